This is an optimization exercise on Yosys and OpenROAD, whose aim is small area, a short achievable clock period and few clock cycles per item, not a production implementation.
RTL that was checked went through simulation tests only; none was proved equivalent to the original.
Order is by start time. A run may have started before the one above it ended, and the first run may already hold edits.
The series may have gaps, and a smaller design here may also do less where the tests do not look.
Function not checked in run 1: the RTL went through the layout flow alone.
Power is estimated from default activity; no workload was simulated.

<file path="flow/design.v">
module PipeLatch #(
    parameter size = 8
)(
    input clk,
    input rst_n,
    input iStart,
    input iDone,
    input [size-1:0] iData,
    output [size-1:0] oData,
    output oLocked
);
reg lock;
reg [size-1:0] data;
assign oData = data;
assign oLocked = lock;
always @(posedge clk, negedge rst_n) begin
    if(!rst_n) begin
        lock <= 0;
        data <= 0;
    end else begin
        if(!lock) begin
            lock <= iStart;
            data <= iData;
        end else begin
            if(iDone) begin
                lock <= iStart;
                data <= iData;
            end else begin
                lock <= 1;
                data <= data;
            end
        end
    end
end
endmodule
module Cordic_Vec_Core(
    input clk,
    input rst_n,
    input start,
    input signed [15:0] angle,   
    input signed [15:0] x_in,
    input signed [15:0] y_in,
    output signed [16:0] cos_out,
    output signed [16:0] sin_out,
    output done,
    output busy
);
parameter ITERATIONS = 14;
reg [4:0] dCounter, qCounter;
reg signed [16:0] qX, dX, dY, qY;
reg signed [15:0] dAngle, qAngle;
reg qDone, dDone;
reg qBusy, dBusy;
reg signed [15:0] atan_val;  
always @(*) begin
    case(qCounter[3:0])
        4'd0: atan_val = 16'sd8192;
        4'd1: atan_val = 16'sd4836;
        4'd2: atan_val = 16'sd2555;
        4'd3: atan_val = 16'sd1297;
        4'd4: atan_val = 16'sd651;
        4'd5: atan_val = 16'sd325;
        4'd6: atan_val = 16'sd162;
        4'd7: atan_val = 16'sd81;
        4'd8: atan_val = 16'sd40;
        4'd9: atan_val = 16'sd20;
        4'd10: atan_val = 16'sd10;
        4'd11: atan_val = 16'sd5;
        4'd12: atan_val = 16'sd2;
        4'd13: atan_val = 16'sd1;
        4'd14: atan_val = 16'sd0;
        4'd15: atan_val = 16'sd0;
    endcase
end
assign cos_out = qX;
assign sin_out = qY;
assign busy = qBusy;
assign done = qDone;
always @(*) begin
    dBusy = qBusy;
    dDone = 0;
    dX = x_in;
    dY = y_in;
    dAngle = angle;
    dCounter = qCounter;
    if(start) begin
        dBusy = 1;
    end
    if(qBusy) begin    
        if (qAngle >= 0) begin
            dX = qX - (qY >>> qCounter);
            dY = qY + (qX >>> qCounter);
            dAngle = qAngle - atan_val;
        end else begin
            dX = qX + (qY >>> qCounter);
            dY = qY - (qX >>> qCounter);
            dAngle = qAngle + atan_val;
        end
        if(qCounter <= ITERATIONS-1)
            dCounter = qCounter + 1;
        else begin
            dCounter = 0;
            dDone = 1;
            dBusy = 0;
        end
    end
end
always @(posedge clk or negedge rst_n) begin
    if (!rst_n) begin
        qCounter <= 0;
        qX <= 0;
        qY <= 0;
        qAngle <= 0;
        qDone <= 0;
        qBusy <= 0;
    end else begin
        qCounter <= dCounter;
        qX <= dX;
        qY <= dY;
        qAngle <= dAngle;
        qDone <= dDone;
        qBusy <= dBusy;
    end
end
endmodule
module Cordic_Vec(
    input clk,
    input rst_n,
    input iStart,
    input signed [15:0] iAngle,
    input signed [15:0] iX,
    input signed [15:0] iY,
    output signed [15:0] oX,
    output signed [15:0] oY,
    output oDone
);
parameter signed [15:0] cordic_gain = 16'd19898;  
reg [15:0] angleReduced, xReduced, yReduced;
always @(*) begin
    angleReduced = iAngle[13:0];
    case(iAngle[15:14])
        2'b00: begin  
            xReduced = iX;
            yReduced = iY;
        end
        2'b01: begin  
            xReduced = -iY;
            yReduced = iX;
        end
        2'b10: begin  
            xReduced = -iX;
            yReduced = -iY;
        end
        2'b11: begin  
            xReduced = iY;
            yReduced = -iX;
        end
    endcase
end
wire doneCore, busyCore;
wire signed [16:0] xCore, yCore;
Cordic_Vec_Core core (
    .clk(clk),
    .rst_n(rst_n),
    .start(iStart),
    .angle(angleReduced),
    .x_in(xReduced),
    .y_in(yReduced),
    .cos_out(xCore),
    .sin_out(yCore),
    .done(doneCore),
    .busy(busyCore)
);
reg done;
reg signed [31:0] xScaled, yScaled;
always @(posedge clk, negedge rst_n) begin
    if(!rst_n) begin
        xScaled <= 0;
        yScaled <= 0;
        done <= 0;
    end else begin
        xScaled <= xCore*cordic_gain;
        yScaled <= yCore*cordic_gain;
        done <= doneCore;
    end
end
assign oDone = done;
assign oX = xScaled[30:15];
assign oY = yScaled[30:15];
endmodule
module Cordic_3d (
    input clk,
    input rst_n,
    input iStart,
    output oDone,
    input signed [15:0] iAlpha,
    input signed [15:0] iBeta,
    input signed [15:0] iGamma,
    input signed [15:0] iX,
    input signed [15:0] iY,
    input signed [15:0] iZ,
    output signed [15:0] oX,
    output signed [15:0] oY,
    output signed [15:0] oZ
);
wire alphaDone;
wire [15:0] alphaX, alphaY, alphaZ;
wire [15:0] alphaBeta, alphaGamma;
Cordic_Vec alpha (
    .clk(clk),
    .rst_n(rst_n),
    .iStart(iStart),
    .iAngle(iAlpha),
    .iX(iX),
    .iY(iY),
    .oX(alphaX),
    .oY(alphaY),
    .oDone(alphaDone)
);
PipeLatch #(.size(16+16+16)) alphaLatch (
    .clk(clk),
    .rst_n(rst_n),
    .iStart(iStart),
    .iDone(alphaDone),
    .iData({iBeta, iGamma, iZ}),
    .oData({alphaBeta, alphaGamma, alphaZ})
);
wire betaDone;
wire [15:0] betaX, betaY, betaZ;
wire [15:0] betaGamma;
Cordic_Vec beta (
    .clk(clk),
    .rst_n(rst_n),
    .iStart(alphaDone),
    .iAngle(alphaBeta),
    .iX(alphaY),
    .iY(alphaZ),
    .oX(betaY),
    .oY(betaZ),
    .oDone(betaDone)
);
PipeLatch #(.size(16+16)) betaLatch (
    .clk(clk),
    .rst_n(rst_n),
    .iStart(alphaDone),
    .iDone(betaDone),
    .iData({alphaGamma, alphaX}),
    .oData({betaGamma, betaX})
);
wire gammaDone;
wire [15:0] gammaX, gammaY, gammaZ;
Cordic_Vec gamma (
    .clk(clk),
    .rst_n(rst_n),
    .iStart(betaDone),
    .iAngle(betaGamma),
    .iX(betaZ),
    .iY(betaX),
    .oX(gammaZ),
    .oY(gammaX),
    .oDone(gammaDone)
);
PipeLatch #(.size(16)) gammaLatch (
    .clk(clk),
    .rst_n(rst_n),
    .iStart(betaDone),
    .iDone(gammaDone),
    .iData(betaY),
    .oData(gammaY)
);
assign oX = gammaX;
assign oY = gammaY;
assign oZ = gammaZ;
assign oDone = gammaDone;
endmodule
module Divider (
    input  wire clk,
    input  wire rst_n,
    input  wire start,
    input  wire [15:0] numerator,
    input  wire [15:0] denominator,
    output      [15:0] q016_result,
    output reg  done
);
reg [3:0] state, next_state;
reg [31:0] dividend, next_dividend;
reg [15:0] divisor, next_divisor;
reg [15:0] quotient, next_quotient;
reg [5:0] count, next_count;
assign q016_result = next_quotient;
localparam IDLE  = 4'd0,
            INIT  = 4'd1,
            DIV   = 4'd2,
            DONE  = 4'd3;
always @(posedge clk or negedge rst_n) begin
        if (!rst_n) begin
            state <= IDLE;
            dividend <= 0;
            divisor <= 0;
            quotient <= 0;
            count <= 0;
            done <= 0;
        end else begin
            state <= next_state;
            dividend <= next_dividend;
            divisor <= next_divisor;
            quotient <= next_quotient;
            count <= next_count;
            done <= (next_state == DONE);
        end
    end
always @(*) begin
        next_state = state;
        next_dividend = dividend;
        next_divisor = divisor;
        next_quotient = quotient;
        next_count = count;
        case (state)
            IDLE: begin
                if (start) begin
                    next_dividend = {numerator, 16'b0};
                    next_divisor = denominator;
                    next_quotient = 0;
                    next_count = 16;
                    next_state = DIV;
                end
            end
            DIV: begin
                next_dividend = next_dividend << 1;
                if (next_dividend[31:16] >= divisor) begin
                    next_dividend[31:16] = next_dividend[31:16] - divisor;
                    next_quotient = (quotient << 1) | 1'b1;
                end else begin
                    next_quotient = quotient << 1;
                end
                next_count = count - 1;
                if (count == 1)
                    next_state = DONE;
            end
            DONE: begin
                next_state = IDLE;
            end
        endcase
    end
endmodule
module Perspective #(
    parameter CAMERA_DISTANCE = 1120,  
    parameter BOX_SIZE = 600
)(
    input clk,
    input rst_n,
    input iStart,
    output oDone,
    input signed [15:0] iX,
    input signed [15:0] iY,
    input signed [15:0] iZ,
    output signed [15:0] oX,
    output signed [15:0] oY
);
wire [15:0] scale;
wire divDone;
wire [15:0] num = CAMERA_DISTANCE;
wire [15:0] den = CAMERA_DISTANCE + BOX_SIZE/2 - iZ;
Divider div (
    .clk(clk),
    .rst_n(rst_n),
    .start(iStart),
    .numerator(num),
    .denominator(den),
    .q016_result(scale),
    .done(divDone)
);
wire signed [15:0] lX, lY;
PipeLatch #(.size(16+16)) xyLatch (
    .clk(clk),
    .rst_n(rst_n),
    .iStart(iStart),
    .iDone(divDone),
    .iData({iX, iY}),
    .oData({lX, lY})
);
reg signed [31:0] U, V;
reg done;
always @(posedge clk, negedge rst_n) begin
    if(!rst_n) begin
        V <= 0;
        U <= 0;
        done <= 0;
    end else begin
        U <= lX * $signed(scale>>1) ;
        V <= lY * $signed(scale>>1);
        done <= divDone;
    end
end
assign oX = U[30:15];
assign oY = V[30:15];
assign oDone = done;
endmodule
module Transformer#(
    parameter CAMERA_DISTANCE = 1120 <<< 3,  
    parameter BOX_SIZE = 600 <<< 3
)(
    input clk,
    input rst_n,
    input iStart,
    output oDone,
    input signed [15:0] iAlpha,
    input signed [15:0] iBeta,
    input signed [15:0] iGamma,
    input signed [15:0] iX,
    input signed [15:0] iY,
    input signed [15:0] iZ,
    output signed [15:0] oX,
    output signed [15:0] oY
);
wire rotateDone;
wire signed [15:0] U, V, W;
Cordic_3d rotater (
    .clk(clk),
    .rst_n(rst_n),
    .iStart(iStart),
    .iX(iX),
    .iY(iY),
    .iZ(iZ),
    .oX(U),
    .oY(V),
    .oZ(W),
    .iAlpha(iAlpha),
    .iBeta(iBeta),
    .iGamma(iGamma),
    .oDone(rotateDone)
);
Perspective #(
    .BOX_SIZE(BOX_SIZE),
    .CAMERA_DISTANCE(CAMERA_DISTANCE)
) projector (
    .clk(clk),
    .rst_n(rst_n),
    .iStart(rotateDone),
    .oDone(oDone),
    .iX(U),
    .iY(V),
    .iZ(W),
    .oX(oX),
    .oY(oY)
);
endmodule
module Polygon #(
    parameter HALF_EYE_ANGLE = 520
)
(
    input clk,
    input rst_n,
    output reg oReadReq,
    input iRAMBusy,
    output [19:0] oRAMAddr,
    input  [15:0] iRAMData,
    input [19:0] iRAMPointCount,
    output [13:0] oAddr,
    input signed [15:0] iMemData,
    input [13:0] iPointCount,
    input signed [15:0] iAlpha, iBeta, iGamma,
    input iUseRAM,
    input i3D,
    input iStart,
    output oFinish,
    input iLineDrawRead,
    output signed [15:0] oU1, oU2, oV1, oV2,
    output oPointValid,
    output oIsRed
);
localparam S_IDLE = 0;
localparam S_MEM = 1;
localparam S_WAIT_DRAW = 2;
localparam S_RAM = 3;
localparam S_WAIT_RAM = 4;
localparam S_RAM_WAIT_DRAW = 5;
reg [13:0] dAddrCntr, qAddrCntr;
reg [3:0] dDesPtr, qDesPtr;
reg dMemReq, qMemReq;
reg [13:0] dLineCntr, qLineCntr;
reg [9:0] dState, qState;
reg signed [15:0] dPointVector [0:5];  
reg signed [15:0] qPointVector [0:5];
reg dTransformerStart, qTransformerStart;
reg d3D, q3D;
reg dRedblue, qRedblue;
wire signed [15:0] lAlpha, lBeta, lGamma;
wire [13:0] lPointCount;
wire [19:0] lRAMPointCount;
assign oRAMAddr = {10'b0, qAddrCntr};
assign oAddr = qAddrCntr;
assign oFinish = qState == S_IDLE;
assign oIsRed = qRedblue;
always_comb begin
    dAddrCntr = qAddrCntr;
    case(qState)
        S_MEM: begin
            dAddrCntr = qAddrCntr + 1;
            if(qDesPtr == 5 && q3D && !qRedblue) begin
                dAddrCntr = qAddrCntr - qDesPtr;
            end
        end
        S_WAIT_DRAW: begin
            if(iLineDrawRead) begin
                if(!q3D) begin
                    if(qLineCntr == lPointCount-1) dAddrCntr = 0;
                end else begin
                    if(qRedblue && qLineCntr == lPointCount-1) dAddrCntr = 0;
                end
            end
        end
        S_RAM: begin
            if(!iRAMBusy) begin
                dAddrCntr = qAddrCntr + 1;
                if(qDesPtr == 5) begin
                    dAddrCntr = qAddrCntr - 2;
                    if(q3D && !qRedblue) begin
                        dAddrCntr = qAddrCntr - qDesPtr;
                    end
                end
            end
        end
        S_RAM_WAIT_DRAW: begin
            if(iLineDrawRead) begin
                if(!q3D) begin
                    if(qLineCntr == lRAMPointCount-2) dAddrCntr = 0;
                end else begin
                    if(qRedblue && qLineCntr == lRAMPointCount-2) dAddrCntr = 0;
                end
            end
        end
    endcase
end
always_comb begin
    dDesPtr = qDesPtr;
    case(qState)
        S_IDLE: begin
            if(iStart) dDesPtr = 0;
        end
        S_MEM: begin
            dDesPtr = qDesPtr + 1;
            if(qDesPtr == 5) dDesPtr = 0;
        end
        S_RAM: begin
            if(!iRAMBusy) begin
                dDesPtr = qDesPtr + 1;
                if(qDesPtr == 5) dDesPtr = 0;
            end
        end
    endcase
end
always_comb begin
    oReadReq = 0;
    case(qState)
        S_RAM: begin
            if(!iRAMBusy) begin
                oReadReq = 1;
            end
        end
    endcase
end
always_comb begin
    dLineCntr = qLineCntr;
    case(qState)
        S_IDLE: begin
            if(iStart) dLineCntr = 0;
        end
        S_WAIT_DRAW: begin
            if(iLineDrawRead) begin
                if(!q3D) begin
                    if(qLineCntr != lPointCount-1) dLineCntr = qLineCntr + 1;
                    else dLineCntr = 0;
                end else begin
                    if(qRedblue) begin
                        if(qLineCntr != lPointCount-1) dLineCntr = qLineCntr + 1;
                        else dLineCntr = 0;
                    end
                end
            end
        end
        S_RAM_WAIT_DRAW: begin
            if(iLineDrawRead) begin
                if(!q3D) begin
                    if(qLineCntr != lRAMPointCount-2) dLineCntr = qLineCntr + 1;
                    else dLineCntr = 0;
                end else begin
                    if(qRedblue) begin
                        if(qLineCntr != lRAMPointCount-2) dLineCntr = qLineCntr + 1;
                        else dLineCntr = 0;
                    end
                end
            end
        end
    endcase
end
always_comb begin
    dState = qState;
    case(qState)
        S_IDLE: begin
            if(iStart) begin
                if(!iUseRAM) dState = S_MEM;
                else dState = S_RAM;
            end
        end
        S_MEM: begin
            if(qDesPtr == 5) dState = S_WAIT_DRAW;
        end
        S_WAIT_DRAW: begin
            if(iLineDrawRead) begin
                if(!q3D) begin
                    if(qLineCntr != lPointCount-1) dState = S_MEM;
                    else dState = S_IDLE;
                end else begin
                    if(!qRedblue) dState = S_MEM;
                    else begin
                        if(qLineCntr != lPointCount-1) dState = S_MEM;
                        else dState = S_IDLE;
                    end
                end
            end
        end
        S_RAM: begin
            if(!iRAMBusy && qDesPtr == 5) dState = S_RAM_WAIT_DRAW;
        end
        S_RAM_WAIT_DRAW: begin
            if(iLineDrawRead) begin
                if(!q3D) begin
                    if(qLineCntr != lRAMPointCount-2) dState = S_RAM;
                    else dState = S_IDLE;
                end else begin
                    if(!qRedblue) dState = S_RAM;
                    else begin
                        if(qLineCntr != lRAMPointCount-2) dState = S_RAM;
                        else dState = S_IDLE;
                    end
                end
            end
        end
    endcase
end
always_comb begin
    for(integer i = 0; i < 6; i++) dPointVector[i] = qPointVector[i];
    case(qState)
        S_MEM: begin
            dPointVector[qDesPtr] = iMemData;
        end
        S_RAM: begin
            if(!iRAMBusy) begin
                dPointVector[qDesPtr] = iRAMData;
            end
        end
    endcase
end
always_comb begin
    dTransformerStart = 0;
    case(qState)
        S_MEM: begin
            if(qDesPtr == 5) dTransformerStart = 1;
        end
        S_RAM: begin
            if(qDesPtr == 5 && !iRAMBusy) dTransformerStart = 1;
        end
    endcase
end
always_comb begin
    d3D = q3D;
    dRedblue = qRedblue;
    case(qState)
        S_IDLE: begin
            if(iStart) begin
                d3D = i3D;
                dRedblue = 0;
            end 
        end
        S_WAIT_DRAW: begin
            if(iLineDrawRead && q3D) begin
                dRedblue = ~qRedblue;
                if(qRedblue && qLineCntr == lPointCount-1) d3D = 0;  
            end
        end
        S_RAM_WAIT_DRAW: begin
            if(iLineDrawRead && q3D) begin
                dRedblue = ~qRedblue;
                if(qRedblue && qLineCntr == lRAMPointCount-2) d3D = 0;
            end
        end
    endcase
end
always @(posedge clk, negedge rst_n) begin
    if(!rst_n) begin
        qState <= S_IDLE;
        qAddrCntr <= 0;
        qMemReq <= 0;
        qLineCntr <= 0;
        qDesPtr <= 0;
        for(integer i = 0; i < 6; i++) begin
            qPointVector[i] <= 0;
        end
        qTransformerStart <= 0;
        q3D <= 0;
        qRedblue <= 0;
    end else begin
        qState <= dState;
        qAddrCntr <= dAddrCntr;
        qMemReq <= dMemReq;
        qLineCntr <= dLineCntr;
        qDesPtr <= dDesPtr;
        for(integer i = 0; i < 6; i++) begin
            qPointVector[i] <= dPointVector[i];
        end 
        qTransformerStart <= dTransformerStart;
        q3D <= d3D;
        qRedblue <= dRedblue;
    end
end
wire signed [15:0] gamma3DSpiced = 
    !q3D ? 
        lGamma : qRedblue ?
            lGamma - HALF_EYE_ANGLE : lGamma + HALF_EYE_ANGLE;
PipeLatch #(.size(16*3 + 14 + 20)) angleLatch (
    .clk(clk),
    .rst_n(rst_n),
    .iStart(iStart),
    .iDone(oFinish),
    .iData({iAlpha, iBeta, iGamma, iPointCount, iRAMPointCount}),
    .oData({lAlpha, lBeta, lGamma, lPointCount, lRAMPointCount})
);
wire done1;
wire signed [15:0] u1, v1;
Transformer point1 (
    .clk(clk),
    .rst_n(rst_n),
    .iStart(qTransformerStart),
    .oDone(done1),
    .iX(qPointVector[0]<<<3),
    .iY(qPointVector[1]<<<3),
    .iZ(qPointVector[2]<<<3),
    .oX(u1),
    .oY(v1),
    .iAlpha(lAlpha),
    .iBeta(lBeta),
    .iGamma(gamma3DSpiced)
);
wire done2;
wire signed [15:0] u2, v2;
Transformer point2 (
    .clk(clk),
    .rst_n(rst_n),
    .iStart(qTransformerStart),
    .oDone(done2),
    .iX(qPointVector[3]<<<3),
    .iY(qPointVector[4]<<<3),
    .iZ(qPointVector[5]<<<3),
    .oX(u2),
    .oY(v2),
    .iAlpha(lAlpha),
    .iBeta(lBeta),
    .iGamma(gamma3DSpiced)
);
wire queueFull1;
PipeLatch #(.size(16*2)) pointQueue1 (
    .clk(clk),
    .rst_n(rst_n),
    .iStart(done1),
    .iDone(iLineDrawRead),
    .iData({u1>>>3, v1>>>3}),
    .oData({oU1, oV1}),
    .oLocked(queueFull1)
);
wire queueFull2;
PipeLatch #(.size(16*2)) pointQueue2 (
    .clk(clk),
    .rst_n(rst_n),
    .iStart(done2),
    .iDone(iLineDrawRead),
    .iData({u2>>>3, v2>>>3}),
    .oData({oU2, oV2}),
    .oLocked(queueFull2)
);
assign oPointValid = queueFull1 & queueFull2;
endmodule
</file>
<file path="flow/run.sh">
#!/bin/bash
# synth_recipe.tcl (not shown) runs the flow's synth.tcl, then flattens the netlist and writes it again
# the make line also repeats each setting of config.mk as NAME=value (left out here)
make -C /OpenROAD-flow-scripts/flow DESIGN_CONFIG=/design/flow/config.mk WORK_HOME=/design/flow/orfs CLKGATE_MAP_FILE= SYNTH_SCRIPT=/design/flow/synth_recipe.tcl finish
</file>
<file path="flow/config.mk">
export PLATFORM = sky130hd
export DESIGN_NAME = Polygon
export DESIGN_NICKNAME = Polygon
export VERILOG_FILES = /design/flow/design.v
export SDC_FILE = /design/flow/constraint.sdc
export NUM_CORES = 4
export LEC_CHECK = 0
export CAP_MARGIN = 20
export CORE_MARGIN = 2
export CORE_UTILIZATION = 40
export SLEW_MARGIN = 20
</file>
<file path="flow/constraint.sdc">
create_clock -name core_clock -period 12.0 [get_ports {clk}]
set_input_delay 2.4000 -clock core_clock [delete_from_list [all_inputs] [get_ports {clk}]]
set_output_delay 2.4000 -clock core_clock [all_outputs]
set_load 0.01 [all_outputs]
</file>
==> run summary, run 1 <==
- The flow ran to the end and the layout has no timing, DRC or antenna violations.
- The final total negative setup slack is 0 ps.
- The vertical die dimension is 664.6 µm.
- At the worst endpoint, the arrival time is 9700 ps.
- The maximum fanout along the worst path is 28.
- For this run, design rule violations remaining after detail routing come to 0.
- The total wirelength of the detailed-routed design is 430200 µm.
- The global placement routability congestion is 0.8963.
- Relative to the synthesized area, the layout overhead comes to 7.683%.
- The hold path depth is 0.
- Global routing consumed, on the met2 layer, 31.92% of the routing resources.
- The number of warnings reported in the yosys synthesis log is 11.
- The floorplan die area is 441600 µm².
- The number of cells on the worst reg-to-reg path is 25.
- The cell with the most instances on the worst path is fa_1.
- The sequential element share of the synthesized area is 17.51%.
- The count of input and output buffers is 210.
- Counting along the longest clock path gives a buffer depth of 4.
- The number of setup buffers added after CTS is 0.
- The kind of end point of the critical path is a register.
- At the worst endpoint, the required time is 12780 ps.
- Of the cells placed in the final design, the portion with a size suffix greater than 1 is 6.916%.
- The worst clock skew is 67.73 ps.
- The width of the chip is 664.6 µm.
- The maximum number of pins on one net before global-route repair is 167.
- The wire length of the first global-routing pass is 708400 µm.
- Detailed routing inserted a total of 125.1k vias.
- The final critical path takes up 74.38% of the cycle.
- The number of antenna violations at the first check in global routing is 24.
- The initial utilization of the core area, before any placement, comes to 40.17%.
- The clock buffer count from CTS is 163.
- The largest delay contributor family on the critical path is adder cells.
- The pre-antenna-repair detailed-routing pass consisted of 6 iterations.
- On the critical path, the stage with the largest delay is an instance of nor3_1.
- The netlist area before placement is 174500 µm².
- Of all cell types, the one taking the most synthesized area is fa_1.
- During I/O placement, the number of pins put on the boundary was 223.
- The worst-case hold path end point is point1.rotater.beta.done.
- The global routing stage identified its most utilized layer as met2.
- The kind of critical path is register to register.
- The delay of the slowest cell on the worst path is 710 ps.
- The maximum level of the CTS H-tree is 4.
- The count of routing violations after the opening detailed-route iteration is 7844.
- The clock-pin transition on the worst setup and hold timing paths is 60 ps.
- The average wire per standard cell is 17.89 µm.
- The count of endpoints failing hold in the final timing report is 0.
- For the worst-skew pair, the clock arrives at the later sink with an insertion delay of 900 ps.
- Max-cap violations in this run came to 0.
- For this run, global-route usage on met3 was measured as 2.404%.
- The fraction of registers with async set or reset after synthesis is 100.0%.
- The startpoint of the worst register-to-register path is point1.rotater.gamma.done.
- The placement row count is 242.
- Measured against its own limit, the worst slew margin works out to 20.93%.
- The number of synthesized register bits is 1221.
- The number of global-route vias before repair is 129.1k.
- Counting I/O delays and the setup requirement, the final critical path takes 8926 ps.
- The cell at the root of the clock tree is clkbuf_16.
- The average instance in the mapped netlist occupies 9.520 µm².
- Once the clock tree was built, the resizer swapped 0 gates to a different size.
- The reg-to-reg critical path endpoint is point1.projector.U[30].
- The layout has 41.91k filler cells.
- The detail route stage leaves a number of antenna-violating nets equal to 0.
- The total count of max-transition violations in the final report was 0.
- Summed over all layers, the global routing overflow is 0.
- The area share of the largest cell type after synthesis is 26.76%.
- Yosys mapped the design onto 95 distinct sky130hd cell types.
- The net count of the finished layout is 22.57k.
- STA classifies the critical path startpoint as a register.
- Leaving out fill and tap cells, the most frequent cells in the layout are 3562 x inv_1, 2333 x fa_1, 1935 x ha_1.
- Synthesis produced a netlist whose cell count is 18.33k.
- Counting every sink on the clock net gives 1221.
- After floorplanning, the core was sized to cover 434500 µm².
- Detailed placement ended at an HPWL of 336500 µm.
- The type of the worst min-delay path is register to register.
- For this run, the top clock speed supported by timing is 0.1120 GHz.
- In this run, post-CTS hold repair placed 0 buffers.
- By area the synthesized netlist is led by fa_1 27%, dfrtp_1 18%, ha_1 14%.
- The met1 demand-to-capacity share in global routing is 27.96%.
- The critical path contains buffers and inverters numbering 4 combined.
- For flop-to-flop paths, the worst setup slack is 3070 ps.
- The detailed-route vias per instance is 5.201.
- The startpoint identified for the worst hold timing path is point1.rotater.beta.core.qDone.
- The count of flip-flops with a built-in enable after synthesis is 0.
- The overall global routing resource usage is 19.69%.
- Setup repair after global routing left no endpoint under its margin.
- For the pin with the worst max-slew slack, the measured transition is 1153 ps.
- Setup violations remaining at the end of the flow were counted as 0.
- The most common library cell in the layout ignoring fill and taps is inv_1.
- The TritonCTS clock tree is built.
- The most common flop cell mapped by yosys is dfrtp_1.
## routing by layer
metal / wire (µm) / share of wire, %
met1: 199200 / 46
met2: 197900 / 46
met3: 21590 / 5.0
met4: 11380 / 2.6
met5: 151 / 0.035
## state kept, by name (all words and copies together) (netlist names), 17 cells and up
signal,cells
point1.rotater.alpha.core.qX,17
point1.rotater.alphaLatch.data,45
point2.rotater.alphaLatch.data,45
pointQueue2.data,26
point2.rotater.gamma.core.qX,17
point2.rotater.betaLatch.data,32
point1.rotater.gamma.core.qX,17
angleLatch.data,82
point2.rotater.beta.core.qX,17
point1.rotater.beta.core.qY,17
point1.rotater.beta.core.qX,17
point1.projector.xyLatch.data,32
pointQueue1.data,26
point1.rotater.gamma.core.qY,17
point2.rotater.alpha.core.qX,17
point2.rotater.alpha.core.qY,17
qPointVector,78
point2.projector.xyLatch.data,32
point2.rotater.gamma.core.qY,17
point1.rotater.betaLatch.data,32
point2.rotater.beta.core.qY,17
point1.rotater.alpha.core.qY,17
## synthesized netlist by cell type (93+ instances only)
cell type and count:
a31oi_1 93, a21oi_1 677, nand2b_1 110, xnor2_1 572
and2_1 532, a21o_1 181, clkbuf_1 528, fa_1 2333
ha_1 1935, a211oi_1 94, xor2_1 311, nand2_1 1616
nor3_1 224, o21ai_0 735, nand3_1 244, mux2_2 412
or3_1 106, nor2_1 849, mux4_2 267, o31ai_1 117
inv_1 3562, buf_1 101, o21a_1 98, dfrtp_1 1221
mux2i_1 246, nor2b_1 105
## cells by family (layout without fill, tap and decap cells)
family / Yosys count / count (layout) / share of synthesized area (%)
simple gates: 4134 / 4134 / 11.08
buf+inv: 4273 / 4241 / 9.287
fa+ha+maj: 4268 / 4268 / 40.63
other cells: 1 / 12 / 0.002149
mux: 925 / 925 / 7.514
compound gates: 2626 / 2626 / 9.521
xor+xnor: 885 / 885 / 4.458
flops: 1221 / 1221 / 17.51
## worst reg2reg max path, stage by stage (launching register included)
cell and delay (ps):
dfrtp_1 430, nor2_1 210, or2_2 580, a22o_1 460
buf_4 390, nand2_1 140, fa_1 540, fa_1 570
fa_1 440, fa_1 560, inv_1 50, fa_1 500
inv_1 50, fa_1 470, inv_1 40, ha_1 280
a21o_1 180, a211o_1 310, a211o_1 270, nor3_1 710
o211ai_1 310, o41a_1 460, a31o_2 310, o21a_1 230
a21oi_1 200, xnor2_1 140
## final cells by class
type                            instances  area (µm²)  share of cell area [%]
Inverter                             3583       13450                   7.156
Tap cell                             5734        7174                   3.817
Clock inverter                         81       934.6                  0.4973
Multi-Input combinational cell      12840      127900                   68.04
Sequential cell                      1221       30590                   16.28
Timing Repair Buffer                  366        3341                   1.777
Clock buffer                          211        4562                   2.427
Antenna cell                            6       15.01                0.007989
## worst max path at each step
stage | startpoint | end | slack, ps | cells past startpoint
3_3_place_gp | point1.projector.div.state[0] | point1.projector.V[30] | 3130 | 26
3_5_place_dp | point1.projector.div.state[0] | point1.projector.V[30] | 3030 | 26
5_1_grt | point1.rotater.gamma.done | point1.projector.U[30] | 2550 | 25
6_report | point1.rotater.gamma.done | point1.projector.U[30] | 3070 | 25
4_1_cts | point1.projector.div.state[0] | point1.projector.V[30] | 2990 | 26
2_1_floorplan | point1.projector.div.state[3] | point1.projector.U[30] | 4360 | 25
## per-stage QoR
step                std cells  setup slack [ps]  area (µm²)  hold slack (ps)  util (%)
floorplan               18340              4355      174600            331.2         -
finish                  24050              3074      187900            347.5     43.25
detailed placement      23750              3030      182400            340.3     41.98
global route            24040              2552      187900            354.1     43.25
global placement        23750              3128      182400            334.3     41.98
CTS                     24040              2986      187900            344.9     43.25
Power of run 1 is left out: the tool's default activity adds up to more than one toggle a clock period on the data nets, which glitch-free logic cannot reach.
==> run 2, diff against run 1 <==
==> flow/design.v (replaced) <==
module Polygon #(
    parameter HALF_EYE_ANGLE = 520
)
(
    input clk,
    input rst_n,
    output reg oReadReq,
    input iRAMBusy,
    output [19:0] oRAMAddr,
    input  [15:0] iRAMData,
    input [19:0] iRAMPointCount,
    output [13:0] oAddr,
    input signed [15:0] iMemData,
    input [13:0] iPointCount,
    input signed [15:0] iAlpha, iBeta, iGamma,
    input iUseRAM,
    input i3D,
    input iStart,
    output oFinish,
    input iLineDrawRead,
    output signed [15:0] oU1, oU2, oV1, oV2,
    output oPointValid,
    output oIsRed
);
localparam PH_RDX = 2'd0, PH_LOAD = 2'd1, PH_ITER = 2'd2, PH_IDLE = 2'd3;
localparam T_A = 2'd0, T_B = 2'd1, T_G = 2'd2;
reg run, fin;
reg mRAM, m3D;
reg [15:0] pA, pB, pG;
reg [13:0] lastPt;           
reg [12:0] rnd;              
reg [13:0] base;             
reg [13:0] ad;
assign oAddr = ad;
assign oRAMAddr = {6'd0, ad};
assign oFinish = fin;
reg [1:0] ph;
reg [2:0] pidx;
reg [3:0] cnt;
reg signed [16:0] x, y;
reg signed [15:0] ang;
reg [15:0] stage;
reg xs_ok;
reg pend;                    
reg [1:0] ptT; reg ptt;      
reg [15:0] s1 [0:1];         
reg [15:0] s2 [0:1];         
reg [15:0] s3 [0:1];         
function automatic [1:0] ptype(input [2:0] p);
    ptype = (p[2]) ? T_G : (p[1] ? T_B : T_A);
endfunction
function automatic pthread(input [2:0] p, input d3);
    pthread = (p[2] & d3) ? p[1] : p[0];
endfunction
wire [1:0] cT = ptype(pidx);
wire       ct = pthread(pidx, m3D);
wire       ce = m3D & pidx[0];           
wire       rEnd = m3D ? (pidx == 3'd7) : (pidx == 3'd5);
wire       lastRnd = (rnd == lastPt[13:1]);
wire [2:0] npidx = rEnd ? 3'd0 : pidx + 3'd1;
wire [1:0] nT = ptype(npidx);
wire       nt = pthread(npidx, m3D);
wire [13:0] nbase = rEnd ? base + 14'd6 : base;
wire [13:0] nXad = nbase + (nt ? 14'd3 : 14'd0);
wire [15:0] memw = mRAM ? iRAMData : iMemData;
wire memok = !mRAM || !iRAMBusy;
wire gacc;
wire [15:0] gAng = m3D ? (ce ? pG - HALF_EYE_ANGLE : pG + HALF_EYE_ANGLE) : pG;
wire [15:0] lAng = (cT == T_A) ? pA : (cT == T_B) ? pB : gAng;
wire [15:0] la = (cT == T_A) ? {stage[12:0], 3'b0} : s2[ct];
wire [15:0] lb = (cT == T_G) ? s1[ct] : {memw[12:0], 3'b0};
wire [15:0] nla = -la;
wire [15:0] nlb = -lb;
reg  [15:0] lx, ly;
always @(*) begin
    case (lAng[15:14])
        2'b00: begin lx = la;  ly = lb;  end
        2'b01: begin lx = nlb; ly = la;  end
        2'b10: begin lx = nla; ly = nlb; end
        default: begin lx = lb; ly = nla; end
    endcase
end
reg signed [15:0] atan;
always @(*) begin
    case (cnt)
        4'd0: atan = 16'sd8192;
        4'd1: atan = 16'sd4836;
        4'd2: atan = 16'sd2555;
        4'd3: atan = 16'sd1297;
        4'd4: atan = 16'sd651;
        4'd5: atan = 16'sd325;
        4'd6: atan = 16'sd162;
        4'd7: atan = 16'sd81;
        4'd8: atan = 16'sd40;
        4'd9: atan = 16'sd20;
        4'd10: atan = 16'sd10;
        4'd11: atan = 16'sd5;
        4'd12: atan = 16'sd2;
        4'd13: atan = 16'sd1;
        default: atan = 16'sd0;
    endcase
end
wire signed [16:0] shy = y >>> cnt;
wire signed [16:0] shx = x >>> cnt;
wire dpos = ~ang[15];
wire signed [16:0] nx = dpos ? x - shy : x + shy;
wire signed [16:0] ny = dpos ? y + shx : y - shx;
wire signed [15:0] nang = dpos ? ang - atan : ang + atan;
wire needMemLoad = (cT != T_G);
wire loadFire = (ph == PH_LOAD) && (!pend || gacc) && (!needMemLoad || memok);
wire iterEnd = (ph == PH_ITER) && (cnt == 4'd14);
wire pfWant = (ph == PH_ITER) && (nT == T_A) && !xs_ok;   
wire pfGot = pfWant && memok;
always @(posedge clk or negedge rst_n) begin
    if (!rst_n) begin
        ph <= PH_IDLE;
        pidx <= 3'd0;
        cnt <= 4'd0;
        xs_ok <= 1'b0;
        pend <= 1'b0;
        oReadReq <= 1'b0;
        rnd <= 13'd0;
        base <= 14'd0;
        ad <= 14'd0;
    end else if (!run) begin
        pend <= 1'b0;
        xs_ok <= 1'b0;
        pidx <= 3'd0;
        cnt <= 4'd0;
        rnd <= 13'd0;
        base <= 14'd0;
        ad <= 14'd0;
        if (iStart) begin
            ph <= PH_RDX;
            oReadReq <= iUseRAM;
        end else begin
            ph <= PH_IDLE;
            oReadReq <= 1'b0;
        end
    end else begin
        if (gacc) pend <= 1'b0;
        case (ph)
            PH_RDX: begin
                if (memok) begin
                    ph <= PH_LOAD;
                    ad <= ad + 14'd1;
                    oReadReq <= mRAM;
                end
            end
            PH_LOAD: begin
                if (loadFire) begin
                    ph <= PH_ITER;
                    cnt <= 4'd0;
                    xs_ok <= 1'b0;
                    if (nT == T_A) begin
                        ad <= nXad;
                        oReadReq <= mRAM;
                    end else begin
                        oReadReq <= 1'b0;
                    end
                end
            end
            PH_ITER: begin
                cnt <= cnt + 4'd1;
                if (pfGot) begin
                    xs_ok <= 1'b1;
                    oReadReq <= 1'b0;
                end
                if (iterEnd) begin
                    pend <= 1'b1;
                    pidx <= npidx;
                    if (rEnd) begin
                        rnd <= rnd + 13'd1;
                        base <= nbase;
                    end
                    if (rEnd && lastRnd) begin
                        ph <= PH_IDLE;
                        oReadReq <= 1'b0;
                    end else if (nT == T_A) begin
                        if (xs_ok || pfGot) begin
                            ph <= PH_LOAD;
                            ad <= nXad + 14'd1;
                        end else begin
                            ph <= PH_RDX;
                        end
                        oReadReq <= mRAM;
                    end else if (nT == T_B) begin
                        ph <= PH_LOAD;
                        ad <= nXad + 14'd2;
                        oReadReq <= mRAM;
                    end else begin
                        ph <= PH_LOAD;
                        oReadReq <= 1'b0;
                    end
                end
            end
            default: ;
        endcase
    end
end
always @(posedge clk) begin
    if (iterEnd) begin
        ptT <= cT;
        ptt <= ct;
    end
    if ((ph == PH_RDX && memok) || pfGot) stage <= memw;
    if (loadFire) begin
        x <= {lx[15], lx};
        y <= {ly[15], ly};
        ang <= {2'b00, lAng[13:0]};
    end else if (ph == PH_ITER) begin
        x <= nx;
        y <= ny;
        ang <= nang;
    end
end
reg gbusy;
reg [3:0] gc;                
reg [1:0] gT; reg gt;
reg signed [17:0] acc;
reg signed [16:0] gv, gv2;
wire [15:0] gres = acc[16:1];
wire gw1 = gbusy && (gc == 4'd5);
wire gw2 = gbusy && (gc == 4'd11);
wire dfree;                  
wire gHold = gw1 && (gT == T_G) && !dfree;
assign gacc = pend && (!gbusy || gw2);
reg [2:0] gstep;
always @(*) begin
    gstep = (gc < 4'd5) ? gc[2:0] : (gc - 4'd6);
end
wire gsub = (gstep < 3'd3);
wire signed [17:0] gsh = (gstep == 3'd0 || gstep == 3'd4) ? (acc >>> 2) : (acc >>> 3);
wire signed [17:0] gvx = {gv[16], gv};
wire signed [17:0] gnext = gsub ? gsh - gvx : gsh + gvx;
always @(posedge clk or negedge rst_n) begin
    if (!rst_n) begin
        gbusy <= 1'b0;
        gc <= 4'd0;
    end else if (!run) begin
        gbusy <= 1'b0;
        gc <= 4'd0;
    end else begin
        if (gacc) begin
            gbusy <= 1'b1;
            gc <= 4'd0;
        end else if (gw2) begin
            gbusy <= 1'b0;
        end else if (gbusy && !gHold) begin
            gc <= gc + 4'd1;
        end
    end
end
always @(posedge clk) begin
    if (gacc) begin
        gv  <= (ptT == T_G) ? x : y;
        gv2 <= (ptT == T_G) ? y : x;
        acc <= (ptT == T_G) ? {x[16], x} : {y[16], y};
        gT <= ptT;
        gt <= ptt;
    end else if (gw1) begin
        if (!gHold) begin
            gv <= gv2;
            acc <= {gv2[16], gv2};
        end
    end else if (gbusy && !gw2) begin
        acc <= gnext;
    end
    if (gw1 && !gHold) begin
        if (gT == T_A) s2[gt] <= gres;       
        if (gT == T_B) s2[gt] <= gres;       
    end
    if (gw2) begin
        if (gT == T_A) s1[gt] <= gres;       
        if (gT == T_B) s3[gt] <= gres;       
    end
end
reg dbusy;
reg [4:0] dc;
reg dxok;
reg [15:0] dR, dd, dq;
reg [15:0] dX, dY;
wire dStart = gw1 && (gT == T_G) && dfree;
assign dfree = !dbusy || dHand;
wire [15:0] dRs = {dR[14:0], 1'b0};
wire dge = (dRs >= dd);
wire dDone = dbusy && (dc == 5'd16) && dxok;
wire mfree;
wire dHand = dDone && mfree;
always @(posedge clk or negedge rst_n) begin
    if (!rst_n) begin
        dbusy <= 1'b0;
        dc <= 5'd0;
        dxok <= 1'b0;
    end else if (!run) begin
        dbusy <= 1'b0;
        dc <= 5'd0;
        dxok <= 1'b0;
    end else begin
        if (dStart) begin
            dbusy <= 1'b1;
            dc <= 5'd0;
            dxok <= 1'b0;
        end else begin
            if (dbusy && dc != 5'd16) dc <= dc + 5'd1;
            if (gw2 && gT == T_G) dxok <= 1'b1;
            if (dHand) dbusy <= 1'b0;
        end
    end
end
always @(posedge clk) begin
    if (dStart) begin
        dR <= 16'd8960;
        dd <= 16'd11360 - gres;
    end else if (dbusy && dc != 5'd16) begin
        dR <= dge ? dRs - dd : dRs;
        dq <= {dq[14:0], dge};
    end
    if (gw2 && gT == T_G) begin
        dX <= gres;
        dY <= s3[gt];
    end
end
reg mbusy;
reg [3:0] mc;
reg [14:0] ms;
reg signed [15:0] mX, mY, aU, aV;
wire mDone = mbusy && (mc == 4'd15);
wire aTake;                  
assign mfree = !mbusy || aTake;
wire signed [16:0] sU = {aU[15], aU} + (ms[0] ? {mX[15], mX} : 17'sd0);
wire signed [16:0] sV = {aV[15], aV} + (ms[0] ? {mY[15], mY} : 17'sd0);
always @(posedge clk or negedge rst_n) begin
    if (!rst_n) begin
        mbusy <= 1'b0;
        mc <= 4'd0;
    end else if (!run) begin
        mbusy <= 1'b0;
        mc <= 4'd0;
    end else begin
        if (dHand) begin
            mbusy <= 1'b1;
            mc <= 4'd0;
        end else begin
            if (mbusy && !mDone) mc <= mc + 4'd1;
            if (aTake) mbusy <= 1'b0;
        end
    end
end
always @(posedge clk) begin
    if (dHand) begin
        ms <= dq[15:1];
        mX <= dX;
        mY <= dY;
        aU <= 16'sd0;
        aV <= 16'sd0;
    end else if (mbusy && !mDone) begin
        aU <= sU[16:1];
        aV <= sV[16:1];
        ms <= ms >> 1;
    end
end
reg [13:0] rJ;               
reg rEye;                    
reg ended;                   
reg [25:0] Lp, Lm;           
reg oValid, oRed, oLast;
reg [12:0] oU1r, oV1r, oU2r, oV2r;
wire [25:0] res = {aU[15:3], aV[15:3]};
wire aEmit = (mRAM ? (rJ != 14'd0) : rJ[0]) && !ended;
wire oFree = !oValid || iLineDrawRead;
assign aTake = mDone && (!aEmit || oFree);
wire isLast = (rJ == lastPt) && (rEye || !m3D);
wire lineRead = oValid && iLineDrawRead;
assign oPointValid = oValid;
assign oIsRed = oRed;
assign oU1 = {{3{oU1r[12]}}, oU1r};
assign oV1 = {{3{oV1r[12]}}, oV1r};
assign oU2 = {{3{oU2r[12]}}, oU2r};
assign oV2 = {{3{oV2r[12]}}, oV2r};
always @(posedge clk or negedge rst_n) begin
    if (!rst_n) begin
        run <= 1'b0;
        fin <= 1'b1;
        oValid <= 1'b0;
        oLast <= 1'b0;
        ended <= 1'b0;
        rJ <= 14'd0;
        rEye <= 1'b0;
    end else if (!run) begin
        oValid <= 1'b0;
        oLast <= 1'b0;
        ended <= 1'b0;
        rJ <= 14'd0;
        rEye <= 1'b0;
        if (iStart) begin
            run <= 1'b1;
            fin <= 1'b0;
        end
    end else begin
        if (lineRead) begin
            oValid <= 1'b0;
            if (oLast) begin
                run <= 1'b0;
                fin <= 1'b1;
            end
        end
        if (aTake && !ended) begin
            if (aEmit) begin
                oValid <= 1'b1;
                oLast <= isLast;
                if (isLast) ended <= 1'b1;
            end
            if (m3D && !rEye) begin
                rEye <= 1'b1;
            end else begin
                rEye <= 1'b0;
                rJ <= rJ + 14'd1;
            end
        end
    end
end
always @(posedge clk) begin
    if (!run && iStart) begin
        mRAM <= iUseRAM;
        m3D <= i3D;
        pA <= iAlpha;
        pB <= iBeta;
        pG <= iGamma;
        lastPt <= iUseRAM ? iRAMPointCount[13:0] - 14'd1 : {iPointCount[12:0] - 13'd1, 1'b1};
    end
    if (run && aTake && !ended) begin
        if (aEmit) begin
            {oU1r, oV1r} <= rEye ? Lm : Lp;
            {oU2r, oV2r} <= res;
            oRed <= rEye;
        end
        if (rEye) Lm <= res; else Lp <= res;
    end
end
endmodule
==> run summary, run 2 <==
- The flow ran to the end and the layout has no timing, DRC or antenna violations.
- Clock-pin slew was measured on the worst setup and hold paths at 60 ps.
- Using the TritonRoute via totals, the vias-per-cell ratio works out to 5.496.
- The largest registers in the layout are s1 (32), s2 (32), s3 (32).
- The number of synthesized register bits is 632.
- Dividing total power by cell area gives a power density of 233.0 nW/µm².
- After synthesis, the cell types taking the most area are edfxtp_1 40%, dfrtp_1 5.8%, ha_1 5.2%.
- The length in cells of the worst reg-to-reg path is 20.
- The beginning of the worst hold path is dX[7].
- The number of antenna violations at the first check in global routing was 1.
- The deepest clock path buffer count is 3.
- Measured along the y axis, the die boundary spans 308.1 µm.
- The wire length of the first global-routing pass is 144400 µm.
- At the pin with the least slew margin, the transition time is 1054 ps.
- The fraction of registers with async set or reset after synthesis is 14.08%.
- In this run the power spent charging and discharging nets is 3.767 mW.
- The sequential element share of the synthesized area is 48.78%.
- The maximum operating frequency is 0.1657 GHz.
- The total wirelength of the detailed-routed design is 91830 µm.
- The area share of the largest cell type after synthesis is 40.10%.
- The tree built by TritonCTS fans out to 632 sinks.
- The final route contains 26.98k vias.
- For this run, the leading register cell type out of synthesis is edfxtp_1.
- The residual DRC count is 0.
- The largest total area in the synthesized netlist belongs to edfxtp_1.
- The worst hold path passes through 0 cells.
- Summed over all nets, the half-perimeter wirelength after detailed placement is 65200 µm.
- The diode insertion count for antenna repair is 0.
- Counting flops with a built-in enable in the synthesized netlist gives 494.
- The global placement routability congestion is 0.8939.
- The final standard cell area without fillers is 42590 µm².
- The cell internal power dissipation is 6.155 mW.
- Across all register-to-register paths, the minimum setup slack is 5970 ps.
- The maximum number of pins on one net before global-route repair is 62.
- For the finished layout, the period the worst path requires is 6035 ps.
- Hold repair after CTS inserted 0 buffers.
- The average wire per standard cell is 18.71 µm.
- The die covers 94930 µm².
- The number of distinct library cells after synthesis is 101.
- Once the clock tree was built, the setup fixing pass inserted 0 buffers.
- The arrival time at the worst endpoint is 6380 ps.
- The cell at the root of the clock tree is clkbuf_16.
- Per report_power, the clock group accounts for 23.4% of the total.
- The final net count is 3952.
- The post-synthesis to final-layout area growth is 15.14%.
- Of the available clock period, the critical path in the final layout requires 50.29%.
- The delay of the slowest cell on the worst path is 680 ps.
- The worst register-to-register path ends at x[16].
- STA classifies the critical path endpoint as a register.
- In the final layout, the share of cells above drive strength 1 is 9.508%.
- The number of warnings reported in the yosys synthesis log is 1.
- The most common cell in the netlist is edfxtp_1.
- In the layout the commonest cells are 494 x edfxtp_1, 336 x nand2_1, 327 x nor2_1.
- The overall global routing resource usage is 19.31%.
- TritonCTS built the clock tree.
- The synthesized area per cell is 10.50 µm².
- The maximum fanout along the worst path is 42.
- The signal on the critical path passes through buf_4 -> mux4_2 -> mux2i_1 -> nor2_1 -> a21oi_1 -> ha_1 -> inv_1 -> mux2i_1 -> fa_1 -> a21o_1 -> a21oi_1 -> o21a_1 -> nor3_1 -> a2111oi_0 -> o21bai_1 -> a21oi_1 -> o21ai_0 -> a31oi_1 -> xnor2_1 -> o221ai_1.
- Once the floorplan was initialized, standard cells occupied 40.36% of the core.
- In this run the tightest slew margin relative to its limit is 29.51%.
- For this design the static power due to leakage is 16.00 nW.
- Setup violations remaining at the end of the flow were counted as 0.
- The clock arrives with 41.96 ps of skew.
- The final total negative setup slack is 0 ps.
- The count of endpoints failing hold in the final timing report came to 0.
- In this run switching power makes up 37.97% of total power.
- The number of max-capacitance violations reported is 0.
- The H-tree generated during clock tree synthesis spans 3 levels.
- The area inside the core boundary is 91660 µm².
- For the worst-skew pair, the clock arrives at the later sink with an insertion delay of 640 ps.
- Setup repair after global routing left no endpoint under its margin.
- The maximum vdd ir drop is 0.1596 mV.
- For the worst setup path, the data required time is 12340 ps.
- The cell family contributing the most delay on the critical path is compound AO/OA/AOI/OAI gates.
- In this run the remaining antenna-violating nets after routing total 0.
- The total global routing overflow is 0.
- The worst-case hold path end point is mX[7].
- The number of global-route vias before repair was 25.56k.
- Once the clock tree was built, the resizer swapped 0 gates to a different size.
- The startpoint type of the worst setup path is a register.
- The critical path contains buffers and inverters numbering 2 combined.
- In the synthesized netlist, the cells that appear most often are 494 x edfxtp_1, 336 x nand2_1, 329 x nor2_1, 215 x a21oi_1, 199 x o21ai_0.
- The path class of the tightest hold or removal check is register to register.
- The worst setup path is of the register to register kind.
- The I/O pin count is 223.
- The total count of max-transition violations in the final report came to 0.
- The share of power burned in registers is 31.8%.
- In this run the critical register-to-register path is launched from cnt[0].
- The most common library cell in the layout ignoring fill and taps is edfxtp_1.
- The instance area after placement is 40090 µm².
- The largest individual stage delay along the critical path comes from the cell mux4_2.
- The cell with the most instances on the worst path is a21oi_1.
- The tightest hold path in the finished design has a slack of 416.4 ps.
- Combinational logic burns 44.8% of the power.
- Synthesis produced a netlist whose cell count is 3523.
- The completed layout was analyzed and its total power is 9.922 mW.
- For this block, the initial DRC count from the detailed router was 1863.
- From left edge to right edge, the die measures 308.1 µm.
- Clock tree synthesis inserted a total of 73 buffers.
- Buffers placed on the I/O ports in this run total 203.
- In this run the cell area of the synthesized design comes to 36990 µm².
- The placement row count is 111.
- For this run, the detailed router's first-pass iteration total came to 5.
## run 2: cell count changes after synthesis, sizes merged, moves of 494 or more
cell	before	now
o21ai	739	207
inv	3568	122
ha	1935	155
fa	2333	9
edfxtp	0	494
nor2	849	330
nand2	1617	337
dfrtp	1221	86
## run 2: worst max path at each step
stage | end | cells after the start | startpoint | slack (ps)
6_report | x[16] | 20 | cnt[0] | 5970
5_1_grt | x[16] | 20 | cnt[0] | 5460
2_1_floorplan | lastPt[0] | 1 | iStart | 6260
3_3_place_gp | x[16] | 20 | cnt[0] | 6030
3_5_place_dp | x[16] | 20 | cnt[0] | 6000
4_1_cts | x[16] | 20 | cnt[0] | 5960
## run 2: power by group through the flow
stage / registers, mW / clock network [mW] / logic [mW]
global route: 3.19 / 2.46 / 4.97
finish: 3.16 / 2.32 / 4.44
global placement: 3.19 / 0 / 4.34
floorplan: 3.02 / 0 / 3.46
CTS: 3.16 / 2.37 / 4.43
detailed placement: 3.20 / 0 / 4.39
## run 2: cells by family (layout without fill, tap and decap cells)
family	Yosys count	after routing	synth area share [%]
flip-flops	632	632	48.78
adder cells (fa/ha/maj)	164	164	5.730
AND/OR/NAND/NOR	1135	1135	14.45
AO/OA/AOI/OAI	769	769	13.27
other	1	7	0.01014
buffers and inverters	311	505	3.619
XOR/XNOR	297	297	7.082
multiplexers	214	214	7.055
## run 2: layer usage
metal  GRT usage, %  vias up  part of all wire [%]
li1               -    13210                     -
met4          6.523        0                   2.9
met1          27.03    12950                    46
met3          2.810      144                   5.3
met5              0        -                     0
met2          30.65      675                    46
## run 2: metrics by stage
step	cells	worst slack, ps	util (%)
final	4909	5965	46.47
after floorplan	3529	6259	-
after global routing	4909	5458	46.47
after CTS	4909	5957	46.47
after detailed placement	4778	6000	43.74
after global placement	4778	6031	43.74
## run 2: final cells by class
| class | count | area, µm² |
|---|---|---|
| fillers | 8410 | 49070 |
| flip-flops and latches | 632 | 18050 |
| multi-input cells | 2586 | 17710 |
| repair buffers | 250 | 2382 |
| clock buffers | 89 | 1937 |
| well taps | 1186 | 1484 |
| clock inverters | 42 | 565.5 |
| inverters | 124 | 465.4 |
## run 2: worst reg2reg max path: stages, from the launching register on
cell       delay [ps]
dfrtp_2           340
buf_4             530
mux4_2            740
mux2i_1           330
nor2_1             80
a21oi_1           200
ha_1              270
inv_1              50
mux2i_1           120
fa_1              470
a21o_1            180
a21oi_1           250
o21a_1            180
nor3_1             60
a2111oi_0         660
o21bai_1          190
a21oi_1           300
o21ai_0           190
a31oi_1           230
xnor2_1           190
o221ai_1          170
Testbench counts for the RTL of run 2, summed over its fixed seeds: cycles 220,019, lines 3,390.
==> run 3, diff against run 2 <==
==> flow/design.v (replaced) <==
module Polygon #(
    parameter HALF_EYE_ANGLE = 520
)
(
    input clk,
    input rst_n,
    output reg oReadReq,
    input iRAMBusy,
    output [19:0] oRAMAddr,
    input  [15:0] iRAMData,
    input [19:0] iRAMPointCount,
    output [13:0] oAddr,
    input signed [15:0] iMemData,
    input [13:0] iPointCount,
    input signed [15:0] iAlpha, iBeta, iGamma,
    input iUseRAM,
    input i3D,
    input iStart,
    output oFinish,
    input iLineDrawRead,
    output signed [15:0] oU1, oU2, oV1, oV2,
    output oPointValid,
    output oIsRed
);
localparam T_A = 2'd0, T_B = 2'd1, T_G = 2'd2;
reg run, fin;
reg mRAM, m3D;
reg [15:0] pA, pB, pG;
reg [13:0] NP;               
assign oFinish = fin;
always @(posedge clk) begin
    if (!run) begin
        mRAM <= iUseRAM;
        m3D <= i3D;
        pA <= iAlpha;
        pB <= iBeta;
        pG <= iGamma;
        NP <= iUseRAM ? iRAMPointCount[13:0] : {iPointCount[12:0], 1'b0};
    end
end
function automatic [1:0] ptype(input [2:0] p);
    ptype = (p[2]) ? T_G : (p[1] ? T_B : T_A);
endfunction
function automatic pthread(input [2:0] p, input d3);
    pthread = (p[2] & d3) ? p[1] : p[0];
endfunction
reg [2:0] up;                
reg upV;                     
reg [13:0] pn2;              
wire [1:0] uT = ptype(up);
wire       ut = pthread(up, m3D);
wire       ue = m3D & up[0];             
wire       rEnd = m3D ? (up == 3'd7) : (up == 3'd5);
wire       lastRnd = (pn2 >= NP);
wire [2:0] nu = rEnd ? 3'd0 : up + 3'd1;
wire [1:0] nuT = ptype(nu);
wire       nut = pthread(nu, m3D);
wire       nuV = !(rEnd && lastRnd);
wire [1:0] needN = !nuV ? 2'd0 : (nuT == T_A) ? 2'd2 : (nuT == T_B) ? 2'd1 : 2'd0;
wire [13:0] adDelta = (nuT == T_A) ? (nut ? 14'd1 : 14'd0) :
                      (nut ? 14'd2 : 14'h3ffd);
reg [13:0] ad;
reg [1:0] need;              
reg [15:0] SX, SY;
assign oAddr = ad;
assign oRAMAddr = {6'd0, ad};
wire [15:0] memw = mRAM ? iRAMData : iMemData;
wire fetch = (need != 2'd0) && (!mRAM || !iRAMBusy);
always @(posedge clk) begin
    if (fetch) begin
        if (need == 2'd2) SX <= memw; else SY <= memw;
    end
end
reg [15:0] s1 [0:1];         
reg [15:0] s2 [0:1];         
reg [15:0] s3 [0:1];         
wire [15:0] gAng = m3D ? (ue ? pG - HALF_EYE_ANGLE : pG + HALF_EYE_ANGLE) : pG;
wire [15:0] uAng = (uT == T_A) ? pA : (uT == T_B) ? pB : gAng;
wire [15:0] la = (uT == T_A) ? {SX[12:0], 3'b0} : s2[ut];
wire [15:0] lb = (uT == T_G) ? s1[ut] : {SY[12:0], 3'b0};
wire [15:0] nla = -la;
wire [15:0] nlb = -lb;
reg  [15:0] lx, ly;
always @(*) begin
    case (uAng[15:14])
        2'b00: begin lx = la;  ly = lb;  end
        2'b01: begin lx = nlb; ly = la;  end
        2'b10: begin lx = nla; ly = nlb; end
        default: begin lx = lb; ly = nla; end
    endcase
end
reg signed [15:0] L1x, L1y;
reg signed [16:0] P2x, P2y;
always @(posedge clk) begin
    L1x <= lx;
    L1y <= ly;
    P2x <= {L1x[15], L1x} - {L1y[15], L1y};
    P2y <= {L1y[15], L1y} + {L1x[15], L1x};
end
reg running;
reg [14:1] oh;               
reg signed [16:0] x, y;
reg signed [15:0] ang;
reg [1:0] curT; reg curt;    
reg r1, r2;                  
reg signed [15:0] atan;
reg signed [16:0] shx, shy;
integer k;
always @(*) begin
    atan = 16'sd0;
    shx = 17'sd0;
    shy = 17'sd0;
    for (k = 1; k < 15; k = k + 1) begin
        if (oh[k]) begin
            shx = shx | (x >>> k);
            shy = shy | (y >>> k);
        end
    end
    case (1'b1)
        oh[1]: atan = 16'sd4836;
        oh[2]: atan = 16'sd2555;
        oh[3]: atan = 16'sd1297;
        oh[4]: atan = 16'sd651;
        oh[5]: atan = 16'sd325;
        oh[6]: atan = 16'sd162;
        oh[7]: atan = 16'sd81;
        oh[8]: atan = 16'sd40;
        oh[9]: atan = 16'sd20;
        oh[10]: atan = 16'sd10;
        oh[11]: atan = 16'sd5;
        oh[12]: atan = 16'sd2;
        oh[13]: atan = 16'sd1;
        default: atan = 16'sd0;
    endcase
end
wire dpos = ~ang[15];
wire signed [16:0] nx = dpos ? x - shy : x + shy;
wire signed [16:0] ny = dpos ? y + shx : y - shx;
wire signed [15:0] nang = dpos ? ang - atan : ang + atan;
wire gfree;
wire gacc = running && oh[14] && gfree;          
wire canStart = upV && r2;
wire startFire = canStart && (!running || gacc);
wire inFinal;
always @(posedge clk or negedge rst_n) begin
    if (!rst_n) begin
        running <= 1'b0;
        up <= 3'd0;
        upV <= 1'b0;
        pn2 <= 14'd2;
        need <= 2'd0;
        ad <= 14'd0;
        oReadReq <= 1'b0;
        r1 <= 1'b0;
        r2 <= 1'b0;
    end else if (!run) begin
        running <= 1'b0;
        up <= 3'd0;
        upV <= 1'b1;
        pn2 <= 14'd2;
        need <= 2'd2;
        ad <= 14'd0;
        oReadReq <= iUseRAM;
        r1 <= 1'b0;
        r2 <= 1'b0;
    end else begin
        r1 <= inFinal;
        r2 <= r1;
        if (fetch) begin
            need <= need - 2'd1;
            ad <= ad + 14'd1;
            if (need == 2'd1) oReadReq <= 1'b0;
        end
        if (gacc) running <= 1'b0;
        if (startFire) begin
            running <= 1'b1;
            up <= nu;
            upV <= nuV;
            if (rEnd) pn2 <= pn2 + 14'd2;
            need <= needN;
            if (needN != 2'd0) ad <= ad + adDelta;
            oReadReq <= mRAM && (needN != 2'd0);
            r1 <= 1'b0;
            r2 <= 1'b0;
        end
    end
end
always @(posedge clk) begin
    if (startFire) begin
        x <= P2x;
        y <= P2y;
        ang <= {{3{~uAng[13]}}, uAng[12:0]};     
        oh <= 14'd1;
        curT <= uT;
        curt <= ut;
    end else if (running && !oh[14]) begin
        x <= nx;
        y <= ny;
        ang <= nang;
        oh <= {oh[13:1], 1'b0};
    end
end
reg gbusy;
reg [3:0] gc;                
reg [1:0] gT; reg gt;
reg signed [17:0] acc;
reg signed [16:0] gv, gv2;
wire [15:0] gres = acc[16:1];
wire gw1 = gbusy && (gc == 4'd5);
wire gw2 = gbusy && (gc == 4'd10);
assign gfree = !gbusy || gw2;
wire dfree;                  
wire gHold = gw1 && (gT == T_G) && !dfree;
assign inFinal = (need == 2'd0) && !(gbusy && (gc <= 4'd5) && (gT != T_G));
wire [2:0] gstep = gw1 ? 3'd0 : (gc < 4'd5) ? gc[2:0] : (gc[2:0] - 3'd5);
wire signed [17:0] gAin = gw1 ? {gv2[16], gv2} : acc;
wire signed [17:0] gVin = gw1 ? {gv2[16], gv2} : {gv[16], gv};
wire gsub = (gstep < 3'd3);
wire signed [17:0] gsh = (gstep == 3'd0 || gstep == 3'd4) ? (gAin >>> 2) : (gAin >>> 3);
wire signed [17:0] gnext = gsub ? gsh - gVin : gsh + gVin;
always @(posedge clk or negedge rst_n) begin
    if (!rst_n) begin
        gbusy <= 1'b0;
        gc <= 4'd0;
    end else if (!run) begin
        gbusy <= 1'b0;
        gc <= 4'd0;
    end else begin
        if (gacc) begin
            gbusy <= 1'b1;
            gc <= 4'd0;
        end else if (gw2) begin
            gbusy <= 1'b0;
        end else if (gbusy && !gHold) begin
            gc <= gc + 4'd1;
        end
    end
end
always @(posedge clk) begin
    if (gacc) begin
        gv  <= (curT == T_G) ? nx : ny;
        gv2 <= (curT == T_G) ? ny : nx;
        acc <= (curT == T_G) ? {nx[16], nx} : {ny[16], ny};
        gT <= curT;
        gt <= curt;
    end else if (gbusy && !gw2 && !gHold) begin
        acc <= gnext;
        if (gw1) gv <= gv2;
    end
    if (gw1 && !gHold && gT != T_G) s2[gt] <= gres;      
    if (gw2) begin
        if (gT == T_A) s1[gt] <= gres;                   
        if (gT == T_B) s3[gt] <= gres;                   
    end
end
reg dbusy;
reg [4:0] dc;
reg dxok;
reg [15:0] dR, dd, dq;
reg [15:0] dX, dY;
wire dStart = gw1 && (gT == T_G) && dfree;
wire [15:0] dRs = {dR[14:0], 1'b0};
wire dge = (dRs >= dd);
wire dDone = dbusy && (dc == 5'd16) && dxok;
wire mfree;
wire dHand = dDone && mfree;
assign dfree = !dbusy || dHand;
always @(posedge clk or negedge rst_n) begin
    if (!rst_n) begin
        dbusy <= 1'b0;
        dc <= 5'd0;
        dxok <= 1'b0;
    end else if (!run) begin
        dbusy <= 1'b0;
        dc <= 5'd0;
        dxok <= 1'b0;
    end else begin
        if (dStart) begin
            dbusy <= 1'b1;
            dc <= 5'd0;
            dxok <= 1'b0;
        end else begin
            if (dbusy && dc != 5'd16) dc <= dc + 5'd1;
            if (gw2 && gT == T_G) dxok <= 1'b1;
            if (dHand) dbusy <= 1'b0;
        end
    end
end
always @(posedge clk) begin
    if (dStart) begin
        dR <= 16'd8960;
        dd <= 16'd11360 - gres;
    end else if (dbusy && dc != 5'd16) begin
        dR <= dge ? dRs - dd : dRs;
        dq <= {dq[14:0], dge};
    end
    if (gw2 && gT == T_G) begin
        dX <= gres;
        dY <= s3[gt];
    end
end
reg mbusy;
reg [3:0] mc;
reg [14:0] ms;
reg signed [15:0] mX, mY, aU, aV;
wire mDone = mbusy && (mc == 4'd15);
wire aTake;                  
assign mfree = !mbusy || aTake;
wire signed [16:0] sU = {aU[15], aU} + (ms[0] ? {mX[15], mX} : 17'sd0);
wire signed [16:0] sV = {aV[15], aV} + (ms[0] ? {mY[15], mY} : 17'sd0);
always @(posedge clk or negedge rst_n) begin
    if (!rst_n) begin
        mbusy <= 1'b0;
        mc <= 4'd0;
    end else if (!run) begin
        mbusy <= 1'b0;
        mc <= 4'd0;
    end else begin
        if (dHand) begin
            mbusy <= 1'b1;
            mc <= 4'd0;
        end else begin
            if (mbusy && !mDone) mc <= mc + 4'd1;
            if (aTake) mbusy <= 1'b0;
        end
    end
end
always @(posedge clk) begin
    if (dHand) begin
        ms <= dq[15:1];
        mX <= dX;
        mY <= dY;
        aU <= 16'sd0;
        aV <= 16'sd0;
    end else if (mbusy && !mDone) begin
        aU <= sU[16:1];
        aV <= sV[16:1];
        ms <= ms >> 1;
    end
end
reg [13:0] rJ1;              
reg rEye;                    
reg ended;                   
reg [25:0] Lp, Lm;           
reg oValid, oRed, oLast;
reg [12:0] oU1r, oV1r, oU2r, oV2r;
wire [25:0] res = {aU[15:3], aV[15:3]};
wire aEmit = (mRAM ? (rJ1 != 14'd1) : !rJ1[0]) && !ended;
assign aTake = mDone && (!aEmit || !oValid);
wire isLast = (rJ1 == NP) && (rEye || !m3D);
wire lineRead = oValid && iLineDrawRead;
assign oPointValid = oValid;
assign oIsRed = oRed;
assign oU1 = {{3{oU1r[12]}}, oU1r};
assign oV1 = {{3{oV1r[12]}}, oV1r};
assign oU2 = {{3{oU2r[12]}}, oU2r};
assign oV2 = {{3{oV2r[12]}}, oV2r};
always @(posedge clk or negedge rst_n) begin
    if (!rst_n) begin
        run <= 1'b0;
        fin <= 1'b1;
        oValid <= 1'b0;
        oLast <= 1'b0;
        ended <= 1'b0;
        rJ1 <= 14'd1;
        rEye <= 1'b0;
    end else if (!run) begin
        oValid <= 1'b0;
        oLast <= 1'b0;
        ended <= 1'b0;
        rJ1 <= 14'd1;
        rEye <= 1'b0;
        if (iStart) begin
            run <= 1'b1;
            fin <= 1'b0;
        end
    end else begin
        if (lineRead) begin
            oValid <= 1'b0;
            if (oLast) begin
                run <= 1'b0;
                fin <= 1'b1;
            end
        end
        if (aTake && !ended) begin
            if (aEmit) begin
                oValid <= 1'b1;
                oLast <= isLast;
                if (isLast) ended <= 1'b1;
            end
            if (m3D && !rEye) begin
                rEye <= 1'b1;
            end else begin
                rEye <= 1'b0;
                rJ1 <= rJ1 + 14'd1;
            end
        end
    end
end
always @(posedge clk) begin
    if (run && aTake && !ended) begin
        if (aEmit) begin
            {oU1r, oV1r} <= rEye ? Lm : Lp;
            {oU2r, oV2r} <= res;
            oRed <= rEye;
        end
        if (rEye) Lm <= res; else Lp <= res;
    end
end
endmodule
==> run summary, run 3 <==
- The flow ran to the end and the layout has no timing, DRC or antenna violations.
- The cell with the most instances on the worst path is ha_1.
- Counting instances in the post-synthesis netlist gives the leading cell types as 509 x edfxtp_1, 392 x nand2_1, 303 x nor2_1, 251 x a21oi_1, 216 x o21ai_0.
- The I/O pin count is 223.
- After detailed routing, the met2 layer carries 45870 µm of wire.
- The TritonCTS clock tree is built.
- The largest delay contributor family on the critical path is compound AO/OA/AOI/OAI gates.
- The proportion of layout cells with a drive suffix above 1 is 7.698%.
- CTS built an H-tree with a depth of 3.
- Together, buffers and inverters on the worst path number 2.
- Setup repair after global routing left no endpoint under its margin.
- After synthesis, the share of flip-flops with an asynchronous set or reset is 10.44%.
- The wire length of the first global-routing pass is 152700 µm.
- The tree is rooted in a clkbuf_16.
- Once detail routing completed, the nets flagged for antenna violations numbered 0.
- The detailed-route vias per instance is 5.447.
- The area share of the largest cell type after synthesis is 38.67%.
- The hold buffer count at CTS is 0.
- Traced cell by cell, the critical path runs through ha_1 -> nand4b_1 -> buf_4 -> mux2i_1 -> ha_1 -> inv_1 -> or2_2 -> nor2_1 -> nor2_1 -> xnor2_1 -> ha_1 -> a21o_1 -> a21o_1 -> a21oi_1 -> o22ai_1 -> a2111oi_0 -> or2_2 -> nand2b_1 -> a21oi_1 -> xor2_1 -> a21boi_0.
- Summed over all layers, the routed wires come to 96060 µm.
- The first routing iteration left 2361 violations.
- Gates resized during post-CTS repair numbered 0.
- The worst register-to-register path begins at gc[0].
- In the final routing, the length of wire on met1 measures 42630 µm.
- Max-cap violations in this run came to 0.
- The largest registers in the layout are s1 (32), s2 (32), s3 (32).
- In this run the standard cell core region covers 98130 µm².
- The placement row count is 115.
- The worst hold path passes through 0 cells.
- The number of global-route vias before repair was 27.91k.
- The wire-length estimate of the detail-placed layout is 67360 µm.
- The count of endpoints failing hold in the final timing report is 0.
- The final net count is 4300.
- The number of antenna violations at the first check in global routing is 2.
- The most used flip-flop cell after synthesis is edfxtp_1.
- The most common cell in the synthesized netlist is edfxtp_1.
- The average wire per standard cell is 18.07 µm.
- The final setup violation count is 0.
- The number of distinct library cells after synthesis is 95.
- In this run the register-to-register setup slack is 6540 ps.
- The worst setup path is captured at a register.
- For this run, the number of Yosys warnings is 1.
- In this run the critical register-to-register path is captured at acc[15].
- The floorplan die area is 101400 µm².
- The maximum number of pins on one net before global-route repair is 78.
- The number of iterations in the first detailed-routing pass is 7.
- Counting every sink on the clock net gives 709.
- The post-synthesis to final-layout area growth is 14.52%.
- The congestion estimate from routability-driven global placement came to 0.8469.
- The kind of critical path is register to register.
- After detailed routing, the number of remaining DRC violations is 0.
- The number of setup buffers added after CTS is 0.
- The count of buffers added on input and output ports is 203.
- The detailed route wirelength on metal3 is 5036 µm.
- The effective utilization at floorplan is 40.28%.
- The routed design could run at a clock period as short as 5461 ps.
- Counting flops and latches in the post-synthesis netlist gives 709.
- In the post-synthesis netlist, the biggest area contributors are edfxtp_1 39%, ha_1 6.4%, dfxtp_1 6.4%.
- The netlist area before placement is 39530 µm².
- The worst slew slack as a fraction of its limit is 27.98%.
- The actual transition at the worst max-transition pin is 1080 ps.
- Summed over all layers, the global routing overflow is 0.
- Summing the sequential cell areas from Yosys gives 49.74% of the chip area.
- In this run the deepest clock path goes through 3 buffers.
- The total number of vias is 28.95k.
- The clock-pin transition on the worst setup and hold timing paths is 60 ps.
- The synthesized instance count is 3849.
- The path class of the tightest hold or removal check is register to register.
- For the final routed database, the setup TNS stands at 0 ps.
- In this design, the stage delay of the slowest critical-path cell is 570 ps.
- At the worst endpoint, the arrival time is 5810 ps.
- The width of the chip is 318.4 µm.
- The worst hold path terminates at mX[2].
- The data required time at the worst endpoint is 12350 ps.
- The vertical die dimension is 318.4 µm.
- The library cell used most frequently in the layout, excluding fill and tap cells, is edfxtp_1.
- Between clock sinks in the finished design, the worst skew comes to 24.62 ps.
- The synthesized area per cell is 10.27 µm².
- The final worst-path cycle share is 45.51%.
- Signal routing reaches up to met4.
- The total count of max-transition violations in the final report came to 0.
- The library cells used most frequently in the layout, excluding fill and tap cells, are 509 x edfxtp_1, 391 x nand2_1, 298 x nor2_1.
- Summed over all instances, the cell type with the most area after synthesis is edfxtp_1.
- The maximum fanout along the worst path is 28.
- For the worst-skew pair, the clock arrives at the later sink with an insertion delay of 640 ps.
- In this run the most critical hold path is launched from dX[2].
- The slowest stage of the critical path is the a2111oi_0 cell.
- Counting flops with a built-in enable in the synthesized netlist gives 509.
- The length in cells of the worst reg-to-reg path is 21.
- The maximum operating frequency is 0.1831 GHz.
- The startpoint type of the worst setup path is a register.
- The overall global routing resource usage is 18.64%.
- The clock buffer count from CTS is 75.
run 3: area by class of cell:
class,count,area (µm²)
Fill cell,9160,52860
Sequential cell,709,19660
Multi-Input combinational cell,2746,18300
Timing Repair Buffer,260,2477
Clock buffer,98,2004
Tap cell,1287,1610
Inverter,174,655.6
Clock inverter,40,558.0
Antenna cell,1,2.502
run 3: cells by family (layout without fill, tap and decap cells):
group	count (synthesis)	count (layout)	share of synthesized area [%]
compound gates	927	927	15.08
mux	163	163	4.390
buf+inv	399	572	4.194
fa+ha+maj	213	213	6.951
other cells	1	7	0.009486
simple gates	1179	1179	13.92
xor+xnor	258	258	5.716
flops	709	709	49.74
run 3: metal layers:
layer / GRT usage, % / up-vias
li1: - / 14200
met1: 24.45 / 13840
met2: 31.57 / 743
met3: 2.856 / 171
met4: 5.919 / 0
met5: 0 / -
run 3: per-stage QoR:
stage | instance area (µm²) | setup WS [ps] | std cells | utilization [%] | hold WS, ps
after global routing | 45270 | 6054 | 5314 | 46.13 | 420.5
after CTS | 45240 | 6534 | 5313 | 46.10 | 409.9
after detailed placement | 42680 | 6575 | 5175 | 43.49 | 404.5
final | 45270 | 6539 | 5315 | 46.13 | 414.9
after global placement | 42680 | 6595 | 5175 | 43.49 | 400.7
after floorplan | 39550 | 6543 | 3854 | - | 400.3
run 3: worst max-delay path by stage:
stage | to | cells after the start | from | slack, ps
after detailed placement | acc[15] | 21 | gc[0] | 6580
after CTS | acc[15] | 21 | gc[0] | 6530
after floorplan | oRed | 5 | run | 6540
final | acc[15] | 21 | gc[0] | 6540
after global routing | acc[15] | 19 | x[15] | 6050
after global placement | acc[16] | 18 | oh[11] | 6590
Testbench counts for the RTL of run 3, summed over its fixed seeds: cycles 198,205, lines 3,390.
Power of run 3 is left out: the tool's default activity adds up to more than one toggle a clock period on the data nets, which glitch-free logic cannot reach.
==> run 4, diff against run 3 <==
==> flow/flow/run.sh (new file) <==
#!/bin/bash
set -euo pipefail
bash standard.sh SETUP_SLACK_MARGIN=8 finish > standard_flow.log 2>&1
==> flow/standard.sh (new file) <==
#!/bin/bash
# synth_recipe.tcl (not shown) runs the flow's synth.tcl, then flattens the netlist and writes it again
# the make line also repeats each setting of config.mk as NAME=value (left out here)
make -C /OpenROAD-flow-scripts/flow DESIGN_CONFIG=/design/flow/config.mk WORK_HOME=/design/flow/orfs CLKGATE_MAP_FILE= SYNTH_SCRIPT=/design/flow/synth_recipe.tcl "${@:-finish}"
removed: flow/run.sh
==> run summary, run 4 <==
- The flow ran to the end and the layout has no timing, DRC or antenna violations.
- Clock tree synthesis found a total of 709 sinks.
- Counting instances, the worst hold path has a depth of 0.
- The count of input and output buffers is 203.
- Once routing completed, OpenROAD measured the worst setup slack at 7511 ps.
- The total count of max-transition violations in the final report was 0.
- The number of warnings reported in the yosys synthesis log is 1.
- The most common library cell in the layout ignoring fill and taps is edfxtp_1.
- The dominant cell type by area after synthesis is edfxtp_1.
- The cell with the largest stage delay on the worst path is dfxtp_4.
- The residual DRC count is 0.
- The vertical die dimension is 318.4 µm.
- In the final layout, the share of cells above drive strength 1 is 18.98%.
- The internal reg-to-reg setup slack is 7510 ps.
- In the synthesized netlist, the cells that appear most often are 509 x edfxtp_1, 392 x nand2_1, 303 x nor2_1, 251 x a21oi_1, 216 x o21ai_0.
- The startpoint type of the worst setup path is a register.
- In this run the critical register-to-register path is captured at acc[16].
- The maximum fanout along the worst path is 6.
- The hold buffer count at CTS is 0.
- The global-route track usage on met2 is 32.61%.
- The number of iterations in the first detailed-routing pass is 8.
- The path with the worst hold slack has its endpoint at mY[1].
- Setup repair after global routing could not meet its margin everywhere.
- In the post-synthesis netlist, the biggest area contributors are edfxtp_1 39%, ha_1 6.4%, dfxtp_1 6.4%.
- The number of antenna violations at the first check in global routing is 1.
- The clock passes through at most 3 buffers.
- The later pin in the worst-skew pair is clocked with a latency of 640 ps.
- Registers take 19740 µm².
- For this run, global-route usage on met3 was measured as 3.441%.
- Traced cell by cell, the critical path runs through buf_4 -> a22o_1 -> a221oi_2 -> nand3_1 -> nor2_2 -> ha_2 -> buf_4 -> buf_4 -> nor2_1 -> xnor2_1 -> ha_1 -> a21o_1 -> a21oi_2 -> o21bai_1 -> a21oi_2 -> o21bai_4 -> a21o_1 -> a2111oi_4 -> nor3_2 -> xnor2_1 -> buf_4 -> mux2_4 -> mux2i_1.
- The final setup violation count is 0.
- Once detail routing completed, the nets flagged for antenna violations numbered 0.
- The final total negative setup slack is 0 ps.
- The fraction of registers with async set or reset after synthesis is 10.44%.
- 0 antenna diodes ended up in the layout.
- Subtracting the final worst setup slack from the clock period gives 4489 ps.
- Clock-pin slew was measured on the worst setup and hold paths at 60 ps.
- The number of global-route vias before repair was 29.17k.
- The type of the worst min-delay path is register to register.
- In the synthesized netlist, the number of instances is 3849.
- The die covers 101400 µm².
- Based on the critical path, the design can be clocked at up to 0.2228 GHz.
- The kind of end point of the critical path is a register.
- The beginning of the worst hold path is dY[1].
- Global routing consumed, on the met1 layer, 25.66% of the routing resources.
- The floorplan step defined a core boundary enclosing 98130 µm².
- The number of clock buffers added by TritonCTS is 77.
- Yosys mapped a number of flops with a built-in enable equal to 509.
- Max-cap violations in this run came to 0.
- The global placement routability congestion is 0.8704.
- The worst register-to-register path begins at oh[11].
- The total wirelength of the detailed-routed design is 104900 µm.
- The detailed-route vias per instance is 5.517.
- In the final layout, the registers with the most flip-flops are s1 (32), s2 (32), s3 (32).
- Entering global routing, the biggest net connects 80 pins.
- The most common flop cell mapped by yosys is edfxtp_1.
- Once the floorplan was initialized, standard cells occupied 40.28% of the core.
- After the last flow step, the layout net total stands at 4534.
- The I/O pin count is 223.
- The post-detailed-placement half-perimeter wirelength is 68080 µm.
- The area share of the largest cell type after synthesis is 38.67%.
- Global routing finished with a remaining overflow of 0.
- The wire length of the first global-routing pass is 160200 µm.
- In this design, the stage delay of the slowest critical-path cell is 380 ps.
- The worst clock skew is 18.21 ps.
- The worst slew slack as a fraction of its limit is 32.06%.
- The share of the Yosys chip area taken by registers is 49.74%.
- The netlist area before placement is 39530 µm².
- The placement row count is 115.
- STA puts the critical path data required time at 12490 ps.
- The cell with the most instances on the worst path is buf_4.
- Detailed routing inserted a total of 30.62k vias.
- Counting the fill cells in the layout gives 8864.
- The length in cells of the worst reg-to-reg path is 23.
- The count of endpoints failing hold in the final timing report is 0.
- For the pin with the worst max-slew slack, the measured transition is 1019 ps.
- The top cell types in the final layout, fill and taps aside, are 509 x edfxtp_1, 387 x nand2_1, 282 x nor2_1.
- The maximum level of the CTS H-tree is 3.
- After detailed routing, the average wire length per cell comes to 18.89 µm.
- The arrival time at the worst endpoint is 4970 ps.
- The worst setup path is of the register to register kind.
- The number of different library cells used by synthesis comes to 95.
- The synthesized area per cell is 10.27 µm².
- The cell sitting at the root of the clock tree is a clkbuf_16.
- The post-synthesis to final-layout area growth is 24.32%.
- The overall global routing resource usage is 19.70%.
- Timing analysis after detailed placement gives a worst setup slack of 6323 ps.
- The width of the chip is 318.4 µm.
- After global routing, the most crowded layer is met2.
- The final worst-path cycle share is 37.41%.
- The TritonCTS clock tree is built.
- Yosys instantiated no cell more often than edfxtp_1.
- In the final layout, the multi-input gates occupy 19970 µm².
- After synthesis the netlist holds a flip-flop and latch count of 709.
- The first routing iteration left 2886 violations.
-- run 4: worst max-delay path by stage --
stage	startpoint	endpoint	cells past startpoint
floorplan	oh[2]	acc[16]	24
global placement	gc[1]	acc[17]	21
detailed placement	gc[1]	acc[15]	21
CTS	oh[11]	acc[15]	17
global route	gc[1]	acc[15]	23
finish	oh[11]	acc[16]	23
-- run 4: final cells by class --
cell class / instances / area share [%]
clock buffers: 105 / 4.600
clock inverters: 37 / 0.7409
inverters: 174 / 1.375
multi-input cells: 2752 / 40.62
flip-flops and latches: 709 / 40.17
well taps: 1287 / 3.277
repair buffers: 485 / 9.198
repair inverters: 1 / 0.01528
-- run 4: cells by family after synthesis --
family          count (synthesis)  synth area share [%]
simple gates                 1179                 13.92
fa+ha+maj                     213                 6.951
xor+xnor                      258                 5.716
mux                           163                 4.390
other cells                     1              0.009486
flops                         709                 49.74
compound gates                927                 15.08
buf+inv                       399                 4.194
-- run 4: repair_timing --
action,in CTS,in global routing
cloned,7,7
resized for setup,294,153
endpoints found under the hold margin,0,0
endpoints found under the setup margin,276,173
buffers inserted,152,66
pin swaps,96,121
-- run 4: critical path: cells and delay by family, from the launching register on --
| family | cells | cell delay (ps) |
|---|---|---|
| buffers and inverters | 4 | 530 |
| multiplexers | 2 | 440 |
| flip-flops | 1 | 380 |
| XOR/XNOR | 2 | 350 |
| AND/OR/NAND/NOR | 4 | 400 |
| AO/OA/AOI/OAI | 9 | 1770 |
| adder cells (fa/ha/maj) | 2 | 480 |
-- run 4: per-stage QoR --
stage	hold WS [ps]	instances	utilization, %	cell area [µm²]
floorplan	400.3	3854	-	39990
global placement	400.5	5176	43.71	42900
detailed placement	404.5	5176	43.72	42900
CTS	404.4	5477	48.65	47740
global route	417.6	5550	50.08	49150
finish	410.8	5550	50.08	49150
-- run 4: metal layers --
metal  vias to the layer above  wire length (µm)
met1                     14730             45210
li1                      14700                 -
met2                       962             49400
met5                         -                 0
met3                       234              6535
met4                         0              3720
Power of run 4 is left out for the same reason.
==> run 5, diff against run 4 <==
--- a/flow/design.v
+++ b/flow/design.v
@@ -78,15 +78,22 @@
 wire [15:0] uAng = (uT == T_A) ? pA : (uT == T_B) ? pB : gAng;
 wire [15:0] la = (uT == T_A) ? {SX[12:0], 3'b0} : s2[ut];
 wire [15:0] lb = (uT == T_G) ? s1[ut] : {SY[12:0], 3'b0};
-wire [15:0] nla = -la;
-wire [15:0] nlb = -lb;
+reg [15:0] L0a, L0b;
+reg [1:0] L0q;
+always @(posedge clk) begin
+    L0a <= la;
+    L0b <= lb;
+    L0q <= uAng[15:14];
+end
+wire [15:0] nla = -L0a;
+wire [15:0] nlb = -L0b;
 reg  [15:0] lx, ly;
 always @(*) begin
-    case (uAng[15:14])
-        2'b00: begin lx = la;  ly = lb;  end
-        2'b01: begin lx = nlb; ly = la;  end
+    case (L0q)
+        2'b00: begin lx = L0a; ly = L0b; end
+        2'b01: begin lx = nlb; ly = L0a; end
         2'b10: begin lx = nla; ly = nlb; end
-        default: begin lx = lb; ly = nla; end
+        default: begin lx = L0b; ly = nla; end
     endcase
 end
 reg signed [15:0] L1x, L1y;
@@ -102,7 +109,7 @@
 reg signed [16:0] x, y;
 reg signed [15:0] ang;
 reg [1:0] curT; reg curt;    
-reg r1, r2;                  
+reg r1, r2, r3;              
 reg signed [15:0] atan;
 reg signed [16:0] shx, shy;
 integer k;
@@ -116,22 +123,13 @@
             shy = shy | (y >>> k);
         end
     end
-    case (1'b1)
-        oh[1]: atan = 16'sd4836;
-        oh[2]: atan = 16'sd2555;
-        oh[3]: atan = 16'sd1297;
-        oh[4]: atan = 16'sd651;
-        oh[5]: atan = 16'sd325;
-        oh[6]: atan = 16'sd162;
-        oh[7]: atan = 16'sd81;
-        oh[8]: atan = 16'sd40;
-        oh[9]: atan = 16'sd20;
-        oh[10]: atan = 16'sd10;
-        oh[11]: atan = 16'sd5;
-        oh[12]: atan = 16'sd2;
-        oh[13]: atan = 16'sd1;
-        default: atan = 16'sd0;
-    endcase
+    atan = ({16{oh[1]}} & 16'sd4836) | ({16{oh[2]}} & 16'sd2555) |
+           ({16{oh[3]}} & 16'sd1297) | ({16{oh[4]}} & 16'sd651) |
+           ({16{oh[5]}} & 16'sd325) | ({16{oh[6]}} & 16'sd162) |
+           ({16{oh[7]}} & 16'sd81) | ({16{oh[8]}} & 16'sd40) |
+           ({16{oh[9]}} & 16'sd20) | ({16{oh[10]}} & 16'sd10) |
+           ({16{oh[11]}} & 16'sd5) | ({16{oh[12]}} & 16'sd2) |
+           ({16{oh[13]}} & 16'sd1);
 end
 wire dpos = ~ang[15];
 wire signed [16:0] nx = dpos ? x - shy : x + shy;
@@ -139,7 +137,7 @@
 wire signed [15:0] nang = dpos ? ang - atan : ang + atan;
 wire gfree;
 wire gacc = running && oh[14] && gfree;          
-wire canStart = upV && r2;
+wire canStart = upV && r3;
 wire startFire = canStart && (!running || gacc);
 wire inFinal;
 always @(posedge clk or negedge rst_n) begin
@@ -153,6 +151,7 @@
         oReadReq <= 1'b0;
         r1 <= 1'b0;
         r2 <= 1'b0;
+        r3 <= 1'b0;
     end else if (!run) begin
         running <= 1'b0;
         up <= 3'd0;
@@ -163,9 +162,11 @@
         oReadReq <= iUseRAM;
         r1 <= 1'b0;
         r2 <= 1'b0;
+        r3 <= 1'b0;
     end else begin
         r1 <= inFinal;
         r2 <= r1;
+        r3 <= r2;
         if (fetch) begin
             need <= need - 2'd1;
             ad <= ad + 14'd1;
@@ -182,6 +183,7 @@
             oReadReq <= mRAM && (needN != 2'd0);
             r1 <= 1'b0;
             r2 <= 1'b0;
+            r3 <= 1'b0;
         end
     end
 end
@@ -201,38 +203,39 @@
     end
 end
 reg gbusy;
-reg [3:0] gc;                
+reg [10:0] gh;               
 reg [1:0] gT; reg gt;
 reg signed [17:0] acc;
 reg signed [16:0] gv, gv2;
 wire [15:0] gres = acc[16:1];
-wire gw1 = gbusy && (gc == 4'd5);
-wire gw2 = gbusy && (gc == 4'd10);
+wire gw1 = gh[5];
+wire gw2 = gh[10];
 assign gfree = !gbusy || gw2;
 wire dfree;                  
 wire gHold = gw1 && (gT == T_G) && !dfree;
-assign inFinal = (need == 2'd0) && !(gbusy && (gc <= 4'd5) && (gT != T_G));
-wire [2:0] gstep = gw1 ? 3'd0 : (gc < 4'd5) ? gc[2:0] : (gc[2:0] - 3'd5);
+assign inFinal = (need == 2'd0) && !((|gh[5:0]) && (gT != T_G));
 wire signed [17:0] gAin = gw1 ? {gv2[16], gv2} : acc;
 wire signed [17:0] gVin = gw1 ? {gv2[16], gv2} : {gv[16], gv};
-wire gsub = (gstep < 3'd3);
-wire signed [17:0] gsh = (gstep == 3'd0 || gstep == 3'd4) ? (gAin >>> 2) : (gAin >>> 3);
+wire gsub = gh[0] | gh[1] | gh[2] | gh[5] | gh[6] | gh[7];
+wire gsh2 = gh[0] | gh[4] | gh[5] | gh[9];
+wire signed [17:0] gsh = gsh2 ? (gAin >>> 2) : (gAin >>> 3);
 wire signed [17:0] gnext = gsub ? gsh - gVin : gsh + gVin;
 always @(posedge clk or negedge rst_n) begin
     if (!rst_n) begin
         gbusy <= 1'b0;
-        gc <= 4'd0;
+        gh <= 11'd0;
     end else if (!run) begin
         gbusy <= 1'b0;
-        gc <= 4'd0;
+        gh <= 11'd0;
     end else begin
         if (gacc) begin
             gbusy <= 1'b1;
-            gc <= 4'd0;
+            gh <= 11'd1;
         end else if (gw2) begin
             gbusy <= 1'b0;
-        end else if (gbusy && !gHold) begin
-            gc <= gc + 4'd1;
+            gh <= 11'd0;
+        end else if (!gHold) begin
+            gh <= {gh[9:0], 1'b0};
         end
     end
 end
==> flow/run.sh (new file) <==
#!/bin/bash
# synth_recipe.tcl (not shown) runs the flow's synth.tcl, then flattens the netlist and writes it again
# the make line also repeats each setting of config.mk as NAME=value (left out here)
make -C /OpenROAD-flow-scripts/flow DESIGN_CONFIG=/design/flow/config.mk WORK_HOME=/design/flow/orfs CLKGATE_MAP_FILE= SYNTH_SCRIPT=/design/flow/synth_recipe.tcl finish
removed: flow/flow/run.sh
removed: flow/standard.sh
==> run summary, run 5 <==
- The flow ran to the end and the layout has no timing, DRC or antenna violations.
- The number of iterations in the first detailed-routing pass is 6.
- The dominant cell type by area after synthesis is edfxtp_1.
- The worst hold path passes through 0 cells.
- In the synthesized netlist, the cells that appear most often are 509 x edfxtp_1, 383 x nand2_1, 297 x nor2_1, 226 x a21oi_1, 200 x o21ai_0.
- In this run the worst path has a maximum fanout of 15.
- The final setup violation count is 0.
- The multi-input combinational cells in the finished layout cover a total of 18200 µm².
- The residual DRC count is 0.
- The cell at the root of the clock tree is clkbuf_16.
- The time the final worst path needs with I/O delays and setup is 5784 ps.
- The sequential cells in the finished layout cover a total of 20550 µm².
- The wire length of the first global-routing pass is 152700 µm.
- Counting flops with an async set or reset pin after synthesis yields a share of 10.92%.
- The die covers 102900 µm².
- The count of routing violations after the opening detailed-route iteration is 2315.
- The global placement routability congestion is 0.8726.
- The arrival time at the worst endpoint is 6180 ps.
- Summing the areas of all and, or, nand and nor instances in the mapped netlist gives 13.81% of the synthesized area.
- The number of distinct library cells after synthesis is 86.
- In the final layout, the share of cells above drive strength 1 is 8.093%.
- The clock latency on the worst-skew pair is 650 ps.
- By area, the combinational part of the netlist is dominated by compound AO/OA/AOI/OAI gates.
- The sequential element share of the synthesized area is 51.16%.
- The worst clock skew is 31.23 ps.
- In the final layout, the registers with the most flip-flops are s1 (32), s2 (32), s3 (32).
- Dividing the synthesized area by the synthesized cell count gives 10.47 µm².
- The worst setup path is captured at a register.
- The number of antenna-violating nets in the routed design is 0.
- Global routing consumed, over all layers together, 18.31% of the routing resources.
- The share of the synthesized area in compound gates (AO/OA/AOI/OAI) is 14.59%.
- The type of the worst min-delay path is register to register.
- Of the total synthesized cell area, the portion taken by full adders, half adders and majority gates is 6.717%.
- After clock tree synthesis, the clock-pin slew on the worst setup and hold paths is 70 ps.
- The fill cell total of the finished layout is 9243.
- The post-synthesis to final-layout area growth is 14.69%.
- The synthesized instance count is 3834.
- The maximum level of the CTS H-tree is 3.
- Setup repair after global routing left no endpoint under its margin.
- Summed over all layers, the routed wires come to 95110 µm.
- The worst register-to-register path has a depth of 16.
- The routed layout has 28.84k vias.
- Measured against its own limit, the worst slew margin works out to 32.49%.
- The diode insertion count for antenna repair is 0.
- The core region is 99860 µm².
- 223 I/O pins were placed.
- Of the total synthesized cell area, the portion taken by XOR and XNOR cells is 5.409%.
- The number of max-capacitance violations reported is 0.
- After detailed routing, the number of vias per cell comes to 5.415.
- The area share of the largest cell type after synthesis is 38.06%.
- The kind of critical path is register to register.
- For the pin with the worst max-slew slack, the measured transition is 1013 ps.
- Post-CTS timing repair inserted 0 buffers for setup.
- The synthesized netlist occupies a cell area of 40160 µm².
- The clock buffer count from CTS is 79.
- The number of antenna violations at the first check in global routing is 0.
- For this run, the leading register cell type out of synthesis is edfxtp_1.
- The deepest clock path buffer count is 3.
- The final net count is 4293.
- The data required time at the worst endpoint is 12390 ps.
- The placement row count is 116.
- Multiplexer cells account for 4.515% of the synthesized area.
- Once the floorplan was initialized, standard cells occupied 40.22% of the core.
- The total count of max-transition violations in the final report is 0.
- The most common cell in the netlist is edfxtp_1.
- The vertical die dimension is 320.9 µm.
- The count of endpoints failing hold in the final timing report is 0.
- The startpoint type of the worst setup path is a register.
- The final total negative setup slack is 0 ps.
- The hold buffer count at CTS is 0.
- The average wire per standard cell is 17.86 µm.
- Post-CTS repair changed the size of 0 cells.
- The TritonCTS clock tree is built.
- The number of synthesized register bits is 751.
- The number of warnings reported in the yosys synthesis log is 1.
- Yosys mapped a number of flops with a built-in enable equal to 509.
- Based on the critical path, the design can be clocked at up to 0.1729 GHz.
- The number of global-route vias before repair was 27.90k.
- By area the synthesized netlist is led by edfxtp_1 38%, dfxtp_1 8.0%, ha_1 6.2%.
- Counting every sink on the clock net gives 751.
- The maximum number of pins on one net before global-route repair is 82.
- The library cells used most frequently in the layout, excluding fill and tap cells, are 509 x edfxtp_1, 382 x nand2_1, 292 x nor2_1.
- Measured along the x axis, the die boundary spans 320.9 µm.
- The HPWL after detailed placement is 66310 µm.
- The library cell used most frequently in the layout, excluding fill and tap cells, is edfxtp_1.
- After global routing the overflow that remains totals 0.
- The count of input and output buffers is 203.
- The final worst-path cycle share is 48.20%.
run 5: cell count changes in the layout (fill, tap and decap cells not counted), moves of 24 or more:
cell / before / now
buf_4: 229 / 57
buf_6: 30 / 0
dlygate4sd2_1: 49 / 0
dfrtp_1: 54 / 78
a211oi_1: 43 / 73
clkdlybuf4s50_1: 152 / 202
dfxtp_1: 112 / 158
run 5: cell families after synthesis:
family / after synthesis
fa+ha+maj: 209
other cells: 1
compound gates: 903
mux: 168
xor+xnor: 248
simple gates: 1182
flops: 751
buf+inv: 372
run 5: cell type report:
cell class | instances | share of cell area [%]
flip-flops and latches | 751 | 44.61
multi-input cells | 2716 | 39.51
repair buffers | 259 | 5.319
clock buffers | 100 | 4.618
well taps | 1298 | 3.526
inverters | 156 | 1.277
clock inverters | 46 | 1.136
run 5: metal layers:
| layer | vias to the layer above | share of wire [%] | GRT usage, % | routed length, µm |
|---|---|---|---|---|
| met3 | 132 | 4.5 | 2.474 | 4282 |
| met4 | 0 | 2.0 | 4.559 | 1908 |
| met2 | 656 | 48 | 30.93 | 45250 |
| met1 | 13810 | 46 | 24.85 | 43660 |
| met5 | - | 0 | 0 | 0 |
| li1 | 14240 | - | - | - |
run 5: path summary, 6_finish.rpt:
kind | start | end | slack (ps)
min in group asynchronous | rst_n | oValid | 1760
setup / recovery | x[14] | gv[13] | 6220
max in group asynchronous | rst_n | up[2] | 9230
setup reg to reg | x[14] | gv[13] | 6220
hold reg to reg | dX[2] | mX[2] | 420
hold / removal | dX[2] | mX[2] | 420
run 5: metrics by stage:
step / instance area, µm² / cells / hold WS (ps) / worst slack (ps) / utilization (%)
after CTS: 46050 / 5326 / 418.2 / 6378 / 46.12
final: 46060 / 5326 / 415.9 / 6216 / 46.12
after global placement: 43400 / 5180 / 401.4 / 6488 / 43.47
after global routing: 46060 / 5326 / 423.8 / 6054 / 46.12
after detailed placement: 43400 / 5180 / 404.5 / 6418 / 43.47
after floorplan: 40180 / 3839 / 400.3 / 6563 / -
run 5: worst max-delay path, stage by stage (launching register included):
cell	delay, ps
edfxtp_1	660
a22oi_1	310
nand2_1	90
nor3_1	450
ha_1	270
inv_1	50
nor3_1	550
a21oi_1	170
xor2_1	200
ha_1	250
o41ai_1	710
a211oi_1	240
or3_1	390
a21oi_1	180
xor2_1	350
o21ai_0	290
mux2_2	330
Testbench counts for the RTL of run 5, summed over its fixed seeds: cycles 198,397, lines 3,390.
Power of run 5 is left out for the same reason.
==> run 6, diff against run 5 <==
--- a/flow/design.v
+++ b/flow/design.v
@@ -109,6 +109,7 @@
 reg signed [16:0] x, y;
 reg signed [15:0] ang;
 reg [1:0] curT; reg curt;    
+reg curL;                    
 reg r1, r2, r3;              
 reg signed [15:0] atan;
 reg signed [16:0] shx, shy;
@@ -195,6 +196,7 @@
         oh <= 14'd1;
         curT <= uT;
         curt <= ut;
+        curL <= lastRnd;
     end else if (running && !oh[14]) begin
         x <= nx;
         y <= ny;
@@ -204,9 +206,10 @@
 end
 reg gbusy;
 reg [10:0] gh;               
-reg [1:0] gT; reg gt;
+reg gord;                    
+reg [1:0] gT; reg gt, gL;
 reg signed [17:0] acc;
-reg signed [16:0] gv, gv2;
+reg signed [16:0] gx, gy;
 wire [15:0] gres = acc[16:1];
 wire gw1 = gh[5];
 wire gw2 = gh[10];
@@ -214,8 +217,10 @@
 wire dfree;                  
 wire gHold = gw1 && (gT == T_G) && !dfree;
 assign inFinal = (need == 2'd0) && !((|gh[5:0]) && (gT != T_G));
-wire signed [17:0] gAin = gw1 ? {gv2[16], gv2} : acc;
-wire signed [17:0] gVin = gw1 ? {gv2[16], gv2} : {gv[16], gv};
+wire gsecond = |gh[10:5];
+wire signed [16:0] gV = (gord ^ gsecond) ? gx : gy;
+wire signed [17:0] gVin = {gV[16], gV};
+wire signed [17:0] gAin = (gh[0] | gh[5]) ? gVin : acc;
 wire gsub = gh[0] | gh[1] | gh[2] | gh[5] | gh[6] | gh[7];
 wire gsh2 = gh[0] | gh[4] | gh[5] | gh[9];
 wire signed [17:0] gsh = gsh2 ? (gAin >>> 2) : (gAin >>> 3);
@@ -241,15 +246,14 @@
 end
 always @(posedge clk) begin
     if (gacc) begin
-        gv  <= (curT == T_G) ? nx : ny;
-        gv2 <= (curT == T_G) ? ny : nx;
-        acc <= (curT == T_G) ? {nx[16], nx} : {ny[16], ny};
+        gx <= nx;
+        gy <= ny;
+        gord <= (curT == T_G);
         gT <= curT;
         gt <= curt;
-    end else if (gbusy && !gw2 && !gHold) begin
-        acc <= gnext;
-        if (gw1) gv <= gv2;
+        gL <= curL;
     end
+    if (gbusy && !gw2 && !gHold) acc <= gnext;
     if (gw1 && !gHold && gT != T_G) s2[gt] <= gres;      
     if (gw2) begin
         if (gT == T_A) s1[gt] <= gres;                   
@@ -261,6 +265,7 @@
 reg dxok;
 reg [15:0] dR, dd, dq;
 reg [15:0] dX, dY;
+reg dt, dL;
 wire dStart = gw1 && (gT == T_G) && dfree;
 wire [15:0] dRs = {dR[14:0], 1'b0};
 wire dge = (dRs >= dd);
@@ -300,12 +305,15 @@
     if (gw2 && gT == T_G) begin
         dX <= gres;
         dY <= s3[gt];
+        dt <= gt;
+        dL <= gL;
     end
 end
 reg mbusy;
 reg [3:0] mc;
 reg [14:0] ms;
 reg signed [15:0] mX, mY, aU, aV;
+reg mt, mL;
 wire mDone = mbusy && (mc == 4'd15);
 wire aTake;                  
 assign mfree = !mbusy || aTake;
@@ -333,6 +341,8 @@
         ms <= dq[15:1];
         mX <= dX;
         mY <= dY;
+        mt <= dt;
+        mL <= dL;
         aU <= 16'sd0;
         aV <= 16'sd0;
     end else if (mbusy && !mDone) begin
@@ -341,23 +351,23 @@
         ms <= ms >> 1;
     end
 end
-reg [13:0] rJ1;              
 reg rEye;                    
+reg gotFirst;                
 reg ended;                   
-reg [25:0] Lp, Lm;           
 reg oValid, oRed, oLast;
-reg [12:0] oU1r, oV1r, oU2r, oV2r;
+reg [25:0] O1, O2, Xs;       
 wire [25:0] res = {aU[15:3], aV[15:3]};
-wire aEmit = (mRAM ? (rJ1 != 14'd1) : !rJ1[0]) && !ended;
-assign aTake = mDone && (!aEmit || !oValid);
-wire isLast = (rJ1 == NP) && (rEye || !m3D);
+wire aEmit = (mRAM ? gotFirst : mt) && !ended;
+assign aTake = mDone && !oValid;
+wire isLast = mL && (mt ^ NP[0]) && (rEye || !m3D);
 wire lineRead = oValid && iLineDrawRead;
+wire aUpd = run && aTake && !ended;
 assign oPointValid = oValid;
 assign oIsRed = oRed;
-assign oU1 = {{3{oU1r[12]}}, oU1r};
-assign oV1 = {{3{oV1r[12]}}, oV1r};
-assign oU2 = {{3{oU2r[12]}}, oU2r};
-assign oV2 = {{3{oV2r[12]}}, oV2r};
+assign oU1 = {{3{O1[25]}}, O1[25:13]};
+assign oV1 = {{3{O1[12]}}, O1[12:0]};
+assign oU2 = {{3{O2[25]}}, O2[25:13]};
+assign oV2 = {{3{O2[12]}}, O2[12:0]};
 always @(posedge clk or negedge rst_n) begin
     if (!rst_n) begin
         run <= 1'b0;
@@ -365,13 +375,13 @@
         oValid <= 1'b0;
         oLast <= 1'b0;
         ended <= 1'b0;
-        rJ1 <= 14'd1;
+        gotFirst <= 1'b0;
         rEye <= 1'b0;
     end else if (!run) begin
         oValid <= 1'b0;
         oLast <= 1'b0;
         ended <= 1'b0;
-        rJ1 <= 14'd1;
+        gotFirst <= 1'b0;
         rEye <= 1'b0;
         if (iStart) begin
             run <= 1'b1;
@@ -391,23 +401,29 @@
                 oLast <= isLast;
                 if (isLast) ended <= 1'b1;
             end
-            if (m3D && !rEye) begin
-                rEye <= 1'b1;
-            end else begin
-                rEye <= 1'b0;
-                rJ1 <= rJ1 + 14'd1;
-            end
+            if (m3D) rEye <= !rEye;
+            if (!m3D || rEye) gotFirst <= 1'b1;
         end
     end
 end
 always @(posedge clk) begin
-    if (run && aTake && !ended) begin
-        if (aEmit) begin
-            {oU1r, oV1r} <= rEye ? Lm : Lp;
-            {oU2r, oV2r} <= res;
-            oRed <= rEye;
+    if (aUpd) begin
+        oRed <= rEye;
+        if (mRAM) begin
+            if (gotFirst) O1 <= m3D ? Xs : O2;
+            if (gotFirst || !m3D || rEye) O2 <= res;
+            if (m3D) begin
+                if (gotFirst) Xs <= O2;
+                else if (!rEye) Xs <= res;
+            end
+        end else begin
+            if (!mt) begin
+                if (!rEye) O1 <= res; else Xs <= res;
+            end else begin
+                O2 <= res;
+                if (rEye) O1 <= Xs;
+            end
         end
-        if (rEye) Lm <= res; else Lp <= res;
     end
 end
 endmodule
==> flow/flow/run.sh (new file) <==
#!/bin/bash
set -euo pipefail
bash standard.sh SETUP_SLACK_MARGIN=8 finish > standard_flow.log 2>&1
==> flow/standard.sh (new file) <==
#!/bin/bash
# synth_recipe.tcl (not shown) runs the flow's synth.tcl, then flattens the netlist and writes it again
# the make line also repeats each setting of config.mk as NAME=value (left out here)
make -C /OpenROAD-flow-scripts/flow DESIGN_CONFIG=/design/flow/config.mk WORK_HOME=/design/flow/orfs CLKGATE_MAP_FILE= SYNTH_SCRIPT=/design/flow/synth_recipe.tcl "${@:-finish}"
removed: flow/run.sh
==> run summary, run 6 <==
- Sorting the synthesized cells by area gives the leading types as edfxtp_1 38%, dfxtp_1 8.3%, ha_1 6.4%.
- In the layout the commonest cells are 490 x edfxtp_1, 369 x nand2_1, 237 x buf_4.
- The count of endpoints failing hold in the final timing report was 0.
- The total clock sinks is 719.
- The largest registers in the layout are s1 (32), s2 (32), s3 (32).
- The cell count after synthesis came out at 3650.
- The average wire per standard cell is 18.95 µm.
- The deepest clock path buffer count is 3.
- Entering global routing, the biggest net connects 74 pins.
- The worst hold slack is 395.5 ps.
- Synthesis inferred 719 register bits.
- After the last flow step, the layout net total stands at 4343.
- After detailed routing, the number of vias per cell comes to 5.397.
- The worst slew slack as a fraction of its limit is 29.38%.
- By count the netlist is led by 490 x edfxtp_1, 377 x nand2_1, 257 x nor2_1, 220 x a21oi_1, 196 x ha_1.
- The sequential element share of the synthesized area is 50.98%.
- The worst clock skew is 33.03 ps.
- Adding up every negative setup slack in the final design gives 0 ps.
- The total number of vias is 28.86k.
- Relative to the synthesized area, the layout overhead comes to 24.10%.
- The number of distinct library cells after synthesis is 80.
- For the pin with the worst max-slew slack, the measured transition is 1056 ps.
- Summed over all layers, the routed wires come to 101300 µm.
- Cells with a size suffix above 1 make up 19.11% of the layout.
- The fill cell total of the finished layout is 8493.
- The residual DRC count is 0.
- The cell at the root of the clock tree is clkbuf_16.
- 223 I/O pins were placed.
- The placement row count is 113.
- Of the post-synthesis cell area, the dominant cell type holds 38.18%.
- The number of antenna violations at the first check in global routing came to 2.
- The data required time at the worst endpoint is 12350 ps.
- After global routing the overflow that remains totals 0.
- Data on the critical path arrives at its endpoint at 4610 ps.
- The wire length of the first global-routing pass is 154600 µm.
- The width of the chip is 314.4 µm.
- The hold buffer count at CTS is 0.
- For this run, the detailed router's first-pass iteration total came to 10.
- The die is 314.4 µm tall.
- Input and output buffers added on the ports amount to 203.
- The maximum operating frequency is 0.2347 GHz.
- The flow ran to the end and the layout has no timing, DRC or antenna violations.
- The clock buffer count from CTS is 79.
- The most common cell in the netlist is edfxtp_1.
- The HPWL after detailed placement is 64420 µm.
- The number of global-route vias before repair came to 27.42k.
- The total area inside the core boundary comes to 95290 µm².
- The biggest area contributor in the post-synthesis netlist is edfxtp_1.
- In this run the worst hold path is classified as register to register.
- The detail route stage leaves a number of antenna-violating nets equal to 0.
- The clock latency on the worst-skew pair is 660 ps.
- The worst setup path is of the register to register kind.
- The synthesized area per cell is 10.56 µm².
- The number of max-capacitance violations reported is 0.
- The effective utilization at floorplan is 40.44%.
- The kind of end point of the critical path is a register.
- The overall global routing resource usage is 19.71%.
- The final worst-path cycle share is 35.50%.
- The H-tree was split into 3 levels.
- The count of flip-flops with a built-in enable after synthesis is 490.
- For this run, asynchronously set or reset flops after synthesis account for 9.597%.
- The count of routing violations after the opening detailed-route iteration is 2783.
- The congestion estimate from routability-driven global placement came to 0.8912.
- Setup violations remaining at the end of the flow were counted as 0.
- TritonCTS built the clock tree.
- The most common flop cell mapped by yosys is edfxtp_1.
- The clock-pin transition on the worst setup and hold timing paths is 60 ps.
- The total count of max-transition violations in the final report is 0.
- The maximum fanout along the worst path is 6.
- The die covers 98850 µm².
- The startpoint type of the worst setup path is a register.
- Setup repair after global routing could not meet its margin everywhere.
- The number of warnings reported in the yosys synthesis log is 1.
- Subtracting the final worst setup slack from the clock period gives 4260 ps.
- In this run the cell area of the synthesized design comes to 38540 µm².
- The most common library cell in the layout ignoring fill and taps is edfxtp_1.
[run 6: changes by cell type after synthesis, moves of 11 or more]
cell,before,now
a21boi_0,22,10
and2_1,54,39
dfrtp_1,79,67
edfxtp_1,509,490
mux2i_1,84,95
nand3_1,119,92
nor2_1,297,257
nor2b_1,35,65
nor3_1,89,74
o21a_1,28,14
o21ai_0,200,166
xnor2_1,143,158
xor2_1,105,118
[run 6: final timing paths]
path                        from  slack, ps  depth (start not counted)     to
hold reg to reg            dX[0]        400                          0  mX[0]
hold / removal             dX[0]        400                          0  mX[0]
setup / recovery            y[5]       7740                         17  x[16]
max in group asynchronous  rst_n       9160                          2  up[2]
setup reg to reg            y[5]       7740                         17  x[16]
min in group asynchronous  rst_n       1610                          1  mc[3]
[run 6: per-stage QoR]
step	area (µm²)	util (%)	setup slack, ps	cells
final	47830	50.19	7740	5348
after global routing	47830	50.19	7594	5347
after CTS	46750	49.06	7782	5289
after detailed placement	41740	43.80	6816	4953
after global placement	41730	43.79	6824	4953
after floorplan	38730	-	7470	3655
[run 6: worst max-delay path: stages, from the launching register on]
cell and delay [ps]:
edfxtp_1 540, a222oi_1 360, nand2_1 140, nor2_4 170, nand3_2 120, or4_4 600
nor3_4 190, and3_4 260, buf_6 100, a41oi_2 110, xnor2_1 180, ha_2 430
nand3_2 100, nor3_2 200, o31ai_2 80, buf_4 150, a21oi_4 150, o31ai_1 80
[run 6: final cells by class]
| cell class | count | area [µm²] | area share, % |
|---|---|---|---|
| multi-input combinational | 2576 | 18770 | 39.25 |
| inverter | 152 | 576.8 | 1.206 |
| clock inverter | 31 | 489.2 | 1.023 |
| sequential | 719 | 19700 | 41.19 |
| clock buffer | 117 | 2246 | 4.696 |
| tap | 1265 | 1583 | 3.309 |
| antenna | 1 | 2.502 | 0.005232 |
| timing repair buffer | 487 | 4461 | 9.326 |
[run 6: cells by family (layout without fill, tap and decap cells)]
| group | count (synthesis) | after routing | share of synthesized area (%) |
|---|---|---|---|
| AND/OR/NAND/NOR | 1101 | 1102 | 13.46 |
| AO/OA/AOI/OAI | 797 | 797 | 13.27 |
| buffers and inverters | 362 | 787 | 3.863 |
| multiplexers | 187 | 187 | 5.214 |
| other | 1 | 7 | 0.009730 |
| XOR/XNOR | 276 | 277 | 6.272 |
| adder cells (fa/ha/maj) | 207 | 207 | 6.935 |
| flip-flops | 719 | 719 | 50.98 |
[run 6: timing repair]
action	in CTS	in global routing
setup endpoints to repair	144	69
cloned	4	4
pin swaps	124	105
setup buffers	184	54
resized for setup	281	136
[run 6: routing by layer]
metal / routed length (µm) / part of all wire [%] / GRT usage [%]
met4: 2810 / 2.8 / 5.974
met1: 45560 / 45 / 27.54
met2: 46190 / 46 / 31.74
met3: 6773 / 6.7 / 2.806
met5: 0 / 0 / 0
Testbench counts for the RTL of run 6, summed over its fixed seeds: cycles 198,397, lines 3,390.
Power of run 6 is left out for the same reason.
==> run 7, diff against run 6 <==
==> flow/flow/run.sh (replaced) <==
#!/bin/bash
set -euo pipefail
bash standard.sh SETUP_SLACK_MARGIN=9 finish > standard_flow.log 2>&1
==> run summary, run 7 <==
- The total count of max-transition violations in the final report came to 0.
- The hold path depth is 0.
- The I/O pin count is 223.
- The clock drives 719 sinks.
- The kind of critical path is register to register.
- Averaged over all synthesized cells, the footprint is 10.56 µm².
- For this block, the routed nets add up to 105000 µm of wire.
- Compared with the post-synthesis result, the final layout area differs by 30.41%.
- The floorplan step set the die width to 314.4 µm.
- The number of different library cells used by synthesis comes to 80.
- Data on the critical path arrives at its endpoint at 4650 ps.
- At the end of routability-driven placement, the weighted congestion stood at 0.8760.
- The cell at the root of the clock tree is clkbuf_16.
- The total global routing overflow is 0.
- The clock-pin transition on the worst setup and hold timing paths is 70 ps.
- The H-tree was split into 3 levels.
- Input and output buffers added on the ports amount to 203.
- Synthesis inferred 719 register bits.
- The reg-to-reg critical path endpoint is acc[16].
- The effective utilization at floorplan is 40.44%.
- Cells fill 52.74% of the core in the end.
- The first global-routing pass estimated 158400 µm of wire.
- Derived from the worst setup path, the maximum achievable clock frequency is 0.2340 GHz.
- Dividing the detail-routed wire length by the instance count gives 19.23 µm.
- The hold buffer count at CTS is 0.
- The count of flip-flops with a built-in enable after synthesis is 490.
- The number of antenna violations at the first check in global routing was 3.
- The fraction of registers with async set or reset after synthesis is 9.597%.
- The floorplan die area is 98850 µm².
- Global routing consumed, over all layers together, 20.15% of the routing resources.
- The final setup violation count is 0.
- The proportion of layout cells with a drive suffix above 1 is 27.46%.
- For the final database, setup skew stands at 40.55 ps.
- The final net count is 4457.
- After synthesis, the most frequently instantiated cells are 490 x edfxtp_1, 377 x nand2_1, 257 x nor2_1, 220 x a21oi_1, 196 x ha_1.
- The floorplan step set the die height to 314.4 µm.
- Clock latency on the worst-skew pair, taken at its later pin, is 650 ps.
- The startpoint type of the worst setup path is a register.
- The number of antenna-violating nets in the routed design is 0.
- The number of warnings reported in the yosys synthesis log is 1.
- For the finished layout, the period the worst path requires is 4273 ps.
- The startpoint of the worst register-to-register path is gh[8].
- Dividing the detail-routed via count by the number of cells gives 5.407.
- The type of the worst min-delay path is register to register.
- The number of max-capacitance violations reported is 0.
- For the worst setup path, the data required time is 12370 ps.
- In this run the deepest clock path goes through 3 buffers.
- In this run the tightest slew margin relative to its limit is 27.20%.
- The internal reg-to-reg setup slack is 7730 ps.
- The first detailed-routing pass ran for 9 iterations.
- For this run, the leading register cell type out of synthesis is edfxtp_1.
- The maximum number of pins on one net before global-route repair is 70.
- The placement row count is 113.
- The top cell types in the final layout, fill and taps aside, are 490 x edfxtp_1, 365 x nand2_1, 279 x buf_4.
- The residual DRC count is 0.
- The most common library cell in the layout ignoring fill and taps is edfxtp_1.
- Counting cells, the worst reg-to-reg path comes to 17.
- The final worst-path cycle share is 35.61%.
- For the pin with the worst max-slew slack, the measured transition is 1092 ps.
- Setup repair after global routing could not meet its margin everywhere.
- The most common cell in the netlist is edfxtp_1.
- In the final timing run, aggregate negative setup slack is 0 ps.
- The worst hold path terminates at mY[7].
- The run finished with no timing, DRC or antenna violations.
- Of the synthesized area, sequential elements account for 50.98%.
- The maximum fanout along the worst path is 5.
- The area inside the core boundary is 95290 µm².
- The kind of end point of the critical path is a register.
- The count of endpoints failing hold in the final timing report is 0.
- In the final layout, the registers with the most flip-flops are s1 (32), s2 (32), s3 (32).
- The beginning of the worst hold path is dY[7].
- The synthesized instance count is 3650.
- The area share of the largest cell type after synthesis is 38.18%.
- 0 antenna diodes ended up in the layout.
- The mapped netlist covers 38540 µm².
- TritonCTS built the clock tree.
- The number of clock buffers added by TritonCTS is 79.
- The routed layout has 29.52k vias.
- The number of global-route vias before repair is 28.20k.
- The dominant cell type by area after synthesis is edfxtp_1.
- The count of routing violations after the opening detailed-route iteration is 2425.
- Detailed placement ended at an HPWL of 63620 µm.
- Sorting the synthesized cells by area gives the leading types as edfxtp_1 38%, dfxtp_1 8.3%, ha_1 6.4%.
## run 7: area by class of cell
class | count | area (µm²)
sequential | 719 | 19700
clock inverter | 42 | 619.3
fill | 8181 | 45040
clock buffer | 105 | 2250
multi-input combinational | 2580 | 20030
timing repair buffer | 596 | 5473
tap | 1265 | 1583
timing repair inverter | 1 | 7.507
inverter | 152 | 593.1
## run 7: critical path, stage by stage (launching register included)
cell and delay (ps):
dfrtp_1 390, or4_4 560, nor2_4 170, xnor2_4 180
mux2i_2 280, ha_2 300, o21a_1 200, fa_2 350
nor2b_2 150, o21ai_2 90, a21boi_2 180, o21ai_2 80
a21oi_2 150, nand4_1 190, a311oi_2 270, o21a_1 200
o21a_1 140, o211ai_1 90
## run 7: metal layers
| metal | GRT usage (%) | routed length (µm) | vias up | part of all wire, % |
|---|---|---|---|---|
| li1 | - | - | 14180 | - |
| met5 | 0 | 25 | - | 0.024 |
| met1 | 27.14 | 45770 | 14140 | 44 |
| met2 | 33.32 | 49490 | 962 | 47 |
| met3 | 3.116 | 6689 | 229 | 6.4 |
| met4 | 6.407 | 3042 | 4 | 2.9 |
## run 7: how the worst max path moves through the flow
stage	from	endpoint	slack, ps	cells after the start
after floorplan	gh[5]	acc[16]	7470	21
after global placement	up[1]	ad[12]	7140	16
after detailed placement	gh[5]	acc[16]	7140	18
after CTS	gh[5]	acc[16]	7710	17
after global routing	gh[8]	acc[16]	7580	17
final	gh[8]	acc[16]	7730	17
## run 7: cells by family (layout without fill, tap and decap cells)
group           after synthesis  count (layout)  share of synthesized area, %
mux                         187             187                         5.214
compound gates              797             800                         13.27
xor+xnor                    276             277                         6.272
flops                       719             719                         50.98
buf+inv                     362             896                         3.863
simple gates               1101            1103                         13.46
fa+ha+maj                   207             207                         6.935
other cells                   1               6                      0.009730
## run 7: through the flow
stage | area [µm²] | cells | setup WS (ps) | hold slack, ps
global route | 50260 | 5460 | 7578 | 422.3
CTS | 48090 | 5362 | 7707 | 407.8
finish | 50260 | 5460 | 7727 | 413.4
detailed placement | 42030 | 4951 | 7136 | 404.5
floorplan | 39270 | 3655 | 7471 | 400.3
global placement | 42030 | 4951 | 7141 | 400.9
## run 7: what timing repair did
| action | in CTS | in global routing |
|---|---|---|
| cloned | 7 | 7 |
| endpoints found under the setup margin | 322 | 475 |
| resized for setup | 705 | 298 |
| pin swaps | 187 | 188 |
| setup buffers | 257 | 91 |
Power of run 7 is left out for the same reason.
==> run 8, diff against run 7 <==
--- a/flow/design.v
+++ b/flow/design.v
@@ -105,7 +105,7 @@
     P2y <= {L1y[15], L1y} + {L1x[15], L1x};
 end
 reg running;
-reg [14:1] oh;               
+reg [13:1] oh;               
 reg signed [16:0] x, y;
 reg signed [15:0] ang;
 reg [1:0] curT; reg curt;    
@@ -118,7 +118,7 @@
     atan = 16'sd0;
     shx = 17'sd0;
     shy = 17'sd0;
-    for (k = 1; k < 15; k = k + 1) begin
+    for (k = 1; k < 14; k = k + 1) begin
         if (oh[k]) begin
             shx = shx | (x >>> k);
             shy = shy | (y >>> k);
@@ -136,10 +136,20 @@
 wire signed [16:0] nx = dpos ? x - shy : x + shy;
 wire signed [16:0] ny = dpos ? y + shx : y - shx;
 wire signed [15:0] nang = dpos ? ang - atan : ang + atan;
-wire gfree;
-wire gacc = running && oh[14] && gfree;          
+reg qv;
+reg signed [16:0] qx, qy;
+reg qd;
+reg [1:0] qT; reg qt, qL;
+wire gfree;                  
+wire gacc = qv && gfree;
+wire qfree = !qv || gacc;
+wire hand = running && oh[13] && qfree;          
 wire canStart = upV && r3;
-wire startFire = canStart && (!running || gacc);
+wire startFire = canStart && (!running || hand);
+wire signed [16:0] qshy = qy >>> 14;
+wire signed [16:0] qshx = qx >>> 14;
+wire signed [16:0] fx = qd ? qx - qshy : qx + qshy;
+wire signed [16:0] fy = qd ? qy + qshx : qy - qshx;
 wire inFinal;
 always @(posedge clk or negedge rst_n) begin
     if (!rst_n) begin
@@ -173,7 +183,7 @@
             ad <= ad + 14'd1;
             if (need == 2'd1) oReadReq <= 1'b0;
         end
-        if (gacc) running <= 1'b0;
+        if (hand) running <= 1'b0;
         if (startFire) begin
             running <= 1'b1;
             up <= nu;
@@ -197,13 +207,29 @@
         curT <= uT;
         curt <= ut;
         curL <= lastRnd;
-    end else if (running && !oh[14]) begin
+    end else if (running && !oh[13]) begin
         x <= nx;
         y <= ny;
         ang <= nang;
         oh <= {oh[13:1], 1'b0};
     end
 end
+always @(posedge clk or negedge rst_n) begin
+    if (!rst_n) qv <= 1'b0;
+    else if (!run) qv <= 1'b0;
+    else if (hand) qv <= 1'b1;
+    else if (gacc) qv <= 1'b0;
+end
+always @(posedge clk) begin
+    if (hand) begin
+        qx <= nx;
+        qy <= ny;
+        qd <= ~nang[15];
+        qT <= curT;
+        qt <= curt;
+        qL <= curL;
+    end
+end
 reg gbusy;
 reg [10:0] gh;               
 reg gord;                    
@@ -216,15 +242,30 @@
 assign gfree = !gbusy || gw2;
 wire dfree;                  
 wire gHold = gw1 && (gT == T_G) && !dfree;
-assign inFinal = (need == 2'd0) && !((|gh[5:0]) && (gT != T_G));
-wire gsecond = |gh[10:5];
-wire signed [16:0] gV = (gord ^ gsecond) ? gx : gy;
+reg [1:0] pw;
+assign inFinal = (need == 2'd0) && !((uT != T_A) && pw[ut]);
+always @(posedge clk or negedge rst_n) begin
+    if (!rst_n) pw <= 2'b00;
+    else if (!run) pw <= 2'b00;
+    else begin
+        if (gw1 && !gHold && gT != T_G) pw[gt] <= 1'b0;
+        if (hand && curT != T_G) pw[curt] <= 1'b1;
+    end
+end
+wire [10:0] ghN = gacc ? 11'd1 : gw2 ? 11'd0 : gHold ? gh : {gh[9:0], 1'b0};
+wire gordN = gacc ? (qT == T_G) : gord;
+reg cInit, cSh2, cSub, cUseX;
+always @(posedge clk) begin
+    cInit <= ghN[0] | ghN[5];
+    cSh2 <= ghN[0] | ghN[4] | ghN[5] | ghN[9];
+    cSub <= ghN[0] | ghN[1] | ghN[2] | ghN[5] | ghN[6] | ghN[7];
+    cUseX <= gordN ^ (|ghN[10:5]);
+end
+wire signed [16:0] gV = cUseX ? gx : gy;
 wire signed [17:0] gVin = {gV[16], gV};
-wire signed [17:0] gAin = (gh[0] | gh[5]) ? gVin : acc;
-wire gsub = gh[0] | gh[1] | gh[2] | gh[5] | gh[6] | gh[7];
-wire gsh2 = gh[0] | gh[4] | gh[5] | gh[9];
-wire signed [17:0] gsh = gsh2 ? (gAin >>> 2) : (gAin >>> 3);
-wire signed [17:0] gnext = gsub ? gsh - gVin : gsh + gVin;
+wire signed [17:0] gAin = cInit ? gVin : acc;
+wire signed [17:0] gsh = cSh2 ? (gAin >>> 2) : (gAin >>> 3);
+wire signed [17:0] gnext = cSub ? gsh - gVin : gsh + gVin;
 always @(posedge clk or negedge rst_n) begin
     if (!rst_n) begin
         gbusy <= 1'b0;
@@ -246,12 +287,12 @@
 end
 always @(posedge clk) begin
     if (gacc) begin
-        gx <= nx;
-        gy <= ny;
-        gord <= (curT == T_G);
-        gT <= curT;
-        gt <= curt;
-        gL <= curL;
+        gx <= fx;
+        gy <= fy;
+        gord <= gordN;
+        gT <= qT;
+        gt <= qt;
+        gL <= qL;
     end
     if (gbusy && !gw2 && !gHold) acc <= gnext;
     if (gw1 && !gHold && gT != T_G) s2[gt] <= gres;      
==> flow/flow/run.sh (replaced) <==
#!/bin/bash
set -euo pipefail
bash standard.sh SETUP_SLACK_MARGIN=8 finish > standard_flow.log 2>&1
==> run summary, run 8 <==
- The flow ran to the end and the layout has no timing, DRC or antenna violations.
- Max-cap violations in this run came to 0.
- edfxtp_1 is the most common cell in the netlist.
- The final net count is 4546.
- The final worst-path cycle share is 35.00%.
- Data on the critical path arrives at its endpoint at 4580 ps.
- Entering global routing, the biggest net connects 83 pins.
- The count of endpoints failing hold in the final timing report is 0.
- The worst slew slack as a fraction of its limit is 25.96%.
- The count of input and output buffers is 203.
- Clock-pin slew was measured on the worst setup and hold paths at 60 ps.
- The total count of max-transition violations in the final report is 0.
- The area share of the largest cell type after synthesis is 37.80%.
- Ranked by instance count, the synthesized netlist is headed by 529 x edfxtp_1, 349 x nand2_1, 294 x nor2_1, 254 x a21oi_1, 234 x ha_1.
- The area inside the core boundary is 103800 µm².
- The first global-routing pass estimated 161700 µm of wire.
- The vertical die dimension is 328.1 µm.
- The critical path is of the register to register type.
- The critical path starts at y[13].
- Global routing used 18.83% of the available tracks.
- Along the worst path, the maximum fanout reaches 4.
- The maximum level of the CTS H-tree is 3.
- Yosys mapped the design onto 88 distinct sky130hd cell types.
- Once the floorplan was initialized, standard cells occupied 40.49% of the core.
- The number of antenna-violating nets in the routed design is 0.
- The fraction of registers with async set or reset after synthesis is 9.424%.
- The clock drives 764 sinks.
- During I/O placement, the number of pins put on the boundary was 223.
- For this run, the number of Yosys warnings is 1.
- After detailed routing, the number of remaining DRC violations is 0.
- The internal reg-to-reg setup slack is 7800 ps.
- The number of antenna violations at the first check in global routing was 1.
- STA classifies the critical path endpoint as a register.
- The fill cell total of the finished layout is 9326.
- The final setup violation count is 0.
- The actual transition at the worst max-transition pin is 1111 ps.
- The tree is rooted in a clkbuf_16.
- Clock latency on the worst-skew pair, taken at its later pin, is 630 ps.
- After global routing the overflow that remains totals 0.
- For this run, the leading register cell type out of synthesis is edfxtp_1.
- The synthesized instance count is 3926.
- The diode insertion count for antenna repair is 0.
- The floorplan has 118 rows.
- The dominant cell type by area after synthesis is edfxtp_1.
- The path class of the tightest hold or removal check is register to register.
- After the first detailed-routing iteration, the DRC count stood at 2401.
- The largest registers in the layout are s1 (32), s2 (32), s3 (32).
- The synthesized area per cell is 10.70 µm².
- Setup repair after global routing could not meet its margin everywhere.
- The most common library cell in the layout ignoring fill and taps is edfxtp_1.
- Data on the critical path is required at its endpoint by 12370 ps.
- The beginning of the worst hold path is qt.
- The total wirelength of the detailed-routed design is 103800 µm.
- Dividing the detail-routed via count by the number of cells gives 5.398.
- In this run the deepest clock path goes through 3 buffers.
- The final total negative setup slack is 0 ps.
- The netlist area before placement is 42020 µm².
- In the layout the commonest cells are 529 x edfxtp_1, 346 x nand2_1, 274 x nor2_1.
- The number of global-route vias before repair is 29.17k.
- After detailed routing, the average wire length per cell comes to 18.46 µm.
- The smallest clock period supported by the final layout is computed as 4201 ps.
- The die is 328.1 µm wide.
- Compared with the post-synthesis result, the final layout area differs by 19.16%.
- The startpoint identified for the worst register-to-register timing path is y[13].
- The worst clock skew is 21.17 ps.
- The die covers 107700 µm².
- The maximum operating frequency is 0.2381 GHz.
- The hold buffer count at CTS is 0.
- Summing the sequential cell areas from Yosys gives 49.86% of the chip area.
- The post-detailed-placement half-perimeter wirelength is 69460 µm.
- TritonCTS built the clock tree.
- The synthesized design contains 764 register bits.
- The count of flip-flops with a built-in enable after synthesis is 529.
- The worst setup path is launched from a register.
- The clock buffer count from CTS is 80.
- The first TritonRoute pass finished after 10 iterations.
- The proportion of layout cells with a drive suffix above 1 is 14.82%.
- Sorting the synthesized cells by area gives the leading types as edfxtp_1 38%, dfxtp_1 7.8%, ha_1 7.0%.
- The global placement routability congestion is 0.8466.
- Detailed routing inserted a total of 30.36k vias.
[run 8: logic make-up (layout without fill, tap and decap cells)]
group	after synthesis	in the layout	synth area share, %
XOR/XNOR	302	302	6.327
multiplexers	223	223	6.238
AND/OR/NAND/NOR	1148	1148	13.03
AO/OA/AOI/OAI	853	853	13.19
flip-flops	764	764	49.86
other	1	6	0.008924
adder cells (fa/ha/maj)	247	247	7.587
buffers and inverters	388	702	3.758
[run 8: what timing repair did]
item,in CTS,in global routing
hold endpoints to repair,0,0
buffers inserted,91,42
pin swaps,50,68
gates cloned,1,2
setup endpoints to repair,110,67
gates resized for setup,159,110
[run 8: through the flow]
stage	hold slack [ps]	setup WS (ps)	utilization, %	cells	cell area [µm²]
global placement	400.8	7075	43.63	5340	45290
finish	412.3	7799	48.24	5625	50070
detailed placement	404.5	7099	43.63	5340	45290
CTS	412.4	7876	47.42	5581	49210
floorplan	400.3	7919	-	3931	42070
global route	414.8	7647	48.24	5625	50070
[run 8: area by class of cell]
cell class	count	area [µm²]	area share, %
flip-flops and latches	764	21000	41.94
clock buffers	106	2293	4.580
clock inverters	43	500.5	0.9995
well taps	1380	1727	3.448
inverters	171	644.4	1.287
multi-input cells	2779	20340	40.63
repair buffers	382	3566	7.121
[run 8: path summary, 6_finish.rpt]
path                          to  depth (start not counted)
min                           gt                          0
min reg2reg                   gt                          0
max in group asynchronous  up[0]                          1
max reg2reg                x[12]                         16
min in group asynchronous  ad[0]                          1
max                        x[12]                         16
[run 8: layer usage]
metal / vias up / routed length [µm] / track usage, %
li1: 14830 / - / -
met1: 14620 / 47240 / 25.94
met2: 733 / 49000 / 30.96
met3: 173 / 5049 / 2.669
met4: 0 / 2539 / 5.215
met5: - / 0 / 0
[run 8: critical path: stages (launching register included)]
cell	delay, ps
edfxtp_1	530
a222oi_1	340
nand3_1	130
nor2_2	160
ha_2	230
inv_2	50
nor3_4	220
a31oi_1	150
xnor2_1	280
ha_2	370
o21a_1	130
o221a_4	270
o41ai_4	300
o21bai_1	160
a21oi_2	220
xnor2_2	120
mux2_2	270
Testbench counts for the RTL of run 8, summed over its fixed seeds: cycles 186,817, lines 3,390.
Power of run 8 is left out for the same reason.
==> run 9, diff against run 8 <==
--- a/flow/config.mk
+++ b/flow/config.mk
@@ -8,4 +8,6 @@
 export CAP_MARGIN = 20
 export CORE_MARGIN = 2
 export CORE_UTILIZATION = 40
+export CTS_BUF_LIST = sky130_fd_sc_hd__clkbuf_8
+export CTS_CLUSTER_SIZE = 30
 export SLEW_MARGIN = 20
==> run summary, run 9 <==
- The worst slew slack as a fraction of its limit is 31.73%.
- After global routing the overflow that remains totals 0.
- At the later pin of the worst-skew pair, clock insertion delay measures 760 ps.
- Clock tree synthesis found a total of 764 sinks.
- Global routing used 18.94% of the available tracks across all layers.
- The clock-pin transition on the worst setup and hold timing paths is 70 ps.
- 223 I/O pins were placed.
- In the final layout, the registers with the most flip-flops are s1 (32), s2 (32), s3 (32).
- The count of endpoints failing hold in the final timing report is 0.
- The die is 328.1 µm tall.
- The commonest cells after synthesis are 529 x edfxtp_1, 349 x nand2_1, 294 x nor2_1, 254 x a21oi_1, 234 x ha_1.
- Yosys instantiated no cell more often than edfxtp_1.
- The number of synthesized register bits is 764.
- The number of max-capacitance violations reported is 0.
- The synthesized instance count is 3926.
- Counting flops with a built-in enable in the synthesized netlist gives 529.
- The number of buffers and inverters on the critical path is 1.
- Across the routed clock network, the largest skew measured is 35.08 ps.
- In this design, the stage delay of the slowest critical-path cell is 550 ps.
- The maximum fanout along the worst path is 6.
- Entering global routing, the biggest net connects 83 pins.
- For this block, the initial DRC count from the detailed router was 2451.
- The most common flop cell mapped by yosys is edfxtp_1.
- The fraction of registers with async set or reset after synthesis is 9.424%.
- The synthesized area per cell is 10.70 µm².
- Once detailed placement completed, the half-perimeter wirelength came to 69460 µm.
- The area share of the largest cell type after synthesis is 37.80%.
- The number of global-route vias before repair is 29.47k.
- The final layout contains 4589 nets.
- Setup violations remaining at the end of the flow were counted as 0.
- The global placement routability congestion is 0.8466.
- For this run, the number of Yosys warnings is 1.
- The final worst-path cycle share is 34.49%.
- The average wire per standard cell is 18.22 µm.
- After detailed routing, the total wire length is 104000 µm.
- Data arrives at the worst endpoint at 4650 ps.
- The maximum level of the CTS H-tree is 3.
- The flow ran to the end and the layout has no timing, DRC or antenna violations.
- Of the synthesized area, sequential elements account for 49.86%.
- The number of iterations in the first detailed-routing pass is 7.
- Yosys mapped the design onto 88 distinct sky130hd cell types.
- The mapped netlist covers 42020 µm².
- The deepest clock path buffer count is 3.
- Row generation in the floorplan step produced 118 rows.
- The number of antenna violations at the first check in global routing is 1.
- The time the final worst path needs with I/O delays and setup is 4139 ps.
- The effective utilization at floorplan is 40.49%.
- The library cells used most frequently in the layout, excluding fill and tap cells, are 529 x edfxtp_1, 346 x nand2_1, 270 x nor2_1.
- The worst setup path is captured at a register.
- The total number of vias is 30.52k.
- TritonCTS built the clock tree.
- Setup repair after global routing could not meet its margin everywhere.
- The largest individual stage delay along the critical path comes from the cell edfxtp_1.
- CTS placed an instance of clkbuf_8 at the clock tree root.
- The width of the chip is 328.1 µm.
- The residual DRC count is 0.
- The detail route stage leaves a number of antenna-violating nets equal to 0.
- The detailed-route vias per instance is 5.344.
- During placement, the flow inserted port buffers numbering 203.
- The maximum operating frequency is 0.2416 GHz.
- Clock tree synthesis inserted a total of 121 buffers.
- The proportion of layout cells with a drive suffix above 1 is 15.82%.
- The final total negative setup slack is 0 ps.
- The die covers 107700 µm².
- The kind of critical path is register to register.
- Yosys attributes the largest share of cell area to edfxtp_1 38%, dfxtp_1 7.8%, ha_1 7.0%.
- The post-synthesis to final-layout area growth is 18.65%.
- The wire length of the first global-routing pass is 162400 µm.
- The type of the worst min-delay path is register to register.
- The data required time at the worst endpoint is 12510 ps.
- The actual transition at the worst max-transition pin is 1022 ps.
- Summed over all instances, the cell type with the most area after synthesis is edfxtp_1.
- The library cell used most frequently in the layout, excluding fill and tap cells, is edfxtp_1.
- The area inside the core boundary is 103800 µm².
- Among cell families on the critical path, the largest total delay comes from compound AO/OA/AOI/OAI gates.
- STA classifies the critical path startpoint as a register.
- The signal on the critical path passes through a222oi_1 -> nand3_1 -> nor2_2 -> ha_2 -> inv_2 -> nor3_4 -> a21oi_2 -> xnor2_2 -> ha_1 -> or3_1 -> o221a_4 -> o41ai_4 -> o21bai_1 -> a21oi_2 -> xnor2_2 -> mux2_4.
- The total count of max-transition violations in the final report was 0.
run 9: changes by cell type in the layout (fill, tap and decap cells not counted), moves of 4 or more:
cell / delta
clkbuf_16: -84
dlymetal6s2s_1: -18
dlygate4sd2_1: +44
clkinvlp_4: -5
bufinv_16: +4
nor2_1: -4
clkbuf_2: +4
clkdlybuf4s50_1: -33
buf_6: +5
clkinv_2: +11
clkbuf_8: +125
clkinv_1: +5
inv_1: +40
clkbuf_1: -10
run 9: per-layer routing:
metal	part of all wire [%]	GRT usage [%]	vias to the layer above
met4	2.7	5.624	0
met1	46	25.82	14580
met2	47	31.11	796
li1	-	-	14940
met5	0	0	-
met3	5.0	2.917	200
run 9: logic make-up after synthesis:
| group | synth area share, % |
|---|---|
| other | 0.008924 |
| adder cells (fa/ha/maj) | 7.587 |
| AND/OR/NAND/NOR | 13.03 |
| multiplexers | 6.238 |
| AO/OA/AOI/OAI | 13.19 |
| XOR/XNOR | 6.327 |
| flip-flops | 49.86 |
| buffers and inverters | 3.758 |
run 9: final cells by class:
cell class | count | area (µm²)
fillers | 9393 | 53930
flip-flops and latches | 764 | 21000
multi-input cells | 2779 | 20350
repair buffers | 384 | 3493
clock buffers | 138 | 1899
well taps | 1380 | 1727
clock inverters | 94 | 743.2
inverters | 171 | 644.4
diodes | 1 | 2.502
run 9: path summary, 6_finish.rpt:
path                       endpoint  startpoint  depth (start not counted)  slack, ps
max                           x[12]       y[12]                         16       7860
min                          mY[10]      dY[10]                          0        410
max reg2reg                   x[12]       y[12]                         16       7860
min reg2reg                  mY[10]      dY[10]                          0        410
max in group asynchronous     ad[3]       rst_n                          1       9750
min in group asynchronous     ad[0]       rst_n                          1       1680
run 9: metrics by stage:
| step | utilization [%] | worst slack [ps] | instance area, µm² | hold WS, ps | instances |
|---|---|---|---|---|---|
| global route | 48.04 | 7661 | 49860 | 420.5 | 5711 |
| detailed placement | 43.63 | 7099 | 45290 | 404.5 | 5340 |
| finish | 48.04 | 7861 | 49860 | 406.2 | 5711 |
| CTS | 47.26 | 7879 | 49060 | 406.8 | 5667 |
| floorplan | - | 7919 | 42070 | 400.3 | 3931 |
| global placement | 43.63 | 7075 | 45290 | 400.8 | 5340 |
run 9: repair_timing:
item	CTS	global route
hold buffers	0	0
resized for setup	224	104
cloned	2	1
setup buffers	93	41
pin swaps	54	50
endpoints found under the setup margin	146	56
Power of run 9 is left out for the same reason.
==> run 10, diff against run 9 <==
--- a/flow/config.mk
+++ b/flow/config.mk
@@ -8,6 +8,5 @@
 export CAP_MARGIN = 20
 export CORE_MARGIN = 2
 export CORE_UTILIZATION = 40
-export CTS_BUF_LIST = sky130_fd_sc_hd__clkbuf_8
-export CTS_CLUSTER_SIZE = 30
 export SLEW_MARGIN = 20
+export TNS_END_PERCENT = 5
==> run summary, run 10 <==
- The actual transition at the worst max-transition pin is 1107 ps.
- Relative to the synthesized area, the layout overhead comes to 17.89%.
- Setup violations remaining at the end of the flow were counted as 0.
- The floorplan die area is 107700 µm².
- Across the routed clock network, the largest skew measured is 32.30 ps.
- The count of endpoints failing hold in the final timing report is 0.
- The count of flip-flops with a built-in enable after synthesis is 529.
- Entering global routing, the biggest net connects 83 pins.
- At the end of routability-driven placement, the weighted congestion stood at 0.8676.
- In this run the biggest area consumer among cell types represents 37.80% of the synthesized area.
- Sorting the synthesized cells by area gives the leading types as edfxtp_1 38%, dfxtp_1 7.8%, ha_1 7.0%.
- For this run, the share of the core covered by cells in the final layout is 47.73%.
- The largest single stage delay on the critical path is 530 ps.
- For this run, the register share of the synthesized area comes to 49.86%.
- In this run the count of I/O pins placed on the die edge is 223.
- The hold buffer count at CTS is 0.
- The largest delay contributor family on the critical path is simple AND/OR/NAND/NOR gates.
- The worst slew slack as a fraction of its limit is 26.17%.
- In this run the register-to-register setup slack is 7650 ps.
- Setup repair after global routing could not meet its margin everywhere.
- The residual DRC count is 0.
- The final total negative setup slack is 0 ps.
- The number of global-route vias before repair is 29.19k.
- The time the final worst path needs with I/O delays and setup is 4352 ps.
- TritonCTS created 80 clock buffers.
- The detail route stage leaves a number of antenna-violating nets equal to 0.
- The netlist area before placement is 42020 µm².
- The final layout contains 4505 nets.
- The H-tree was split into 3 levels.
- The arrival time at the worst endpoint is 4740 ps.
- Counting the fill cells in the layout gives 9435.
- The deepest clock path buffer count is 3.
- The count of input and output buffers is 203.
- In this run the vertical extent of the chip is 328.1 µm.
- The largest total area in the synthesized netlist belongs to edfxtp_1.
- The number of iterations in the first detailed-routing pass is 9.
- STA classifies the critical path startpoint as a register.
- After detailed routing, the average wire length per cell comes to 18.42 µm.
- Across the whole layout, storage elements account for 20980 µm².
- Of all nets on the critical path, the largest fanout is 4.
- After detailed routing, the number of vias per cell comes to 5.431.
- The number of max-capacitance violations reported is 0.
- TritonCTS built the clock tree.
- The cell at the root of the clock tree is clkbuf_16.
- The reg-to-reg critical path endpoint is y[15].
- Dividing the final minimum period by the clock period gives 36.27%.
- The fraction of registers with async set or reset after synthesis is 9.424%.
- The effective utilization at floorplan is 40.49%.
- The number of antenna violations at the first check in global routing is 0.
- In this run, the number of DRC markers left after iteration 0 of detailed routing was 2729.
- The commonest cells after synthesis are 529 x edfxtp_1, 349 x nand2_1, 294 x nor2_1, 254 x a21oi_1, 234 x ha_1.
- The largest registers in the layout are s1 (32), s2 (32), s3 (32).
- The most common library cell in the layout ignoring fill and taps is edfxtp_1.
- In this run the mean area of a mapped cell was 10.70 µm².
- The core region is 103800 µm².
- After synthesis the netlist holds a flip-flop and latch count of 764.
- For the worst-skew pair, the clock arrives at the later sink with an insertion delay of 650 ps.
- The worst-case hold path end point is mX[8].
- The most common flop cell mapped by yosys is edfxtp_1.
- The wire length of the first global-routing pass is 161700 µm.
- The data required time at the worst endpoint is 12390 ps.
- The type of the worst min-delay path is register to register.
- The worst register-to-register path begins at x[13].
- For this run the aggregate overflow at the end of global routing stands at 0.
- The width of the chip is 328.1 µm.
- Among all cell types in the netlist, the one instantiated most often is edfxtp_1.
- The kind of critical path is register to register.
- The hold path depth is 0.
- The signal on the critical path passes through buf_6 -> a222oi_1 -> nand3_1 -> nor4_4 -> buf_4 -> nand4_1 -> nor2_2 -> nor4b_4 -> buf_4 -> a41oi_2 -> xnor2_1 -> ha_1 -> a21o_1 -> a41oi_2 -> xnor2_2 -> mux2_4.
- The kind of end point of the critical path is a register.
- The library cells used most frequently in the layout, excluding fill and tap cells, are 529 x edfxtp_1, 348 x nand2_1, 278 x nor2_1.
- The run finished with no timing, DRC or antenna violations.
- The beginning of the worst hold path is dX[8].
- The total count of max-transition violations in the final report was 0.
- The overall global routing resource usage is 18.74%.
- For the worst flop-to-flop path, the logic depth is 16.
- The number of buffers and inverters on the critical path is 3.
- The post-detailed-placement half-perimeter wirelength is 70290 µm.
- The multi-input gate area in the final layout is 20150 µm².
- The number of warnings reported in the yosys synthesis log is 1.
- The total number of vias is 30.34k.
- The total wirelength of the detailed-routed design is 102900 µm.
- The slowest stage of the critical path is the edfxtp_1 cell.
- The placement row count is 118.
- The synthesized instance count is 3926.
- The proportion of layout cells with a drive suffix above 1 is 12.56%.
- The maximum operating frequency is 0.2298 GHz.
- Clock-pin slew was measured on the worst setup and hold paths at 60 ps.
- The total clock sinks is 764.
- In this run, distinct cell masters in the synthesized netlist total 88.
run 10: cell counts after synthesis:
No cell type changed its count.
run 10: stage by stage:
step / cell area, µm² / std cells / hold slack (ps) / worst slack (ps)
final: 49540 / 5586 / 405.3 / 7648
after global routing: 49540 / 5585 / 410.1 / 7566
after CTS: 49140 / 5565 / 398.2 / 7805
after detailed placement: 45260 / 5337 / 404.5 / 6936
after global placement: 45260 / 5337 / 401.1 / 6990
after floorplan: 42060 / 3931 / 400.3 / 7919
run 10: how the worst max path moves through the flow:
stage,from,end,slack (ps),cells after the start
floorplan,oh[1],x[16],7920,18
global placement,iRAMBusy,ad[11],6990,7
detailed placement,iRAMBusy,ad[11],6940,7
CTS,cUseX,acc[15],7800,13
global route,x[13],y[16],7570,16
finish,x[13],y[15],7650,16
run 10: worst reg2reg max path, delay by kind of cell, from the launching register on:
kind                     cells  cell delay (ps)
XOR/XNOR                     2              380
AND/OR/NAND/NOR              5             1190
buffers and inverters        3              530
adder cells (fa/ha/maj)      1              320
multiplexers                 1              270
flip-flops                   1              530
AO/OA/AOI/OAI                4              890
run 10: final cells by class:
cell class | instances | share of cell area (%)
well taps | 1380 | 3.485
repair buffers | 341 | 6.478
inverters | 171 | 1.301
clock inverters | 44 | 1.169
flip-flops and latches | 764 | 42.35
multi-input cells | 2779 | 40.68
diodes | 1 | 0.005051
clock buffers | 106 | 4.529
run 10: layer usage:
layer  track usage [%]  up-vias  part of all wire [%]
met4             4.727        0                   2.1
li1                  -    14770                     -
met3             2.778      181                   4.6
met2             30.96      756                    48
met5                 0        -                     0
met1             25.78    14630                    45
run 10: repair_timing:
item | 4_1_cts | 5_1_grt
resized for setup | 101 | 43
cloned | 1 | 0
pin swaps | 51 | 43
setup buffers | 77 | 20
endpoints found under the setup margin | 124 | 115
run 10: kinds of logic after synthesis:
| family | Yosys count | share of synthesized area [%] |
|---|---|---|
| xor+xnor | 302 | 6.327 |
| mux | 223 | 6.238 |
| flops | 764 | 49.86 |
| fa+ha+maj | 247 | 7.587 |
| buf+inv | 388 | 3.758 |
| other cells | 1 | 0.008924 |
| simple gates | 1148 | 13.03 |
| compound gates | 853 | 13.19 |
Power of run 10 is left out for the same reason.
==> run 11, diff against run 10 <==
==> flow/design.v (replaced) <==
module Polygon #(
    parameter HALF_EYE_ANGLE = 520
)
(
    input clk,
    input rst_n,
    output reg oReadReq,
    input iRAMBusy,
    output [19:0] oRAMAddr,
    input  [15:0] iRAMData,
    input [19:0] iRAMPointCount,
    output [13:0] oAddr,
    input signed [15:0] iMemData,
    input [13:0] iPointCount,
    input signed [15:0] iAlpha, iBeta, iGamma,
    input iUseRAM,
    input i3D,
    input iStart,
    output oFinish,
    input iLineDrawRead,
    output signed [15:0] oU1, oU2, oV1, oV2,
    output oPointValid,
    output oIsRed
);
localparam T_A = 2'd0, T_B = 2'd1, T_G = 2'd2;
reg run, fin;
reg mRAM, m3D;
reg [15:0] pA, pB, pG;
reg [13:0] NP;               
assign oFinish = fin;
always @(posedge clk) begin
    if (!run) begin
        mRAM <= iUseRAM;
        m3D <= i3D;
        pA <= iAlpha;
        pB <= iBeta;
        pG <= iGamma;
        NP <= iUseRAM ? iRAMPointCount[13:0] : {iPointCount[12:0], 1'b0};
    end
end
function automatic [1:0] ptype(input [2:0] p);
    ptype = (p[2]) ? T_G : (p[1] ? T_B : T_A);
endfunction
function automatic pthread(input [2:0] p, input d3);
    pthread = (p[2] & d3) ? p[1] : p[0];
endfunction
reg [2:0] up;                
reg upV;                     
reg [13:0] pn4;              
wire [1:0] uT = ptype(up);
wire       ut = pthread(up, m3D);
wire       ue = m3D & up[0];             
wire       rEnd = m3D ? (up == 3'd7) : (up == 3'd5);
wire       lastRnd = (pn4 >= NP);
wire [2:0] nu = rEnd ? 3'd0 : up + 3'd1;
wire [1:0] nuT = ptype(nu);
wire       nut = pthread(nu, m3D);
wire       nuV = !(rEnd && lastRnd);
wire [2:0] needN = !nuV ? 3'd0 : (nuT == T_A) ? 3'd4 : (nuT == T_B) ? 3'd2 : 3'd0;
wire [13:0] adDelta = (nuT == T_A) ? (nut ? 14'd1 : 14'd0) :
                      (nut ? 14'd2 : 14'h3ff7);
reg [13:0] ad;
reg [2:0] need;              
reg fA;                      
assign oAddr = ad;
assign oRAMAddr = {6'd0, ad};
wire [15:0] memw = mRAM ? iRAMData : iMemData;
wire fetch = (need != 3'd0) && (!mRAM || !iRAMBusy);
wire capX0 = fetch && fA && (need == 3'd4);
wire capY0 = fetch && (fA ? (need == 3'd3) : (need == 3'd2));
wire capX1 = fetch && fA && (need == 3'd2);
wire capY1 = fetch && (need == 3'd1);
wire [13:0] adStep = (fA && need == 3'd3) ? 14'd2 : (!fA && need == 3'd2) ? 14'd3 : 14'd1;
wire [15:0] gAng = m3D ? (ue ? pG - HALF_EYE_ANGLE : pG + HALF_EYE_ANGLE) : pG;
wire [15:0] uAng = (uT == T_A) ? pA : (uT == T_B) ? pB : gAng;
reg [1:0] L0q;
always @(posedge clk) L0q <= uAng[15:14];
reg running;
reg [13:1] oh;               
reg signed [15:0] ang;
reg [1:0] curT; reg curt;    
reg curL;                    
reg r1, r2, r3;              
reg signed [15:0] atan;
always @(*) begin
    atan = ({16{oh[1]}} & 16'sd4836) | ({16{oh[2]}} & 16'sd2555) |
           ({16{oh[3]}} & 16'sd1297) | ({16{oh[4]}} & 16'sd651) |
           ({16{oh[5]}} & 16'sd325) | ({16{oh[6]}} & 16'sd162) |
           ({16{oh[7]}} & 16'sd81) | ({16{oh[8]}} & 16'sd40) |
           ({16{oh[9]}} & 16'sd20) | ({16{oh[10]}} & 16'sd10) |
           ({16{oh[11]}} & 16'sd5) | ({16{oh[12]}} & 16'sd2) |
           ({16{oh[13]}} & 16'sd1);
end
wire dpos = ~ang[15];
wire signed [15:0] nang = dpos ? ang - atan : ang + atan;
wire iter = running && !oh[13];
reg qv;
reg qd;
reg [1:0] qT; reg qt, qL;
wire gfree;                  
wire gacc = qv && gfree;
wire qfree = !qv || gacc;
wire hand = running && oh[13] && qfree;          
wire canStart = upV && r3;
wire startFire = canStart && (!running || hand);
wire inFinal;
always @(posedge clk or negedge rst_n) begin
    if (!rst_n) begin
        running <= 1'b0;
        up <= 3'd0;
        upV <= 1'b0;
        pn4 <= 14'd4;
        need <= 3'd0;
        fA <= 1'b1;
        ad <= 14'd0;
        oReadReq <= 1'b0;
        r1 <= 1'b0;
        r2 <= 1'b0;
        r3 <= 1'b0;
    end else if (!run) begin
        running <= 1'b0;
        up <= 3'd0;
        upV <= 1'b1;
        pn4 <= 14'd4;
        need <= 3'd4;
        fA <= 1'b1;
        ad <= 14'd0;
        oReadReq <= iUseRAM;
        r1 <= 1'b0;
        r2 <= 1'b0;
        r3 <= 1'b0;
    end else begin
        r1 <= inFinal;
        r2 <= r1;
        r3 <= r2;
        if (fetch) begin
            need <= need - 3'd1;
            ad <= ad + adStep;
            if (need == 3'd1) oReadReq <= 1'b0;
        end
        if (hand) running <= 1'b0;
        if (startFire) begin
            running <= 1'b1;
            up <= nu;
            upV <= nuV;
            if (rEnd) pn4 <= pn4 + 14'd4;
            need <= needN;
            fA <= (nuT == T_A);
            if (needN != 3'd0) ad <= ad + adDelta;
            oReadReq <= mRAM && (needN != 3'd0);
            r1 <= 1'b0;
            r2 <= 1'b0;
            r3 <= 1'b0;
        end
    end
end
always @(posedge clk) begin
    if (startFire) begin
        ang <= {{3{~uAng[13]}}, uAng[12:0]};     
        oh <= 13'd1;
        curT <= uT;
        curt <= ut;
        curL <= lastRnd;
    end else if (iter) begin
        ang <= nang;
        oh <= {oh[12:1], 1'b0};
    end
end
always @(posedge clk or negedge rst_n) begin
    if (!rst_n) qv <= 1'b0;
    else if (!run) qv <= 1'b0;
    else if (hand) qv <= 1'b1;
    else if (gacc) qv <= 1'b0;
end
always @(posedge clk) begin
    if (hand) begin
        qd <= ~nang[15];
        qT <= curT;
        qt <= curt;
        qL <= curL;
    end
end
reg gbusy;
reg [10:0] gh;               
reg gord;                    
reg [1:0] gT; reg gt, gL;
wire gw1 = gh[5];
wire gw2 = gh[10];
assign gfree = !gbusy || gw2;
wire dfree0, dfree1;
wire dfree = dfree0 && dfree1;
wire gHold = gw1 && (gT == T_G) && !dfree;
wire dStart = gw1 && (gT == T_G) && dfree;
reg [1:0] pw;
assign inFinal = (need == 3'd0) && !((uT != T_A) && pw[ut]);
always @(posedge clk or negedge rst_n) begin
    if (!rst_n) pw <= 2'b00;
    else if (!run) pw <= 2'b00;
    else begin
        if (gw1 && !gHold && gT != T_G) pw[gt] <= 1'b0;
        if (hand && curT != T_G) pw[curt] <= 1'b1;
    end
end
wire [10:0] ghN = gacc ? 11'd1 : gw2 ? 11'd0 : gHold ? gh : {gh[9:0], 1'b0};
wire gordN = gacc ? (qT == T_G) : gord;
reg cInit, cSh2, cSub, cUseX;
always @(posedge clk) begin
    cInit <= ghN[0] | ghN[5];
    cSh2 <= ghN[0] | ghN[4] | ghN[5] | ghN[9];
    cSub <= ghN[0] | ghN[1] | ghN[2] | ghN[5] | ghN[6] | ghN[7];
    cUseX <= gordN ^ (|ghN[10:5]);
end
always @(posedge clk or negedge rst_n) begin
    if (!rst_n) begin
        gbusy <= 1'b0;
        gh <= 11'd0;
    end else if (!run) begin
        gbusy <= 1'b0;
        gh <= 11'd0;
    end else begin
        if (gacc) begin
            gbusy <= 1'b1;
            gh <= 11'd1;
        end else if (gw2) begin
            gbusy <= 1'b0;
            gh <= 11'd0;
        end else if (!gHold) begin
            gh <= {gh[9:0], 1'b0};
        end
    end
end
always @(posedge clk) begin
    if (gacc) begin
        gord <= gordN;
        gT <= qT;
        gt <= qt;
        gL <= qL;
    end
end
wire accEn = gbusy && !gw2 && !gHold;
wire w1s2 = gw1 && !gHold && (gT != T_G);       
wire w2s1 = gw2 && (gT == T_A);                  
wire w2s3 = gw2 && (gT == T_B);                  
wire w2g = gw2 && (gT == T_G);                   
wire mDone0, mDone1, mt0, mt1, mL0, mL1;
wire [25:0] res0, res1;
wire aTake0, aTake1;
PolyLane lane0 (
    .clk(clk), .rst_n(rst_n), .run(run),
    .memw(memw), .capX(capX0), .capY(capY0),
    .uT(uT), .ut(ut), .L0q(L0q),
    .startFire(startFire), .iter(iter), .oh(oh), .dpos(dpos), .hand(hand), .qd(qd),
    .gacc(gacc), .cInit(cInit), .cSh2(cSh2), .cSub(cSub), .cUseX(cUseX), .accEn(accEn),
    .gt(gt), .gL(gL), .w1s2(w1s2), .w2s1(w2s1), .w2s3(w2s3), .w2g(w2g),
    .dStart(dStart), .aTake(aTake0),
    .dfree(dfree0), .mDone(mDone0), .res(res0), .mt(mt0), .mL(mL0)
);
PolyLane lane1 (
    .clk(clk), .rst_n(rst_n), .run(run),
    .memw(memw), .capX(capX1), .capY(capY1),
    .uT(uT), .ut(ut), .L0q(L0q),
    .startFire(startFire), .iter(iter), .oh(oh), .dpos(dpos), .hand(hand), .qd(qd),
    .gacc(gacc), .cInit(cInit), .cSh2(cSh2), .cSub(cSub), .cUseX(cUseX), .accEn(accEn),
    .gt(gt), .gL(gL), .w1s2(w1s2), .w2s1(w2s1), .w2s3(w2s3), .w2g(w2g),
    .dStart(dStart), .aTake(aTake1),
    .dfree(dfree1), .mDone(mDone1), .res(res1), .mt(mt1), .mL(mL1)
);
reg sel;                     
reg rEye;                    
reg gotFirst;                
reg ended;                   
reg oValid, oRed, oLast;
reg [25:0] O1, O2, Xs;       
wire [25:0] res = sel ? res1 : res0;
wire rDone = sel ? mDone1 : mDone0;
wire rt = sel ? mt1 : mt0;
wire rL = sel ? mL1 : mL0;
wire aEmit = (mRAM ? gotFirst : sel) && !ended;
wire take = rDone && !oValid && !ended;
assign aTake0 = mDone0 && (ended || (!sel && !oValid));
assign aTake1 = mDone1 && (ended || (sel && !oValid));
wire [1:0] lastIdx = NP[1:0] - 2'd1;
wire isLast = rL && ({rt, sel} == lastIdx) && (rEye || !m3D);
wire lineRead = oValid && iLineDrawRead;
wire aUpd = run && take;
assign oPointValid = oValid;
assign oIsRed = oRed;
assign oU1 = {{3{O1[25]}}, O1[25:13]};
assign oV1 = {{3{O1[12]}}, O1[12:0]};
assign oU2 = {{3{O2[25]}}, O2[25:13]};
assign oV2 = {{3{O2[12]}}, O2[12:0]};
always @(posedge clk or negedge rst_n) begin
    if (!rst_n) begin
        run <= 1'b0;
        fin <= 1'b1;
        oValid <= 1'b0;
        oLast <= 1'b0;
        ended <= 1'b0;
        gotFirst <= 1'b0;
        rEye <= 1'b0;
        sel <= 1'b0;
    end else if (!run) begin
        oValid <= 1'b0;
        oLast <= 1'b0;
        ended <= 1'b0;
        gotFirst <= 1'b0;
        rEye <= 1'b0;
        sel <= 1'b0;
        if (iStart) begin
            run <= 1'b1;
            fin <= 1'b0;
        end
    end else begin
        if (lineRead) begin
            oValid <= 1'b0;
            if (oLast) begin
                run <= 1'b0;
                fin <= 1'b1;
            end
        end
        if (take) begin
            if (aEmit) begin
                oValid <= 1'b1;
                oLast <= isLast;
                if (isLast) ended <= 1'b1;
            end
            if (m3D) rEye <= !rEye;
            if (!m3D || rEye) begin
                gotFirst <= 1'b1;
                sel <= !sel;
            end
        end
    end
end
always @(posedge clk) begin
    if (aUpd) begin
        oRed <= rEye;
        if (mRAM) begin
            if (gotFirst) O1 <= m3D ? Xs : O2;
            if (gotFirst || !m3D || rEye) O2 <= res;
            if (m3D) begin
                if (gotFirst) Xs <= O2;
                else if (!rEye) Xs <= res;
            end
        end else begin
            if (!sel) begin
                if (!rEye) O1 <= res; else Xs <= res;
            end else begin
                O2 <= res;
                if (rEye) O1 <= Xs;
            end
        end
    end
end
endmodule
module PolyLane (
    input clk,
    input rst_n,
    input run,
    input [15:0] memw,
    input capX,
    input capY,
    input [1:0] uT,
    input ut,
    input [1:0] L0q,
    input startFire,
    input iter,
    input [13:1] oh,
    input dpos,
    input hand,
    input qd,
    input gacc,
    input cInit,
    input cSh2,
    input cSub,
    input cUseX,
    input accEn,
    input gt,
    input gL,
    input w1s2,
    input w2s1,
    input w2s3,
    input w2g,
    input dStart,
    input aTake,
    output dfree,
    output mDone,
    output [25:0] res,
    output reg mt,
    output reg mL
);
localparam T_A = 2'd0, T_B = 2'd1, T_G = 2'd2;
reg [15:0] SX, SY;
always @(posedge clk) begin
    if (capX) SX <= memw;
    if (capY) SY <= memw;
end
reg [15:0] s1 [0:1];         
reg [15:0] s2 [0:1];         
reg [15:0] s3 [0:1];         
wire [15:0] la = (uT == T_A) ? {SX[12:0], 3'b0} : s2[ut];
wire [15:0] lb = (uT == T_G) ? s1[ut] : {SY[12:0], 3'b0};
reg [15:0] L0a, L0b;
always @(posedge clk) begin
    L0a <= la;
    L0b <= lb;
end
wire [15:0] nla = -L0a;
wire [15:0] nlb = -L0b;
reg  [15:0] lx, ly;
always @(*) begin
    case (L0q)
        2'b00: begin lx = L0a; ly = L0b; end
        2'b01: begin lx = nlb; ly = L0a; end
        2'b10: begin lx = nla; ly = nlb; end
        default: begin lx = L0b; ly = nla; end
    endcase
end
reg signed [15:0] L1x, L1y;
reg signed [16:0] P2x, P2y;
always @(posedge clk) begin
    L1x <= lx;
    L1y <= ly;
    P2x <= {L1x[15], L1x} - {L1y[15], L1y};
    P2y <= {L1y[15], L1y} + {L1x[15], L1x};
end
reg signed [16:0] x, y;
reg signed [16:0] shx, shy;
integer k;
always @(*) begin
    shx = 17'sd0;
    shy = 17'sd0;
    for (k = 1; k < 14; k = k + 1) begin
        if (oh[k]) begin
            shx = shx | (x >>> k);
            shy = shy | (y >>> k);
        end
    end
end
wire signed [16:0] nx = dpos ? x - shy : x + shy;
wire signed [16:0] ny = dpos ? y + shx : y - shx;
always @(posedge clk) begin
    if (startFire) begin
        x <= P2x;
        y <= P2y;
    end else if (iter) begin
        x <= nx;
        y <= ny;
    end
end
reg signed [16:0] qx, qy;
always @(posedge clk) begin
    if (hand) begin
        qx <= nx;
        qy <= ny;
    end
end
wire signed [16:0] qshy = qy >>> 14;
wire signed [16:0] qshx = qx >>> 14;
wire signed [16:0] fx = qd ? qx - qshy : qx + qshy;
wire signed [16:0] fy = qd ? qy + qshx : qy - qshx;
reg signed [17:0] acc;
reg signed [16:0] gx, gy;
wire [15:0] gres = acc[16:1];
wire signed [16:0] gV = cUseX ? gx : gy;
wire signed [17:0] gVin = {gV[16], gV};
wire signed [17:0] gAin = cInit ? gVin : acc;
wire signed [17:0] gsh = cSh2 ? (gAin >>> 2) : (gAin >>> 3);
wire signed [17:0] gnext = cSub ? gsh - gVin : gsh + gVin;
always @(posedge clk) begin
    if (gacc) begin
        gx <= fx;
        gy <= fy;
    end
    if (accEn) acc <= gnext;
    if (w1s2) s2[gt] <= gres;
    if (w2s1) s1[gt] <= gres;
    if (w2s3) s3[gt] <= gres;
end
reg dbusy;
reg [4:0] dc;
reg dxok;
reg [15:0] dR, dd, dq;
reg [15:0] dX, dY;
reg dt, dL;
wire [15:0] dRs = {dR[14:0], 1'b0};
wire dge = (dRs >= dd);
wire dDone = dbusy && (dc == 5'd16) && dxok;
wire mfree;
wire dHand = dDone && mfree;
assign dfree = !dbusy || dHand;
always @(posedge clk or negedge rst_n) begin
    if (!rst_n) begin
        dbusy <= 1'b0;
        dc <= 5'd0;
        dxok <= 1'b0;
    end else if (!run) begin
        dbusy <= 1'b0;
        dc <= 5'd0;
        dxok <= 1'b0;
    end else begin
        if (dStart) begin
            dbusy <= 1'b1;
            dc <= 5'd0;
            dxok <= 1'b0;
        end else begin
            if (dbusy && dc != 5'd16) dc <= dc + 5'd1;
            if (w2g) dxok <= 1'b1;
            if (dHand) dbusy <= 1'b0;
        end
    end
end
always @(posedge clk) begin
    if (dStart) begin
        dR <= 16'd8960;
        dd <= 16'd11360 - gres;
    end else if (dbusy && dc != 5'd16) begin
        dR <= dge ? dRs - dd : dRs;
        dq <= {dq[14:0], dge};
    end
    if (w2g) begin
        dX <= gres;
        dY <= s3[gt];
        dt <= gt;
        dL <= gL;
    end
end
reg mbusy;
reg [3:0] mc;
reg [14:0] ms;
reg signed [15:0] mX, mY, aU, aV;
assign mDone = mbusy && (mc == 4'd15);
assign mfree = !mbusy || aTake;
wire signed [16:0] sU = {aU[15], aU} + (ms[0] ? {mX[15], mX} : 17'sd0);
wire signed [16:0] sV = {aV[15], aV} + (ms[0] ? {mY[15], mY} : 17'sd0);
assign res = {aU[15:3], aV[15:3]};
always @(posedge clk or negedge rst_n) begin
    if (!rst_n) begin
        mbusy <= 1'b0;
        mc <= 4'd0;
    end else if (!run) begin
        mbusy <= 1'b0;
        mc <= 4'd0;
    end else begin
        if (dHand) begin
            mbusy <= 1'b1;
            mc <= 4'd0;
        end else begin
            if (mbusy && !mDone) mc <= mc + 4'd1;
            if (aTake) mbusy <= 1'b0;
        end
    end
end
always @(posedge clk) begin
    if (dHand) begin
        ms <= dq[15:1];
        mX <= dX;
        mY <= dY;
        mt <= dt;
        mL <= dL;
        aU <= 16'sd0;
        aV <= 16'sd0;
    end else if (mbusy && !mDone) begin
        aU <= sU[16:1];
        aV <= sV[16:1];
        ms <= ms >> 1;
    end
end
endmodule
--- a/flow/config.mk
+++ b/flow/config.mk
@@ -9,4 +9,3 @@
 export CORE_MARGIN = 2
 export CORE_UTILIZATION = 40
 export SLEW_MARGIN = 20
-export TNS_END_PERCENT = 5
==> run summary, run 11 <==
- The worst path setup slack after routing is 7731 ps.
- For hold timing, the worst endpoint is lane0.mX[3].
- The floorplan has 153 rows.
- Detailed placement ended at an HPWL of 131100 µm.
- Multiplexer cells account for 5.392% of the synthesized area.
- The first routing iteration left 5097 violations.
- The net count of the finished layout is 7492.
- Measured along the x axis, the die boundary spans 421.9 µm.
- The synthesized netlist occupies a cell area of 69840 µm².
- Along the worst hold path, the cell count comes to 0.
- Cells with a size suffix above 1 make up 16.15% of the layout.
- The flow ran to the end and the layout has no timing, DRC or antenna violations.
- The number of antenna violations at the first check in global routing is 8.
- The worst hold path begins at lane0.dX[3].
- The sequential element share of the synthesized area is 49.82%.
- The fill cell total of the finished layout is 15.78k.
- The count of input and output buffers is 203.
- Yosys printed 2 warnings.
- Counting instances in the post-synthesis netlist gives the leading cell types as 883 x edfxtp_1, 730 x nand2_1, 452 x a21oi_1, 417 x nor2_1, 408 x ha_1.
- The total count of max-transition violations in the final report is 0.
- The area occupied by registers is 34860 µm².
- The final route contains 52.24k vias.
- The internal reg-to-reg setup slack is 7730 ps.
- The number of synthesized register bits is 1275.
- The worst hold slack is 404.7 ps.
- The actual transition at the worst max-transition pin is 989.7 ps.
- The worst hold path belongs to the class register to register.
- The count of endpoints failing hold in the final timing report is 0.
- The final setup violation count is 0.
- The detailed-route vias per instance is 5.562.
- The library cells used most frequently in the layout, excluding fill and tap cells, are 883 x edfxtp_1, 717 x nand2_1, 411 x a21oi_1.
- Static timing analysis puts the maximum clock frequency at 0.2342 GHz.
- The number of iterations in the first detailed-routing pass is 12.
- The clock buffer count from CTS is 145.
- The cell sitting at the root of the clock tree is a clkbuf_16.
- The worst setup path is launched from a register.
- The global placement routability congestion is 0.8874.
- The startpoint of the worst register-to-register path is oh[11].
- The clock latency on the worst-skew pair is 810 ps.
- The number of placed instances with taps included is 8838.
- Of the total synthesized cell area, the portion taken by full adders, half adders and majority gates is 7.997%.
- Leaving out fill and tap cells, the most frequent cell in the layout is edfxtp_1.
- The total wirelength of the detailed-routed design is 195400 µm.
- Ranked by total cell area, the synthesized netlist is headed by edfxtp_1 38%, dfxtp_1 8.8%, ha_1 7.3%.
- The initial utilization of the core area, before any placement, comes to 40.22%.
- The number of antenna-violating nets in the routed design is 0.
- The deepest clock path buffer count is 3.
- The highest signal layer in the routed design is met5.
- The final total negative setup slack is 0 ps.
- The most common flop cell mapped by yosys is edfxtp_1.
- The reg-to-reg critical path endpoint is lane0.y[16].
- Counting distinct cell types in the post-synthesis netlist gives 88.
- TritonCTS built the clock tree.
- In the final routing, the length of wire on met1 measures 80910 µm.
- The share of the synthesized area in compound gates (AO/OA/AOI/OAI) is 14.55%.
- The kind of critical path is register to register.
- In this run, synthesis inferred 883 flip-flops with an integrated enable.
- The number of max-capacitance violations reported is 0.
- In this run the mean area of a mapped cell was 10.61 µm².
- In the finished design, the share of the clock period the worst path needs comes to 35.58%.
- Across every metal layer, demand over resource in global routing totals 21.13%.
- The total global routing overflow is 0.
- The detailed route wirelength on metal3 is 12050 µm.
- The routed design uses 93090 µm of met2 wire.
- The worst path needs 4269 ps of the cycle, external delays included.
- Setup repair after global routing could not meet its margin everywhere.
- Clock-pin slew was measured on the worst setup and hold paths at 60 ps.
- The largest family of logic cells by synthesized area is compound AO/OA/AOI/OAI gates.
- Leaving out filler cells and counting taps, the final layout contains 9393.
- The xor/xnor share of the synthesized area is 6.046%.
- Synthesis handed over a netlist of 6583 instances.
- The fraction of registers with async set or reset after synthesis is 6.667%.
- The biggest area contributor in the post-synthesis netlist is edfxtp_1.
- Prior to clock tree synthesis, the placed netlist has a worst setup slack of 6841 ps.
- The residual DRC count is 0.
- The wire length of the first global-routing pass is 295100 µm.
- After floorplanning, the core was sized to cover 173600 µm².
- The number of global-route vias before repair is 50.82k.
- The floorplan step set the die height to 421.9 µm.
- The maximum fanout along the worst path is 5.
- The maximum number of pins on one net before global-route repair is 93.
- The total clock sinks is 1275.
- The I/O pin count is 223.
- The worst slew slack as a fraction of its limit is 33.95%.
- The top cell type by area accounts for 37.97% of the synthesized area.
- The length in cells of the worst reg-to-reg path is 20.
- The kind of end point of the critical path is a register.
- The most common cell in the netlist is edfxtp_1.
- CTS built an H-tree with a depth of 4.
- The post-synthesis to final-layout area growth is 18.70%.
- The floorplan step defined a die boundary enclosing 178000 µm².
- At the worst endpoint, the required time is 12540 ps.
- STA puts the critical path data arrival time at 4810 ps.
- The simple logic cell fraction of the synthesized area is 12.44%.
- Dividing the detail-routed wire length by the instance count gives 20.81 µm.
- The multi-input combinational cells in the finished layout cover a total of 33940 µm².
- The worst clock skew is 59.64 ps.
## run 11: changes by cell type in the layout (fill, tap and decap cells not counted), sizes merged, moves of 79 or more
cell | previous run | this run
dfxtp | 163 | 307
inv | 173 | 305
clkbuf | 106 | 196
clkdlybuf4s50 | 202 | 106
a31oi | 33 | 121
ha | 234 | 408
a21o | 49 | 128
xnor2 | 192 | 311
nor2 | 294 | 417
nand2 | 349 | 731
a21oi | 254 | 452
buf | 138 | 364
o21ai | 154 | 268
edfxtp | 529 | 883
## run 11: cells by family (layout without fill, tap and decap cells)
logic type      after synthesis  after routing
simple gates               1883           1883
flops                      1275           1275
fa+ha+maj                   432            432
buf+inv                     663           1139
xor+xnor                    479            479
other cells                   1             10
mux                         287            287
compound gates             1563           1563
## run 11: cell type report
class	instances	share of cell area, %
clock inverters	80	1.016
multi-input cells	4650	40.95
repair buffers	564	6.277
inverters	303	1.386
flip-flops and latches	1275	42.06
clock buffers	192	4.800
well taps	2325	3.509
diodes	4	0.01207
## run 11: per-stage QoR
step,utilization [%],cell area (µm²)
2_1_floorplan,-,70270
3_3_place_gp,42.72,74170
3_5_place_dp,42.72,74170
4_1_cts,46.93,81490
5_1_grt,47.74,82890
6_report,47.74,82900
## run 11: critical path, cell delays in order, from the launching register on
cell and delay [ps]:
dfxtp_4 390, buf_12 150, or4_4 610, nand2_2 100, and3_4 190, and3_4 200, nand2_4 60, nor2_1 110
nor2_1 60, xnor2_1 170, ha_1 350, a21o_1 170, a21o_1 170, nand2_1 70, nand2_1 50, a211o_1 270
a21o_1 220, a21oi_2 180, o21ai_2 80, xnor2_1 140, mux2_4 260
## run 11: per-layer routing
layer / vias up / global-route usage, %
met5: - / 0
met4: 4 / 9.815
met3: 471 / 3.593
met2: 1733 / 35.35
met1: 25280 / 26.60
li1: 24750 / -
## run 11: worst max path at each step
stage / slack, ps / endpoint / start
5_1_grt: 7580 / lane0.x[16] / oh[11]
2_1_floorplan: 7790 / lane0.acc[16] / cUseX
6_report: 7730 / lane0.y[16] / oh[11]
3_3_place_gp: 7010 / lane1.x[16] / oh[9]
3_5_place_dp: 6840 / lane1.x[16] / oh[9]
4_1_cts: 7800 / lane0.y[16] / oh[12]
## run 11: timing repair
| item | in CTS | in global routing |
|---|---|---|
| pin swaps | 128 | 114 |
| gates resized for setup | 359 | 172 |
| setup endpoints to repair | 201 | 94 |
| hold buffers | 0 | 0 |
| buffers inserted | 195 | 73 |
| cloned | 9 | 2 |
Testbench counts for the RTL of run 11, summed over its fixed seeds: cycles 108,063, lines 3,390.
Power of run 11 is left out for the same reason.
==> run 12, diff against run 11 <==
--- a/flow/design.v
+++ b/flow/design.v
@@ -275,12 +275,15 @@
 wire rDone = sel ? mDone1 : mDone0;
 wire rt = sel ? mt1 : mt0;
 wire rL = sel ? mL1 : mL0;
-wire aEmit = (mRAM ? gotFirst : sel) && !ended;
-wire take = rDone && !oValid && !ended;
-assign aTake0 = mDone0 && (ended || (!sel && !oValid));
-assign aTake1 = mDone1 && (ended || (sel && !oValid));
+wire aEmit = (mRAM ? gotFirst : 1'b1) && !ended;
+wire romTake = !mRAM && mDone0 && mDone1 && !oValid && !ended;
+wire ramTake = mRAM && rDone && !oValid && !ended;
+wire take = romTake || ramTake;
+assign aTake0 = mDone0 && (ended || romTake || (ramTake && !sel));
+assign aTake1 = mDone1 && (ended || romTake || (ramTake && sel));
 wire [1:0] lastIdx = NP[1:0] - 2'd1;
-wire isLast = rL && ({rt, sel} == lastIdx) && (rEye || !m3D);
+wire isLast = (mRAM ? (rL && ({rt, sel} == lastIdx)) : (mL1 && (mt1 == lastIdx[1]))) &&
+              (rEye || !m3D);
 wire lineRead = oValid && iLineDrawRead;
 wire aUpd = run && take;
 assign oPointValid = oValid;
@@ -327,7 +330,7 @@
             if (m3D) rEye <= !rEye;
             if (!m3D || rEye) begin
                 gotFirst <= 1'b1;
-                sel <= !sel;
+                if (mRAM) sel <= !sel;
             end
         end
     end
@@ -343,12 +346,8 @@
                 else if (!rEye) Xs <= res;
             end
         end else begin
-            if (!sel) begin
-                if (!rEye) O1 <= res; else Xs <= res;
-            end else begin
-                O2 <= res;
-                if (rEye) O1 <= Xs;
-            end
+            O1 <= res0;
+            O2 <= res1;
         end
     end
 end
==> run summary, run 12 <==
- After Yosys synthesis, and, or, nand and nor cells account for 13.49% of the synthesized area.
- The most common library cell in the layout ignoring fill and taps is edfxtp_1.
- For this block, the routed nets add up to 199900 µm of wire.
- The final layout contains 7659 nets.
- The dominant cell type by area after synthesis is edfxtp_1.
- The clock buffer count from CTS is 143.
- In this run the horizontal extent of the chip is 424.1 µm.
- The first global-routing pass estimated 302300 µm of wire.
- A synthesized cell averages 10.48 µm².
- On the final layout, the worst clock skew is 60.96 ps.
- The final setup violation count is 0.
- For this run, design rule violations remaining after detail routing come to 0.
- Among all flip-flop cells after synthesis, the most frequent one is edfxtp_1.
- In the synthesized netlist, the cells that appear most often are 883 x edfxtp_1, 711 x nand2_1, 536 x nor2_1, 430 x a21oi_1, 408 x ha_1.
- Leaving out fill and tap cells, the most frequent cells in the layout are 883 x edfxtp_1, 704 x nand2_1, 503 x nor2_1.
- Ranked by total cell area, the synthesized netlist is headed by edfxtp_1 38%, dfxtp_1 8.7%, ha_1 7.2%.
- The worst slew slack as a fraction of its limit is 29.73%.
- The length in cells of the worst reg-to-reg path is 17.
- The I/O pin count is 223.
- The total count of max-transition violations in the final report is 0.
- Setup slack on the worst reg-to-reg path comes out at 7600 ps.
- The maximum number of pins on one net before global-route repair is 77.
- The share of the synthesized area in compound gates (AO/OA/AOI/OAI) is 13.37%.
- Sequential elements use 49.29% of the synthesized area.
- The final worst-path cycle share is 36.66%.
- The number of warnings reported in the yosys synthesis log is 2.
- The post-detailed-placement half-perimeter wirelength is 132400 µm.
- The netlist area before placement is 70590 µm².
- The detailed-route vias per instance is 5.607.
- In the global route stage, overall resource usage came out at 21.53%.
- The number of antenna violations at the first check in global routing is 6.
- TritonCTS built the clock tree.
- After synthesis the netlist holds a flip-flop and latch count of 1275.
- In this run the critical register-to-register path is captured at lane0.y[16].
- The total number of vias is 53.65k.
- In this run the biggest area consumer among cell types represents 37.56% of the synthesized area.
- The netlist uses 85 different library cells.
- The startpoint of the worst register-to-register path is lane0.x[12].
- At the worst endpoint, the required time is 12570 ps.
- The most common cell in the netlist is edfxtp_1.
- The detail route stage leaves a number of antenna-violating nets equal to 0.
- The total global routing overflow is 0.
- The critical path in this run is classified as register to register.
- The fraction of registers with async set or reset after synthesis is 6.667%.
- The cell at the root of the clock tree is clkbuf_16.
- The worst setup path is launched from a register.
- Yosys mapped a number of flops with a built-in enable equal to 883.
- The time the final worst path needs with I/O delays and setup is 4399 ps.
- The count of endpoints failing hold in the final timing report is 0.
- Counting every instance in the synthesized netlist gives 6737.
- The count of routing violations after the opening detailed-route iteration is 5145.
- The largest family of logic cells by synthesized area is simple AND/OR/NAND/NOR gates.
- The xor/xnor share of the synthesized area is 5.858%.
- Of the total synthesized cell area, the portion taken by full adders, half adders and majority gates is 7.912%.
- The number of global-route vias before repair is 52.01k.
- The number of max-capacitance violations reported is 0.
- In the final timing run, aggregate negative setup slack is 0 ps.
- STA classifies the critical path endpoint as a register.
- Input and output buffers added on the ports amount to 203.
- The maximum fanout along the worst path is 4.
- The vertical die dimension is 424.1 µm.
- The number of iterations in the first detailed-routing pass is 11.
- The flow ran to the end and the layout has no timing, DRC or antenna violations.
- The floorplan step defined a die boundary enclosing 179900 µm².
- The effective utilization at floorplan is 40.17%.
- The proportion of layout cells with a drive suffix above 1 is 15.79%.
- The start point of the critical path is lane0.x[12].
- The total clock sinks is 1275.
- At the end of routability-driven placement, the weighted congestion stood at 0.8760.
- Setup repair after global routing could not meet its margin everywhere.
- Relative to the synthesized area, the layout overhead comes to 19.13%.
- The placement row count is 154.
- The actual transition at the worst max-transition pin is 1051 ps.
- The type of the worst min-delay path is register to register.
- Of the post-synthesis cell area, the part taken by muxes is 6.273%.
- The maximum level of the CTS H-tree is 4.
- In the final routed layout, each cell accounts on average for 20.89 µm.
- The arrival time at the worst endpoint is 4970 ps.
- Static timing analysis puts the maximum clock frequency at 0.2273 GHz.
- The core region is 175700 µm².
- Clock latency on the worst-skew pair, taken at its later pin, is 830 ps.
- After clock tree synthesis, the clock-pin slew on the worst setup and hold paths is 60 ps.
- The capture point of the worst path is lane0.y[16].
- The longest clock path from root to sink contains 3 buffers.
-- run 12: changes by cell type in the layout (fill, tap and decap cells not counted), moves of 31 or more --
cell           before  now
nand3_1           164  195
nor3_1             87  137
a21o_1            128   64
dlygate4sd2_1      75   42
nor2_1            382  503
mux2i_1            72  121
nor2b_1            88   52
-- run 12: what timing repair did --
action / in CTS / in global routing
endpoints found under the setup margin: 331 / 155
gates resized for setup: 408 / 150
pin swaps: 105 / 113
hold buffers: 0 / 0
buffers inserted: 218 / 71
gates cloned: 11 / 5
-- run 12: metrics by stage --
step           utilization [%]  hold slack (ps)  setup WS [ps]  cell area, µm²  instances
6_report                 47.85            398.6           7601           84090       9568
5_1_grt                  47.85            404.7           7489           84090       9567
4_1_cts                  47.12            390.7           7618           82800       9490
3_5_place_dp             42.65            404.5           6317           74960       8995
3_3_place_gp             42.65            401.9           6410           74950       8995
2_1_floorplan                -            400.3           7516           71000       6742
-- run 12: critical path: stages (launching register included) --
cell and delay (ps):
edfxtp_1 540, buf_4 210, a222oi_1 320, nand3_1 170, nor2_4 190, nand2_1 90, or3_4 340, buf_4 150
nor3_2 170, nor2_1 70, xnor2_1 290, ha_2 350, and4_1 150, a221o_1 380, nand4_1 100, nand4b_1 140
xor2_2 200, mux2_4 270
-- run 12: logic make-up after synthesis --
group,Yosys count
simple gates,2067
flops,1275
other cells,1
fa+ha+maj,432
xor+xnor,469
compound gates,1473
buf+inv,681
mux,339
-- run 12: layer usage --
layer / up-vias / routed length, µm / track usage, %
li1: 25320 / - / -
met1: 26010 / 84070 / 28.17
met2: 1832 / 94550 / 35.78
met3: 484 / 13020 / 3.369
met4: 0 / 8265 / 8.244
met5: - / 0 / 0
-- run 12: worst min path at each step --
stage               depth (start not counted)          end        start  slack [ps]
floorplan                                   0           gL           qL         400
global placement                            0  lane1.mY[0]  lane1.dY[0]         400
detailed placement                          0  lane0.mY[8]  lane0.dY[8]         400
CTS                                         0        qT[0]      curT[0]         390
global route                                0        qT[0]      curT[0]         400
finish                                      0        qT[0]      curT[0]         400
-- run 12: cell type report --
type | count | area, µm²
fill | 15810 | 91640
sequential | 1275 | 34850
multi-input combinational | 4786 | 34650
timing repair buffer | 587 | 5564
clock buffer | 184 | 3854
tap | 2340 | 2928
inverter | 313 | 1186
clock inverter | 82 | 1060
antenna | 1 | 2.502
Testbench counts for the RTL of run 12, summed over its fixed seeds: cycles 103,731, lines 3,390.
Power of run 12 is left out for the same reason.
==> run 13, diff against run 12 <==
--- a/flow/config.mk
+++ b/flow/config.mk
@@ -8,4 +8,6 @@
 export CAP_MARGIN = 20
 export CORE_MARGIN = 2
 export CORE_UTILIZATION = 40
+export CTS_BUF_LIST = sky130_fd_sc_hd__clkbuf_8
+export CTS_CLUSTER_SIZE = 30
 export SLEW_MARGIN = 20
==> run summary, run 13 <==
- At the pin with the least slew margin, the transition time is 1028 ps.
- The critical path crosses 17 cells after its start point.
- The top cell types in the final layout, fill and taps aside, are 883 x edfxtp_1, 702 x nand2_1, 501 x nor2_1.
- The number of buffers and inverters on the critical path is 0.
- The clock latency on the worst-skew pair is 1020 ps.
- The area share of the largest cell type after synthesis is 37.56%.
- The Yosys step of the flow raised 2 warnings.
- Global routing used 21.61% of the available tracks across all layers.
- The cell with the largest stage delay on the worst path is edfxtp_1.
- The total clock sinks is 1275.
- The number of synthesized register bits is 1275.
- The signal on the critical path passes through a22oi_1 -> nand3_1 -> nor2_4 -> and2_4 -> and3_4 -> a21oi_2 -> xnor2_2 -> ha_4 -> a21o_1 -> a21o_1 -> or3_1 -> o311a_1 -> o21a_1 -> o21a_1 -> o41ai_4 -> xnor2_1 -> mux2_2.
- The synthesized netlist occupies a cell area of 70590 µm².
- The capture point of the worst path is lane0.x[15].
- The start point of the critical path is lane0.y[14].
- The tree is rooted in a clkbuf_8.
- The number of antenna violations at the first check in global routing is 10.
- The startpoint of the worst register-to-register path is lane0.y[14].
- For the finished layout, the period the worst path requires is 4399 ps.
- The vertical die dimension is 424.1 µm.
- Counting cells, the worst reg-to-reg path comes to 17.
- Synthesis produced a netlist whose cell count is 6737.
- Based on the critical path, the design can be clocked at up to 0.2273 GHz.
- The flow ran to the end and the layout has no timing, DRC or antenna violations.
- The effective utilization at floorplan is 40.17%.
- The layout has 15.94k filler cells.
- For the worst setup path, the data required time is 12720 ps.
- The detailed router placed 54.26k vias in this run.
- The global routing met3 resource utilization is 3.599%.
- The maximum level of the CTS H-tree is 4.
- For this block, the routed nets add up to 201600 µm of wire.
- The count of flip-flops with a built-in enable after synthesis is 883.
- The first global-routing pass estimated 304200 µm of wire.
- Sequential cells were found to cover 49.29% of the synthesized design area.
- The met1 demand-to-capacity share in global routing is 28.05%.
- The layer with the highest usage is met2.
- In this run the count of I/O pins placed on the die edge is 223.
- The HPWL after detailed placement is 132400 µm.
- Setup repair after global routing could not meet its margin everywhere.
- After clock tree synthesis, the clock-pin slew on the worst setup and hold paths is 60 ps.
- The most common library cell in the layout ignoring fill and taps is edfxtp_1.
- The count of endpoints failing hold in the final timing report came to 0.
- Yosys instantiated no cell more often than edfxtp_1.
- At the end of routability-driven placement, the weighted congestion stood at 0.8760.
- The clock arrives with 92.63 ps of skew.
- The area inside the core boundary is 175700 µm².
- In this run the remaining antenna-violating nets after routing total 0.
- The final total negative setup slack is 0 ps.
- The synthesized area per cell is 10.48 µm².
- The clock passes through at most 3 buffers.
- Summed over all instances, the cell type with the most area after synthesis is edfxtp_1.
- The floorplan die area is 179900 µm².
- The area occupied by registers is 34860 µm².
- Entering global routing, the biggest net connects 77 pins.
- In this run the worst hold path is classified as register to register.
- Compared with the post-synthesis result, the final layout area differs by 19.36%.
- The most used flip-flop cell after synthesis is edfxtp_1.
- In the global route stage, met2 resource usage came out at 35.90%.
- The total count of max-transition violations in the final report is 0.
- The maximum fanout along the worst path is 14.
- Yosys attributes the largest share of cell area to edfxtp_1 38%, dfxtp_1 8.7%, ha_1 7.2%.
- The worst register-to-register path ends at lane0.x[15].
- The width of the chip is 424.1 µm.
- The count of input and output buffers is 203.
- The delay of the slowest cell on the worst path is 620 ps.
- Of all flip-flops after synthesis, the portion carrying an async set or reset was 6.667%.
- The number of distinct library cells after synthesis is 85.
- Clock tree synthesis inserted a total of 209 buffers.
- The arrival time at the worst endpoint is 5120 ps.
- By count the netlist is led by 883 x edfxtp_1, 711 x nand2_1, 536 x nor2_1, 430 x a21oi_1, 408 x ha_1.
- The multi-input gate area in the final layout is 34930 µm².
- For this run, the post-layout net count is 7764.
- Row generation in the floorplan step produced 154 rows.
- For this run, design rule violations remaining after detail routing come to 0.
- The worst setup path is captured at a register.
- The final setup violation count is 0.
- For this run, the detailed router's first-pass iteration total came to 14.
- In the routed layout, each cell is associated on average with a via count of 5.568.
- The total global routing overflow is 0.
- The worst hold path was traced through 0 stages.
- In the final layout, the share of cells above drive strength 1 is 18.30%.
- The largest delay contributor family on the critical path is compound AO/OA/AOI/OAI gates.
- Setup slack on the worst reg-to-reg path comes out at 7600 ps.
- The tool flagged a number of max-cap violations equal to 0.
- The first routing iteration left 5388 violations.
- Of the available clock period, the critical path in the final layout requires 36.66%.
- The startpoint type of the worst setup path is a register.
- TritonCTS built the clock tree.
- The average wire per standard cell is 20.68 µm.
- The number of global-route vias before repair was 52.86k.
- In this run the tightest slew margin relative to its limit is 31.24%.
- The worst setup path is of the register to register kind.
-- run 13: metrics by stage --
step                      utilization [%]  setup WS [ps]  cells  area (µm²)  hold slack [ps]
final                               47.95           7601   9745       84250            400.6
after global placement              42.65           6410   8995       74950            401.9
after global routing                47.94           7440   9742       84250            392.7
after CTS                           46.97           7597   9642       82540            389.1
after detailed placement            42.65           6317   8995       74960            404.5
after floorplan                         -           7516   6742       71000            400.3
-- run 13: how the worst min path moves through the flow --
stage / from / to / slack (ps)
floorplan: qL / gL / 400
global placement: lane1.dY[0] / lane1.mY[0] / 400
detailed placement: lane0.dY[8] / lane0.mY[8] / 400
CTS: lane1.dq[2] / lane1.dq[3] / 390
global route: curT[0] / qT[0] / 390
finish: curT[0] / qT[0] / 400
-- run 13: metal layers --
layer  vias to the layer above  part of all wire, %
met5                         -               0.0050
met4                         2                  4.0
li1                      25570                    -
met2                      1862                   47
met1                     26290                   42
met3                       529                  6.6
-- run 13: logic make-up after synthesis --
kind of cell / Yosys count / synth area share [%]
other cells: 1 / 0.005312
xor+xnor: 469 / 5.858
flops: 1275 / 49.29
simple gates: 2067 / 13.49
buf+inv: 681 / 3.800
mux: 339 / 6.273
fa+ha+maj: 432 / 7.912
compound gates: 1473 / 13.37
-- run 13: cell type report --
type	count	share of cell area (%)
multi-input cells	4786	41.46
flip-flops and latches	1275	41.37
repair buffers	626	6.954
clock buffers	222	3.626
well taps	2340	3.475
clock inverters	175	1.677
inverters	313	1.408
diodes	8	0.02376
-- run 13: timing repair --
item                                    in CTS  in global routing
setup buffers                              238                 90
gates resized for setup                    680                198
cloned                                      12                  4
hold buffers                                 0                  0
endpoints found under the hold margin        0                  0
pin swaps                                  102                129
endpoints found under the setup margin     333                237
Power of run 13 is left out for the same reason.
==> run 14, diff against run 13 <==
--- a/flow/config.mk
+++ b/flow/config.mk
@@ -7,7 +7,6 @@
 export LEC_CHECK = 0
 export CAP_MARGIN = 20
 export CORE_MARGIN = 2
-export CORE_UTILIZATION = 40
-export CTS_BUF_LIST = sky130_fd_sc_hd__clkbuf_8
-export CTS_CLUSTER_SIZE = 30
+export CORE_UTILIZATION = 55
+export PLACE_DENSITY = 0.7
 export SLEW_MARGIN = 20
==> run summary, run 14 <==
- Along the worst path, the maximum fanout reaches 8.
- The beginning of the worst hold path is lane1.dY[11].
- In this run the cell area of the synthesized design comes to 70590 µm².
- The number of iterations in the first detailed-routing pass is 9.
- The synthesized area per cell is 10.48 µm².
- Counting instances in the post-synthesis netlist gives the leading cell types as 883 x edfxtp_1, 711 x nand2_1, 536 x nor2_1, 430 x a21oi_1, 408 x ha_1.
- The time the final worst path needs with I/O delays and setup is 4512 ps.
- Across all layers, the routed design uses 54.11k vias.
- In the global route stage, met1 resource usage came out at 37.70%.
- TritonCTS built the clock tree.
- Dividing the detail-routed via count by the number of cells gives 6.106.
- The post-synthesis to final-layout area growth is 17.10%.
- Measured against its own limit, the worst slew margin works out to 30.06%.
- The final worst-path cycle share is 37.60%.
- The sequential element share of the synthesized area is 49.29%.
- STA puts the critical path data required time at 12510 ps.
- Global routing used 28.20% of the available tracks across all layers.
- Summed over all layers, the global routing overflow is 0.
- The post-route netlist has 15.26% of its cells at a drive strength greater than 1.
- The critical path in this run is classified as register to register.
- The startpoint of the worst register-to-register path is lane0.x[7].
- The worst hold slack is 402.8 ps.
- The number of global-route vias before repair is 50.97k.
- For this run, the post-layout net count is 7638.
- The most common flop cell mapped by yosys is edfxtp_1.
- The area inside the core boundary is 127500 µm².
- Synthesis produced a netlist whose cell count is 6737.
- The hold buffer count at CTS is 0.
- The count of endpoints failing hold in the final timing report is 0.
- Detailed placement ended at an HPWL of 126800 µm.
- Among all cell types in the netlist, the one instantiated most often is edfxtp_1.
- In this run the horizontal extent of the chip is 362.3 µm.
- The number of synthesized register bits is 1275.
- The die covers 131200 µm².
- The global placement routability congestion is 0.9218.
- The dominant cell type by area after synthesis is edfxtp_1.
- The effective utilization at floorplan is 55.36%.
- For met2 alone, demand over resource in global routing was 46.44%.
- The start point of the critical path is lane0.x[7].
- In this run the remaining antenna-violating nets after routing total 0.
- The library cell used most frequently in the layout, excluding fill and tap cells, is edfxtp_1.
- The detailed router finished its first iteration with 5990 violations.
- In the final routed layout, each cell accounts on average for 21.75 µm.
- The vertical die dimension is 362.3 µm.
- The maximum level of the CTS H-tree is 4.
- The worst hold path belongs to the class register to register.
- By area the synthesized netlist is led by edfxtp_1 38%, dfxtp_1 8.7%, ha_1 7.2%.
- The first global-routing pass estimated 288700 µm of wire.
- In the routed design, unresolved DRC markers number 0.
- The root buffer cell chosen for the clock tree is clkbuf_16.
- The worst setup path is launched from a register.
- In the layout the commonest cells are 883 x edfxtp_1, 704 x nand2_1, 505 x nor2_1.
- The repair_antennas step left the layout with diodes totalling 0.
- For this run, asynchronously set or reset flops after synthesis account for 6.667%.
- The maximum operating frequency is 0.2216 GHz.
- In this run the biggest area consumer among cell types represents 37.56% of the synthesized area.
- The number of warnings reported in the yosys synthesis log is 2.
- The count of flip-flops with a built-in enable after synthesis is 883.
- Global routing used 4.592% of the available met3 tracks.
- Counting along the longest clock path gives a buffer depth of 3.
- The total count of max-transition violations in the final report is 0.
- Setup violations remaining at the end of the flow were counted as 0.
- The routed design has 192700 µm of wire.
- For the worst setup path, the data arrival time is 5020 ps.
- The number of antenna violations at the first check in global routing was 9.
- Entering global routing, the biggest net connects 88 pins.
- The clock latency on the worst-skew pair is 790 ps.
- The tool flagged a number of max-cap violations equal to 0.
- The layer with the highest usage is met2.
- Setup repair after global routing could not meet its margin everywhere.
- The worst clock skew is 37.47 ps.
- STA classifies the critical path endpoint as a register.
- The flow ran to the end and the layout has no timing, DRC or antenna violations.
- The clock-pin transition on the worst setup and hold timing paths is 60 ps.
- The total clock sinks is 1275.
- The final total negative setup slack is 0 ps.
- The number of distinct library cells after synthesis is 85.
- The floorplan has 131 rows.
- The count of buffers added on input and output ports is 203.
- At the pin with the least slew margin, the transition time is 1048 ps.
- TritonCTS created 137 clock buffers.
- The I/O pin count is 223.
==> run 14: cell families after synthesis <==
family | share of synthesized area [%]
simple gates | 13.49
compound gates | 13.37
flops | 49.29
buf+inv | 3.800
xor+xnor | 5.858
fa+ha+maj | 7.912
mux | 6.273
other cells | 0.005312
==> run 14: routing by layer <==
metal	vias up	wire, µm	share of wire (%)
li1	25260	-	-
met1	26110	79710	41
met2	2245	91210	47
met3	495	14550	7.5
met4	2	7265	3.8
met5	-	13	0.0067
==> run 14: what timing repair did <==
item	in CTS	in global routing
cloned	8	6
endpoints found under the setup margin	244	153
pin swaps	92	117
gates resized for setup	329	166
buffers inserted	171	108
==> run 14: final cells by class <==
type                    count  area (µm²)
clock buffers             188        3835
clock inverters            66       710.7
fillers                  9826       44860
inverters                 313        1181
multi-input cells        4786       34660
flip-flops and latches   1275       34850
well taps                1662        2079
repair buffers            572        5346
==> run 14: critical path, stage by stage, from the launching register on <==
cell and delay [ps]:
edfxtp_1 630, a222oi_1 350, nand3_1 180, nor2_4 180, nand3_2 100, or3_4 340, inv_2 60, buf_4 90
a41oi_1 130, xor2_1 280, ha_1 370, a21o_1 250, and3_1 190, a221o_1 310, nand4_1 110, nand4b_1 180
xor2_2 210, mux2_2 270
==> run 14: worst paths after layout <==
path,depth (start not counted),to,slack (ps)
worst max-delay path,17,lane0.y[16],7490
worst min-delay path,0,lane1.mY[11],400
worst max register to register,17,lane0.y[16],7490
worst min register to register,0,lane1.mY[11],400
max in group asynchronous,2,up[0],9230
min in group asynchronous,1,ended,1590
==> run 14: per-stage QoR <==
step | std cells | worst slack (ps) | instance area [µm²] | util [%]
2_1_floorplan | 6742 | 7516 | 71000 | -
3_3_place_gp | 8314 | 6712 | 74080 | 58.09
3_5_place_dp | 8314 | 6623 | 74080 | 58.09
4_1_cts | 8747 | 7578 | 80970 | 63.50
5_1_grt | 8862 | 7350 | 82660 | 64.82
6_report | 8862 | 7488 | 82660 | 64.82
Power of run 14 is left out for the same reason.
==> run 15, diff against run 14 <==
--- a/flow/design.v
+++ b/flow/design.v
@@ -75,9 +75,11 @@
 wire [15:0] uAng = (uT == T_A) ? pA : (uT == T_B) ? pB : gAng;
 reg [1:0] L0q;
 always @(posedge clk) L0q <= uAng[15:14];
-reg running;
-reg [13:1] oh;               
+reg [12:1] oh;               
+reg full;
 reg signed [15:0] ang;
+reg signed [15:0] A1r;       
+always @(posedge clk) A1r <= {{3{~uAng[13]}}, uAng[12:0]};
 reg [1:0] curT; reg curt;    
 reg curL;                    
 reg r1, r2, r3;              
@@ -88,25 +90,28 @@
            ({16{oh[5]}} & 16'sd325) | ({16{oh[6]}} & 16'sd162) |
            ({16{oh[7]}} & 16'sd81) | ({16{oh[8]}} & 16'sd40) |
            ({16{oh[9]}} & 16'sd20) | ({16{oh[10]}} & 16'sd10) |
-           ({16{oh[11]}} & 16'sd5) | ({16{oh[12]}} & 16'sd2) |
-           ({16{oh[13]}} & 16'sd1);
+           ({16{oh[11]}} & 16'sd5) | ({16{oh[12]}} & 16'sd2);
 end
+wire busyIter = |oh;
 wire dpos = ~ang[15];
-wire signed [15:0] nang = dpos ? ang - atan : ang + atan;
-wire iter = running && !oh[13];
+wire signed [15:0] angA = busyIter ? ang : A1r;
+wire signed [15:0] nang = dpos ? angA - atan : angA + atan;
+wire d13 = ~ang[15];
+wire signed [15:0] a14 = d13 ? ang - 16'sd1 : ang + 16'sd1;
 reg qv;
-reg qd;
+reg qd13, qd14;
 reg [1:0] qT; reg qt, qL;
 wire gfree;                  
 wire gacc = qv && gfree;
 wire qfree = !qv || gacc;
-wire hand = running && oh[13] && qfree;          
+wire hand = full && qfree;                       
 wire canStart = upV && r3;
-wire startFire = canStart && (!running || hand);
+wire startFire = canStart && !busyIter && (!full || hand);
 wire inFinal;
 always @(posedge clk or negedge rst_n) begin
     if (!rst_n) begin
-        running <= 1'b0;
+        oh <= 12'd0;
+        full <= 1'b0;
         up <= 3'd0;
         upV <= 1'b0;
         pn4 <= 14'd4;
@@ -118,7 +123,8 @@
         r2 <= 1'b0;
         r3 <= 1'b0;
     end else if (!run) begin
-        running <= 1'b0;
+        oh <= 12'd0;
+        full <= 1'b0;
         up <= 3'd0;
         upV <= 1'b1;
         pn4 <= 14'd4;
@@ -138,9 +144,11 @@
             ad <= ad + adStep;
             if (need == 3'd1) oReadReq <= 1'b0;
         end
-        if (hand) running <= 1'b0;
+        if (oh[12]) full <= 1'b1;
+        else if (hand) full <= 1'b0;
+        if (startFire) oh <= 12'd1;
+        else oh <= {oh[11:1], 1'b0};
         if (startFire) begin
-            running <= 1'b1;
             up <= nu;
             upV <= nuV;
             if (rEnd) pn4 <= pn4 + 14'd4;
@@ -155,15 +163,11 @@
     end
 end
 always @(posedge clk) begin
+    if (startFire || busyIter) ang <= nang;
     if (startFire) begin
-        ang <= {{3{~uAng[13]}}, uAng[12:0]};     
-        oh <= 13'd1;
         curT <= uT;
         curt <= ut;
         curL <= lastRnd;
-    end else if (iter) begin
-        ang <= nang;
-        oh <= {oh[12:1], 1'b0};
     end
 end
 always @(posedge clk or negedge rst_n) begin
@@ -174,7 +178,8 @@
 end
 always @(posedge clk) begin
     if (hand) begin
-        qd <= ~nang[15];
+        qd13 <= d13;
+        qd14 <= ~a14[15];
         qT <= curT;
         qt <= curt;
         qL <= curL;
@@ -249,7 +254,8 @@
     .clk(clk), .rst_n(rst_n), .run(run),
     .memw(memw), .capX(capX0), .capY(capY0),
     .uT(uT), .ut(ut), .L0q(L0q),
-    .startFire(startFire), .iter(iter), .oh(oh), .dpos(dpos), .hand(hand), .qd(qd),
+    .startFire(startFire), .busyIter(busyIter), .oh(oh), .dpos(dpos), .hand(hand),
+    .qd13(qd13), .qd14(qd14),
     .gacc(gacc), .cInit(cInit), .cSh2(cSh2), .cSub(cSub), .cUseX(cUseX), .accEn(accEn),
     .gt(gt), .gL(gL), .w1s2(w1s2), .w2s1(w2s1), .w2s3(w2s3), .w2g(w2g),
     .dStart(dStart), .aTake(aTake0),
@@ -259,7 +265,8 @@
     .clk(clk), .rst_n(rst_n), .run(run),
     .memw(memw), .capX(capX1), .capY(capY1),
     .uT(uT), .ut(ut), .L0q(L0q),
-    .startFire(startFire), .iter(iter), .oh(oh), .dpos(dpos), .hand(hand), .qd(qd),
+    .startFire(startFire), .busyIter(busyIter), .oh(oh), .dpos(dpos), .hand(hand),
+    .qd13(qd13), .qd14(qd14),
     .gacc(gacc), .cInit(cInit), .cSh2(cSh2), .cSub(cSub), .cUseX(cUseX), .accEn(accEn),
     .gt(gt), .gL(gL), .w1s2(w1s2), .w2s1(w2s1), .w2s3(w2s3), .w2g(w2g),
     .dStart(dStart), .aTake(aTake1),
@@ -363,11 +370,12 @@
     input ut,
     input [1:0] L0q,
     input startFire,
-    input iter,
-    input [13:1] oh,
+    input busyIter,
+    input [12:1] oh,
     input dpos,
     input hand,
-    input qd,
+    input qd13,
+    input qd14,
     input gacc,
     input cInit,
     input cSh2,
@@ -429,20 +437,19 @@
 always @(*) begin
     shx = 17'sd0;
     shy = 17'sd0;
-    for (k = 1; k < 14; k = k + 1) begin
+    for (k = 1; k < 13; k = k + 1) begin
         if (oh[k]) begin
             shx = shx | (x >>> k);
             shy = shy | (y >>> k);
         end
     end
 end
-wire signed [16:0] nx = dpos ? x - shy : x + shy;
-wire signed [16:0] ny = dpos ? y + shx : y - shx;
+wire signed [16:0] ax = busyIter ? x : P2x;
+wire signed [16:0] ay = busyIter ? y : P2y;
+wire signed [16:0] nx = dpos ? ax - shy : ax + shy;
+wire signed [16:0] ny = dpos ? ay + shx : ay - shx;
 always @(posedge clk) begin
-    if (startFire) begin
-        x <= P2x;
-        y <= P2y;
-    end else if (iter) begin
+    if (startFire || busyIter) begin
         x <= nx;
         y <= ny;
     end
@@ -450,14 +457,14 @@
 reg signed [16:0] qx, qy;
 always @(posedge clk) begin
     if (hand) begin
-        qx <= nx;
-        qy <= ny;
+        qx <= x;
+        qy <= y;
     end
 end
-wire signed [16:0] qshy = qy >>> 14;
-wire signed [16:0] qshx = qx >>> 14;
-wire signed [16:0] fx = qd ? qx - qshy : qx + qshy;
-wire signed [16:0] fy = qd ? qy + qshx : qy - qshx;
+wire signed [16:0] ex = qd13 ? qx - (qy >>> 13) : qx + (qy >>> 13);
+wire signed [16:0] ey = qd13 ? qy + (qx >>> 13) : qy - (qx >>> 13);
+wire signed [16:0] fx = qd14 ? ex - (ey >>> 14) : ex + (ey >>> 14);
+wire signed [16:0] fy = qd14 ? ey + (ex >>> 14) : ey - (ex >>> 14);
 reg signed [17:0] acc;
 reg signed [16:0] gx, gy;
 wire [15:0] gres = acc[16:1];
@@ -477,33 +484,35 @@
     if (w2s3) s3[gt] <= gres;
 end
 reg dbusy;
-reg [4:0] dc;
+reg [3:0] dc;
 reg dxok;
-reg [15:0] dR, dd, dq;
+reg [15:0] dR, dd;
+reg [14:0] dq;               
 reg [15:0] dX, dY;
 reg dt, dL;
 wire [15:0] dRs = {dR[14:0], 1'b0};
 wire dge = (dRs >= dd);
-wire dDone = dbusy && (dc == 5'd16) && dxok;
+wire dDone = dbusy && (dc == 4'd14) && dxok;
+wire dq15 = (gres <= 16'd11360) || (gres >= 16'd58976);
 wire mfree;
 wire dHand = dDone && mfree;
 assign dfree = !dbusy || dHand;
 always @(posedge clk or negedge rst_n) begin
     if (!rst_n) begin
         dbusy <= 1'b0;
-        dc <= 5'd0;
+        dc <= 4'd0;
         dxok <= 1'b0;
     end else if (!run) begin
         dbusy <= 1'b0;
-        dc <= 5'd0;
+        dc <= 4'd0;
         dxok <= 1'b0;
     end else begin
         if (dStart) begin
             dbusy <= 1'b1;
-            dc <= 5'd0;
+            dc <= 4'd0;
             dxok <= 1'b0;
         end else begin
-            if (dbusy && dc != 5'd16) dc <= dc + 5'd1;
+            if (dbusy && dc != 4'd14) dc <= dc + 4'd1;
             if (w2g) dxok <= 1'b1;
             if (dHand) dbusy <= 1'b0;
         end
@@ -511,11 +520,12 @@
 end
 always @(posedge clk) begin
     if (dStart) begin
-        dR <= 16'd8960;
+        dR <= dq15 ? gres + 16'd6560 : 16'd17920;
+        dq <= {14'd0, dq15};
         dd <= 16'd11360 - gres;
-    end else if (dbusy && dc != 5'd16) begin
+    end else if (dbusy && dc != 4'd14) begin
         dR <= dge ? dRs - dd : dRs;
-        dq <= {dq[14:0], dge};
+        dq <= {dq[13:0], dge};
     end
     if (w2g) begin
         dX <= gres;
@@ -526,9 +536,9 @@
 end
 reg mbusy;
 reg [3:0] mc;
-reg [14:0] ms;
+reg [13:0] ms;
 reg signed [15:0] mX, mY, aU, aV;
-assign mDone = mbusy && (mc == 4'd15);
+assign mDone = mbusy && (mc == 4'd14);
 assign mfree = !mbusy || aTake;
 wire signed [16:0] sU = {aU[15], aU} + (ms[0] ? {mX[15], mX} : 17'sd0);
 wire signed [16:0] sV = {aV[15], aV} + (ms[0] ? {mY[15], mY} : 17'sd0);
@@ -552,13 +562,13 @@
 end
 always @(posedge clk) begin
     if (dHand) begin
-        ms <= dq[15:1];
+        ms <= dq[14:1];
         mX <= dX;
         mY <= dY;
         mt <= dt;
         mL <= dL;
-        aU <= 16'sd0;
-        aV <= 16'sd0;
+        aU <= dq[0] ? {dX[15], dX[15:1]} : 16'sd0;
+        aV <= dq[0] ? {dY[15], dY[15:1]} : 16'sd0;
     end else if (mbusy && !mDone) begin
         aU <= sU[16:1];
         aV <= sV[16:1];
--- a/flow/config.mk
+++ b/flow/config.mk
@@ -7,6 +7,5 @@
 export LEC_CHECK = 0
 export CAP_MARGIN = 20
 export CORE_MARGIN = 2
-export CORE_UTILIZATION = 55
-export PLACE_DENSITY = 0.7
+export CORE_UTILIZATION = 40
 export SLEW_MARGIN = 20
==> run summary, run 15 <==
- The run finished with no timing, DRC or antenna violations.
- For this run, asynchronously set or reset flops after synthesis account for 7.405%.
- The hold buffer count at CTS is 0.
- The maximum level of the CTS H-tree is 4.
- Detailed placement finished with a half-perimeter wire length of 143200 µm.
- Input and output buffers added on the ports amount to 203.
- For this block, the via count after detailed routing is 59.42k.
- The worst slew slack as a fraction of its limit is 20.87%.
- The clock-pin transition on the worst setup and hold timing paths is 60 ps.
- Wires add up to 218700 µm.
- The number of antenna violations at the first check in global routing is 21.
- The global routing met3 resource utilization is 3.106%.
- The layer with the highest usage is met2.
- STA classifies the critical path startpoint as a register.
- The most common flop cell mapped by yosys is edfxtp_1.
- The worst clock skew is 49.06 ps.
- The average wire per standard cell is 20.78 µm.
- After layout, the minimum clock period comes to 5800 ps.
- Setup repair after global routing could not meet its margin everywhere.
- The worst path setup slack after routing is 6201 ps.
- The I/O pin count is 223.
- The width of the chip is 440.0 µm.
- The effective utilization at floorplan is 40.12%.
- The area share of the largest cell type after synthesis is 37.35%.
- The clock buffer count from CTS is 146.
- The worst register-to-register path begins at lane0.qy[14].
- The wire length of the first global-routing pass is 331500 µm.
- The total clock sinks is 1283.
- The area inside the core boundary is 189600 µm².
- The start point of the critical path is lane0.qy[14].
- Synthesis inferred 1283 register bits.
- The residual DRC count is 0.
- In this run the deepest clock path goes through 3 buffers.
- After global routing the overflow that remains totals 0.
- The netlist area before placement is 76050 µm².
- Yosys attributes the largest share of cell area to edfxtp_1 37%, ha_1 8.4%, dfxtp_1 6.4%.
- For this run, the detailed router's first-pass iteration total came to 9.
- For met2 alone, demand over resource in global routing was 37.35%.
- For the pin with the worst max-slew slack, the measured transition is 1187 ps.
- Setup violations remaining at the end of the flow were counted as 0.
- The floorplan die area is 193600 µm².
- The count of flip-flops with a built-in enable after synthesis is 946.
- Compared with the post-synthesis result, the final layout area differs by 22.52%.
- The final worst-path cycle share is 48.33%.
- The post-route netlist has 19.55% of its cells at a drive strength greater than 1.
- The total count of max-transition violations in the final report is 0.
- Along the worst path, the maximum fanout reaches 5.
- The number of max-capacitance violations reported is 0.
- The filler cells instantiated in the layout total 16.87k.
- Data on the critical path arrives at its endpoint at 6380 ps.
- In the layout the commonest cells are 946 x edfxtp_1, 801 x nand2_1, 517 x nor2_1.
- The data required time at the worst endpoint is 12590 ps.
- Entering global routing, the biggest net connects 88 pins.
- For this run, the post-layout net count is 8548.
- The worst setup path is captured at a register.
- The count of routing violations after the opening detailed-route iteration is 5272.
- Summed over all failing endpoints, the final setup total negative slack is 0 ps.
- Synthesis handed over a netlist of 7440 instances.
- The root buffer cell chosen for the clock tree is clkbuf_16.
- The beginning of the worst hold path is qt.
- In the final layout, the multi-input gates occupy 41160 µm².
- For this run, the number of standard cells in the final layout without fillers is 10.53k.
- The Yosys step of the flow raised 2 warnings.
- The number of antenna-violating nets in the routed design is 0.
- The sequential element share of the synthesized area is 46.85%.
- TritonCTS built the clock tree.
- The global placement routability congestion is 0.8574.
- Summed over all instances, the cell type with the most area after synthesis is edfxtp_1.
- The count of endpoints failing hold in the final timing report came to 0.
- The tightest min-delay check is of the register to register type.
- The most common cell in the netlist is edfxtp_1.
- The met1 demand-to-capacity share in global routing is 27.59%.
- The area occupied by registers is 35690 µm².
- Counting instances in the post-synthesis netlist gives the leading cell types as 946 x edfxtp_1, 848 x nand2_1, 552 x nor2_1, 508 x ha_1, 480 x a21oi_1.
- OpenSTA, run right after detailed placement, puts the worst setup slack at 5459 ps.
- The number of global-route vias before repair is 57.87k.
- The overall global routing resource usage is 21.76%.
- The placement row count is 160.
- The synthesized area per cell is 10.22 µm².
- The kind of critical path is register to register.
- The clock latency on the worst-skew pair is 800 ps.
- The maximum operating frequency is 0.1724 GHz.
- The number of placed instances with taps included is 9838.
- The number of distinct library cells after synthesis is 92.
- The detailed-route vias per instance is 5.645.
- The library cell used most frequently in the layout, excluding fill and tap cells, is edfxtp_1.
- Measured along the y axis, the die boundary spans 440.0 µm.
==> run 15: area by class of cell <==
type	instances	share of cell area, %
Antenna cell	1	0.002686
Clock buffer	204	4.429
Clock inverter	67	0.9789
Inverter	365	1.504
Multi-Input combinational cell	5395	44.18
Sequential cell	1283	38.30
Tap cell	2511	3.372
Timing Repair Buffer	699	7.231
Timing Repair inverter	1	0.008057
==> run 15: final timing paths <==
kind | to | slack, ps | cells past startpoint
worst max-delay path | lane0.gy[15] | 6200 | 25
worst min-delay path | gt | 420 | 0
worst max register to register | lane0.gy[15] | 6200 | 25
worst min register to register | gt | 420 | 0
max in group asynchronous | oh[2] | 9000 | 2
min in group asynchronous | pn4[13] | 1510 | 1
==> run 15: cells by family (layout without fill, tap and decap cells) <==
family	count (synthesis)	in the layout	share of synthesized area [%]
XOR/XNOR	506	506	5.827
adder cells (fa/ha/maj)	536	536	9.095
AND/OR/NAND/NOR	2295	2296	13.91
AO/OA/AOI/OAI	1724	1724	14.85
buffers and inverters	768	1336	3.971
flip-flops	1283	1283	46.85
other	1	7	0.004931
multiplexers	327	327	5.483
==> run 15: metrics by stage <==
stage                     cell area (µm²)  hold slack (ps)  utilization, %
final                               93180            421.3           49.15
after global routing                93180            428.3           49.15
after CTS                           90890            422.5           47.94
after detailed placement            81110            409.0           42.78
after global placement              81110            400.9           42.78
after floorplan                     77050            400.3               -
==> run 15: timing repair <==
item	in CTS	in global routing
pin swaps	245	216
cloned	13	2
resized for setup	611	307
endpoints found under the setup margin	445	141
buffers inserted	294	107
==> run 15: worst max-delay path, stage by stage (launching register included) <==
cell and delay [ps]:
edfxtp_1 470, or3_4 430, nand2b_4 160, ha_4 240
inv_2 60, o21ai_4 70, ha_4 300, and3_4 180
and3_4 170, inv_2 40, a211o_4 340, a2111oi_4 330
a211o_1 230, inv_2 70, ha_4 220, mux2_4 280
ha_4 210, a21o_1 170, a21oi_2 150, nor2b_1 70
o21ai_2 140, a2111o_1 220, a21oi_2 80, or4_4 440
a2111o_1 390, o311ai_1 110
==> run 15: metal layers <==
metal	vias up	share of wire [%]
met2	1933	49
met3	523	5.6
met4	2	4.3
met1	28910	42
li1	28050	-
met5	-	0.0082
Testbench counts for the RTL of run 15, summed over its fixed seeds: cycles 100,942, lines 3,390.
Power of run 15 is left out for the same reason.
==> run 16, diff against run 15 <==
--- a/flow/design.v
+++ b/flow/design.v
@@ -76,13 +76,14 @@
 reg [1:0] L0q;
 always @(posedge clk) L0q <= uAng[15:14];
 reg [12:1] oh;               
+reg itr;                     
 reg full;
 reg signed [15:0] ang;
 reg signed [15:0] A1r;       
 always @(posedge clk) A1r <= {{3{~uAng[13]}}, uAng[12:0]};
 reg [1:0] curT; reg curt;    
 reg curL;                    
-reg r1, r2, r3;              
+reg r1, r2;                  
 reg signed [15:0] atan;
 always @(*) begin
     atan = ({16{oh[1]}} & 16'sd4836) | ({16{oh[2]}} & 16'sd2555) |
@@ -92,8 +93,8 @@
            ({16{oh[9]}} & 16'sd20) | ({16{oh[10]}} & 16'sd10) |
            ({16{oh[11]}} & 16'sd5) | ({16{oh[12]}} & 16'sd2);
 end
-wire busyIter = |oh;
-wire dpos = ~ang[15];
+wire busyIter = itr;
+wire dpos = ~ang[15] | ~busyIter;       
 wire signed [15:0] angA = busyIter ? ang : A1r;
 wire signed [15:0] nang = dpos ? angA - atan : angA + atan;
 wire d13 = ~ang[15];
@@ -105,12 +106,13 @@
 wire gacc = qv && gfree;
 wire qfree = !qv || gacc;
 wire hand = full && qfree;                       
-wire canStart = upV && r3;
+wire canStart = upV && r2;
 wire startFire = canStart && !busyIter && (!full || hand);
 wire inFinal;
 always @(posedge clk or negedge rst_n) begin
     if (!rst_n) begin
         oh <= 12'd0;
+        itr <= 1'b0;
         full <= 1'b0;
         up <= 3'd0;
         upV <= 1'b0;
@@ -121,9 +123,9 @@
         oReadReq <= 1'b0;
         r1 <= 1'b0;
         r2 <= 1'b0;
-        r3 <= 1'b0;
     end else if (!run) begin
         oh <= 12'd0;
+        itr <= 1'b0;
         full <= 1'b0;
         up <= 3'd0;
         upV <= 1'b1;
@@ -134,11 +136,9 @@
         oReadReq <= iUseRAM;
         r1 <= 1'b0;
         r2 <= 1'b0;
-        r3 <= 1'b0;
     end else begin
         r1 <= inFinal;
         r2 <= r1;
-        r3 <= r2;
         if (fetch) begin
             need <= need - 3'd1;
             ad <= ad + adStep;
@@ -148,6 +148,7 @@
         else if (hand) full <= 1'b0;
         if (startFire) oh <= 12'd1;
         else oh <= {oh[11:1], 1'b0};
+        itr <= startFire || (|oh[11:1]);
         if (startFire) begin
             up <= nu;
             upV <= nuV;
@@ -158,8 +159,7 @@
             oReadReq <= mRAM && (needN != 3'd0);
             r1 <= 1'b0;
             r2 <= 1'b0;
-            r3 <= 1'b0;
-        end
+            end
     end
 end
 always @(posedge clk) begin
@@ -424,19 +424,16 @@
     endcase
 end
 reg signed [15:0] L1x, L1y;
-reg signed [16:0] P2x, P2y;
 always @(posedge clk) begin
     L1x <= lx;
     L1y <= ly;
-    P2x <= {L1x[15], L1x} - {L1y[15], L1y};
-    P2y <= {L1y[15], L1y} + {L1x[15], L1x};
 end
 reg signed [16:0] x, y;
 reg signed [16:0] shx, shy;
 integer k;
 always @(*) begin
-    shx = 17'sd0;
-    shy = 17'sd0;
+    shx = busyIter ? 17'sd0 : {L1x[15], L1x};
+    shy = busyIter ? 17'sd0 : {L1y[15], L1y};
     for (k = 1; k < 13; k = k + 1) begin
         if (oh[k]) begin
             shx = shx | (x >>> k);
@@ -444,8 +441,8 @@
         end
     end
 end
-wire signed [16:0] ax = busyIter ? x : P2x;
-wire signed [16:0] ay = busyIter ? y : P2y;
+wire signed [16:0] ax = busyIter ? x : {L1x[15], L1x};
+wire signed [16:0] ay = busyIter ? y : {L1y[15], L1y};
 wire signed [16:0] nx = dpos ? ax - shy : ax + shy;
 wire signed [16:0] ny = dpos ? ay + shx : ay - shx;
 always @(posedge clk) begin
==> run summary, run 16 <==
- The flow ran to the end and the layout has no timing, DRC or antenna violations.
- The post-placement setup slack is 5586 ps.
- Once the floorplan was initialized, standard cells occupied 40.29% of the core.
- Summing every instance area after synthesis gives 71880 µm².
- Counting the buffers created by CTS gives 132.
- The total wirelength of the detailed-routed design is 206800 µm.
- The die covers 183100 µm².
- The clock-pin transition on the worst setup and hold timing paths is 60 ps.
- In this run the count of I/O pins placed on the die edge is 223.
- The area inside the core boundary is 178400 µm².
- The number of antenna violations at the first check in global routing is 19.
- The critical path is of the register to register type.
- The HPWL after detailed placement is 134200 µm.
- The utilization after layout is 49.29%.
- The most common flop cell mapped by yosys is edfxtp_1.
- The total global routing overflow is 0.
- Routability-driven placement finished with a final weighted congestion of 0.8761.
- In the final timing run, aggregate negative setup slack is 0 ps.
- The most common cell in the netlist is edfxtp_1.
- The later pin in the worst-skew pair is clocked with a latency of 780 ps.
- The time the final worst path needs with I/O delays and setup is 5805 ps.
- The wire length of the first global-routing pass is 312800 µm.
- The largest delay contributor family on the critical path is compound AO/OA/AOI/OAI gates.
- The cell at the root of the clock tree is clkbuf_16.
- The actual transition at the worst max-transition pin is 1080 ps.
- The overall global routing resource usage is 21.59%.
- By count the netlist is led by 946 x edfxtp_1, 736 x nand2_1, 536 x nor2_1, 447 x a21oi_1, 443 x ha_1.
- Setup repair after global routing could not meet its margin everywhere.
- The type of the worst min-delay path is register to register.
- The internal reg-to-reg setup slack is 6200 ps.
- In the final routed layout, each cell accounts on average for 20.95 µm.
- The number of max-capacitance violations reported is 0.
- The maximum level of the CTS H-tree is 4.
- The total number of vias is 56.00k.
- Summed over all instances, the cell type with the most area after synthesis is edfxtp_1.
- The number of iterations in the first detailed-routing pass is 8.
- The count of endpoints failing hold in the final timing report is 0.
- The maximum number of pins on one net before global-route repair is 101.
- The startpoint of the worst register-to-register path is lane1.qx[14].
- After synthesis, the largest area contributor takes up 39.52% of total cell area.
- The count of routing violations after the opening detailed-route iteration is 5735.
- The beginning of the worst hold path is qt.
- Among all stages on the critical path, the largest delay is contributed by edfxtp_1.
- The final worst-path cycle share is 48.37%.
- Hold timing on the final database bottoms out at a slack of 417.6 ps.
- The worst path setup slack after routing is 6195 ps.
- The most common library cell in the layout ignoring fill and taps is edfxtp_1.
- The library cells used most frequently in the layout, excluding fill and tap cells, are 946 x edfxtp_1, 719 x nand2_1, 480 x nor2_1.
- The residual DRC count is 0.
- The total count of max-transition violations in the final report is 0.
- Data on the critical path is required at its endpoint by 12510 ps.
- The longest clock path from root to sink contains 3 buffers.
- After synthesis, the mean cell area works out to 10.35 µm².
- The number of buffers and inverters on the critical path is 1.
- The kind of end point of the critical path is a register.
- The placement row count is 155.
- The number of distinct library cells after synthesis is 91.
- During placement, the flow inserted port buffers numbering 203.
- The startpoint type of the worst setup path is a register.
- The proportion of layout cells with a drive suffix above 1 is 20.51%.
- The sequential element share of the synthesized area is 47.73%.
- In the post-synthesis netlist, the biggest area contributors are edfxtp_1 40%, ha_1 7.7%, dfxtp_1 4.9%.
- TritonCTS built the clock tree.
- Clock skew on the completed layout was measured at 29.24 ps.
- The count of flip-flops with a built-in enable after synthesis is 946.
- The start point of the critical path is lane1.qx[14].
- Based on the critical path, the design can be clocked at up to 0.1723 GHz.
- Data arrives at the worst endpoint at 6310 ps.
- The detailed-route vias per instance is 5.676.
- The final setup violation count is 0.
- The clock net in this run drives a total of 1217 sinks.
- The number of synthesized register bits is 1217.
- The fraction of registers with async set or reset after synthesis is 7.806%.
- The post-synthesis to final-layout area growth is 22.35%.
- The final net count is 7991.
- The detail route stage leaves a number of antenna-violating nets equal to 0.
- The width of the chip is 427.9 µm.
- The vertical die dimension is 427.9 µm.
- In the synthesized netlist, the number of instances is 6944.
- For this run, the slowest stage of the critical path takes 450 ps.
- During synthesis, Yosys emitted a total of 2 warnings.
- The worst pin sits at a relative slew slack of 27.99%.
- The number of global-route vias before repair is 54.22k.
- The maximum fanout along the worst path is 3.
==> run 16: stage by stage <==
stage                     instance area, µm²  instances
after floorplan                        72720       6949
after global placement                 76770       9215
after detailed placement               76770       9215
after CTS                              85200       9727
after global routing                   87950       9866
final                                  87950       9867
==> run 16: cells by family after synthesis <==
kind of cell	Yosys count	synth area share, %
AOI/OAI and AO/OA	1575	14.07
and+or+nand+nor	2193	14.25
buffers and inverters	668	3.667
adders and majority gates	467	8.379
other	1	0.005217
DFF	1217	47.73
xor gates and xnor gates	470	5.746
muxes	353	6.153
==> run 16: path summary, 6_finish.rpt <==
check	to	cells past startpoint
setup / recovery	lane1.gx[16]	25
hold / removal	gt	0
setup reg to reg	lane1.gx[16]	25
hold reg to reg	gt	0
max in group asynchronous	sel	2
min in group asynchronous	ad[12]	1
==> run 16: layout make-up <==
| class | instances | area (µm²) |
|---|---|---|
| antenna | 2 | 5.005 |
| clock inverter | 60 | 498.0 |
| sequential | 1217 | 34370 |
| multi-input combinational | 5064 | 38510 |
| tap | 2355 | 2947 |
| fill | 15860 | 90470 |
| clock buffer | 181 | 3770 |
| inverter | 285 | 1104 |
| timing repair buffer | 703 | 6745 |
==> run 16: worst register-to-register path: stages, from the launching register on <==
cell and delay (ps):
edfxtp_1 450, or3_4 400, buf_4 150, ha_4 260, a21oi_2 50, ha_1 300, o21a_1 220, o21ai_2 90
a21oi_2 90, a41o_1 220, a2bb2oi_2 140, a221oi_2 330, xnor2_2 130, or3_1 320, ha_1 310, o21a_1 220
ha_4 250, o21ai_4 160, a21oi_4 50, o21ai_2 180, a21boi_2 100, o2111a_1 270, o31a_1 280, a31o_2 230
a31o_2 210, xnor2_1 140
==> run 16: what timing repair did <==
action                     4_1_cts  5_1_grt
setup endpoints to repair      335      146
cloned                          11       10
resized for setup              538      312
setup buffers                  260      124
hold buffers                     0        0
pin swaps                      239      245
==> run 16: per-layer routing <==
layer / track usage [%] / vias up / part of all wire (%)
li1: - / 26410 / -
met1: 28.41 / 26990 / 42
met2: 34.95 / 2079 / 46
met3: 3.523 / 522 / 6.9
met4: 9.760 / 0 / 5.0
met5: 0 / - / 0
Testbench counts for the RTL of run 16, summed over its fixed seeds: cycles 100,489, lines 3,390.
Power of run 16 is not shown: the default activity estimate is doubtful for this run.
==> run 17, diff against run 16 <==
--- a/flow/design.v
+++ b/flow/design.v
@@ -186,15 +186,20 @@
     end
 end
 reg gbusy;
-reg [10:0] gh;               
+reg [11:0] gh;               
+reg gd14;                    
 reg gord;                    
 reg [1:0] gT; reg gt, gL;
-wire gw1 = gh[5];
-wire gw2 = gh[10];
-assign gfree = !gbusy || gw2;
+wire gw1 = gh[6];
+wire gw2 = gh[11];
+wire git = gh[0];
+wire gHold;
+assign gfree = !gbusy || (gw2 && !gHold);
 wire dfree0, dfree1;
 wire dfree = dfree0 && dfree1;
-wire gHold = gw1 && (gT == T_G) && !dfree;
+wire dbz0, dbz1, dbt0, dbt1;
+wire dBlk = (dbz0 && (dbt0 == gt)) || (dbz1 && (dbt1 == gt));
+assign gHold = (gw1 && (gT == T_G) && !dfree) || (gw2 && (gT == T_B) && dBlk);
 wire dStart = gw1 && (gT == T_G) && dfree;
 reg [1:0] pw;
 assign inFinal = (need == 3'd0) && !((uT != T_A) && pw[ut]);
@@ -206,36 +211,38 @@
         if (hand && curT != T_G) pw[curt] <= 1'b1;
     end
 end
-wire [10:0] ghN = gacc ? 11'd1 : gw2 ? 11'd0 : gHold ? gh : {gh[9:0], 1'b0};
+wire [11:0] ghN = gacc ? 12'd1 : gHold ? gh : gw2 ? 12'd0 : {gh[10:0], 1'b0};
 wire gordN = gacc ? (qT == T_G) : gord;
 reg cInit, cSh2, cSub, cUseX;
 always @(posedge clk) begin
-    cInit <= ghN[0] | ghN[5];
-    cSh2 <= ghN[0] | ghN[4] | ghN[5] | ghN[9];
-    cSub <= ghN[0] | ghN[1] | ghN[2] | ghN[5] | ghN[6] | ghN[7];
-    cUseX <= gordN ^ (|ghN[10:5]);
+    cInit <= ghN[1] | ghN[6];
+    cSh2 <= ghN[1] | ghN[5] | ghN[6] | ghN[10];
+    cSub <= ghN[1] | ghN[2] | ghN[3] | ghN[6] | ghN[7] | ghN[8];
+    cUseX <= gordN ^ (|ghN[11:6]);
 end
 always @(posedge clk or negedge rst_n) begin
     if (!rst_n) begin
         gbusy <= 1'b0;
-        gh <= 11'd0;
+        gh <= 12'd0;
     end else if (!run) begin
         gbusy <= 1'b0;
-        gh <= 11'd0;
+        gh <= 12'd0;
     end else begin
         if (gacc) begin
             gbusy <= 1'b1;
-            gh <= 11'd1;
+            gh <= 12'd1;
+        end else if (gHold) begin
         end else if (gw2) begin
             gbusy <= 1'b0;
-            gh <= 11'd0;
-        end else if (!gHold) begin
-            gh <= {gh[9:0], 1'b0};
+            gh <= 12'd0;
+        end else begin
+            gh <= {gh[10:0], 1'b0};
         end
     end
 end
 always @(posedge clk) begin
     if (gacc) begin
+        gd14 <= qd14;
         gord <= gordN;
         gT <= qT;
         gt <= qt;
@@ -245,7 +252,7 @@
 wire accEn = gbusy && !gw2 && !gHold;
 wire w1s2 = gw1 && !gHold && (gT != T_G);       
 wire w2s1 = gw2 && (gT == T_A);                  
-wire w2s3 = gw2 && (gT == T_B);                  
+wire w2s3 = gw2 && (gT == T_B) && !gHold;        
 wire w2g = gw2 && (gT == T_G);                   
 wire mDone0, mDone1, mt0, mt1, mL0, mL1;
 wire [25:0] res0, res1;
@@ -255,22 +262,22 @@
     .memw(memw), .capX(capX0), .capY(capY0),
     .uT(uT), .ut(ut), .L0q(L0q),
     .startFire(startFire), .busyIter(busyIter), .oh(oh), .dpos(dpos), .hand(hand),
-    .qd13(qd13), .qd14(qd14),
+    .qd13(qd13), .gd14(gd14), .git(git),
     .gacc(gacc), .cInit(cInit), .cSh2(cSh2), .cSub(cSub), .cUseX(cUseX), .accEn(accEn),
     .gt(gt), .gL(gL), .w1s2(w1s2), .w2s1(w2s1), .w2s3(w2s3), .w2g(w2g),
     .dStart(dStart), .aTake(aTake0),
-    .dfree(dfree0), .mDone(mDone0), .res(res0), .mt(mt0), .mL(mL0)
+    .dfree(dfree0), .dbz(dbz0), .dbt(dbt0), .mDone(mDone0), .res(res0), .mt(mt0), .mL(mL0)
 );
 PolyLane lane1 (
     .clk(clk), .rst_n(rst_n), .run(run),
     .memw(memw), .capX(capX1), .capY(capY1),
     .uT(uT), .ut(ut), .L0q(L0q),
     .startFire(startFire), .busyIter(busyIter), .oh(oh), .dpos(dpos), .hand(hand),
-    .qd13(qd13), .qd14(qd14),
+    .qd13(qd13), .gd14(gd14), .git(git),
     .gacc(gacc), .cInit(cInit), .cSh2(cSh2), .cSub(cSub), .cUseX(cUseX), .accEn(accEn),
     .gt(gt), .gL(gL), .w1s2(w1s2), .w2s1(w2s1), .w2s3(w2s3), .w2g(w2g),
     .dStart(dStart), .aTake(aTake1),
-    .dfree(dfree1), .mDone(mDone1), .res(res1), .mt(mt1), .mL(mL1)
+    .dfree(dfree1), .dbz(dbz1), .dbt(dbt1), .mDone(mDone1), .res(res1), .mt(mt1), .mL(mL1)
 );
 reg sel;                     
 reg rEye;                    
@@ -375,7 +382,8 @@
     input dpos,
     input hand,
     input qd13,
-    input qd14,
+    input gd14,
+    input git,
     input gacc,
     input cInit,
     input cSh2,
@@ -391,26 +399,24 @@
     input dStart,
     input aTake,
     output dfree,
+    output dbz,
+    output dbt,
     output mDone,
     output [25:0] res,
     output reg mt,
     output reg mL
 );
 localparam T_A = 2'd0, T_B = 2'd1, T_G = 2'd2;
-reg [15:0] SX, SY;
-always @(posedge clk) begin
-    if (capX) SX <= memw;
-    if (capY) SY <= memw;
-end
 reg [15:0] s1 [0:1];         
 reg [15:0] s2 [0:1];         
 reg [15:0] s3 [0:1];         
-wire [15:0] la = (uT == T_A) ? {SX[12:0], 3'b0} : s2[ut];
-wire [15:0] lb = (uT == T_G) ? s1[ut] : {SY[12:0], 3'b0};
+wire [15:0] mw8 = {memw[12:0], 3'b0};
 reg [15:0] L0a, L0b;
 always @(posedge clk) begin
-    L0a <= la;
-    L0b <= lb;
+    if (uT != T_A) L0a <= s2[ut];
+    else if (capX) L0a <= mw8;
+    if (uT == T_G) L0b <= s1[ut];
+    else if (capY) L0b <= mw8;
 end
 wire [15:0] nla = -L0a;
 wire [15:0] nlb = -L0b;
@@ -460,8 +466,8 @@
 end
 wire signed [16:0] ex = qd13 ? qx - (qy >>> 13) : qx + (qy >>> 13);
 wire signed [16:0] ey = qd13 ? qy + (qx >>> 13) : qy - (qx >>> 13);
-wire signed [16:0] fx = qd14 ? ex - (ey >>> 14) : ex + (ey >>> 14);
-wire signed [16:0] fy = qd14 ? ey + (ex >>> 14) : ey - (ex >>> 14);
+wire signed [16:0] fx = gd14 ? gx - (gy >>> 14) : gx + (gy >>> 14);
+wire signed [16:0] fy = gd14 ? gy + (gx >>> 14) : gy - (gx >>> 14);
 reg signed [17:0] acc;
 reg signed [16:0] gx, gy;
 wire [15:0] gres = acc[16:1];
@@ -472,6 +478,9 @@
 wire signed [17:0] gnext = cSub ? gsh - gVin : gsh + gVin;
 always @(posedge clk) begin
     if (gacc) begin
+        gx <= ex;
+        gy <= ey;
+    end else if (git) begin
         gx <= fx;
         gy <= fy;
     end
@@ -485,8 +494,10 @@
 reg dxok;
 reg [15:0] dR, dd;
 reg [14:0] dq;               
-reg [15:0] dX, dY;
+reg [15:0] dX;
 reg dt, dL;
+assign dbz = dbusy;
+assign dbt = dt;
 wire [15:0] dRs = {dR[14:0], 1'b0};
 wire dge = (dRs >= dd);
 wire dDone = dbusy && (dc == 4'd14) && dxok;
@@ -526,7 +537,6 @@
     end
     if (w2g) begin
         dX <= gres;
-        dY <= s3[gt];
         dt <= gt;
         dL <= gL;
     end
@@ -561,11 +571,11 @@
     if (dHand) begin
         ms <= dq[14:1];
         mX <= dX;
-        mY <= dY;
+        mY <= s3[dt];
         mt <= dt;
         mL <= dL;
         aU <= dq[0] ? {dX[15], dX[15:1]} : 16'sd0;
-        aV <= dq[0] ? {dY[15], dY[15:1]} : 16'sd0;
+        aV <= dq[0] ? {s3[dt][15], s3[dt][15:1]} : 16'sd0;
     end else if (mbusy && !mDone) begin
         aU <= sU[16:1];
         aV <= sV[16:1];
==> run summary, run 17 <==
- Once detailed placement completed, the half-perimeter wirelength came to 131800 µm.
- The deepest clock path buffer count is 3.
- STA classifies the critical path endpoint as a register.
- The number of antenna-violating nets in the routed design is 0.
- The floorplan has 153 rows.
- The maximum number of pins on one net before global-route repair is 86.
- Max-cap violations in this run came to 0.
- The width of the chip is 422.3 µm.
- The final route contains 54.07k vias.
- The first global-routing pass estimated 306700 µm of wire.
- The worst path in the final design needs a cycle of 4358 ps, including I/O delays and setup.
- The total count of max-transition violations in the final report was 0.
- edfxtp_1 is the most common cell in the netlist.
- The startpoint type of the worst setup path is a register.
- The kind of critical path is register to register.
- The type of the worst min-delay path is register to register.
- The library cells used most frequently in the layout, excluding fill and tap cells, are 927 x edfxtp_1, 735 x nand2_1, 426 x ha_1.
- The synthesized area per cell is 10.36 µm².
- Summed over all layers, the routed wires come to 203800 µm.
- The total global routing overflow is 0.
- The average wire per standard cell is 21.51 µm.
- The sequential element share of the synthesized area is 46.45%.
- STA puts the critical path data arrival time at 4900 ps.
- The total clock sinks is 1136.
- The area growth from synthesis to layout is 18.28%.
- The final setup violation count is 0.
- For this run, the leading register cell type out of synthesis is edfxtp_1.
- The vertical die dimension is 422.3 µm.
- For the pin with the worst max-slew slack, the measured transition is 1202 ps.
- The number of iterations in the first detailed-routing pass is 9.
- The floorplan die area is 178300 µm².
- The netlist area before placement is 69980 µm².
- The count of endpoints failing hold in the final timing report is 0.
- The synthesized instance count is 6752.
- Derived from the worst setup path, the maximum achievable clock frequency is 0.2295 GHz.
- Once the floorplan was initialized, standard cells occupied 40.26% of the core.
- The number of antenna violations at the first check in global routing is 9.
- The number of distinct library cells after synthesis is 89.
- The clock buffer count from CTS is 121.
- Summed over all failing endpoints, the final setup total negative slack is 0 ps.
- In the routed layout, each cell is associated on average with a via count of 5.707.
- During synthesis, Yosys emitted a total of 2 warnings.
- In this run, post-CTS hold repair placed 0 buffers.
- The area inside the core boundary is 173800 µm².
- The fraction of registers with async set or reset after synthesis is 8.451%.
- The number of global-route vias before repair came to 51.75k.
- The worst slew slack as a fraction of its limit is 19.87%.
- The data required time at the worst endpoint is 12540 ps.
- Yosys mapped a number of flops with a built-in enable equal to 927.
- At the end of routability-driven placement, the weighted congestion stood at 0.8821.
- The run finished with no timing, DRC or antenna violations.
- TritonCTS built the clock tree.
- Setup repair after global routing could not meet its margin everywhere.
- The proportion of layout cells with a drive suffix above 1 is 16.15%.
- The count of input and output buffers is 203.
- The clock-pin transition on the worst setup and hold timing paths is 70 ps.
- The library cell used most frequently in the layout, excluding fill and tap cells, is edfxtp_1.
- The tree is rooted in a clkbuf_16.
- The maximum level of the CTS H-tree is 3.
- After detailed routing, the number of remaining DRC violations is 0.
- The clock latency on the worst-skew pair is 790 ps.
- In this run the worst path has a maximum fanout of 3.
- In this run the count of I/O pins placed on the die edge is 223.
- The dominant cell type by area after synthesis is edfxtp_1.
- After the last flow step, the layout net total stands at 7628.
- In the global route stage, overall resource usage came out at 21.83%.
- The worst path uses 36.32% of the clock period.
- The worst clock skew is 50.63 ps.
- In the post-synthesis netlist, the biggest area contributors are edfxtp_1 40%, ha_1 7.9%, nand2_1 4.0%.
- The count of routing violations after the opening detailed-route iteration is 5230.
- The commonest cells after synthesis are 927 x edfxtp_1, 748 x nand2_1, 461 x a21oi_1, 458 x nor2_1, 442 x ha_1.
- The area share of the largest cell type after synthesis is 39.78%.
- In this run, synthesis produced a sequential element count of 1136.
## run 17: cell count changes in the layout (fill, tap and decap cells not counted), moves of 50 or more
cell,before,now
mux2i_1,125,186
buf_4,387,257
a21oi_1,369,419
nor2_1,480,420
dfxtp_1,172,110
ha_1,374,426
a31oi_1,100,32
## run 17: through the flow
step | util, % | hold slack [ps] | area (µm²) | setup slack, ps | instances
floorplan | - | 400.3 | 70470 | 7932 | 6757
CTS | 46.52 | 416.7 | 80860 | 7614 | 9367
detailed placement | 42.77 | 404.5 | 74340 | 6220 | 8993
global route | 47.62 | 431.4 | 82770 | 7512 | 9472
global placement | 42.77 | 401.6 | 74340 | 6292 | 8993
finish | 47.62 | 421.7 | 82770 | 7642 | 9474
## run 17: what timing repair did
action | CTS | global route
endpoints found under the setup margin | 824 | 300
resized for setup | 351 | 262
pin swaps | 115 | 147
cloned | 13 | 3
buffers inserted | 133 | 101
endpoints found under the hold margin | 0 | 0
## run 17: cell families (layout without fill, tap and decap cells)
kind of cell	Yosys count	in the layout	synth area share [%]
AND/OR/NAND/NOR	2047	2047	13.61
flip-flops	1136	1136	46.45
multiplexers	427	427	7.550
AO/OA/AOI/OAI	1524	1524	13.87
adder cells (fa/ha/maj)	466	466	8.589
XOR/XNOR	491	491	6.184
buffers and inverters	660	1049	3.744
other	1	9	0.005359
## run 17: worst paths after layout
path | start | end | slack, ps | cells past startpoint
max | oh[2] | ang[14] | 7640 | 21
min | curL | qL | 420 | 0
max reg2reg | oh[2] | ang[14] | 7640 | 21
min reg2reg | curL | qL | 420 | 0
max in group asynchronous | rst_n | oh[2] | 9130 | 2
min in group asynchronous | rst_n | ad[10] | 1610 | 1
## run 17: cell type report
class	count	area, µm²
diodes	3	7.507
clock buffers	166	3477
clock inverters	62	726.9
fillers	15970	91050
inverters	282	1107
multi-input cells	4961	36740
flip-flops and latches	1136	32560
well taps	2325	2909
repair buffers	539	5250
## run 17: critical path, cell delays in order (launching register included)
cell and delay (ps):
dfrtp_4 530, buf_6 150, buf_6 110, buf_6 110, or3_4 330, or3_4 370
inv_4 70, ha_4 130, nor2_2 30, xor2_1 200, ha_1 310, a21o_1 190
a21oi_2 180, o21ai_2 70, a21oi_2 160, o21bai_1 90, a21oi_2 170, o21ai_2 100
o41a_1 390, a21o_1 210, a21oi_2 150, xnor2_1 70
## run 17: metal layers
metal / GRT usage, % / routed length, µm / up-vias
met2: 35.34 / 93590 / 1950
met3: 3.557 / 14240 / 442
met4: 7.036 / 7530 / 0
li1: - / - / 25390
met1: 29.81 / 88430 / 26290
met5: 0 / 0 / -
Testbench counts for the RTL of run 17, summed over its fixed seeds: cycles 101,203, lines 3,390.
Power of run 17 is not shown: the default activity estimate is doubtful for this run.
==> run 18, diff against run 17 <==
--- a/flow/design.v
+++ b/flow/design.v
@@ -75,15 +75,12 @@
 wire [15:0] uAng = (uT == T_A) ? pA : (uT == T_B) ? pB : gAng;
 reg [1:0] L0q;
 always @(posedge clk) L0q <= uAng[15:14];
-reg [12:1] oh;               
-reg itr;                     
-reg full;
+reg running;
+reg [13:1] oh;               
 reg signed [15:0] ang;
-reg signed [15:0] A1r;       
-always @(posedge clk) A1r <= {{3{~uAng[13]}}, uAng[12:0]};
 reg [1:0] curT; reg curt;    
 reg curL;                    
-reg r1, r2;                  
+reg r1, r2, r3;              
 reg signed [15:0] atan;
 always @(*) begin
     atan = ({16{oh[1]}} & 16'sd4836) | ({16{oh[2]}} & 16'sd2555) |
@@ -91,29 +88,25 @@
            ({16{oh[5]}} & 16'sd325) | ({16{oh[6]}} & 16'sd162) |
            ({16{oh[7]}} & 16'sd81) | ({16{oh[8]}} & 16'sd40) |
            ({16{oh[9]}} & 16'sd20) | ({16{oh[10]}} & 16'sd10) |
-           ({16{oh[11]}} & 16'sd5) | ({16{oh[12]}} & 16'sd2);
+           ({16{oh[11]}} & 16'sd5) | ({16{oh[12]}} & 16'sd2) |
+           ({16{oh[13]}} & 16'sd1);
 end
-wire busyIter = itr;
-wire dpos = ~ang[15] | ~busyIter;       
-wire signed [15:0] angA = busyIter ? ang : A1r;
-wire signed [15:0] nang = dpos ? angA - atan : angA + atan;
-wire d13 = ~ang[15];
-wire signed [15:0] a14 = d13 ? ang - 16'sd1 : ang + 16'sd1;
+wire dpos = ~ang[15];
+wire signed [15:0] nang = dpos ? ang - atan : ang + atan;
+wire iter = running && !oh[13];
 reg qv;
-reg qd13, qd14;
+reg qd;
 reg [1:0] qT; reg qt, qL;
 wire gfree;                  
 wire gacc = qv && gfree;
 wire qfree = !qv || gacc;
-wire hand = full && qfree;                       
-wire canStart = upV && r2;
-wire startFire = canStart && !busyIter && (!full || hand);
+wire hand = running && oh[13] && qfree;          
+wire canStart = upV && r3;
+wire startFire = canStart && (!running || hand);
 wire inFinal;
 always @(posedge clk or negedge rst_n) begin
     if (!rst_n) begin
-        oh <= 12'd0;
-        itr <= 1'b0;
-        full <= 1'b0;
+        running <= 1'b0;
         up <= 3'd0;
         upV <= 1'b0;
         pn4 <= 14'd4;
@@ -123,10 +116,9 @@
         oReadReq <= 1'b0;
         r1 <= 1'b0;
         r2 <= 1'b0;
+        r3 <= 1'b0;
     end else if (!run) begin
-        oh <= 12'd0;
-        itr <= 1'b0;
-        full <= 1'b0;
+        running <= 1'b0;
         up <= 3'd0;
         upV <= 1'b1;
         pn4 <= 14'd4;
@@ -136,20 +128,19 @@
         oReadReq <= iUseRAM;
         r1 <= 1'b0;
         r2 <= 1'b0;
+        r3 <= 1'b0;
     end else begin
         r1 <= inFinal;
         r2 <= r1;
+        r3 <= r2;
         if (fetch) begin
             need <= need - 3'd1;
             ad <= ad + adStep;
             if (need == 3'd1) oReadReq <= 1'b0;
         end
-        if (oh[12]) full <= 1'b1;
-        else if (hand) full <= 1'b0;
-        if (startFire) oh <= 12'd1;
-        else oh <= {oh[11:1], 1'b0};
-        itr <= startFire || (|oh[11:1]);
+        if (hand) running <= 1'b0;
         if (startFire) begin
+            running <= 1'b1;
             up <= nu;
             upV <= nuV;
             if (rEnd) pn4 <= pn4 + 14'd4;
@@ -159,15 +150,20 @@
             oReadReq <= mRAM && (needN != 3'd0);
             r1 <= 1'b0;
             r2 <= 1'b0;
-            end
+            r3 <= 1'b0;
+        end
     end
 end
 always @(posedge clk) begin
-    if (startFire || busyIter) ang <= nang;
     if (startFire) begin
+        ang <= {{3{~uAng[13]}}, uAng[12:0]};     
+        oh <= 13'd1;
         curT <= uT;
         curt <= ut;
         curL <= lastRnd;
+    end else if (iter) begin
+        ang <= nang;
+        oh <= {oh[12:1], 1'b0};
     end
 end
 always @(posedge clk or negedge rst_n) begin
@@ -178,28 +174,22 @@
 end
 always @(posedge clk) begin
     if (hand) begin
-        qd13 <= d13;
-        qd14 <= ~a14[15];
+        qd <= ~nang[15];
         qT <= curT;
         qt <= curt;
         qL <= curL;
     end
 end
 reg gbusy;
-reg [11:0] gh;               
-reg gd14;                    
+reg [10:0] gh;               
 reg gord;                    
 reg [1:0] gT; reg gt, gL;
-wire gw1 = gh[6];
-wire gw2 = gh[11];
-wire git = gh[0];
-wire gHold;
-assign gfree = !gbusy || (gw2 && !gHold);
+wire gw1 = gh[5];
+wire gw2 = gh[10];
+assign gfree = !gbusy || gw2;
 wire dfree0, dfree1;
 wire dfree = dfree0 && dfree1;
-wire dbz0, dbz1, dbt0, dbt1;
-wire dBlk = (dbz0 && (dbt0 == gt)) || (dbz1 && (dbt1 == gt));
-assign gHold = (gw1 && (gT == T_G) && !dfree) || (gw2 && (gT == T_B) && dBlk);
+wire gHold = gw1 && (gT == T_G) && !dfree;
 wire dStart = gw1 && (gT == T_G) && dfree;
 reg [1:0] pw;
 assign inFinal = (need == 3'd0) && !((uT != T_A) && pw[ut]);
@@ -211,38 +201,36 @@
         if (hand && curT != T_G) pw[curt] <= 1'b1;
     end
 end
-wire [11:0] ghN = gacc ? 12'd1 : gHold ? gh : gw2 ? 12'd0 : {gh[10:0], 1'b0};
+wire [10:0] ghN = gacc ? 11'd1 : gw2 ? 11'd0 : gHold ? gh : {gh[9:0], 1'b0};
 wire gordN = gacc ? (qT == T_G) : gord;
 reg cInit, cSh2, cSub, cUseX;
 always @(posedge clk) begin
-    cInit <= ghN[1] | ghN[6];
-    cSh2 <= ghN[1] | ghN[5] | ghN[6] | ghN[10];
-    cSub <= ghN[1] | ghN[2] | ghN[3] | ghN[6] | ghN[7] | ghN[8];
-    cUseX <= gordN ^ (|ghN[11:6]);
+    cInit <= ghN[0] | ghN[5];
+    cSh2 <= ghN[0] | ghN[4] | ghN[5] | ghN[9];
+    cSub <= ghN[0] | ghN[1] | ghN[2] | ghN[5] | ghN[6] | ghN[7];
+    cUseX <= gordN ^ (|ghN[10:5]);
 end
 always @(posedge clk or negedge rst_n) begin
     if (!rst_n) begin
         gbusy <= 1'b0;
-        gh <= 12'd0;
+        gh <= 11'd0;
     end else if (!run) begin
         gbusy <= 1'b0;
-        gh <= 12'd0;
+        gh <= 11'd0;
     end else begin
         if (gacc) begin
             gbusy <= 1'b1;
-            gh <= 12'd1;
-        end else if (gHold) begin
+            gh <= 11'd1;
         end else if (gw2) begin
             gbusy <= 1'b0;
-            gh <= 12'd0;
-        end else begin
-            gh <= {gh[10:0], 1'b0};
+            gh <= 11'd0;
+        end else if (!gHold) begin
+            gh <= {gh[9:0], 1'b0};
         end
     end
 end
 always @(posedge clk) begin
     if (gacc) begin
-        gd14 <= qd14;
         gord <= gordN;
         gT <= qT;
         gt <= qt;
@@ -252,7 +240,7 @@
 wire accEn = gbusy && !gw2 && !gHold;
 wire w1s2 = gw1 && !gHold && (gT != T_G);       
 wire w2s1 = gw2 && (gT == T_A);                  
-wire w2s3 = gw2 && (gT == T_B) && !gHold;        
+wire w2s3 = gw2 && (gT == T_B);                  
 wire w2g = gw2 && (gT == T_G);                   
 wire mDone0, mDone1, mt0, mt1, mL0, mL1;
 wire [25:0] res0, res1;
@@ -261,23 +249,21 @@
     .clk(clk), .rst_n(rst_n), .run(run),
     .memw(memw), .capX(capX0), .capY(capY0),
     .uT(uT), .ut(ut), .L0q(L0q),
-    .startFire(startFire), .busyIter(busyIter), .oh(oh), .dpos(dpos), .hand(hand),
-    .qd13(qd13), .gd14(gd14), .git(git),
+    .startFire(startFire), .iter(iter), .oh(oh), .dpos(dpos), .hand(hand), .qd(qd),
     .gacc(gacc), .cInit(cInit), .cSh2(cSh2), .cSub(cSub), .cUseX(cUseX), .accEn(accEn),
     .gt(gt), .gL(gL), .w1s2(w1s2), .w2s1(w2s1), .w2s3(w2s3), .w2g(w2g),
     .dStart(dStart), .aTake(aTake0),
-    .dfree(dfree0), .dbz(dbz0), .dbt(dbt0), .mDone(mDone0), .res(res0), .mt(mt0), .mL(mL0)
+    .dfree(dfree0), .mDone(mDone0), .res(res0), .mt(mt0), .mL(mL0)
 );
 PolyLane lane1 (
     .clk(clk), .rst_n(rst_n), .run(run),
     .memw(memw), .capX(capX1), .capY(capY1),
     .uT(uT), .ut(ut), .L0q(L0q),
-    .startFire(startFire), .busyIter(busyIter), .oh(oh), .dpos(dpos), .hand(hand),
-    .qd13(qd13), .gd14(gd14), .git(git),
+    .startFire(startFire), .iter(iter), .oh(oh), .dpos(dpos), .hand(hand), .qd(qd),
     .gacc(gacc), .cInit(cInit), .cSh2(cSh2), .cSub(cSub), .cUseX(cUseX), .accEn(accEn),
     .gt(gt), .gL(gL), .w1s2(w1s2), .w2s1(w2s1), .w2s3(w2s3), .w2g(w2g),
     .dStart(dStart), .aTake(aTake1),
-    .dfree(dfree1), .dbz(dbz1), .dbt(dbt1), .mDone(mDone1), .res(res1), .mt(mt1), .mL(mL1)
+    .dfree(dfree1), .mDone(mDone1), .res(res1), .mt(mt1), .mL(mL1)
 );
 reg sel;                     
 reg rEye;                    
@@ -377,13 +363,11 @@
     input ut,
     input [1:0] L0q,
     input startFire,
-    input busyIter,
-    input [12:1] oh,
+    input iter,
+    input [13:1] oh,
     input dpos,
     input hand,
-    input qd13,
-    input gd14,
-    input git,
+    input qd,
     input gacc,
     input cInit,
     input cSh2,
@@ -399,24 +383,26 @@
     input dStart,
     input aTake,
     output dfree,
-    output dbz,
-    output dbt,
     output mDone,
     output [25:0] res,
     output reg mt,
     output reg mL
 );
 localparam T_A = 2'd0, T_B = 2'd1, T_G = 2'd2;
+reg [15:0] SX, SY;
+always @(posedge clk) begin
+    if (capX) SX <= memw;
+    if (capY) SY <= memw;
+end
 reg [15:0] s1 [0:1];         
 reg [15:0] s2 [0:1];         
 reg [15:0] s3 [0:1];         
-wire [15:0] mw8 = {memw[12:0], 3'b0};
+wire [15:0] la = (uT == T_A) ? {SX[12:0], 3'b0} : s2[ut];
+wire [15:0] lb = (uT == T_G) ? s1[ut] : {SY[12:0], 3'b0};
 reg [15:0] L0a, L0b;
 always @(posedge clk) begin
-    if (uT != T_A) L0a <= s2[ut];
-    else if (capX) L0a <= mw8;
-    if (uT == T_G) L0b <= s1[ut];
-    else if (capY) L0b <= mw8;
+    L0a <= la;
+    L0b <= lb;
 end
 wire [15:0] nla = -L0a;
 wire [15:0] nlb = -L0b;
@@ -430,29 +416,33 @@
     endcase
 end
 reg signed [15:0] L1x, L1y;
+reg signed [16:0] P2x, P2y;
 always @(posedge clk) begin
     L1x <= lx;
     L1y <= ly;
+    P2x <= {L1x[15], L1x} - {L1y[15], L1y};
+    P2y <= {L1y[15], L1y} + {L1x[15], L1x};
 end
 reg signed [16:0] x, y;
 reg signed [16:0] shx, shy;
 integer k;
 always @(*) begin
-    shx = busyIter ? 17'sd0 : {L1x[15], L1x};
-    shy = busyIter ? 17'sd0 : {L1y[15], L1y};
-    for (k = 1; k < 13; k = k + 1) begin
+    shx = 17'sd0;
+    shy = 17'sd0;
+    for (k = 1; k < 14; k = k + 1) begin
         if (oh[k]) begin
             shx = shx | (x >>> k);
             shy = shy | (y >>> k);
         end
     end
 end
-wire signed [16:0] ax = busyIter ? x : {L1x[15], L1x};
-wire signed [16:0] ay = busyIter ? y : {L1y[15], L1y};
-wire signed [16:0] nx = dpos ? ax - shy : ax + shy;
-wire signed [16:0] ny = dpos ? ay + shx : ay - shx;
+wire signed [16:0] nx = dpos ? x - shy : x + shy;
+wire signed [16:0] ny = dpos ? y + shx : y - shx;
 always @(posedge clk) begin
-    if (startFire || busyIter) begin
+    if (startFire) begin
+        x <= P2x;
+        y <= P2y;
+    end else if (iter) begin
         x <= nx;
         y <= ny;
     end
@@ -460,14 +450,14 @@
 reg signed [16:0] qx, qy;
 always @(posedge clk) begin
     if (hand) begin
-        qx <= x;
-        qy <= y;
+        qx <= nx;
+        qy <= ny;
     end
 end
-wire signed [16:0] ex = qd13 ? qx - (qy >>> 13) : qx + (qy >>> 13);
-wire signed [16:0] ey = qd13 ? qy + (qx >>> 13) : qy - (qx >>> 13);
-wire signed [16:0] fx = gd14 ? gx - (gy >>> 14) : gx + (gy >>> 14);
-wire signed [16:0] fy = gd14 ? gy + (gx >>> 14) : gy - (gx >>> 14);
+wire signed [16:0] qshy = qy >>> 14;
+wire signed [16:0] qshx = qx >>> 14;
+wire signed [16:0] fx = qd ? qx - qshy : qx + qshy;
+wire signed [16:0] fy = qd ? qy + qshx : qy - qshx;
 reg signed [17:0] acc;
 reg signed [16:0] gx, gy;
 wire [15:0] gres = acc[16:1];
@@ -478,9 +468,6 @@
 wire signed [17:0] gnext = cSub ? gsh - gVin : gsh + gVin;
 always @(posedge clk) begin
     if (gacc) begin
-        gx <= ex;
-        gy <= ey;
-    end else if (git) begin
         gx <= fx;
         gy <= fy;
     end
@@ -494,10 +481,8 @@
 reg dxok;
 reg [15:0] dR, dd;
 reg [14:0] dq;               
-reg [15:0] dX;
+reg [15:0] dX, dY;
 reg dt, dL;
-assign dbz = dbusy;
-assign dbt = dt;
 wire [15:0] dRs = {dR[14:0], 1'b0};
 wire dge = (dRs >= dd);
 wire dDone = dbusy && (dc == 4'd14) && dxok;
@@ -537,6 +522,7 @@
     end
     if (w2g) begin
         dX <= gres;
+        dY <= s3[gt];
         dt <= gt;
         dL <= gL;
     end
@@ -571,11 +557,11 @@
     if (dHand) begin
         ms <= dq[14:1];
         mX <= dX;
-        mY <= s3[dt];
+        mY <= dY;
         mt <= dt;
         mL <= dL;
         aU <= dq[0] ? {dX[15], dX[15:1]} : 16'sd0;
-        aV <= dq[0] ? {s3[dt][15], s3[dt][15:1]} : 16'sd0;
+        aV <= dq[0] ? {dY[15], dY[15:1]} : 16'sd0;
     end else if (mbusy && !mDone) begin
         aU <= sU[16:1];
         aV <= sV[16:1];
==> run summary, run 18 <==
- The final total negative setup slack is 0 ps.
- The floorplan die area is 185000 µm².
- The count of input and output buffers is 203.
- The worst clock skew is 44.30 ps.
- Entering global routing, the biggest net connects 91 pins.
- The actual transition at the worst max-transition pin is 1171 ps.
- The fill cell total of the finished layout is 16.19k.
- The worst hold slack is 405.0 ps.
- The number of antenna violations at the first check in global routing is 14.
- TritonCTS built the clock tree.
- The cell with the most instances on the worst path is buf_4.
- Summed over all layers, the global routing overflow is 0.
- Counting flops and latches in the post-synthesis netlist gives 1269.
- The hold buffer count at CTS is 0.
- The count of endpoints failing hold in the final timing report is 0.
- The data required time at the worst endpoint is 12530 ps.
- The residual DRC count is 0.
- The count of routing violations after the opening detailed-route iteration is 5269.
- The number of iterations in the first detailed-routing pass is 10.
- The clock latency on the worst-skew pair is 800 ps.
- The total count of max-transition violations in the final report is 0.
- The kind of end point of the critical path is a register.
- For this run, asynchronously set or reset flops after synthesis account for 6.541%.
- The tree is rooted in a clkbuf_16.
- 223 I/O pins were placed.
- In the synthesized netlist, the cells that appear most often are 945 x edfxtp_1, 720 x nand2_1, 549 x nor2_1, 447 x a21oi_1, 412 x ha_1.
- Sorting the synthesized cells by area gives the leading types as edfxtp_1 39%, ha_1 7.1%, dfxtp_1 6.6%.
- Clock-pin slew was measured on the worst setup and hold paths at 60 ps.
- Setup repair after global routing could not meet its margin everywhere.
- In the final layout, the multi-input gates occupy 36610 µm².
- Subtracting the final worst setup slack from the clock period gives 4401 ps.
- edfxtp_1 is the most common cell in the netlist.
- In the post-route analysis, the smallest setup slack over all paths is 7599 ps.
- The type of the worst min-delay path is register to register.
- In this run, CTS created clock tree buffers numbering 138.
- Summing all flip-flop and latch instances after layout gives 35350 µm².
- The initialized floorplan defines 156 standard-cell rows.
- The tree built by TritonCTS fans out to 1269 sinks.
- The library cell used most frequently in the layout, excluding fill and tap cells, is edfxtp_1.
- The number of max-capacitance violations reported is 0.
- Setup violations remaining at the end of the flow were counted as 0.
- The synthesized instance count is 6956.
- For this run, the top clock speed supported by timing is 0.2272 GHz.
- The final net count is 7846.
- The H-tree was split into 4 levels.
- The post-placement setup slack is 6509 ps.
- The number of antenna-violating nets in the routed design is 0.
- Of all cell types, the one taking the most synthesized area is edfxtp_1.
- In this run the register-to-register setup slack is 7600 ps.
- Of the available clock period, the critical path in the final layout requires 36.67%.
- The run finished with no timing, DRC or antenna violations.
- The number of global-route vias before repair is 53.99k.
- The number of buffers and inverters on the critical path is 16.
- Among cell families on the critical path, the largest total delay comes from buffers and inverters.
- The average wire per standard cell is 20.91 µm.
- The proportion of layout cells with a drive suffix above 1 is 16.29%.
- The effective utilization at floorplan is 40.22%.
- In this run, synthesis inferred 945 flip-flops with an integrated enable.
- Across every metal layer, demand over resource in global routing totals 21.08%.
- Routability-driven placement finished with a final weighted congestion of 0.8667.
- Walking the worst path, the cells encountered are buf_6 -> buf_4 -> a22oi_1 -> nand4_1 -> a21oi_2 -> nand3_2 -> buf_4 -> nor3_4 -> buf_4 -> buf_4 -> buf_4 -> buf_4 -> buf_4 -> buf_4 -> buf_4 -> buf_4 -> buf_4 -> buf_4 -> buf_4 -> buf_4 -> buf_4 -> o211ai_1 -> xnor2_1 -> mux2_2.
- The total number of vias is 56.14k.
- The number of warnings reported in the yosys synthesis log is 2.
- The sequential element share of the synthesized area is 48.58%.
- Measured along the x axis, the die boundary spans 430.1 µm.
- Leaving out fill and tap cells, the most frequent cells in the layout are 945 x edfxtp_1, 709 x nand2_1, 505 x nor2_1.
- The post-detailed-placement half-perimeter wirelength is 136800 µm.
- The largest individual stage delay along the critical path comes from the cell edfxtp_1.
- The netlist area before placement is 72620 µm².
- Synthesis instantiated 92 different standard cells from the library.
- The most common flop cell mapped by yosys is edfxtp_1.
- The maximum fanout along the worst path is 6.
- The worst setup path is launched from a register.
- The first global-routing pass estimated 307500 µm of wire.
- After floorplanning, the core was sized to cover 180500 µm².
- The utilization after layout is 47.72%.
- The area growth from synthesis to layout is 18.65%.
- The area share of the largest cell type after synthesis is 39.07%.
- The synthesized area per cell is 10.44 µm².
- The vertical die dimension is 430.1 µm.
- The clock passes through at most 3 buffers.
- The detailed-route vias per instance is 5.740.
- The total wirelength of the detailed-routed design is 204500 µm.
- For this run, the slowest stage of the critical path takes 470 ps.
- The arrival time at the worst endpoint is 4930 ps.
- In this run the tightest slew margin relative to its limit is 21.67%.
- The kind of critical path is register to register.
[run 18: area by class of cell]
class	instances	share of cell area, %
clock inverters	74	0.8074
multi-input cells	5002	42.48
well taps	2370	3.441
flip-flops and latches	1269	41.03
inverters	287	1.255
diodes	6	0.01742
repair buffers	591	6.380
clock buffers	182	4.586
[run 18: per-stage QoR]
| stage | std cells | cell area [µm²] |
|---|---|---|
| global placement | 9226 | 76960 |
| CTS | 9677 | 84100 |
| global route | 9776 | 86150 |
| detailed placement | 9226 | 76960 |
| finish | 9781 | 86170 |
| floorplan | 6961 | 73000 |
[run 18: what timing repair did]
action	CTS	global route
setup endpoints to repair	220	88
pin swaps	91	149
resized for setup	329	252
cloned	6	8
setup buffers	189	88
[run 18: final timing paths]
path                        startpoint  cells past startpoint           to
setup / recovery           lane1.x[11]                     24  lane1.y[16]
hold / removal             lane0.dX[0]                      0  lane0.mX[0]
setup reg to reg           lane1.x[11]                     24  lane1.y[16]
hold reg to reg            lane0.dX[0]                      0  lane0.mX[0]
max in group asynchronous        rst_n                      2       ad[10]
min in group asynchronous        rst_n                      1      pn4[13]
[run 18: layer usage]
layer	share of wire (%)	vias up	global-route usage, %	routed length [µm]
met2	48	1975	35.87	98060
met4	4.4	0	8.543	8908
met5	0	-	0	0
met1	41	27390	26.99	84820
met3	6.2	550	2.890	12730
li1	-	26230	-	-
[run 18: kinds of logic (layout without fill, tap and decap cells)]
group	after synthesis	after routing	synth area share (%)
buffers and inverters	690	1134	3.768
XOR/XNOR	455	455	5.525
other	1	12	0.005164
adder cells (fa/ha/maj)	436	436	7.760
flip-flops	1269	1269	48.58
multiplexers	368	368	6.406
AND/OR/NAND/NOR	2153	2153	13.81
AO/OA/AOI/OAI	1584	1584	14.14
Testbench counts for the RTL of run 18, summed over its fixed seeds: cycles 100,942, lines 3,390.
Power of run 18 is left out: the tool's default activity adds up to more than one toggle a clock period on the data nets, which glitch-free logic cannot reach.
==> run 19, diff against run 18 <==
--- a/flow/design.v
+++ b/flow/design.v
@@ -75,12 +75,15 @@
 wire [15:0] uAng = (uT == T_A) ? pA : (uT == T_B) ? pB : gAng;
 reg [1:0] L0q;
 always @(posedge clk) L0q <= uAng[15:14];
-reg running;
-reg [13:1] oh;               
+reg [12:1] oh;               
+reg itr;                     
+reg full;
 reg signed [15:0] ang;
+reg signed [15:0] A1r;       
+always @(posedge clk) A1r <= {{3{~uAng[13]}}, uAng[12:0]};
 reg [1:0] curT; reg curt;    
 reg curL;                    
-reg r1, r2, r3;              
+reg r1, r2;                  
 reg signed [15:0] atan;
 always @(*) begin
     atan = ({16{oh[1]}} & 16'sd4836) | ({16{oh[2]}} & 16'sd2555) |
@@ -88,25 +91,30 @@
            ({16{oh[5]}} & 16'sd325) | ({16{oh[6]}} & 16'sd162) |
            ({16{oh[7]}} & 16'sd81) | ({16{oh[8]}} & 16'sd40) |
            ({16{oh[9]}} & 16'sd20) | ({16{oh[10]}} & 16'sd10) |
-           ({16{oh[11]}} & 16'sd5) | ({16{oh[12]}} & 16'sd2) |
-           ({16{oh[13]}} & 16'sd1);
+           ({16{oh[11]}} & 16'sd5) | ({16{oh[12]}} & 16'sd2);
 end
-wire dpos = ~ang[15];
-wire signed [15:0] nang = dpos ? ang - atan : ang + atan;
-wire iter = running && !oh[13];
+wire busyIter = itr;
+wire dpos = ~ang[15] | ~busyIter;       
+wire signed [15:0] angA = busyIter ? ang : A1r;
+wire dposA = ~ang[15];       
+wire signed [15:0] nang = angA + (atan ^ {16{dposA}}) + {15'd0, dposA};
+wire d13 = ~ang[15];
+wire signed [15:0] a14 = ang + (d13 ? 16'hffff : 16'h0001);
 reg qv;
-reg qd;
+reg qd13, qd14;
 reg [1:0] qT; reg qt, qL;
 wire gfree;                  
 wire gacc = qv && gfree;
 wire qfree = !qv || gacc;
-wire hand = running && oh[13] && qfree;          
-wire canStart = upV && r3;
-wire startFire = canStart && (!running || hand);
+wire hand = full && qfree;                       
+wire canStart = upV && r2;
+wire startFire = canStart && !busyIter && (!full || hand);
 wire inFinal;
 always @(posedge clk or negedge rst_n) begin
     if (!rst_n) begin
-        running <= 1'b0;
+        oh <= 12'd0;
+        itr <= 1'b0;
+        full <= 1'b0;
         up <= 3'd0;
         upV <= 1'b0;
         pn4 <= 14'd4;
@@ -116,9 +124,10 @@
         oReadReq <= 1'b0;
         r1 <= 1'b0;
         r2 <= 1'b0;
-        r3 <= 1'b0;
     end else if (!run) begin
-        running <= 1'b0;
+        oh <= 12'd0;
+        itr <= 1'b0;
+        full <= 1'b0;
         up <= 3'd0;
         upV <= 1'b1;
         pn4 <= 14'd4;
@@ -128,19 +137,20 @@
         oReadReq <= iUseRAM;
         r1 <= 1'b0;
         r2 <= 1'b0;
-        r3 <= 1'b0;
     end else begin
         r1 <= inFinal;
         r2 <= r1;
-        r3 <= r2;
         if (fetch) begin
             need <= need - 3'd1;
             ad <= ad + adStep;
             if (need == 3'd1) oReadReq <= 1'b0;
         end
-        if (hand) running <= 1'b0;
+        if (oh[12]) full <= 1'b1;
+        else if (hand) full <= 1'b0;
+        if (startFire) oh <= 12'd1;
+        else oh <= {oh[11:1], 1'b0};
+        itr <= startFire || (|oh[11:1]);
         if (startFire) begin
-            running <= 1'b1;
             up <= nu;
             upV <= nuV;
             if (rEnd) pn4 <= pn4 + 14'd4;
@@ -150,20 +160,15 @@
             oReadReq <= mRAM && (needN != 3'd0);
             r1 <= 1'b0;
             r2 <= 1'b0;
-            r3 <= 1'b0;
-        end
+            end
     end
 end
 always @(posedge clk) begin
+    if (startFire || busyIter) ang <= nang;
     if (startFire) begin
-        ang <= {{3{~uAng[13]}}, uAng[12:0]};     
-        oh <= 13'd1;
         curT <= uT;
         curt <= ut;
         curL <= lastRnd;
-    end else if (iter) begin
-        ang <= nang;
-        oh <= {oh[12:1], 1'b0};
     end
 end
 always @(posedge clk or negedge rst_n) begin
@@ -174,22 +179,28 @@
 end
 always @(posedge clk) begin
     if (hand) begin
-        qd <= ~nang[15];
+        qd13 <= d13;
+        qd14 <= ~a14[15];
         qT <= curT;
         qt <= curt;
         qL <= curL;
     end
 end
 reg gbusy;
-reg [10:0] gh;               
+reg [11:0] gh;               
+reg gd14;                    
 reg gord;                    
 reg [1:0] gT; reg gt, gL;
-wire gw1 = gh[5];
-wire gw2 = gh[10];
-assign gfree = !gbusy || gw2;
+wire gw1 = gh[6];
+wire gw2 = gh[11];
+wire git = gh[0];
+wire gHold;
+assign gfree = !gbusy || (gw2 && !gHold);
 wire dfree0, dfree1;
 wire dfree = dfree0 && dfree1;
-wire gHold = gw1 && (gT == T_G) && !dfree;
+wire dbz0, dbz1, dbt0, dbt1;
+wire dBlk = (dbz0 && (dbt0 == gt)) || (dbz1 && (dbt1 == gt));
+assign gHold = (gw1 && (gT == T_G) && !dfree) || (gw2 && (gT == T_B) && dBlk);
 wire dStart = gw1 && (gT == T_G) && dfree;
 reg [1:0] pw;
 assign inFinal = (need == 3'd0) && !((uT != T_A) && pw[ut]);
@@ -201,36 +212,38 @@
         if (hand && curT != T_G) pw[curt] <= 1'b1;
     end
 end
-wire [10:0] ghN = gacc ? 11'd1 : gw2 ? 11'd0 : gHold ? gh : {gh[9:0], 1'b0};
+wire [11:0] ghN = gacc ? 12'd1 : gHold ? gh : gw2 ? 12'd0 : {gh[10:0], 1'b0};
 wire gordN = gacc ? (qT == T_G) : gord;
 reg cInit, cSh2, cSub, cUseX;
 always @(posedge clk) begin
-    cInit <= ghN[0] | ghN[5];
-    cSh2 <= ghN[0] | ghN[4] | ghN[5] | ghN[9];
-    cSub <= ghN[0] | ghN[1] | ghN[2] | ghN[5] | ghN[6] | ghN[7];
-    cUseX <= gordN ^ (|ghN[10:5]);
+    cInit <= ghN[1] | ghN[6];
+    cSh2 <= ghN[1] | ghN[5] | ghN[6] | ghN[10];
+    cSub <= ghN[1] | ghN[2] | ghN[3] | ghN[6] | ghN[7] | ghN[8];
+    cUseX <= gordN ^ (|ghN[11:6]);
 end
 always @(posedge clk or negedge rst_n) begin
     if (!rst_n) begin
         gbusy <= 1'b0;
-        gh <= 11'd0;
+        gh <= 12'd0;
     end else if (!run) begin
         gbusy <= 1'b0;
-        gh <= 11'd0;
+        gh <= 12'd0;
     end else begin
         if (gacc) begin
             gbusy <= 1'b1;
-            gh <= 11'd1;
+            gh <= 12'd1;
+        end else if (gHold) begin
         end else if (gw2) begin
             gbusy <= 1'b0;
-            gh <= 11'd0;
-        end else if (!gHold) begin
-            gh <= {gh[9:0], 1'b0};
+            gh <= 12'd0;
+        end else begin
+            gh <= {gh[10:0], 1'b0};
         end
     end
 end
 always @(posedge clk) begin
     if (gacc) begin
+        gd14 <= qd14;
         gord <= gordN;
         gT <= qT;
         gt <= qt;
@@ -240,7 +253,7 @@
 wire accEn = gbusy && !gw2 && !gHold;
 wire w1s2 = gw1 && !gHold && (gT != T_G);       
 wire w2s1 = gw2 && (gT == T_A);                  
-wire w2s3 = gw2 && (gT == T_B);                  
+wire w2s3 = gw2 && (gT == T_B) && !gHold;        
 wire w2g = gw2 && (gT == T_G);                   
 wire mDone0, mDone1, mt0, mt1, mL0, mL1;
 wire [25:0] res0, res1;
@@ -249,21 +262,23 @@
     .clk(clk), .rst_n(rst_n), .run(run),
     .memw(memw), .capX(capX0), .capY(capY0),
     .uT(uT), .ut(ut), .L0q(L0q),
-    .startFire(startFire), .iter(iter), .oh(oh), .dpos(dpos), .hand(hand), .qd(qd),
+    .startFire(startFire), .busyIter(busyIter), .oh(oh), .dpos(dpos), .hand(hand),
+    .qd13(qd13), .gd14(gd14), .git(git),
     .gacc(gacc), .cInit(cInit), .cSh2(cSh2), .cSub(cSub), .cUseX(cUseX), .accEn(accEn),
     .gt(gt), .gL(gL), .w1s2(w1s2), .w2s1(w2s1), .w2s3(w2s3), .w2g(w2g),
     .dStart(dStart), .aTake(aTake0),
-    .dfree(dfree0), .mDone(mDone0), .res(res0), .mt(mt0), .mL(mL0)
+    .dfree(dfree0), .dbz(dbz0), .dbt(dbt0), .mDone(mDone0), .res(res0), .mt(mt0), .mL(mL0)
 );
 PolyLane lane1 (
     .clk(clk), .rst_n(rst_n), .run(run),
     .memw(memw), .capX(capX1), .capY(capY1),
     .uT(uT), .ut(ut), .L0q(L0q),
-    .startFire(startFire), .iter(iter), .oh(oh), .dpos(dpos), .hand(hand), .qd(qd),
+    .startFire(startFire), .busyIter(busyIter), .oh(oh), .dpos(dpos), .hand(hand),
+    .qd13(qd13), .gd14(gd14), .git(git),
     .gacc(gacc), .cInit(cInit), .cSh2(cSh2), .cSub(cSub), .cUseX(cUseX), .accEn(accEn),
     .gt(gt), .gL(gL), .w1s2(w1s2), .w2s1(w2s1), .w2s3(w2s3), .w2g(w2g),
     .dStart(dStart), .aTake(aTake1),
-    .dfree(dfree1), .mDone(mDone1), .res(res1), .mt(mt1), .mL(mL1)
+    .dfree(dfree1), .dbz(dbz1), .dbt(dbt1), .mDone(mDone1), .res(res1), .mt(mt1), .mL(mL1)
 );
 reg sel;                     
 reg rEye;                    
@@ -363,11 +378,13 @@
     input ut,
     input [1:0] L0q,
     input startFire,
-    input iter,
-    input [13:1] oh,
+    input busyIter,
+    input [12:1] oh,
     input dpos,
     input hand,
-    input qd,
+    input qd13,
+    input gd14,
+    input git,
     input gacc,
     input cInit,
     input cSh2,
@@ -383,26 +400,24 @@
     input dStart,
     input aTake,
     output dfree,
+    output dbz,
+    output dbt,
     output mDone,
     output [25:0] res,
     output reg mt,
     output reg mL
 );
 localparam T_A = 2'd0, T_B = 2'd1, T_G = 2'd2;
-reg [15:0] SX, SY;
-always @(posedge clk) begin
-    if (capX) SX <= memw;
-    if (capY) SY <= memw;
-end
 reg [15:0] s1 [0:1];         
 reg [15:0] s2 [0:1];         
 reg [15:0] s3 [0:1];         
-wire [15:0] la = (uT == T_A) ? {SX[12:0], 3'b0} : s2[ut];
-wire [15:0] lb = (uT == T_G) ? s1[ut] : {SY[12:0], 3'b0};
+wire [15:0] mw8 = {memw[12:0], 3'b0};
 reg [15:0] L0a, L0b;
 always @(posedge clk) begin
-    L0a <= la;
-    L0b <= lb;
+    if (uT != T_A) L0a <= s2[ut];
+    else if (capX) L0a <= mw8;
+    if (uT == T_G) L0b <= s1[ut];
+    else if (capY) L0b <= mw8;
 end
 wire [15:0] nla = -L0a;
 wire [15:0] nlb = -L0b;
@@ -416,33 +431,29 @@
     endcase
 end
 reg signed [15:0] L1x, L1y;
-reg signed [16:0] P2x, P2y;
 always @(posedge clk) begin
     L1x <= lx;
     L1y <= ly;
-    P2x <= {L1x[15], L1x} - {L1y[15], L1y};
-    P2y <= {L1y[15], L1y} + {L1x[15], L1x};
 end
 reg signed [16:0] x, y;
 reg signed [16:0] shx, shy;
 integer k;
 always @(*) begin
-    shx = 17'sd0;
-    shy = 17'sd0;
-    for (k = 1; k < 14; k = k + 1) begin
+    shx = busyIter ? 17'sd0 : {L1x[15], L1x};
+    shy = busyIter ? 17'sd0 : {L1y[15], L1y};
+    for (k = 1; k < 13; k = k + 1) begin
         if (oh[k]) begin
             shx = shx | (x >>> k);
             shy = shy | (y >>> k);
         end
     end
 end
-wire signed [16:0] nx = dpos ? x - shy : x + shy;
-wire signed [16:0] ny = dpos ? y + shx : y - shx;
+wire signed [16:0] ax = busyIter ? x : {L1x[15], L1x};
+wire signed [16:0] ay = busyIter ? y : {L1y[15], L1y};
+wire signed [16:0] nx = ax + (shy ^ {17{dpos}}) + {16'd0, dpos};
+wire signed [16:0] ny = ay + (shx ^ {17{~dpos}}) + {16'd0, ~dpos};
 always @(posedge clk) begin
-    if (startFire) begin
-        x <= P2x;
-        y <= P2y;
-    end else if (iter) begin
+    if (startFire || busyIter) begin
         x <= nx;
         y <= ny;
     end
@@ -450,24 +461,31 @@
 reg signed [16:0] qx, qy;
 always @(posedge clk) begin
     if (hand) begin
-        qx <= nx;
-        qy <= ny;
+        qx <= x;
+        qy <= y;
     end
 end
-wire signed [16:0] qshy = qy >>> 14;
-wire signed [16:0] qshx = qx >>> 14;
-wire signed [16:0] fx = qd ? qx - qshy : qx + qshy;
-wire signed [16:0] fy = qd ? qy + qshx : qy - qshx;
-reg signed [17:0] acc;
+wire signed [16:0] qsy = qy >>> 13;
+wire signed [16:0] qsx = qx >>> 13;
+wire signed [16:0] ex = qx + (qsy ^ {17{qd13}}) + {16'd0, qd13};
+wire signed [16:0] ey = qy + (qsx ^ {17{~qd13}}) + {16'd0, ~qd13};
 reg signed [16:0] gx, gy;
+wire signed [16:0] gsy = gy >>> 14;
+wire signed [16:0] gsx = gx >>> 14;
+wire signed [16:0] fx = gx + (gsy ^ {17{gd14}}) + {16'd0, gd14};
+wire signed [16:0] fy = gy + (gsx ^ {17{~gd14}}) + {16'd0, ~gd14};
+reg signed [17:0] acc;
 wire [15:0] gres = acc[16:1];
 wire signed [16:0] gV = cUseX ? gx : gy;
 wire signed [17:0] gVin = {gV[16], gV};
 wire signed [17:0] gAin = cInit ? gVin : acc;
 wire signed [17:0] gsh = cSh2 ? (gAin >>> 2) : (gAin >>> 3);
-wire signed [17:0] gnext = cSub ? gsh - gVin : gsh + gVin;
+wire signed [17:0] gnext = gsh + (gVin ^ {18{cSub}}) + {17'd0, cSub};
 always @(posedge clk) begin
     if (gacc) begin
+        gx <= ex;
+        gy <= ey;
+    end else if (git) begin
         gx <= fx;
         gy <= fy;
     end
@@ -481,8 +499,10 @@
 reg dxok;
 reg [15:0] dR, dd;
 reg [14:0] dq;               
-reg [15:0] dX, dY;
+reg [15:0] dX;
 reg dt, dL;
+assign dbz = dbusy;
+assign dbt = dt;
 wire [15:0] dRs = {dR[14:0], 1'b0};
 wire dge = (dRs >= dd);
 wire dDone = dbusy && (dc == 4'd14) && dxok;
@@ -522,7 +542,6 @@
     end
     if (w2g) begin
         dX <= gres;
-        dY <= s3[gt];
         dt <= gt;
         dL <= gL;
     end
@@ -557,11 +576,11 @@
     if (dHand) begin
         ms <= dq[14:1];
         mX <= dX;
-        mY <= dY;
+        mY <= s3[dt];
         mt <= dt;
         mL <= dL;
         aU <= dq[0] ? {dX[15], dX[15:1]} : 16'sd0;
-        aV <= dq[0] ? {dY[15], dY[15:1]} : 16'sd0;
+        aV <= dq[0] ? {s3[dt][15], s3[dt][15:1]} : 16'sd0;
     end else if (mbusy && !mDone) begin
         aU <= sU[16:1];
         aV <= sV[16:1];
==> run summary, run 19 <==
- The initial utilization of the core area, before any placement, comes to 40.19%.
- The number of iterations in the first detailed-routing pass is 10.
- The residual DRC count is 0.
- The endpoint identified for the worst register-to-register timing path is lane1.x[16].
- The global-route track usage on met2 is 33.95%.
- Clock-pin slew was measured on the worst setup and hold paths at 60 ps.
- The type of the worst min-delay path is register to register.
- The length in cells of the worst reg-to-reg path is 18.
- The I/O pin count is 223.
- The worst-case hold path end point is gL.
- Registers take 32570 µm².
- The clock latency on the worst-skew pair is 790 ps.
- The TritonCTS clock tree is built.
- The global placement routability congestion is 0.8656.
- Entering global routing, the biggest net connects 88 pins.
- edfxtp_1 takes more of the synthesized area than any other cell.
- The met1 demand-to-capacity share in global routing is 28.51%.
- Broken down by cell family, the worst path's largest delay share belongs to compound AO/OA/AOI/OAI gates.
- The critical path goes through buf_12 -> a222oi_1 -> nand3_1 -> a2111oi_4 -> mux2i_1 -> inv_1 -> fa_2 -> nor2b_2 -> o21ai_2 -> a21boi_2 -> o21ai_2 -> a21boi_2 -> o2111ai_2 -> a31oi_4 -> nand4_1 -> nand4b_1 -> a21oi_2 -> xnor2_1.
- Setup repair after global routing could not meet its margin everywhere.
- The core region is 169100 µm².
- Measured against its own limit, the worst slew margin works out to 23.96%.
- The sequential element share of the synthesized area is 47.83%.
- The post-synthesis to final-layout area growth is 16.34%.
- The first global-routing pass estimated 288500 µm of wire.
- The time the final worst path needs with I/O delays and setup is 4068 ps.
- Counting every instance in the synthesized netlist gives 6488.
- CTS built an H-tree with a depth of 4.
- The number of antenna-violating nets in the routed design is 0.
- Summing all multi-input logic gate instances after layout gives 34120 µm².
- The mapped netlist covers 67950 µm².
- The number of antenna violations at the first check in global routing is 12.
- Summed over all layers, the global routing overflow is 0.
- The count of endpoints failing hold in the final timing report came to 0.
- The kind of end point of the critical path is a register.
- The worst setup path is launched from a register.
- The setup check on the worst reg-to-reg path leaves a slack of 7930 ps.
- In the post-synthesis netlist, the biggest area contributors are edfxtp_1 41%, ha_1 7.3%, xnor2_1 4.3%.
- The total count of max-transition violations in the final report is 0.
- The layer with the highest usage is met2.
- Buffers placed on the I/O ports in this run total 203.
- In this run the most critical hold path is launched from qL.
- The average instance in the mapped netlist occupies 10.47 µm².
- The floorplan has 151 rows.
- The proportion of layout cells with a drive suffix above 1 is 13.18%.
- The maximum fanout along the worst path is 7.
- Ranked by instance count, the synthesized netlist is headed by 927 x edfxtp_1, 711 x nand2_1, 438 x nor2_1, 436 x a21oi_1, 394 x ha_1.
- The die is 416.2 µm tall.
- The floorplan die area is 173200 µm².
- The most common cell in the netlist is edfxtp_1.
- Global routing used 21.22% of the available tracks.
- The count of routing violations after the opening detailed-route iteration is 5273.
- The number of buffers and inverters on the critical path is 2.
- The final total negative setup slack is 0 ps.
- The width of the chip is 416.2 µm.
- The detailed-route vias per instance is 5.697.
- The count of flip-flops with a built-in enable after synthesis is 927.
- The cell sitting at the root of the clock tree is a clkbuf_16.
- The arrival time at the worst endpoint is 4560 ps.
- The hold path depth is 0.
- The fill cell total of the finished layout is 15.47k.
- The final net count is 7253.
- The worst path uses 33.90% of the clock period.
- Global routing consumed, on the met3 layer, 3.127% of the routing resources.
- The actual transition at the worst max-transition pin is 1141 ps.
- The hold buffer count at CTS is 0.
- The number of global-route vias before repair is 49.53k.
- The longest clock path from root to sink contains 3 buffers.
- Setup violations remaining at the end of the flow were counted as 0.
- Yosys printed 2 warnings.
- The most common flop cell mapped by yosys is edfxtp_1.
- The startpoint of the worst register-to-register path is oh[9].
- Dividing the detail-routed wire length by the instance count gives 21.08 µm.
- The total clock sinks is 1136.
- The cell with the largest stage delay on the worst path is a2111oi_4.
- In this run, synthesis produced a sequential element count of 1136.
- Leaving out fill and tap cells, the most frequent cell in the layout is edfxtp_1.
- Derived from the worst setup path, the maximum achievable clock frequency is 0.2458 GHz.
- The clock buffer count from CTS is 130.
- Wires add up to 190700 µm.
- Counting distinct cell types in the post-synthesis netlist gives 83.
- Summing over every cut layer, the via total after detailed routing is 51.52k.
- The data required time at the worst endpoint is 12490 ps.
- The delay of the slowest cell on the worst path is 440 ps.
- The number of max-capacitance violations reported is 0.
- The critical path in this run is classified as register to register.
- The run finished with no timing, DRC or antenna violations.
- The share of synthesized area in the top cell type comes to 40.96%.
- The post-detailed-placement half-perimeter wirelength is 125300 µm.
- The clock arrives with 48.46 ps of skew.
- The top cell types in the final layout, fill and taps aside, are 927 x edfxtp_1, 705 x nand2_1, 429 x nor2_1.
- The fraction of registers with async set or reset after synthesis is 8.451%.
## run 19: changes by cell type after synthesis, sizes merged, moves of 51 or more
cell / change
dfxtp: -128
nor2: -111
a31oi: -92
o21ai: +51
inv: -95
a22oi: -79
mux2i: +98
## run 19: cell families (layout without fill, tap and decap cells)
| logic type | after synthesis | count (layout) | synth area share (%) |
|---|---|---|---|
| muxes | 403 | 403 | 6.908 |
| xor gates and xnor gates | 492 | 492 | 6.341 |
| adders and majority gates | 418 | 418 | 7.962 |
| and+or+nand+nor | 2025 | 2025 | 14.05 |
| buffers and inverters | 568 | 897 | 3.364 |
| AOI/OAI and AO/OA | 1445 | 1445 | 13.53 |
| other | 1 | 9 | 0.005518 |
| DFF | 1136 | 1136 | 47.83 |
## run 19: how the worst max path moves through the flow
| stage | startpoint | end | slack, ps | depth (start not counted) |
|---|---|---|---|---|
| final | oh[9] | lane1.x[16] | 7930 | 18 |
| after global routing | oh[9] | lane1.x[16] | 7720 | 18 |
| after CTS | oh[10] | lane0.y[16] | 7790 | 13 |
| after detailed placement | iRAMBusy | ad[12] | 6780 | 10 |
| after global placement | mRAM | ad[13] | 6850 | 14 |
| after floorplan | lane1.mc[0] | lane0.acc[10] | 7810 | 10 |
## run 19: routing by layer
layer  vias to the layer above  routed length [µm]
li1                      24390                   -
met1                     24960               82750
met2                      1761               86960
met3                       407               11840
met4                         0                9117
met5                         -                   0
## run 19: worst register-to-register path, stage by stage (launching register included)
cell and delay, ps:
dfrtp_2 420, buf_12 140, a222oi_1 360, nand3_1 180, a2111oi_4 440, mux2i_1 230
inv_1 80, fa_2 410, nor2b_2 140, o21ai_2 80, a21boi_2 180, o21ai_2 80
a21boi_2 190, o2111ai_2 180, a31oi_4 220, nand4_1 120, nand4b_1 140, a21oi_2 70
xnor2_1 120
## run 19: area by class of cell
cell class / instances / share of cell area (%)
clock inverter: 73 / 0.7818
tap: 2218 / 3.510
multi-input combinational: 4789 / 43.16
antenna: 3 / 0.009496
timing repair buffer: 462 / 5.884
inverter: 195 / 0.9702
clock buffer: 167 / 4.488
sequential: 1136 / 41.19
## run 19: what timing repair did
| item | 4_1_cts | 5_1_grt |
|---|---|---|
| buffers inserted | 85 | 62 |
| resized for setup | 297 | 156 |
| setup endpoints to repair | 549 | 292 |
| gates cloned | 12 | 7 |
| pin swaps | 50 | 84 |
## run 19: through the flow
step / worst slack [ps] / util [%] / hold slack, ps / instances / cell area [µm²]
after detailed placement: 6785 / 42.65 / 410.9 / 8634 / 72120
after CTS: 7792 / 46.06 / 413.8 / 8971 / 77890
final: 7932 / 46.75 / 410.6 / 9043 / 79060
after global routing: 7715 / 46.75 / 412.3 / 9041 / 79050
after floorplan: 7811 / - / 400.3 / 6493 / 68090
after global placement: 6851 / 42.65 / 401.1 / 8634 / 72120
Testbench counts for the RTL of run 19, summed over its fixed seeds: cycles 101,203, lines 3,390.
Power of run 19 is not shown: the default activity estimate is doubtful for this run.
==> run 20, diff against run 19 <==
==> flow/flow/run.sh (replaced) <==
#!/bin/bash
set -euo pipefail
bash standard.sh SETUP_SLACK_MARGIN=7.7 finish > standard_flow.log 2>&1
==> run summary, run 20 <==
- The detailed-route vias per instance is 5.667.
- The post-placement setup slack is 6579 ps.
- The H-tree was split into 3 levels.
- The post-route netlist has 10.64% of its cells at a drive strength greater than 1.
- Yosys printed 2 warnings.
- The total clock sinks is 1136.
- The type of the worst min-delay path is register to register.
- The vertical die dimension is 416.2 µm.
- The number of global-route vias before repair was 49.05k.
- At the pin with the least slew margin, the transition time is 1169 ps.
- After synthesis the netlist holds a flip-flop and latch count of 1136.
- The synthesized instance count is 6488.
- For this run, the leading register cell type out of synthesis is edfxtp_1.
- The maximum operating frequency is 0.2332 GHz.
- The floorplan has 151 rows.
- The dominant cell type by area after synthesis is edfxtp_1.
- The worst path setup slack after routing is 7712 ps.
- After global routing the overflow that remains totals 0.
- The startpoint type of the worst setup path is a register.
- The width of the chip is 416.2 µm.
- The core region is 169100 µm².
- The detail route stage leaves a number of antenna-violating nets equal to 0.
- The signal on the critical path passes through buf_12 -> or3_4 -> or2_4 -> or3_4 -> or4_4 -> or3_4 -> a222oi_1 -> xnor2_1 -> ha_1 -> nand4_1 -> nand4b_1 -> a21oi_1 -> xnor2_1.
- The number of clock buffers added by TritonCTS is 121.
- The total count of max-transition violations in the final report is 0.
- The first routing iteration left 4860 violations.
- Subtracting the final worst setup slack from the clock period gives 4288 ps.
- The largest delay contributor family on the critical path is simple AND/OR/NAND/NOR gates.
- Across all layers, the routed design uses 50.72k vias.
- Cells fill 45.91% of the core in the end.
- After clock tree synthesis, the clock-pin slew on the worst setup and hold paths is 60 ps.
- The final total negative setup slack is 0 ps.
- The cell with the most instances on the worst path is or3_4.
- The data required time at the worst endpoint is 12490 ps.
- After detailed routing, the average wire length per cell comes to 20.80 µm.
- The fraction of registers with async set or reset after synthesis is 8.451%.
- The most common cell in the netlist is edfxtp_1.
- The number of iterations in the first detailed-routing pass is 7.
- During placement, the flow inserted port buffers numbering 203.
- The maximum number of pins on one net before global-route repair is 84.
- The commonest cells after synthesis are 927 x edfxtp_1, 711 x nand2_1, 438 x nor2_1, 436 x a21oi_1, 394 x ha_1.
- Sequential cells were found to cover 47.83% of the synthesized design area.
- Yosys mapped a number of flops with a built-in enable equal to 927.
- The number of buffers and inverters on the critical path is 1.
- The synthesized netlist occupies a cell area of 67950 µm².
- The first global-routing pass estimated 285200 µm of wire.
- In the routed design, unresolved DRC markers number 0.
- The floorplan die area is 173200 µm².
- The area growth from synthesis to layout is 14.25%.
- The cell at the root of the clock tree is clkbuf_16.
- On the final layout, the worst clock skew is 58.63 ps.
- The synthesized area per cell is 10.47 µm².
- In the finished design, the share of the clock period the worst path needs comes to 35.73%.
- The netlist uses 83 different library cells.
- The library cells used most frequently in the layout, excluding fill and tap cells, are 927 x edfxtp_1, 705 x nand2_1, 433 x nor2_1.
- The worst slew slack as a fraction of its limit is 22.10%.
- For this run, the total global-route usage over all layers was measured as 20.88%.
- The deepest clock path buffer count is 3.
- The delay of the slowest cell on the worst path is 520 ps.
- At the later pin of the worst-skew pair, clock insertion delay measures 790 ps.
- The number of antenna violations at the first check in global routing is 8.
- Setup violations remaining at the end of the flow were counted as 0.
- The most common library cell in the layout ignoring fill and taps is edfxtp_1.
- In the final design database the tool counted 7163 nets.
- Across the run, the number of max-cap violations was 0.
- The run finished with no timing, DRC or antenna violations.
- Pin placement for this block handled 223 I/O pins.
- The total wirelength of the detailed-routed design is 186200 µm.
- The maximum fanout along the worst path is 28.
- In the post-synthesis netlist, the biggest area contributors are edfxtp_1 41%, ha_1 7.3%, xnor2_1 4.3%.
- The count of endpoints failing hold in the final timing report is 0.
- The post-detailed-placement half-perimeter wirelength is 127000 µm.
- The TritonCTS clock tree is built.
- For the worst setup path, the data arrival time is 4780 ps.
- The effective utilization at floorplan is 40.19%.
- Summing all non-filler instances in the final layout gives an area of 77630 µm².
- The area share of the largest cell type after synthesis is 40.96%.
- For this design, the slowest cell found on the critical path is or4_4.
- The instance area after placement is 72140 µm².
- The worst setup path is captured at a register.
- The kind of critical path is register to register.
- Setup repair after global routing could not meet its margin everywhere.
- The global placement routability congestion is 0.8694.
## run 20: cell counts after synthesis
No cell type changed its count.
## run 20: cell type report
class	instances	area, µm²
antenna	1	2.502
timing repair buffer	381	3712
clock inverter	80	947.2
sequential	1136	32560
tap	2218	2775
multi-input combinational	4789	33730
clock buffer	151	3162
fill	15650	91460
inverter	195	747.0
## run 20: kinds of logic after synthesis
| group | synth area share, % |
|---|---|
| AOI/OAI and AO/OA | 13.53 |
| xor gates and xnor gates | 6.341 |
| adders and majority gates | 7.962 |
| buffers and inverters | 3.364 |
| DFF | 47.83 |
| muxes | 6.908 |
| other | 0.005518 |
| and+or+nand+nor | 14.05 |
## run 20: stage by stage
stage	hold WS, ps	std cells
after floorplan	400.3	6493
after global placement	400.5	8643
after detailed placement	404.5	8643
after CTS	408.5	8896
after global routing	424.4	8951
final	404.7	8951
## run 20: worst paths after layout
check	startpoint	end	slack (ps)	cells after the start
min in group asynchronous	rst_n	ad[2]	1600	1
min	curL	qL	400	0
max	oh[11]	lane0.y[16]	7710	13
min reg2reg	curL	qL	400	0
max reg2reg	oh[11]	lane0.y[16]	7710	13
max in group asynchronous	rst_n	oValid	9070	2
## run 20: layer usage
| metal | GRT usage (%) | vias up | part of all wire (%) |
|---|---|---|---|
| met3 | 2.697 | 342 | 5.1 |
| met5 | 0 | - | 0 |
| met1 | 27.80 | 24620 | 44 |
| met2 | 34.29 | 1567 | 47 |
| met4 | 8.709 | 0 | 4.3 |
| li1 | - | 24200 | - |
## run 20: timing repair
item	CTS	global route
hold buffers	0	0
endpoints found under the setup margin	174	221
gates resized for setup	87	108
buffers inserted	19	52
pin swaps	9	35
cloned	3	1
Power of run 20 is not shown: the default activity estimate is doubtful for this run.
==> run 21, diff against run 20 <==
--- a/flow/design.v
+++ b/flow/design.v
@@ -100,13 +100,9 @@
 wire signed [15:0] nang = angA + (atan ^ {16{dposA}}) + {15'd0, dposA};
 wire d13 = ~ang[15];
 wire signed [15:0] a14 = ang + (d13 ? 16'hffff : 16'h0001);
-reg qv;
-reg qd13, qd14;
-reg [1:0] qT; reg qt, qL;
 wire gfree;                  
-wire gacc = qv && gfree;
-wire qfree = !qv || gacc;
-wire hand = full && qfree;                       
+wire hand = full && gfree;
+wire gacc = hand;
 wire canStart = upV && r2;
 wire startFire = canStart && !busyIter && (!full || hand);
 wire inFinal;
@@ -171,29 +167,15 @@
         curL <= lastRnd;
     end
 end
-always @(posedge clk or negedge rst_n) begin
-    if (!rst_n) qv <= 1'b0;
-    else if (!run) qv <= 1'b0;
-    else if (hand) qv <= 1'b1;
-    else if (gacc) qv <= 1'b0;
-end
-always @(posedge clk) begin
-    if (hand) begin
-        qd13 <= d13;
-        qd14 <= ~a14[15];
-        qT <= curT;
-        qt <= curt;
-        qL <= curL;
-    end
-end
 reg gbusy;
-reg [11:0] gh;               
-reg gd14;                    
+reg [12:0] gh;               
+reg gd13, gd14;              
 reg gord;                    
 reg [1:0] gT; reg gt, gL;
-wire gw1 = gh[6];
-wire gw2 = gh[11];
-wire git = gh[0];
+wire gw1 = gh[7];
+wire gw2 = gh[12];
+wire git = gh[0] | gh[1];
+wire git13 = gh[0];
 wire gHold;
 assign gfree = !gbusy || (gw2 && !gHold);
 wire dfree0, dfree1;
@@ -212,42 +194,43 @@
         if (hand && curT != T_G) pw[curt] <= 1'b1;
     end
 end
-wire [11:0] ghN = gacc ? 12'd1 : gHold ? gh : gw2 ? 12'd0 : {gh[10:0], 1'b0};
-wire gordN = gacc ? (qT == T_G) : gord;
+wire [12:0] ghN = gacc ? 13'd1 : gHold ? gh : gw2 ? 13'd0 : {gh[11:0], 1'b0};
+wire gordN = gacc ? (curT == T_G) : gord;
 reg cInit, cSh2, cSub, cUseX;
 always @(posedge clk) begin
-    cInit <= ghN[1] | ghN[6];
-    cSh2 <= ghN[1] | ghN[5] | ghN[6] | ghN[10];
-    cSub <= ghN[1] | ghN[2] | ghN[3] | ghN[6] | ghN[7] | ghN[8];
-    cUseX <= gordN ^ (|ghN[11:6]);
+    cInit <= ghN[2] | ghN[7];
+    cSh2 <= ghN[2] | ghN[6] | ghN[7] | ghN[11];
+    cSub <= ghN[2] | ghN[3] | ghN[4] | ghN[7] | ghN[8] | ghN[9];
+    cUseX <= gordN ^ (|ghN[12:7]);
 end
 always @(posedge clk or negedge rst_n) begin
     if (!rst_n) begin
         gbusy <= 1'b0;
-        gh <= 12'd0;
+        gh <= 13'd0;
     end else if (!run) begin
         gbusy <= 1'b0;
-        gh <= 12'd0;
+        gh <= 13'd0;
     end else begin
         if (gacc) begin
             gbusy <= 1'b1;
-            gh <= 12'd1;
+            gh <= 13'd1;
         end else if (gHold) begin
         end else if (gw2) begin
             gbusy <= 1'b0;
-            gh <= 12'd0;
+            gh <= 13'd0;
         end else begin
-            gh <= {gh[10:0], 1'b0};
+            gh <= {gh[11:0], 1'b0};
         end
     end
 end
 always @(posedge clk) begin
     if (gacc) begin
-        gd14 <= qd14;
+        gd13 <= d13;
+        gd14 <= ~a14[15];
         gord <= gordN;
-        gT <= qT;
-        gt <= qt;
-        gL <= qL;
+        gT <= curT;
+        gt <= curt;
+        gL <= curL;
     end
 end
 wire accEn = gbusy && !gw2 && !gHold;
@@ -263,7 +246,7 @@
     .memw(memw), .capX(capX0), .capY(capY0),
     .uT(uT), .ut(ut), .L0q(L0q),
     .startFire(startFire), .busyIter(busyIter), .oh(oh), .dpos(dpos), .hand(hand),
-    .qd13(qd13), .gd14(gd14), .git(git),
+    .gd13(gd13), .gd14(gd14), .git(git), .git13(git13),
     .gacc(gacc), .cInit(cInit), .cSh2(cSh2), .cSub(cSub), .cUseX(cUseX), .accEn(accEn),
     .gt(gt), .gL(gL), .w1s2(w1s2), .w2s1(w2s1), .w2s3(w2s3), .w2g(w2g),
     .dStart(dStart), .aTake(aTake0),
@@ -274,7 +257,7 @@
     .memw(memw), .capX(capX1), .capY(capY1),
     .uT(uT), .ut(ut), .L0q(L0q),
     .startFire(startFire), .busyIter(busyIter), .oh(oh), .dpos(dpos), .hand(hand),
-    .qd13(qd13), .gd14(gd14), .git(git),
+    .gd13(gd13), .gd14(gd14), .git(git), .git13(git13),
     .gacc(gacc), .cInit(cInit), .cSh2(cSh2), .cSub(cSub), .cUseX(cUseX), .accEn(accEn),
     .gt(gt), .gL(gL), .w1s2(w1s2), .w2s1(w2s1), .w2s3(w2s3), .w2g(w2g),
     .dStart(dStart), .aTake(aTake1),
@@ -382,9 +365,10 @@
     input [12:1] oh,
     input dpos,
     input hand,
-    input qd13,
+    input gd13,
     input gd14,
     input git,
+    input git13,
     input gacc,
     input cInit,
     input cSh2,
@@ -458,22 +442,12 @@
         y <= ny;
     end
 end
-reg signed [16:0] qx, qy;
-always @(posedge clk) begin
-    if (hand) begin
-        qx <= x;
-        qy <= y;
-    end
-end
-wire signed [16:0] qsy = qy >>> 13;
-wire signed [16:0] qsx = qx >>> 13;
-wire signed [16:0] ex = qx + (qsy ^ {17{qd13}}) + {16'd0, qd13};
-wire signed [16:0] ey = qy + (qsx ^ {17{~qd13}}) + {16'd0, ~qd13};
 reg signed [16:0] gx, gy;
-wire signed [16:0] gsy = gy >>> 14;
-wire signed [16:0] gsx = gx >>> 14;
-wire signed [16:0] fx = gx + (gsy ^ {17{gd14}}) + {16'd0, gd14};
-wire signed [16:0] fy = gy + (gsx ^ {17{~gd14}}) + {16'd0, ~gd14};
+wire signed [16:0] gsy = git13 ? (gy >>> 13) : (gy >>> 14);
+wire signed [16:0] gsx = git13 ? (gx >>> 13) : (gx >>> 14);
+wire gdi = git13 ? gd13 : gd14;
+wire signed [16:0] fx = gx + (gsy ^ {17{gdi}}) + {16'd0, gdi};
+wire signed [16:0] fy = gy + (gsx ^ {17{~gdi}}) + {16'd0, ~gdi};
 reg signed [17:0] acc;
 wire [15:0] gres = acc[16:1];
 wire signed [16:0] gV = cUseX ? gx : gy;
@@ -483,8 +457,8 @@
 wire signed [17:0] gnext = gsh + (gVin ^ {18{cSub}}) + {17'd0, cSub};
 always @(posedge clk) begin
     if (gacc) begin
-        gx <= ex;
-        gy <= ey;
+        gx <= x;
+        gy <= y;
     end else if (git) begin
         gx <= fx;
         gy <= fy;
==> flow/flow/run.sh (replaced) <==
#!/bin/bash
set -euo pipefail
bash standard.sh SETUP_SLACK_MARGIN=8 finish > standard_flow.log 2>&1
==> run summary, run 21 <==
- The most common library cell in the layout ignoring fill and taps is edfxtp_1.
- From synthesis to final layout, the design area changed by 17.89%.
- After synthesis, the most frequently instantiated cells are 854 x edfxtp_1, 656 x nand2_1, 439 x nor2_1, 388 x a21oi_1, 343 x o21ai_0.
- The area inside the core boundary is 156200 µm².
- Among all stages on the critical path, the largest delay is contributed by or3_4.
- The final net count is 6749.
- The maximum number of pins on one net before global-route repair is 99.
- The clock latency on the worst-skew pair is 750 ps.
- The worst setup path is of the register to register kind.
- The flow ran to the end and the layout has no timing, DRC or antenna violations.
- The area share of the largest cell type after synthesis is 40.72%.
- The total global routing overflow is 0.
- The worst setup path is captured at a register.
- For this run, asynchronously set or reset flops after synthesis account for 9.031%.
- Clock-pin slew was measured on the worst setup and hold paths at 60 ps.
- TritonCTS built the clock tree.
- The tree built by TritonCTS fans out to 1063 sinks.
- The synthesized instance count is 6043.
- The effective utilization at floorplan is 40.32%.
- The area occupied by registers is 30380 µm².
- The number of antenna-violating nets in the routed design is 0.
- The number of max-capacitance violations reported is 0.
- The floorplan step set the die height to 400.8 µm.
- Of the cells placed in the final design, the portion with a size suffix greater than 1 is 14.90%.
- Counting distinct cell types in the post-synthesis netlist gives 85.
- The post-detailed-placement half-perimeter wirelength is 120400 µm.
- At the pin with the least slew margin, the transition time is 1109 ps.
- The total number of vias is 48.45k.
- After the first detailed-routing iteration, the DRC count stood at 5043.
- Setup violations remaining at the end of the flow were counted as 0.
- Setup repair after global routing could not meet its margin everywhere.
- After synthesis, flip-flops and latches occupy 48.13% of the total area.
- In this run the clock root is driven by a clkbuf_16.
- STA classifies the critical path startpoint as a register.
- Of all nets on the critical path, the largest fanout is 29.
- The critical path goes through buf_12 -> or3_4 -> or2_4 -> or3_4 -> buf_6 -> or3_4 -> a21oi_4 -> xnor2_2 -> ha_2 -> or3_4 -> o31ai_4 -> o2111ai_2 -> a21oi_2 -> xnor2_1.
- The placement row count is 145.
- The final total negative setup slack is 0 ps.
- The top cell types in the final layout, fill and taps aside, are 854 x edfxtp_1, 646 x nand2_1, 431 x nor2_1.
- For this run, the total global-route usage over all layers was measured as 21.64%.
- The maximum operating frequency is 0.2456 GHz.
- The worst slew slack as a fraction of its limit is 26.07%.
- The average wire per standard cell is 21.65 µm.
- The final worst-path cycle share is 33.92%.
- The path class of the tightest hold or removal check is register to register.
- On the final layout, the worst clock skew is 37.26 ps.
- In the routed design, unresolved DRC markers number 0.
- The synthesized design contains 854 enable-type register cells.
- The clock buffer count from CTS is 118.
- The die covers 160700 µm².
- During I/O placement, the number of pins put on the boundary was 223.
- The total wirelength of the detailed-routed design is 182600 µm.
- The cell area that synthesis handed to floorplanning was 62990 µm².
- The number of antenna violations at the first check in global routing is 5.
- Dividing the detail-routed via count by the number of cells gives 5.744.
- In this run the horizontal extent of the chip is 400.8 µm.
- Fill cells in the final layout number 14.21k.
- The average instance in the mapped netlist occupies 10.42 µm².
- The data required time at the worst endpoint is 12490 ps.
- The dominant cell type by area after synthesis is edfxtp_1.
- The longest clock path from root to sink contains 3 buffers.
- On the worst path, the slowest cell contributes a delay of 440 ps.
- The number of iterations in the first detailed-routing pass is 7.
- Routability-driven placement finished with a final weighted congestion of 0.8865.
- The total count of max-transition violations in the final report was 0.
- The count of input and output buffers is 203.
- The worst path needs 4071 ps of the cycle, external delays included.
- By instance count, the cell type seen most on the critical path is or3_4.
- Sorting the synthesized cells by area gives the leading types as edfxtp_1 41%, ha_1 6.6%, xnor2_1 4.1%.
- The most common flop cell mapped by yosys is edfxtp_1.
- The count of endpoints failing hold in the final timing report is 0.
- The number of warnings reported in the yosys synthesis log is 2.
- Data on the critical path arrives at its endpoint at 4560 ps.
- Summing all multi-input logic gate instances after layout gives 31710 µm².
- The number of global-route vias before repair is 46.49k.
- The most common cell in the netlist is edfxtp_1.
- The maximum level of the CTS H-tree is 3.
- Synthesis inferred 1063 register bits.
- The wire length of the first global-routing pass is 274300 µm.
run 21: cell types whose count changed in the layout (fill, tap and decap cells not counted), sizes merged, moves of 28 or more:
cell           change
clkdlybuf4s50     -92
buf               +93
xnor2             -34
nand2             -55
a21oi             -48
nand2b            -31
or3               -28
ha                -60
edfxtp            -73
dlygate4sd2       +91
run 21: per-layer routing:
| layer | wire, µm | vias up | track usage (%) |
|---|---|---|---|
| met5 | 13 | - | 0 |
| met4 | 5584 | 2 | 7.673 |
| met3 | 14270 | 324 | 3.824 |
| met2 | 84750 | 1763 | 34.91 |
| met1 | 77990 | 23680 | 29.21 |
| li1 | - | 22680 | - |
run 21: what timing repair did:
item,CTS,global route
gates resized for setup,301,209
endpoints found under the setup margin,526,244
hold buffers,0,0
setup buffers,93,96
pin swaps,41,101
cloned,8,4
run 21: metrics by stage:
stage                     utilization [%]  worst slack, ps  hold slack (ps)  instance area, µm²  cells
final                               47.53             7929            422.3               74250   8435
after global routing                47.53             7805            436.9               74240   8432
after CTS                           46.45             7879            423.0               72560   8332
after detailed placement            42.81             6581            406.5               66880   8011
after global placement              42.81             6571            401.8               66870   8011
after floorplan                         -             7644            400.3               63120   6048
run 21: logic make-up after synthesis:
logic type	share of synthesized area [%]
buffers and inverters	3.701
flip-flops	48.13
other	0.005954
multiplexers	7.459
AO/OA/AOI/OAI	14.19
XOR/XNOR	6.160
AND/OR/NAND/NOR	13.09
adder cells (fa/ha/maj)	7.271
run 21: path summary, 6_finish.rpt:
path | start | slack [ps] | end | cells after the start
max in group asynchronous | rst_n | 9040 | sel | 2
hold / removal | curL | 420 | gL | 0
setup / recovery | oh[11] | 7930 | lane1.y[16] | 14
setup reg to reg | oh[11] | 7930 | lane1.y[16] | 14
min in group asynchronous | rst_n | 1580 | ad[8] | 1
hold reg to reg | curL | 420 | gL | 0
run 21: layout make-up:
class	count	share of cell area, %
Clock inverter	75	1.070
Timing Repair Buffer	482	6.358
Sequential cell	1063	40.91
Tap cell	2058	3.468
Multi-Input combinational cell	4397	42.71
Clock buffer	145	4.368
Inverter	212	1.110
Antenna cell	3	0.01011
run 21: worst max-delay path, delay by kind of cell, from the launching register on:
family	cells	cell delay, ps
and+or+nand+nor	5	1820
AOI/OAI and AO/OA	4	860
DFF	1	400
buffers and inverters	2	330
adders and majority gates	1	210
xor gates and xnor gates	2	170
Testbench counts for the RTL of run 21, summed over its fixed seeds: cycles 103,158, lines 3,390.
Power of run 21 is not shown: the default activity estimate is doubtful for this run.

[separate check: timing with driven ports]
The results above use ideal ports. As a check the final layouts listed here were re-extracted and re-timed, cells and wires unchanged. Step 1: set_driving_cell puts a clkbuf_16 on clk and a buf_2 on each other input, an assumption about the parent block. Step 2, shift: input delay + t, output delay - t, t = (earliest + latest rising clock arrival at the registers) / 2. This alone moves slack from input paths to output paths. a / b / c = ideal / step 1 / step 2; a / b = the first two.
run	t, ns	setup WS [ns]	worst hold slack (ns)	slew at the worst register clock pin (ns)	worst slew at a driven data input, ns
run 1	0.980	3.074 / 3.074 / 3.074	0.348 / 0.348 / 0.348	0.07 / 0.07	0.24
run 2	0.690	5.965 / 5.965 / 5.965	0.416 / 0.416 / 0.416	0.07 / 0.07	0.07
run 3	0.695	6.539 / 6.539 / 6.539	0.415 / 0.415 / 0.415	0.07 / 0.07	0.07
run 4	0.702	7.511 / 7.511 / 7.475	0.411 / 0.411 / 0.411	0.07 / 0.07	0.06
run 5	0.700	6.216 / 6.216 / 6.216	0.416 / 0.416 / 0.416	0.07 / 0.07	0.09
run 6	0.704	7.740 / 7.740 / 7.479	0.395 / 0.395 / 0.395	0.06 / 0.06	0.09
run 7	0.690	7.727 / 7.727 / 7.727	0.413 / 0.413 / 0.413	0.07 / 0.07	0.09
run 8	0.690	7.799 / 7.799 / 7.444	0.412 / 0.412 / 0.412	0.07 / 0.07	0.10
run 9	0.825	7.861 / 7.861 / 7.472	0.406 / 0.406 / 0.406	0.07 / 0.07	0.10
run 10	0.703	7.648 / 7.648 / 7.296	0.405 / 0.405 / 0.405	0.07 / 0.07	0.09
run 11	0.865	7.731 / 7.731 / 7.479	0.405 / 0.405 / 0.405	0.07 / 0.07	0.14
run 12	0.883	7.601 / 7.601 / 7.393	0.399 / 0.399 / 0.399	0.07 / 0.07	0.10
run 13	1.048	7.601 / 7.601 / 7.418	0.401 / 0.401 / 0.401	0.07 / 0.07	0.09
run 14	0.853	7.488 / 7.488 / 7.221	0.403 / 0.403 / 0.403	0.07 / 0.07	0.07
run 15	0.864	6.200 / 6.200 / 6.200	0.421 / 0.421 / 0.421	0.07 / 0.07	0.06
run 16	0.855	6.195 / 6.195 / 6.195	0.418 / 0.418 / 0.418	0.07 / 0.07	0.04
run 17	0.847	7.642 / 7.642 / 7.347	0.422 / 0.422 / 0.422	0.07 / 0.07	0.06
run 18	0.859	7.599 / 7.599 / 7.346	0.405 / 0.405 / 0.405	0.07 / 0.07	0.05
run 19	0.857	7.932 / 7.915 / 7.363	0.411 / 0.411 / 0.411	0.06 / 0.06	0.07
run 20	0.846	7.712 / 7.688 / 7.043	0.405 / 0.405 / 0.405	0.07 / 0.07	0.07
run 21	0.810	7.929 / 7.929 / 7.260	0.422 / 0.422 / 0.422	0.07 / 0.07	0.13
After both steps setup and hold are still met in every run listed.
